Source: an optimization exercise on an open RTL-to-GDS flow (aim: small area, a short achievable clock period and few clock cycles per item). Production flows keep margins and buffers that such runs may drop. Where RTL was checked, it was by simulation tests only, not by an equivalence proof against the original. Runs are listed by start time; runs that overlapped did not see each other's results, and the first one shown may already differ from the original design. Not every run is shown, and edits may drop behaviour that the tests do not exercise. Only the layout flow was run in runs 16 and 18; the RTL was not checked for function there.

===== flow/run.sh =====
#!/bin/bash
# synth_recipe.tcl (not shown) runs the flow's synth.tcl, then flattens the netlist and writes it again
# the make line also repeats each setting of config.mk as NAME=value (left out here)
make -C /OpenROAD-flow-scripts/flow DESIGN_CONFIG=/design/flow/config.mk WORK_HOME=/design/flow/orfs CLKGATE_MAP_FILE= SYNTH_SCRIPT=/design/flow/synth_recipe.tcl finish

===== flow/config.mk =====
export PLATFORM = sky130hd
export DESIGN_NAME = pt100_temp
export DESIGN_NICKNAME = pt100_temp
export VERILOG_FILES = /design/flow/design.v
export SDC_FILE = /design/flow/constraint.sdc
export NUM_CORES = 4
export LEC_CHECK = 0
export CAP_MARGIN = 20
export CORE_MARGIN = 2
export CORE_UTILIZATION = 40
export PLACE_DENSITY = 0.6
export SLEW_MARGIN = 20

===== flow/constraint.sdc =====
create_clock -name core_clock -period 24.0 [get_ports {clk}]
set_input_delay 4.8000 -clock core_clock [delete_from_list [all_inputs] [get_ports {clk}]]
set_output_delay 4.8000 -clock core_clock [all_outputs]
set_load 0.01 [all_outputs]

===== flow/design.v =====
`timescale 1ns / 1ps
module qtwosComp(
    input [N-2:0] a,
    output [2*N-1:0] b
    );
	reg [2*N-1:0] data;
	reg [2*N-1:0] flip;
	reg [2*N-1:0] out;
	parameter Q = 15;
	parameter N = 32;
	assign b = out;
	always @*
	begin
		data <= a;		 
	end
	always @*
	begin
		flip <= ~a;
	end
	always @*
	begin
		out <= flip + 1;
	end
endmodule
`timescale 1ns / 1ps
module qmult(
    input [N-1:0] a,
    input [N-1:0] b,
    output [N-1:0] c
    );
	wire [2*N-1:0] a_ext;
	wire [2*N-1:0] b_ext;
	wire [2*N-1:0] r_ext;
	reg [2*N-1:0] a_mult;
	reg [2*N-1:0] b_mult;
	reg [2*N-1:0] result;
	reg [N-1:0] retVal;
	parameter Q = 8;
	parameter N = 20;
	qtwosComp #(Q,N) comp_a (a[N-2:0], a_ext);
	qtwosComp #(Q,N) comp_b (b[N-2:0], b_ext);
	qtwosComp #(Q,N) comp_r (result[N-2+Q:Q], r_ext);
	assign c = retVal;
	always @*
	begin
		if(a[N-1] == 1)
			a_mult <= a_ext;
		else
			a_mult <= a;
		if(b[N-1] == 1)
			b_mult <= b_ext;
		else
			b_mult <= b;		
	end 
	always @*
	begin
		result <= a_mult * b_mult;
	end
	always @*
	begin		
		if((a[N-1] == 1 && b[N-1] == 0) || (a[N-1] == 0 && b[N-1] == 1)) begin
			retVal[N-1] <= 1;
			retVal[N-2:0] <= r_ext[N-2:0];
		end
		else begin
			retVal[N-1] <= 0;
			retVal[N-2:0] <= result[N-2+Q:Q];
		end
	end
endmodule
`timescale 1ns / 1ps
module qadd(
    input [N-1:0] a,
    input [N-1:0] b,
    output reg [N-1:0] c
    );
	parameter Q = 15;
	parameter N = 28;
reg [N-1:0] res;
always @* begin
    if ( res[N-2:0] == 0 )
        c = 0;
    else
        c = res;
end
always @*
begin
	if(a[N-1] == 1 && b[N-1] == 1) begin
		res[N-1] = 1;
		res[N-2:0] = a[N-2:0] + b[N-2:0];
	end
	else if(a[N-1] == 0 && b[N-1] == 0) begin
		res[N-1] = 0;
		res[N-2:0] = a[N-2:0] + b[N-2:0];
	end
	else if(a[N-1] == 0 && b[N-1] == 1) begin
		if(a[N-2:0] > b[N-2:0]) begin
			res[N-1] = 0;
			res[N-2:0] = a[N-2:0] - b[N-2:0];
		end
		else begin
			res[N-1] = 1;
		    res[N-2:0] = b[N-2:0] - a[N-2:0];
        end
	end
	else begin
        if(a[N-2:0] > b[N-2:0]) begin
            res[N-1] = 1;
            res[N-2:0] = a[N-2:0] - b[N-2:0];
        end
        else begin
            res[N-1] = 0;
            res[N-2:0] = b[N-2:0] - a[N-2:0];
        end
    end
end
endmodule
`timescale 1ns / 1ps
module negar(
    in,
    neg_in
    );
input logic [N-1:0] in;
output logic [N-1:0] neg_in;
parameter Q = 15;
parameter N = 28;    
logic [N-1:0] aux;
always_comb begin
    if ( in[N-1] == 1) begin
        neg_in[N-1] = 0; 
        neg_in[N-2:0] = in[N-2:0];
    end
    else begin
        neg_in[N-1] = 1;
        neg_in[N-2:0] = in[N-2:0];
    end
end
endmodule
`timescale 1ns / 1ps
module qdiv(
	input [N-1:0] dividend,
	input [N-1:0] divisor,
	input rst,
	input start,
	input clk,
	output reg [N-1:0] quotient_out,
	output complete
	);
	parameter Q = 8;
	parameter N = 20;
	reg [N-1:0] quotient;
	reg [N-1:0] dividend_copy;
	reg [2*(N-1)-1:0] divider_copy;
	reg [5:0] bitn; 
	reg done;
	always @* begin
	   if (dividend[N-2:0] == 0 )
	       quotient_out = 0;
       else
           quotient_out = quotient;
	end
	assign complete = done;
	always @( posedge clk ) 
	begin
		if( rst )
			done <= 1'b1;
		else if( done && start ) begin
			done <= 1'b0;
			bitn <= N+Q-2;
			quotient <= 0;
			dividend_copy <= {1'b0,dividend[N-2:0]};
			divider_copy[2*(N-1)-1] <= 0;
			divider_copy[2*(N-1)-2:N-2] <= divisor[N-2:0];
			divider_copy[N-3:0] <= 0;
			if((dividend[N-1] == 1 && divisor[N-1] == 0) || (dividend[N-1] == 0 && divisor[N-1] == 1))
				quotient[N-1] <= 1;
			else
				quotient[N-1] <= 0;
		end 
		else if(!done) begin
			if(dividend_copy >= divider_copy) begin
				dividend_copy <= dividend_copy - divider_copy;
				quotient[bitn] <= 1'b1;
			end
			divider_copy <= divider_copy >> 1;
			if(bitn == 0)
				done <= 1'b1;
			bitn <= bitn - 1;	
		end
	end
endmodule
`timescale 1ns / 1ps
module bits2temp1(
    clk,
    rst,
    start,
    yk,
    done,
    yT
    );
input wire clk;
input wire rst;
input wire start;
input wire [11:0] yk;
output reg done;
output reg [N-1:0] yT;
parameter Q = 15;
parameter N = 28;
localparam V = 163840;   
localparam inv_res_V = 40662109;  
localparam gain = 9863168;  
localparam c = 32932;  
localparam b = 6619300;   
localparam betha = 8511169;  
localparam dos = 65536;  
localparam S_IDLE = 3'd0;
localparam S_D1S  = 3'd1;
localparam S_D1W  = 3'd2;
localparam S_D2S  = 3'd3;
localparam S_D2W  = 3'd4;
localparam S_D3S  = 3'd5;
localparam S_D3W  = 3'd6;
reg [2:0] state;
reg [N-1:0] bits;
reg [N-1:0] Vg;
reg [N-1:0] gain_Vg;
wire st1 = (state == S_D1S);
wire st2 = (state == S_D2S);
wire st3 = (state == S_D3S);
wire done1, done2, done3;
wire [N-1:0] q_Vg;
qdiv #(Q,N) div_Vg (bits, inv_res_V, rst, st1, clk, q_Vg, done1);
wire [N-1:0] q_gain_Vg;
qdiv #(Q,N) div1 (gain, Vg, rst, st2, clk, q_gain_Vg, done2);
wire [N-1:0] V_gain_Vg;
qmult #(Q,N) mult1 (V, gain_Vg, V_gain_Vg);
wire [N-1:0] neg_V_gain_Vg;
negar #(Q,N) neg2 (V_gain_Vg,neg_V_gain_Vg);
wire [N-1:0] den;
qadd #(Q,N) sum1 ( neg_V_gain_Vg, c, den);
wire [N-1:0] num;
negar #(Q,N) neg1 (b,num);
wire [N-1:0]  aux1;
qdiv #(Q,N) div2 (num, den, rst, st3, clk, aux1, done3);
wire [N-1:0] t_o;
qmult #(Q,N) mult2 (betha, aux1, t_o);
always @(posedge clk) begin
    done <= 1'b0;
    if (rst) begin
        state <= S_IDLE;
    end
    else begin
        case (state)
        S_IDLE: if (start) begin
                    bits <= {1'b0, (yk == 0) ? 12'd1 : yk, {Q{1'b0}}};
                    state <= S_D1S;
                end
        S_D1S:  state <= S_D1W;
        S_D1W:  if (done1) begin
                    Vg <= q_Vg;
                    state <= S_D2S;
                end
        S_D2S:  state <= S_D2W;
        S_D2W:  if (done2) begin
                    gain_Vg <= q_gain_Vg;
                    state <= S_D3S;
                end
        S_D3S:  state <= S_D3W;
        S_D3W:  if (done3) begin
                    yT <= t_o;
                    done <= 1'b1;
                    state <= S_IDLE;
                end
        default: state <= S_IDLE;
        endcase
    end
end
endmodule
`timescale 1ns / 1ps
module lowpass_filter(
    clk,
    rst,
    start,
    yT,
    yT_filt
    );
input logic clk;
input logic rst;
input logic start;
input logic [N-1:0] yT;
output logic [N-1:0] yT_filt;
parameter Q = 15; 
parameter N = 28;
localparam offset = 0;
localparam neg_a1 = 64567; 
localparam a2 = 31813;
localparam a3 = 0; 
localparam a4 = 0;
localparam a5 = 0; 
localparam b0 = 4;
localparam b1 = 7;
localparam b2 = 4;
localparam b3 = 0;
localparam b4 = 0;
localparam b5 = 0;
logic [N-1:0] a1; 
negar #(Q,N) neg0 (neg_a1,a1);
logic [N-1:0] y0; 
logic [N-1:0] y1; 
logic [N-1:0] y2; 
logic [N-1:0] y3;
logic [N-1:0] y4; 
logic [N-1:0] y5;
logic [N-1:0] u1;  
logic [N-1:0] u2;  
logic [N-1:0] u3;  
logic [N-1:0] u4;  
logic [N-1:0] u5; 
always_ff @(posedge clk) begin
    if (rst) begin
        y5 <= 0;
        y4 <= 0;
        y3 <= 0;
        y2 <= 0;
        y1 <= 0;
        y0 <= 0;
        u5 <= 0;
        u4 <= 0;
        u3 <= 0;
        u2 <= 0;
        u1 <= 0;
    end
    else if (start) begin
        y5 <= y4;
        y4 <= y3;
        y3 <= y2;
        y2 <= y1; 
        y1 <= y0;
        y0 <= yT;
        u5 <= u4; 
        u4 <= u3; 
        u3 <= u2;
        u2 <= u1;
        u1 <=  u0 + offset;
    end
end
logic [N-1:0] yb0; 
qmult #(Q,N) multb0 (b0, y0, yb0);
logic [N-1:0] yb1; 
qmult #(Q,N) multb1 (b1, y1, yb1);
logic [N-1:0] yb2; 
qmult #(Q,N) multb2 (b2, y2, yb2);
logic [N-1:0] yb3; 
qmult #(Q,N) multb3 (b3, y3, yb3);
logic [N-1:0] yb4; 
qmult #(Q,N) multb4 (b4, y4, yb4);
logic [N-1:0] yb5; 
qmult #(Q,N) multb5 (b5, y5, yb5);
logic [N-1:0] auxb0;  
qadd #(Q,N) sumb0 (yb0, yb1, auxb0);
logic [N-1:0] auxb1;  
qadd #(Q,N) sumb1 (yb2, yb3, auxb1);
logic [N-1:0] auxb2;  
qadd #(Q,N) sumb2 (yb4, yb5, auxb2);
logic [N-1:0] auxb3;  
qadd #(Q,N) sumb3 (auxb0, auxb1, auxb3);
logic [N-1:0] yb;  
qadd #(Q,N) sumb (auxb2, auxb3, yb);
logic [N-1:0] ua1; 
qmult #(Q,N) multa1 (a1, u1, ua1);
logic [N-1:0] ua2; 
qmult #(Q,N) multa2 (a2, u2, ua2);
logic [N-1:0] ua3; 
qmult #(Q,N) multa3 (a3, u3, ua3);
logic [N-1:0] ua4; 
qmult #(Q,N) multa4 (a4, u4, ua4);
logic [N-1:0] ua5; 
qmult #(Q,N) multa5 (a5, u5, ua5);
logic [N-1:0] auxa1;  
qadd #(Q,N) suma1 (ua1, ua2, auxa1);
logic [N-1:0] auxa2;  
qadd #(Q,N) suma2 (ua3, ua4, auxa2);
logic [N-1:0] auxa3;  
qadd #(Q,N) suma3 (auxa1, auxa2, auxa3);
logic [N-1:0] ua;  
qadd #(Q,N) suma (auxa3, ua5, ua);
logic [N-1:0] ya; 
negar #(Q,N) nega (ua,ya);
logic [N-1:0] u0;  
qadd #(Q,N) sum_ab (yb, ya, u0);
always_ff @(posedge clk) begin
    yT_filt <= u0; 
end
endmodule
`timescale 1ns / 1ps
module pt100_temp (
    input  wire        clk,
    input  wire        rst,
    input  wire        in_valid,
    output wire        in_ready,
    input  wire [11:0] yk,
    output wire        out_valid,
    output wire [27:0] temp,
    output wire [27:0] temp_filt,
    output wire        alarm
    );
parameter Q = 15;
parameter N = 28;
localparam HT = 2457600;  
localparam T_IDLE = 2'd0;
localparam T_CONV = 2'd1;
localparam T_FILT = 2'd2;
localparam T_OUT  = 2'd3;
reg [1:0] tstate;
reg alarm_r;
wire conv_done;
wire [N-1:0] yT;
assign in_ready  = (tstate == T_IDLE);
assign out_valid = (tstate == T_OUT);
assign temp      = yT;
assign alarm     = alarm_r;
wire accept = in_valid && in_ready;
bits2temp1 #(Q,N) conv (
    .clk(clk), .rst(rst), .start(accept), .yk(yk), .done(conv_done), .yT(yT));
lowpass_filter #(Q,N) filt (
    .clk(clk), .rst(rst), .start(conv_done), .yT(yT), .yT_filt(temp_filt));
always @(posedge clk) begin
    if (conv_done)
        alarm_r <= (yT > HT);
end
always @(posedge clk) begin
    if (rst)
        tstate <= T_IDLE;
    else begin
        case (tstate)
        T_IDLE: if (accept) tstate <= T_CONV;
        T_CONV: if (conv_done) tstate <= T_FILT;
        T_FILT: tstate <= T_OUT;
        T_OUT:  tstate <= T_IDLE;
        endcase
    end
end
endmodule

==> results.txt, run 1 <==
Placed cell areas -> 86500 um2
Critical-path top delay cell -> nand2_1
Post-Place Worst Slack -> 1.53 ns
TritonCTS Buffers -> 77
Port buffer count -> 73
CTS Root Cell -> clkbuf_16
Status -> timing/DRC/antenna clean
CTS Hold Bufs -> 0
Finish-stage setup viols -> 0
Pin count of the biggest net entering global routing -> 109
Fin nets -> 11200
Max Fclk -> 0.0449 GHz
Pre-Repair DR Iteration Count -> 6
Fin util -> 43.4%
H-tree depth -> 3
Unique masters post-synth -> 135
Register bit total from synthesis -> 622
DIE AREA -> 211000 um2
Gr usage total -> 21.5%
Setup ws final -> 1.72 ns
Cell row count -> 166
Min-Delay Path Class -> reg -> reg
Wire per inst -> 18.7 um
Clk sinks -> 622
Yosys warns -> 25
Cell mode on critical path -> ha_1
DRT iter0 DRCs -> 4546
Clock latency at the later pin of the worst-skew pair -> 0.70 ns
Gp weighted congestion -> 0.955
Vias in the first global route -> 66100
Slowest stage delay, CP -> 0.72 ns
Final Cell Area -> 89100 um2
Setup TNS -> 0 ns
CP endpoint kind -> flop
Post_cts resized -> 0
CTS tree -> built
Post-synth EDFFs -> 441
Boundary pin count -> 74
First-pass GRT wire length -> 367000 um
Die H -> 459 um
DRC -> 0
Filler Cell Count -> 20100
Via/cell ratio -> 5.44
Slew Viols, Final -> 0
CP Launch Type -> flop
Commonest non-fill, non-tap cell in the layout -> inv_1
Syn_area_per_cell -> 8.65 um2
Min Clock Period, post-route -> 22.28 ns
Commonest cells after routing, fill and taps aside -> inv_1 (1419), ha_1 (1091), nor2_1 (928)
Sequential fraction of the synthesis area -> 20.4%
WL final -> 230000 um
Routed vias -> 66700
Initial antenna violation count -> 2
Die X -> 459 um
Worst-path fanout max -> 19
Final Cycle Share -> 92.8%
Postcts setup bufs -> 0
Top Registers -> conv.div1.divider_copy: 53 flops, conv.div2.divider_copy: 53 flops, conv.div_Vg.divider_copy: 52 flops
Core area -> 205000 um2
HPWL after DPL -> 185000 um
Grt ovf -> 0
RSZ-0062 raised after global routing -> no
Worst-path clk slew -> 0.06 ns
Mapped Cells -> 9565
Clock Skews -> 0.0387 ns
Critical path class -> reg -> reg
Worst-margin pin slew -> 1.10 ns
Area growth syn-to-layout -> 7.67%
Async SR Flop Fraction -> 0%
Hold violation count in the final report -> 0
Slew HR -> 26.6%
Critical path arrival -> 22.82 ns
CP Data Required Time -> 24.55 ns
Layout cells sized above 1 -> 4.15%
CTS Buffer Depth -> 3
Post-Synthesis Cell Area -> 82800 um2
Max Cap Violations -> 0
Antenna viol nets, final -> 0
Top FF cell, synth -> edfxtp_1
Initial Util -> 40.3%
-- worst paths after layout --
kind	slack, ns	end	start	cells after the start
min	0.44	conv.gain_Vg[15]$_DFFE_PP_	conv.div1.quotient[15]$_SDFFCE_PP0P_	0
max	1.72	filt.u1[27]$_SDFFE_PP0P_	filt.u2[0]$_SDFFE_PP0P_	78
min reg2reg	0.44	conv.gain_Vg[15]$_DFFE_PP_	conv.div1.quotient[15]$_SDFFCE_PP0P_	0
max reg2reg	1.72	filt.u1[27]$_SDFFE_PP0P_	filt.u2[0]$_SDFFE_PP0P_	78
-- Yosys cell counts, types with 19 or more instances --
library cell | number | area, um2
o21ai_0 | 387 | 1940
nand4_1 | 84 | 526
nand2_1 | 567 | 2130
a21boi_0 | 50 | 375
o21a_1 | 70 | 526
a21o_1 | 133 | 998
o21bai_1 | 70 | 526
clkbuf_1 | 271 | 1020
nor2b_1 | 87 | 544
or2_2 | 45 | 282
buf_1 | 20 | 75.1
mux2i_1 | 209 | 2090
ha_1 | 1091 | 13700
edfxtp_1 | 441 | 13200
o22ai_1 | 28 | 175
inv_1 | 1419 | 5330
fa_1 | 603 | 12100
a2111oi_0 | 20 | 175
a211oi_1 | 53 | 398
a221oi_1 | 20 | 175
dfxtp_1 | 181 | 3620
nor2_1 | 931 | 3490
or4_1 | 54 | 405
or3_1 | 102 | 638
nand2b_1 | 103 | 644
o21ai_1 | 21 | 105
xnor2_1 | 443 | 3880
a21oi_1 | 528 | 2640
nor4_1 | 89 | 557
o211ai_1 | 33 | 248
mux2_2 | 29 | 327
o41ai_1 | 33 | 289
buf_2 | 29 | 145
nor3b_1 | 33 | 248
o31ai_1 | 96 | 721
and3_1 | 55 | 344
xor2_1 | 156 | 1370
nand3_1 | 163 | 816
nand3b_1 | 19 | 143
a31oi_1 | 77 | 482
nor3_1 | 252 | 1260
and2_1 | 114 | 713
-- cell type report --
cell class	instances	area (um2)	share of cell area [%]
Multi-Input combinational cell	7206	59400	66.6
Sequential cell	622	16900	18.9
Inverter	1425	5350	6.00
Tap cell	2688	3360	3.77
Clock buffer	102	2080	2.33
Timing Repair Buffer	177	1520	1.71
Clock inverter	41	529	0.594
Antenna cell	2	5.00	0.00562
-- critical path: cells and delay by family (launching register included) --
family,cells,cell delay [ns]
compound gates,26,6.79
xor+xnor,4,1.10
fa+ha+maj,9,3.57
buf+inv,7,0.96
flops,1,0.42
simple gates,32,9.24
-- through the flow --
| stage | cells | hold WS (ns) |
|---|---|---|
| 2_1_floorplan | 9599 | 0.424 |
| 3_3_place_gp | 12100 | 0.439 |
| 3_5_place_dp | 12100 | 0.437 |
| 4_1_cts | 12300 | 0.434 |
| 5_1_grt | 12300 | 0.447 |
| 6_report | 12300 | 0.438 |
-- layer usage --
metal,part of all wire [%],wire [um],global-route usage (%)
met5,0,0,0
met4,2.3,5280,5.10
met3,4.4,10200,2.05
met2,46,106000,35.5
met1,47,108000,30.2
-- kinds of logic after synthesis --
family | count (synthesis) | synth area share, %
flops | 622 | 20.4
compound gates | 1840 | 14.4
simple gates | 2792 | 16.5
buf+inv | 1772 | 8.25
other cells | 2 | 0.00907
mux | 242 | 2.98
fa+ha+maj | 1694 | 31.1
xor+xnor | 601 | 6.38
Testbench counts, summed over its fixed seeds: cycles 130,560, samples 960.
Power of run 1 is left out: the tool's default activity adds up to more than one toggle a clock period on the data nets, which glitch-free logic cannot reach.
==> run 2, diff against run 1 <==
--- a/flow/design.v
+++ b/flow/design.v
@@ -404,40 +404,238 @@
     output wire [27:0] temp_filt,
     output wire        alarm
     );
-parameter Q = 15;
-parameter N = 28;
-localparam HT = 2457600;  
-localparam T_IDLE = 2'd0;
-localparam T_CONV = 2'd1;
-localparam T_FILT = 2'd2;
-localparam T_OUT  = 2'd3;
-reg [1:0] tstate;
-reg alarm_r;
-wire conv_done;
-wire [N-1:0] yT;
-assign in_ready  = (tstate == T_IDLE);
-assign out_valid = (tstate == T_OUT);
-assign temp      = yT;
-assign alarm     = alarm_r;
-wire accept = in_valid && in_ready;
-bits2temp1 #(Q,N) conv (
-    .clk(clk), .rst(rst), .start(accept), .yk(yk), .done(conv_done), .yT(yT));
-lowpass_filter #(Q,N) filt (
-    .clk(clk), .rst(rst), .start(conv_done), .yT(yT), .yT_filt(temp_filt));
-always @(posedge clk) begin
-    if (conv_done)
-        alarm_r <= (yT > HT);
+localparam [26:0] C1 = 27'd40662109;     
+localparam [8:0]  G8 = 9'd301;           
+localparam [22:0] BN = 23'd6619300;      
+localparam [26:0] HT = 27'd2457600;
+localparam S_RDY = 3'd0, S_D1 = 3'd1, S_T1 = 3'd2, S_D2 = 3'd3,
+           S_T2 = 3'd4, S_T3 = 3'd5, S_D3 = 3'd6;
+reg [2:0]  state;
+reg        fin;
+reg [27:0] P;         
+reg [26:0] D;         
+reg [27:0] Q;         
+reg [5:0]  cnt;       
+reg        dsign;     
+reg [27:0] T;         
+reg        alarm_r;
+assign in_ready = (state == S_RDY);
+assign temp     = T;
+assign alarm    = alarm_r;
+wire accept = in_valid && (state == S_RDY);
+wire [5:0] p1 = cnt;
+wire [5:0] p2 = cnt - 6'd1;
+function [26:0] dmask(input [26:0] d, input [5:0] p);
+    integer i;
+    begin
+        for (i = 0; i < 27; i = i + 1)
+            dmask[i] = d[i] & ((i >= 15) || (p + i >= 15));
+    end
+endfunction
+function nbit(input [2:0] st, input [5:0] p);
+    reg [5:0] j;
+    begin
+        nbit = 1'b0;
+        if (st == S_D2) begin
+            j = p - 6'd31;
+            if (p >= 31 && j < 9) nbit = G8[j];
+        end else if (st == S_D3) begin
+            j = p - 6'd16;
+            if (p >= 16 && j < 23) nbit = BN[j];
+        end
+    end
+endfunction
+wire [26:0] de1 = dmask(D, p1);
+wire [26:0] de2 = dmask(D, p2);
+wire [28:0] df1 = {1'b0, P} - {2'b0, de1};
+wire        q1  = ~df1[28];
+wire [26:0] r1  = q1 ? df1[26:0] : P[26:0];
+wire [27:0] pm  = {r1, nbit(state, p1)};
+wire [28:0] df2 = {1'b0, pm} - {2'b0, de2};
+wire        q2  = ~df2[28];
+wire [26:0] r2  = q2 ? df2[26:0] : pm[26:0];
+wire [27:0] pn  = {r2, nbit(state, p2)};
+reg [5:0]  p0_2;
+reg [27:0] pi_2;
+always @* begin
+    casez (Q[16:5])
+    12'b1???????????: begin p0_2 = 6'd23; pi_2 = 28'd38528; end
+    12'b01??????????: begin p0_2 = 6'd23; pi_2 = 28'd38528; end
+    12'b001?????????: begin p0_2 = 6'd25; pi_2 = 28'd9632;  end
+    12'b0001????????: begin p0_2 = 6'd25; pi_2 = 28'd9632;  end
+    12'b00001???????: begin p0_2 = 6'd27; pi_2 = 28'd2408;  end
+    12'b000001??????: begin p0_2 = 6'd27; pi_2 = 28'd2408;  end
+    12'b0000001?????: begin p0_2 = 6'd29; pi_2 = 28'd602;   end
+    12'b00000001????: begin p0_2 = 6'd29; pi_2 = 28'd602;   end
+    12'b000000001???: begin p0_2 = 6'd31; pi_2 = 28'd150;   end
+    12'b0000000001??: begin p0_2 = 6'd31; pi_2 = 28'd150;   end
+    12'b00000000001?: begin p0_2 = 6'd33; pi_2 = 28'd37;    end
+    12'b000000000001: begin p0_2 = 6'd33; pi_2 = 28'd37;    end
+    default:          begin p0_2 = 6'd35; pi_2 = 28'd9;     end
+    endcase
+end
+reg [5:0]  p0_3;
+reg [27:0] pi_3;
+always @* begin
+    casez (D[26:10])
+    17'b1????????????????: begin p0_3 = 6'd11; pi_3 = 28'd105908800; end
+    17'b01???????????????: begin p0_3 = 6'd13; pi_3 = 28'd26477200; end
+    17'b001??????????????: begin p0_3 = 6'd13; pi_3 = 28'd26477200; end
+    17'b0001?????????????: begin p0_3 = 6'd15; pi_3 = 28'd6619300; end
+    17'b00001????????????: begin p0_3 = 6'd15; pi_3 = 28'd6619300; end
+    17'b000001???????????: begin p0_3 = 6'd17; pi_3 = 28'd1654825; end
+    17'b0000001??????????: begin p0_3 = 6'd17; pi_3 = 28'd1654825; end
+    17'b00000001?????????: begin p0_3 = 6'd19; pi_3 = 28'd413706; end
+    17'b000000001????????: begin p0_3 = 6'd19; pi_3 = 28'd413706; end
+    17'b0000000001???????: begin p0_3 = 6'd21; pi_3 = 28'd103426; end
+    17'b00000000001??????: begin p0_3 = 6'd21; pi_3 = 28'd103426; end
+    17'b000000000001?????: begin p0_3 = 6'd23; pi_3 = 28'd25856; end
+    17'b0000000000001????: begin p0_3 = 6'd23; pi_3 = 28'd25856; end
+    17'b00000000000001???: begin p0_3 = 6'd25; pi_3 = 28'd6464; end
+    17'b000000000000001??: begin p0_3 = 6'd25; pi_3 = 28'd6464; end
+    17'b0000000000000001?: begin p0_3 = 6'd27; pi_3 = 28'd1616; end
+    17'b00000000000000001: begin p0_3 = 6'd27; pi_3 = 28'd1616; end
+    default:               begin p0_3 = 6'd29; pi_3 = 28'd404; end
+    endcase
 end
+wire        gs  = Q[27];
+wire [26:0] m5  = Q[26:0] + {Q[24:0], 2'b00};
+wire [27:0] dd  = {1'b0, m5} - 28'd32932;
+reg  [26:0] dm;
+reg         ds;
+always @* begin
+    if (gs) begin
+        dm = m5 + 27'd32932; ds = 1'b0;
+    end else if (!dd[27] && dd[26:0] != 27'd0) begin
+        dm = dd[26:0]; ds = 1'b1;
+    end else begin
+        dm = 27'd32932 - m5; ds = 1'b0;
+    end
+end
+wire        as   = ~dsign | Q[27];
+wire [41:0] A42  = {15'd0, Q[26:0]};
+wire [41:0] X    = (A42 << 13) + (A42 << 8) + (A42 << 6) - A42 + (as ? 42'd0 : 42'd32767);
+wire [26:0] tmag = (Q[26:0] << 8) + (Q[26:0] << 2) - X[41:15];
 always @(posedge clk) begin
-    if (rst)
-        tstate <= T_IDLE;
-    else begin
-        case (tstate)
-        T_IDLE: if (accept) tstate <= T_CONV;
-        T_CONV: if (conv_done) tstate <= T_FILT;
-        T_FILT: tstate <= T_OUT;
-        T_OUT:  tstate <= T_IDLE;
+    if (rst) begin
+        state <= S_RDY;
+        fin   <= 1'b0;
+    end else begin
+        case (state)
+        S_RDY: begin
+            fin <= 1'b0;
+            if (accept) begin
+                P     <= {1'b0, (yk == 12'd0) ? 12'd1 : yk, 13'd0} ;
+                D     <= C1;
+                Q     <= 28'd0;
+                cnt   <= 6'd17;
+                state <= S_D1;
+            end
+        end
+        S_D1, S_D2, S_D3: begin
+            P   <= pn;
+            Q   <= {Q[25:0], q1, q2};
+            cnt <= cnt - 6'd2;
+            if (cnt == 6'd1) begin
+                if (state == S_D1) state <= S_T1;
+                else if (state == S_D2) state <= S_T2;
+                else begin state <= S_RDY; fin <= 1'b1; end
+            end
+        end
+        S_T1: begin
+            D     <= {10'd0, Q[16:0]};
+            P     <= pi_2;
+            cnt   <= p0_2;
+            Q     <= 28'd0;
+            state <= S_D2;
+        end
+        S_T2: begin
+            D     <= dm;
+            dsign <= ds;
+            Q     <= 28'd0;
+            state <= S_T3;
+        end
+        S_T3: begin
+            P     <= pi_3;
+            cnt   <= p0_3;
+            state <= S_D3;
+        end
+        default: state <= S_RDY;
         endcase
     end
 end
+wire tdone = fin && (state == S_RDY) && !rst;
+always @(posedge clk) begin
+    if (tdone) begin
+        T       <= {as, tmag};
+        alarm_r <= as | (tmag > HT);
+    end
+end
+function signed [27:0] wrap(input signed [29:0] x);
+    begin
+        if (x >= 30'sd134217728)       wrap = x - 30'sd134217728;
+        else if (x <= -30'sd134217728) wrap = x + 30'sd134217728;
+        else                           wrap = x[27:0];
+    end
+endfunction
+reg        f1, f2, f3, f4;
+reg        ovr;
+reg signed [16:0] Py;     
+reg signed [14:0] v4p;    
+reg signed [27:0] U0;     
+reg signed [27:0] U1;     
+reg signed [27:0] UA;     
+reg signed [22:0] MR;
+reg [27:0] TF;
+assign out_valid = ovr;
+assign temp_filt = TF;
+wire signed [27:0] Tm  = {1'b0, T[26:0]};
+wire signed [27:0] Ts  = T[27] ? -Tm : Tm;
+wire signed [14:0] v4  = Ts >>> 13;
+wire signed [30:0] Ts8 = {Ts, 3'b000};
+wire signed [30:0] t7  = Ts8 - Ts;
+wire signed [15:0] v7  = t7 >>> 15;
+wire signed [29:0] u0n = v4 + Py - UA;
+wire        msel = f3;                    
+wire signed [27:0] mx  = msel ? U0 : U1;
+wire signed [37:0] mxx = mx;
+wire signed [37:0] mz  = (mxx <<< 10) - (mxx <<< 6);
+wire signed [37:0] mm  = msel ? (mz + (mxx <<< 3) + mxx)
+                              : ((mxx <<< 2) + mxx - mz);
+wire signed [22:0] mq  = mm >>> 15;
+wire signed [29:0] ua2 = U1 + MR;
+wire signed [29:0] U0x = U0;
+wire signed [29:0] ua1s = MR - (U0x <<< 1);
+wire signed [27:0] ua1 = wrap(ua1s);
+wire signed [29:0] uas = ua1 + UA;
+wire [26:0] u0abs = U0[27] ? -U0[26:0] : U0[26:0];
+always @(posedge clk) begin
+    if (rst) begin
+        f1 <= 1'b0; f2 <= 1'b0; f3 <= 1'b0; f4 <= 1'b0;
+        ovr <= 1'b0;
+        Py <= 17'sd0; v4p <= 15'sd0;
+        U0 <= 28'sd0; U1 <= 28'sd0; UA <= 28'sd0;
+    end else begin
+        f1  <= tdone;
+        f2  <= f1;
+        f3  <= f2;
+        f4  <= f3;
+        ovr <= f2;
+        if (f1) begin
+            U0  <= wrap(u0n);
+            U1  <= U0;
+            Py  <= v7 + v4p;
+            v4p <= v4;
+        end
+        if (f2) begin
+            TF <= {U0[27], u0abs};
+        end
+        if (f2 | f3)
+            MR <= mq;
+        if (f3)
+            UA <= wrap(ua2);
+        if (f4)
+            UA <= wrap(uas);
+    end
+end
 endmodule
==> run 2 against run 1 <==
Still clean. Utilization is 0.32 points higher. First-iteration DRC count is 48% lower. Flip-flop and latch count is 328 lower. Fmax is 93% higher. Design area is 52% lower. Cell count is 50% lower. Clock-buffer cell count is 61 lower. Critical endpoint is now P[4]$_DFFE_PP_.
==> results.txt, run 2 <==
Status -> timing/DRC/antenna clean
CP endpoint kind -> flop
CP Launch Type -> flop
FF-to-FF End -> P[4]$_DFFE_PP_
Reg2Reg Launch Point -> cnt[0]$_DFFE_PP_
Initial Util -> 40.3%
Commonest cells after routing, fill and taps aside -> ha_1 (535), inv_1 (419), nor2_1 (415)
Most common cell in the netlist -> ha_1
Placed cell areas -> 41800 um2
First-pass GRT wire length -> 187000 um
Postcts setup bufs -> 0
Layout cells sized above 1 -> 4.35%
DRT iter0 DRCs -> 2364
Pin count of the biggest net entering global routing -> 61
Worst-path clk slew -> 0.06 ns
Max Cap Violations -> 0
Top FF cell, synth -> edfxtp_1
Pre-Repair DR Iteration Count -> 6
Wire per inst -> 19.5 um
Die H -> 319 um
Hold violation count in the final report -> 0
Final Cell Area -> 43100 um2
Critical path arrival -> 11.89 ns
Mapped Cells -> 4774
H-tree depth -> 2
Cell taking the most area after synthesis -> ha_1
Post-Synthesis Cell Area -> 39700 um2
Final Cycle Share -> 48.2%
Worst-margin pin slew -> 1.05 ns
CTS Root Cell -> clkbuf_16
Slew Viols, Final -> 0
Die X -> 319 um
Worst-path fanout max -> 47
Grt ovf -> 0
Gr usage total -> 22.7%
Unique masters post-synth -> 102
Setup TNS -> 0 ns
Register bit total from synthesis -> 294
Syn_area_per_cell -> 8.31 um2
Reg2reg path depth -> 33
Async SR Flop Fraction -> 0%
TritonCTS Buffers -> 37
Min Clock Period, post-route -> 11.56 ns
Yosys warns -> 1
Critical-path top delay cell -> edfxtp_1
Core area -> 98400 um2
HPWL after DPL -> 95000 um
Commonest non-fill, non-tap cell in the layout -> ha_1
CTS Buffer Depth -> 3
DIE AREA -> 102000 um2
Critical path class -> reg -> reg
Hold Path End -> f3$_SDFF_PP0_
CP Data Required Time -> 24.33 ns
Fin nets -> 5468
Via/cell ratio -> 5.71
Routed vias -> 34800
Post-synth EDFFs -> 170
Min-Delay Path Class -> reg -> reg
R2r setup slk -> 12.44 ns
Max Fclk -> 0.0865 GHz
CTS tree -> built
Cell row count -> 115
CTS Hold Bufs -> 0
Clock latency at the later pin of the worst-skew pair -> 0.59 ns
Clock Skews -> 0.0305 ns
Finish-stage setup viols -> 0
Antenna viol nets, final -> 0
Area growth syn-to-layout -> 8.51%
Hold Crit Depth -> 1
Clk sinks -> 294
Post-synth top area share -> 16.9%
Slew HR -> 30.2%
Filler Cell Count -> 9881
Sequential fraction of the synthesis area -> 19.1%
Initial antenna violation count -> 0
Port buffer count -> 73
Post_cts resized -> 0
Vias in the first global route -> 33200
WL final -> 119000 um
Hold path start -> f2$_SDFF_PP0_
RSZ-0062 raised after global routing -> no
DRC -> 0
Commonest cells post-synth -> ha_1 (535), inv_1 (420), nor2_1 (415)
Boundary pin count -> 74
Top post-synthesis cells by area -> ha_1 (17%), edfxtp_1 (13%), fa_1 (7.0%), xnor2_1 (6.3%), dfxtp_1 (6.3%)
Gp weighted congestion -> 0.929
Slowest stage delay, CP -> 0.85 ns
run 2: worst max-delay path by stage:
| stage | startpoint | endpoint | slack, ns | cells past startpoint |
|---|---|---|---|---|
| 6_report | cnt[0]$_DFFE_PP_ | P[4]$_DFFE_PP_ | 12.44 | 33 |
| 5_1_grt | cnt[0]$_DFFE_PP_ | P[4]$_DFFE_PP_ | 11.62 | 33 |
| 4_1_cts | cnt[0]$_DFFE_PP_ | P[4]$_DFFE_PP_ | 12.65 | 33 |
| 3_5_place_dp | cnt[0]$_DFFE_PP_ | P[4]$_DFFE_PP_ | 12.71 | 33 |
| 3_3_place_gp | cnt[0]$_DFFE_PP_ | P[4]$_DFFE_PP_ | 12.77 | 33 |
| 2_1_floorplan | cnt[0]$_DFFE_PP_ | P[19]$_DFFE_PP_ | 15.04 | 38 |
run 2: metrics by stage:
stage	hold WS (ns)	utilization [%]	std cells	setup slack, ns
4_1_cts	0.459	43.7	6095	12.65
3_5_place_dp	0.449	42.5	6027	12.71
6_report	0.453	43.7	6096	12.44
3_3_place_gp	0.444	42.5	6027	12.77
5_1_grt	0.477	43.7	6095	11.62
2_1_floorplan	0.428	-	4774	15.04
run 2: cell families (layout without fill, tap and decap cells):
logic type      count (synthesis)  in the layout  synth area share, %
simple gates                 1350           1350                 16.5
compound gates               1319           1319                 22.0
fa+ha+maj                     674            674                 23.9
buf+inv                       572            606                 5.50
xor+xnor                      415            415                 9.16
flops                         294            294                 19.1
mux                           150            150                 3.83
other cells                     0              1                    0
run 2: layout make-up:
class	instances	area [um2]	share of cell area (%)
diodes	1	2.50	0.00581
repair buffers	112	1020	2.37
clock buffers	41	951	2.21
clock inverters	27	309	0.718
well taps	1287	1610	3.74
inverters	426	1600	3.71
flip-flops and latches	294	7600	17.6
multi-input cells	3908	30000	69.6
run 2: routing by layer:
layer	wire (um)	GRT usage [%]
met1	53900	30.1
met2	56700	39.3
met5	0	0
met4	2860	5.66
met3	5390	2.44
run 2: critical path: cells and delay by family (launching register included):
family,cells,cell delay (ns)
AOI/OAI and AO/OA,18,4.77
adders and majority gates,5,2.09
buffers and inverters,4,1.48
DFF,1,0.85
muxes,2,0.81
and+or+nand+nor,4,1.25
Testbench counts for the RTL of run 2, summed over its fixed seeds: cycles 31,022, samples 960.
Power of run 2 is not shown: the default activity estimate is doubtful for this run.
==> run 3, diff against run 2 <==
--- a/flow/design.v
+++ b/flow/design.v
@@ -405,8 +405,6 @@
     output wire        alarm
     );
 localparam [26:0] C1 = 27'd40662109;     
-localparam [8:0]  G8 = 9'd301;           
-localparam [22:0] BN = 23'd6619300;      
 localparam [26:0] HT = 27'd2457600;
 localparam S_RDY = 3'd0, S_D1 = 3'd1, S_T1 = 3'd2, S_D2 = 3'd3,
            S_T2 = 3'd4, S_T3 = 3'd5, S_D3 = 3'd6;
@@ -417,44 +415,50 @@
 reg [27:0] Q;         
 reg [5:0]  cnt;       
 reg        dsign;     
-reg [27:0] T;         
-reg        alarm_r;
 assign in_ready = (state == S_RDY);
-assign temp     = T;
-assign alarm    = alarm_r;
 wire accept = in_valid && (state == S_RDY);
-wire [5:0] p1 = cnt;
-wire [5:0] p2 = cnt - 6'd1;
-function [26:0] dmask(input [26:0] d, input [5:0] p);
-    integer i;
-    begin
-        for (i = 0; i < 27; i = i + 1)
-            dmask[i] = d[i] & ((i >= 15) || (p + i >= 15));
+wire [5:0] p2 = {cnt[5:1], 1'b0};
+reg [14:0] keep1, keep2;
+integer k;
+always @* begin
+    for (k = 0; k < 15; k = k + 1) begin
+        keep1[k] = (cnt >= 15 - k);
+        keep2[k] = (cnt >= 16 - k);
     end
-endfunction
-function nbit(input [2:0] st, input [5:0] p);
-    reg [5:0] j;
-    begin
-        nbit = 1'b0;
-        if (st == S_D2) begin
-            j = p - 6'd31;
-            if (p >= 31 && j < 9) nbit = G8[j];
-        end else if (st == S_D3) begin
-            j = p - 6'd16;
-            if (p >= 16 && j < 23) nbit = BN[j];
-        end
+end
+wire [26:0] de1 = {D[26:15], D[14:0] & keep1};
+wire [26:0] de2 = {D[26:15], D[14:0] & keep2};
+reg nb1, nb2;
+always @* begin
+    nb1 = 1'b0; nb2 = 1'b0;
+    if (state == S_D2) begin
+        case (cnt)
+        6'd31, 6'd33: nb1 = 1'b1;
+        default: nb1 = 1'b0;
+        endcase
+        case (cnt)
+        6'd35: nb2 = 1'b1;       
+        default: nb2 = 1'b0;
+        endcase
+    end else if (state == S_D3) begin
+        case (cnt)
+        6'd21, 6'd23: nb1 = 1'b1;
+        default: nb1 = 1'b0;
+        endcase
+        case (cnt)
+        6'd19: nb2 = 1'b1;       
+        default: nb2 = 1'b0;
+        endcase
     end
-endfunction
-wire [26:0] de1 = dmask(D, p1);
-wire [26:0] de2 = dmask(D, p2);
+end
 wire [28:0] df1 = {1'b0, P} - {2'b0, de1};
 wire        q1  = ~df1[28];
 wire [26:0] r1  = q1 ? df1[26:0] : P[26:0];
-wire [27:0] pm  = {r1, nbit(state, p1)};
+wire [27:0] pm  = {r1, nb1};
 wire [28:0] df2 = {1'b0, pm} - {2'b0, de2};
 wire        q2  = ~df2[28];
 wire [26:0] r2  = q2 ? df2[26:0] : pm[26:0];
-wire [27:0] pn  = {r2, nbit(state, p2)};
+wire [27:0] pn  = {r2, nb2};
 reg [5:0]  p0_2;
 reg [27:0] pi_2;
 always @* begin
@@ -500,22 +504,11 @@
 end
 wire        gs  = Q[27];
 wire [26:0] m5  = Q[26:0] + {Q[24:0], 2'b00};
-wire [27:0] dd  = {1'b0, m5} - 28'd32932;
-reg  [26:0] dm;
-reg         ds;
-always @* begin
-    if (gs) begin
-        dm = m5 + 27'd32932; ds = 1'b0;
-    end else if (!dd[27] && dd[26:0] != 27'd0) begin
-        dm = dd[26:0]; ds = 1'b1;
-    end else begin
-        dm = 27'd32932 - m5; ds = 1'b0;
-    end
-end
-wire        as   = ~dsign | Q[27];
-wire [41:0] A42  = {15'd0, Q[26:0]};
-wire [41:0] X    = (A42 << 13) + (A42 << 8) + (A42 << 6) - A42 + (as ? 42'd0 : 42'd32767);
-wire [26:0] tmag = (Q[26:0] << 8) + (Q[26:0] << 2) - X[41:15];
+wire [27:0] e   = {1'b0, m5} + (gs ? 28'd32932 : 28'hfff7f5c);
+wire        en  = ~gs & e[27];
+wire [15:0] eneg = ~e[15:0] + 16'd1;
+wire [26:0] dm  = en ? {11'd0, eneg} : e[26:0];
+wire        ds  = ~gs & ~en & (e[26:0] != 27'd0);
 always @(posedge clk) begin
     if (rst) begin
         state <= S_RDY;
@@ -525,7 +518,7 @@
         S_RDY: begin
             fin <= 1'b0;
             if (accept) begin
-                P     <= {1'b0, (yk == 12'd0) ? 12'd1 : yk, 13'd0} ;
+                P     <= {1'b0, (yk == 12'd0) ? 12'd1 : yk, 13'd0};
                 D     <= C1;
                 Q     <= 28'd0;
                 cnt   <= 6'd17;
@@ -564,78 +557,142 @@
         endcase
     end
 end
-wire tdone = fin && (state == S_RDY) && !rst;
-always @(posedge clk) begin
-    if (tdone) begin
-        T       <= {as, tmag};
-        alarm_r <= as | (tmag > HT);
-    end
-end
-function signed [27:0] wrap(input signed [29:0] x);
-    begin
-        if (x >= 30'sd134217728)       wrap = x - 30'sd134217728;
-        else if (x <= -30'sd134217728) wrap = x + 30'sd134217728;
-        else                           wrap = x[27:0];
-    end
-endfunction
-reg        f1, f2, f3, f4;
+reg [27:0] T;         
+reg        alarm_r;
+reg [27:0] TF;        
+reg [27:0] U1;        
+reg [27:0] UA;        
+reg [16:0] Py;        
+reg [14:0] v4p;       
+reg [28:0] ACC;
+reg        sticky;
+reg [4:0]  upc;
+reg        run;
 reg        ovr;
-reg signed [16:0] Py;     
-reg signed [14:0] v4p;    
-reg signed [27:0] U0;     
-reg signed [27:0] U1;     
-reg signed [27:0] UA;     
-reg signed [22:0] MR;
-reg [27:0] TF;
-assign out_valid = ovr;
+assign temp      = T;
+assign alarm     = alarm_r;
 assign temp_filt = TF;
-wire signed [27:0] Tm  = {1'b0, T[26:0]};
-wire signed [27:0] Ts  = T[27] ? -Tm : Tm;
-wire signed [14:0] v4  = Ts >>> 13;
-wire signed [30:0] Ts8 = {Ts, 3'b000};
-wire signed [30:0] t7  = Ts8 - Ts;
-wire signed [15:0] v7  = t7 >>> 15;
-wire signed [29:0] u0n = v4 + Py - UA;
-wire        msel = f3;                    
-wire signed [27:0] mx  = msel ? U0 : U1;
-wire signed [37:0] mxx = mx;
-wire signed [37:0] mz  = (mxx <<< 10) - (mxx <<< 6);
-wire signed [37:0] mm  = msel ? (mz + (mxx <<< 3) + mxx)
-                              : ((mxx <<< 2) + mxx - mz);
-wire signed [22:0] mq  = mm >>> 15;
-wire signed [29:0] ua2 = U1 + MR;
-wire signed [29:0] U0x = U0;
-wire signed [29:0] ua1s = MR - (U0x <<< 1);
-wire signed [27:0] ua1 = wrap(ua1s);
-wire signed [29:0] uas = ua1 + UA;
-wire [26:0] u0abs = U0[27] ? -U0[26:0] : U0[26:0];
+assign out_valid = ovr;
+localparam SRC_T = 3'd0, SRC_PY = 3'd1, SRC_V4 = 3'd2, SRC_UA = 3'd3,
+           SRC_ACC = 3'd4, SRC_U1 = 3'd5, SRC_TF = 3'd6;
+reg [2:0] src;
+reg [1:0] negm;
+reg [1:0] ls;         
+reg [2:0] rs;         
+reg       useacc;
+reg       wr;
+always @* begin
+    src = SRC_T; negm = 2'd0; ls = 2'd0; rs = 3'd0; useacc = 1'b1; wr = 1'b0;
+    case (upc)
+    5'd0:  begin src = SRC_T;   useacc = 1'b0; rs = 3'd5; end           
+    5'd1:  begin src = SRC_T;   negm = 2'd1;   rs = 3'd1; end           
+    5'd2:  begin src = SRC_T;   negm = 2'd1;   rs = 3'd4; end           
+    5'd3:  begin src = SRC_T;   negm = 2'd1;   rs = 3'd1; end           
+    5'd4:  begin src = SRC_T;   ls = 2'd2; end                           
+    5'd5:  begin src = SRC_T;   ls = 2'd3; end                           
+    5'd6:  begin src = SRC_T;   negm = 2'd2; useacc = 1'b0; rs = 3'd7; end  
+    5'd7:  begin src = SRC_PY; end                                       
+    5'd8:  begin src = SRC_UA;  negm = 2'd1; wr = 1'b1; end              
+    5'd9:  begin src = SRC_ACC; negm = 2'd2; useacc = 1'b0; end          
+    5'd10: begin src = SRC_T;   negm = 2'd3; useacc = 1'b0; rs = 3'd2; end  
+    5'd11: begin src = SRC_T;   negm = 2'd2; rs = 3'd6; end              
+    5'd12: begin src = SRC_V4; end
+    5'd13: begin src = SRC_U1;  negm = 2'd2; useacc = 1'b0; rs = 3'd1; end  
+    5'd14: begin src = SRC_U1;  negm = 2'd2; rs = 3'd3; end              
+    5'd15: begin src = SRC_U1;  negm = 2'd2; rs = 3'd3; end              
+    5'd16: begin src = SRC_U1;  negm = 2'd3; rs = 3'd4; end              
+    5'd17: begin src = SRC_U1;  negm = 2'd2; wr = 1'b1; end
+    5'd18: begin src = SRC_TF;  negm = 2'd2; useacc = 1'b0; rs = 3'd2; end  
+    5'd19: begin src = SRC_TF;  negm = 2'd2; rs = 3'd2; end              
+    5'd20: begin src = SRC_TF;  negm = 2'd3; rs = 3'd3; end              
+    5'd21: begin src = SRC_TF;  negm = 2'd2; rs = 3'd4; end              
+    5'd22: begin src = SRC_TF;  negm = 2'd3; ls = 2'd1; wr = 1'b1; end   
+    5'd23: begin src = SRC_UA;  wr = 1'b1; end                           
+    default: ;
+    endcase
+end
+reg [28:0] sv;        
+reg        ssg;       
+always @* begin
+    case (src)
+    SRC_T:   begin sv = {2'b00, T[26:0]};  ssg = T[27];  end
+    SRC_PY:  begin sv = {{12{Py[16]}}, Py}; ssg = 1'b0;  end
+    SRC_V4:  begin sv = {{14{v4p[14]}}, v4p}; ssg = 1'b0; end
+    SRC_UA:  begin sv = {UA[27], UA};       ssg = 1'b0;  end
+    SRC_ACC: begin sv = ACC;                ssg = ACC[28]; end
+    SRC_U1:  begin sv = {2'b00, U1[26:0]}; ssg = U1[27]; end
+    default: begin sv = {2'b00, TF[26:0]}; ssg = TF[27]; end
+    endcase
+end
+reg [28:0] sh;
+always @* begin
+    case (ls)
+    2'd0: sh = sv;
+    2'd1: sh = {sv[27:0], 1'b0};
+    2'd2: sh = {sv[26:0], 2'b00};
+    default: sh = {sv[20:0], 8'd0};
+    endcase
+end
+wire neg = (negm == 2'd1) | ((negm == 2'd2) & ssg) | ((negm == 2'd3) & ~ssg);
+wire cin = neg | ((upc == 5'd4) & T[27] & sticky);
+wire [28:0] base = useacc ? ACC : 29'd0;
+wire [28:0] sum  = base + (sh ^ {29{neg}}) + {28'd0, cin};
+reg [28:0] shr;
+reg        lost;
+always @* begin
+    case (rs)
+    3'd0: begin shr = sum;                         lost = 1'b0; end
+    3'd1: begin shr = {{2{sum[28]}}, sum[28:2]};   lost = |sum[1:0]; end
+    3'd2: begin shr = {{3{sum[28]}}, sum[28:3]};   lost = 1'b0; end
+    3'd3: begin shr = {{4{sum[28]}}, sum[28:4]};   lost = 1'b0; end
+    3'd4: begin shr = {{5{sum[28]}}, sum[28:5]};   lost = |sum[4:0]; end
+    3'd5: begin shr = {{6{sum[28]}}, sum[28:6]};   lost = |sum[5:0]; end
+    3'd6: begin shr = {{12{sum[28]}}, sum[28:12]}; lost = 1'b0; end
+    default: begin shr = {{13{sum[28]}}, sum[28:13]}; lost = 1'b0; end
+    endcase
+end
+reg [28:0] res;
+always @* begin
+    res = shr;
+    if (wr) begin
+        if (shr[28:27] == 2'b01)      res[27] = 1'b0;
+        else if (shr[28:27] == 2'b10) res[27] = 1'b1;
+        else if (shr[28:27] == 2'b11 && shr[26:0] == 27'd0) res = 29'd0;
+    end
+end
+wire tload = fin && (state == S_RDY) && !rst;
 always @(posedge clk) begin
     if (rst) begin
-        f1 <= 1'b0; f2 <= 1'b0; f3 <= 1'b0; f4 <= 1'b0;
-        ovr <= 1'b0;
-        Py <= 17'sd0; v4p <= 15'sd0;
-        U0 <= 28'sd0; U1 <= 28'sd0; UA <= 28'sd0;
+        run <= 1'b0; upc <= 5'd0; ovr <= 1'b0;
+        TF <= 28'd0; U1 <= 28'd0; UA <= 28'd0; Py <= 17'd0; v4p <= 15'd0;
     end else begin
-        f1  <= tdone;
-        f2  <= f1;
-        f3  <= f2;
-        f4  <= f3;
-        ovr <= f2;
-        if (f1) begin
-            U0  <= wrap(u0n);
-            U1  <= U0;
-            Py  <= v7 + v4p;
-            v4p <= v4;
-        end
-        if (f2) begin
-            TF <= {U0[27], u0abs};
-        end
-        if (f2 | f3)
-            MR <= mq;
-        if (f3)
-            UA <= wrap(ua2);
-        if (f4)
-            UA <= wrap(uas);
+        ovr <= 1'b0;
+        if (tload) begin
+            T   <= {~dsign | Q[27], Q[26:0]};
+            run <= 1'b1;
+            upc <= 5'd0;
+        end else if (run) begin
+            ACC <= res;
+            upc <= upc + 5'd1;
+            if (upc == 5'd23) run <= 1'b0;
+            case (upc)
+            5'd0: sticky <= lost;
+            5'd1, 5'd2, 5'd3: sticky <= sticky | lost;
+            5'd5: begin
+                T[26:0] <= res[26:0];
+                alarm_r <= T[27] | (res[26:0] > HT);
+            end
+            5'd7: Py <= ACC[16:0];
+            5'd9: begin
+                TF  <= {ACC[28], res[26:0]};
+                U1  <= TF;
+                ovr <= 1'b1;
+            end
+            5'd12: begin Py <= res[16:0]; v4p <= Py[14:0]; end
+            5'd17, 5'd23: UA <= res[27:0];
+            default: ;
+            endcase
+        end
     end
 end
 endmodule
==> run 3 against run 2 <==
Largest cell class unchanged. Design area down 38%. First-iteration DRC count rose by 21%. Utilization is 0.86 points higher. Clock-buffer cell count increased by 7. Wire length fell by 24%. Register-to-register slack gained 3.0 ns. Global-route usage grew 5.2 points. Non-clock buffer count fell by 2. Worst hold slack got worse by 0.0026 ns. Area after synthesis fell by 39%. Cell count fell by 37%.
==> results.txt, run 3 <==
Status -> timing/DRC/antenna clean
Reg2Reg Launch Point -> cnt[1]$_DFFE_PP_
Max Cap Violations -> 0
Adder-Cell Fraction of Synth Area -> 8.10%
Post-synth EDFFs -> 149
Layout cells sized above 1 -> 6.80%
Max reg flops -> 29
CTS Root Cell -> clkbuf_16
Antenna viol nets, final -> 0
Most common cell in the netlist -> nand2_1
Area growth syn-to-layout -> 10.7%
Pin count of the biggest net entering global routing -> 92
Wire per inst -> 23.7 um
Top post-synthesis cells by area -> edfxtp_1 (18%), dfxtp_1 (12%), ha_1 (7.6%), nand2_1 (7.0%), a21oi_1 (5.8%)
Core area -> 60000 um2
TritonCTS Buffers -> 34
Initial antenna violation count -> 0
Xor/xnor cell area share of the yosys netlist -> 5.38%
WL final -> 90900 um
Critical path arrival -> 8.83 ns
Complex-gate fraction of the synthesized area -> 24.5%
Reg2reg path depth -> 34
Die H -> 250 um
Largest family of logic cells by synthesized area -> compound AO/OA/AOI/OAI gates
Min-Delay Path Class -> reg -> reg
Top FF cell, synth -> edfxtp_1
DRC -> 0
Clock Skews -> 0.0178 ns
Critical-path top delay cell -> edfxtp_1
Biggest register -> ACC
Hold Path End -> U1[19]$_SDFFE_PP0P_
Worst-path clk slew -> 0.07 ns
Gr usage total -> 27.9%
Fin nets -> 3186
Hold path start -> U1[19]$_SDFFE_PP0P_
Cell mode on critical path -> a21oi_1
Async SR Flop Fraction -> 0%
Final Cycle Share -> 35.5%
Slew HR -> 27.2%
Setup TNS -> 0 ns
Die X -> 250 um
Sequential fraction of the synthesis area -> 30.0%
CTS tree -> built
Worst-margin pin slew -> 1.06 ns
Pre-Repair DR Iteration Count -> 7
Routed vias -> 23800
Post_cts resized -> 0
Hold violation count in the final report -> 0
Mux contribution to synthesized area -> 5.61%
Hold Crit Depth -> 2
CTS Buffer Depth -> 3
Port buffer count -> 73
Post-Synthesis Cell Area -> 24200 um2
Syn_area_per_cell -> 7.97 um2
Commonest cells post-synth -> nand2_1 (448), nor2_1 (294), a21oi_1 (278)
R2r setup slk -> 15.47 ns
Synth Area in Simple Gates -> 22.1%
CTS Hold Bufs -> 0
DIE AREA -> 62500 um2
H-tree depth -> 2
Postcts setup bufs -> 0
Filler Cell Count -> 5967
CP Data Required Time -> 24.30 ns
Mapped Cells -> 3035
Grt ovf -> 0
Register bit total from synthesis -> 288
Finish-stage setup viols -> 0
Clock latency at the later pin of the worst-skew pair -> 0.56 ns
Slew Viols, Final -> 0
Gp weighted congestion -> 1.00
Cell taking the most area after synthesis -> edfxtp_1
Worst-path fanout max -> 42
Unique masters post-synth -> 104
HPWL after DPL -> 68600 um
FF-to-FF End -> P[13]$_DFFE_PP_
CP endpoint kind -> flop
Critical path class -> reg -> reg
Commonest non-fill, non-tap cell in the layout -> nand2_1
Commonest cells after routing, fill and taps aside -> nand2_1 (448), nor2_1 (293), a21oi_1 (276)
Via/cell ratio -> 6.21
Clk sinks -> 288
DRT iter0 DRCs -> 2858
Min Clock Period, post-route -> 8.53 ns
Boundary pin count -> 74
First-pass GRT wire length -> 136000 um
Max Fclk -> 0.117 GHz
Vias in the first global route -> 21700
Post-synth top area share -> 18.5%
CP Launch Type -> flop
Slowest stage delay, CP -> 0.51 ns
Cell row count -> 90
Initial Util -> 40.3%
Yosys warns -> 1
RSZ-0062 raised after global routing -> no
==> run 3: final cells by class <==
type	count	area (um2)	area share (%)
Inverter	95	357	1.33
Clock buffer	48	1000	3.73
Tap cell	782	978	3.65
Timing Repair Buffer	110	1010	3.76
Sequential cell	288	7260	27.1
Clock inverter	14	185	0.692
Multi-Input combinational cell	2489	16000	59.7
Antenna cell	2	5.00	0.0187
==> run 3: layer usage <==
metal  routed length, um  global-route usage, %  share of wire, %  vias up
met2               39500                   42.3                44     1080
met3                6930                   3.77               7.6      121
met4                2190                   7.00               2.4        0
met5                   0                      0                 0        -
li1                    -                      -                 -    11000
met1               42200                   41.5                46    11500
==> run 3: metrics by stage <==
| step | instance area (um2) | hold WS [ns] | utilization (%) | instances | setup WS (ns) |
|---|---|---|---|---|---|
| 5_1_grt | 26800 | 0.464 | 44.6 | 3826 | 14.90 |
| 3_5_place_dp | 25600 | 0.444 | 42.6 | 3764 | 15.63 |
| 6_report | 26800 | 0.450 | 44.6 | 3828 | 15.47 |
| 2_1_floorplan | 24200 | 0.432 | - | 3035 | 16.20 |
| 3_3_place_gp | 25600 | 0.438 | 42.6 | 3764 | 15.79 |
| 4_1_cts | 26800 | 0.451 | 44.6 | 3826 | 15.59 |
==> run 3: critical path: cells and delay by family (launching register included) <==
kind | cells | cell delay (ns)
DFF | 1 | 0.51
and+or+nand+nor | 10 | 1.63
buffers and inverters | 4 | 0.97
AOI/OAI and AO/OA | 15 | 3.44
adders and majority gates | 3 | 0.93
muxes | 2 | 0.75
==> run 3: cells by family after synthesis <==
| logic type | count (synthesis) |
|---|---|
| buffers and inverters | 258 |
| adders and majority gates | 153 |
| DFF | 288 |
| AOI/OAI and AO/OA | 930 |
| xor gates and xnor gates | 146 |
| and+or+nand+nor | 1153 |
| muxes | 107 |
==> run 3: how the worst max path moves through the flow <==
stage | slack (ns) | cells past startpoint | from | to
final | 15.47 | 34 | cnt[1]$_DFFE_PP_ | P[13]$_DFFE_PP_
after CTS | 15.59 | 33 | cnt[1]$_DFFE_PP_ | P[23]$_DFFE_PP_
after global placement | 15.79 | 34 | cnt[1]$_DFFE_PP_ | P[13]$_DFFE_PP_
after global routing | 14.90 | 34 | cnt[1]$_DFFE_PP_ | P[13]$_DFFE_PP_
after floorplan | 16.20 | 3 | rst | Q[0]$_SDFFCE_PN0P_
after detailed placement | 15.63 | 33 | cnt[1]$_DFFE_PP_ | P[23]$_DFFE_PP_
Testbench counts for the RTL of run 3, summed over its fixed seeds: cycles 31,086, samples 960.
Power of run 3 is not shown: the default activity estimate is doubtful for this run.
==> run 4, diff against run 3 <==
--- a/flow/design.v
+++ b/flow/design.v
@@ -406,28 +406,22 @@
     );
 localparam [26:0] C1 = 27'd40662109;     
 localparam [26:0] HT = 27'd2457600;
-localparam S_RDY = 3'd0, S_D1 = 3'd1, S_T1 = 3'd2, S_D2 = 3'd3,
-           S_T2 = 3'd4, S_T3 = 3'd5, S_D3 = 3'd6;
+localparam S_IDLE = 3'd0, S_D1A = 3'd1, S_D1 = 3'd2, S_D2 = 3'd3,
+           S_T2 = 3'd4, S_D3 = 3'd5;
+reg        rst_r;     
 reg [2:0]  state;
-reg        fin;
+reg [11:0] ybuf;      
+reg        yv;
 reg [27:0] P;         
 reg [26:0] D;         
 reg [27:0] Q;         
 reg [5:0]  cnt;       
+reg [15:0] KM;        
 reg        dsign;     
-assign in_ready = (state == S_RDY);
-wire accept = in_valid && (state == S_RDY);
-wire [5:0] p2 = {cnt[5:1], 1'b0};
-reg [14:0] keep1, keep2;
-integer k;
-always @* begin
-    for (k = 0; k < 15; k = k + 1) begin
-        keep1[k] = (cnt >= 15 - k);
-        keep2[k] = (cnt >= 16 - k);
-    end
-end
-wire [26:0] de1 = {D[26:15], D[14:0] & keep1};
-wire [26:0] de2 = {D[26:15], D[14:0] & keep2};
+assign in_ready = ~(yv | rst_r);
+wire accept = in_valid & ~yv & ~rst_r;
+wire [26:0] de1 = {D[26:15], D[14:0] & KM[15:1]};
+wire [26:0] de2 = {D[26:15], D[14:0] & KM[14:0]};
 reg nb1, nb2;
 always @* begin
     nb1 = 1'b0; nb2 = 1'b0;
@@ -436,33 +430,30 @@
         6'd31, 6'd33: nb1 = 1'b1;
         default: nb1 = 1'b0;
         endcase
-        case (cnt)
-        6'd35: nb2 = 1'b1;       
-        default: nb2 = 1'b0;
-        endcase
+        nb2 = (cnt == 6'd35);            
     end else if (state == S_D3) begin
         case (cnt)
         6'd21, 6'd23: nb1 = 1'b1;
         default: nb1 = 1'b0;
         endcase
-        case (cnt)
-        6'd19: nb2 = 1'b1;       
-        default: nb2 = 1'b0;
-        endcase
+        nb2 = (cnt == 6'd19);            
     end
 end
-wire [28:0] df1 = {1'b0, P} - {2'b0, de1};
-wire        q1  = ~df1[28];
-wire [26:0] r1  = q1 ? df1[26:0] : P[26:0];
-wire [27:0] pm  = {r1, nb1};
-wire [28:0] df2 = {1'b0, pm} - {2'b0, de2};
-wire        q2  = ~df2[28];
-wire [26:0] r2  = q2 ? df2[26:0] : pm[26:0];
+wire [28:0] s1  = {1'b0, P} - {2'b0, de1};
+wire        q1  = ~s1[28];
+wire [29:0] X   = {1'b0, P, nb1};
+wire [29:0] A2  = X - {3'b0, de2};
+wire [29:0] B2  = X - {2'b0, de1, 1'b0} - {3'b0, de2};
+wire        q2  = q1 ? ~B2[29] : ~A2[29];
+wire [26:0] r2  = q1 ? (q2 ? B2[26:0] : {s1[25:0], nb1})
+                     : (q2 ? A2[26:0] : X[26:0]);
 wire [27:0] pn  = {r2, nb2};
+wire        last = (cnt == 6'd1);
+wire [1:0]  km_in = {cnt >= 6'd17, cnt >= 6'd19};
 reg [5:0]  p0_2;
 reg [27:0] pi_2;
 always @* begin
-    casez (Q[16:5])
+    casez (Q[14:3])             
     12'b1???????????: begin p0_2 = 6'd23; pi_2 = 28'd38528; end
     12'b01??????????: begin p0_2 = 6'd23; pi_2 = 28'd38528; end
     12'b001?????????: begin p0_2 = 6'd25; pi_2 = 28'd9632;  end
@@ -478,15 +469,24 @@
     default:          begin p0_2 = 6'd35; pi_2 = 28'd9;     end
     endcase
 end
+wire        gs  = Q[27];
+wire [26:0] m5  = Q[26:0] + {Q[24:0], 2'b00};
+wire [27:0] e   = {1'b0, m5} + (gs ? 28'd32932 : 28'hfff7f5c);
+wire        en  = ~gs & e[27];
+wire [15:0] eneg = ~e[15:0] + 16'd1;
+wire [26:0] dm  = en ? {11'd0, eneg} : e[26:0];
+wire        ds  = ~gs & ~en & (e[26:0] != 27'd0);
 reg [5:0]  p0_3;
 reg [27:0] pi_3;
+reg [15:0] km_3;
 always @* begin
-    casez (D[26:10])
-    17'b1????????????????: begin p0_3 = 6'd11; pi_3 = 28'd105908800; end
-    17'b01???????????????: begin p0_3 = 6'd13; pi_3 = 28'd26477200; end
-    17'b001??????????????: begin p0_3 = 6'd13; pi_3 = 28'd26477200; end
-    17'b0001?????????????: begin p0_3 = 6'd15; pi_3 = 28'd6619300; end
-    17'b00001????????????: begin p0_3 = 6'd15; pi_3 = 28'd6619300; end
+    km_3 = 16'hffff;
+    casez (dm[26:10])
+    17'b1????????????????: begin p0_3 = 6'd11; pi_3 = 28'd105908800; km_3 = 16'hffe0; end
+    17'b01???????????????: begin p0_3 = 6'd13; pi_3 = 28'd26477200; km_3 = 16'hfff8; end
+    17'b001??????????????: begin p0_3 = 6'd13; pi_3 = 28'd26477200; km_3 = 16'hfff8; end
+    17'b0001?????????????: begin p0_3 = 6'd15; pi_3 = 28'd6619300; km_3 = 16'hfffe; end
+    17'b00001????????????: begin p0_3 = 6'd15; pi_3 = 28'd6619300; km_3 = 16'hfffe; end
     17'b000001???????????: begin p0_3 = 6'd17; pi_3 = 28'd1654825; end
     17'b0000001??????????: begin p0_3 = 6'd17; pi_3 = 28'd1654825; end
     17'b00000001?????????: begin p0_3 = 6'd19; pi_3 = 28'd413706; end
@@ -502,58 +502,71 @@
     default:               begin p0_3 = 6'd29; pi_3 = 28'd404; end
     endcase
 end
-wire        gs  = Q[27];
-wire [26:0] m5  = Q[26:0] + {Q[24:0], 2'b00};
-wire [27:0] e   = {1'b0, m5} + (gs ? 28'd32932 : 28'hfff7f5c);
-wire        en  = ~gs & e[27];
-wire [15:0] eneg = ~e[15:0] + 16'd1;
-wire [26:0] dm  = en ? {11'd0, eneg} : e[26:0];
-wire        ds  = ~gs & ~en & (e[26:0] != 27'd0);
+wire [11:0] y1  = (ybuf == 12'd0) ? 12'd1 : ybuf;
+wire [12:0] yd  = {1'b0, y1} - 13'd2482;
+wire        q16 = ~yd[12];
+wire start = (state == S_IDLE) | ((state == S_D3) & last);
+wire go    = start & (yv | accept);
+wire tload = (state == S_D3) & last;
 always @(posedge clk) begin
-    if (rst) begin
-        state <= S_RDY;
-        fin   <= 1'b0;
+    rst_r <= rst;
+    if (rst_r) begin
+        state <= S_IDLE;
+        yv    <= 1'b0;
     end else begin
+        if (accept) begin
+            ybuf <= yk;
+            yv   <= 1'b1;
+        end else if (state == S_D1A)
+            yv   <= 1'b0;
         case (state)
-        S_RDY: begin
-            fin <= 1'b0;
-            if (accept) begin
-                P     <= {1'b0, (yk == 12'd0) ? 12'd1 : yk, 13'd0};
-                D     <= C1;
+        S_D1A: begin
+            P     <= q16 ? {1'b0, yd[11:0], 15'd5958} : {1'b0, y1, 15'd0};
+            D     <= C1;
+            Q     <= {27'd0, q16};
+            cnt   <= 6'd15;
+            KM    <= 16'hfffe;
+            state <= S_D1;
+        end
+        S_D1: begin
+            Q   <= {Q[25:0], q1, q2};
+            if (last) begin
+                D     <= {10'd0, Q[14:0], q1, q2};
+                P     <= pi_2;
+                cnt   <= p0_2;
+                KM    <= 16'hffff;
                 Q     <= 28'd0;
-                cnt   <= 6'd17;
-                state <= S_D1;
+                state <= S_D2;
+            end else begin
+                P   <= pn;
+                cnt <= cnt - 6'd2;
+                KM  <= {KM[13:0], km_in};
             end
         end
-        S_D1, S_D2, S_D3: begin
+        S_D2: begin
             P   <= pn;
             Q   <= {Q[25:0], q1, q2};
             cnt <= cnt - 6'd2;
-            if (cnt == 6'd1) begin
-                if (state == S_D1) state <= S_T1;
-                else if (state == S_D2) state <= S_T2;
-                else begin state <= S_RDY; fin <= 1'b1; end
-            end
-        end
-        S_T1: begin
-            D     <= {10'd0, Q[16:0]};
-            P     <= pi_2;
-            cnt   <= p0_2;
-            Q     <= 28'd0;
-            state <= S_D2;
+            KM  <= {KM[13:0], km_in};
+            if (last) state <= S_T2;
         end
         S_T2: begin
             D     <= dm;
             dsign <= ds;
-            Q     <= 28'd0;
-            state <= S_T3;
-        end
-        S_T3: begin
             P     <= pi_3;
             cnt   <= p0_3;
+            KM    <= km_3;
+            Q     <= 28'd0;
             state <= S_D3;
         end
-        default: state <= S_RDY;
+        S_D3: begin
+            P   <= pn;
+            Q   <= {Q[25:0], q1, q2};
+            cnt <= cnt - 6'd2;
+            KM  <= {KM[13:0], km_in};
+            if (last) state <= go ? S_D1A : S_IDLE;
+        end
+        default: if (go) state <= S_D1A;
         endcase
     end
 end
@@ -660,15 +673,14 @@
         else if (shr[28:27] == 2'b11 && shr[26:0] == 27'd0) res = 29'd0;
     end
 end
-wire tload = fin && (state == S_RDY) && !rst;
 always @(posedge clk) begin
-    if (rst) begin
+    if (rst_r) begin
         run <= 1'b0; upc <= 5'd0; ovr <= 1'b0;
         TF <= 28'd0; U1 <= 28'd0; UA <= 28'd0; Py <= 17'd0; v4p <= 15'd0;
     end else begin
         ovr <= 1'b0;
         if (tload) begin
-            T   <= {~dsign | Q[27], Q[26:0]};
+            T   <= {~dsign | Q[25], Q[24:0], q1, q2};
             run <= 1'b1;
             upc <= 5'd0;
         end else if (run) begin
@@ -686,7 +698,7 @@
             5'd9: begin
                 TF  <= {ACC[28], res[26:0]};
                 U1  <= TF;
-                ovr <= 1'b1;
+                ovr <= ~rst;
             end
             5'd12: begin Py <= res[16:0]; v4p <= Py[14:0]; end
             5'd17, 5'd23: UA <= res[27:0];
==> run 4 against run 3 <==
Die area grew 14%. Clock-buffer cell count grew 8. First-iteration DRC count increased by 19%. Critical endpoint is now alarm_r$_DFFE_PP_. Non-clock buffer count grew 11. Largest cell class unchanged. Sequential share of layout area down 0.55 points.
==> results.txt, run 4 <==
Status -> timing/DRC/antenna clean
Gr usage total -> 27.7%
Initial antenna violation count -> 1
Hold path start -> U1[0]$_SDFFE_PP0P_
CTS Root Cell -> clkbuf_16
Post-synth EDFFs -> 177
CTS tree -> built
CP Launch Type -> flop
HPWL after DPL -> 76000 um
Unique masters post-synth -> 108
H-tree depth -> 2
Pin count of the biggest net entering global routing -> 88
Initial Util -> 40.4%
WL final -> 101000 um
Via/cell ratio -> 6.23
Slew Viols, Final -> 0
Core area -> 68500 um2
Clock Skews -> 0.0217 ns
Critical path class -> reg -> reg
Worst setup path start -> src[1]$_DFF_P_
Critical path arrival -> 7.94 ns
TritonCTS Buffers -> 40
CTS Buffer Depth -> 3
Reg2Reg Launch Point -> src[1]$_DFF_P_
Die H -> 267 um
Worst-margin pin slew -> 1.06 ns
Worst-path fanout max -> 61
RSZ-0062 raised after global routing -> no
CP endpoint kind -> flop
Fin nets -> 3650
Post_cts resized -> 0
Clk sinks -> 317
Max Fclk -> 0.131 GHz
Filler Cell Count -> 6861
Post-synth top area share -> 19.2%
Vias in the first global route -> 24300
CP delay by family, top -> compound AO/OA/AOI/OAI gates
Setup TNS -> 0 ns
Max reg flops -> 29
Area growth syn-to-layout -> 10.6%
Commonest non-fill, non-tap cell in the layout -> nand2_1
Syn_area_per_cell -> 8.04 um2
Worst-path clk slew -> 0.06 ns
CP Data Required Time -> 24.32 ns
Critical-path top delay cell -> nor3_1
CTS Hold Bufs -> 0
Register bit total from synthesis -> 317
Antenna viol nets, final -> 0
Placed Instances -> 4266
Top post-synthesis cells by area -> edfxtp_1 (19%), dfxtp_1 (10%), ha_1 (8.0%), nand2_1 (6.6%), a21oi_1 (5.6%)
Gp weighted congestion -> 0.990
Cell taking the most area after synthesis -> edfxtp_1
First-pass GRT wire length -> 152000 um
Async SR Flop Fraction -> 0%
Slowest stage delay, CP -> 0.83 ns
Grt ovf -> 0
Routed vias -> 27000
Cell mode on critical path -> nor2_1
Boundary pin count -> 74
DRC -> 0
Final Cycle Share -> 31.7%
Most common cell in the netlist -> nand2_1
Mapped Cells -> 3441
Layout cells sized above 1 -> 6.13%
Post-Synthesis Cell Area -> 27700 um2
Commonest cells after routing, fill and taps aside -> nand2_1 (483), nor2_1 (334), a21oi_1 (307)
Top FF cell, synth -> edfxtp_1
Buf+Inv Stages, Crit Path -> 2
Min Clock Period, post-route -> 7.61 ns
Wire per inst -> 23.3 um
Hold violation count in the final report -> 0
Non-filler cells, final -> 4341
Biggest register -> ACC
R2r setup slk -> 16.39 ns
DIE AREA -> 71300 um2
Yosys warns -> 1
Max Cap Violations -> 0
Slew HR -> 29.2%
Clock latency at the later pin of the worst-skew pair -> 0.58 ns
Postcts setup bufs -> 0
DRT iter0 DRCs -> 3404
Finish-stage setup viols -> 0
Commonest cells post-synth -> nand2_1 (483), nor2_1 (337), a21oi_1 (309)
Min-Delay Path Class -> reg -> reg
Cell row count -> 96
Diodes inserted -> 0
Crit-path cells -> buf_4 -> inv_1 -> nor2_1 -> a221oi_1 -> a21oi_1 -> nor2_1 -> o21ai_0 -> o31ai_1 -> xor2_1 -> ha_1 -> a21oi_1 -> o211a_1 -> o21ai_1 -> or3_1 -> o211a_1 -> or2_1 -> xnor2_1 -> a221oi_1 -> o21ai_0 -> nor3_1 -> nor2_1 -> o41ai_1 -> o21ai_1
Port buffer count -> 73
Pre-Repair DR Iteration Count -> 8
Sequential fraction of the synthesis area -> 29.4%
Die X -> 267 um
## run 4: cell count changes after synthesis, moves of 18 or more
| cell | before | now |
|---|---|---|
| a21oi_1 | 278 | 309 |
| ha_1 | 147 | 176 |
| edfxtp_1 | 149 | 177 |
| xor2_1 | 53 | 78 |
| o22ai_1 | 11 | 45 |
| fa_1 | 6 | 32 |
| inv_1 | 92 | 110 |
| clkbuf_1 | 125 | 143 |
| o21ai_0 | 243 | 221 |
| nor2_1 | 294 | 337 |
| nand2_1 | 448 | 483 |
| a21o_1 | 42 | 67 |
| nand3_1 | 54 | 75 |
## run 4: path summary, 6_finish.rpt
kind / endpoint / cells past startpoint
setup / recovery: alarm_r$_DFFE_PP_ / 23
setup reg to reg: alarm_r$_DFFE_PP_ / 23
hold / removal: U1[0]$_SDFFE_PP0P_ / 2
hold reg to reg: U1[0]$_SDFFE_PP0P_ / 2
## run 4: worst min-delay path: cells and delay by family, from the launching register on
kind,cells,cell delay [ns]
AND/OR/NAND/NOR,1,0.05
flip-flops,1,0.31
AO/OA/AOI/OAI,1,0.05
## run 4: area by class of cell
class	count	area [um2]	share of cell area (%)
clock inverter	18	206	0.675
multi-input combinational	2834	18500	60.5
clock buffer	56	1100	3.60
tap	882	1100	3.61
sequential	317	8120	26.6
inverter	113	424	1.39
timing repair buffer	121	1100	3.61
## run 4: per-stage QoR
stage	cell area, um2	hold slack (ns)	util (%)	worst slack, ns
finish	30600	0.454	44.7	16.39
global route	30600	0.476	44.7	15.94
CTS	30600	0.456	44.6	16.54
detailed placement	29200	0.447	42.7	16.60
global placement	29200	0.438	42.7	16.65
floorplan	27700	0.433	-	16.06
## run 4: routing by layer
layer / vias up / global-route usage (%) / part of all wire, %
li1: 12600 / - / -
met1: 12900 / 43.0 / 47
met2: 1377 / 39.1 / 41
met3: 154 / 4.45 / 9.8
met4: 0 / 7.12 / 2.5
met5: - / 0 / 0
## run 4: logic make-up (layout without fill, tap and decap cells)
group,count (synthesis),after routing,synth area share [%]
AO/OA/AOI/OAI,1080,1080,25.6
AND/OR/NAND/NOR,1283,1283,21.3
multiplexers,83,83,3.68
adder cells (fa/ha/maj),208,208,10.3
flip-flops,317,317,29.4
XOR/XNOR,180,180,5.70
buffers and inverters,290,308,4.05
Testbench counts for the RTL of run 4, summed over its fixed seeds: cycles 28,206, samples 960.
Power of run 4 is not shown: the default activity estimate is doubtful for this run.
==> run 5, diff against run 4 <==
--- a/flow/design.v
+++ b/flow/design.v
@@ -406,10 +406,9 @@
     );
 localparam [26:0] C1 = 27'd40662109;     
 localparam [26:0] HT = 27'd2457600;
-localparam S_IDLE = 3'd0, S_D1A = 3'd1, S_D1 = 3'd2, S_D2 = 3'd3,
-           S_T2 = 3'd4, S_D3 = 3'd5;
+localparam S_IDLE = 2'd0, S_D2 = 2'd1, S_T2 = 2'd2, S_D3 = 2'd3;
 reg        rst_r;     
-reg [2:0]  state;
+reg [1:0]  state;
 reg [11:0] ybuf;      
 reg        yv;
 reg [27:0] P;         
@@ -453,7 +452,7 @@
 reg [5:0]  p0_2;
 reg [27:0] pi_2;
 always @* begin
-    casez (Q[14:3])             
+    casez (V1[16:5])
     12'b1???????????: begin p0_2 = 6'd23; pi_2 = 28'd38528; end
     12'b01??????????: begin p0_2 = 6'd23; pi_2 = 28'd38528; end
     12'b001?????????: begin p0_2 = 6'd25; pi_2 = 28'd9632;  end
@@ -502,72 +501,86 @@
     default:               begin p0_3 = 6'd29; pi_3 = 28'd404; end
     endcase
 end
+localparam U_IDLE = 2'd0, U_RUN = 2'd1, U_DONE = 2'd2;
+reg [1:0]  ust;
+reg [26:0] P1;
+reg [16:0] V1;        
+reg [3:0]  c1;        
 wire [11:0] y1  = (ybuf == 12'd0) ? 12'd1 : ybuf;
 wire [12:0] yd  = {1'b0, y1} - 13'd2482;
 wire        q16 = ~yd[12];
-wire start = (state == S_IDLE) | ((state == S_D3) & last);
-wire go    = start & (yv | accept);
-wire tload = (state == S_D3) & last;
+integer k;
+reg [14:0] km1;
+always @* begin
+    for (k = 0; k < 15; k = k + 1)
+        km1[k] = (c1 >= 15 - k);
+end
+wire [26:0] de0 = {C1[26:15], C1[14:0] & km1};
+wire [27:0] s0  = {1'b0, P1} - {1'b0, de0};
+wire        q0  = ~s0[27];
+wire [25:0] r0  = q0 ? s0[25:0] : P1[25:0];
+wire startm = ((state == S_IDLE) | ((state == S_D3) & last)) & (ust == U_DONE);
+wire start1 = yv & ((ust == U_IDLE) | ((ust == U_DONE) & startm));
+wire tload  = (state == S_D3) & last;
 always @(posedge clk) begin
     rst_r <= rst;
     if (rst_r) begin
         state <= S_IDLE;
+        ust   <= U_IDLE;
         yv    <= 1'b0;
     end else begin
         if (accept) begin
             ybuf <= yk;
             yv   <= 1'b1;
-        end else if (state == S_D1A)
+        end else if (start1)
             yv   <= 1'b0;
-        case (state)
-        S_D1A: begin
-            P     <= q16 ? {1'b0, yd[11:0], 15'd5958} : {1'b0, y1, 15'd0};
-            D     <= C1;
-            Q     <= {27'd0, q16};
-            cnt   <= 6'd15;
-            KM    <= 16'hfffe;
-            state <= S_D1;
-        end
-        S_D1: begin
-            Q   <= {Q[25:0], q1, q2};
-            if (last) begin
-                D     <= {10'd0, Q[14:0], q1, q2};
-                P     <= pi_2;
-                cnt   <= p0_2;
-                KM    <= 16'hffff;
+        if (start1) begin
+            P1  <= q16 ? {yd[11:0], 15'd5958} : {y1, 15'd0};
+            V1  <= {16'd0, q16};
+            c1  <= 4'd15;
+            ust <= U_RUN;
+        end else if (ust == U_RUN) begin
+            P1  <= {r0, 1'b0};
+            V1  <= {V1[15:0], q0};
+            c1  <= c1 - 4'd1;
+            if (c1 == 4'd0) ust <= U_DONE;
+        end else if (startm)
+            ust <= U_IDLE;
+        if (startm) begin
+            D     <= {10'd0, V1};
+            P     <= pi_2;
+            cnt   <= p0_2;
+            KM    <= 16'hffff;
+            Q     <= 28'd0;
+            state <= S_D2;
+        end else begin
+            case (state)
+            S_D2: begin
+                P   <= pn;
+                Q   <= {Q[25:0], q1, q2};
+                cnt <= cnt - 6'd2;
+                KM  <= {KM[13:0], km_in};
+                if (last) state <= S_T2;
+            end
+            S_T2: begin
+                D     <= dm;
+                dsign <= ds;
+                P     <= pi_3;
+                cnt   <= p0_3;
+                KM    <= km_3;
                 Q     <= 28'd0;
-                state <= S_D2;
-            end else begin
+                state <= S_D3;
+            end
+            S_D3: begin
                 P   <= pn;
+                Q   <= {Q[25:0], q1, q2};
                 cnt <= cnt - 6'd2;
                 KM  <= {KM[13:0], km_in};
+                if (last) state <= S_IDLE;
             end
+            default: ;
+            endcase
         end
-        S_D2: begin
-            P   <= pn;
-            Q   <= {Q[25:0], q1, q2};
-            cnt <= cnt - 6'd2;
-            KM  <= {KM[13:0], km_in};
-            if (last) state <= S_T2;
-        end
-        S_T2: begin
-            D     <= dm;
-            dsign <= ds;
-            P     <= pi_3;
-            cnt   <= p0_3;
-            KM    <= km_3;
-            Q     <= 28'd0;
-            state <= S_D3;
-        end
-        S_D3: begin
-            P   <= pn;
-            Q   <= {Q[25:0], q1, q2};
-            cnt <= cnt - 6'd2;
-            KM  <= {KM[13:0], km_in};
-            if (last) state <= go ? S_D1A : S_IDLE;
-        end
-        default: if (go) state <= S_D1A;
-        endcase
     end
 end
 reg [27:0] T;         
@@ -579,89 +592,96 @@
 reg [14:0] v4p;       
 reg [28:0] ACC;
 reg        sticky;
-reg [4:0]  upc;
+reg [3:0]  upc;
 reg        run;
 reg        ovr;
+reg        tfl;       
 assign temp      = T;
 assign alarm     = alarm_r;
 assign temp_filt = TF;
 assign out_valid = ovr;
 localparam SRC_T = 3'd0, SRC_PY = 3'd1, SRC_V4 = 3'd2, SRC_UA = 3'd3,
-           SRC_ACC = 3'd4, SRC_U1 = 3'd5, SRC_TF = 3'd6;
+           SRC_U1 = 3'd4, SRC_TF = 3'd5;
 reg [2:0] src;
-reg [1:0] negm;
-reg [1:0] ls;         
+reg [2:0] ma, mb;
+reg [1:0] sa;         
+reg [2:0] sb;         
 reg [2:0] rs;         
 reg       useacc;
 reg       wr;
 always @* begin
-    src = SRC_T; negm = 2'd0; ls = 2'd0; rs = 3'd0; useacc = 1'b1; wr = 1'b0;
+    src = SRC_T; ma = 3'd0; mb = 3'd0; sa = 2'd0; sb = 3'd0; rs = 3'd0;
+    useacc = 1'b1; wr = 1'b0;
     case (upc)
-    5'd0:  begin src = SRC_T;   useacc = 1'b0; rs = 3'd5; end           
-    5'd1:  begin src = SRC_T;   negm = 2'd1;   rs = 3'd1; end           
-    5'd2:  begin src = SRC_T;   negm = 2'd1;   rs = 3'd4; end           
-    5'd3:  begin src = SRC_T;   negm = 2'd1;   rs = 3'd1; end           
-    5'd4:  begin src = SRC_T;   ls = 2'd2; end                           
-    5'd5:  begin src = SRC_T;   ls = 2'd3; end                           
-    5'd6:  begin src = SRC_T;   negm = 2'd2; useacc = 1'b0; rs = 3'd7; end  
-    5'd7:  begin src = SRC_PY; end                                       
-    5'd8:  begin src = SRC_UA;  negm = 2'd1; wr = 1'b1; end              
-    5'd9:  begin src = SRC_ACC; negm = 2'd2; useacc = 1'b0; end          
-    5'd10: begin src = SRC_T;   negm = 2'd3; useacc = 1'b0; rs = 3'd2; end  
-    5'd11: begin src = SRC_T;   negm = 2'd2; rs = 3'd6; end              
-    5'd12: begin src = SRC_V4; end
-    5'd13: begin src = SRC_U1;  negm = 2'd2; useacc = 1'b0; rs = 3'd1; end  
-    5'd14: begin src = SRC_U1;  negm = 2'd2; rs = 3'd3; end              
-    5'd15: begin src = SRC_U1;  negm = 2'd2; rs = 3'd3; end              
-    5'd16: begin src = SRC_U1;  negm = 2'd3; rs = 3'd4; end              
-    5'd17: begin src = SRC_U1;  negm = 2'd2; wr = 1'b1; end
-    5'd18: begin src = SRC_TF;  negm = 2'd2; useacc = 1'b0; rs = 3'd2; end  
-    5'd19: begin src = SRC_TF;  negm = 2'd2; rs = 3'd2; end              
-    5'd20: begin src = SRC_TF;  negm = 2'd3; rs = 3'd3; end              
-    5'd21: begin src = SRC_TF;  negm = 2'd2; rs = 3'd4; end              
-    5'd22: begin src = SRC_TF;  negm = 2'd3; ls = 2'd1; wr = 1'b1; end   
-    5'd23: begin src = SRC_UA;  wr = 1'b1; end                           
+    4'd0:  begin src = SRC_T;  useacc = 1'b0; ma = 3'd1; mb = 3'd2; sb = 3'd4; rs = 3'd3; end  
+    4'd1:  begin src = SRC_T;  ma = 3'd2; mb = 3'd2; sb = 3'd3; rs = 3'd2; end                 
+    4'd2:  begin src = SRC_T;  ma = 3'd1; sa = 2'd2; mb = 3'd1; sb = 3'd5; end                 
+    4'd3:  begin src = SRC_T;  useacc = 1'b0; ma = 3'd3; rs = 3'd5; end                        
+    4'd4:  begin src = SRC_PY; ma = 3'd1; end
+    4'd5:  begin src = SRC_UA; ma = 3'd2; wr = 1'b1; end
+    4'd6:  begin src = SRC_T;  useacc = 1'b0; ma = 3'd4; mb = 3'd3; sb = 3'd1; rs = 3'd6; end
+    4'd7:  begin src = SRC_V4; ma = 3'd1; end
+    4'd8:  begin src = SRC_U1; useacc = 1'b0; ma = 3'd3; mb = 3'd3; sb = 3'd0; rs = 3'd1; end  
+    4'd9:  begin src = SRC_U1; ma = 3'd3; mb = 3'd4; sb = 3'd2; rs = 3'd4; end                 
+    4'd10: begin src = SRC_U1; ma = 3'd3; wr = 1'b1; end
+    4'd11: begin src = SRC_TF; useacc = 1'b0; ma = 3'd3; mb = 3'd3; sb = 3'd1; rs = 3'd1; end  
+    4'd12: begin src = SRC_TF; ma = 3'd4; mb = 3'd3; sb = 3'd2; rs = 3'd4; end                 
+    4'd13: begin src = SRC_TF; ma = 3'd4; sa = 2'd1; wr = 1'b1; end
+    4'd14: begin src = SRC_UA; ma = 3'd1; wr = 1'b1; end
     default: ;
     endcase
 end
-reg [28:0] sv;        
+reg [34:0] sv;        
 reg        ssg;       
 always @* begin
     case (src)
-    SRC_T:   begin sv = {2'b00, T[26:0]};  ssg = T[27];  end
-    SRC_PY:  begin sv = {{12{Py[16]}}, Py}; ssg = 1'b0;  end
-    SRC_V4:  begin sv = {{14{v4p[14]}}, v4p}; ssg = 1'b0; end
-    SRC_UA:  begin sv = {UA[27], UA};       ssg = 1'b0;  end
-    SRC_ACC: begin sv = ACC;                ssg = ACC[28]; end
-    SRC_U1:  begin sv = {2'b00, U1[26:0]}; ssg = U1[27]; end
-    default: begin sv = {2'b00, TF[26:0]}; ssg = TF[27]; end
+    SRC_T:   begin sv = {8'd0, T[26:0]};       ssg = T[27];  end
+    SRC_PY:  begin sv = {{18{Py[16]}}, Py};    ssg = 1'b0;   end
+    SRC_V4:  begin sv = {{20{v4p[14]}}, v4p};  ssg = 1'b0;   end
+    SRC_UA:  begin sv = {{7{UA[27]}}, UA};     ssg = 1'b0;   end
+    SRC_U1:  begin sv = {8'd0, U1[26:0]};      ssg = U1[27]; end
+    default: begin sv = {8'd0, TF[26:0]};      ssg = TF[27]; end
     endcase
 end
-reg [28:0] sh;
+reg [34:0] oa, ob;
 always @* begin
-    case (ls)
-    2'd0: sh = sv;
-    2'd1: sh = {sv[27:0], 1'b0};
-    2'd2: sh = {sv[26:0], 2'b00};
-    default: sh = {sv[20:0], 8'd0};
+    case (sa)
+    2'd1:    oa = {sv[33:0], 1'b0};
+    2'd2:    oa = {sv[32:0], 2'b00};
+    default: oa = sv;
+    endcase
+    case (sb)
+    3'd0:    ob = {sv[32:0], 2'd0};
+    3'd1:    ob = {sv[31:0], 3'd0};
+    3'd2:    ob = {sv[30:0], 4'd0};
+    3'd3:    ob = {sv[29:0], 5'd0};
+    3'd4:    ob = {sv[28:0], 6'd0};
+    default: ob = {sv[26:0], 8'd0};
     endcase
 end
-wire neg = (negm == 2'd1) | ((negm == 2'd2) & ssg) | ((negm == 2'd3) & ~ssg);
-wire cin = neg | ((upc == 5'd4) & T[27] & sticky);
-wire [28:0] base = useacc ? ACC : 29'd0;
-wire [28:0] sum  = base + (sh ^ {29{neg}}) + {28'd0, cin};
+function opneg(input [2:0] m, input sg);
+    opneg = (m == 3'd2) | ((m == 3'd3) & sg) | ((m == 3'd4) & ~sg);
+endfunction
+wire na = opneg(ma, ssg);
+wire nb = opneg(mb, ssg);
+wire [34:0] xa = (ma == 3'd0) ? 35'd0 : (oa ^ {35{na}});
+wire [34:0] xb = (mb == 3'd0) ? 35'd0 : (ob ^ {35{nb}});
+wire [34:0] base = useacc ? {{6{ACC[28]}}, ACC} : 35'd0;
+wire        cx = (upc == 4'd2) & T[27] & sticky;
+wire [34:0] sum = base + xa + xb + {34'd0, na & (ma != 3'd0)}
+                + {34'd0, nb & (mb != 3'd0)} + {34'd0, cx};
 reg [28:0] shr;
 reg        lost;
 always @* begin
+    lost = 1'b0;
     case (rs)
-    3'd0: begin shr = sum;                         lost = 1'b0; end
-    3'd1: begin shr = {{2{sum[28]}}, sum[28:2]};   lost = |sum[1:0]; end
-    3'd2: begin shr = {{3{sum[28]}}, sum[28:3]};   lost = 1'b0; end
-    3'd3: begin shr = {{4{sum[28]}}, sum[28:4]};   lost = 1'b0; end
-    3'd4: begin shr = {{5{sum[28]}}, sum[28:5]};   lost = |sum[4:0]; end
-    3'd5: begin shr = {{6{sum[28]}}, sum[28:6]};   lost = |sum[5:0]; end
-    3'd6: begin shr = {{12{sum[28]}}, sum[28:12]}; lost = 1'b0; end
-    default: begin shr = {{13{sum[28]}}, sum[28:13]}; lost = 1'b0; end
+    3'd1:    shr = sum[34:6];
+    3'd2:    begin shr = {sum[34], sum[34:7]};      lost = |sum[6:0]; end
+    3'd3:    begin shr = {{2{sum[34]}}, sum[34:8]}; lost = |sum[7:0]; end
+    3'd4:    shr = {{3{sum[34]}}, sum[34:9]};
+    3'd5:    shr = {{7{sum[34]}}, sum[34:13]};
+    3'd6:    shr = {{9{sum[34]}}, sum[34:15]};
+    default: shr = sum[28:0];
     endcase
 end
 reg [28:0] res;
@@ -673,35 +693,36 @@
         else if (shr[28:27] == 2'b11 && shr[26:0] == 27'd0) res = 29'd0;
     end
 end
+wire [26:0] uabs = ACC[28] ? (~ACC[26:0] + 27'd1) : ACC[26:0];
 always @(posedge clk) begin
     if (rst_r) begin
-        run <= 1'b0; upc <= 5'd0; ovr <= 1'b0;
+        run <= 1'b0; upc <= 4'd0; ovr <= 1'b0; tfl <= 1'b0;
         TF <= 28'd0; U1 <= 28'd0; UA <= 28'd0; Py <= 17'd0; v4p <= 15'd0;
     end else begin
-        ovr <= 1'b0;
+        ovr <= tfl & ~rst;
+        tfl <= run & (upc == 4'd5);
+        if (tfl) begin
+            TF <= {ACC[28], uabs};
+            U1 <= TF;
+        end
         if (tload) begin
             T   <= {~dsign | Q[25], Q[24:0], q1, q2};
             run <= 1'b1;
-            upc <= 5'd0;
+            upc <= 4'd0;
         end else if (run) begin
             ACC <= res;
-            upc <= upc + 5'd1;
-            if (upc == 5'd23) run <= 1'b0;
+            upc <= upc + 4'd1;
+            if (upc == 4'd14) run <= 1'b0;
             case (upc)
-            5'd0: sticky <= lost;
-            5'd1, 5'd2, 5'd3: sticky <= sticky | lost;
-            5'd5: begin
+            4'd0: sticky <= lost;
+            4'd1: sticky <= sticky | lost;
+            4'd2: begin
                 T[26:0] <= res[26:0];
                 alarm_r <= T[27] | (res[26:0] > HT);
             end
-            5'd7: Py <= ACC[16:0];
-            5'd9: begin
-                TF  <= {ACC[28], res[26:0]};
-                U1  <= TF;
-                ovr <= ~rst;
-            end
-            5'd12: begin Py <= res[16:0]; v4p <= Py[14:0]; end
-            5'd17, 5'd23: UA <= res[27:0];
+            4'd4: Py <= ACC[16:0];
+            4'd7: begin Py <= res[16:0]; v4p <= Py[14:0]; end
+            4'd10, 4'd14: UA <= res[27:0];
             default: ;
             endcase
         end
--- a/flow/config.mk
+++ b/flow/config.mk
@@ -5,8 +5,9 @@
 export SDC_FILE = /design/flow/constraint.sdc
 export NUM_CORES = 4
 export LEC_CHECK = 0
+export ABC_AREA = 1
 export CAP_MARGIN = 20
 export CORE_MARGIN = 2
-export CORE_UTILIZATION = 40
-export PLACE_DENSITY = 0.6
+export CORE_UTILIZATION = 60
+export PLACE_DENSITY = 0.75
 export SLEW_MARGIN = 20
==> run 5 against run 4 <==
Wire length grew 20%. Clock-buffer cell count grew 2. Register-to-register slack lost 0.21 ns. Non-clock buffer count shrank 15. Critical endpoint unchanged.
==> results.txt, run 5 <==
Status -> timing/DRC/antenna clean
CP Launch Type -> flop
Hold Crit Depth -> 2
Layout cells sized above 1 -> 5.03%
Clock latency at the later pin of the worst-skew pair -> 0.61 ns
Wire per inst -> 21.5 um
Vias in the first global route -> 31200
First-pass GRT wire length -> 183000 um
Fin nets -> 5176
Post_cts resized -> 0
Worst-path fanout max -> 37
Grt ovf -> 0
CP endpoint kind -> flop
Syn_area_per_cell -> 6.95 um2
Most common cell in the netlist -> nand2_1
Reg2Reg Launch Point -> sb[2]$_SDFF_PP0_
Min Clock Period, post-route -> 7.82 ns
Hold path start -> v4p[12]$_SDFFE_PP0P_
Gp weighted congestion -> 1.05
Hold violation count in the final report -> 0
Max reg flops -> 29
Commonest cells post-synth -> nand2_1 (1073), inv_1 (693), nor2_1 (464)
DIE AREA -> 58200 um2
TritonCTS Buffers -> 41
Cell taking the most area after synthesis -> edfxtp_1
CTS Buffer Depth -> 3
Filler Cell Count -> 5035
Hold_ws -> 0.467 ns
DRT iter0 DRCs -> 5099
Min-Delay Path Class -> reg -> reg
Cell mode on critical path -> nand2_1
Pin count of the biggest net entering global routing -> 88
Max Fclk -> 0.128 GHz
Clk sinks -> 371
Mapped Cells -> 4860
Worst-margin pin slew -> 1.14 ns
RSZ-0062 raised after global routing -> no
Antenna viol nets, final -> 0
H-tree depth -> 2
Routed vias -> 34800
Gr usage total -> 41.2%
Critical path class -> reg -> reg
Top FF cell, synth -> edfxtp_1
Core area -> 55400 um2
Slew HR -> 23.5%
Critical-path top delay cell -> clkinv_1
Pre-Repair DR Iteration Count -> 9
HPWL after DPL -> 94800 um
Max Cap Violations -> 0
R2r setup slk -> 16.18 ns
CTS Root Cell -> clkbuf_16
Initial Util -> 61.0%
CTS Hold Bufs -> 0
Sequential fraction of the synthesis area -> 28.6%
Post-Synthesis Cell Area -> 33800 um2
Boundary pin count -> 74
Die X -> 241 um
CTS tree -> built
Reg2reg path depth -> 30
Post-synth top area share -> 19.8%
Postcts setup bufs -> 0
WL final -> 121000 um
Die H -> 241 um
Unique masters post-synth -> 67
Final Cycle Share -> 32.6%
Hold Path End -> v4p[12]$_SDFFE_PP0P_
Post-synth EDFFs -> 223
Cell row count -> 86
Slowest stage delay, CP -> 1.00 ns
Port buffer count -> 73
Top post-synthesis cells by area -> edfxtp_1 (20%), nand2_1 (12%), dfxtp_1 (8.8%), ha_1 (8.7%), inv_1 (7.7%)
Setup TNS -> 0 ns
Async SR Flop Fraction -> 0%
Critical path arrival -> 8.17 ns
Commonest cells after routing, fill and taps aside -> nand2_1 (1072), inv_1 (692), nor2_1 (463)
Commonest non-fill, non-tap cell in the layout -> nand2_1
Worst-path clk slew -> 0.06 ns
Clock Skews -> 0.0480 ns
Finish-stage setup viols -> 0
Biggest register -> ACC
CP Data Required Time -> 24.34 ns
Register bit total from synthesis -> 371
Initial antenna violation count -> 4
Area growth syn-to-layout -> 8.35%
Placed Instances -> 5565
Non-filler cells, final -> 5643
Via/cell ratio -> 6.16
DRC -> 0
Yosys warns -> 1
Slew Viols, Final -> 0
FF-to-FF End -> alarm_r$_DFFE_PP_
run 5: cell count changes after synthesis, sizes merged, moves of 50 or more:
cell / previous run / this run
nand2: 483 / 1095
inv: 112 / 710
o21ai: 234 / 463
nand3: 75 / 280
nor2: 339 / 480
and2: 80 / 9
ha: 176 / 234
a21o: 67 / 11
mux2i: 53 / 3
run 5: cell type report:
type | count | area [um2] | share of cell area [%]
multi-input cells | 3621 | 20900 | 57.0
flip-flops and latches | 371 | 9660 | 26.4
inverters | 720 | 2700 | 7.38
clock buffers | 58 | 1210 | 3.31
repair buffers | 106 | 978 | 2.67
well taps | 748 | 936 | 2.56
clock inverters | 18 | 256 | 0.701
diodes | 1 | 2.50 | 0.00684
run 5: metal layers:
metal  GRT usage (%)  routed length, um  up-vias
met5               0                 26        -
met4            13.8               4580        4
met3            10.6              16900      307
met2            57.7              48500     2291
met1            61.2              51200    15900
li1                -                  -    16300
run 5: worst max-delay path, delay by kind of cell (launching register included):
kind                     cells  cell delay, ns
adder cells (fa/ha/maj)      3            1.20
AO/OA/AOI/OAI                3            1.31
flip-flops                   1            0.44
buffers and inverters        6            1.70
AND/OR/NAND/NOR             18            2.87
run 5: stage by stage:
stage / instance area (um2) / utilization [%] / worst slack, ns
after detailed placement: 35100 / 63.4 / 16.42
after floorplan: 33800 / - / 17.84
after CTS: 36600 / 66.0 / 16.33
after global routing: 36600 / 66.0 / 15.54
final: 36600 / 66.0 / 16.18
after global placement: 35100 / 63.4 / 16.61
run 5: how the worst max path moves through the flow:
stage	startpoint	slack, ns	to	cells after the start
after floorplan	cnt[1]$_DFFE_PP_	17.84	KM[0]$_SDFFCE_PP1P_	13
after global placement	src[2]$_SDFF_PN0_	16.61	ACC[28]$_DFFE_PP_	33
after detailed placement	src[2]$_SDFF_PN0_	16.42	ACC[28]$_DFFE_PP_	33
after CTS	src[2]$_SDFF_PN0_	16.33	ACC[28]$_DFFE_PP_	33
after global routing	src[2]$_SDFF_PN0_	15.54	ACC[28]$_DFFE_PP_	33
final	sb[2]$_SDFF_PP0_	16.18	alarm_r$_DFFE_PP_	30
run 5: logic make-up after synthesis:
| kind of cell | Yosys count | synth area share [%] |
|---|---|---|
| xor+xnor | 162 | 4.22 |
| compound gates | 1103 | 18.7 |
| simple gates | 2053 | 26.0 |
| mux | 3 | 0.0889 |
| fa+ha+maj | 300 | 12.6 |
| flops | 371 | 28.6 |
| buf+inv | 868 | 9.83 |
Testbench counts for the RTL of run 5, summed over its fixed seeds: cycles 19,686, samples 960.
Power of run 5 is not shown: the default activity estimate is doubtful for this run.
==> run 6, diff against run 5 <==
==> flow/design.v: back to that of run 4 <==
==> run 6 against run 5 <==
Setup slack better by 0.61 ns. Cell count decreased by 15%. Die area down 17%. Clock skew is 0.019 ns lower. Critical path type unchanged. Critical path depth decreased by 1. Utilization down 0.17 points. Critical endpoint is now P[9]$_DFFE_PP_. Largest cell class unchanged. Clock-buffer cell count is 6 lower. Highest routed layer unchanged. Sequential share of layout area rose by 0.19 points. Fmax increased by 8.5%. Via count shrank 13%.
==> results.txt, run 6 <==
Pin count of the biggest net entering global routing -> 84
Placed Instances -> 4745
Commonest non-fill, non-tap cell in the layout -> nand2_1
Postcts setup bufs -> 0
Routing usage on met2 -> 68.4%
Cell row count -> 79
DRC -> 0
CTS Root Cell -> clkbuf_16
Mapped Cells -> 4166
Worst-margin pin slew -> 1.14 ns
Min Clock Period, post-route -> 7.21 ns
Via/cell ratio -> 6.28
Pre-Repair DR Iteration Count -> 6
HPWL after DPL -> 83000 um
Antenna viol nets, final -> 0
Fin nets -> 4402
CP delay by family, top -> compound AO/OA/AOI/OAI gates
R2r setup slk -> 16.79 ns
Critical path arrival -> 7.47 ns
Slew Viols, Final -> 0
Final Cycle Share -> 30.1%
Top post-synthesis cells by area -> edfxtp_1 (19%), nand2_1 (14%), dfxtp_1 (10%), inv_1 (7.9%), ha_1 (7.9%)
CP Launch Type -> flop
Port buffer count -> 73
Initial antenna violation count -> 3
Hold violation count in the final report -> 0
Slew HR -> 23.0%
Critical Path Stages -> 29
Met3 Resource Use GR -> 8.85%
Unique masters post-synth -> 62
Core area -> 46400 um2
Worst-path clk slew -> 0.06 ns
Hold Crit Depth -> 2
Die H -> 220 um
Wire per inst -> 22.4 um
TritonCTS Buffers -> 39
Critical-path top delay cell -> o21ai_0
Register bit total from synthesis -> 317
Max Fclk -> 0.139 GHz
Met1 usage -> 56.2%
Sequential fraction of the synthesis area -> 28.9%
Clock latency at the later pin of the worst-skew pair -> 0.60 ns
RSZ-0062 raised after global routing -> no
Critical path class -> reg -> reg
Top FF cell, synth -> edfxtp_1
Async SR Flop Fraction -> 0%
CP endpoint kind -> flop
Setup TNS -> 0 ns
Non-filler cells, final -> 4818
DIE AREA -> 48500 um2
Initial Util -> 60.5%
Vias in the first global route -> 27300
GR peak layer -> met2
Yosys warns -> 1
Post-synth EDFFs -> 177
Filler Cell Count -> 4310
Die X -> 220 um
Max reg flops -> 29
CP Data Required Time -> 24.26 ns
DRT iter0 DRCs -> 4151
Commonest cells post-synth -> nand2_1 (1013), inv_1 (589), a21oi_1 (356)
Routed vias -> 30200
Cell taking the most area after synthesis -> edfxtp_1
Gr usage total -> 43.9%
H-tree depth -> 2
CTS Hold Bufs -> 0
First-pass GRT wire length -> 162000 um
Area of the multi-input gates -> 17200 um2
Max Cap Violations -> 0
Syn_area_per_cell -> 6.73 um2
Gp weighted congestion -> 1.05
Layout cells sized above 1 -> 3.83%
Buf+Inv Stages, Crit Path -> 1
Clock Skews -> 0.0293 ns
CTS tree -> built
Post-Synthesis Cell Area -> 28000 um2
Finish-stage setup viols -> 0
Boundary pin count -> 74
Grt ovf -> 0
Area growth syn-to-layout -> 8.88%
Clk sinks -> 317
Worst-path fanout max -> 28
Status -> timing/DRC/antenna clean
Post-synth top area share -> 18.9%
CTS Buffer Depth -> 3
Commonest cells after routing, fill and taps aside -> nand2_1 (1012), inv_1 (587), a21oi_1 (356)
Min-Delay Path Class -> reg -> reg
Reg2reg path depth -> 29
Reg area -> 8120 um2
Slowest stage delay, CP -> 0.89 ns
Most common cell in the netlist -> nand2_1
WL final -> 108000 um
Post_cts resized -> 0
Biggest register -> ACC
## run 6: cell families (layout without fill, tap and decap cells)
logic type	Yosys count	in the layout	synth area share (%)
muxes	1	1	0.0357
buffers and inverters	737	780	9.97
and+or+nand+nor	1837	1837	28.0
AOI/OAI and AO/OA	933	933	18.7
xor gates and xnor gates	133	133	4.15
other	0	2	0
adders and majority gates	208	208	10.1
DFF	317	317	28.9
## run 6: metrics by stage
| stage | util, % | instance area [um2] | hold slack [ns] | setup WS, ns |
|---|---|---|---|---|
| final | 65.9 | 30500 | 0.454 | 16.79 |
| after global routing | 65.9 | 30500 | 0.467 | 16.48 |
| after floorplan | - | 28000 | 0.425 | 18.13 |
| after CTS | 65.9 | 30500 | 0.451 | 16.90 |
| after detailed placement | 63.1 | 29300 | 0.442 | 17.19 |
| after global placement | 63.1 | 29300 | 0.435 | 17.25 |
## run 6: worst reg2reg max path, delay by kind of cell, from the launching register on
family / cells / cell delay, ns
buf+inv: 1 / 0.20
xor+xnor: 1 / 0.17
simple gates: 14 / 2.28
fa+ha+maj: 2 / 0.79
compound gates: 11 / 2.88
flops: 1 / 0.56
## run 6: final timing paths
path,start,end
setup / recovery,Q[8]$_DFFE_PP_,P[9]$_DFFE_PP_
hold / removal,v4p[12]$_SDFFE_PP0P_,v4p[12]$_SDFFE_PP0P_
setup reg to reg,Q[8]$_DFFE_PP_,P[9]$_DFFE_PP_
hold reg to reg,v4p[12]$_SDFFE_PP0P_,v4p[12]$_SDFFE_PP0P_
## run 6: routing by layer
layer | vias up | wire, um
met1 | 13900 | 41200
met2 | 1997 | 47000
met5 | - | 27
met4 | 4 | 7660
li1 | 14000 | -
met3 | 394 | 12000
## run 6: layout make-up
class | count | share of cell area [%]
multi-input combinational | 3112 | 56.2
sequential | 317 | 26.6
inverter | 608 | 7.47
clock buffer | 52 | 3.39
antenna | 2 | 0.0164
tap | 607 | 2.49
clock inverter | 19 | 0.742
timing repair buffer | 101 | 3.08
Testbench counts for the RTL of run 6, summed over its fixed seeds: cycles 28,206, samples 960.
Power of run 6 is not shown: the default activity estimate is doubtful for this run.
==> run 7, diff against run 6 <==
--- a/flow/design.v
+++ b/flow/design.v
@@ -406,8 +406,7 @@
     );
 localparam [26:0] C1 = 27'd40662109;     
 localparam [26:0] HT = 27'd2457600;
-localparam S_IDLE = 3'd0, S_D1A = 3'd1, S_D1 = 3'd2, S_D2 = 3'd3,
-           S_T2 = 3'd4, S_D3 = 3'd5;
+localparam S_IDLE = 3'd0, S_D2 = 3'd1, S_T2 = 3'd2, S_T3 = 3'd3, S_D3 = 3'd4;
 reg        rst_r;     
 reg [2:0]  state;
 reg [11:0] ybuf;      
@@ -439,21 +438,31 @@
         nb2 = (cnt == 6'd19);            
     end
 end
-wire [28:0] s1  = {1'b0, P} - {2'b0, de1};
-wire        q1  = ~s1[28];
-wire [29:0] X   = {1'b0, P, nb1};
-wire [29:0] A2  = X - {3'b0, de2};
-wire [29:0] B2  = X - {2'b0, de1, 1'b0} - {3'b0, de2};
-wire        q2  = q1 ? ~B2[29] : ~A2[29];
-wire [26:0] r2  = q1 ? (q2 ? B2[26:0] : {s1[25:0], nb1})
-                     : (q2 ? A2[26:0] : X[26:0]);
+wire [28:0] X = {P, nb1};
+wire [27:0] s1;
+wire        q1;
+pt_add28 u_s1 (.a(P), .b(~{1'b0, de1}), .ci(1'b1), .s(s1), .co(q1));
+wire [28:0] sA;
+wire        qa;
+pt_add29 u_sa (.a(X), .b(~{2'b0, de2}), .ci(1'b1), .s(sA), .co(qa));
+wire [29:0] bx = {1'b0, X};
+wire [29:0] by = ~{2'b0, de1, 1'b0};
+wire [29:0] bz = ~{3'b0, de2};
+wire [29:0] bs = bx ^ by ^ bz;
+wire [29:0] bc = (bx & by) | (bx & bz) | (by & bz);
+wire [29:0] sB;
+wire        cB;
+pt_add30 u_sb (.a(bs), .b({bc[28:0], 1'b1}), .ci(1'b1), .s(sB), .co(cB));
+wire        q2  = q1 ? ~sB[29] : qa;
+wire [26:0] r2  = q1 ? (q2 ? sB[26:0] : {s1[25:0], nb1})
+                     : (q2 ? sA[26:0] : X[26:0]);
 wire [27:0] pn  = {r2, nb2};
 wire        last = (cnt == 6'd1);
 wire [1:0]  km_in = {cnt >= 6'd17, cnt >= 6'd19};
 reg [5:0]  p0_2;
 reg [27:0] pi_2;
 always @* begin
-    casez (Q[14:3])             
+    casez (V1[16:5])
     12'b1???????????: begin p0_2 = 6'd23; pi_2 = 28'd38528; end
     12'b01??????????: begin p0_2 = 6'd23; pi_2 = 28'd38528; end
     12'b001?????????: begin p0_2 = 6'd25; pi_2 = 28'd9632;  end
@@ -469,13 +478,18 @@
     default:          begin p0_2 = 6'd35; pi_2 = 28'd9;     end
     endcase
 end
-wire        gs  = Q[27];
-wire [26:0] m5  = Q[26:0] + {Q[24:0], 2'b00};
-wire [27:0] e   = {1'b0, m5} + (gs ? 28'd32932 : 28'hfff7f5c);
-wire        en  = ~gs & e[27];
-wire [15:0] eneg = ~e[15:0] + 16'd1;
+wire [26:0] m5;
+wire        m5c;
+pt_add27 u_m5 (.a(Q[26:0]), .b({Q[24:0], 2'b00}), .ci(1'b0), .s(m5), .co(m5c));
+wire [27:0] e;
+wire        ec;
+pt_add28 u_e (.a({1'b0, D}), .b(dsign ? 28'd32932 : 28'hfff7f5c), .ci(1'b0), .s(e), .co(ec));
+wire        en  = ~dsign & e[27];
+wire [15:0] eneg;
+wire        enc;
+pt_add16 u_en (.a(~e[15:0]), .b(16'd0), .ci(1'b1), .s(eneg), .co(enc));
 wire [26:0] dm  = en ? {11'd0, eneg} : e[26:0];
-wire        ds  = ~gs & ~en & (e[26:0] != 27'd0);
+wire        ds  = ~dsign & ~en & (e[26:0] != 27'd0);
 reg [5:0]  p0_3;
 reg [27:0] pi_3;
 reg [15:0] km_3;
@@ -502,72 +516,93 @@
     default:               begin p0_3 = 6'd29; pi_3 = 28'd404; end
     endcase
 end
+localparam U_IDLE = 2'd0, U_RUN = 2'd1, U_DONE = 2'd2;
+reg [1:0]  ust;
+reg [26:0] P1;
+reg [16:0] V1;        
+reg [3:0]  c1;        
 wire [11:0] y1  = (ybuf == 12'd0) ? 12'd1 : ybuf;
-wire [12:0] yd  = {1'b0, y1} - 13'd2482;
-wire        q16 = ~yd[12];
-wire start = (state == S_IDLE) | ((state == S_D3) & last);
-wire go    = start & (yv | accept);
-wire tload = (state == S_D3) & last;
+wire [12:0] yd;
+wire        q16;
+pt_add13 u_yd (.a({1'b0, y1}), .b(~13'd2482), .ci(1'b1), .s(yd), .co(q16));
+integer k;
+reg [14:0] km1;
+always @* begin
+    for (k = 0; k < 15; k = k + 1)
+        km1[k] = (c1 >= 15 - k);
+end
+wire [26:0] de0 = {C1[26:15], C1[14:0] & km1};
+wire [26:0] s0;
+wire        q0;
+pt_add27 u_s0 (.a(P1), .b(~de0), .ci(1'b1), .s(s0), .co(q0));
+wire [25:0] r0  = q0 ? s0[25:0] : P1[25:0];
+wire startm = ((state == S_IDLE) | ((state == S_D3) & last)) & (ust == U_DONE);
+wire start1 = yv & ((ust == U_IDLE) | ((ust == U_DONE) & startm));
+wire tload  = (state == S_D3) & last;
 always @(posedge clk) begin
     rst_r <= rst;
     if (rst_r) begin
         state <= S_IDLE;
+        ust   <= U_IDLE;
         yv    <= 1'b0;
     end else begin
         if (accept) begin
             ybuf <= yk;
             yv   <= 1'b1;
-        end else if (state == S_D1A)
+        end else if (start1)
             yv   <= 1'b0;
-        case (state)
-        S_D1A: begin
-            P     <= q16 ? {1'b0, yd[11:0], 15'd5958} : {1'b0, y1, 15'd0};
-            D     <= C1;
-            Q     <= {27'd0, q16};
-            cnt   <= 6'd15;
-            KM    <= 16'hfffe;
-            state <= S_D1;
-        end
-        S_D1: begin
-            Q   <= {Q[25:0], q1, q2};
-            if (last) begin
-                D     <= {10'd0, Q[14:0], q1, q2};
-                P     <= pi_2;
-                cnt   <= p0_2;
-                KM    <= 16'hffff;
+        if (start1) begin
+            P1  <= q16 ? {yd[11:0], 15'd5958} : {y1, 15'd0};
+            V1  <= {16'd0, q16};
+            c1  <= 4'd15;
+            ust <= U_RUN;
+        end else if (ust == U_RUN) begin
+            P1  <= {r0, 1'b0};
+            V1  <= {V1[15:0], q0};
+            c1  <= c1 - 4'd1;
+            if (c1 == 4'd0) ust <= U_DONE;
+        end else if (startm)
+            ust <= U_IDLE;
+        if (startm) begin
+            D     <= {10'd0, V1};
+            P     <= pi_2;
+            cnt   <= p0_2;
+            KM    <= 16'hffff;
+            Q     <= 28'd0;
+            state <= S_D2;
+        end else begin
+            case (state)
+            S_D2: begin
+                P   <= pn;
+                Q   <= {Q[25:0], q1, q2};
+                cnt <= cnt - 6'd2;
+                KM  <= {KM[13:0], km_in};
+                if (last) state <= S_T2;
+            end
+            S_T2: begin
+                D     <= m5;
+                dsign <= Q[27];
+                state <= S_T3;
+            end
+            S_T3: begin
+                D     <= dm;
+                dsign <= ds;
+                P     <= pi_3;
+                cnt   <= p0_3;
+                KM    <= km_3;
                 Q     <= 28'd0;
-                state <= S_D2;
-            end else begin
+                state <= S_D3;
+            end
+            S_D3: begin
                 P   <= pn;
+                Q   <= {Q[25:0], q1, q2};
                 cnt <= cnt - 6'd2;
                 KM  <= {KM[13:0], km_in};
+                if (last) state <= S_IDLE;
             end
+            default: ;
+            endcase
         end
-        S_D2: begin
-            P   <= pn;
-            Q   <= {Q[25:0], q1, q2};
-            cnt <= cnt - 6'd2;
-            KM  <= {KM[13:0], km_in};
-            if (last) state <= S_T2;
-        end
-        S_T2: begin
-            D     <= dm;
-            dsign <= ds;
-            P     <= pi_3;
-            cnt   <= p0_3;
-            KM    <= km_3;
-            Q     <= 28'd0;
-            state <= S_D3;
-        end
-        S_D3: begin
-            P   <= pn;
-            Q   <= {Q[25:0], q1, q2};
-            cnt <= cnt - 6'd2;
-            KM  <= {KM[13:0], km_in};
-            if (last) state <= go ? S_D1A : S_IDLE;
-        end
-        default: if (go) state <= S_D1A;
-        endcase
     end
 end
 reg [27:0] T;         
@@ -579,89 +614,107 @@
 reg [14:0] v4p;       
 reg [28:0] ACC;
 reg        sticky;
-reg [4:0]  upc;
-reg        run;
+reg [3:0]  fpc;       
+reg        frun;
+reg [3:0]  epc;       
+reg        erun;
 reg        ovr;
+reg        tfl;       
 assign temp      = T;
 assign alarm     = alarm_r;
 assign temp_filt = TF;
 assign out_valid = ovr;
 localparam SRC_T = 3'd0, SRC_PY = 3'd1, SRC_V4 = 3'd2, SRC_UA = 3'd3,
-           SRC_ACC = 3'd4, SRC_U1 = 3'd5, SRC_TF = 3'd6;
-reg [2:0] src;
-reg [1:0] negm;
-reg [1:0] ls;         
-reg [2:0] rs;         
-reg       useacc;
-reg       wr;
+           SRC_U1 = 3'd4, SRC_TF = 3'd5;
+reg [2:0] f_src;
+reg [2:0] f_ma, f_mb;
+reg [1:0] f_sa;       
+reg [2:0] f_sb;       
+reg [2:0] f_rs;       
+reg       f_acc;
+reg       f_wr;
 always @* begin
-    src = SRC_T; negm = 2'd0; ls = 2'd0; rs = 3'd0; useacc = 1'b1; wr = 1'b0;
-    case (upc)
-    5'd0:  begin src = SRC_T;   useacc = 1'b0; rs = 3'd5; end           
-    5'd1:  begin src = SRC_T;   negm = 2'd1;   rs = 3'd1; end           
-    5'd2:  begin src = SRC_T;   negm = 2'd1;   rs = 3'd4; end           
-    5'd3:  begin src = SRC_T;   negm = 2'd1;   rs = 3'd1; end           
-    5'd4:  begin src = SRC_T;   ls = 2'd2; end                           
-    5'd5:  begin src = SRC_T;   ls = 2'd3; end                           
-    5'd6:  begin src = SRC_T;   negm = 2'd2; useacc = 1'b0; rs = 3'd7; end  
-    5'd7:  begin src = SRC_PY; end                                       
-    5'd8:  begin src = SRC_UA;  negm = 2'd1; wr = 1'b1; end              
-    5'd9:  begin src = SRC_ACC; negm = 2'd2; useacc = 1'b0; end          
-    5'd10: begin src = SRC_T;   negm = 2'd3; useacc = 1'b0; rs = 3'd2; end  
-    5'd11: begin src = SRC_T;   negm = 2'd2; rs = 3'd6; end              
-    5'd12: begin src = SRC_V4; end
-    5'd13: begin src = SRC_U1;  negm = 2'd2; useacc = 1'b0; rs = 3'd1; end  
-    5'd14: begin src = SRC_U1;  negm = 2'd2; rs = 3'd3; end              
-    5'd15: begin src = SRC_U1;  negm = 2'd2; rs = 3'd3; end              
-    5'd16: begin src = SRC_U1;  negm = 2'd3; rs = 3'd4; end              
-    5'd17: begin src = SRC_U1;  negm = 2'd2; wr = 1'b1; end
-    5'd18: begin src = SRC_TF;  negm = 2'd2; useacc = 1'b0; rs = 3'd2; end  
-    5'd19: begin src = SRC_TF;  negm = 2'd2; rs = 3'd2; end              
-    5'd20: begin src = SRC_TF;  negm = 2'd3; rs = 3'd3; end              
-    5'd21: begin src = SRC_TF;  negm = 2'd2; rs = 3'd4; end              
-    5'd22: begin src = SRC_TF;  negm = 2'd3; ls = 2'd1; wr = 1'b1; end   
-    5'd23: begin src = SRC_UA;  wr = 1'b1; end                           
+    f_src = SRC_T; f_ma = 3'd0; f_mb = 3'd0; f_sa = 2'd0; f_sb = 3'd0;
+    f_rs = 3'd0; f_acc = 1'b1; f_wr = 1'b0;
+    case (fpc)
+    4'd0:  begin f_src = SRC_T;  f_acc = 1'b0; f_ma = 3'd1; f_mb = 3'd2; f_sb = 3'd4; f_rs = 3'd3; end  
+    4'd1:  begin f_src = SRC_T;  f_ma = 3'd2; f_mb = 3'd2; f_sb = 3'd3; f_rs = 3'd2; end                 
+    4'd2:  begin f_src = SRC_T;  f_ma = 3'd1; f_sa = 2'd2; f_mb = 3'd1; f_sb = 3'd5; end                 
+    4'd3:  begin f_src = SRC_TF; f_acc = 1'b0; f_ma = 3'd3; f_mb = 3'd3; f_sb = 3'd0; f_rs = 3'd1; end  
+    4'd4:  begin f_src = SRC_TF; f_ma = 3'd3; f_mb = 3'd4; f_sb = 3'd2; f_rs = 3'd4; end                 
+    4'd5:  begin f_src = SRC_TF; f_ma = 3'd3; f_wr = 1'b1; end
+    4'd6:  begin f_src = SRC_T;  f_acc = 1'b0; f_ma = 3'd3; f_rs = 3'd5; end                           
+    4'd7:  begin f_src = SRC_PY; f_ma = 3'd1; end
+    4'd8:  begin f_src = SRC_UA; f_ma = 3'd2; f_wr = 1'b1; end
+    4'd9:  begin f_src = SRC_T;  f_acc = 1'b0; f_ma = 3'd4; f_mb = 3'd3; f_sb = 3'd1; f_rs = 3'd6; end
+    4'd10: begin f_src = SRC_V4; f_ma = 3'd1; end
+    4'd11: begin f_src = SRC_TF; f_acc = 1'b0; f_ma = 3'd3; f_mb = 3'd3; f_sb = 3'd1; f_rs = 3'd1; end  
+    4'd12: begin f_src = SRC_TF; f_ma = 3'd4; f_mb = 3'd3; f_sb = 3'd2; f_rs = 3'd4; end                 
+    4'd13: begin f_src = SRC_TF; f_ma = 3'd4; f_sa = 2'd1; f_wr = 1'b1; end
+    4'd14: begin f_src = SRC_U1; f_ma = 3'd1; f_wr = 1'b1; end
     default: ;
     endcase
 end
-reg [28:0] sv;        
-reg        ssg;       
+reg [27:0] fv;        
+reg        fsg;       
 always @* begin
-    case (src)
-    SRC_T:   begin sv = {2'b00, T[26:0]};  ssg = T[27];  end
-    SRC_PY:  begin sv = {{12{Py[16]}}, Py}; ssg = 1'b0;  end
-    SRC_V4:  begin sv = {{14{v4p[14]}}, v4p}; ssg = 1'b0; end
-    SRC_UA:  begin sv = {UA[27], UA};       ssg = 1'b0;  end
-    SRC_ACC: begin sv = ACC;                ssg = ACC[28]; end
-    SRC_U1:  begin sv = {2'b00, U1[26:0]}; ssg = U1[27]; end
-    default: begin sv = {2'b00, TF[26:0]}; ssg = TF[27]; end
+    case (f_src)
+    SRC_T:   begin fv = {1'b0, T[26:0]};   fsg = T[27];  end
+    SRC_PY:  begin fv = {{11{Py[16]}}, Py}; fsg = 1'b0;  end
+    SRC_V4:  begin fv = {{13{v4p[14]}}, v4p}; fsg = 1'b0; end
+    SRC_UA:  begin fv = UA;                fsg = 1'b0;   end
+    SRC_U1:  begin fv = U1;                fsg = 1'b0;   end
+    default: begin fv = {1'b0, TF[26:0]};  fsg = TF[27]; end
     endcase
 end
-reg [28:0] sh;
+function opneg(input [2:0] m, input sg);
+    opneg = (m == 3'd2) | ((m == 3'd3) & sg) | ((m == 3'd4) & ~sg);
+endfunction
+reg [27:0] OPR;
+reg        ena, enb, na, nb;
+reg [1:0]  sa;
+reg [2:0]  sb;
+reg [2:0]  rs;
+reg        useacc;
+reg        wr;
+wire [34:0] sv = {{7{OPR[27]}}, OPR};
+reg  [34:0] oa, ob;
 always @* begin
-    case (ls)
-    2'd0: sh = sv;
-    2'd1: sh = {sv[27:0], 1'b0};
-    2'd2: sh = {sv[26:0], 2'b00};
-    default: sh = {sv[20:0], 8'd0};
+    case (sa)
+    2'd1:    oa = {sv[33:0], 1'b0};
+    2'd2:    oa = {sv[32:0], 2'b00};
+    default: oa = sv;
+    endcase
+    case (sb)
+    3'd0:    ob = {sv[32:0], 2'd0};
+    3'd1:    ob = {sv[31:0], 3'd0};
+    3'd2:    ob = {sv[30:0], 4'd0};
+    3'd3:    ob = {sv[29:0], 5'd0};
+    3'd4:    ob = {sv[28:0], 6'd0};
+    default: ob = {sv[26:0], 8'd0};
     endcase
 end
-wire neg = (negm == 2'd1) | ((negm == 2'd2) & ssg) | ((negm == 2'd3) & ~ssg);
-wire cin = neg | ((upc == 5'd4) & T[27] & sticky);
-wire [28:0] base = useacc ? ACC : 29'd0;
-wire [28:0] sum  = base + (sh ^ {29{neg}}) + {28'd0, cin};
+wire [34:0] xa = ena ? (oa ^ {35{na}}) : 35'd0;
+wire [34:0] xb = enb ? (ob ^ {35{nb}}) : 35'd0;
+wire [34:0] xc = useacc ? {{6{ACC[28]}}, ACC} : 35'd0;
+wire        cx = (epc == 4'd2) & T[27] & sticky;
+wire [34:0] cs = xa ^ xb ^ xc;
+wire [34:0] cc = (xa & xb) | (xa & xc) | (xb & xc);
+wire [34:0] sum;
+wire        sco;
+pt_add35 u_alu (.a(cs), .b({cc[33:0], ena & na}), .ci((enb & nb) | cx), .s(sum), .co(sco));
 reg [28:0] shr;
 reg        lost;
 always @* begin
+    lost = 1'b0;
     case (rs)
-    3'd0: begin shr = sum;                         lost = 1'b0; end
-    3'd1: begin shr = {{2{sum[28]}}, sum[28:2]};   lost = |sum[1:0]; end
-    3'd2: begin shr = {{3{sum[28]}}, sum[28:3]};   lost = 1'b0; end
-    3'd3: begin shr = {{4{sum[28]}}, sum[28:4]};   lost = 1'b0; end
-    3'd4: begin shr = {{5{sum[28]}}, sum[28:5]};   lost = |sum[4:0]; end
-    3'd5: begin shr = {{6{sum[28]}}, sum[28:6]};   lost = |sum[5:0]; end
-    3'd6: begin shr = {{12{sum[28]}}, sum[28:12]}; lost = 1'b0; end
-    default: begin shr = {{13{sum[28]}}, sum[28:13]}; lost = 1'b0; end
+    3'd1:    shr = sum[34:6];
+    3'd2:    begin shr = {sum[34], sum[34:7]};      lost = |sum[6:0]; end
+    3'd3:    begin shr = {{2{sum[34]}}, sum[34:8]}; lost = |sum[7:0]; end
+    3'd4:    shr = {{3{sum[34]}}, sum[34:9]};
+    3'd5:    shr = {{7{sum[34]}}, sum[34:13]};
+    3'd6:    shr = {{9{sum[34]}}, sum[34:15]};
+    default: shr = sum[28:0];
     endcase
 end
 reg [28:0] res;
@@ -673,38 +726,705 @@
         else if (shr[28:27] == 2'b11 && shr[26:0] == 27'd0) res = 29'd0;
     end
 end
+wire [26:0] uabs;
+wire        uco;
+pt_add27 u_abs (.a(ACC[26:0] ^ {27{ACC[28]}}), .b(27'd0), .ci(ACC[28]), .s(uabs), .co(uco));
+wire [26:0] tgt;
+wire        tgtc;
+pt_add27 u_ht (.a(T[26:0]), .b(~HT), .ci(1'b0), .s(tgt), .co(tgtc));    
 always @(posedge clk) begin
     if (rst_r) begin
-        run <= 1'b0; upc <= 5'd0; ovr <= 1'b0;
-        TF <= 28'd0; U1 <= 28'd0; UA <= 28'd0; Py <= 17'd0; v4p <= 15'd0;
+        frun <= 1'b0; erun <= 1'b0; fpc <= 4'd0; ovr <= 1'b0; tfl <= 1'b0;
+        TF <= 28'd0; UA <= 28'd0; Py <= 17'd0; v4p <= 15'd0;
     end else begin
-        ovr <= 1'b0;
+        ovr <= tfl & ~rst;
+        tfl <= erun & (epc == 4'd8);
+        if (tfl) begin
+            TF      <= {ACC[28], uabs};
+            alarm_r <= T[27] | tgtc;
+        end
         if (tload) begin
-            T   <= {~dsign | Q[25], Q[24:0], q1, q2};
-            run <= 1'b1;
-            upc <= 5'd0;
-        end else if (run) begin
+            T    <= {~dsign | Q[25], Q[24:0], q1, q2};
+            frun <= 1'b1;
+            fpc  <= 4'd0;
+        end else if (frun) begin
+            fpc <= fpc + 4'd1;
+            if (fpc == 4'd14) frun <= 1'b0;
+        end
+        erun <= frun & ~tload;
+        if (frun) begin
+            OPR    <= fv;
+            epc    <= fpc;
+            ena    <= f_ma != 3'd0;
+            enb    <= f_mb != 3'd0;
+            na     <= opneg(f_ma, fsg);
+            nb     <= opneg(f_mb, fsg);
+            sa     <= f_sa;
+            sb     <= f_sb;
+            rs     <= f_rs;
+            useacc <= f_acc;
+            wr     <= f_wr;
+        end
+        if (erun) begin
             ACC <= res;
-            upc <= upc + 5'd1;
-            if (upc == 5'd23) run <= 1'b0;
-            case (upc)
-            5'd0: sticky <= lost;
-            5'd1, 5'd2, 5'd3: sticky <= sticky | lost;
-            5'd5: begin
-                T[26:0] <= res[26:0];
-                alarm_r <= T[27] | (res[26:0] > HT);
-            end
-            5'd7: Py <= ACC[16:0];
-            5'd9: begin
-                TF  <= {ACC[28], res[26:0]};
-                U1  <= TF;
-                ovr <= ~rst;
-            end
-            5'd12: begin Py <= res[16:0]; v4p <= Py[14:0]; end
-            5'd17, 5'd23: UA <= res[27:0];
+            case (epc)
+            4'd0: sticky <= lost;
+            4'd1: sticky <= sticky | lost;
+            4'd2: T[26:0] <= res[26:0];
+            4'd5: U1 <= res[27:0];
+            4'd7: Py <= ACC[16:0];
+            4'd10: begin Py <= res[16:0]; v4p <= Py[14:0]; end
+            4'd14: UA <= res[27:0];
             default: ;
             endcase
         end
     end
 end
 endmodule
+module pt_add13 (input [12:0] a, input [12:0] b, input ci, output [12:0] s, output co);
+wire [12:0] p0 = a ^ b;
+wire [12:0] g0 = a & b;
+wire gci = g0[0] | (p0[0] & ci);
+wire gx0 = g0[1] | (p0[1] & gci);
+wire px0 = p0[1] & p0[0];
+wire gx1 = g0[3] | (p0[3] & g0[2]);
+wire px1 = p0[3] & p0[2];
+wire gx2 = g0[5] | (p0[5] & g0[4]);
+wire px2 = p0[5] & p0[4];
+wire gx3 = g0[7] | (p0[7] & g0[6]);
+wire px3 = p0[7] & p0[6];
+wire gx4 = g0[9] | (p0[9] & g0[8]);
+wire px4 = p0[9] & p0[8];
+wire gx5 = g0[11] | (p0[11] & g0[10]);
+wire px5 = p0[11] & p0[10];
+wire gx6 = gx1 | (px1 & gx0);
+wire px6 = px1 & px0;
+wire gx7 = gx3 | (px3 & gx2);
+wire px7 = px3 & px2;
+wire gx8 = gx5 | (px5 & gx4);
+wire px8 = px5 & px4;
+wire gx9 = gx7 | (px7 & gx6);
+wire px9 = px7 & px6;
+wire gx10 = gx8 | (px8 & gx9);
+wire px10 = px8 & px9;
+wire gx11 = gx2 | (px2 & gx6);
+wire px11 = px2 & px6;
+wire gx12 = gx4 | (px4 & gx9);
+wire px12 = px4 & px9;
+wire gx13 = g0[2] | (p0[2] & gx0);
+wire px13 = p0[2] & px0;
+wire gx14 = g0[4] | (p0[4] & gx6);
+wire px14 = p0[4] & px6;
+wire gx15 = g0[6] | (p0[6] & gx11);
+wire px15 = p0[6] & px11;
+wire gx16 = g0[8] | (p0[8] & gx9);
+wire px16 = p0[8] & px9;
+wire gx17 = g0[10] | (p0[10] & gx12);
+wire px17 = p0[10] & px12;
+wire gx18 = g0[12] | (p0[12] & gx10);
+wire px18 = p0[12] & px10;
+assign s = p0 ^ {gx10, gx17, gx12, gx16, gx9, gx15, gx11, gx14, gx6, gx13, gx0, gci, ci};
+assign co = gx18;
+endmodule
+module pt_add16 (input [15:0] a, input [15:0] b, input ci, output [15:0] s, output co);
+wire [15:0] p0 = a ^ b;
+wire [15:0] g0 = a & b;
+wire gci = g0[0] | (p0[0] & ci);
+wire gx0 = g0[1] | (p0[1] & gci);
+wire px0 = p0[1] & p0[0];
+wire gx1 = g0[3] | (p0[3] & g0[2]);
+wire px1 = p0[3] & p0[2];
+wire gx2 = g0[5] | (p0[5] & g0[4]);
+wire px2 = p0[5] & p0[4];
+wire gx3 = g0[7] | (p0[7] & g0[6]);
+wire px3 = p0[7] & p0[6];
+wire gx4 = g0[9] | (p0[9] & g0[8]);
+wire px4 = p0[9] & p0[8];
+wire gx5 = g0[11] | (p0[11] & g0[10]);
+wire px5 = p0[11] & p0[10];
+wire gx6 = g0[13] | (p0[13] & g0[12]);
+wire px6 = p0[13] & p0[12];
+wire gx7 = g0[15] | (p0[15] & g0[14]);
+wire px7 = p0[15] & p0[14];
+wire gx8 = gx1 | (px1 & gx0);
+wire px8 = px1 & px0;
+wire gx9 = gx3 | (px3 & gx2);
+wire px9 = px3 & px2;
+wire gx10 = gx5 | (px5 & gx4);
+wire px10 = px5 & px4;
+wire gx11 = gx7 | (px7 & gx6);
+wire px11 = px7 & px6;
+wire gx12 = gx9 | (px9 & gx8);
+wire px12 = px9 & px8;
+wire gx13 = gx11 | (px11 & gx10);
+wire px13 = px11 & px10;
+wire gx14 = gx13 | (px13 & gx12);
+wire px14 = px13 & px12;
+wire gx15 = gx10 | (px10 & gx12);
+wire px15 = px10 & px12;
+wire gx16 = gx2 | (px2 & gx8);
+wire px16 = px2 & px8;
+wire gx17 = gx4 | (px4 & gx12);
+wire px17 = px4 & px12;
+wire gx18 = gx6 | (px6 & gx15);
+wire px18 = px6 & px15;
+wire gx19 = g0[2] | (p0[2] & gx0);
+wire px19 = p0[2] & px0;
+wire gx20 = g0[4] | (p0[4] & gx8);
+wire px20 = p0[4] & px8;
+wire gx21 = g0[6] | (p0[6] & gx16);
+wire px21 = p0[6] & px16;
+wire gx22 = g0[8] | (p0[8] & gx12);
+wire px22 = p0[8] & px12;
+wire gx23 = g0[10] | (p0[10] & gx17);
+wire px23 = p0[10] & px17;
+wire gx24 = g0[12] | (p0[12] & gx15);
+wire px24 = p0[12] & px15;
+wire gx25 = g0[14] | (p0[14] & gx18);
+wire px25 = p0[14] & px18;
+assign s = p0 ^ {gx25, gx18, gx24, gx15, gx23, gx17, gx22, gx12, gx21, gx16, gx20, gx8, gx19, gx0, gci, ci};
+assign co = gx14;
+endmodule
+module pt_add27 (input [26:0] a, input [26:0] b, input ci, output [26:0] s, output co);
+wire [26:0] p0 = a ^ b;
+wire [26:0] g0 = a & b;
+wire gci = g0[0] | (p0[0] & ci);
+wire gx0 = g0[1] | (p0[1] & gci);
+wire px0 = p0[1] & p0[0];
+wire gx1 = g0[3] | (p0[3] & g0[2]);
+wire px1 = p0[3] & p0[2];
+wire gx2 = g0[5] | (p0[5] & g0[4]);
+wire px2 = p0[5] & p0[4];
+wire gx3 = g0[7] | (p0[7] & g0[6]);
+wire px3 = p0[7] & p0[6];
+wire gx4 = g0[9] | (p0[9] & g0[8]);
+wire px4 = p0[9] & p0[8];
+wire gx5 = g0[11] | (p0[11] & g0[10]);
+wire px5 = p0[11] & p0[10];
+wire gx6 = g0[13] | (p0[13] & g0[12]);
+wire px6 = p0[13] & p0[12];
+wire gx7 = g0[15] | (p0[15] & g0[14]);
+wire px7 = p0[15] & p0[14];
+wire gx8 = g0[17] | (p0[17] & g0[16]);
+wire px8 = p0[17] & p0[16];
+wire gx9 = g0[19] | (p0[19] & g0[18]);
+wire px9 = p0[19] & p0[18];
+wire gx10 = g0[21] | (p0[21] & g0[20]);
+wire px10 = p0[21] & p0[20];
+wire gx11 = g0[23] | (p0[23] & g0[22]);
+wire px11 = p0[23] & p0[22];
+wire gx12 = g0[25] | (p0[25] & g0[24]);
+wire px12 = p0[25] & p0[24];
+wire gx13 = gx1 | (px1 & gx0);
+wire px13 = px1 & px0;
+wire gx14 = gx3 | (px3 & gx2);
+wire px14 = px3 & px2;
+wire gx15 = gx5 | (px5 & gx4);
+wire px15 = px5 & px4;
+wire gx16 = gx7 | (px7 & gx6);
+wire px16 = px7 & px6;
+wire gx17 = gx9 | (px9 & gx8);
+wire px17 = px9 & px8;
+wire gx18 = gx11 | (px11 & gx10);
+wire px18 = px11 & px10;
+wire gx19 = gx14 | (px14 & gx13);
+wire px19 = px14 & px13;
+wire gx20 = gx16 | (px16 & gx15);
+wire px20 = px16 & px15;
+wire gx21 = gx18 | (px18 & gx17);
+wire px21 = px18 & px17;
+wire gx22 = gx20 | (px20 & gx19);
+wire px22 = px20 & px19;
+wire gx23 = gx21 | (px21 & gx22);
+wire px23 = px21 & px22;
+wire gx24 = gx15 | (px15 & gx19);
+wire px24 = px15 & px19;
+wire gx25 = gx17 | (px17 & gx22);
+wire px25 = px17 & px22;
+wire gx26 = gx2 | (px2 & gx13);
+wire px26 = px2 & px13;
+wire gx27 = gx4 | (px4 & gx19);
+wire px27 = px4 & px19;
+wire gx28 = gx6 | (px6 & gx24);
+wire px28 = px6 & px24;
+wire gx29 = gx8 | (px8 & gx22);
+wire px29 = px8 & px22;
+wire gx30 = gx10 | (px10 & gx25);
+wire px30 = px10 & px25;
+wire gx31 = gx12 | (px12 & gx23);
+wire px31 = px12 & px23;
+wire gx32 = g0[2] | (p0[2] & gx0);
+wire px32 = p0[2] & px0;
+wire gx33 = g0[4] | (p0[4] & gx13);
+wire px33 = p0[4] & px13;
+wire gx34 = g0[6] | (p0[6] & gx26);
+wire px34 = p0[6] & px26;
+wire gx35 = g0[8] | (p0[8] & gx19);
+wire px35 = p0[8] & px19;
+wire gx36 = g0[10] | (p0[10] & gx27);
+wire px36 = p0[10] & px27;
+wire gx37 = g0[12] | (p0[12] & gx24);
+wire px37 = p0[12] & px24;
+wire gx38 = g0[14] | (p0[14] & gx28);
+wire px38 = p0[14] & px28;
+wire gx39 = g0[16] | (p0[16] & gx22);
+wire px39 = p0[16] & px22;
+wire gx40 = g0[18] | (p0[18] & gx29);
+wire px40 = p0[18] & px29;
+wire gx41 = g0[20] | (p0[20] & gx25);
+wire px41 = p0[20] & px25;
+wire gx42 = g0[22] | (p0[22] & gx30);
+wire px42 = p0[22] & px30;
+wire gx43 = g0[24] | (p0[24] & gx23);
+wire px43 = p0[24] & px23;
+wire gx44 = g0[26] | (p0[26] & gx31);
+wire px44 = p0[26] & px31;
+assign s = p0 ^ {gx31, gx43, gx23, gx42, gx30, gx41, gx25, gx40, gx29, gx39, gx22, gx38, gx28, gx37, gx24, gx36, gx27, gx35, gx19, gx34, gx26, gx33, gx13, gx32, gx0, gci, ci};
+assign co = gx44;
+endmodule
+module pt_add28 (input [27:0] a, input [27:0] b, input ci, output [27:0] s, output co);
+wire [27:0] p0 = a ^ b;
+wire [27:0] g0 = a & b;
+wire gci = g0[0] | (p0[0] & ci);
+wire gx0 = g0[1] | (p0[1] & gci);
+wire px0 = p0[1] & p0[0];
+wire gx1 = g0[3] | (p0[3] & g0[2]);
+wire px1 = p0[3] & p0[2];
+wire gx2 = g0[5] | (p0[5] & g0[4]);
+wire px2 = p0[5] & p0[4];
+wire gx3 = g0[7] | (p0[7] & g0[6]);
+wire px3 = p0[7] & p0[6];
+wire gx4 = g0[9] | (p0[9] & g0[8]);
+wire px4 = p0[9] & p0[8];
+wire gx5 = g0[11] | (p0[11] & g0[10]);
+wire px5 = p0[11] & p0[10];
+wire gx6 = g0[13] | (p0[13] & g0[12]);
+wire px6 = p0[13] & p0[12];
+wire gx7 = g0[15] | (p0[15] & g0[14]);
+wire px7 = p0[15] & p0[14];
+wire gx8 = g0[17] | (p0[17] & g0[16]);
+wire px8 = p0[17] & p0[16];
+wire gx9 = g0[19] | (p0[19] & g0[18]);
+wire px9 = p0[19] & p0[18];
+wire gx10 = g0[21] | (p0[21] & g0[20]);
+wire px10 = p0[21] & p0[20];
+wire gx11 = g0[23] | (p0[23] & g0[22]);
+wire px11 = p0[23] & p0[22];
+wire gx12 = g0[25] | (p0[25] & g0[24]);
+wire px12 = p0[25] & p0[24];
+wire gx13 = g0[27] | (p0[27] & g0[26]);
+wire px13 = p0[27] & p0[26];
+wire gx14 = gx1 | (px1 & gx0);
+wire px14 = px1 & px0;
+wire gx15 = gx3 | (px3 & gx2);
+wire px15 = px3 & px2;
+wire gx16 = gx5 | (px5 & gx4);
+wire px16 = px5 & px4;
+wire gx17 = gx7 | (px7 & gx6);
+wire px17 = px7 & px6;
+wire gx18 = gx9 | (px9 & gx8);
+wire px18 = px9 & px8;
+wire gx19 = gx11 | (px11 & gx10);
+wire px19 = px11 & px10;
+wire gx20 = gx13 | (px13 & gx12);
+wire px20 = px13 & px12;
+wire gx21 = gx15 | (px15 & gx14);
+wire px21 = px15 & px14;
+wire gx22 = gx17 | (px17 & gx16);
+wire px22 = px17 & px16;
+wire gx23 = gx19 | (px19 & gx18);
+wire px23 = px19 & px18;
+wire gx24 = gx22 | (px22 & gx21);
+wire px24 = px22 & px21;
+wire gx25 = gx23 | (px23 & gx24);
+wire px25 = px23 & px24;
+wire gx26 = gx16 | (px16 & gx21);
+wire px26 = px16 & px21;
+wire gx27 = gx18 | (px18 & gx24);
+wire px27 = px18 & px24;
+wire gx28 = gx20 | (px20 & gx25);
+wire px28 = px20 & px25;
+wire gx29 = gx2 | (px2 & gx14);
+wire px29 = px2 & px14;
+wire gx30 = gx4 | (px4 & gx21);
+wire px30 = px4 & px21;
+wire gx31 = gx6 | (px6 & gx26);
+wire px31 = px6 & px26;
+wire gx32 = gx8 | (px8 & gx24);
+wire px32 = px8 & px24;
+wire gx33 = gx10 | (px10 & gx27);
+wire px33 = px10 & px27;
+wire gx34 = gx12 | (px12 & gx25);
+wire px34 = px12 & px25;
+wire gx35 = g0[2] | (p0[2] & gx0);
+wire px35 = p0[2] & px0;
+wire gx36 = g0[4] | (p0[4] & gx14);
+wire px36 = p0[4] & px14;
+wire gx37 = g0[6] | (p0[6] & gx29);
+wire px37 = p0[6] & px29;
+wire gx38 = g0[8] | (p0[8] & gx21);
+wire px38 = p0[8] & px21;
+wire gx39 = g0[10] | (p0[10] & gx30);
+wire px39 = p0[10] & px30;
+wire gx40 = g0[12] | (p0[12] & gx26);
+wire px40 = p0[12] & px26;
+wire gx41 = g0[14] | (p0[14] & gx31);
+wire px41 = p0[14] & px31;
+wire gx42 = g0[16] | (p0[16] & gx24);
+wire px42 = p0[16] & px24;
+wire gx43 = g0[18] | (p0[18] & gx32);
+wire px43 = p0[18] & px32;
+wire gx44 = g0[20] | (p0[20] & gx27);
+wire px44 = p0[20] & px27;
+wire gx45 = g0[22] | (p0[22] & gx33);
+wire px45 = p0[22] & px33;
+wire gx46 = g0[24] | (p0[24] & gx25);
+wire px46 = p0[24] & px25;
+wire gx47 = g0[26] | (p0[26] & gx34);
+wire px47 = p0[26] & px34;
+assign s = p0 ^ {gx47, gx34, gx46, gx25, gx45, gx33, gx44, gx27, gx43, gx32, gx42, gx24, gx41, gx31, gx40, gx26, gx39, gx30, gx38, gx21, gx37, gx29, gx36, gx14, gx35, gx0, gci, ci};
+assign co = gx28;
+endmodule
+module pt_add29 (input [28:0] a, input [28:0] b, input ci, output [28:0] s, output co);
+wire [28:0] p0 = a ^ b;
+wire [28:0] g0 = a & b;
+wire gci = g0[0] | (p0[0] & ci);
+wire gx0 = g0[1] | (p0[1] & gci);
+wire px0 = p0[1] & p0[0];
+wire gx1 = g0[3] | (p0[3] & g0[2]);
+wire px1 = p0[3] & p0[2];
+wire gx2 = g0[5] | (p0[5] & g0[4]);
+wire px2 = p0[5] & p0[4];
+wire gx3 = g0[7] | (p0[7] & g0[6]);
+wire px3 = p0[7] & p0[6];
+wire gx4 = g0[9] | (p0[9] & g0[8]);
+wire px4 = p0[9] & p0[8];
+wire gx5 = g0[11] | (p0[11] & g0[10]);
+wire px5 = p0[11] & p0[10];
+wire gx6 = g0[13] | (p0[13] & g0[12]);
+wire px6 = p0[13] & p0[12];
+wire gx7 = g0[15] | (p0[15] & g0[14]);
+wire px7 = p0[15] & p0[14];
+wire gx8 = g0[17] | (p0[17] & g0[16]);
+wire px8 = p0[17] & p0[16];
+wire gx9 = g0[19] | (p0[19] & g0[18]);
+wire px9 = p0[19] & p0[18];
+wire gx10 = g0[21] | (p0[21] & g0[20]);
+wire px10 = p0[21] & p0[20];
+wire gx11 = g0[23] | (p0[23] & g0[22]);
+wire px11 = p0[23] & p0[22];
+wire gx12 = g0[25] | (p0[25] & g0[24]);
+wire px12 = p0[25] & p0[24];
+wire gx13 = g0[27] | (p0[27] & g0[26]);
+wire px13 = p0[27] & p0[26];
+wire gx14 = gx1 | (px1 & gx0);
+wire px14 = px1 & px0;
+wire gx15 = gx3 | (px3 & gx2);
+wire px15 = px3 & px2;
+wire gx16 = gx5 | (px5 & gx4);
+wire px16 = px5 & px4;
+wire gx17 = gx7 | (px7 & gx6);
+wire px17 = px7 & px6;
+wire gx18 = gx9 | (px9 & gx8);
+wire px18 = px9 & px8;
+wire gx19 = gx11 | (px11 & gx10);
+wire px19 = px11 & px10;
+wire gx20 = gx13 | (px13 & gx12);
+wire px20 = px13 & px12;
+wire gx21 = gx15 | (px15 & gx14);
+wire px21 = px15 & px14;
+wire gx22 = gx17 | (px17 & gx16);
+wire px22 = px17 & px16;
+wire gx23 = gx19 | (px19 & gx18);
+wire px23 = px19 & px18;
+wire gx24 = gx22 | (px22 & gx21);
+wire px24 = px22 & px21;
+wire gx25 = gx23 | (px23 & gx24);
+wire px25 = px23 & px24;
+wire gx26 = gx16 | (px16 & gx21);
+wire px26 = px16 & px21;
+wire gx27 = gx18 | (px18 & gx24);
+wire px27 = px18 & px24;
+wire gx28 = gx20 | (px20 & gx25);
+wire px28 = px20 & px25;
+wire gx29 = gx2 | (px2 & gx14);
+wire px29 = px2 & px14;
+wire gx30 = gx4 | (px4 & gx21);
+wire px30 = px4 & px21;
+wire gx31 = gx6 | (px6 & gx26);
+wire px31 = px6 & px26;
+wire gx32 = gx8 | (px8 & gx24);
+wire px32 = px8 & px24;
+wire gx33 = gx10 | (px10 & gx27);
+wire px33 = px10 & px27;
+wire gx34 = gx12 | (px12 & gx25);
+wire px34 = px12 & px25;
+wire gx35 = g0[2] | (p0[2] & gx0);
+wire px35 = p0[2] & px0;
+wire gx36 = g0[4] | (p0[4] & gx14);
+wire px36 = p0[4] & px14;
+wire gx37 = g0[6] | (p0[6] & gx29);
+wire px37 = p0[6] & px29;
+wire gx38 = g0[8] | (p0[8] & gx21);
+wire px38 = p0[8] & px21;
+wire gx39 = g0[10] | (p0[10] & gx30);
+wire px39 = p0[10] & px30;
+wire gx40 = g0[12] | (p0[12] & gx26);
+wire px40 = p0[12] & px26;
+wire gx41 = g0[14] | (p0[14] & gx31);
+wire px41 = p0[14] & px31;
+wire gx42 = g0[16] | (p0[16] & gx24);
+wire px42 = p0[16] & px24;
+wire gx43 = g0[18] | (p0[18] & gx32);
+wire px43 = p0[18] & px32;
+wire gx44 = g0[20] | (p0[20] & gx27);
+wire px44 = p0[20] & px27;
+wire gx45 = g0[22] | (p0[22] & gx33);
+wire px45 = p0[22] & px33;
+wire gx46 = g0[24] | (p0[24] & gx25);
+wire px46 = p0[24] & px25;
+wire gx47 = g0[26] | (p0[26] & gx34);
+wire px47 = p0[26] & px34;
+wire gx48 = g0[28] | (p0[28] & gx28);
+wire px48 = p0[28] & px28;
+assign s = p0 ^ {gx28, gx47, gx34, gx46, gx25, gx45, gx33, gx44, gx27, gx43, gx32, gx42, gx24, gx41, gx31, gx40, gx26, gx39, gx30, gx38, gx21, gx37, gx29, gx36, gx14, gx35, gx0, gci, ci};
+assign co = gx48;
+endmodule
+module pt_add30 (input [29:0] a, input [29:0] b, input ci, output [29:0] s, output co);
+wire [29:0] p0 = a ^ b;
+wire [29:0] g0 = a & b;
+wire gci = g0[0] | (p0[0] & ci);
+wire gx0 = g0[1] | (p0[1] & gci);
+wire px0 = p0[1] & p0[0];
+wire gx1 = g0[3] | (p0[3] & g0[2]);
+wire px1 = p0[3] & p0[2];
+wire gx2 = g0[5] | (p0[5] & g0[4]);
+wire px2 = p0[5] & p0[4];
+wire gx3 = g0[7] | (p0[7] & g0[6]);
+wire px3 = p0[7] & p0[6];
+wire gx4 = g0[9] | (p0[9] & g0[8]);
+wire px4 = p0[9] & p0[8];
+wire gx5 = g0[11] | (p0[11] & g0[10]);
+wire px5 = p0[11] & p0[10];
+wire gx6 = g0[13] | (p0[13] & g0[12]);
+wire px6 = p0[13] & p0[12];
+wire gx7 = g0[15] | (p0[15] & g0[14]);
+wire px7 = p0[15] & p0[14];
+wire gx8 = g0[17] | (p0[17] & g0[16]);
+wire px8 = p0[17] & p0[16];
+wire gx9 = g0[19] | (p0[19] & g0[18]);
+wire px9 = p0[19] & p0[18];
+wire gx10 = g0[21] | (p0[21] & g0[20]);
+wire px10 = p0[21] & p0[20];
+wire gx11 = g0[23] | (p0[23] & g0[22]);
+wire px11 = p0[23] & p0[22];
+wire gx12 = g0[25] | (p0[25] & g0[24]);
+wire px12 = p0[25] & p0[24];
+wire gx13 = g0[27] | (p0[27] & g0[26]);
+wire px13 = p0[27] & p0[26];
+wire gx14 = g0[29] | (p0[29] & g0[28]);
+wire px14 = p0[29] & p0[28];
+wire gx15 = gx1 | (px1 & gx0);
+wire px15 = px1 & px0;
+wire gx16 = gx3 | (px3 & gx2);
+wire px16 = px3 & px2;
+wire gx17 = gx5 | (px5 & gx4);
+wire px17 = px5 & px4;
+wire gx18 = gx7 | (px7 & gx6);
+wire px18 = px7 & px6;
+wire gx19 = gx9 | (px9 & gx8);
+wire px19 = px9 & px8;
+wire gx20 = gx11 | (px11 & gx10);
+wire px20 = px11 & px10;
+wire gx21 = gx13 | (px13 & gx12);
+wire px21 = px13 & px12;
+wire gx22 = gx16 | (px16 & gx15);
+wire px22 = px16 & px15;
+wire gx23 = gx18 | (px18 & gx17);
+wire px23 = px18 & px17;
+wire gx24 = gx20 | (px20 & gx19);
+wire px24 = px20 & px19;
+wire gx25 = gx23 | (px23 & gx22);
+wire px25 = px23 & px22;
+wire gx26 = gx24 | (px24 & gx25);
+wire px26 = px24 & px25;
+wire gx27 = gx17 | (px17 & gx22);
+wire px27 = px17 & px22;
+wire gx28 = gx19 | (px19 & gx25);
+wire px28 = px19 & px25;
+wire gx29 = gx21 | (px21 & gx26);
+wire px29 = px21 & px26;
+wire gx30 = gx2 | (px2 & gx15);
+wire px30 = px2 & px15;
+wire gx31 = gx4 | (px4 & gx22);
+wire px31 = px4 & px22;
+wire gx32 = gx6 | (px6 & gx27);
+wire px32 = px6 & px27;
+wire gx33 = gx8 | (px8 & gx25);
+wire px33 = px8 & px25;
+wire gx34 = gx10 | (px10 & gx28);
+wire px34 = px10 & px28;
+wire gx35 = gx12 | (px12 & gx26);
+wire px35 = px12 & px26;
+wire gx36 = gx14 | (px14 & gx29);
+wire px36 = px14 & px29;
+wire gx37 = g0[2] | (p0[2] & gx0);
+wire px37 = p0[2] & px0;
+wire gx38 = g0[4] | (p0[4] & gx15);
+wire px38 = p0[4] & px15;
+wire gx39 = g0[6] | (p0[6] & gx30);
+wire px39 = p0[6] & px30;
+wire gx40 = g0[8] | (p0[8] & gx22);
+wire px40 = p0[8] & px22;
+wire gx41 = g0[10] | (p0[10] & gx31);
+wire px41 = p0[10] & px31;
+wire gx42 = g0[12] | (p0[12] & gx27);
+wire px42 = p0[12] & px27;
+wire gx43 = g0[14] | (p0[14] & gx32);
+wire px43 = p0[14] & px32;
+wire gx44 = g0[16] | (p0[16] & gx25);
+wire px44 = p0[16] & px25;
+wire gx45 = g0[18] | (p0[18] & gx33);
+wire px45 = p0[18] & px33;
+wire gx46 = g0[20] | (p0[20] & gx28);
+wire px46 = p0[20] & px28;
+wire gx47 = g0[22] | (p0[22] & gx34);
+wire px47 = p0[22] & px34;
+wire gx48 = g0[24] | (p0[24] & gx26);
+wire px48 = p0[24] & px26;
+wire gx49 = g0[26] | (p0[26] & gx35);
+wire px49 = p0[26] & px35;
+wire gx50 = g0[28] | (p0[28] & gx29);
+wire px50 = p0[28] & px29;
+assign s = p0 ^ {gx50, gx29, gx49, gx35, gx48, gx26, gx47, gx34, gx46, gx28, gx45, gx33, gx44, gx25, gx43, gx32, gx42, gx27, gx41, gx31, gx40, gx22, gx39, gx30, gx38, gx15, gx37, gx0, gci, ci};
+assign co = gx36;
+endmodule
+module pt_add35 (input [34:0] a, input [34:0] b, input ci, output [34:0] s, output co);
+wire [34:0] p0 = a ^ b;
+wire [34:0] g0 = a & b;
+wire gci = g0[0] | (p0[0] & ci);
+wire gx0 = g0[1] | (p0[1] & gci);
+wire px0 = p0[1] & p0[0];
+wire gx1 = g0[3] | (p0[3] & g0[2]);
+wire px1 = p0[3] & p0[2];
+wire gx2 = g0[5] | (p0[5] & g0[4]);
+wire px2 = p0[5] & p0[4];
+wire gx3 = g0[7] | (p0[7] & g0[6]);
+wire px3 = p0[7] & p0[6];
+wire gx4 = g0[9] | (p0[9] & g0[8]);
+wire px4 = p0[9] & p0[8];
+wire gx5 = g0[11] | (p0[11] & g0[10]);
+wire px5 = p0[11] & p0[10];
+wire gx6 = g0[13] | (p0[13] & g0[12]);
+wire px6 = p0[13] & p0[12];
+wire gx7 = g0[15] | (p0[15] & g0[14]);
+wire px7 = p0[15] & p0[14];
+wire gx8 = g0[17] | (p0[17] & g0[16]);
+wire px8 = p0[17] & p0[16];
+wire gx9 = g0[19] | (p0[19] & g0[18]);
+wire px9 = p0[19] & p0[18];
+wire gx10 = g0[21] | (p0[21] & g0[20]);
+wire px10 = p0[21] & p0[20];
+wire gx11 = g0[23] | (p0[23] & g0[22]);
+wire px11 = p0[23] & p0[22];
+wire gx12 = g0[25] | (p0[25] & g0[24]);
+wire px12 = p0[25] & p0[24];
+wire gx13 = g0[27] | (p0[27] & g0[26]);
+wire px13 = p0[27] & p0[26];
+wire gx14 = g0[29] | (p0[29] & g0[28]);
+wire px14 = p0[29] & p0[28];
+wire gx15 = g0[31] | (p0[31] & g0[30]);
+wire px15 = p0[31] & p0[30];
+wire gx16 = g0[33] | (p0[33] & g0[32]);
+wire px16 = p0[33] & p0[32];
+wire gx17 = gx1 | (px1 & gx0);
+wire px17 = px1 & px0;
+wire gx18 = gx3 | (px3 & gx2);
+wire px18 = px3 & px2;
+wire gx19 = gx5 | (px5 & gx4);
+wire px19 = px5 & px4;
+wire gx20 = gx7 | (px7 & gx6);
+wire px20 = px7 & px6;
+wire gx21 = gx9 | (px9 & gx8);
+wire px21 = px9 & px8;
+wire gx22 = gx11 | (px11 & gx10);
+wire px22 = px11 & px10;
+wire gx23 = gx13 | (px13 & gx12);
+wire px23 = px13 & px12;
+wire gx24 = gx15 | (px15 & gx14);
+wire px24 = px15 & px14;
+wire gx25 = gx18 | (px18 & gx17);
+wire px25 = px18 & px17;
+wire gx26 = gx20 | (px20 & gx19);
+wire px26 = px20 & px19;
+wire gx27 = gx22 | (px22 & gx21);
+wire px27 = px22 & px21;
+wire gx28 = gx24 | (px24 & gx23);
+wire px28 = px24 & px23;
+wire gx29 = gx26 | (px26 & gx25);
+wire px29 = px26 & px25;
+wire gx30 = gx28 | (px28 & gx27);
+wire px30 = px28 & px27;
+wire gx31 = gx30 | (px30 & gx29);
+wire px31 = px30 & px29;
+wire gx32 = gx27 | (px27 & gx29);
+wire px32 = px27 & px29;
+wire gx33 = gx19 | (px19 & gx25);
+wire px33 = px19 & px25;
+wire gx34 = gx21 | (px21 & gx29);
+wire px34 = px21 & px29;
+wire gx35 = gx23 | (px23 & gx32);
+wire px35 = px23 & px32;
+wire gx36 = gx2 | (px2 & gx17);
+wire px36 = px2 & px17;
+wire gx37 = gx4 | (px4 & gx25);
+wire px37 = px4 & px25;
+wire gx38 = gx6 | (px6 & gx33);
+wire px38 = px6 & px33;
+wire gx39 = gx8 | (px8 & gx29);
+wire px39 = px8 & px29;
+wire gx40 = gx10 | (px10 & gx34);
+wire px40 = px10 & px34;
+wire gx41 = gx12 | (px12 & gx32);
+wire px41 = px12 & px32;
+wire gx42 = gx14 | (px14 & gx35);
+wire px42 = px14 & px35;
+wire gx43 = gx16 | (px16 & gx31);
+wire px43 = px16 & px31;
+wire gx44 = g0[2] | (p0[2] & gx0);
+wire px44 = p0[2] & px0;
+wire gx45 = g0[4] | (p0[4] & gx17);
+wire px45 = p0[4] & px17;
+wire gx46 = g0[6] | (p0[6] & gx36);
+wire px46 = p0[6] & px36;
+wire gx47 = g0[8] | (p0[8] & gx25);
+wire px47 = p0[8] & px25;
+wire gx48 = g0[10] | (p0[10] & gx37);
+wire px48 = p0[10] & px37;
+wire gx49 = g0[12] | (p0[12] & gx33);
+wire px49 = p0[12] & px33;
+wire gx50 = g0[14] | (p0[14] & gx38);
+wire px50 = p0[14] & px38;
+wire gx51 = g0[16] | (p0[16] & gx29);
+wire px51 = p0[16] & px29;
+wire gx52 = g0[18] | (p0[18] & gx39);
+wire px52 = p0[18] & px39;
+wire gx53 = g0[20] | (p0[20] & gx34);
+wire px53 = p0[20] & px34;
+wire gx54 = g0[22] | (p0[22] & gx40);
+wire px54 = p0[22] & px40;
+wire gx55 = g0[24] | (p0[24] & gx32);
+wire px55 = p0[24] & px32;
+wire gx56 = g0[26] | (p0[26] & gx41);
+wire px56 = p0[26] & px41;
+wire gx57 = g0[28] | (p0[28] & gx35);
+wire px57 = p0[28] & px35;
+wire gx58 = g0[30] | (p0[30] & gx42);
+wire px58 = p0[30] & px42;
+wire gx59 = g0[32] | (p0[32] & gx31);
+wire px59 = p0[32] & px31;
+wire gx60 = g0[34] | (p0[34] & gx43);
+wire px60 = p0[34] & px43;
+assign s = p0 ^ {gx43, gx59, gx31, gx58, gx42, gx57, gx35, gx56, gx41, gx55, gx32, gx54, gx40, gx53, gx34, gx52, gx39, gx51, gx29, gx50, gx38, gx49, gx33, gx48, gx37, gx47, gx25, gx46, gx36, gx45, gx17, gx44, gx0, gci, ci};
+assign co = gx60;
+endmodule
--- a/flow/config.mk
+++ b/flow/config.mk
@@ -6,8 +6,8 @@
 export NUM_CORES = 4
 export LEC_CHECK = 0
 export ABC_AREA = 1
-export CAP_MARGIN = 20
+export CAP_MARGIN = 60
 export CORE_MARGIN = 2
 export CORE_UTILIZATION = 60
 export PLACE_DENSITY = 0.75
-export SLEW_MARGIN = 20
+export SLEW_MARGIN = 60
==> run 7 against run 6 <==
Fmax decreased by 2.6%. Clock-buffer cell count increased by 9. Critical endpoint is now ACC[27]$_DFFE_PP_. Worst hold slack got worse by 0.051 ns.
==> results.txt, run 7 <==
Status -> timing/DRC/antenna clean
Slowest stage delay, CP -> 0.47 ns
Via/cell ratio -> 6.18
Cell row count -> 86
Biggest register -> ACC
Wire per inst -> 21.6 um
DRC -> 0
Register bit total from synthesis -> 419
Routed vias -> 30000
Most common cell in the netlist -> nand2_1
CTS Root Cell -> clkbuf_16
Layout cells sized above 1 -> 5.79%
Grt ovf -> 0
Antenna viol nets, final -> 0
Initial Util -> 60.4%
Worst-path fanout max -> 17
Clock Skews -> 0.0160 ns
Mapped Cells -> 4119
Finish-stage setup viols -> 0
Min-Delay Path Class -> reg -> reg
Pre-Repair DR Iteration Count -> 6
Critical path arrival -> 7.75 ns
Worst-margin pin slew -> 0.625 ns
Pin count of the biggest net entering global routing -> 58
CTS Buffer Depth -> 3
Top FF cell, synth -> edfxtp_1
Diodes inserted -> 0
Slew HR -> 58.3%
Commonest cells post-synth -> nand2_1 (656), inv_1 (605), nor2_1 (408)
Die H -> 239 um
CTS Hold Bufs -> 0
HPWL after DPL -> 78300 um
Syn_area_per_cell -> 8.03 um2
Vias in the first global route -> 27800
Sequential fraction of the synthesis area -> 34.4%
Port buffer count -> 73
CP Data Required Time -> 24.34 ns
CTS tree -> built
Die X -> 239 um
Post-Synthesis Cell Area -> 33100 um2
Postcts setup bufs -> 0
Max reg flops -> 29
DIE AREA -> 57000 um2
Gp weighted congestion -> 0.977
Post-synth top area share -> 27.0%
Area growth syn-to-layout -> 9.50%
Commonest cells after routing, fill and taps aside -> nand2_1 (654), inv_1 (597), nor2_1 (394)
CP Launch Type -> flop
Filler Cell Count -> 4625
Worst-path clk slew -> 0.06 ns
Hold violation count in the final report -> 0
Core area -> 54800 um2
Setup ws final -> 16.59 ns
Post-Place Worst Slack -> 16.86 ns
Clk sinks -> 419
DRT iter0 DRCs -> 4054
Gr usage total -> 36.6%
Commonest non-fill, non-tap cell in the layout -> nand2_1
TritonCTS Buffers -> 45
Final Cycle Share -> 30.9%
Top post-synthesis cells by area -> edfxtp_1 (27%), fa_1 (8.9%), ha_1 (8.3%), nand2_1 (7.4%), dfxtp_1 (7.4%)
Max Cap Violations -> 0
Critical-path top delay cell -> fa_1
Initial antenna violation count -> 6
Max Fclk -> 0.135 GHz
Slew Viols, Final -> 0
WL final -> 105000 um
First-pass GRT wire length -> 161000 um
Unique masters post-synth -> 62
Clock latency at the later pin of the worst-skew pair -> 0.59 ns
Critical path class -> reg -> reg
Post-synth EDFFs -> 297
Post_cts resized -> 0
Cell taking the most area after synthesis -> edfxtp_1
Async SR Flop Fraction -> 0%
Yosys warns -> 1
CP endpoint kind -> flop
Fin nets -> 4493
RSZ-0062 raised after global routing -> no
Cell mode on critical path -> nand2_1
Boundary pin count -> 74
Setup TNS -> 0 ns
Min Clock Period, post-route -> 7.41 ns
H-tree depth -> 2
## run 7: layout make-up
class / count / area [um2] / area share [%]
flip-flops and latches: 419 / 11400 / 31.4
multi-input cells: 2900 / 18800 / 52.1
repair buffers: 118 / 1110 / 3.06
clock inverters: 21 / 288 / 0.795
well taps: 704 / 881 / 2.43
inverters: 628 / 2380 / 6.57
clock buffers: 61 / 1340 / 3.70
## run 7: worst paths after layout
path / depth (start not counted) / slack [ns] / endpoint / startpoint
hold reg to reg: 0 / 0.40 / useacc$_DFFE_PP_ / f_acc$_DFF_P_
setup reg to reg: 36 / 16.59 / ACC[27]$_DFFE_PP_ / sb[0]$_DFFE_PP_
setup / recovery: 36 / 16.59 / ACC[27]$_DFFE_PP_ / sb[0]$_DFFE_PP_
hold / removal: 0 / 0.40 / useacc$_DFFE_PP_ / f_acc$_DFF_P_
## run 7: per-stage QoR
stage	hold slack [ns]	cells	utilization (%)	area, um2
detailed placement	0.389	4768	63.0	34500
CTS	0.403	4850	66.0	36200
finish	0.403	4851	66.1	36200
floorplan	0.386	4119	-	33100
global route	0.408	4851	66.1	36200
global placement	0.390	4760	62.6	34300
## run 7: worst max-delay path, delay by kind of cell (launching register included)
family,cells,cell delay [ns]
xor+xnor,2,0.60
compound gates,7,1.38
flops,1,0.44
buf+inv,4,0.88
simple gates,20,2.58
fa+ha+maj,3,1.27
## run 7: logic make-up after synthesis
family	synth area share, %
AOI/OAI and AO/OA	17.2
xor gates and xnor gates	3.68
and+or+nand+nor	18.2
adders and majority gates	17.2
DFF	34.4
buffers and inverters	9.35
## run 7: metal layers
layer	GRT usage (%)	wire, um	vias to the layer above
li1	-	-	13900
met1	54.8	44600	14200
met2	53.2	43600	1735
met3	8.71	13600	202
met4	9.66	2930	8
met5	0	69	-
Testbench counts for the RTL of run 7, summed over its fixed seeds: cycles 20,678, samples 960.
Power of run 7 is not shown: the default activity estimate is doubtful for this run.
==> run 8, diff against run 7 <==
--- a/flow/design.v
+++ b/flow/design.v
@@ -417,8 +417,9 @@
 reg [5:0]  cnt;       
 reg [15:0] KM;        
 reg        dsign;     
-assign in_ready = ~(yv | rst_r);
-wire accept = in_valid & ~yv & ~rst_r;
+reg        rdy;       
+assign in_ready = rdy;
+wire accept = in_valid & rdy;
 wire [26:0] de1 = {D[26:15], D[14:0] & KM[15:1]};
 wire [26:0] de2 = {D[26:15], D[14:0] & KM[14:0]};
 reg nb1, nb2;
@@ -539,18 +540,16 @@
 wire startm = ((state == S_IDLE) | ((state == S_D3) & last)) & (ust == U_DONE);
 wire start1 = yv & ((ust == U_IDLE) | ((ust == U_DONE) & startm));
 wire tload  = (state == S_D3) & last;
+wire yv_n = ~rst_r & (accept | (yv & ~start1));
 always @(posedge clk) begin
     rst_r <= rst;
+    rdy   <= ~(yv_n | rst);
+    if (~yv) ybuf <= yk;
+    yv    <= yv_n;
     if (rst_r) begin
         state <= S_IDLE;
         ust   <= U_IDLE;
-        yv    <= 1'b0;
     end else begin
-        if (accept) begin
-            ybuf <= yk;
-            yv   <= 1'b1;
-        end else if (start1)
-            yv   <= 1'b0;
         if (start1) begin
             P1  <= q16 ? {yd[11:0], 15'd5958} : {y1, 15'd0};
             V1  <= {16'd0, q16};
@@ -619,7 +618,6 @@
 reg [3:0]  epc;       
 reg        erun;
 reg        ovr;
-reg        tfl;       
 assign temp      = T;
 assign alarm     = alarm_r;
 assign temp_filt = TF;
@@ -630,28 +628,30 @@
 reg [2:0] f_ma, f_mb;
 reg [1:0] f_sa;       
 reg [2:0] f_sb;       
-reg [2:0] f_rs;       
+reg [1:0] f_rs;       
 reg       f_acc;
 reg       f_wr;
+reg       f_abs;      
 always @* begin
     f_src = SRC_T; f_ma = 3'd0; f_mb = 3'd0; f_sa = 2'd0; f_sb = 3'd0;
-    f_rs = 3'd0; f_acc = 1'b1; f_wr = 1'b0;
+    f_rs = 2'd0; f_acc = 1'b1; f_wr = 1'b0; f_abs = 1'b0;
     case (fpc)
-    4'd0:  begin f_src = SRC_T;  f_acc = 1'b0; f_ma = 3'd1; f_mb = 3'd2; f_sb = 3'd4; f_rs = 3'd3; end  
-    4'd1:  begin f_src = SRC_T;  f_ma = 3'd2; f_mb = 3'd2; f_sb = 3'd3; f_rs = 3'd2; end                 
-    4'd2:  begin f_src = SRC_T;  f_ma = 3'd1; f_sa = 2'd2; f_mb = 3'd1; f_sb = 3'd5; end                 
-    4'd3:  begin f_src = SRC_TF; f_acc = 1'b0; f_ma = 3'd3; f_mb = 3'd3; f_sb = 3'd0; f_rs = 3'd1; end  
-    4'd4:  begin f_src = SRC_TF; f_ma = 3'd3; f_mb = 3'd4; f_sb = 3'd2; f_rs = 3'd4; end                 
+    4'd0:  begin f_src = SRC_T;  f_acc = 1'b0; f_ma = 3'd1; f_mb = 3'd2; f_sb = 3'd3; f_rs = 2'd1; end  
+    4'd1:  begin f_src = SRC_T;  f_ma = 3'd2; f_sa = 2'd2; f_mb = 3'd2; f_sb = 3'd4; f_rs = 2'd2; end    
+    4'd2:  begin f_src = SRC_T;  f_ma = 3'd1; f_sa = 2'd2; f_mb = 3'd1; f_sb = 3'd5; end                
+    4'd3:  begin f_src = SRC_TF; f_acc = 1'b0; f_ma = 3'd3; f_mb = 3'd3; f_sb = 3'd0; f_rs = 2'd1; end  
+    4'd4:  begin f_src = SRC_TF; f_ma = 3'd3; f_mb = 3'd4; f_sb = 3'd2; f_rs = 2'd2; end                
     4'd5:  begin f_src = SRC_TF; f_ma = 3'd3; f_wr = 1'b1; end
-    4'd6:  begin f_src = SRC_T;  f_acc = 1'b0; f_ma = 3'd3; f_rs = 3'd5; end                           
+    4'd6:  begin f_src = SRC_T;  f_acc = 1'b0; f_ma = 3'd3; f_sa = 2'd2; f_rs = 2'd3; end
     4'd7:  begin f_src = SRC_PY; f_ma = 3'd1; end
     4'd8:  begin f_src = SRC_UA; f_ma = 3'd2; f_wr = 1'b1; end
-    4'd9:  begin f_src = SRC_T;  f_acc = 1'b0; f_ma = 3'd4; f_mb = 3'd3; f_sb = 3'd1; f_rs = 3'd6; end
-    4'd10: begin f_src = SRC_V4; f_ma = 3'd1; end
-    4'd11: begin f_src = SRC_TF; f_acc = 1'b0; f_ma = 3'd3; f_mb = 3'd3; f_sb = 3'd1; f_rs = 3'd1; end  
-    4'd12: begin f_src = SRC_TF; f_ma = 3'd4; f_mb = 3'd3; f_sb = 3'd2; f_rs = 3'd4; end                 
-    4'd13: begin f_src = SRC_TF; f_ma = 3'd4; f_sa = 2'd1; f_wr = 1'b1; end
-    4'd14: begin f_src = SRC_U1; f_ma = 3'd1; f_wr = 1'b1; end
+    4'd9:  begin f_abs = 1'b1; end                                                                  
+    4'd10: begin f_src = SRC_T;  f_acc = 1'b0; f_ma = 3'd4; f_mb = 3'd3; f_sb = 3'd1; f_rs = 2'd3; end
+    4'd11: begin f_src = SRC_V4; f_ma = 3'd1; end
+    4'd12: begin f_src = SRC_TF; f_acc = 1'b0; f_ma = 3'd3; f_mb = 3'd3; f_sb = 3'd1; f_rs = 2'd1; end  
+    4'd13: begin f_src = SRC_TF; f_ma = 3'd4; f_mb = 3'd3; f_sb = 3'd2; f_rs = 2'd2; end                
+    4'd14: begin f_src = SRC_TF; f_ma = 3'd4; f_sa = 2'd1; f_wr = 1'b1; end
+    4'd15: begin f_src = SRC_U1; f_ma = 3'd1; f_wr = 1'b1; end
     default: ;
     endcase
 end
@@ -674,9 +674,10 @@
 reg        ena, enb, na, nb;
 reg [1:0]  sa;
 reg [2:0]  sb;
-reg [2:0]  rs;
+reg [1:0]  rs;
 reg        useacc;
 reg        wr;
+reg        absop;
 wire [34:0] sv = {{7{OPR[27]}}, OPR};
 reg  [34:0] oa, ob;
 always @* begin
@@ -689,67 +690,63 @@
     3'd0:    ob = {sv[32:0], 2'd0};
     3'd1:    ob = {sv[31:0], 3'd0};
     3'd2:    ob = {sv[30:0], 4'd0};
-    3'd3:    ob = {sv[29:0], 5'd0};
-    3'd4:    ob = {sv[28:0], 6'd0};
+    3'd3:    ob = {sv[28:0], 6'd0};
+    3'd4:    ob = {sv[27:0], 7'd0};
     default: ob = {sv[26:0], 8'd0};
     endcase
 end
 wire [34:0] xa = ena ? (oa ^ {35{na}}) : 35'd0;
 wire [34:0] xb = enb ? (ob ^ {35{nb}}) : 35'd0;
-wire [34:0] xc = useacc ? {{6{ACC[28]}}, ACC} : 35'd0;
+wire        nbase = absop & ACC[28];
+wire [34:0] xc = useacc ? ({{6{ACC[28]}}, ACC} ^ {35{nbase}}) : 35'd0;
 wire        cx = (epc == 4'd2) & T[27] & sticky;
 wire [34:0] cs = xa ^ xb ^ xc;
 wire [34:0] cc = (xa & xb) | (xa & xc) | (xb & xc);
 wire [34:0] sum;
 wire        sco;
-pt_add35 u_alu (.a(cs), .b({cc[33:0], ena & na}), .ci((enb & nb) | cx), .s(sum), .co(sco));
+pt_add35 u_alu (.a(cs), .b({cc[33:0], (ena & na) | nbase}), .ci((enb & nb) | cx), .s(sum), .co(sco));
 reg [28:0] shr;
 reg        lost;
 always @* begin
     lost = 1'b0;
     case (rs)
-    3'd1:    shr = sum[34:6];
-    3'd2:    begin shr = {sum[34], sum[34:7]};      lost = |sum[6:0]; end
-    3'd3:    begin shr = {{2{sum[34]}}, sum[34:8]}; lost = |sum[7:0]; end
-    3'd4:    shr = {{3{sum[34]}}, sum[34:9]};
-    3'd5:    shr = {{7{sum[34]}}, sum[34:13]};
-    3'd6:    shr = {{9{sum[34]}}, sum[34:15]};
+    2'd1:    begin shr = sum[34:6]; lost = |sum[5:0]; end
+    2'd2:    begin shr = {{3{sum[34]}}, sum[34:9]}; lost = |sum[8:0]; end
+    2'd3:    shr = {{9{sum[34]}}, sum[34:15]};
     default: shr = sum[28:0];
     endcase
 end
+localparam [28:0] KW = 29'h18000000;
+wire [28:0] ea = cs[28:0];
+wire [28:0] eb = {cc[27:0], (ena & na) | nbase};
+wire [28:0] ecr = {(ea[27:0] & eb[27:0]) | ((ea[27:0] ^ eb[27:0]) & ~KW[27:0]),
+                   (enb & nb) | cx};
+wire        eqk = ~|(ea ^ eb ^ KW ^ ecr);
 reg [28:0] res;
 always @* begin
     res = shr;
     if (wr) begin
         if (shr[28:27] == 2'b01)      res[27] = 1'b0;
         else if (shr[28:27] == 2'b10) res[27] = 1'b1;
-        else if (shr[28:27] == 2'b11 && shr[26:0] == 27'd0) res = 29'd0;
+        if (eqk) res = 29'd0;
     end
 end
-wire [26:0] uabs;
-wire        uco;
-pt_add27 u_abs (.a(ACC[26:0] ^ {27{ACC[28]}}), .b(27'd0), .ci(ACC[28]), .s(uabs), .co(uco));
 wire [26:0] tgt;
 wire        tgtc;
 pt_add27 u_ht (.a(T[26:0]), .b(~HT), .ci(1'b0), .s(tgt), .co(tgtc));    
 always @(posedge clk) begin
     if (rst_r) begin
-        frun <= 1'b0; erun <= 1'b0; fpc <= 4'd0; ovr <= 1'b0; tfl <= 1'b0;
+        frun <= 1'b0; erun <= 1'b0; fpc <= 4'd0; ovr <= 1'b0;
         TF <= 28'd0; UA <= 28'd0; Py <= 17'd0; v4p <= 15'd0;
     end else begin
-        ovr <= tfl & ~rst;
-        tfl <= erun & (epc == 4'd8);
-        if (tfl) begin
-            TF      <= {ACC[28], uabs};
-            alarm_r <= T[27] | tgtc;
-        end
+        ovr <= erun & absop & ~rst;
         if (tload) begin
             T    <= {~dsign | Q[25], Q[24:0], q1, q2};
             frun <= 1'b1;
             fpc  <= 4'd0;
         end else if (frun) begin
             fpc <= fpc + 4'd1;
-            if (fpc == 4'd14) frun <= 1'b0;
+            if (fpc == 4'd15) frun <= 1'b0;
         end
         erun <= frun & ~tload;
         if (frun) begin
@@ -764,6 +761,7 @@
             rs     <= f_rs;
             useacc <= f_acc;
             wr     <= f_wr;
+            absop  <= f_abs;
         end
         if (erun) begin
             ACC <= res;
@@ -773,8 +771,12 @@
             4'd2: T[26:0] <= res[26:0];
             4'd5: U1 <= res[27:0];
             4'd7: Py <= ACC[16:0];
-            4'd10: begin Py <= res[16:0]; v4p <= Py[14:0]; end
-            4'd14: UA <= res[27:0];
+            4'd9: begin
+                TF      <= {ACC[28], res[26:0]};
+                alarm_r <= T[27] | tgtc;
+            end
+            4'd11: begin Py <= res[16:0]; v4p <= Py[14:0]; end
+            4'd15: UA <= res[27:0];
             default: ;
             endcase
         end
==> run 8 against run 7 <==
Critical path type is now reg -> out. Worst hold slack lost 0.0053 ns. Design area up 1.2%. First-iteration DRC count up 5.7%. Die area grew 1.6%. Still clean. Setup slack better by 0.75 ns. Non-clock buffer count decreased by 3. Largest cell class unchanged. Wire length increased by 0.91%.
==> results.txt, run 8 <==
Vias in the first global route -> 27700
Min Clock Period, post-route -> 6.66 ns
CP Data Required Time -> 19.20 ns
DRC -> 0
Post-synth top area share -> 26.5%
Cell taking the most area after synthesis -> edfxtp_1
Layout cells sized above 1 -> 7.48%
CTS Root Cell -> clkbuf_16
Boundary pin count -> 74
DRT iter0 DRCs -> 4286
Max reg flops -> 29
Register bit total from synthesis -> 419
First-pass GRT wire length -> 162000 um
Top post-synthesis cells by area -> edfxtp_1 (27%), ha_1 (8.9%), fa_1 (8.8%), nand2_1 (8.1%), dfxtp_1 (7.3%)
Reg2reg path depth -> 25
Critical-path top delay cell -> clkdlybuf4s50_1
RSZ-0062 raised after global routing -> no
Hold path start -> f_rs[0]$_DFF_P_
Critical path arrival -> 1.86 ns
Cell row count -> 86
Commonest cells post-synth -> nand2_1 (728), inv_1 (573), o21ai_0 (342)
Fin nets -> 4578
Clock Skews -> 0.0291 ns
DIE AREA -> 57900 um2
Antenna viol nets, final -> 0
CTS Hold Bufs -> 0
Hold violation count in the final report -> 0
Max Fclk -> 0.150 GHz
Port buffer count -> 73
Setup TNS -> 0 ns
Critical path class -> reg -> out
Die H -> 241 um
Slew Viols, Final -> 0
WL final -> 106000 um
Placed Instances -> 4878
Clock latency at the later pin of the worst-skew pair -> 0.61 ns
CP delay by family, top -> buffers and inverters
TritonCTS Buffers -> 44
Hold Crit Depth -> 0
Syn_area_per_cell -> 8.01 um2
Worst setup path start -> T[16]$_DFFE_PN_
Clk sinks -> 419
Non-filler cells, final -> 4963
Biggest register -> ACC
Pin count of the biggest net entering global routing -> 62
Buf+Inv Stages, Crit Path -> 1
Critical Path Stages -> 1
Slew HR -> 51.8%
Core area -> 55200 um2
Most common cell in the netlist -> nand2_1
Routed vias -> 30500
Via/cell ratio -> 6.14
CP Launch Type -> flop
Yosys warns -> 1
CP endpoint kind -> primary output
Area growth syn-to-layout -> 8.99%
Worst-path clk slew -> 0.06 ns
CTS Buffer Depth -> 3
Mapped Cells -> 4195
Gr usage total -> 36.6%
Sequential fraction of the synthesis area -> 33.8%
Reg2Reg Launch Point -> sa[1]$_DFFE_PP_
Initial Util -> 60.9%
Unique masters post-synth -> 72
Post_cts resized -> 0
Slowest stage delay, CP -> 0.64 ns
CTS tree -> built
Async SR Flop Fraction -> 0%
Final Cycle Share -> 27.7%
Gp weighted congestion -> 0.990
Commonest non-fill, non-tap cell in the layout -> nand2_1
Pre-Repair DR Iteration Count -> 8
Post-synth EDFFs -> 297
HPWL after DPL -> 78500 um
Worst-path fanout max -> 4
Status -> timing/DRC/antenna clean
Postcts setup bufs -> 0
H-tree depth -> 2
Min-Delay Path Class -> reg -> reg
Finish-stage setup viols -> 0
Commonest cells after routing, fill and taps aside -> nand2_1 (723), inv_1 (562), o21ai_0 (339)
Max Cap Violations -> 0
Worst-margin pin slew -> 0.721 ns
Crit-path cells -> clkdlybuf4s50_1
Die X -> 241 um
Top FF cell, synth -> edfxtp_1
Wire per inst -> 21.3 um
Post-Synthesis Cell Area -> 33600 um2
Grt ovf -> 0
Initial antenna violation count -> 1
==> run 8: changes by cell type in the layout (fill, tap and decap cells not counted), moves of 32 or more <==
cell      change
o211ai_1     -43
nand3_1      +99
nand2_2      +32
nand2_1      +69
nor2_1       -83
inv_1        -35
==> run 8: worst paths after layout <==
kind                      to  slack, ns
max                 temp[16]      17.34
min          rs[0]$_DFFE_PP_       0.40
max reg2reg  U1[4]$_DFFE_PP_      17.66
min reg2reg  rs[0]$_DFFE_PP_       0.40
==> run 8: per-stage QoR <==
| stage | utilization [%] | area (um2) | hold slack, ns | setup WS, ns |
|---|---|---|---|---|
| floorplan | - | 33600 | 0.386 | 18.65 |
| global placement | 63.0 | 34800 | 0.387 | 17.67 |
| detailed placement | 63.4 | 35000 | 0.389 | 17.90 |
| CTS | 66.2 | 36600 | 0.400 | 17.37 |
| global route | 66.4 | 36600 | 0.415 | 17.21 |
| finish | 66.4 | 36600 | 0.398 | 17.34 |
==> run 8: area by class of cell <==
class / instances / area [um2]
clock inverters: 28 / 367
multi-input cells: 2992 / 19300
well taps: 748 / 936
clock buffers: 54 / 1210
diodes: 1 / 2.50
inverters: 606 / 2280
flip-flops and latches: 419 / 11400
repair buffers: 115 / 1130
fillers: 4669 / 18600
==> run 8: cells by family after synthesis <==
| kind of cell | Yosys count | synth area share [%] |
|---|---|---|
| flops | 419 | 33.8 |
| simple gates | 1556 | 20.3 |
| buf+inv | 784 | 9.16 |
| compound gates | 943 | 16.3 |
| fa+ha+maj | 385 | 17.6 |
| xor+xnor | 108 | 2.81 |
==> run 8: layer usage <==
layer / GRT usage (%) / vias to the layer above / wire, um
met3: 9.12 / 194 / 13900
met1: 55.9 / 14300 / 45900
met5: 0 / - / 68
met4: 9.75 / 2 / 2940
met2: 51.3 / 1846 / 43000
li1: - / 14100 / -
Testbench counts for the RTL of run 8, summed over its fixed seeds: cycles 20,678, samples 960.
Power of run 8 is not shown: the default activity estimate is doubtful for this run.
==> run 9, diff against run 8 <==
--- a/flow/design.v
+++ b/flow/design.v
@@ -496,7 +496,7 @@
 reg [15:0] km_3;
 always @* begin
     km_3 = 16'hffff;
-    casez (dm[26:10])
+    casez (e[26:10] & {17{~en}})
     17'b1????????????????: begin p0_3 = 6'd11; pi_3 = 28'd105908800; km_3 = 16'hffe0; end
     17'b01???????????????: begin p0_3 = 6'd13; pi_3 = 28'd26477200; km_3 = 16'hfff8; end
     17'b001??????????????: begin p0_3 = 6'd13; pi_3 = 28'd26477200; km_3 = 16'hfff8; end
@@ -516,6 +516,7 @@
     17'b00000000000000001: begin p0_3 = 6'd27; pi_3 = 28'd1616; end
     default:               begin p0_3 = 6'd29; pi_3 = 28'd404; end
     endcase
+    if (en) begin p0_3 = 6'd23; pi_3 = 28'd25856; km_3 = 16'hffff; end
 end
 localparam U_IDLE = 2'd0, U_RUN = 2'd1, U_DONE = 2'd2;
 reg [1:0]  ust;
@@ -670,41 +671,39 @@
 function opneg(input [2:0] m, input sg);
     opneg = (m == 3'd2) | ((m == 3'd3) & sg) | ((m == 3'd4) & ~sg);
 endfunction
-reg [27:0] OPR;
-reg        ena, enb, na, nb;
-reg [1:0]  sa;
-reg [2:0]  sb;
-reg [1:0]  rs;
-reg        useacc;
-reg        wr;
-reg        absop;
-wire [34:0] sv = {{7{OPR[27]}}, OPR};
-reg  [34:0] oa, ob;
+wire [34:0] fsv = {{7{fv[27]}}, fv};
+reg  [34:0] foa, fob;
 always @* begin
-    case (sa)
-    2'd1:    oa = {sv[33:0], 1'b0};
-    2'd2:    oa = {sv[32:0], 2'b00};
-    default: oa = sv;
+    case (f_sa)
+    2'd1:    foa = {fsv[33:0], 1'b0};
+    2'd2:    foa = {fsv[32:0], 2'b00};
+    default: foa = fsv;
     endcase
-    case (sb)
-    3'd0:    ob = {sv[32:0], 2'd0};
-    3'd1:    ob = {sv[31:0], 3'd0};
-    3'd2:    ob = {sv[30:0], 4'd0};
-    3'd3:    ob = {sv[28:0], 6'd0};
-    3'd4:    ob = {sv[27:0], 7'd0};
-    default: ob = {sv[26:0], 8'd0};
+    case (f_sb)
+    3'd0:    fob = {fsv[32:0], 2'd0};
+    3'd1:    fob = {fsv[31:0], 3'd0};
+    3'd2:    fob = {fsv[30:0], 4'd0};
+    3'd3:    fob = {fsv[28:0], 6'd0};
+    3'd4:    fob = {fsv[27:0], 7'd0};
+    default: fob = {fsv[26:0], 8'd0};
     endcase
 end
-wire [34:0] xa = ena ? (oa ^ {35{na}}) : 35'd0;
-wire [34:0] xb = enb ? (ob ^ {35{nb}}) : 35'd0;
+wire fna = opneg(f_ma, fsg);
+wire fnb = opneg(f_mb, fsg);
+reg [34:0] XA, XB;    
+reg        ca, cb;    
+reg [1:0]  rs;
+reg        useacc;
+reg        wr;
+reg        absop;
 wire        nbase = absop & ACC[28];
 wire [34:0] xc = useacc ? ({{6{ACC[28]}}, ACC} ^ {35{nbase}}) : 35'd0;
 wire        cx = (epc == 4'd2) & T[27] & sticky;
-wire [34:0] cs = xa ^ xb ^ xc;
-wire [34:0] cc = (xa & xb) | (xa & xc) | (xb & xc);
+wire [34:0] cs = XA ^ XB ^ xc;
+wire [34:0] cc = (XA & XB) | (XA & xc) | (XB & xc);
 wire [34:0] sum;
 wire        sco;
-pt_add35 u_alu (.a(cs), .b({cc[33:0], (ena & na) | nbase}), .ci((enb & nb) | cx), .s(sum), .co(sco));
+pt_add35 u_alu (.a(cs), .b({cc[33:0], ca | nbase}), .ci(cb | cx), .s(sum), .co(sco));
 reg [28:0] shr;
 reg        lost;
 always @* begin
@@ -718,9 +717,9 @@
 end
 localparam [28:0] KW = 29'h18000000;
 wire [28:0] ea = cs[28:0];
-wire [28:0] eb = {cc[27:0], (ena & na) | nbase};
+wire [28:0] eb = {cc[27:0], ca | nbase};
 wire [28:0] ecr = {(ea[27:0] & eb[27:0]) | ((ea[27:0] ^ eb[27:0]) & ~KW[27:0]),
-                   (enb & nb) | cx};
+                   cb | cx};
 wire        eqk = ~|(ea ^ eb ^ KW ^ ecr);
 reg [28:0] res;
 always @* begin
@@ -750,14 +749,11 @@
         end
         erun <= frun & ~tload;
         if (frun) begin
-            OPR    <= fv;
+            XA     <= (f_ma == 3'd0) ? 35'd0 : (foa ^ {35{fna}});
+            XB     <= (f_mb == 3'd0) ? 35'd0 : (fob ^ {35{fnb}});
+            ca     <= (f_ma != 3'd0) & fna;
+            cb     <= (f_mb != 3'd0) & fnb;
             epc    <= fpc;
-            ena    <= f_ma != 3'd0;
-            enb    <= f_mb != 3'd0;
-            na     <= opneg(f_ma, fsg);
-            nb     <= opneg(f_mb, fsg);
-            sa     <= f_sa;
-            sb     <= f_sb;
             rs     <= f_rs;
             useacc <= f_acc;
             wr     <= f_wr;
==> run 9 against run 8 <==
Still clean on timing, DRC and antenna. Utilization increased by 0.28 points. Register-to-register slack improved by 0.41 ns. Area after synthesis increased by 2.3%. Critical path depth stayed put. Flip-flop and latch count rose by 29. Setup slack lost 0.045 ns. Global-route usage down 1.5 points. Worst hold slack better by 0.0062 ns. First-iteration DRC count down 8.9%.
==> results.txt, run 9 <==
Complex-gate fraction of the synthesized area -> 14.9%
Slowest stage delay, CP -> 0.64 ns
Fin nets -> 4653
CP Data Required Time -> 19.20 ns
H-tree depth -> 2
CP delay by family, top -> flip-flops
Post-synth EDFFs -> 326
Post-Synthesis Cell Area -> 34400 um2
Post-synth top area share -> 28.5%
DRT iter0 DRCs -> 3905
Post_cts resized -> 0
Final Cycle Share -> 27.9%
Antenna viol nets, final -> 0
Min Clock Period, post-route -> 6.70 ns
Wire per inst -> 20.8 um
CTS tree -> built
Hold violation count in the final report -> 0
Slew Viols, Final -> 0
Max reg flops -> 34
TritonCTS Buffers -> 51
Die H -> 243 um
Mux contribution to synthesized area -> 0%
Top Registers -> XB: 34 flops, XA: 30 flops, ACC: 29 flops
Async SR Flop Fraction -> 0%
CTS Hold Bufs -> 0
Clk sinks -> 448
Routed vias -> 30700
Gp weighted congestion -> 1.03
CTS Root Cell -> clkbuf_16
DIE AREA -> 59200 um2
Cell taking the most area after synthesis -> edfxtp_1
Most common cell in the netlist -> nand2_1
Setup ws final -> 17.30 ns
Boundary pin count -> 74
Cell row count -> 87
Via/cell ratio -> 6.08
Unique masters post-synth -> 67
Critical path class -> reg -> out
Core area -> 56500 um2
Setup TNS -> 0 ns
Commonest non-fill, non-tap cell in the layout -> nand2_1
Reg2Reg Launch Point -> absop$_DFFE_PP_
Port buffer count -> 73
Sequential fraction of the synthesis area -> 35.6%
Post-Place Worst Slack -> 17.98 ns
CP Launch Type -> flop
Adder-Cell Fraction of Synth Area -> 17.2%
Biggest register -> XB
First-pass GRT wire length -> 162000 um
Fin util -> 66.6%
Gr usage total -> 35.1%
Clock latency at the later pin of the worst-skew pair -> 0.63 ns
Finish-stage setup viols -> 0
Initial antenna violation count -> 3
HPWL after DPL -> 78700 um
Die X -> 243 um
Mapped Cells -> 4246
Worst-path fanout max -> 4
Area growth syn-to-layout -> 9.55%
Top FF cell, synth -> edfxtp_1
Worst setup path start -> T[27]$_DFFE_PP_
Worst-margin pin slew -> 0.653 ns
Synth Area in Simple Gates -> 21.0%
Min-Delay Path Class -> reg -> reg
Vias in the first global route -> 28400
Commonest cells after routing, fill and taps aside -> nand2_1 (875), inv_1 (555), edfxtp_1 (326)
Hold path start -> f_rs[0]$_DFF_P_
Status -> timing/DRC/antenna clean
Grt ovf -> 0
Syn_area_per_cell -> 8.09 um2
Layout cells sized above 1 -> 7.40%
Xor/xnor cell area share of the yosys netlist -> 2.50%
Buf+Inv Stages, Crit Path -> 1
Worst-path clk slew -> 0.06 ns
RSZ-0062 raised after global routing -> no
Largest family of logic cells by synthesized area -> simple AND/OR/NAND/NOR gates
Pre-Repair DR Iteration Count -> 7
Yosys warns -> 1
Max Cap Violations -> 0
CP endpoint kind -> primary output
Critical path arrival -> 1.90 ns
Crit-path cells -> clkdlybuf4s50_1
Critical-path top delay cell -> edfxtp_1
Pin count of the biggest net entering global routing -> 69
Commonest cells post-synth -> nand2_1 (879), inv_1 (567), nor2_1 (335)
Top post-synthesis cells by area -> edfxtp_1 (28%), nand2_1 (9.6%), ha_1 (8.7%), fa_1 (8.6%), dfxtp_1 (7.1%)
Max Fclk -> 0.149 GHz
WL final -> 105000 um
DRC -> 0
Initial Util -> 60.8%
CTS Buffer Depth -> 3
Postcts setup bufs -> 0
Register bit total from synthesis -> 448
Slew HR -> 56.4%
Clock Skews -> 0.0229 ns
## run 9: cell count changes after synthesis, moves of 11 or more
cell	delta
nand2_1	+151
o21ai_0	-63
nand3_1	-56
clkbuf_1	-35
edfxtp_1	+29
a31oi_1	-26
o21ai_2	+20
nand2_2	-18
nor2_1	+18
o21ai_1	+15
buf_2	+14
xnor2_1	-13
o2111ai_1	-12
nand4_1	+11
## run 9: logic make-up after synthesis
family / count (synthesis)
and+or+nand+nor: 1670
AOI/OAI and AO/OA: 883
buffers and inverters: 762
DFF: 448
adders and majority gates: 385
xor gates and xnor gates: 98
## run 9: path summary, 6_finish.rpt
path	end	slack (ns)	cells after the start
worst max register to register	Py[16]$_SDFFE_PP0P_	18.07	30
worst min register to register	rs[0]$_DFFE_PP_	0.40	0
worst max-delay path	temp[27]	17.30	1
worst min-delay path	rs[0]$_DFFE_PP_	0.40	0
## run 9: area by class of cell
type,instances,area [um2]
multi-input combinational,3036,19300
fill,4758,18800
sequential,448,12200
inverter,605,2310
clock buffer,73,1530
timing repair buffer,111,1100
tap,756,946
clock inverter,23,241
antenna,2,5.00
## run 9: layer usage
metal,GRT usage [%],part of all wire [%],up-vias
met5,0,0.012,-
met4,12.7,3.7,2
met3,7.55,12,219
met2,51.2,42,1753
met1,51.5,42,14500
li1,-,-,14200
## run 9: per-stage QoR
step / area (um2) / std cells / hold WS (ns)
final: 37600 / 5054 / 0.404
after global routing: 37600 / 5052 / 0.423
after CTS: 37500 / 5047 / 0.407
after detailed placement: 35800 / 4951 / 0.392
after global placement: 35600 / 4948 / 0.394
after floorplan: 34400 / 4246 / 0.386
Testbench counts for the RTL of run 9, summed over its fixed seeds: cycles 20,678, samples 960.
Power of run 9 is not shown: the default activity estimate is doubtful for this run.
==> run 10, diff against run 9 <==
--- a/flow/design.v
+++ b/flow/design.v
@@ -551,60 +551,47 @@
         state <= S_IDLE;
         ust   <= U_IDLE;
     end else begin
-        if (start1) begin
-            P1  <= q16 ? {yd[11:0], 15'd5958} : {y1, 15'd0};
-            V1  <= {16'd0, q16};
-            c1  <= 4'd15;
+        if (start1)
             ust <= U_RUN;
-        end else if (ust == U_RUN) begin
-            P1  <= {r0, 1'b0};
-            V1  <= {V1[15:0], q0};
-            c1  <= c1 - 4'd1;
+        else if (ust == U_RUN) begin
             if (c1 == 4'd0) ust <= U_DONE;
         end else if (startm)
             ust <= U_IDLE;
-        if (startm) begin
-            D     <= {10'd0, V1};
-            P     <= pi_2;
-            cnt   <= p0_2;
-            KM    <= 16'hffff;
-            Q     <= 28'd0;
+        if (startm)
             state <= S_D2;
-        end else begin
+        else begin
             case (state)
-            S_D2: begin
-                P   <= pn;
-                Q   <= {Q[25:0], q1, q2};
-                cnt <= cnt - 6'd2;
-                KM  <= {KM[13:0], km_in};
-                if (last) state <= S_T2;
-            end
-            S_T2: begin
-                D     <= m5;
-                dsign <= Q[27];
-                state <= S_T3;
-            end
-            S_T3: begin
-                D     <= dm;
-                dsign <= ds;
-                P     <= pi_3;
-                cnt   <= p0_3;
-                KM    <= km_3;
-                Q     <= 28'd0;
-                state <= S_D3;
-            end
-            S_D3: begin
-                P   <= pn;
-                Q   <= {Q[25:0], q1, q2};
-                cnt <= cnt - 6'd2;
-                KM  <= {KM[13:0], km_in};
-                if (last) state <= S_IDLE;
-            end
+            S_D2: if (last) state <= S_T2;
+            S_T2: state <= S_T3;
+            S_T3: state <= S_D3;
+            S_D3: if (last) state <= S_IDLE;
             default: ;
             endcase
         end
     end
 end
+always @(posedge clk) begin
+    P1 <= start1 ? (q16 ? {yd[11:0], 15'd5958} : {y1, 15'd0}) : {r0, 1'b0};
+    c1 <= start1 ? 4'd15 : c1 - 4'd1;
+    if (start1)
+        V1 <= {16'd0, q16};
+    else if (ust == U_RUN)
+        V1 <= {V1[15:0], q0};
+    P   <= startm ? pi_2 : (state == S_T3) ? pi_3 : pn;
+    cnt <= startm ? p0_2 : (state == S_T3) ? p0_3 : cnt - 6'd2;
+    KM  <= startm ? 16'hffff : (state == S_T3) ? km_3 : {KM[13:0], km_in};
+    Q   <= (startm | (state == S_T3)) ? 28'd0 : {Q[25:0], q1, q2};
+    if (startm)
+        D <= {10'd0, V1};
+    else if (state == S_T2)
+        D <= m5;
+    else if (state == S_T3)
+        D <= dm;
+    if (state == S_T2)
+        dsign <= Q[27];
+    else if (state == S_T3)
+        dsign <= ds;
+end
 reg [27:0] T;         
 reg        alarm_r;
 reg [27:0] TF;        
@@ -735,36 +722,21 @@
 pt_add27 u_ht (.a(T[26:0]), .b(~HT), .ci(1'b0), .s(tgt), .co(tgtc));    
 always @(posedge clk) begin
     if (rst_r) begin
-        frun <= 1'b0; erun <= 1'b0; fpc <= 4'd0; ovr <= 1'b0;
+        frun <= 1'b0; erun <= 1'b0; ovr <= 1'b0;
         TF <= 28'd0; UA <= 28'd0; Py <= 17'd0; v4p <= 15'd0;
     end else begin
-        ovr <= erun & absop & ~rst;
-        if (tload) begin
-            T    <= {~dsign | Q[25], Q[24:0], q1, q2};
+        ovr  <= erun & absop & ~rst;
+        if (tload)
             frun <= 1'b1;
-            fpc  <= 4'd0;
-        end else if (frun) begin
-            fpc <= fpc + 4'd1;
-            if (fpc == 4'd15) frun <= 1'b0;
-        end
+        else if (fpc == 4'd15)
+            frun <= 1'b0;
         erun <= frun & ~tload;
-        if (frun) begin
-            XA     <= (f_ma == 3'd0) ? 35'd0 : (foa ^ {35{fna}});
-            XB     <= (f_mb == 3'd0) ? 35'd0 : (fob ^ {35{fnb}});
-            ca     <= (f_ma != 3'd0) & fna;
-            cb     <= (f_mb != 3'd0) & fnb;
-            epc    <= fpc;
-            rs     <= f_rs;
-            useacc <= f_acc;
-            wr     <= f_wr;
-            absop  <= f_abs;
-        end
+        if (tload)
+            T <= {~dsign | Q[25], Q[24:0], q1, q2};
+        else if (erun && epc == 4'd2)
+            T[26:0] <= res[26:0];
         if (erun) begin
-            ACC <= res;
             case (epc)
-            4'd0: sticky <= lost;
-            4'd1: sticky <= sticky | lost;
-            4'd2: T[26:0] <= res[26:0];
             4'd5: U1 <= res[27:0];
             4'd7: Py <= ACC[16:0];
             4'd9: begin
@@ -778,6 +750,23 @@
         end
     end
 end
+always @(posedge clk) begin
+    fpc    <= tload ? 4'd0 : fpc + 4'd1;
+    XA     <= (f_ma == 3'd0) ? 35'd0 : (foa ^ {35{fna}});
+    XB     <= (f_mb == 3'd0) ? 35'd0 : (fob ^ {35{fnb}});
+    ca     <= (f_ma != 3'd0) & fna;
+    cb     <= (f_mb != 3'd0) & fnb;
+    epc    <= fpc;
+    rs     <= f_rs;
+    useacc <= f_acc;
+    wr     <= f_wr;
+    absop  <= f_abs;
+    ACC    <= res;
+    if (epc == 4'd0)
+        sticky <= lost;
+    else if (epc == 4'd1)
+        sticky <= sticky | lost;
+end
 endmodule
 module pt_add13 (input [12:0] a, input [12:0] b, input ci, output [12:0] s, output co);
 wire [12:0] p0 = a ^ b;
==> run 10 against run 9 <==
Flip-flop and latch count is the same. Area after synthesis shrank 7.3%. Design area shrank 7.6%. Critical path depth is the same. Die area shrank 7.2%. Worst hold slack lost 0.076 ns. Synthesized cell count shrank 1.2%. Register-to-register slack gained 0.12 ns. Via count shrank 4.4%. Clock-buffer cell count shrank 8. Wire length shrank 1.6%. Critical path type unchanged.
==> results.txt, run 10 <==
Slew Viols, Final -> 0
Pre-Repair DR Iteration Count -> 6
Status -> timing/DRC/antenna clean
Critical-path top delay cell -> clkdlybuf4s50_1
Routed vias -> 29400
Top FF cell, synth -> dfxtp_1
Commonest cells post-synth -> nand2_1 (867), inv_1 (539), dfxtp_1 (359)
CTS tree -> built
Post-synth top area share -> 22.6%
Reg area -> 9860 um2
Fin util -> 66.2%
Vias in the first global route -> 26500
Area of the multi-input gates -> 19200 um2
Non-filler cells, final -> 4917
First-pass GRT wire length -> 155000 um
CP Data Required Time -> 19.20 ns
Initial antenna violation count -> 0
Mapped Cells -> 4197
TritonCTS Buffers -> 49
Register bit total from synthesis -> 448
Via/cell ratio -> 5.97
Postcts setup bufs -> 0
Clock latency at the later pin of the worst-skew pair -> 0.63 ns
Slew HR -> 56.5%
Post-synth EDFFs -> 89
WL final -> 103000 um
Core area -> 52600 um2
Initial Util -> 60.6%
Biggest register -> XB
Critical path class -> reg -> out
Most common cell in the netlist -> nand2_1
CP Launch Type -> flop
Setup TNS -> 0 ns
Pin count of the biggest net entering global routing -> 90
DRC -> 0
Final Cycle Share -> 26.9%
Worst-margin pin slew -> 0.652 ns
Max Cap Violations -> 0
Die H -> 234 um
RSZ-0062 raised after global routing -> no
Cell taking the most area after synthesis -> dfxtp_1
Worst-path clk slew -> 0.06 ns
Syn_area_per_cell -> 7.59 um2
DIE AREA -> 55000 um2
Die X -> 234 um
Max Fclk -> 0.155 GHz
Finish-stage setup viols -> 0
Post-Synthesis Cell Area -> 31900 um2
Filler Cell Count -> 4653
Fin nets -> 4588
CP delay by family, top -> buffers and inverters
Async SR Flop Fraction -> 0%
Clk sinks -> 448
H-tree depth -> 2
Antenna viol nets, final -> 0
Gp weighted congestion -> 1.04
Slowest stage delay, CP -> 0.58 ns
Top post-synthesis cells by area -> dfxtp_1 (23%), nand2_1 (10%), ha_1 (9.3%), fa_1 (9.2%), edfxtp_1 (8.4%)
Worst-path fanout max -> 3
Diodes inserted -> 0
Port buffer count -> 73
DRT iter0 DRCs -> 3562
Wire per inst -> 21.0 um
Area growth syn-to-layout -> 9.17%
Gr usage total -> 37.3%
Layout cells sized above 1 -> 7.66%
Post_cts resized -> 0
Crit-path cells -> clkdlybuf4s50_1
CTS Root Cell -> clkbuf_16
Min-Delay Path Class -> reg -> reg
Critical path arrival -> 1.65 ns
Yosys warns -> 1
Sequential fraction of the synthesis area -> 30.9%
Max reg flops -> 34
Grt ovf -> 0
CP endpoint kind -> primary output
Min Clock Period, post-route -> 6.45 ns
Top Registers -> XB: 34 flops, XA: 30 flops, ACC: 29 flops
Commonest non-fill, non-tap cell in the layout -> nand2_1
Clock Skews -> 0.0324 ns
Placed Instances -> 4823
HPWL after DPL -> 77700 um
Buf+Inv Stages, Crit Path -> 1
Cell row count -> 84
Hold violation count in the final report -> 0
Boundary pin count -> 74
Unique masters post-synth -> 72
Commonest cells after routing, fill and taps aside -> nand2_1 (860), inv_1 (526), dfxtp_1 (359)
CTS Hold Bufs -> 0
CTS Buffer Depth -> 3
[run 10: cell count changes after synthesis, moves of 11 or more]
cell | before | now
edfxtp_1 | 326 | 89
clkbuf_1 | 93 | 106
dfxtp_1 | 122 | 359
nand3_1 | 225 | 180
nor2_1 | 335 | 352
nand2_1 | 879 | 867
o21ai_1 | 20 | 58
o21ai_0 | 279 | 251
a211oi_1 | 18 | 7
inv_1 | 567 | 539
a21oi_1 | 322 | 294
nand2_2 | 17 | 30
o21a_1 | 6 | 31
[run 10: final timing paths]
check	end	slack, ns	from	cells past startpoint
max	temp[7]	17.55	T[7]$_DFFE_PP_	1
max reg2reg	T[16]$_DFFE_PP_	18.19	ACC[28]$_DFF_P_	31
min	rs[0]$_DFF_P_	0.33	f_rs[0]$_DFF_P_	0
min reg2reg	rs[0]$_DFF_P_	0.33	f_rs[0]$_DFF_P_	0
[run 10: metrics by stage]
| stage | worst slack, ns | hold WS [ns] | area [um2] |
|---|---|---|---|
| floorplan | 18.67 | 0.310 | 31900 |
| global placement | 18.20 | 0.310 | 32900 |
| detailed placement | 18.20 | 0.313 | 33100 |
| CTS | 17.54 | 0.327 | 34800 |
| global route | 17.52 | 0.331 | 34800 |
| finish | 17.55 | 0.329 | 34800 |
[run 10: kinds of logic (layout without fill, tap and decap cells)]
kind of cell	after synthesis	count (layout)	synth area share [%]
buffers and inverters	730	762	9.12
DFF	448	448	30.9
and+or+nand+nor	1641	1641	22.1
AOI/OAI and AO/OA	892	892	16.4
xor gates and xnor gates	101	101	2.78
adders and majority gates	385	385	18.6
[run 10: layout make-up]
| type | instances | share of cell area [%] |
|---|---|---|
| inverters | 569 | 6.20 |
| clock buffers | 65 | 4.09 |
| well taps | 688 | 2.48 |
| multi-input cells | 3019 | 55.3 |
| flip-flops and latches | 448 | 28.3 |
| repair buffers | 101 | 2.82 |
| clock inverters | 27 | 0.748 |
[run 10: per-layer routing]
layer / GRT usage (%) / routed length [um] / vias up
met2: 52.7 / 42400 / 1559
met5: 1.52 / 110 / -
met1: 54.0 / 44600 / 13700
met3: 10.2 / 12600 / 238
met4: 13.9 / 3790 / 2
li1: - / - / 13800
Testbench counts for the RTL of run 10, summed over its fixed seeds: cycles 20,678, samples 960.
Power of run 10 is left out: the tool's default activity adds up to more than one toggle a clock period on the data nets, which glitch-free logic cannot reach.
==> run 11, diff against run 10 <==
==> flow/flow/run.sh (new file) <==
#!/bin/bash
# The standard layout (standard.sh), with the input and output port
# buffers made of sky130_fd_sc_hd__buf_2 instead of the default cell.
set -euo pipefail
export BUFFER_PORTS_ARGS="-buffer_cell sky130_fd_sc_hd__buf_2"
bash standard.sh > standard_flow.log 2>&1
==> flow/standard.sh (new file) <==
#!/bin/bash
# synth_recipe.tcl (not shown) runs the flow's synth.tcl, then flattens the netlist and writes it again
# the make line also repeats each setting of config.mk as NAME=value (left out here)
make -C /OpenROAD-flow-scripts/flow DESIGN_CONFIG=/design/flow/config.mk WORK_HOME=/design/flow/orfs CLKGATE_MAP_FILE= SYNTH_SCRIPT=/design/flow/synth_recipe.tcl "${@:-finish}"
removed: flow/run.sh
==> run 11 against run 10 <==
Setup slack improved by 0.36 ns. Worst hold slack got worse by 0.0016 ns. Non-clock buffer count increased by 4. Critical endpoint is now temp[18]. Largest cell class unchanged. Highest routed layer is now met4.
==> results.txt, run 11 <==
Via/cell ratio -> 5.97
DRT iter0 DRCs -> 3886
Max Fclk -> 0.164 GHz
CTS Buffer Depth -> 3
DRC -> 0
Post-synth EDFFs -> 89
Core area -> 52600 um2
CP delay by family, top -> flip-flops
HPWL after DPL -> 76700 um
Post-Place Worst Slack -> 18.39 ns
Slew Viols, Final -> 0
CTS tree -> built
Hold_ws -> 0.327 ns
Pre-Repair DR Iteration Count -> 8
Vias in the first global route -> 26900
Boundary pin count -> 74
Die H -> 234 um
Status -> timing/DRC/antenna clean
Setup ws final -> 17.91 ns
Layout cells sized above 1 -> 9.45%
Clk sinks -> 448
CTS Root Cell -> clkbuf_16
Buf+Inv Stages, Crit Path -> 1
Routed vias -> 29400
Hold violation count in the final report -> 0
Hold path start -> f_rs[0]$_DFF_P_
Min Clock Period, post-route -> 6.09 ns
Commonest cells after routing, fill and taps aside -> nand2_1 (860), inv_1 (527), dfxtp_1 (358)
Antenna viol nets, final -> 0
Gp weighted congestion -> 1.02
CP endpoint kind -> primary output
Sequential fraction of the synthesis area -> 30.9%
Yosys warns -> 1
Top Registers -> XB: 34 flops, XA: 30 flops, ACC: 29 flops
Post-Synthesis Cell Area -> 31900 um2
Top FF cell, synth -> dfxtp_1
Max Cap Violations -> 0
Wire per inst -> 20.8 um
Non-filler cells, final -> 4923
Crit-path cells -> buf_2
Setup TNS -> 0 ns
Clock latency at the later pin of the worst-skew pair -> 0.62 ns
Initial antenna violation count -> 0
Grt ovf -> 0
Placed Instances -> 4828
Unique masters post-synth -> 72
Die X -> 234 um
CP Launch Type -> flop
Async SR Flop Fraction -> 0%
Worst-path fanout max -> 3
TritonCTS Buffers -> 50
DIE AREA -> 55000 um2
Post-synth top area share -> 22.6%
Slowest stage delay, CP -> 0.49 ns
Syn_area_per_cell -> 7.59 um2
Mapped Cells -> 4197
H-tree depth -> 2
Gr usage total -> 37.1%
Clock Skews -> 0.0258 ns
Biggest register -> XB
Critical-path top delay cell -> edfxtp_1
RSZ-0062 raised after global routing -> no
Min-Delay Path Class -> reg -> reg
Slew HR -> 54.2%
Critical path class -> reg -> out
Initial Util -> 60.6%
CP Data Required Time -> 19.20 ns
Most common cell in the netlist -> nand2_1
Commonest cells post-synth -> nand2_1 (867), inv_1 (539), dfxtp_1 (359)
Port buffer count -> 73
Finish-stage setup viols -> 0
Worst-margin pin slew -> 0.680 ns
Critical path arrival -> 1.29 ns
Pin count of the biggest net entering global routing -> 90
Final Cycle Share -> 25.4%
Max reg flops -> 34
Fin nets -> 4593
Area growth syn-to-layout -> 8.54%
Register bit total from synthesis -> 448
Cell taking the most area after synthesis -> dfxtp_1
Commonest non-fill, non-tap cell in the layout -> nand2_1
Cell row count -> 84
Post_cts resized -> 0
WL final -> 102000 um
Worst setup path start -> T[18]$_DFFE_PP_
Worst-path clk slew -> 0.06 ns
Reg2Reg Launch Point -> ACC[28]$_DFF_P_
Top post-synthesis cells by area -> dfxtp_1 (23%), nand2_1 (10%), ha_1 (9.3%), fa_1 (9.2%), edfxtp_1 (8.4%)
Postcts setup bufs -> 0
CTS Hold Bufs -> 0
First-pass GRT wire length -> 156000 um
run 11: cell counts after synthesis:
No cell type changed its count.
run 11: per-layer routing:
| layer | vias to the layer above | GRT usage (%) | share of wire [%] |
|---|---|---|---|
| li1 | 13800 | - | - |
| met1 | 13700 | 53.2 | 42 |
| met2 | 1610 | 53.3 | 41 |
| met3 | 246 | 10.2 | 12 |
| met4 | 0 | 13.6 | 3.9 |
| met5 | - | 0 | 0 |
run 11: path summary, 6_finish.rpt:
check / cells past startpoint / end / slack, ns
worst max register to register: 33 / Py[16]$_SDFFE_PP0P_ / 18.31
worst max-delay path: 1 / temp[18] / 17.91
worst min register to register: 0 / rs[0]$_DFF_P_ / 0.33
worst min-delay path: 0 / rs[0]$_DFF_P_ / 0.33
run 11: layout make-up:
| type | instances | area, um2 |
|---|---|---|
| Timing Repair Buffer | 105 | 633 |
| Antenna cell | 2 | 5.00 |
| Clock inverter | 17 | 293 |
| Inverter | 569 | 2150 |
| Multi-Input combinational cell | 3019 | 19200 |
| Fill cell | 4589 | 18000 |
| Tap cell | 688 | 861 |
| Clock buffer | 75 | 1560 |
| Sequential cell | 448 | 9860 |
run 11: cell families after synthesis:
family,Yosys count,synth area share (%)
AND/OR/NAND/NOR,1641,22.1
AO/OA/AOI/OAI,892,16.4
buffers and inverters,730,9.12
flip-flops,448,30.9
adder cells (fa/ha/maj),385,18.6
XOR/XNOR,101,2.78
run 11: through the flow:
| step | cell area [um2] | utilization, % |
|---|---|---|
| after global routing | 34600 | 65.8 |
| final | 34600 | 65.8 |
| after CTS | 34500 | 65.7 |
| after detailed placement | 32700 | 62.2 |
| after global placement | 32500 | 61.9 |
| after floorplan | 31900 | - |
Power of run 11 is left out for the same reason.
==> run 12, diff against run 11 <==
--- a/flow/design.v
+++ b/flow/design.v
@@ -658,36 +658,40 @@
 function opneg(input [2:0] m, input sg);
     opneg = (m == 3'd2) | ((m == 3'd3) & sg) | ((m == 3'd4) & ~sg);
 endfunction
-wire [34:0] fsv = {{7{fv[27]}}, fv};
-reg  [34:0] foa, fob;
-always @* begin
-    case (f_sa)
-    2'd1:    foa = {fsv[33:0], 1'b0};
-    2'd2:    foa = {fsv[32:0], 2'b00};
-    default: foa = fsv;
-    endcase
-    case (f_sb)
-    3'd0:    fob = {fsv[32:0], 2'd0};
-    3'd1:    fob = {fsv[31:0], 3'd0};
-    3'd2:    fob = {fsv[30:0], 4'd0};
-    3'd3:    fob = {fsv[28:0], 6'd0};
-    3'd4:    fob = {fsv[27:0], 7'd0};
-    default: fob = {fsv[26:0], 8'd0};
-    endcase
-end
-wire fna = opneg(f_ma, fsg);
-wire fnb = opneg(f_mb, fsg);
-reg [34:0] XA, XB;    
-reg        ca, cb;    
+reg [27:0] OPR;       
+reg        ena, enb, na, nb;
+reg [1:0]  sa;
+reg [2:0]  sb;
 reg [1:0]  rs;
 reg        useacc;
 reg        wr;
 reg        absop;
+wire [34:0] sv = {{7{OPR[27]}}, OPR};
+reg  [34:0] oa, ob;
+always @* begin
+    case (sa)
+    2'd1:    oa = {sv[33:0], 1'b0};
+    2'd2:    oa = {sv[32:0], 2'b00};
+    default: oa = sv;
+    endcase
+    case (sb)
+    3'd0:    ob = {sv[32:0], 2'd0};
+    3'd1:    ob = {sv[31:0], 3'd0};
+    3'd2:    ob = {sv[30:0], 4'd0};
+    3'd3:    ob = {sv[28:0], 6'd0};
+    3'd4:    ob = {sv[27:0], 7'd0};
+    default: ob = {sv[26:0], 8'd0};
+    endcase
+end
+wire [34:0] xa = ena ? (oa ^ {35{na}}) : 35'd0;
+wire [34:0] xb = enb ? (ob ^ {35{nb}}) : 35'd0;
+wire        ca = ena & na;
+wire        cb = enb & nb;
 wire        nbase = absop & ACC[28];
 wire [34:0] xc = useacc ? ({{6{ACC[28]}}, ACC} ^ {35{nbase}}) : 35'd0;
 wire        cx = (epc == 4'd2) & T[27] & sticky;
-wire [34:0] cs = XA ^ XB ^ xc;
-wire [34:0] cc = (XA & XB) | (XA & xc) | (XB & xc);
+wire [34:0] cs = xa ^ xb ^ xc;
+wire [34:0] cc = (xa & xb) | (xa & xc) | (xb & xc);
 wire [34:0] sum;
 wire        sco;
 pt_add35 u_alu (.a(cs), .b({cc[33:0], ca | nbase}), .ci(cb | cx), .s(sum), .co(sco));
@@ -752,10 +756,13 @@
 end
 always @(posedge clk) begin
     fpc    <= tload ? 4'd0 : fpc + 4'd1;
-    XA     <= (f_ma == 3'd0) ? 35'd0 : (foa ^ {35{fna}});
-    XB     <= (f_mb == 3'd0) ? 35'd0 : (fob ^ {35{fnb}});
-    ca     <= (f_ma != 3'd0) & fna;
-    cb     <= (f_mb != 3'd0) & fnb;
+    OPR    <= fv;
+    ena    <= f_ma != 3'd0;
+    enb    <= f_mb != 3'd0;
+    na     <= opneg(f_ma, fsg);
+    nb     <= opneg(f_mb, fsg);
+    sa     <= f_sa;
+    sb     <= f_sb;
     epc    <= fpc;
     rs     <= f_rs;
     useacc <= f_acc;
==> run 12 against run 11 <==
Clock-buffer cell count down 18. Highest routed layer is now met5. Flip-flop and latch count shrank 29. Cell count decreased by 3.4%. Critical path type is now reg -> reg. Fmax decreased by 7.9%. Still clean. First-iteration DRC count decreased by 16%. Worst hold slack got worse by 0.0025 ns. Critical path depth is 24 higher. Critical endpoint is now Py[13]$_SDFFE_PP0P_.
==> results.txt, run 12 <==
Worst-margin pin slew -> 0.642 ns
Async SR Flop Fraction -> 0%
Area of the multi-input gates -> 18900 um2
Fin util -> 65.7%
CTS Hold Bufs -> 0
CP endpoint kind -> flop
CP delay by family, top -> compound AO/OA/AOI/OAI gates
Max Cap Violations -> 0
Clk sinks -> 419
Hold_ws -> 0.325 ns
Area growth syn-to-layout -> 8.76%
Vias in the first global route -> 27000
Cell taking the most area after synthesis -> dfxtp_1
Hold violation count in the final report -> 0
Commonest cells post-synth -> nand2_1 (795), inv_1 (528), o21ai_0 (333)
Post-synth EDFFs -> 89
Initial antenna violation count -> 3
DIE AREA -> 53200 um2
Critical-path top delay cell -> fa_1
Yosys warns -> 1
Register bit total from synthesis -> 419
Worst-path fanout max -> 18
Mapped Cells -> 4044
Layout cells sized above 1 -> 8.46%
Post-Synthesis Cell Area -> 30800 um2
First-pass GRT wire length -> 152000 um
RSZ-0062 raised after global routing -> no
Port buffer count -> 73
Clock Skews -> 0.0206 ns
Max reg flops -> 29
Critical path class -> reg -> reg
Initial Util -> 60.4%
Reg area -> 9280 um2
Finish-stage setup viols -> 0
Die X -> 231 um
Setup TNS -> 0 ns
Post-Place Worst Slack -> 17.59 ns
Filler Cell Count -> 4482
Die H -> 231 um
Slew Viols, Final -> 0
Post_cts resized -> 0
Pre-Repair DR Iteration Count -> 7
Sequential fraction of the synthesis area -> 30.1%
Commonest cells after routing, fill and taps aside -> nand2_1 (792), inv_1 (517), o21ai_0 (332)
Min-Delay Path Class -> reg -> reg
Worst-path clk slew -> 0.06 ns
DRC -> 0
CTS Root Cell -> clkbuf_16
CTS tree -> built
Status -> timing/DRC/antenna clean
WL final -> 98600 um
Wire per inst -> 20.7 um
Commonest non-fill, non-tap cell in the layout -> nand2_1
CP Data Required Time -> 24.53 ns
CP Launch Type -> flop
Max Fclk -> 0.151 GHz
H-tree depth -> 2
Antenna viol nets, final -> 0
Unique masters post-synth -> 69
Cell row count -> 83
Fin nets -> 4438
DRT iter0 DRCs -> 3246
Most common cell in the netlist -> nand2_1
Post-synth top area share -> 21.4%
Slew HR -> 57.2%
Biggest register -> ACC
Top post-synthesis cells by area -> dfxtp_1 (21%), nand2_1 (9.7%), ha_1 (9.7%), fa_1 (9.6%), edfxtp_1 (8.7%)
HPWL after DPL -> 73800 um
Gr usage total -> 36.8%
Top FF cell, synth -> dfxtp_1
Syn_area_per_cell -> 7.62 um2
Routed vias -> 28400
TritonCTS Buffers -> 47
Postcts setup bufs -> 0
Pin count of the biggest net entering global routing -> 90
Diodes inserted -> 0
Grt ovf -> 0
CTS Buffer Depth -> 3
Via/cell ratio -> 5.98
Critical path arrival -> 7.15 ns
Slowest stage delay, CP -> 0.70 ns
Clock latency at the later pin of the worst-skew pair -> 0.61 ns
Cell mode on critical path -> nand2_1
Gp weighted congestion -> 1.03
Setup ws final -> 17.38 ns
Buf+Inv Stages, Crit Path -> 3
Min Clock Period, post-route -> 6.62 ns
Final Cycle Share -> 27.6%
Boundary pin count -> 74
Core area -> 51000 um2
run 12: changes by cell type in the layout (fill, tap and decap cells not counted), sizes merged, moves of 22 or more:
cell	before	now
nor2	366	291
nand3	185	210
dfxtp	359	330
nand2	904	814
o21ai	328	356
o21a	31	9
a21oi	298	274
run 12: metrics by stage:
stage,cell area [um2],cells
global route,33500,4757
floorplan,30800,4044
global placement,31600,4664
CTS,33500,4756
detailed placement,31800,4668
finish,33500,4757
run 12: worst paths after layout:
check / depth (start not counted) / slack [ns] / endpoint / from
setup / recovery: 25 / 17.38 / Py[13]$_SDFFE_PP0P_ / sb[1]$_DFF_P_
hold / removal: 0 / 0.32 / sa[0]$_DFF_P_ / f_sa[0]$_SDFF_PN0_
setup reg to reg: 25 / 17.38 / Py[13]$_SDFFE_PP0P_ / sb[1]$_DFF_P_
hold reg to reg: 0 / 0.32 / sa[0]$_DFF_P_ / f_sa[0]$_SDFF_PN0_
run 12: worst reg2reg max path: stages (launching register included):
cell      delay, ns
dfxtp_1        0.33
inv_1          0.19
nand2_2        0.14
nor2_2         0.44
clkinv_1       0.61
o22ai_1        0.35
a21oi_1        0.06
a32oi_1        0.22
xor2_1         0.10
nor2_1         0.19
fa_1           0.49
ha_1           0.39
a21o_1         0.20
nand2_1        0.05
nand2_1        0.05
a21oi_1        0.13
nand2_1        0.16
a31oi_1        0.40
o21bai_1       0.20
fa_1           0.70
a221oi_1       0.15
a22oi_1        0.45
nand2_1        0.23
inv_1          0.14
nand2_1        0.06
a31oi_1        0.13
run 12: logic make-up (layout without fill, tap and decap cells):
| kind of cell | after synthesis | count (layout) | share of synthesized area (%) |
|---|---|---|---|
| and+or+nand+nor | 1463 | 1463 | 20.3 |
| AOI/OAI and AO/OA | 932 | 932 | 17.8 |
| buffers and inverters | 725 | 758 | 9.10 |
| DFF | 419 | 419 | 30.1 |
| adders and majority gates | 385 | 385 | 19.2 |
| xor gates and xnor gates | 120 | 120 | 3.41 |
run 12: layer usage:
layer	vias to the layer above	wire length (um)	GRT usage [%]
li1	13500	-	-
met1	13200	39700	48.0
met2	1412	45200	59.7
met3	301	8530	5.81
met4	6	5090	17.8
met5	-	31	0
run 12: cell type report:
cell class	instances	area share (%)
Timing Repair Buffer	115	2.11
Multi-Input combinational cell	2900	56.4
Sequential cell	419	27.7
Tap cell	680	2.54
Inverter	555	6.24
Clock buffer	57	3.84
Clock inverter	31	1.21
Testbench counts for the RTL of run 12, summed over its fixed seeds: cycles 20,678, samples 960.
Power of run 12 is not shown: the default activity estimate is doubtful for this run.
==> run 13, diff against run 12 <==
==> flow/flow/run.sh (replaced) <==
#!/bin/bash
# The standard layout (standard.sh), with the input and output port
# buffers made of sky130_fd_sc_hd__buf_2 instead of the default cell, and
# timing repair asked to leave 17.8 ns of setup slack (a 6.2 ns target) on
# the design's own 24 ns clock and constraints.
set -euo pipefail
export BUFFER_PORTS_ARGS="-buffer_cell sky130_fd_sc_hd__buf_2"
export SETUP_SLACK_MARGIN=17.8
bash standard.sh > standard_flow.log 2>&1
==> run 13 against run 12 <==
Global-route usage hardly changed. Fmax is 7.4% higher. First-iteration DRC count is 1.1% higher. Clock skew is 0.0017 ns higher. Non-clock buffer count is 12 higher. Critical path depth is 24 lower. Cell count is 0.27% higher. Still clean. Wire length is 0.17% higher. Utilization is 0.37 points higher. Worst hold slack hardly changed. Sequential share of layout area is 0.14 points lower. Critical path type is now reg -> out. Area after synthesis stayed put.
==> results.txt, run 13 <==
Core area -> 51000 um2
First-pass GRT wire length -> 152000 um
Max reg flops -> 29
Xor/xnor cell area share of the yosys netlist -> 3.41%
Max Cap Violations -> 0
Commonest non-fill, non-tap cell in the layout -> nand2_1
Reg2Reg Launch Point -> sb[0]$_DFF_P_
Syn_area_per_cell -> 7.62 um2
CP endpoint kind -> primary output
Hold path start -> f_sa[0]$_SDFF_PN0_
CTS Hold Bufs -> 0
Complex-gate fraction of the synthesized area -> 17.8%
Slowest stage delay, CP -> 0.54 ns
Pre-Repair DR Iteration Count -> 6
CP Data Required Time -> 19.20 ns
Largest family of logic cells by synthesized area -> simple AND/OR/NAND/NOR gates
Initial antenna violation count -> 4
Buf+Inv Stages, Crit Path -> 1
Most common cell in the netlist -> nand2_1
Clk sinks -> 419
Layout cells sized above 1 -> 9.05%
Cell row count -> 83
Mux contribution to synthesized area -> 0%
Gr usage total -> 36.8%
Commonest cells post-synth -> nand2_1 (795), inv_1 (528), o21ai_0 (333)
Hold violation count in the final report -> 0
Sequential fraction of the synthesis area -> 30.1%
Final Cycle Share -> 25.7%
Die H -> 231 um
Placed Instances -> 4668
Unique masters post-synth -> 69
Vias in the first global route -> 27000
Cell taking the most area after synthesis -> dfxtp_1
Hold_ws -> 0.324 ns
WL final -> 98700 um
Post-Place Worst Slack -> 17.59 ns
Biggest register -> ACC
Gp weighted congestion -> 1.03
Clock latency at the later pin of the worst-skew pair -> 0.61 ns
Critical path class -> reg -> out
Worst-path fanout max -> 3
Adder-Cell Fraction of Synth Area -> 19.2%
Die X -> 231 um
CP Launch Type -> flop
TritonCTS Buffers -> 47
DIE AREA -> 53200 um2
Slew Viols, Final -> 0
Min Clock Period, post-route -> 6.16 ns
Synth Area in Simple Gates -> 20.3%
DRC -> 0
Initial Util -> 60.4%
Routed vias -> 28700
H-tree depth -> 2
CTS Root Cell -> clkbuf_16
Async SR Flop Fraction -> 0%
CTS tree -> built
Setup ws final -> 17.84 ns
Diodes inserted -> 0
Boundary pin count -> 74
Top post-synthesis cells by area -> dfxtp_1 (21%), nand2_1 (9.7%), ha_1 (9.7%), fa_1 (9.6%), edfxtp_1 (8.7%)
Slew HR -> 56.7%
Critical-path top delay cell -> edfxtp_1
Mapped Cells -> 4044
Yosys warns -> 1
Fin nets -> 4451
Pin count of the biggest net entering global routing -> 90
Commonest cells after routing, fill and taps aside -> nand2_1 (792), inv_1 (515), o21ai_0 (332)
CP delay by family, top -> flip-flops
HPWL after DPL -> 73800 um
Clock Skews -> 0.0223 ns
Worst-path clk slew -> 0.06 ns
CTS Buffer Depth -> 3
Grt ovf -> 0
Post-Synthesis Cell Area -> 30800 um2
Non-filler cells, final -> 4770
Wire per inst -> 20.7 um
Post-synth EDFFs -> 89
Critical path arrival -> 1.36 ns
DRT iter0 DRCs -> 3281
Finish-stage setup viols -> 0
Setup TNS -> 0 ns
Worst setup path start -> T[16]$_DFFE_PP_
Antenna viol nets, final -> 0
Crit-path cells -> buf_2
Status -> timing/DRC/antenna clean
Via/cell ratio -> 6.02
Worst-margin pin slew -> 0.649 ns
Register bit total from synthesis -> 419
Post-synth top area share -> 21.4%
Area growth syn-to-layout -> 9.37%
Max Fclk -> 0.162 GHz
Top FF cell, synth -> dfxtp_1
Port buffer count -> 73
RSZ-0062 raised after global routing -> no
Min-Delay Path Class -> reg -> reg
## run 13: metal layers
metal / up-vias / part of all wire [%] / GRT usage [%]
met3: 312 / 8.8 / 5.82
met5: - / 0.032 / 0
met4: 6 / 5.2 / 17.8
li1: 13500 / - / -
met1: 13400 / 40 / 48.1
met2: 1475 / 46 / 59.7
## run 13: final timing paths
kind                            slack (ns)         endpoint  depth (start not counted)
worst min-delay path                  0.32    sa[0]$_DFF_P_                          0
worst max-delay path                 17.84         temp[16]                          1
worst max register to register       18.16  T[11]$_DFFE_PP_                         24
worst min register to register        0.32    sa[0]$_DFF_P_                          0
## run 13: through the flow
| step | cell area, um2 | util [%] |
|---|---|---|
| detailed placement | 31800 | 62.3 |
| floorplan | 30800 | - |
| finish | 33700 | 66.1 |
| global route | 33700 | 66.1 |
| global placement | 31600 | 62.0 |
| CTS | 33500 | 65.7 |
## run 13: cell families after synthesis
family	Yosys count
xor gates and xnor gates	120
AOI/OAI and AO/OA	932
adders and majority gates	385
and+or+nand+nor	1463
buffers and inverters	725
DFF	419
## run 13: layout make-up
| type | count | area [um2] |
|---|---|---|
| Timing Repair inverter | 1 | 5.00 |
| Tap cell | 680 | 851 |
| Inverter | 555 | 2100 |
| Sequential cell | 419 | 9290 |
| Fill cell | 4469 | 17300 |
| Timing Repair Buffer | 127 | 802 |
| Clock inverter | 31 | 405 |
| Multi-Input combinational cell | 2900 | 19000 |
| Clock buffer | 57 | 1290 |
## run 13: timing repair
action                                  CTS  global route
pin swaps                                 0             5
hold endpoints to repair                  0             0
gates cloned                              0             1
endpoints found under the setup margin   32           114
setup buffers                             0            12
resized for setup                         3            20
Power of run 13 is not shown: the default activity estimate is doubtful for this run.
==> run 14, diff against run 13 <==
--- a/flow/design.v
+++ b/flow/design.v
@@ -406,9 +406,11 @@
     );
 localparam [26:0] C1 = 27'd40662109;     
 localparam [26:0] HT = 27'd2457600;
-localparam S_IDLE = 3'd0, S_D2 = 3'd1, S_T2 = 3'd2, S_T3 = 3'd3, S_D3 = 3'd4;
+localparam S_IDLE = 2'd0, S_D2 = 2'd1, S_D3 = 2'd2;
 reg        rst_r;     
-reg [2:0]  state;
+reg [1:0]  state;
+reg [3:0]  fpc;       
+reg        frun;
 reg [11:0] ybuf;      
 reg        yv;
 reg [27:0] P;         
@@ -479,24 +481,28 @@
     default:          begin p0_2 = 6'd35; pi_2 = 28'd9;     end
     endcase
 end
+reg [26:0] G;
+reg        gsf;       
+reg        dsg;       
+reg [1:0]  bst;
 wire [26:0] m5;
 wire        m5c;
-pt_add27 u_m5 (.a(Q[26:0]), .b({Q[24:0], 2'b00}), .ci(1'b0), .s(m5), .co(m5c));
+pt_add27 u_m5 (.a(G), .b({G[24:0], 2'b00}), .ci(1'b0), .s(m5), .co(m5c));
 wire [27:0] e;
 wire        ec;
-pt_add28 u_e (.a({1'b0, D}), .b(dsign ? 28'd32932 : 28'hfff7f5c), .ci(1'b0), .s(e), .co(ec));
-wire        en  = ~dsign & e[27];
+pt_add28 u_e (.a({1'b0, G}), .b(gsf ? 28'd32932 : 28'hfff7f5c), .ci(1'b0), .s(e), .co(ec));
+wire        en  = ~gsf & e[27];
 wire [15:0] eneg;
 wire        enc;
 pt_add16 u_en (.a(~e[15:0]), .b(16'd0), .ci(1'b1), .s(eneg), .co(enc));
 wire [26:0] dm  = en ? {11'd0, eneg} : e[26:0];
-wire        ds  = ~dsign & ~en & (e[26:0] != 27'd0);
+wire        ds  = ~gsf & ~en & (e[26:0] != 27'd0);
 reg [5:0]  p0_3;
 reg [27:0] pi_3;
 reg [15:0] km_3;
 always @* begin
     km_3 = 16'hffff;
-    casez (e[26:10] & {17{~en}})
+    casez (G[26:10])
     17'b1????????????????: begin p0_3 = 6'd11; pi_3 = 28'd105908800; km_3 = 16'hffe0; end
     17'b01???????????????: begin p0_3 = 6'd13; pi_3 = 28'd26477200; km_3 = 16'hfff8; end
     17'b001??????????????: begin p0_3 = 6'd13; pi_3 = 28'd26477200; km_3 = 16'hfff8; end
@@ -516,7 +522,6 @@
     17'b00000000000000001: begin p0_3 = 6'd27; pi_3 = 28'd1616; end
     default:               begin p0_3 = 6'd29; pi_3 = 28'd404; end
     endcase
-    if (en) begin p0_3 = 6'd23; pi_3 = 28'd25856; km_3 = 16'hffff; end
 end
 localparam U_IDLE = 2'd0, U_RUN = 2'd1, U_DONE = 2'd2;
 reg [1:0]  ust;
@@ -538,9 +543,13 @@
 wire        q0;
 pt_add27 u_s0 (.a(P1), .b(~de0), .ci(1'b1), .s(s0), .co(q0));
 wire [25:0] r0  = q0 ? s0[25:0] : P1[25:0];
-wire startm = ((state == S_IDLE) | ((state == S_D3) & last)) & (ust == U_DONE);
+wire d2end  = (state == S_D2) & last;
+wire d3end  = (state == S_D3) & last;
+wire aluok  = ~frun | (fpc >= 4'd10);
+wire start3 = (((state == S_IDLE) & (ust == U_IDLE) & aluok) | d2end) & (bst == 2'd3);
+wire startm = ((state == S_IDLE) | d3end) & (ust == U_DONE);
 wire start1 = yv & ((ust == U_IDLE) | ((ust == U_DONE) & startm));
-wire tload  = (state == S_D3) & last;
+wire tload  = d3end;
 wire yv_n = ~rst_r & (accept | (yv & ~start1));
 always @(posedge clk) begin
     rst_r <= rst;
@@ -550,6 +559,7 @@
     if (rst_r) begin
         state <= S_IDLE;
         ust   <= U_IDLE;
+        bst   <= 2'd0;
     end else begin
         if (start1)
             ust <= U_RUN;
@@ -557,17 +567,18 @@
             if (c1 == 4'd0) ust <= U_DONE;
         end else if (startm)
             ust <= U_IDLE;
-        if (startm)
+        if (start3)
+            state <= S_D3;
+        else if (startm)
             state <= S_D2;
-        else begin
-            case (state)
-            S_D2: if (last) state <= S_T2;
-            S_T2: state <= S_T3;
-            S_T3: state <= S_D3;
-            S_D3: if (last) state <= S_IDLE;
-            default: ;
-            endcase
-        end
+        else if (last)
+            state <= S_IDLE;
+        if (d2end)
+            bst <= 2'd1;
+        else if (bst == 2'd1 || bst == 2'd2)
+            bst <= bst + 2'd1;
+        else if (start3)
+            bst <= 2'd0;
     end
 end
 always @(posedge clk) begin
@@ -577,20 +588,24 @@
         V1 <= {16'd0, q16};
     else if (ust == U_RUN)
         V1 <= {V1[15:0], q0};
-    P   <= startm ? pi_2 : (state == S_T3) ? pi_3 : pn;
-    cnt <= startm ? p0_2 : (state == S_T3) ? p0_3 : cnt - 6'd2;
-    KM  <= startm ? 16'hffff : (state == S_T3) ? km_3 : {KM[13:0], km_in};
-    Q   <= (startm | (state == S_T3)) ? 28'd0 : {Q[25:0], q1, q2};
-    if (startm)
+    P   <= start3 ? pi_3 : startm ? pi_2 : pn;
+    cnt <= start3 ? p0_3 : startm ? p0_2 : cnt - 6'd2;
+    KM  <= start3 ? km_3 : startm ? 16'hffff : {KM[13:0], km_in};
+    Q   <= (start3 | startm) ? 28'd0 : {Q[25:0], q1, q2};
+    if (start3) begin
+        D     <= G;
+        dsign <= dsg;
+    end else if (startm)
         D <= {10'd0, V1};
-    else if (state == S_T2)
-        D <= m5;
-    else if (state == S_T3)
-        D <= dm;
-    if (state == S_T2)
-        dsign <= Q[27];
-    else if (state == S_T3)
-        dsign <= ds;
+    if (d2end) begin
+        G   <= {Q[24:0], q1, q2};
+        gsf <= Q[25];
+    end else if (bst == 2'd1)
+        G   <= m5;
+    else if (bst == 2'd2) begin
+        G   <= dm;
+        dsg <= ds;
+    end
 end
 reg [27:0] T;         
 reg        alarm_r;
@@ -601,8 +616,6 @@
 reg [14:0] v4p;       
 reg [28:0] ACC;
 reg        sticky;
-reg [3:0]  fpc;       
-reg        frun;
 reg [3:0]  epc;       
 reg        erun;
 reg        ovr;
==> run 14 against run 13 <==
Still clean on timing, DRC and antenna. Global-route usage is 1.1 points lower. Highest routed layer is now met4. Cell count is 3.2% higher. Via count is 3.8% higher.
==> results.txt, run 14 <==
Antenna viol nets, final -> 0
Initial antenna violation count -> 3
Yosys warns -> 1
HPWL after DPL -> 74300 um
Post-Synthesis Cell Area -> 32200 um2
Setup TNS -> 0 ns
Min-Delay Path Class -> reg -> reg
Placed cell areas -> 33000 um2
TritonCTS Buffers -> 50
Crit-path cells -> buf_2
Cell taking the most area after synthesis -> dfxtp_1
Max reg flops -> 29
DRT iter0 DRCs -> 4023
Cell row count -> 84
Fin nets -> 4599
Register bit total from synthesis -> 447
Critical path class -> reg -> out
Diodes inserted -> 0
Die X -> 236 um
Buf+Inv Stages, Crit Path -> 1
CTS Buffer Depth -> 3
Commonest non-fill, non-tap cell in the layout -> nand2_1
Via/cell ratio -> 6.05
H-tree depth -> 2
RSZ-0062 raised after global routing -> yes
Area growth syn-to-layout -> 8.32%
Slew Viols, Final -> 0
Min Clock Period, post-route -> 6.19 ns
CP endpoint kind -> primary output
Filler Cell Count -> 4618
Clock latency at the later pin of the worst-skew pair -> 0.65 ns
Pin count of the biggest net entering global routing -> 73
CP Data Required Time -> 19.20 ns
Worst-margin pin slew -> 0.587 ns
Finish-stage setup viols -> 0
Top post-synthesis cells by area -> dfxtp_1 (20%), edfxtp_1 (12%), nand2_1 (10%), ha_1 (9.4%), fa_1 (9.1%)
Status -> timing/DRC/antenna clean
Initial Util -> 60.9%
Boundary pin count -> 74
CTS Root Cell -> clkbuf_16
Commonest cells post-synth -> nand2_1 (865), inv_1 (557), o21ai_0 (343)
Grt ovf -> 0
Port buffer count -> 73
Core area -> 52900 um2
Most common cell in the netlist -> nand2_1
DIE AREA -> 55600 um2
Vias in the first global route -> 27400
DRC -> 0
WL final -> 101000 um
Layout cells sized above 1 -> 7.63%
Clock Skews -> 0.0303 ns
Final Cycle Share -> 25.8%
Critical path arrival -> 1.39 ns
Post-synth EDFFs -> 128
Commonest cells after routing, fill and taps aside -> nand2_1 (861), inv_1 (550), o21ai_0 (342)
Slew HR -> 60.6%
Mapped Cells -> 4204
CP delay by family, top -> flip-flops
CP Launch Type -> flop
Pre-Repair DR Iteration Count -> 7
Sequential fraction of the synthesis area -> 31.7%
Unique masters post-synth -> 68
Gr usage total -> 35.7%
Worst-path clk slew -> 0.06 ns
Syn_area_per_cell -> 7.66 um2
CTS tree -> built
CTS Hold Bufs -> 0
Biggest register -> ACC
Routed vias -> 29800
Slowest stage delay, CP -> 0.54 ns
Post-synth top area share -> 19.8%
Async SR Flop Fraction -> 0%
First-pass GRT wire length -> 156000 um
Wire per inst -> 20.4 um
Hold violation count in the final report -> 0
Max Cap Violations -> 0
Top FF cell, synth -> dfxtp_1
Critical-path top delay cell -> edfxtp_1
Max Fclk -> 0.162 GHz
Die H -> 236 um
Gp weighted congestion -> 0.980
Worst-path fanout max -> 3
Clk sinks -> 447
Final Cell Area -> 34900 um2
-- run 14: stage by stage --
stage | cells | hold slack [ns] | setup WS [ns] | utilization [%]
floorplan | 4204 | 0.310 | 18.65 | -
global placement | 4824 | 0.310 | 17.89 | 62.3
detailed placement | 4825 | 0.313 | 18.01 | 62.5
CTS | 4918 | 0.326 | 17.82 | 65.7
global route | 4924 | 0.341 | 17.77 | 66.0
finish | 4924 | 0.327 | 17.81 | 66.0
-- run 14: repair_timing --
item	CTS	global route
setup buffers	0	5
endpoints found under the setup margin	0	43
resized for setup	0	12
-- run 14: cell type report --
cell class | instances | area [um2] | share of cell area [%]
clock buffer | 65 | 1380 | 3.95
tap | 688 | 861 | 2.47
multi-input combinational | 2999 | 19200 | 55.0
sequential | 447 | 10200 | 29.3
timing repair buffer | 112 | 691 | 1.98
clock inverter | 28 | 317 | 0.907
inverter | 585 | 2210 | 6.35
-- run 14: worst paths after layout --
check                   endpoint  depth (start not counted)            start  slack (ns)
max                      temp[9]                          1   T[9]$_DFFE_PP_       17.81
min                rs[0]$_DFF_P_                          0  f_rs[0]$_DFF_P_        0.33
max reg2reg  Py[10]$_SDFFE_PP0P_                         28    sb[1]$_DFF_P_       18.23
min reg2reg        rs[0]$_DFF_P_                          0  f_rs[0]$_DFF_P_        0.33
-- run 14: per-layer routing --
metal  vias to the layer above  global-route usage, %  share of wire [%]
li1                      14000                      -                  -
met1                     13900                   53.2                 43
met4                         0                   10.2                2.9
met3                       207                   8.72                 13
met5                         -                      0                  0
met2                      1707                   51.2                 41
-- run 14: cell families after synthesis --
family / count (synthesis) / share of synthesized area [%]
adders and majority gates: 389 / 18.5
buffers and inverters: 758 / 9.14
and+or+nand+nor: 1528 / 20.2
DFF: 447 / 31.7
xor gates and xnor gates: 115 / 3.13
AOI/OAI and AO/OA: 967 / 17.3
Testbench counts for the RTL of run 14, summed over its fixed seeds: cycles 18,885, samples 960.
Power of run 14 is not shown: default switching activity piles up to over one toggle a cycle in this logic, so the estimate is an artifact.
==> run 15, diff against run 14 <==
--- a/flow/design.v
+++ b/flow/design.v
@@ -483,20 +483,22 @@
 end
 reg [26:0] G;
 reg        gsf;       
+reg        gneg;      
 reg        dsg;       
-reg [1:0]  bst;
-wire [26:0] m5;
-wire        m5c;
-pt_add27 u_m5 (.a(G), .b({G[24:0], 2'b00}), .ci(1'b0), .s(m5), .co(m5c));
-wire [27:0] e;
-wire        ec;
-pt_add28 u_e (.a({1'b0, G}), .b(gsf ? 28'd32932 : 28'hfff7f5c), .ci(1'b0), .s(e), .co(ec));
-wire        en  = ~gsf & e[27];
-wire [15:0] eneg;
-wire        enc;
-pt_add16 u_en (.a(~e[15:0]), .b(16'd0), .ci(1'b1), .s(eneg), .co(enc));
-wire [26:0] dm  = en ? {11'd0, eneg} : e[26:0];
-wire        ds  = ~gsf & ~en & (e[26:0] != 27'd0);
+reg [2:0]  bst;
+reg [26:0] ga, gb;
+reg        gci;
+always @* begin
+    case (bst)
+    3'd1:    begin ga = G;  gb = {G[24:0], 2'b00}; gci = 1'b0; end
+    3'd2:    begin ga = G;  gb = gsf ? 27'd32932 : 27'h7ff7f5c; gci = 1'b0; end
+    default: begin ga = ~G; gb = 27'd0; gci = 1'b1; end
+    endcase
+end
+wire [26:0] gs;
+wire        gco;
+pt_add27 u_g (.a(ga), .b(gb), .ci(gci), .s(gs), .co(gco));
+wire        e_neg = ~gsf & ~gco;
 reg [5:0]  p0_3;
 reg [27:0] pi_3;
 reg [15:0] km_3;
@@ -546,7 +548,7 @@
 wire d2end  = (state == S_D2) & last;
 wire d3end  = (state == S_D3) & last;
 wire aluok  = ~frun | (fpc >= 4'd10);
-wire start3 = (((state == S_IDLE) & (ust == U_IDLE) & aluok) | d2end) & (bst == 2'd3);
+wire start3 = (((state == S_IDLE) & (ust == U_IDLE) & aluok) | d2end) & (bst == 3'd4);
 wire startm = ((state == S_IDLE) | d3end) & (ust == U_DONE);
 wire start1 = yv & ((ust == U_IDLE) | ((ust == U_DONE) & startm));
 wire tload  = d3end;
@@ -559,7 +561,7 @@
     if (rst_r) begin
         state <= S_IDLE;
         ust   <= U_IDLE;
-        bst   <= 2'd0;
+        bst   <= 3'd0;
     end else begin
         if (start1)
             ust <= U_RUN;
@@ -574,11 +576,15 @@
         else if (last)
             state <= S_IDLE;
         if (d2end)
-            bst <= 2'd1;
-        else if (bst == 2'd1 || bst == 2'd2)
-            bst <= bst + 2'd1;
+            bst <= 3'd1;
+        else if (bst == 3'd1)
+            bst <= 3'd2;
+        else if (bst == 3'd2)
+            bst <= e_neg ? 3'd3 : 3'd4;
+        else if (bst == 3'd3)
+            bst <= 3'd4;
         else if (start3)
-            bst <= 2'd0;
+            bst <= 3'd0;
     end
 end
 always @(posedge clk) begin
@@ -600,12 +606,13 @@
     if (d2end) begin
         G   <= {Q[24:0], q1, q2};
         gsf <= Q[25];
-    end else if (bst == 2'd1)
-        G   <= m5;
-    else if (bst == 2'd2) begin
-        G   <= dm;
-        dsg <= ds;
-    end
+    end else if (bst == 3'd1)
+        G   <= gs;
+    else if (bst == 3'd2) begin
+        G   <= gs;
+        dsg <= ~gsf & gco & (gs != 27'd0);
+    end else if (bst == 3'd3)
+        G   <= gs;
 end
 reg [27:0] T;         
 reg        alarm_r;
==> run 15 against run 14 <==
Non-clock buffer count unchanged. Setup slack improved by 0.058 ns. Global-route usage is 0.81 points higher. Die area is 3.7% lower. Flip-flop and latch count up 1. Critical path depth stayed put. Sequential share of layout area grew 1.1 points. Utilization decreased by 0.29 points. Still clean on timing, DRC and antenna. Design area down 3.6%. Wire length fell by 2.4%. First-iteration DRC count is 2.3% lower. Clock-buffer cell count up 2.
==> results.txt, run 15 <==
Slew Viols, Final -> 0
Finish-stage setup viols -> 0
CP endpoint kind -> primary output
Final Cycle Share -> 25.5%
Sequential fraction of the synthesis area -> 33.1%
Clock Skews -> 0.0304 ns
DIE AREA -> 53500 um2
Core area -> 51200 um2
Min Clock Period, post-route -> 6.13 ns
Critical Path Stages -> 1
CP Data Required Time -> 19.20 ns
Clock latency at the later pin of the worst-skew pair -> 0.61 ns
Post-synth top area share -> 20.7%
Boundary pin count -> 74
Setup TNS -> 0 ns
Most common cell in the netlist -> nand2_1
Antenna viol nets, final -> 0
Worst-margin pin slew -> 0.621 ns
Filler Cell Count -> 4413
CTS Buffer Depth -> 3
Gp weighted congestion -> 1.03
Slew HR -> 58.6%
Critical path class -> reg -> out
Initial Util -> 60.5%
Max Cap Violations -> 0
CP Launch Type -> flop
Buf+Inv Stages, Crit Path -> 1
Pin count of the biggest net entering global routing -> 72
Post-synth EDFFs -> 128
TritonCTS Buffers -> 49
Unique masters post-synth -> 68
Status -> timing/DRC/antenna clean
R2r setup slk -> 18.07 ns
Hold Crit Depth -> 0
Cell taking the most area after synthesis -> dfxtp_1
Die X -> 231 um
Syn_area_per_cell -> 7.76 um2
Routed vias -> 28700
Mapped Cells -> 3994
Min-Delay Path Class -> reg -> reg
Die H -> 231 um
Slowest stage delay, CP -> 0.53 ns
Port buffer count -> 73
First-pass GRT wire length -> 152000 um
Max Fclk -> 0.163 GHz
Worst-path clk slew -> 0.06 ns
Async SR Flop Fraction -> 0%
Wire per inst -> 20.8 um
WL final -> 98200 um
Commonest non-fill, non-tap cell in the layout -> nand2_1
Cell row count -> 83
HPWL after DPL -> 72900 um
Critical-path top delay cell -> edfxtp_1
Yosys warns -> 1
CP delay by family, top -> flip-flops
CTS Root Cell -> clkbuf_16
RSZ-0062 raised after global routing -> no
H-tree depth -> 2
Top post-synthesis cells by area -> dfxtp_1 (21%), edfxtp_1 (12%), fa_1 (8.7%), nand2_1 (8.6%), ha_1 (8.4%)
Gr usage total -> 36.5%
Vias in the first global route -> 26400
DRC -> 0
Commonest cells post-synth -> nand2_1 (712), inv_1 (568), o21ai_0 (387)
Post-Synthesis Cell Area -> 31000 um2
Max reg flops -> 29
Diodes inserted -> 0
Initial antenna violation count -> 5
Critical path arrival -> 1.33 ns
CTS tree -> built
Commonest cells after routing, fill and taps aside -> nand2_1 (709), inv_1 (562), o21ai_0 (387)
Fin nets -> 4348
Hold violation count in the final report -> 0
DRT iter0 DRCs -> 3931
Reg2reg path depth -> 25
Crit-path cells -> buf_2
Register bit total from synthesis -> 448
Worst-path fanout max -> 3
Top FF cell, synth -> dfxtp_1
Clk sinks -> 448
Layout cells sized above 1 -> 8.34%
Via/cell ratio -> 6.10
Area growth syn-to-layout -> 8.57%
Area of the multi-input gates -> 17900 um2
Pre-Repair DR Iteration Count -> 6
Reg area -> 10300 um2
Biggest register -> ACC
Grt ovf -> 0
run 15: cell types whose count changed in the layout (fill, tap and decap cells not counted), moves of 14 or more:
cell	delta
a21oi_1	-25
ha_1	-33
nand2_1	-152
nand3_1	-36
nor2_1	-14
o211ai_1	-24
o21ai_0	+45
o221ai_1	+32
xor2_1	+18
run 15: logic make-up (layout without fill, tap and decap cells):
logic type      after synthesis  count (layout)  synth area share [%]
compound gates              989             989                  18.5
flops                       448             448                  33.1
simple gates               1321            1321                  18.2
buf+inv                     770             805                  9.60
fa+ha+maj                   344             344                  17.2
xor+xnor                    122             122                  3.45
run 15: worst register-to-register path, delay by kind of cell (launching register included):
| family | cells | cell delay (ns) |
|---|---|---|
| AO/OA/AOI/OAI | 8 | 1.49 |
| flip-flops | 1 | 0.41 |
| buffers and inverters | 5 | 0.83 |
| adder cells (fa/ha/maj) | 3 | 1.46 |
| AND/OR/NAND/NOR | 9 | 1.46 |
run 15: layout make-up:
type	count	area share, %
multi-input combinational	2776	53.2
sequential	448	30.5
inverter	602	6.77
clock buffer	67	4.22
tap	680	2.53
timing repair buffer	112	2.07
clock inverter	24	0.729
run 15: path summary, 6_finish.rpt:
kind / from / endpoint
worst max-delay path: T[22]$_DFFE_PP_ / temp[22]
worst min-delay path: f_abs$_SDFF_PP0_ / absop$_DFF_P_
worst max register to register: sb[2]$_DFF_P_ / T[8]$_DFFE_PP_
worst min register to register: f_abs$_SDFF_PP0_ / absop$_DFF_P_
run 15: per-layer routing:
layer / GRT usage (%) / vias up / wire (um) / part of all wire (%)
li1: - / 13300 / - / -
met1: 53.8 / 13500 / 41800 / 43
met2: 53.9 / 1749 / 41200 / 42
met3: 7.15 / 241 / 11600 / 12
met4: 11.7 / 4 / 3510 / 3.6
met5: 0 / - / 21 / 0.021
run 15: per-stage QoR:
stage          utilization [%]  worst slack [ns]  instance area (um2)  instances  hold slack [ns]
3_5_place_dp              62.3             17.72                31900       4616            0.312
5_1_grt                   65.7             17.82                33700       4709            0.336
3_3_place_gp              62.1             17.69                31800       4614            0.313
4_1_cts                   65.5             17.81                33600       4707            0.327
6_report                  65.7             17.87                33700       4709            0.328
2_1_floorplan                -             18.68                31000       3994            0.310
run 15: what timing repair did:
item | 4_1_cts | 5_1_grt
buffers inserted | 0 | 1
gates resized for setup | 1 | 11
gates cloned | 0 | 0
endpoints found under the setup margin | 4 | 91
hold buffers | 0 | 0
Testbench counts for the RTL of run 15, summed over its fixed seeds: cycles 18,885, samples 960.
Power of run 15 is left out for the same reason.
==> run 16, diff against run 15 <==
--- a/flow/design.v
+++ b/flow/design.v
@@ -649,7 +649,7 @@
     4'd2:  begin f_src = SRC_T;  f_ma = 3'd1; f_sa = 2'd2; f_mb = 3'd1; f_sb = 3'd5; end                
     4'd3:  begin f_src = SRC_TF; f_acc = 1'b0; f_ma = 3'd3; f_mb = 3'd3; f_sb = 3'd0; f_rs = 2'd1; end  
     4'd4:  begin f_src = SRC_TF; f_ma = 3'd3; f_mb = 3'd4; f_sb = 3'd2; f_rs = 2'd2; end                
-    4'd5:  begin f_src = SRC_TF; f_ma = 3'd3; f_wr = 1'b1; end
+    4'd5:  begin f_src = SRC_TF; f_ma = 3'd3; end                                  
     4'd6:  begin f_src = SRC_T;  f_acc = 1'b0; f_ma = 3'd3; f_sa = 2'd2; f_rs = 2'd3; end
     4'd7:  begin f_src = SRC_PY; f_ma = 3'd1; end
     4'd8:  begin f_src = SRC_UA; f_ma = 3'd2; f_wr = 1'b1; end
@@ -726,19 +726,13 @@
     default: shr = sum[28:0];
     endcase
 end
-localparam [28:0] KW = 29'h18000000;
-wire [28:0] ea = cs[28:0];
-wire [28:0] eb = {cc[27:0], ca | nbase};
-wire [28:0] ecr = {(ea[27:0] & eb[27:0]) | ((ea[27:0] ^ eb[27:0]) & ~KW[27:0]),
-                   cb | cx};
-wire        eqk = ~|(ea ^ eb ^ KW ^ ecr);
 reg [28:0] res;
 always @* begin
     res = shr;
     if (wr) begin
         if (shr[28:27] == 2'b01)      res[27] = 1'b0;
         else if (shr[28:27] == 2'b10) res[27] = 1'b1;
-        if (eqk) res = 29'd0;
+        if (shr[28:27] == 2'b11 && shr[26:0] == 27'd0) res = 29'd0;
     end
 end
 wire [26:0] tgt;
==> run 16 against run 15 <==
Sequential share of layout area rose by 0.92 points. Non-clock buffer count rose by 21. Flip-flop and latch count did not move. Register-to-register slack improved by 0.12 ns. Via count fell by 5.5%. Critical path depth did not move. Wire length fell by 6.5%. Global-route usage fell by 0.93 points. Design area fell by 2.9%. Utilization rose by 0.86 points. Synthesized cell count fell by 5.1%. Critical path type unchanged. Largest cell class unchanged.
==> results.txt, run 16 <==
WL final -> 91800 um
Fin util -> 66.6%
CTS Buffer Depth -> 3
Worst-path fanout max -> 3
Clk sinks -> 448
Commonest non-fill, non-tap cell in the layout -> nand2_1
Mapped Cells -> 3789
Register bit total from synthesis -> 448
CTS tree -> built
Cell row count -> 81
Commonest cells after routing, fill and taps aside -> nand2_1 (565), inv_1 (514), o21ai_0 (444)
CP Data Required Time -> 19.20 ns
Async SR Flop Fraction -> 0%
Initial antenna violation count -> 0
Initial Util -> 60.8%
Die H -> 227 um
Commonest cells post-synth -> nand2_1 (568), inv_1 (523), o21ai_0 (458)
CP endpoint kind -> primary output
Post-Synthesis Cell Area -> 29800 um2
Final Cycle Share -> 25.7%
HPWL after DPL -> 67600 um
Top post-synthesis cells by area -> dfxtp_1 (21%), edfxtp_1 (13%), fa_1 (9.1%), o21ai_0 (7.7%), ha_1 (7.6%)
Layout cells sized above 1 -> 8.80%
Antenna viol nets, final -> 0
Pin count of the biggest net entering global routing -> 73
Routed vias -> 27200
Grt ovf -> 0
Area growth syn-to-layout -> 9.49%
Vias in the first global route -> 24900
Clock Skews -> 0.0208 ns
Min-Delay Path Class -> reg -> reg
Post-synth EDFFs -> 128
Crit-path cells -> buf_2
Slew HR -> 59.3%
Port buffer count -> 73
Filler Cell Count -> 4203
Gp weighted congestion -> 0.967
RSZ-0062 raised after global routing -> no
Biggest register -> ACC
Pre-Repair DR Iteration Count -> 9
DIE AREA -> 51500 um2
Unique masters post-synth -> 65
Diodes inserted -> 0
Finish-stage setup viols -> 0
Slowest stage delay, CP -> 0.53 ns
Yosys warns -> 1
Buf+Inv Stages, Crit Path -> 1
CP delay by family, top -> flip-flops
Critical path class -> reg -> out
Fin nets -> 4132
DRC -> 0
Worst-path clk slew -> 0.06 ns
Area of the multi-input gates -> 17000 um2
TritonCTS Buffers -> 48
Top FF cell, synth -> dfxtp_1
Setup TNS -> 0 ns
CP Launch Type -> flop
Post-synth top area share -> 21.5%
First-pass GRT wire length -> 141000 um
Gr usage total -> 35.6%
H-tree depth -> 2
Die X -> 227 um
Max Fclk -> 0.162 GHz
Status -> timing/DRC/antenna clean
Syn_area_per_cell -> 7.87 um2
Boundary pin count -> 74
Critical path arrival -> 1.36 ns
Sequential fraction of the synthesis area -> 34.4%
CTS Hold Bufs -> 0
Min Clock Period, post-route -> 6.16 ns
Wire per inst -> 20.4 um
Cell taking the most area after synthesis -> dfxtp_1
Clock latency at the later pin of the worst-skew pair -> 0.62 ns
Max Cap Violations -> 0
Via/cell ratio -> 6.03
CTS Root Cell -> clkbuf_16
DRT iter0 DRCs -> 3531
Critical-path top delay cell -> edfxtp_1
Hold violation count in the final report -> 0
Most common cell in the netlist -> nand2_1
Core area -> 49100 um2
Max reg flops -> 29
Slew Viols, Final -> 0
Worst-margin pin slew -> 0.610 ns
Reg area -> 10300 um2
[run 16: changes by cell type after synthesis, moves of 12 or more]
cell / delta
o21ai_0: +71
ha_1: -28
nor3_1: +12
o221ai_1: -16
or2_2: -33
inv_1: -45
xor2_1: -13
a21oi_1: +51
nand2_1: -144
nand3_1: -47
[run 16: kinds of logic (layout without fill, tap and decap cells)]
kind of cell	after synthesis	in the layout	share of synthesized area, %
flops	448	448	34.4
simple gates	1101	1101	15.5
buf+inv	719	771	9.41
fa+ha+maj	316	316	16.7
compound gates	1099	1099	20.9
xor+xnor	106	106	3.11
[run 16: cell type report]
cell class,count,area share (%)
multi-input combinational,2622,51.9
sequential,448,31.4
inverter,547,6.39
clock buffer,68,4.10
timing repair buffer,133,2.62
tap,664,2.54
clock inverter,22,1.00
timing repair inverter,1,0.0153
[run 16: per-layer routing]
metal  vias to the layer above  global-route usage [%]  wire length, um
li1                      12800                       -                -
met1                     12600                    52.1            39000
met2                      1489                    51.7            38500
met5                         -                       0                0
met4                         0                    12.0             3200
met3                       232                    8.52            11100
[run 16: repair_timing]
item                       in CTS  in global routing
setup buffers                   9                  7
pin swaps                       1                  5
setup endpoints to repair       4                  6
cloned                          0                  1
gates resized for setup         8                 24
[run 16: metrics by stage]
step	cells	area (um2)	setup WS (ns)	hold slack, ns
6_report	4505	32700	17.84	0.323
5_1_grt	4505	32700	17.77	0.336
4_1_cts	4495	32500	17.82	0.329
3_5_place_dp	4396	30700	17.44	0.313
3_3_place_gp	4392	30600	17.31	0.310
2_1_floorplan	3789	29800	18.40	0.310
[run 16: worst paths after layout]
check / startpoint / to / slack [ns] / cells past startpoint
worst min register to register: f_rs[0]$_DFF_P_ / rs[0]$_DFF_P_ / 0.32 / 0
worst min-delay path: f_rs[0]$_DFF_P_ / rs[0]$_DFF_P_ / 0.32 / 0
worst max register to register: absop$_DFF_P_ / U1[27]$_DFFE_PP_ / 18.19 / 31
worst max-delay path: T[22]$_DFFE_PP_ / temp[22] / 17.84 / 1
Power of run 16 is left out for the same reason.
==> run 17, diff against run 16 <==
--- a/flow/design.v
+++ b/flow/design.v
@@ -529,16 +529,13 @@
 reg [1:0]  ust;
 reg [26:0] P1;
 reg [16:0] V1;        
-reg [3:0]  c1;        
+reg [4:0]  c1;        
 wire [11:0] y1  = (ybuf == 12'd0) ? 12'd1 : ybuf;
-wire [12:0] yd;
-wire        q16;
-pt_add13 u_yd (.a({1'b0, y1}), .b(~13'd2482), .ci(1'b1), .s(yd), .co(q16));
 integer k;
 reg [14:0] km1;
 always @* begin
     for (k = 0; k < 15; k = k + 1)
-        km1[k] = (c1 >= 15 - k);
+        km1[k] = (c1 >= 5'd15 - k);
 end
 wire [26:0] de0 = {C1[26:15], C1[14:0] & km1};
 wire [26:0] s0;
@@ -566,7 +563,7 @@
         if (start1)
             ust <= U_RUN;
         else if (ust == U_RUN) begin
-            if (c1 == 4'd0) ust <= U_DONE;
+            if (c1 == 5'd0) ust <= U_DONE;
         end else if (startm)
             ust <= U_IDLE;
         if (start3)
@@ -588,11 +585,9 @@
     end
 end
 always @(posedge clk) begin
-    P1 <= start1 ? (q16 ? {yd[11:0], 15'd5958} : {y1, 15'd0}) : {r0, 1'b0};
-    c1 <= start1 ? 4'd15 : c1 - 4'd1;
-    if (start1)
-        V1 <= {16'd0, q16};
-    else if (ust == U_RUN)
+    P1 <= start1 ? {1'b0, y1, 14'd0} : {r0, 1'b0};
+    c1 <= start1 ? 5'd16 : c1 - 5'd1;
+    if (ust == U_RUN)
         V1 <= {V1[15:0], q0};
     P   <= start3 ? pi_3 : startm ? pi_2 : pn;
     cnt <= start3 ? p0_3 : startm ? p0_2 : cnt - 6'd2;
==> run 17 against run 16 <==
Still clean. First-iteration DRC count is 1.1% higher. Critical path depth stayed put. Setup slack better by 0.0034 ns. Clock-buffer cell count is 9 lower. Utilization is 0.089 points higher.
==> results.txt, run 17 <==
Status -> timing/DRC/antenna clean
DRT iter0 DRCs -> 3571
Hold violation count in the final report -> 0
Top FF cell, synth -> dfxtp_1
Critical-path top delay cell -> edfxtp_1
Clock Skews -> 0.0322 ns
Max Fclk -> 0.163 GHz
Yosys warns -> 1
Biggest register -> ACC
Pin count of the biggest net entering global routing -> 75
CP Launch Type -> flop
Critical path class -> reg -> out
Sequential fraction of the synthesis area -> 35.2%
Worst-margin pin slew -> 0.668 ns
Crit-path cells -> buf_2
Min-Delay Path Class -> reg -> reg
Cell taking the most area after synthesis -> dfxtp_1
Worst-path fanout max -> 3
CP endpoint kind -> primary output
Die H -> 226 um
Reg area -> 10400 um2
Vias in the first global route -> 24400
Setup TNS -> 0 ns
Top post-synthesis cells by area -> dfxtp_1 (21%), edfxtp_1 (15%), fa_1 (9.1%), o21ai_0 (7.6%), ha_1 (7.5%)
Gp weighted congestion -> 0.973
Post-synth top area share -> 20.6%
HPWL after DPL -> 65600 um
H-tree depth -> 2
Critical path arrival -> 1.35 ns
Slowest stage delay, CP -> 0.53 ns
Final Cell Area -> 32600 um2
First-pass GRT wire length -> 140000 um
Routed vias -> 26800
CTS Buffer Depth -> 3
WL final -> 90600 um
Via/cell ratio -> 6.02
Wire per inst -> 20.4 um
Slew Viols, Final -> 0
Initial Util -> 60.6%
R2r setup slk -> 18.13 ns
Fin nets -> 4069
Register bit total from synthesis -> 449
Buf+Inv Stages, Crit Path -> 1
CTS tree -> built
Layout cells sized above 1 -> 8.91%
Final Cycle Share -> 25.6%
Port buffer count -> 73
Min Clock Period, post-route -> 6.15 ns
Max Cap Violations -> 0
Post-Synthesis Cell Area -> 29600 um2
Initial antenna violation count -> 1
Placed cell areas -> 30500 um2
Post-synth EDFFs -> 144
CP delay by family, top -> flip-flops
Grt ovf -> 0
Max reg flops -> 29
Clock latency at the later pin of the worst-skew pair -> 0.62 ns
Gr usage total -> 35.3%
Core area -> 48800 um2
Antenna viol nets, final -> 0
Clk sinks -> 449
TritonCTS Buffers -> 48
Finish-stage setup viols -> 0
Die X -> 226 um
Filler Cell Count -> 4161
DRC -> 0
Worst-path clk slew -> 0.07 ns
Commonest cells post-synth -> nand2_1 (555), inv_1 (540), o21ai_0 (450)
Hold_ws -> 0.332 ns
Unique masters post-synth -> 63
Async SR Flop Fraction -> 0%
Cell row count -> 81
Area growth syn-to-layout -> 10.0%
CP Data Required Time -> 19.20 ns
Syn_area_per_cell -> 7.96 um2
Most common cell in the netlist -> nand2_1
Commonest non-fill, non-tap cell in the layout -> nand2_1
CTS Hold Bufs -> 0
Boundary pin count -> 74
Area of the multi-input gates -> 16700 um2
Pre-Repair DR Iteration Count -> 12
Slew HR -> 55.2%
Commonest cells after routing, fill and taps aside -> nand2_1 (546), inv_1 (533), o21ai_0 (438)
RSZ-0062 raised after global routing -> no
DIE AREA -> 51100 um2
Mapped Cells -> 3719
CTS Root Cell -> clkbuf_16
## run 17: repair_timing
item                       CTS  global route
setup endpoints to repair    8            15
setup buffers                1            20
pin swaps                    1             6
gates cloned                 0             1
gates resized for setup      9            47
## run 17: cell type report
class	count	area share, %
tap	664	2.55
timing repair buffer	137	2.80
inverter	559	6.51
clock buffer	59	4.10
clock inverter	31	0.868
sequential	449	32.0
multi-input combinational	2547	51.1
antenna	1	0.00768
## run 17: layer usage
layer	GRT usage (%)	part of all wire [%]	wire length [um]	vias to the layer above
met3	7.83	12	11000	223
met2	49.9	41	37100	1566
met1	52.8	43	39200	12400
met4	12.2	3.6	3290	2
li1	-	-	-	12500
met5	0	0.012	11	-
## run 17: path summary, 6_finish.rpt
check	cells after the start	endpoint	from
worst min-delay path	0	sa[0]$_DFF_P_	f_sa[0]$_SDFF_PN0_
worst max-delay path	1	temp[2]	T[2]$_DFFE_PP_
worst min register to register	0	sa[0]$_DFF_P_	f_sa[0]$_SDFF_PN0_
worst max register to register	33	U1[27]$_DFFE_PP_	sb[0]$_DFF_P_
## run 17: logic make-up after synthesis
kind of cell	Yosys count	share of synthesized area, %
simple gates	1062	15.0
fa+ha+maj	312	16.6
buf+inv	723	9.48
compound gates	1055	20.2
xor+xnor	118	3.49
flops	449	35.2
## run 17: per-stage QoR
| stage | utilization, % | instances | worst slack, ns |
|---|---|---|---|
| final | 66.7 | 4447 | 17.85 |
| after global routing | 66.7 | 4446 | 17.71 |
| after CTS | 65.9 | 4424 | 17.83 |
| after detailed placement | 62.5 | 4333 | 17.15 |
| after global placement | 62.2 | 4331 | 16.98 |
| after floorplan | - | 3719 | 18.30 |
Testbench counts for the RTL of run 17, summed over its fixed seeds: cycles 18,901, samples 960.
Power of run 17 is left out for the same reason.
==> run 18, diff against run 17 <==
--- a/flow/design.v
+++ b/flow/design.v
@@ -417,11 +417,16 @@
 reg [26:0] D;         
 reg [27:0] Q;         
 reg [5:0]  cnt;       
-reg [15:0] KM;        
 reg        dsign;     
 reg        rdy;       
 assign in_ready = rdy;
 wire accept = in_valid & rdy;
+reg  [15:0] KM;       
+integer j;
+always @* begin
+    for (j = 0; j < 16; j = j + 1)
+        KM[j] = (cnt >= 6'd16 - j);
+end
 wire [26:0] de1 = {D[26:15], D[14:0] & KM[15:1]};
 wire [26:0] de2 = {D[26:15], D[14:0] & KM[14:0]};
 reg nb1, nb2;
@@ -461,7 +466,6 @@
                      : (q2 ? sA[26:0] : X[26:0]);
 wire [27:0] pn  = {r2, nb2};
 wire        last = (cnt == 6'd1);
-wire [1:0]  km_in = {cnt >= 6'd17, cnt >= 6'd19};
 reg [5:0]  p0_2;
 reg [27:0] pi_2;
 always @* begin
@@ -501,15 +505,13 @@
 wire        e_neg = ~gsf & ~gco;
 reg [5:0]  p0_3;
 reg [27:0] pi_3;
-reg [15:0] km_3;
 always @* begin
-    km_3 = 16'hffff;
     casez (G[26:10])
-    17'b1????????????????: begin p0_3 = 6'd11; pi_3 = 28'd105908800; km_3 = 16'hffe0; end
-    17'b01???????????????: begin p0_3 = 6'd13; pi_3 = 28'd26477200; km_3 = 16'hfff8; end
-    17'b001??????????????: begin p0_3 = 6'd13; pi_3 = 28'd26477200; km_3 = 16'hfff8; end
-    17'b0001?????????????: begin p0_3 = 6'd15; pi_3 = 28'd6619300; km_3 = 16'hfffe; end
-    17'b00001????????????: begin p0_3 = 6'd15; pi_3 = 28'd6619300; km_3 = 16'hfffe; end
+    17'b1????????????????: begin p0_3 = 6'd11; pi_3 = 28'd105908800; end
+    17'b01???????????????: begin p0_3 = 6'd13; pi_3 = 28'd26477200; end
+    17'b001??????????????: begin p0_3 = 6'd13; pi_3 = 28'd26477200; end
+    17'b0001?????????????: begin p0_3 = 6'd15; pi_3 = 28'd6619300; end
+    17'b00001????????????: begin p0_3 = 6'd15; pi_3 = 28'd6619300; end
     17'b000001???????????: begin p0_3 = 6'd17; pi_3 = 28'd1654825; end
     17'b0000001??????????: begin p0_3 = 6'd17; pi_3 = 28'd1654825; end
     17'b00000001?????????: begin p0_3 = 6'd19; pi_3 = 28'd413706; end
@@ -591,7 +593,6 @@
         V1 <= {V1[15:0], q0};
     P   <= start3 ? pi_3 : startm ? pi_2 : pn;
     cnt <= start3 ? p0_3 : startm ? p0_2 : cnt - 6'd2;
-    KM  <= start3 ? km_3 : startm ? 16'hffff : {KM[13:0], km_in};
     Q   <= (start3 | startm) ? 28'd0 : {Q[25:0], q1, q2};
     if (start3) begin
         D     <= G;
==> run 18 against run 17 <==
Design area down 2.1%. Flip-flop and latch count decreased by 16. Worst hold slack worse by 0.0044 ns. Setup slack got worse by 0.0071 ns. Sequential share of layout area down 0.33 points. Highest routed layer unchanged. Via count about the same. Die area fell by 1.8%. Clock-buffer cell count grew 9. Non-clock buffer count fell by 3. Still clean on timing, DRC and antenna. Wire length increased by 5.8%.
==> results.txt, run 18 <==
Min Clock Period, post-route -> 6.16 ns
Hold_ws -> 0.328 ns
Crit-path cells -> buf_2
Post-synth EDFFs -> 144
DRT iter0 DRCs -> 3640
Commonest cells after routing, fill and taps aside -> nand2_1 (535), inv_1 (518), o21ai_0 (422)
HPWL after DPL -> 71300 um
Worst setup path start -> T[0]$_DFFE_PP_
TritonCTS Buffers -> 47
Syn_area_per_cell -> 7.97 um2
Max Fclk -> 0.162 GHz
Die H -> 224 um
Fin nets -> 3994
H-tree depth -> 2
Top post-synthesis cells by area -> dfxtp_1 (20%), edfxtp_1 (15%), fa_1 (9.3%), ha_1 (7.6%), o21ai_0 (7.6%)
Min-Delay Path Class -> reg -> reg
Initial antenna violation count -> 6
RSZ-0062 raised after global routing -> no
Critical path class -> reg -> out
Commonest non-fill, non-tap cell in the layout -> nand2_1
Layout cells sized above 1 -> 9.07%
Routed vias -> 26800
Area growth syn-to-layout -> 9.78%
CP delay by family, top -> flip-flops
Boundary pin count -> 74
Initial Util -> 60.9%
Worst-path fanout max -> 3
Grt ovf -> 0
WL final -> 95900 um
Clock Skews -> 0.0278 ns
Slew HR -> 59.3%
Worst-margin pin slew -> 0.611 ns
Most common cell in the netlist -> nand2_1
CP Launch Type -> flop
Hold violation count in the final report -> 0
Yosys warns -> 1
Status -> timing/DRC/antenna clean
Register bit total from synthesis -> 433
CTS Hold Bufs -> 0
Reg2Reg Launch Point -> sa[0]$_DFF_P_
CTS Buffer Depth -> 3
Filler Cell Count -> 4035
DRC -> 0
Antenna viol nets, final -> 0
Non-filler cells, final -> 4321
Buf+Inv Stages, Crit Path -> 1
Post-synth top area share -> 19.9%
CTS Root Cell -> clkbuf_16
Setup TNS -> 0 ns
Critical-path top delay cell -> edfxtp_1
Area of the multi-input gates -> 16500 um2
Critical path arrival -> 1.36 ns
Gp weighted congestion -> 1.00
Vias in the first global route -> 25100
Finish-stage setup viols -> 0
Port buffer count -> 73
Placed Instances -> 4206
Via/cell ratio -> 6.20
Slowest stage delay, CP -> 0.54 ns
DIE AREA -> 50200 um2
CTS tree -> built
Sequential fraction of the synthesis area -> 34.8%
Commonest cells post-synth -> nand2_1 (541), inv_1 (524), o21ai_0 (439)
Die X -> 224 um
Clk sinks -> 433
Final Cycle Share -> 25.7%
Biggest register -> ACC
Worst-path clk slew -> 0.07 ns
Fin util -> 66.8%
CP endpoint kind -> primary output
Wire per inst -> 22.2 um
Unique masters post-synth -> 63
Hold path start -> f_sa[0]$_SDFF_PN0_
Cell taking the most area after synthesis -> dfxtp_1
Gr usage total -> 37.8%
CP Data Required Time -> 19.20 ns
Async SR Flop Fraction -> 0%
Clock latency at the later pin of the worst-skew pair -> 0.61 ns
Mapped Cells -> 3645
Cell row count -> 80
Pin count of the biggest net entering global routing -> 74
Core area -> 47700 um2
Max Cap Violations -> 0
Post-Synthesis Cell Area -> 29100 um2
Reg area -> 10100 um2
Slew Viols, Final -> 0
Pre-Repair DR Iteration Count -> 9
Max reg flops -> 29
Top FF cell, synth -> dfxtp_1
First-pass GRT wire length -> 146000 um
[run 18: layout make-up]
cell class	count	share of cell area [%]
clock buffer	68	4.26
sequential	433	31.7
antenna	1	0.00784
multi-input combinational	2504	51.7
clock inverter	19	0.573
timing repair buffer	134	2.76
tap	615	2.41
inverter	547	6.53
[run 18: worst paths after layout]
check / endpoint / slack (ns) / depth (start not counted)
worst max register to register: U1[27]$_DFFE_PP_ / 18.22 / 31
worst min-delay path: sa[0]$_DFF_P_ / 0.33 / 0
worst max-delay path: temp[0] / 17.84 / 1
worst min register to register: sa[0]$_DFF_P_ / 0.33 / 0
[run 18: timing repair]
action,CTS,global route
endpoints found under the hold margin,0,0
gates resized for setup,12,55
pin swaps,0,12
endpoints found under the setup margin,4,15
buffers inserted,0,22
cloned,0,1
[run 18: kinds of logic after synthesis]
kind of cell / Yosys count / synth area share [%]
adder cells (fa/ha/maj): 312 / 16.9
buffers and inverters: 708 / 9.44
flip-flops: 433 / 34.8
XOR/XNOR: 116 / 3.50
AO/OA/AOI/OAI: 1043 / 20.4
AND/OR/NAND/NOR: 1033 / 15.0
[run 18: metal layers]
metal	GRT usage [%]	part of all wire, %	vias up
met5	0	0.038	-
met1	55.1	42	12600
met2	53.0	40	1645
met4	11.6	3.3	6
met3	12.6	14	203
li1	-	-	12300
[run 18: metrics by stage]
stage	area, um2	setup WS (ns)
after detailed placement	29900	17.54
after floorplan	29100	18.49
after global routing	31900	17.74
final	31900	17.84
after global placement	29800	17.27
after CTS	31400	17.82
Power of run 18 is left out for the same reason.
==> run 19, diff against run 18 <==
--- a/flow/design.v
+++ b/flow/design.v
@@ -487,7 +487,6 @@
 end
 reg [26:0] G;
 reg        gsf;       
-reg        gneg;      
 reg        dsg;       
 reg [2:0]  bst;
 reg [26:0] ga, gb;
--- a/flow/config.mk
+++ b/flow/config.mk
@@ -9,5 +9,6 @@
 export CAP_MARGIN = 60
 export CORE_MARGIN = 2
 export CORE_UTILIZATION = 60
+export CTS_BUF_LIST = sky130_fd_sc_hd__clkbuf_8
 export PLACE_DENSITY = 0.75
 export SLEW_MARGIN = 60
==> run 19 against run 18 <==
Global-route usage up 0.26 points. Via count up 0.86%. Synthesized cell count unchanged. Register-to-register slack worse by 0.03 ns. Cell count up 1.3%. Area after synthesis unchanged. First-iteration DRC count down 0.38%. Flip-flop and latch count unchanged. Wire length up 0.56%.
==> results.txt, run 19 <==
Min-Delay Path Class -> reg -> reg
Boundary pin count -> 74
Area growth syn-to-layout -> 9.90%
Reg2Reg Launch Point -> sa[0]$_DFF_P_
Slowest stage delay, CP -> 0.51 ns
Top FF cell, synth -> dfxtp_1
CTS tree -> built
Critical path arrival -> 1.40 ns
Layout cells sized above 1 -> 9.94%
Pin count of the biggest net entering global routing -> 74
Mapped Cells -> 3645
Worst-path clk slew -> 0.06 ns
Gp weighted congestion -> 1.00
Post-Place Worst Slack -> 17.54 ns
CTS Root Cell -> clkbuf_8
Clk sinks -> 433
Pre-Repair DR Iteration Count -> 8
Hold path start -> f_sa[0]$_SDFF_PN0_
Critical path class -> reg -> out
Antenna viol nets, final -> 0
Via/cell ratio -> 6.17
Slew HR -> 58.1%
WL final -> 96400 um
Syn_area_per_cell -> 7.97 um2
Area of the multi-input gates -> 16500 um2
Post-Synthesis Cell Area -> 29100 um2
Crit-path cells -> buf_2
Cell taking the most area after synthesis -> dfxtp_1
Die X -> 224 um
DRC -> 0
Hold violation count in the final report -> 0
CP Launch Type -> flop
Post-synth EDFFs -> 144
CP endpoint kind -> primary output
Initial Util -> 60.9%
TritonCTS Buffers -> 76
Die H -> 224 um
Setup TNS -> 0 ns
R2r setup slk -> 18.19 ns
Max Fclk -> 0.161 GHz
DRT iter0 DRCs -> 3626
Top post-synthesis cells by area -> dfxtp_1 (20%), edfxtp_1 (15%), fa_1 (9.3%), ha_1 (7.6%), o21ai_0 (7.6%)
Hold Crit Depth -> 0
Commonest cells post-synth -> nand2_1 (541), inv_1 (524), o21ai_0 (439)
Commonest non-fill, non-tap cell in the layout -> inv_1
Vias in the first global route -> 25300
Sequential fraction of the synthesis area -> 34.8%
HPWL after DPL -> 71300 um
Reg area -> 10100 um2
FF-to-FF End -> U1[27]$_DFFE_PP_
Routed vias -> 27000
Max Cap Violations -> 0
Port buffer count -> 73
H-tree depth -> 3
Buf+Inv Stages, Crit Path -> 1
Register bit total from synthesis -> 433
Initial antenna violation count -> 7
CP delay by family, top -> flip-flops
CTS Buffer Depth -> 3
Post-synth top area share -> 19.9%
First-pass GRT wire length -> 147000 um
Async SR Flop Fraction -> 0%
Commonest cells after routing, fill and taps aside -> inv_1 (546), nand2_1 (535), o21ai_0 (422)
Critical-path top delay cell -> edfxtp_1
Clock Skews -> 0.0432 ns
Gr usage total -> 38.1%
Setup ws final -> 17.80 ns
Min Clock Period, post-route -> 6.20 ns
CP Data Required Time -> 19.20 ns
Filler Cell Count -> 4056
Wire per inst -> 22.0 um
Hold Path End -> sa[0]$_DFF_P_
Core area -> 47700 um2
Slew Viols, Final -> 0
DIE AREA -> 50200 um2
Yosys warns -> 1
Worst-margin pin slew -> 0.629 ns
Fin nets -> 4025
CTS Hold Bufs -> 0
Reg2reg path depth -> 31
RSZ-0062 raised after global routing -> yes
Cell row count -> 80
Clock latency at the later pin of the worst-skew pair -> 0.69 ns
Final Cycle Share -> 25.8%
Biggest register -> ACC
Status -> timing/DRC/antenna clean
Finish-stage setup viols -> 0
Most common cell in the netlist -> nand2_1
Max reg flops -> 29
Grt ovf -> 0
Unique masters post-synth -> 63
Worst-path fanout max -> 2
-- run 19: cell types whose count changed in the layout (fill, tap and decap cells not counted), moves of 5 or more --
cell	change
clkbuf_1	-13
clkbuf_16	-49
clkbuf_8	+81
clkinv_2	+5
inv_1	+28
-- run 19: worst max path at each step --
| stage | from | endpoint | slack [ns] | depth (start not counted) |
|---|---|---|---|---|
| floorplan | sa[0]$_DFF_P_ | U1[27]$_DFFE_PP_ | 18.49 | 31 |
| finish | T[1]$_DFFE_PP_ | temp[1] | 17.80 | 1 |
| global route | sa[0]$_DFF_P_ | U1[27]$_DFFE_PP_ | 17.76 | 31 |
| global placement | sb[2]$_DFF_P_ | U1[27]$_DFFE_PP_ | 17.27 | 31 |
| CTS | T[1]$_DFFE_PP_ | temp[1] | 17.80 | 1 |
| detailed placement | sb[2]$_DFF_P_ | U1[27]$_DFFE_PP_ | 17.54 | 31 |
-- run 19: final cells by class --
cell class | instances | area share (%)
multi-input cells | 2504 | 51.6
flip-flops and latches | 433 | 31.7
inverters | 547 | 6.53
clock buffers | 87 | 3.75
repair buffers | 136 | 2.90
well taps | 615 | 2.41
clock inverters | 54 | 1.09
diodes | 1 | 0.00783
-- run 19: routing by layer --
layer	global-route usage (%)	share of wire, %	up-vias
li1	-	-	12400
met2	53.6	40	1648
met4	12.2	3.0	4
met5	0	0.019	-
met3	12.5	14	181
met1	55.1	42	12800
-- run 19: per-stage QoR --
stage	std cells	cell area [um2]	hold slack [ns]	util, %
4_1_cts	4351	31500	0.329	65.9
6_report	4377	31900	0.331	66.9
3_3_place_gp	4205	29800	0.313	62.4
3_5_place_dp	4206	29900	0.312	62.5
5_1_grt	4376	31900	0.349	66.9
2_1_floorplan	3645	29100	0.310	-
-- run 19: cell families after synthesis --
kind of cell             count (synthesis)  share of synthesized area, %
AO/OA/AOI/OAI                         1043                          20.4
AND/OR/NAND/NOR                       1033                          15.0
XOR/XNOR                               116                          3.50
adder cells (fa/ha/maj)                312                          16.9
flip-flops                             433                          34.8
buffers and inverters                  708                          9.44
-- run 19: what timing repair did --
item                                    CTS  global route
gates cloned                              0             1
endpoints found under the setup margin    8            19
pin swaps                                 0            13
gates resized for setup                  12            52
buffers inserted                          4            19
Testbench counts for the RTL of run 19, summed over its fixed seeds: cycles 18,901, samples 960.
Power of run 19 is left out for the same reason.
==> run 20, diff against run 19 <==
--- a/flow/config.mk
+++ b/flow/config.mk
@@ -9,6 +9,5 @@
 export CAP_MARGIN = 60
 export CORE_MARGIN = 2
 export CORE_UTILIZATION = 60
-export CTS_BUF_LIST = sky130_fd_sc_hd__clkbuf_8
 export PLACE_DENSITY = 0.75
 export SLEW_MARGIN = 60
==> run 20 against run 19 <==
Global-route usage shrank 0.26 points. Fmax increased by 0.61%. Area after synthesis stayed put. Critical path depth did not move. Register-to-register slack better by 0.03 ns. Clock skew shrank 0.015 ns. Flip-flop and latch count did not move. Cell count fell by 1.3%. Die area did not move. Still clean on timing, DRC and antenna. Utilization fell by 0.073 points. Via count down 0.85%. Critical path type unchanged. Setup slack better by 0.038 ns.
==> results.txt, run 20 <==
Status -> timing/DRC/antenna clean
Register bit total from synthesis -> 433
Via/cell ratio -> 6.20
Core area -> 47700 um2
Unique masters post-synth -> 63
Initial antenna violation count -> 6
Post-synth EDFFs -> 144
Max Cap Violations -> 0
Cell taking the most area after synthesis -> dfxtp_1
Biggest register -> ACC
DRT iter0 DRCs -> 3640
Routed vias -> 26800
Filler Cell Count -> 4035
Post-Place Worst Slack -> 17.54 ns
HPWL after DPL -> 71300 um
Yosys warns -> 1
Min-Delay Path Class -> reg -> reg
Critical path class -> reg -> out
Initial Util -> 60.9%
Worst-margin pin slew -> 0.611 ns
Setup TNS -> 0 ns
Reg2Reg Launch Point -> sa[0]$_DFF_P_
Mapped Cells -> 3645
Clk sinks -> 433
Most common cell in the netlist -> nand2_1
Async SR Flop Fraction -> 0%
H-tree depth -> 2
Pre-Repair DR Iteration Count -> 9
Top FF cell, synth -> dfxtp_1
Port buffer count -> 73
TritonCTS Buffers -> 47
RSZ-0062 raised after global routing -> no
CTS Root Cell -> clkbuf_16
Post-synth top area share -> 19.9%
Reg area -> 10100 um2
Max Fclk -> 0.162 GHz
CTS Hold Bufs -> 0
Commonest non-fill, non-tap cell in the layout -> nand2_1
Worst-path clk slew -> 0.07 ns
First-pass GRT wire length -> 146000 um
Buf+Inv Stages, Crit Path -> 1
Fin nets -> 3994
CTS Buffer Depth -> 3
WL final -> 95900 um
Boundary pin count -> 74
Hold path start -> f_sa[0]$_SDFF_PN0_
Grt ovf -> 0
Top post-synthesis cells by area -> dfxtp_1 (20%), edfxtp_1 (15%), fa_1 (9.3%), ha_1 (7.6%), o21ai_0 (7.6%)
Area growth syn-to-layout -> 9.78%
Min Clock Period, post-route -> 6.16 ns
Hold Path End -> sa[0]$_DFF_P_
Layout cells sized above 1 -> 9.07%
Final Cycle Share -> 25.7%
Max reg flops -> 29
Slowest stage delay, CP -> 0.54 ns
Clock Skews -> 0.0278 ns
Pin count of the biggest net entering global routing -> 74
Die X -> 224 um
DRC -> 0
Area of the multi-input gates -> 16500 um2
Commonest cells after routing, fill and taps aside -> nand2_1 (535), inv_1 (518), o21ai_0 (422)
Hold Crit Depth -> 0
Gr usage total -> 37.8%
CP Launch Type -> flop
Worst-path fanout max -> 3
Finish-stage setup viols -> 0
Clock latency at the later pin of the worst-skew pair -> 0.61 ns
CP delay by family, top -> flip-flops
Sequential fraction of the synthesis area -> 34.8%
DIE AREA -> 50200 um2
Slew HR -> 59.3%
Die H -> 224 um
Antenna viol nets, final -> 0
Commonest cells post-synth -> nand2_1 (541), inv_1 (524), o21ai_0 (439)
Hold violation count in the final report -> 0
Wire per inst -> 22.2 um
Vias in the first global route -> 25100
Gp weighted congestion -> 1.00
R2r setup slk -> 18.22 ns
FF-to-FF End -> U1[27]$_DFFE_PP_
Syn_area_per_cell -> 7.97 um2
Critical-path top delay cell -> edfxtp_1
Reg2reg path depth -> 31
Cell row count -> 80
CP endpoint kind -> primary output
Setup ws final -> 17.84 ns
Post-Synthesis Cell Area -> 29100 um2
Critical path arrival -> 1.36 ns
CP Data Required Time -> 19.20 ns
CTS tree -> built
Slew Viols, Final -> 0
Crit-path cells -> buf_2
-- run 20: changes by cell type in the layout (fill, tap and decap cells not counted), moves of 5 or more --
cell / before / now
clkbuf_1: 0 / 13
clkbuf_8: 87 / 6
inv_1: 546 / 518
clkinv_2: 20 / 15
clkbuf_16: 1 / 50
-- run 20: worst max path at each step --
stage,to,cells past startpoint,from
6_report,temp[0],1,T[0]$_DFFE_PP_
5_1_grt,U1[27]$_DFFE_PP_,31,sa[0]$_DFF_P_
4_1_cts,U1[27]$_DFFE_PP_,33,sa[0]$_DFF_P_
3_5_place_dp,U1[27]$_DFFE_PP_,31,sb[2]$_DFF_P_
3_3_place_gp,U1[27]$_DFFE_PP_,31,sb[2]$_DFF_P_
2_1_floorplan,U1[27]$_DFFE_PP_,31,sa[0]$_DFF_P_
-- run 20: per-layer routing --
layer	up-vias	global-route usage (%)	wire length, um
met5	-	0	36
met4	6	11.6	3150
met3	203	12.6	13500
met1	12600	55.1	40400
li1	12300	-	-
met2	1645	53.0	38800
-- run 20: area by class of cell --
cell class / count / area share, %
Tap cell: 615 / 2.41
Sequential cell: 433 / 31.7
Inverter: 547 / 6.53
Antenna cell: 1 / 0.00784
Clock buffer: 68 / 4.26
Timing Repair Buffer: 134 / 2.76
Multi-Input combinational cell: 2504 / 51.7
Clock inverter: 19 / 0.573
-- run 20: timing repair --
item / in CTS / in global routing
buffers inserted: 0 / 22
cloned: 0 / 1
resized for setup: 12 / 55
setup endpoints to repair: 4 / 15
pin swaps: 0 / 12
-- run 20: kinds of logic (layout without fill, tap and decap cells) --
group / count (synthesis) / count (layout) / share of synthesized area [%]
simple gates: 1033 / 1033 / 15.0
compound gates: 1043 / 1043 / 20.4
flops: 433 / 433 / 34.8
xor+xnor: 116 / 116 / 3.50
other cells: 0 / 1 / 0
buf+inv: 708 / 768 / 9.44
fa+ha+maj: 312 / 312 / 16.9
-- run 20: through the flow --
stage	util [%]	hold slack, ns	instances	area (um2)
after detailed placement	62.5	0.312	4206	29900
after global placement	62.4	0.313	4205	29800
after floorplan	-	0.310	3645	29100
after CTS	65.9	0.329	4293	31400
final	66.8	0.328	4321	31900
after global routing	66.8	0.348	4320	31900
Power of run 20 is left out for the same reason.
==> run 21, diff against run 20 <==
--- a/flow/config.mk
+++ b/flow/config.mk
@@ -6,8 +6,8 @@
 export NUM_CORES = 4
 export LEC_CHECK = 0
 export ABC_AREA = 1
-export CAP_MARGIN = 60
+export CAP_MARGIN = 20
 export CORE_MARGIN = 2
 export CORE_UTILIZATION = 60
 export PLACE_DENSITY = 0.75
-export SLEW_MARGIN = 60
+export SLEW_MARGIN = 20
==> run 21 against run 20 <==
Critical path depth is the same. Die area is the same. Highest routed layer unchanged. Non-clock buffer count shrank 3. Still clean on timing, DRC and antenna.
==> results.txt, run 21 <==
Mapped Cells -> 3645
Hold violation count in the final report -> 0
Grt ovf -> 0
Clock latency at the later pin of the worst-skew pair -> 0.61 ns
Critical-path top delay cell -> edfxtp_1
Area growth syn-to-layout -> 9.75%
Register bit total from synthesis -> 433
WL final -> 96100 um
Initial antenna violation count -> 5
Syn_area_per_cell -> 7.97 um2
Die X -> 224 um
DIE AREA -> 50200 um2
Clk sinks -> 433
FF-to-FF End -> P[15]$_DFF_P_
Fin util -> 66.8%
Min Clock Period, post-route -> 6.18 ns
CTS Root Cell -> clkbuf_16
Setup TNS -> 0 ns
Slew Viols, Final -> 0
Hold Path End -> sa[0]$_DFF_P_
CP endpoint kind -> primary output
Critical path arrival -> 1.38 ns
Async SR Flop Fraction -> 0%
Post-Synthesis Cell Area -> 29100 um2
Port buffer count -> 73
Commonest cells after routing, fill and taps aside -> nand2_1 (538), inv_1 (521), o21ai_0 (424)
Max Cap Violations -> 0
Clock Skews -> 0.0263 ns
Buf+Inv Stages, Crit Path -> 1
Filler Cell Count -> 4026
Max reg flops -> 29
Routed vias -> 26800
Gr usage total -> 37.8%
Die H -> 224 um
Critical path class -> reg -> out
Layout cells sized above 1 -> 8.58%
Slowest stage delay, CP -> 0.55 ns
Hold Crit Depth -> 0
Slew HR -> 27.0%
H-tree depth -> 2
Cell taking the most area after synthesis -> dfxtp_1
Fin nets -> 3994
Non-filler cells, final -> 4321
CTS Buffer Depth -> 3
CP Data Required Time -> 19.20 ns
Biggest register -> ACC
Worst setup path start -> T[0]$_DFFE_PP_
Max Fclk -> 0.162 GHz
Post-synth EDFFs -> 144
R2r setup slk -> 18.12 ns
Worst-path clk slew -> 0.06 ns
Worst-path fanout max -> 3
Reg2Reg Launch Point -> cnt[4]$_DFF_P_
Sequential fraction of the synthesis area -> 34.8%
Crit-path cells -> buf_2
Pin count of the biggest net entering global routing -> 74
Pre-Repair DR Iteration Count -> 8
RSZ-0062 raised after global routing -> yes
Top FF cell, synth -> dfxtp_1
Initial Util -> 60.9%
CP delay by family, top -> flip-flops
Boundary pin count -> 74
Most common cell in the netlist -> nand2_1
CTS Hold Bufs -> 0
HPWL after DPL -> 71300 um
Yosys warns -> 1
CP Launch Type -> flop
Status -> timing/DRC/antenna clean
Antenna viol nets, final -> 0
Final Cycle Share -> 25.7%
Hold path start -> f_sa[0]$_SDFF_PN0_
DRT iter0 DRCs -> 3522
First-pass GRT wire length -> 146000 um
Commonest cells post-synth -> nand2_1 (541), inv_1 (524), o21ai_0 (439)
Post-synth top area share -> 19.9%
Vias in the first global route -> 25100
TritonCTS Buffers -> 48
Finish-stage setup viols -> 0
Unique masters post-synth -> 63
Worst-margin pin slew -> 1.08 ns
Reg area -> 10100 um2
Area of the multi-input gates -> 16500 um2
Commonest non-fill, non-tap cell in the layout -> nand2_1
Placed Instances -> 4205
DRC -> 0
Min-Delay Path Class -> reg -> reg
Top post-synthesis cells by area -> dfxtp_1 (20%), edfxtp_1 (15%), fa_1 (9.3%), ha_1 (7.6%), o21ai_0 (7.6%)
Wire per inst -> 22.2 um
Reg2reg path depth -> 24
Via/cell ratio -> 6.21
CTS tree -> built
Core area -> 47700 um2
Cell row count -> 80
Gp weighted congestion -> 1.00
-- run 21: kinds of logic (layout without fill, tap and decap cells) --
family          after synthesis  in the layout  share of synthesized area [%]
compound gates             1043           1043                           20.4
xor+xnor                    116            116                           3.50
fa+ha+maj                   312            312                           16.9
buf+inv                     708            768                           9.44
flops                       433            433                           34.8
other cells                   0              1                              0
simple gates               1033           1033                           15.0
-- run 21: per-layer routing --
metal / track usage (%) / share of wire (%)
met5: 1.96 / 0.17
met2: 53.9 / 41
met3: 12.0 / 14
met4: 10.5 / 3.0
met1: 54.9 / 42
-- run 21: repair_timing --
action / in CTS / in global routing
resized for setup: 24 / 60
buffers inserted: 0 / 24
endpoints found under the setup margin: 21 / 30
gates cloned: 0 / 2
pin swaps: 0 / 12
-- run 21: how the worst max path moves through the flow --
stage                           to  cells after the start
6_report                   temp[0]                      1
5_1_grt           U1[27]$_DFFE_PP_                     33
2_1_floorplan     U1[27]$_DFFE_PP_                     31
3_5_place_dp      U1[27]$_DFFE_PP_                     31
4_1_cts        UA[27]$_SDFFE_PP0P_                     29
3_3_place_gp      U1[27]$_DFFE_PP_                     31
-- run 21: area by class of cell --
cell class / count / share of cell area [%]
multi-input combinational: 2504 / 51.6
sequential: 433 / 31.7
inverter: 547 / 6.52
clock buffer: 64 / 4.32
timing repair buffer: 131 / 2.61
tap: 615 / 2.41
clock inverter: 24 / 0.773
timing repair inverter: 2 / 0.0392
antenna: 1 / 0.00785
-- run 21: stage by stage --
stage               cell area [um2]  worst slack [ns]  hold slack (ns)
floorplan                     29100             18.49            0.310
global placement              29800             17.27            0.313
detailed placement            29800             17.22            0.314
CTS                           31500             17.81            0.328
global route                  31900             17.67            0.344
finish                        31900             17.82            0.328
Power of run 21 is left out for the same reason.
==> run 22, diff against run 21 <==
--- a/flow/config.mk
+++ b/flow/config.mk
@@ -6,8 +6,9 @@
 export NUM_CORES = 4
 export LEC_CHECK = 0
 export ABC_AREA = 1
-export CAP_MARGIN = 20
+export CAP_MARGIN = 60
 export CORE_MARGIN = 2
 export CORE_UTILIZATION = 60
+export GPL_TIMING_DRIVEN = 1
 export PLACE_DENSITY = 0.75
-export SLEW_MARGIN = 20
+export SLEW_MARGIN = 60
==> run 22 against run 21 <==
Setup slack better by 0.016 ns. Design area about the same. Synthesized cell count is the same. Die area stayed put. Utilization hardly changed. Non-clock buffer count increased by 3. Flip-flop and latch count unchanged. Clock-buffer cell count is 4 higher. Sequential share of layout area barely moved. Via count decreased by 0.24%. Cell count is the same. Critical endpoint unchanged. Highest routed layer unchanged.
==> results.txt, run 22 <==
Status -> timing/DRC/antenna clean
CP endpoint kind -> primary output
Die X -> 224 um
Min-Delay Path Class -> reg -> reg
Routed vias -> 26800
Slew HR -> 59.3%
Min Clock Period, post-route -> 6.16 ns
Post-synth top area share -> 19.9%
FF-to-FF End -> U1[27]$_DFFE_PP_
Biggest register -> ACC
Cell taking the most area after synthesis -> dfxtp_1
Die H -> 224 um
Fin util -> 66.8%
TritonCTS Buffers -> 47
Crit-path cells -> buf_2
Max reg flops -> 29
Most common cell in the netlist -> nand2_1
Unique masters post-synth -> 63
Gp weighted congestion -> 1.00
Post-synth EDFFs -> 144
Commonest cells post-synth -> nand2_1 (541), inv_1 (524), o21ai_0 (439)
Gr usage total -> 37.8%
Slowest stage delay, CP -> 0.54 ns
Finish-stage setup viols -> 0
Grt ovf -> 0
Boundary pin count -> 74
Yosys warns -> 1
Clock latency at the later pin of the worst-skew pair -> 0.61 ns
Pre-Repair DR Iteration Count -> 9
Initial Util -> 60.9%
Antenna viol nets, final -> 0
Worst-path clk slew -> 0.07 ns
Critical Path Stages -> 1
Slew Viols, Final -> 0
Sequential fraction of the synthesis area -> 34.8%
CTS Root Cell -> clkbuf_16
RSZ-0062 raised after global routing -> no
Commonest cells after routing, fill and taps aside -> nand2_1 (535), inv_1 (518), o21ai_0 (422)
CP Launch Type -> flop
Critical-path top delay cell -> edfxtp_1
Clk sinks -> 433
Worst-path fanout max -> 3
Port buffer count -> 73
Async SR Flop Fraction -> 0%
Hold violation count in the final report -> 0
Core area -> 47700 um2
Top post-synthesis cells by area -> dfxtp_1 (20%), edfxtp_1 (15%), fa_1 (9.3%), ha_1 (7.6%), o21ai_0 (7.6%)
Reg2reg path depth -> 31
Worst setup path start -> T[0]$_DFFE_PP_
Reg2Reg Launch Point -> sa[0]$_DFF_P_
Crit path capture -> temp[0]
CP delay by family, top -> flip-flops
Hold Crit Depth -> 0
CTS Buffer Depth -> 3
Final Cycle Share -> 25.7%
Buf+Inv Stages, Crit Path -> 1
Vias in the first global route -> 25100
Area growth syn-to-layout -> 9.78%
DRT iter0 DRCs -> 3640
Setup TNS -> 0 ns
WL final -> 95900 um
HPWL after DPL -> 71300 um
Max Cap Violations -> 0
DRC -> 0
Post-Synthesis Cell Area -> 29100 um2
Register bit total from synthesis -> 433
Top FF cell, synth -> dfxtp_1
Via/cell ratio -> 6.20
R2r setup slk -> 18.22 ns
Cell row count -> 80
H-tree depth -> 2
Syn_area_per_cell -> 7.97 um2
DIE AREA -> 50200 um2
Layout cells sized above 1 -> 9.07%
Worst-margin pin slew -> 0.611 ns
First-pass GRT wire length -> 146000 um
CTS Hold Bufs -> 0
CTS tree -> built
Commonest non-fill, non-tap cell in the layout -> nand2_1
Initial antenna violation count -> 6
Max Fclk -> 0.162 GHz
Mapped Cells -> 3645
Fin nets -> 3994
Pin count of the biggest net entering global routing -> 74
Clock Skews -> 0.0278 ns
CP Data Required Time -> 19.20 ns
Critical path class -> reg -> out
Critical path arrival -> 1.36 ns
Wire per inst -> 22.2 um
==> run 22: cell count changes in the layout (fill, tap and decap cells not counted), sizes merged <==
cell	delta
bufinv	-2
clkinvlp	-4
clkinv	+2
buf	+3
inv	-3
clkbuf	+4
==> run 22: per-layer routing <==
layer  wire length (um)  GRT usage, %  vias up
li1                   -             -    12300
met5                 36             0        -
met2              38800          53.0     1645
met4               3150          11.6        6
met3              13500          12.6      203
met1              40400          55.1    12600
==> run 22: layout make-up <==
class	count	area (um2)
Clock inverter	19	183
Inverter	547	2080
Clock buffer	68	1360
Sequential cell	433	10100
Timing Repair Buffer	134	882
Antenna cell	1	2.50
Fill cell	4035	15800
Multi-Input combinational cell	2504	16500
Tap cell	615	769
==> run 22: per-stage QoR <==
step	instance area (um2)	hold slack, ns	worst slack [ns]	cells
after floorplan	29100	0.310	18.49	3645
after detailed placement	29900	0.312	17.54	4206
final	31900	0.328	17.84	4321
after CTS	31400	0.329	17.82	4293
after global routing	31900	0.348	17.74	4320
after global placement	29800	0.313	17.27	4205
==> run 22: worst min path at each step <==
stage | from | endpoint | slack [ns]
finish | f_sa[0]$_SDFF_PN0_ | sa[0]$_DFF_P_ | 0.33
global route | f_sa[0]$_SDFF_PN0_ | sa[0]$_DFF_P_ | 0.35
CTS | f_sa[0]$_SDFF_PN0_ | sa[0]$_DFF_P_ | 0.33
detailed placement | f_rs[1]$_DFF_P_ | rs[1]$_DFF_P_ | 0.31
global placement | f_sa[1]$_SDFF_PP0_ | sa[1]$_DFF_P_ | 0.31
floorplan | f_abs$_SDFF_PP0_ | absop$_DFF_P_ | 0.31
==> run 22: what timing repair did <==
item                                    in CTS  in global routing
endpoints found under the setup margin       4                 15
setup buffers                                0                 22
cloned                                       0                  1
hold endpoints to repair                     0                  0
gates resized for setup                     12                 55
pin swaps                                    0                 12
==> run 22: cell families (layout without fill, tap and decap cells) <==
logic type | after synthesis | count (layout) | synth area share (%)
other cells | 0 | 1 | 0
xor+xnor | 116 | 116 | 3.50
flops | 433 | 433 | 34.8
compound gates | 1043 | 1043 | 20.4
buf+inv | 708 | 768 | 9.44
simple gates | 1033 | 1033 | 15.0
fa+ha+maj | 312 | 312 | 16.9
==> run 22: worst register-to-register path: cells and delay by family (launching register included) <==
family / cells / cell delay, ns
buf+inv: 5 / 0.45
fa+ha+maj: 5 / 2.18
compound gates: 5 / 0.94
flops: 1 / 0.33
simple gates: 16 / 1.66
Power of run 22 is left out for the same reason.
==> run 23, diff against run 22 <==
--- a/flow/config.mk
+++ b/flow/config.mk
@@ -8,7 +8,6 @@
 export ABC_AREA = 1
 export CAP_MARGIN = 60
 export CORE_MARGIN = 2
-export CORE_UTILIZATION = 60
-export GPL_TIMING_DRIVEN = 1
-export PLACE_DENSITY = 0.75
+export CORE_UTILIZATION = 66
+export PLACE_DENSITY = 0.8
 export SLEW_MARGIN = 60
==> run 23 against run 22 <==
Register-to-register slack lost 0.16 ns. Clock skew down 0.0035 ns. Non-clock buffer count is 7 lower. Flip-flop and latch count unchanged. Setup slack got worse by 0.026 ns. Critical path depth unchanged. Utilization is 6.7 points higher. Largest cell class unchanged.
==> results.txt, run 23 <==
Status -> timing/DRC/antenna clean
Worst-margin pin slew -> 0.635 ns
Area growth syn-to-layout -> 9.45%
Biggest register -> ACC
H-tree depth -> 2
Syn_area_per_cell -> 7.97 um2
Initial Util -> 67.2%
First-pass GRT wire length -> 145000 um
Max reg flops -> 29
CTS Buffer Depth -> 3
Buf+Inv Stages, Crit Path -> 1
Reg2reg path depth -> 30
Slowest stage delay, CP -> 0.55 ns
CP delay by family, top -> flip-flops
Min Clock Period, post-route -> 6.19 ns
Final Cell Area -> 31800 um2
Layout cells sized above 1 -> 8.85%
Finish-stage setup viols -> 0
Post-synth EDFFs -> 144
CTS Root Cell -> clkbuf_16
Cell taking the most area after synthesis -> dfxtp_1
RSZ-0062 raised after global routing -> yes
DIE AREA -> 45700 um2
Hold Crit Depth -> 0
Unique masters post-synth -> 63
Die H -> 214 um
CTS tree -> built
Pin count of the biggest net entering global routing -> 75
Placed cell areas -> 29800 um2
Top post-synthesis cells by area -> dfxtp_1 (20%), edfxtp_1 (15%), fa_1 (9.3%), ha_1 (7.6%), o21ai_0 (7.6%)
Worst-path fanout max -> 3
CP Data Required Time -> 19.20 ns
Yosys warns -> 1
Top FF cell, synth -> dfxtp_1
TritonCTS Buffers -> 45
Gp weighted congestion -> 1.02
Setup TNS -> 0 ns
Max Cap Violations -> 0
Vias in the first global route -> 26100
Critical path arrival -> 1.39 ns
Fin nets -> 3988
Min-Delay Path Class -> reg -> reg
WL final -> 95900 um
Hold violation count in the final report -> 0
Commonest cells after routing, fill and taps aside -> nand2_1 (535), inv_1 (518), o21ai_0 (421)
Most common cell in the netlist -> nand2_1
Boundary pin count -> 74
Critical-path top delay cell -> dfxtp_1
Clock Skews -> 0.0244 ns
Critical Path Stages -> 1
Critical path class -> reg -> out
Hold_ws -> 0.322 ns
Slew HR -> 57.5%
Commonest cells post-synth -> nand2_1 (541), inv_1 (524), o21ai_0 (439)
DRT iter0 DRCs -> 3372
Routed vias -> 27100
Filler Cell Count -> 3243
Max Fclk -> 0.162 GHz
Commonest non-fill, non-tap cell in the layout -> nand2_1
Port buffer count -> 73
Clk sinks -> 433
Async SR Flop Fraction -> 0%
Via/cell ratio -> 6.32
Register bit total from synthesis -> 433
Slew Viols, Final -> 0
Gr usage total -> 41.7%
Clock latency at the later pin of the worst-skew pair -> 0.60 ns
Crit-path cells -> buf_2
Core area -> 43300 um2
Post-synth top area share -> 19.9%
Mapped Cells -> 3645
Sequential fraction of the synthesis area -> 34.8%
CP endpoint kind -> primary output
Initial antenna violation count -> 7
Final Cycle Share -> 25.8%
Pre-Repair DR Iteration Count -> 9
Grt ovf -> 0
CP Launch Type -> flop
Post-Synthesis Cell Area -> 29100 um2
Worst-path clk slew -> 0.06 ns
Cell row count -> 76
Wire per inst -> 22.4 um
DRC -> 0
Die X -> 214 um
HPWL after DPL -> 71200 um
Antenna viol nets, final -> 0
run 23: logic make-up (layout without fill, tap and decap cells):
kind of cell | after synthesis | after routing | synth area share (%)
compound gates | 1043 | 1043 | 20.4
simple gates | 1033 | 1035 | 15.0
buf+inv | 708 | 758 | 9.44
flops | 433 | 433 | 34.8
fa+ha+maj | 312 | 312 | 16.9
xor+xnor | 116 | 116 | 3.50
other cells | 0 | 2 | 0
run 23: layout make-up:
class / count / area (um2) / area share (%)
inverters: 547 / 2090 / 6.56
multi-input cells: 2506 / 16500 / 52.0
flip-flops and latches: 433 / 10100 / 31.8
well taps: 585 / 732 / 2.30
clock buffers: 62 / 1270 / 3.99
clock inverters: 21 / 274 / 0.861
repair inverters: 1 / 7.51 / 0.0236
diodes: 2 / 5.00 / 0.0157
repair buffers: 127 / 782 / 2.46
run 23: repair_timing:
item                                    CTS  global route
pin swaps                                 0             8
endpoints found under the setup margin    4             6
endpoints found under the hold margin     0             0
hold buffers                              0             0
gates cloned                              0             3
setup buffers                             0            19
gates resized for setup                  17            47
run 23: worst paths after layout:
path	start	to	slack, ns
worst max-delay path	TF[27]$_SDFFE_PP0P_	temp_filt[27]	17.81
worst min-delay path	f_sa[1]$_SDFF_PP0_	sa[1]$_DFF_P_	0.32
worst max register to register	sb[1]$_DFF_P_	U1[27]$_DFFE_PP_	18.06
worst min register to register	f_sa[1]$_SDFF_PP0_	sa[1]$_DFF_P_	0.32
run 23: metrics by stage:
stage	worst slack (ns)	std cells	util (%)
3_3_place_gp	17.22	4174	68.7
3_5_place_dp	17.29	4176	68.9
6_report	17.81	4284	73.5
5_1_grt	17.71	4282	73.5
4_1_cts	17.81	4259	72.6
2_1_floorplan	18.49	3645	-
run 23: layer usage:
metal | wire length (um) | vias to the layer above | global-route usage (%)
li1 | - | 12300 | -
met1 | 35900 | 12600 | 52.3
met2 | 42000 | 1762 | 64.5
met3 | 11600 | 383 | 11.5
met4 | 6310 | 6 | 24.8
met5 | 39 | - | 0
Power of run 23 is left out for the same reason.
==> run 24, diff against run 23 <==
--- a/flow/config.mk
+++ b/flow/config.mk
@@ -8,6 +8,6 @@
 export ABC_AREA = 1
 export CAP_MARGIN = 60
 export CORE_MARGIN = 2
-export CORE_UTILIZATION = 66
-export PLACE_DENSITY = 0.8
+export CORE_UTILIZATION = 70
+export PLACE_DENSITY = 0.82
 export SLEW_MARGIN = 60
==> run 24 against run 23 <==
Die area fell by 5.6%. Worst hold slack gained 0.0048 ns. Wire length grew 2.7%. Sequential share of layout area is 0.10 points higher. Area after synthesis did not move. Register-to-register slack lost 0.14 ns. Via count rose by 3.0%. Utilization increased by 3.9 points. Critical path type unchanged.
==> results.txt, run 24 <==
Pre-Repair DR Iteration Count -> 8
Buf+Inv Stages, Crit Path -> 1
Post-Place Worst Slack -> 17.54 ns
Post-synth top area share -> 19.9%
Pin count of the biggest net entering global routing -> 75
Fin nets -> 3987
CTS Hold Bufs -> 0
H-tree depth -> 2
CP Data Required Time -> 19.20 ns
Filler Cell Count -> 2843
Worst-path clk slew -> 0.07 ns
Worst-margin pin slew -> 0.694 ns
Cell taking the most area after synthesis -> dfxtp_1
Register bit total from synthesis -> 433
Yosys warns -> 1
DRT iter0 DRCs -> 3979
Wire per inst -> 23.3 um
CTS Root Cell -> clkbuf_16
DRC -> 0
Commonest cells post-synth -> nand2_1 (541), inv_1 (524), o21ai_0 (439)
Top FF cell, synth -> dfxtp_1
Syn_area_per_cell -> 7.97 um2
Biggest register -> ACC
Post-Synthesis Cell Area -> 29100 um2
Clock latency at the later pin of the worst-skew pair -> 0.61 ns
Initial Util -> 71.0%
WL final -> 98400 um
Commonest non-fill, non-tap cell in the layout -> nand2_1
Worst-path fanout max -> 3
Max reg flops -> 29
Hold violation count in the final report -> 0
Critical path class -> reg -> out
Diodes inserted -> 0
Die H -> 208 um
Crit-path cells -> buf_2
TritonCTS Buffers -> 45
CP delay by family, top -> flip-flops
Slew Viols, Final -> 0
Slew HR -> 53.3%
Cell row count -> 74
Clk sinks -> 433
Clock Skews -> 0.0318 ns
Reg area -> 10100 um2
Finish-stage setup viols -> 0
CP endpoint kind -> primary output
Sequential fraction of the synthesis area -> 34.8%
Max Fclk -> 0.162 GHz
Vias in the first global route -> 27200
Top post-synthesis cells by area -> dfxtp_1 (20%), edfxtp_1 (15%), fa_1 (9.3%), ha_1 (7.6%), o21ai_0 (7.6%)
Slowest stage delay, CP -> 0.53 ns
DIE AREA -> 43200 um2
Critical-path top delay cell -> edfxtp_1
Post-synth EDFFs -> 144
Area growth syn-to-layout -> 9.05%
Final Cycle Share -> 25.7%
Routed vias -> 27900
HPWL after DPL -> 71300 um
Gr usage total -> 44.5%
Min-Delay Path Class -> reg -> reg
Boundary pin count -> 74
Min Clock Period, post-route -> 6.17 ns
Gp weighted congestion -> 1.03
Antenna viol nets, final -> 0
Mapped Cells -> 3645
Layout cells sized above 1 -> 8.39%
Die X -> 208 um
Via/cell ratio -> 6.60
Critical path arrival -> 1.37 ns
CTS tree -> built
Fin util -> 77.4%
Most common cell in the netlist -> nand2_1
RSZ-0062 raised after global routing -> yes
CTS Buffer Depth -> 3
Core area -> 40900 um2
Initial antenna violation count -> 0
Setup TNS -> 0 ns
First-pass GRT wire length -> 151000 um
Area of the multi-input gates -> 16400 um2
Port buffer count -> 73
Setup ws final -> 17.83 ns
Async SR Flop Fraction -> 0%
Commonest cells after routing, fill and taps aside -> nand2_1 (537), inv_1 (516), o21ai_0 (424)
Max Cap Violations -> 0
Grt ovf -> 0
Status -> timing/DRC/antenna clean
CP Launch Type -> flop
Unique masters post-synth -> 63
-- run 24: cell counts after synthesis --
No cell type changed its count.
-- run 24: cell families after synthesis --
kind of cell	synth area share, %
compound gates	20.4
simple gates	15.0
buf+inv	9.44
flops	34.8
fa+ha+maj	16.9
xor+xnor	3.50
-- run 24: layout make-up --
class | instances | area share, %
clock buffer | 65 | 4.19
clock inverter | 19 | 0.632
inverter | 547 | 6.64
multi-input combinational | 2504 | 51.9
sequential | 433 | 31.9
tap | 532 | 2.10
timing repair buffer | 129 | 2.64
-- run 24: repair_timing --
| item | 4_1_cts | 5_1_grt |
|---|---|---|
| gates cloned | 0 | 0 |
| pin swaps | 0 | 5 |
| setup buffers | 0 | 20 |
| gates resized for setup | 13 | 32 |
| setup endpoints to repair | 4 | 7 |
-- run 24: worst paths after layout --
| kind | startpoint | endpoint | slack, ns | cells past startpoint |
|---|---|---|---|---|
| setup / recovery | T[27]$_DFFE_PP_ | temp[27] | 17.83 | 1 |
| hold / removal | f_acc$_DFF_P_ | useacc$_DFF_P_ | 0.33 | 0 |
| setup reg to reg | sb[0]$_DFF_P_ | U1[27]$_DFFE_PP_ | 17.92 | 30 |
| hold reg to reg | f_acc$_DFF_P_ | useacc$_DFF_P_ | 0.33 | 0 |
-- run 24: through the flow --
stage	std cells	instance area [um2]	hold slack (ns)
6_report	4229	31700	0.327
3_5_place_dp	4123	29800	0.312
2_1_floorplan	3645	29100	0.310
4_1_cts	4207	31300	0.327
5_1_grt	4229	31700	0.337
3_3_place_gp	4122	29700	0.312
-- run 24: layer usage --
layer  global-route usage, %  share of wire, %
met4                    30.6               8.0
met3                    12.4                13
met2                    69.4                45
met5                       0                 0
met1                    53.8                34
Power of run 24 is left out for the same reason.
==> run 25, diff against run 24 <==
--- a/flow/config.mk
+++ b/flow/config.mk
@@ -8,6 +8,8 @@
 export ABC_AREA = 1
 export CAP_MARGIN = 60
 export CORE_MARGIN = 2
-export CORE_UTILIZATION = 70
-export PLACE_DENSITY = 0.82
+export CORE_UTILIZATION = 66
+export CTS_CLUSTER_DIAMETER = 60
+export CTS_CLUSTER_SIZE = 30
+export PLACE_DENSITY = 0.8
 export SLEW_MARGIN = 60
==> run 25 against run 24 <==
Design area decreased by 0.19%. Utilization decreased by 4.3 points. Cell count increased by 0.76%. Clock-buffer cell count decreased by 29. Still clean on timing, DRC and antenna. Wire length decreased by 3.2%. Die area increased by 5.9%. Worst hold slack improved by 0.0076 ns. Global-route usage decreased by 3.0 points. Flip-flop and latch count unchanged. Sequential share of layout area increased by 0.074 points. Clock skew increased by 0.013 ns.
==> results.txt, run 25 <==
Status -> timing/DRC/antenna clean
Async SR Flop Fraction -> 0%
Critical-path top delay cell -> dfxtp_1
Commonest non-fill, non-tap cell in the layout -> nand2_1
Yosys warns -> 1
HPWL after DPL -> 71200 um
Die X -> 214 um
Min-Delay Path Class -> reg -> reg
Post-Synthesis Cell Area -> 29100 um2
DRC -> 0
Via/cell ratio -> 6.33
Largest family of logic cells by synthesized area -> compound AO/OA/AOI/OAI gates
CP Data Required Time -> 19.20 ns
Max Cap Violations -> 0
Most common cell in the netlist -> nand2_1
Clk sinks -> 433
Pre-Repair DR Iteration Count -> 6
Mapped Cells -> 3645
Gp weighted congestion -> 1.02
CP endpoint kind -> primary output
CP delay by family, top -> flip-flops
Adder-Cell Fraction of Synth Area -> 16.9%
Buf+Inv Stages, Crit Path -> 1
Hold_ws -> 0.335 ns
CTS Root Cell -> clkbuf_16
Routed vias -> 27000
Placed Instances -> 4176
Slowest stage delay, CP -> 0.56 ns
Final Cycle Share -> 25.8%
Port buffer count -> 73
Post-synth top area share -> 19.9%
Wire per inst -> 22.4 um
Min Clock Period, post-route -> 6.19 ns
Clock Skews -> 0.0448 ns
Boundary pin count -> 74
Gr usage total -> 41.5%
Synth Area in Simple Gates -> 15.0%
Fin nets -> 3975
Antenna viol nets, final -> 0
CTS Buffer Depth -> 3
Biggest register -> ACC
Grt ovf -> 0
Post-synth EDFFs -> 144
DIE AREA -> 45700 um2
Complex-gate fraction of the synthesized area -> 20.4%
Unique masters post-synth -> 63
Crit-path cells -> buf_2
Cell row count -> 76
Syn_area_per_cell -> 7.97 um2
Worst-path clk slew -> 0.10 ns
First-pass GRT wire length -> 145000 um
Vias in the first global route -> 25900
WL final -> 95300 um
Area growth syn-to-layout -> 8.84%
Slew HR -> 60.0%
Max Fclk -> 0.161 GHz
Clock latency at the later pin of the worst-skew pair -> 0.60 ns
Initial antenna violation count -> 8
Worst-margin pin slew -> 0.595 ns
Mux contribution to synthesized area -> 0%
Xor/xnor cell area share of the yosys netlist -> 3.50%
Cell taking the most area after synthesis -> dfxtp_1
Core area -> 43300 um2
Filler Cell Count -> 3296
Setup TNS -> 0 ns
Critical path arrival -> 1.39 ns
Finish-stage setup viols -> 0
Sequential fraction of the synthesis area -> 34.8%
Hold violation count in the final report -> 0
Top FF cell, synth -> dfxtp_1
Max reg flops -> 29
Layout cells sized above 1 -> 8.46%
H-tree depth -> 2
RSZ-0062 raised after global routing -> yes
CP Launch Type -> flop
TritonCTS Buffers -> 34
Commonest cells after routing, fill and taps aside -> nand2_1 (535), inv_1 (518), o21ai_0 (419)
Top post-synthesis cells by area -> dfxtp_1 (20%), edfxtp_1 (15%), fa_1 (9.3%), ha_1 (7.6%), o21ai_0 (7.6%)
DRT iter0 DRCs -> 3554
Die H -> 214 um
CTS Hold Bufs -> 0
Worst-path fanout max -> 3
Pin count of the biggest net entering global routing -> 75
Register bit total from synthesis -> 433
Critical path class -> reg -> out
CTS tree -> built
Slew Viols, Final -> 0
Commonest cells post-synth -> nand2_1 (541), inv_1 (524), o21ai_0 (439)
Non-filler cells, final -> 4261
Initial Util -> 67.2%
==> run 25: cell counts after synthesis <==
No cell type changed its count.
==> run 25: path summary, 6_finish.rpt <==
path                                          start  depth (start not counted)  slack [ns]                to
worst max-delay path            TF[27]$_SDFFE_PP0P_                          1       17.81     temp_filt[27]
worst min-delay path                f_wr$_SDFF_PN0_                          0        0.33        wr$_DFF_P_
worst max register to register        sb[0]$_DFF_P_                         31       18.04  U1[27]$_DFFE_PP_
worst min register to register      f_wr$_SDFF_PN0_                          0        0.33        wr$_DFF_P_
==> run 25: cell families (layout without fill, tap and decap cells) <==
kind of cell             count (synthesis)  after routing
AO/OA/AOI/OAI                         1043           1043
AND/OR/NAND/NOR                       1033           1035
buffers and inverters                  708            735
flip-flops                             433            433
adder cells (fa/ha/maj)                312            312
XOR/XNOR                               116            116
other                                    0              2
==> run 25: metal layers <==
layer | share of wire (%) | vias up | routed length (um) | global-route usage, %
met4 | 5.8 | 10 | 5550 | 24.0
met3 | 12 | 356 | 11600 | 11.9
met1 | 37 | 12600 | 35700 | 52.2
li1 | - | 12300 | - | -
met5 | 0.073 | - | 70 | 0
met2 | 45 | 1735 | 42400 | 64.2
==> run 25: metrics by stage <==
stage | utilization [%] | area (um2) | worst slack [ns]
6_report | 73.1 | 31600 | 17.81
5_1_grt | 73.1 | 31600 | 17.72
4_1_cts | 72.2 | 31300 | 17.80
3_5_place_dp | 68.9 | 29800 | 17.29
3_3_place_gp | 68.7 | 29700 | 17.22
2_1_floorplan | - | 29100 | 18.49
==> run 25: layout make-up <==
cell class                 instances  area, um2  area share [%]
timing repair inverter             1       7.51          0.0237
clock buffer                      36        901            2.85
tap                              585        732            2.31
timing repair buffer             125        790            2.50
clock inverter                    26        479            1.51
inverter                         547       2090            6.59
sequential                       433      10100            32.0
antenna                            2       5.00          0.0158
multi-input combinational       2506      16500            52.2
==> run 25: repair_timing <==
item	4_1_cts	5_1_grt
gates resized for setup	16	45
pin swaps	0	7
gates cloned	0	3
buffers inserted	0	16
hold endpoints to repair	0	0
setup endpoints to repair	4	8
==> run 25: worst register-to-register path: cells and delay by family, from the launching register on <==
family                   cells  cell delay (ns)
AND/OR/NAND/NOR             13             1.70
AO/OA/AOI/OAI                9             1.48
buffers and inverters        5             0.55
XOR/XNOR                     1             0.21
flip-flops                   1             0.33
adder cells (fa/ha/maj)      3             1.48
Power of run 25 is left out for the same reason.
==> run 26, diff against run 25 <==
==> flow/flow/run.sh (replaced) <==
#!/bin/bash
# The standard layout (standard.sh), with the input and output port
# buffers made of sky130_fd_sc_hd__buf_2 instead of the default cell, and
# timing repair asked to leave 18.1 ns of setup slack (a 5.9 ns target) on
# the design's own 24 ns clock and constraints.
set -euo pipefail
export BUFFER_PORTS_ARGS="-buffer_cell sky130_fd_sc_hd__buf_2"
export SETUP_SLACK_MARGIN=18.1
bash standard.sh > standard_flow.log 2>&1
--- a/flow/config.mk
+++ b/flow/config.mk
@@ -9,7 +9,5 @@
 export CAP_MARGIN = 60
 export CORE_MARGIN = 2
 export CORE_UTILIZATION = 66
-export CTS_CLUSTER_DIAMETER = 60
-export CTS_CLUSTER_SIZE = 30
 export PLACE_DENSITY = 0.8
 export SLEW_MARGIN = 60
==> run 26 against run 25 <==
Critical endpoint is now alarm. Cell count rose by 1.9%. Largest cell class unchanged. Via count rose by 2.3%. Design area rose by 2.9%. Sequential share of layout area fell by 0.73 points. Critical path type unchanged. Wire length rose by 3.3%. Worst hold slack got worse by 0.0098 ns. Critical path depth did not move. Fmax rose by 0.35%.
==> results.txt, run 26 <==
Core area -> 43300 um2
DRT iter0 DRCs -> 3776
Post-Synthesis Cell Area -> 29100 um2
Cell row count -> 76
Async SR Flop Fraction -> 0%
Initial Util -> 67.2%
CTS tree -> built
Max Cap Violations -> 0
Setup TNS -> 0 ns
Reg2Reg Launch Point -> sb[0]$_DFF_P_
Area growth syn-to-layout -> 12.0%
Critical Path Stages -> 1
Max reg flops -> 29
Die H -> 214 um
Most common cell in the netlist -> nand2_1
Gr usage total -> 42.6%
Worst-path clk slew -> 0.06 ns
CP endpoint kind -> primary output
Pin count of the biggest net entering global routing -> 75
Slew HR -> 57.1%
Worst setup path start -> alarm_r$_DFFE_PP_
HPWL after DPL -> 71200 um
Max Fclk -> 0.162 GHz
Worst-path fanout max -> 1
Gp weighted congestion -> 1.02
Unique masters post-synth -> 63
Die X -> 214 um
Mapped Cells -> 3645
Slew Viols, Final -> 0
Top post-synthesis cells by area -> dfxtp_1 (20%), edfxtp_1 (15%), fa_1 (9.3%), ha_1 (7.6%), o21ai_0 (7.6%)
Hold violation count in the final report -> 0
H-tree depth -> 2
Syn_area_per_cell -> 7.97 um2
Post-synth top area share -> 19.9%
CP delay by family, top -> flip-flops
Boundary pin count -> 74
Largest family of logic cells by synthesized area -> compound AO/OA/AOI/OAI gates
Yosys warns -> 1
Antenna viol nets, final -> 0
Register bit total from synthesis -> 433
Adder-Cell Fraction of Synth Area -> 16.9%
Critical path class -> reg -> out
Commonest cells post-synth -> nand2_1 (541), inv_1 (524), o21ai_0 (439)
Slowest stage delay, CP -> 0.57 ns
GR peak layer -> met2
CP Launch Type -> flop
Min-Delay Path Class -> reg -> reg
WL final -> 98500 um
Hold Crit Depth -> 0
Worst-margin pin slew -> 0.641 ns
Xor/xnor cell area share of the yosys netlist -> 3.50%
CTS Root Cell -> clkbuf_16
First-pass GRT wire length -> 148000 um
Commonest cells after routing, fill and taps aside -> nand2_1 (533), inv_1 (513), o21ai_0 (416)
CTS Buffer Depth -> 3
Routed vias -> 27600
Clock Skews -> 0.0262 ns
DIE AREA -> 45700 um2
Via/cell ratio -> 6.36
Complex-gate fraction of the synthesized area -> 20.4%
Finish-stage setup viols -> 0
Fin nets -> 4046
Routing usage on met2 -> 66.3%
RSZ-0062 raised after global routing -> yes
Grt ovf -> 0
Post-synth EDFFs -> 144
Synth Area in Simple Gates -> 15.0%
Met3 Resource Use GR -> 12.2%
Clk sinks -> 433
Buf+Inv Stages, Crit Path -> 1
Clock latency at the later pin of the worst-skew pair -> 0.61 ns
Status -> timing/DRC/antenna clean
Mux contribution to synthesized area -> 0%
Wire per inst -> 22.7 um
Reg2reg path depth -> 35
Min Clock Period, post-route -> 6.17 ns
Commonest non-fill, non-tap cell in the layout -> nand2_1
Cell taking the most area after synthesis -> dfxtp_1
Biggest register -> ACC
Critical path arrival -> 1.37 ns
Hold path start -> f_sa[1]$_SDFF_PP0_
Critical-path top delay cell -> edfxtp_1
Top FF cell, synth -> dfxtp_1
CP Data Required Time -> 19.20 ns
Initial antenna violation count -> 6
Sequential fraction of the synthesis area -> 34.8%
TritonCTS Buffers -> 45
Pre-Repair DR Iteration Count -> 6
Layout cells sized above 1 -> 11.7%
Crit-path cells -> buf_6
Vias in the first global route -> 26500
DRC -> 0
Final Cycle Share -> 25.7%
Port buffer count -> 73
Met1 usage -> 52.8%
-- run 26: cell counts after synthesis --
Identical to the previous run, type by type.
-- run 26: final timing paths --
path	slack [ns]	endpoint
worst min register to register	0.32	sa[1]$_DFF_P_
worst max register to register	18.29	U1[27]$_DFFE_PP_
worst max-delay path	17.83	alarm
worst min-delay path	0.32	sa[1]$_DFF_P_
-- run 26: what timing repair did --
action / in CTS / in global routing
buffers inserted: 40 / 40
gates resized for setup: 86 / 70
setup endpoints to repair: 92 / 46
pin swaps: 5 / 19
hold buffers: 0 / 0
cloned: 1 / 0
-- run 26: per-layer routing --
metal / share of wire, % / wire length, um / vias up
met4: 6.3 / 6240 / 4
met5: 0.027 / 27 / -
li1: - / - / 12400
met3: 13 / 12800 / 395
met2: 44 / 43700 / 1862
met1: 36 / 35700 / 12900
-- run 26: cells by family after synthesis --
family,count (synthesis)
compound gates,1043
xor+xnor,116
fa+ha+maj,312
buf+inv,708
flops,433
simple gates,1033
-- run 26: cell type report --
class	instances	area (um2)
diodes	3	7.51
multi-input cells	2504	16700
clock inverters	21	274
well taps	585	732
fillers	3137	10700
inverters	547	2090
repair buffers	187	1340
clock buffers	62	1270
flip-flops and latches	433	10200
repair inverters	1	3.75
-- run 26: metrics by stage --
step | cells | hold slack (ns) | utilization [%] | area, um2 | setup slack, ns
5_1_grt | 4340 | 0.338 | 75.2 | 32500 | 17.83
6_report | 4343 | 0.325 | 75.2 | 32500 | 17.83
3_3_place_gp | 4174 | 0.311 | 68.7 | 29700 | 17.22
3_5_place_dp | 4176 | 0.312 | 68.9 | 29800 | 17.29
4_1_cts | 4300 | 0.323 | 73.8 | 31900 | 17.86
2_1_floorplan | 3645 | 0.310 | - | 29100 | 18.49
Power of run 26 is left out for the same reason.

re-timing with driven ports:
Ports are ideal in the flow. The routed layouts listed here were re-timed in OpenROAD.
Step 1 (the two cells are an assumption about what drives the block):
set clk [get_ports {clk}]
set_driving_cell -lib_cell sky130_fd_sc_hd__clkbuf_16 $clk
set_driving_cell -lib_cell sky130_fd_sc_hd__buf_2 [delete_from_list [all_inputs] $clk]
Step 2, shift: input delay + t, output delay - t, t = (earliest + latest rising clock arrival at the registers) / 2. This alone moves slack from input paths to output paths.
Three values: ideal, step 1, step 2; two values: the first two.
run | t (ns) | slack for setup (ns) | worst setup path at the end | worst register clock-pin slew, ns | pins driven straight from the clock port
run 1 | 0.772 | 1.723 / 1.723 / 1.723 | register to register | 0.09 / 0.09 | 1
run 2 | 0.647 | 12.437 / 12.437 / 12.437 | register to register | 0.07 / 0.07 | 1
run 3 | 0.615 | 15.472 / 15.472 / 15.472 | register to register | 0.07 / 0.07 | 1
run 4 | 0.627 | 16.389 / 16.389 / 16.389 | register to register | 0.07 / 0.07 | 1
run 5 | 0.649 | 16.176 / 16.176 / 16.176 | register to register | 0.07 / 0.07 | 1
run 6 | 0.641 | 16.786 / 16.784 / 16.786 | register to register | 0.07 / 0.07 | 1
run 7 | 0.649 | 16.593 / 16.593 / 16.593 | register to register | 0.07 / 0.07 | 1
run 8 | 0.655 | 17.344 / 17.282 / 17.657 | register to register | 0.08 / 0.08 | 1
run 9 | 0.678 | 17.299 / 17.240 / 17.918 | register to output | 0.07 / 0.07 | 1
run 10 | 0.677 | 17.549 / 17.487 / 18.156 | input to register | 0.07 / 0.07 | 1
run 11 | 0.672 | 17.908 / 17.843 / 18.310 | register to register | 0.07 / 0.07 | 1
run 12 | 0.662 | 17.385 / 17.385 / 17.385 | register to register | 0.07 / 0.07 | 1
run 13 | 0.657 | 17.843 / 17.783 / 18.162 | register to register | 0.07 / 0.07 | 1
run 14 | 0.692 | 17.814 / 17.752 / 18.233 | register to register | 0.07 / 0.07 | 1
run 15 | 0.653 | 17.872 / 17.810 / 18.074 | register to register | 0.07 / 0.07 | 1
run 16 | 0.667 | 17.843 / 17.782 / 18.195 | register to register | 0.07 / 0.07 | 1
run 17 | 0.661 | 17.846 / 17.787 / 18.134 | register to register | 0.07 / 0.07 | 1
run 18 | 0.659 | 17.839 / 17.781 / 18.217 | register to register | 0.07 / 0.07 | 1
run 19 | 0.728 | 17.802 / 17.744 / 18.193 | register to register | 0.07 / 0.07 | 1
run 20 | 0.659 | 17.839 / 17.781 / 18.217 | register to register | 0.07 / 0.07 | 1
run 21 | 0.665 | 17.823 / 17.760 / 18.118 | register to register | 0.07 / 0.07 | 1
run 22 | 0.659 | 17.839 / 17.781 / 18.217 | register to register | 0.07 / 0.07 | 1
run 23 | 0.653 | 17.814 / 17.754 / 18.060 | register to register | 0.07 / 0.07 | 1
run 24 | 0.658 | 17.830 / 17.766 / 17.917 | register to register | 0.07 / 0.07 | 1
run 25 | 0.641 | 17.807 / 17.748 / 18.036 | register to register | 0.11 / 0.11 | 1
run 26 | 0.661 | 17.829 / 17.766 / 18.291 | input to register | 0.07 / 0.07 | 1
After both steps every run listed still meets setup and hold.
